This design comes from an exercise in tuning for small area, a short achievable clock period and few clock cycles per item on the open sky130 flow, not from production work.
At most, simulation tests tie the RTL to the original design; equivalence was not proved.
Runs are listed by start time; runs that overlapped did not see each other's results, and the first one shown may already differ from the original design.
Not every run is shown, and edits may drop behaviour that the tests do not exercise.
Function not checked in runs 2, 3, 7 and 13: the RTL went through the layout flow alone.
Power and IR drop assume default switching activity.

`design/flow/design.v`:
```
`timescale 1ns / 1ps
module fixed_div#(
    parameter Q = 16,
    parameter N = 32
)(
    input 	        clk_i,
    input           nrst_i,
    input 	        valid_i,
    input 	[N-1:0] opA_i,
    input 	[N-1:0] opB_i,
    output 	        ready_o,
    output 	[N-1:0] result_o
);
reg [2*N+Q-3:0] aux_quotient_r;
reg [N-1:0]     quotient_r;			
reg [N-2+Q:0]   aux_dividend_r;	
reg [2*N+Q-3:0]	aux_divisor_r;	
reg [N-1:0]     cnt_r;
reg             done_r;	
reg             sign_r;	
reg             compute_r;
assign result_o     = {sign_r, quotient_r[N-2:0]};			
assign ready_o      = done_r;
always @(posedge clk_i or negedge nrst_i) begin
    if(~nrst_i) begin
        compute_r       <= 1'b0;
        done_r          <= 1'b0;		
        sign_r          <= 1'b0;		
        aux_quotient_r  <= 0;
        quotient_r      <= 0;		
        aux_dividend_r  <= 0;
        aux_divisor_r   <= 0;
        cnt_r           <= 0; 		
    end
    else begin
        if(valid_i) begin
            if(~compute_r) begin
                compute_r       <= 1'b1;
                done_r          <= 1'b0;
                cnt_r           <= N+Q-1;                 
                aux_quotient_r  <= 0;                      
                aux_dividend_r  <= 0;							
                aux_divisor_r   <= 0;								
                aux_dividend_r[N+Q-2:Q]         <= opA_i[N-2:0];				
                aux_divisor_r[2*N+Q-3:N+Q-1]    <= opB_i[N-2:0];		
                sign_r <= opA_i[N-1] ^ opB_i[N-1];
            end
            else if(~done_r) begin
                aux_divisor_r   <= aux_divisor_r >> 1;	
                cnt_r           <= cnt_r - 1;								
                if(aux_dividend_r >= aux_divisor_r) begin
                    aux_quotient_r[cnt_r]   <= 1'b1;										
                    aux_dividend_r          <= aux_dividend_r - aux_divisor_r;	
                end
                if(cnt_r == 0) begin
                    done_r      <= 1'b1;										
                    quotient_r  <= aux_quotient_r;		
                end           
            end
        end
        else begin
            compute_r   <= 1'b0;
            done_r      <= 1'b0;
        end
    end
end
endmodule
`timescale 1ns / 1ps
module fixed_sub #(
    parameter Q = 16,
    parameter N = 32
)(
    input           clk_i,
    input           nrst_i,
    input           valid_i,
    input   [N-1:0] opA_i,
    input   [N-1:0] opB_i,
    output          ready_o,
    output  [N-1:0] result_o
);
reg [N-1:0] result_r;
reg         ready_r;
assign ready_o  = ready_r;
assign result_o = result_r[N-1]?{1'b1,~result_r[N-2:0]}:result_r;
always @(posedge clk_i or negedge nrst_i) begin
    if(~nrst_i) begin
        result_r    <= 0;
        ready_r     <= 1'b0;
    end
    else begin
        if(valid_i)begin
            result_r    <= opA_i - opB_i;
            ready_r     <= 1'b1;
        end
        else begin
            ready_r         <= 1'b0;
        end
    end
end
endmodule
`timescale 1ns / 1ps
module fixed_sqrt #(
    parameter   Q       = 16,    
    parameter   N       = 32,  
    localparam  ITER    = (N+Q) >> 1
)(
    input           clk_i,
    input           nrst_i,
    input           valid_i,  
    input   [N-1:0] opA_i,    
    output          ready_o,   
    output  [N-1:0] result_o   
);
reg [N-1:0] radCpy_r;   
reg [N-1:0] radCpy_next_r;   
reg [N-1:0] auxRoot_r;
reg [N-1:0] auxRoot_next_r; 
reg [N+1:0] acc_r;
reg [N+1:0] acc_next_r;  
reg [N+1:0] checkSign_r;  
reg [clog2(ITER)-1:0] iterator_r;     
reg compute_r;
reg done_r;	
assign ready_o  = done_r;
assign result_o = auxRoot_next_r;
always @(*) begin
    checkSign_r = acc_r - {auxRoot_r, 2'b01};
    if (checkSign_r[N+1] == 0) begin 
        {acc_next_r, radCpy_next_r} = {checkSign_r[N-1:0], radCpy_r, 2'b0};
        auxRoot_next_r              = {auxRoot_r[N-2:0], 1'b1};
    end else begin
        {acc_next_r, radCpy_next_r} = {acc_r[N-1:0], radCpy_r, 2'b0};
        auxRoot_next_r              = auxRoot_r << 1;
    end
end
always @(posedge clk_i or negedge nrst_i) begin
    if(~nrst_i) begin
        compute_r           <= 1'b0;
        done_r              <= 1'b0;
        iterator_r          <= 0;
        auxRoot_r           <= 0;
        acc_r               <= 0;
        radCpy_r            <= 0;
    end
    else begin
        if(valid_i) begin
            if(~compute_r) begin
                compute_r           <= 1'b1;
                done_r              <= 1'b0;
                iterator_r          <= 0;
                auxRoot_r           <= 0;
                acc_r               <= 0;
                radCpy_r            <= 0;
                {acc_r, radCpy_r}   <= {{N{1'b0}}, opA_i, 2'b0};
            end
            else if(~done_r) begin
                if (iterator_r >= ITER-1) begin 
                    done_r  <= 1'b1; 
                end 
                else begin 
                    iterator_r  <= iterator_r + 1;
                    radCpy_r    <= radCpy_next_r;
                    acc_r       <= acc_next_r;
                    auxRoot_r   <= auxRoot_next_r;
                end
            end
        end
        else begin
            compute_r   <= 1'b0;
            done_r      <= 1'b0;    
        end
    end
end
function integer clog2;
input integer value;
begin  
    value = value-1;
    for (clog2=0; value>0; clog2=clog2+1)
        value = value>>1;
end  
endfunction
endmodule
`timescale 1ns / 1ps
module new_fixed_mul #(
    parameter Q = 16,
    parameter N = 32
)(
    input   clk_i, 
    input   nrst_i,
    input   signed	[(N-1):0]  opA_i, 
    input   signed	[(N-1):0]  opB_i, 
    input   valid_i, 
    output  signed	[(N-1):0]   result_o, 
    output  ready_o
);
reg	[clog2(N)-1:0]	mult_it_r;
reg	[N-1:0]	        opA_r;
reg	[N-1:0]	        opB_r;
reg	[N+N-1:0]	    result_r;
reg			        ready_r;
reg                 busy_r;
wire	last_step_w;
assign	last_step_w = (mult_it_r == 0);
wire	[N-1:0]	soft_mult_w;
assign	soft_mult_w = (opB_r[0] ? opA_r : 0);
wire [N+N-1:0] pre_result_w;
assign pre_result_w = result_r[N+N-1:0] + {1'b1, {(N-2){1'b0}}, 1'b1, {(N){1'b0}}};
assign result_o =  {(opA_i[N-1] ^ opB_i[N-1]), pre_result_w[N-2+Q : Q]};
assign ready_o =   ready_r;
always @(posedge clk_i or negedge nrst_i) begin
    if (~nrst_i) begin
        ready_r <= 1'b0;
        busy_r <= 1'b0;
    end 
    else begin
        if(valid_i) begin
            ready_r <= last_step_w;
            busy_r <= 1'b1;
        end
        else begin
            ready_r <= 1'b0;
            busy_r <= 1'b0;
        end
    end
end
always @(posedge clk_i or negedge nrst_i) begin
    if (~nrst_i) begin
        mult_it_r <= N-1;
        result_r <= 0;
        opA_r <= 0;
        opB_r <= 0;
    end 
    else begin
        if(busy_r) begin
            if (~ready_r) begin
                opB_r <= (opB_r >> 1);
                result_r[N-2:0] <= result_r[N-1:1];
                if(~last_step_w) begin
                    result_r[N+N-1:N-1] <=   {1'b0,result_r[N+N-1:N]} +
                                            { 1'b0, !soft_mult_w[N-1], soft_mult_w[N-2:0] };
                    mult_it_r <= mult_it_r - 1;
                end
                else begin
                    result_r[N+N-1:N-1] <=   { 1'b0, result_r[N+N-1:N]} +
                                                { 1'b0, soft_mult_w[N-1], ~soft_mult_w[N-2:0] };
                end
            end
        end
        else begin
            mult_it_r <= N-1;
            result_r <= 0;
            opA_r <= {1'b0, opA_i[N-2:0]};
            opB_r <= {1'b0, opB_i[N-2:0]};
        end
    end
end
function integer clog2;
input integer value;
begin  
    value = value-1;
    for (clog2=0; value>0; clog2=clog2+1)
        value = value>>1;
end  
endfunction
endmodule
`timescale 1ns / 1ps
module arcTan #(
    localparam	IW=16,      
    localparam	NSTAGES=18,
    localparam	WW=21,       
    localparam	PW=26	     
)(
	input                       clk_i,
    input                       nrst_i,
    input                       valid_i,
	input   signed	[(IW-1):0]	cos_i,
    input   signed	[(IW-1):0]	sin_i,
	output          [(IW-1):0]	phase_o,
	output                      atang_valid_o
);
wire	signed  [(WW-1):0]	    cos_w;
wire	signed  [(WW-1):0]	    sin_w;
reg	    signed  [(WW-1):0]	    x_r	    [0:NSTAGES];
reg	    signed	[(WW-1):0]	    y_r	    [0:NSTAGES];
reg		        [(PW-1):0]	    ph_r    [0:NSTAGES];
reg		        [(NSTAGES):0]   atang_valid_r;
wire	[25:0]	cordic_angles_w [0:(NSTAGES-1)];
assign	cos_w = { {(2){cos_i[(IW-1)]}}, cos_i, {(WW-IW-2){1'b0}} };
assign	sin_w = { {(2){sin_i[(IW-1)]}}, sin_i, {(WW-IW-2){1'b0}} };
assign phase_o          = ph_r[NSTAGES][(PW-2):9];
assign atang_valid_o    = atang_valid_r[NSTAGES];
always @(posedge clk_i or negedge nrst_i) begin
    if (~nrst_i) begin
        atang_valid_r <= 0;
    end
    else begin
        atang_valid_r <= { atang_valid_r[(NSTAGES-1):0], valid_i };
    end
end
always @(posedge clk_i or negedge nrst_i) begin
    if (~nrst_i) begin
        x_r[0] <= 0;
        y_r[0] <= 0;
        ph_r[0] <= 0;
    end 
    else if (valid_i) begin
        case({cos_i[IW-1], sin_i[IW-1]})
            2'b01: begin  
                x_r[0]  <=  cos_w - sin_w;
                y_r[0]  <=  cos_w + sin_w;
                ph_r[0] <= 26'b01010111111101101110111110;
            end
            2'b10: begin  
                x_r[0]  <= -cos_w + sin_w;
                y_r[0]  <= -cos_w - sin_w;
                ph_r[0] <= 26'b00100101101100101111100011;
            end
            2'b11: begin  
                x_r[0]  <= -cos_w - sin_w;
                y_r[0]  <=  cos_w - sin_w;
                ph_r[0] <= 26'b00111110110101001111010001;
            end
            default: begin  
                x_r[0]  <=  cos_w + sin_w;
                y_r[0]  <=  sin_w - cos_w;
                ph_r[0] <= 26'b00001100100100001111110110;
            end                
        endcase
    end
end
assign	cordic_angles_w[ 0] =  26'b00000111011010110001100111;  
assign	cordic_angles_w[ 1] =  26'b00000011111010110110111010;  
assign	cordic_angles_w[ 2] =  26'b00000001111111010101101110;  
assign	cordic_angles_w[ 3] =  26'b00000000111111111010101011;  
assign	cordic_angles_w[ 4] =  26'b00000000011111111111010101;  
assign	cordic_angles_w[ 5] =  26'b00000000001111111111111010;  
assign	cordic_angles_w[ 6] =  26'b00000000000111111111111111;  
assign	cordic_angles_w[ 7] =  26'b00000000000011111111111111;  
assign	cordic_angles_w[ 8] =  26'b00000000000010000000000000;  
assign	cordic_angles_w[ 9] =  26'b00000000000001000000000000;  
assign	cordic_angles_w[10] =  26'b00000000000000011111111111;  
assign	cordic_angles_w[11] =  26'b00000000000000001111111111;  
assign	cordic_angles_w[12] =  26'b00000000000000000111111111;  
assign	cordic_angles_w[13] =  26'b00000000000000000011111111;  
assign	cordic_angles_w[14] =  26'b00000000000000000010000000;  
assign	cordic_angles_w[15] =  26'b00000000000000000000111111;  
assign	cordic_angles_w[16] =  26'b00000000000000000000011111;  
assign	cordic_angles_w[17] =  26'b00000000000000000000010000;  
genvar	i;
generate 
    for(i=0; i<NSTAGES; i=i+1) begin : CORDIC_ROT
        always @(posedge clk_i or negedge nrst_i) begin
            if (~nrst_i) begin
                x_r[i+1]    <= 0;
                y_r[i+1]    <= 0;
                ph_r[i+1]   <= 0;
            end 
            else if (valid_i) begin
                if ((cordic_angles_w[i] == 0)||(i >= WW)) begin  
                    x_r[i+1]    <= x_r[i];
                    y_r[i+1]    <= y_r[i];
                    ph_r[i+1]   <= ph_r[i];
                end 
                else if (y_r[i][WW-1]) begin 
                    x_r[i+1]    <= x_r[i]   - (y_r[i]>>>(i+1));
                    y_r[i+1]    <= y_r[i]   + (x_r[i]>>>(i+1));
                    ph_r[i+1]   <= ph_r[i]  - cordic_angles_w[i];
                end 
                else begin
                    x_r[i+1]    <= x_r[i]   + (y_r[i]>>>(i+1));
                    y_r[i+1]    <= y_r[i]   - (x_r[i]>>>(i+1));
                    ph_r[i+1]   <= ph_r[i]  + cordic_angles_w[i];
                end
            end
        end
    end 
endgenerate
endmodule
`timescale 1ns / 1ps
module thetaCos #(
    parameter   [4:0]   THETAMAX_P      = 9, 
    parameter   [9:0]   FRAME_COLUMNS_P = 360, 
    parameter   [2:0]   FRAME_NUMBER_P  = 5, 
    localparam  [11:0]  TOTAL_POINTS_P  = (FRAME_COLUMNS_P*FRAME_NUMBER_P) 
)(
    input           clk_i,
    input           nrst_i,
    input           theta_iteration_valid_i,
    input   [11:0]  theta_iteration_i,
    output          thetaCos_valid_o,
    output  [33:0]  thetaCos_o
);
reg         thetaM_valid_r;
wire        thetaM_ready_w;
wire [36:0] thetaM_w;
reg         mirrorStepPoints_valid_r;
wire        mirrorStepPoints_ready_w;
wire [37:0] mirrorStepPoints_w;
wire        mirrorStep_ready_w;
wire [33:0] mirrorStep_w;
wire        thetaItStep_ready_w;
wire [47:0] thetaItStep_w;
wire        thetaStep_valid_w;
wire [33:0] thetaStep_w;
wire        thetaCos_ovr_w;
always @(posedge clk_i or negedge nrst_i) begin
    if(~nrst_i) begin
        thetaM_valid_r              <= 1'b0;
        mirrorStepPoints_valid_r    <= 1'b0;
    end
    else begin
        thetaM_valid_r              <= 1'b1;
        mirrorStepPoints_valid_r    <= 1'b1;
    end
end
new_fixed_mul #(32,37) mul_uut ( 
    .clk_i(clk_i),
    .nrst_i(nrst_i),
    .valid_i(thetaM_valid_r),
    .opA_i({THETAMAX_P, {32{1'b0}}}), 
    .opB_i({{5{1'b0}}, 32'b00000100011101111101000110101000}), 
    .ready_o(thetaM_ready_w),
    .result_o(thetaM_w)
);
fixed_div #(26,38) div_uut ( 
    .clk_i(clk_i),
    .nrst_i(nrst_i),
    .valid_i(mirrorStepPoints_valid_r), 
    .opA_i({12'd2, {26{1'b0}}}), 
    .opB_i({TOTAL_POINTS_P - 1'b1, {26{1'b0}}}), 
    .ready_o(mirrorStepPoints_ready_w),
    .result_o(mirrorStepPoints_w)
);
new_fixed_mul #(32,34) mul_uut2 ( 
    .clk_i(clk_i),
    .nrst_i(nrst_i),
    .valid_i(thetaM_ready_w & mirrorStepPoints_ready_w),
    .opA_i({mirrorStepPoints_w[27:0], {6{1'b0}}}), 
    .opB_i(thetaM_w[33:0]), 
    .ready_o(mirrorStep_ready_w),
    .result_o(mirrorStep_w)
);
new_fixed_mul #(32,48) mul_uut3 ( 
    .clk_i(clk_i),
    .nrst_i(nrst_i),
    .valid_i(mirrorStep_ready_w & theta_iteration_valid_i),
    .opA_i({{4{1'b0}}, theta_iteration_i, {32{1'b0}}}), 
    .opB_i({{14{1'b0}}, mirrorStep_w}), 
    .ready_o(thetaItStep_ready_w),
    .result_o(thetaItStep_w)
);
fixed_sub #(32,34) sub_uut ( 
    .clk_i(clk_i),
    .nrst_i(nrst_i),
    .valid_i(thetaM_ready_w & thetaItStep_ready_w),
    .opA_i(thetaM_w[33:0]), 
    .opB_i(thetaItStep_w[33:0]), 
    .ready_o(thetaStep_valid_w),
    .result_o(thetaStep_w)
);
fixed_div #(32,34) div_uut1 ( 
    .clk_i(clk_i),
    .nrst_i(nrst_i),
    .valid_i(thetaStep_valid_w&thetaM_ready_w), 
    .opA_i(thetaStep_w), 
    .opB_i(thetaM_w[33:0]), 
    .ready_o(thetaCos_valid_o),
    .result_o(thetaCos_o)
);
endmodule
`timescale 1ns / 1ps
module thetaSin(
    input           clk_i,
    input           nrst_i,
    input           thetaCos_valid_i,
    input   [33:0]  thetaCos_i,
    output          thetaSin_valid_o,
    output  [33:0]  thetaSin_o
);
wire        squared_thetaCos_ready_w;
wire [33:0] squared_thetaCos_w;
wire        pre_thetaSin_ready_w;
wire [33:0] pre_thetaSin_w;
new_fixed_mul #(32,34) mul_uut ( 
    .clk_i(clk_i),
    .nrst_i(nrst_i),
    .valid_i(thetaCos_valid_i),
    .opA_i(thetaCos_i), 
    .opB_i(thetaCos_i), 
    .ready_o(squared_thetaCos_ready_w),
    .result_o(squared_thetaCos_w)
);
fixed_sub #(32,34) sub_uut ( 
    .clk_i(clk_i),
    .nrst_i(nrst_i),
    .valid_i(squared_thetaCos_ready_w),
    .opA_i({2'b01, {32{1'b0}}}), 
    .opB_i(squared_thetaCos_w), 
    .ready_o(pre_thetaSin_ready_w),
    .result_o(pre_thetaSin_w)
);
fixed_sqrt #(32,34) fixed_sqrt_uut ( 
    .clk_i(clk_i),
    .nrst_i(nrst_i),
    .valid_i(pre_thetaSin_ready_w),    
    .opA_i(pre_thetaSin_w), 
    .ready_o(thetaSin_valid_o),   
    .result_o(thetaSin_o)
);
endmodule
`timescale 1ns / 1ps
module cordicManager #(
  parameter   [4:0]   THETAMAX_P      = 9, 
  parameter   [9:0]   FRAME_COLUMNS_P = 360, 
  parameter   [2:0]   FRAME_NUMBER_P  = 5, 
  localparam  [11:0]  TOTAL_POINTS_P  = (FRAME_COLUMNS_P*FRAME_NUMBER_P)
)(
  input           clk_i,
  input           nrst_i,
  input   [23:0]  freq_i,
  input           theta_iteration_valid_i,
  input   [11:0]  theta_iteration_i,
  output          dt_Ticks_valid_o,
  output          next_dt_Ticks_o,
  output  [15:0]  dt_Ticks_o
);
reg         new_dtTick_r, next_dtTick_r;
reg [1:0]   dtTick_states_r;
wire        thetaCos_valid_w;
wire [33:0] thetaCos_w;
wire        thetaSin_valid_w;
wire [33:0] thetaSin_w;
wire        cordic_dout_tvalid_w;
wire [15:0] cordic_dout_tdata_w;
wire        pre_dtTicks_valid_w;
wire [31:0] pre_dtTicks_w;
wire        dtTicks_valid_w;
wire [38:0] dtTicks_w;
assign  dt_Ticks_valid_o  = new_dtTick_r;
assign  next_dt_Ticks_o   = next_dtTick_r;
assign  dt_Ticks_o        = dtTicks_w[35:20];
wire [15:0] cordic_cos_w;
wire [15:0] cordic_sin_w;
assign cordic_cos_w = thetaCos_w[33] ? {1'b1,~thetaCos_w[32:18] + 1'b1}:thetaCos_w[33:18];
assign cordic_sin_w = (theta_iteration_i == TOTAL_POINTS_P-1) ? {16{1'b0}} : thetaSin_w[33:18]; 
always @(posedge clk_i or negedge nrst_i) begin
  if(~nrst_i) begin
    dtTick_states_r <= 2'b00;
    new_dtTick_r    <= 1'b0;
    next_dtTick_r   <= 1'b0;
  end
  else begin 
    dtTick_states_r <= {dtTick_states_r[0], dtTicks_valid_w};
    new_dtTick_r    <= (dtTick_states_r[0] & ~dtTick_states_r[1]);
    next_dtTick_r   <= (~dtTick_states_r[0] & dtTick_states_r[1]);
  end
end
fixed_div #(20,39) div_uut( 
  .clk_i(clk_i),
  .nrst_i(nrst_i),
  .valid_i(pre_dtTicks_valid_w), 
  .opA_i({pre_dtTicks_w, {7{1'b0}}}), 
  .opB_i({{16{1'b0}}, 23'b11001001000011111101101}),  
  .ready_o(dtTicks_valid_w),
  .result_o(dtTicks_w)
);
new_fixed_mul #(13,32) mul_uut( 
  .clk_i(clk_i),
  .nrst_i(nrst_i),
  .valid_i(cordic_dout_tvalid_w),
  .opA_i({{16{1'b0}}, cordic_dout_tdata_w}),
  .opB_i({freq_i[18:0], {13{1'b0}}}), 
  .ready_o(pre_dtTicks_valid_w),
  .result_o(pre_dtTicks_w)
);
arcTan arcTan_uut(
  .clk_i(clk_i),
  .nrst_i(nrst_i),
  .valid_i(thetaCos_valid_w & thetaSin_valid_w),
  .cos_i(cordic_cos_w),
  .sin_i(cordic_sin_w),
  .phase_o(cordic_dout_tdata_w),
  .atang_valid_o(cordic_dout_tvalid_w)
);
thetaCos  #(
  .THETAMAX_P(THETAMAX_P),
  .FRAME_COLUMNS_P(FRAME_COLUMNS_P),
  .FRAME_NUMBER_P(FRAME_NUMBER_P)
) thetaCos_uut(
  .clk_i(clk_i),
  .nrst_i(nrst_i),
  .theta_iteration_valid_i(theta_iteration_valid_i),
  .theta_iteration_i(theta_iteration_i),
  .thetaCos_valid_o(thetaCos_valid_w),
  .thetaCos_o(thetaCos_w)
);
thetaSin  thetaSin_uut(
  .clk_i(clk_i),
  .nrst_i(nrst_i),
  .thetaCos_valid_i(thetaCos_valid_w),
  .thetaCos_i(thetaCos_w),
  .thetaSin_valid_o(thetaSin_valid_w),
  .thetaSin_o(thetaSin_w)
);
endmodule
```
`design/flow/run.sh`:
```
#!/bin/bash
# synth_recipe.tcl (not shown) runs the flow's synth.tcl, then flattens the netlist and writes it again
# the make line also repeats each setting of config.mk as NAME=value (left out here)
make -C /OpenROAD-flow-scripts/flow DESIGN_CONFIG=/design/flow/config.mk WORK_HOME=/design/flow/orfs CLKGATE_MAP_FILE= SYNTH_SCRIPT=/design/flow/synth_recipe.tcl finish
```
`design/flow/config.mk`:
```
export PLATFORM = sky130hd
export DESIGN_NAME = cordicManager
export DESIGN_NICKNAME = cordicManager
export VERILOG_FILES = /design/flow/design.v
export SDC_FILE = /design/flow/constraint.sdc
export NUM_CORES = 4
export LEC_CHECK = 0
export CAP_MARGIN = 20
export CORE_MARGIN = 2
export CORE_UTILIZATION = 40
export SLEW_MARGIN = 20
```
`design/flow/constraint.sdc`:
```
create_clock -name core_clock -period 8.0 [get_ports {clk_i}]
set_input_delay 1.6000 -clock core_clock [delete_from_list [all_inputs] [get_ports {clk_i}]]
set_output_delay 1.6000 -clock core_clock [all_outputs]
set_load 0.01 [all_outputs]
```
==> impl_results.md, run 1 <==
* Status: timing/DRC/antenna clean
* Final setup violation count at 0
* Pwr per Cell Area at 146 nW/um^2
* Htree depth at 5
* Overall global routing resource usage at between 15 and 20%
* CTS buffer count at 321
* Share of layout cells above drive strength 1 at 5.44%
* Vias in the first global route at 142000
* Worst-path cell chain: clkdlybuf4s50_1 -> nor4bb_1 -> nand3_1 -> nand2_1 -> inv_1 -> ha_1 -> inv_1 -> fa_1 -> o21bai_1 -> a21oi_1 -> o21bai_1 -> o311ai_0 -> nand2_1 -> o41a_1 -> a221oi_1 -> o211ai_1 -> o21a_1 -> o221ai_1 -> and3_1 -> nand2b_1
* Min-Delay Path Class: flop to flop
* Die H at 680 um
* Routed wl met2 at slightly above 200 mm
* Period utilisation layout at 75.4%
* Max-slew violation count at 0
* RSZ-0062 raised after global routing: no
* Post-DR vias/cell at around 5.4
* # resized after CTS at 0
* Max Cap Viol at 0
* Crit path required time at 8.90 ns
* Wire per inst at 16.2 um
* Post-Syn Nets at about 23000
* R2r endpoint: arcTan_uut.x_r[0][16]
* Crit path DAT at ~7 ns
* Worst-margin pin slew at 1.03 ns
* Largest stage delay, worst path at 0.56 ns
* HP Start: arcTan_uut.atang_valid_r[13]
* Final Hold Viols at 0
* Clk latency of the worst-skew pair at a little under 1 ns
* Crit path from: theta_iteration_i[9]
* Iter 0 DRT Violations at about 8700
* CP max stage cell: nand3_1
* Max Freq at 166 MHz
* Largest net degree at the start of global routing at roughly 250
* WL met1 at 210 mm
* DP Area at ~190000 sq um
* Worst Path Max Fanout at 3
* Die area at 462000 sq um
* CTS Hold Bufs at 0
* Fin Setup TNS at 0 ns
* Max Used Layer: met4
* Cell Area, Synth at ~180000 sq um
* Tot Pwr at 29.2 mW
* Initial core utilization at between 40% and 50%
* CP Launch Type: input port
* Cell chosen for the clock root: clkbuf_16
* IO Count at 57
* Post-route cell area at 200000 sq um
* Antenna viol nets, final at 0
* Worst Reg-to-Reg Cells at 19
* NumNets Final at around 23000
* Synth Flop Type: dfrtp_1
* Placer Congestion at approximately 0.86
* Synthesis-stage register bit count at 2590
* Hold path endpoint: arcTan_uut.atang_valid_r[14]
* Clk buf depth at 4
* Crit. End Element: flop
* Minimum clock period after layout at just over 6 ns
* EDFF count, synth at 0
* Avg Cell Area, Syn at 8.61 sq um
* Sequential fraction of the synthesis area at a little over a third
* Remaining Overflow, GRT at 0
* Initial antenna violation count at 7
* LEAKAGE at 94.4 nW
* VDD IR max at 0.181 mV
* Slew margin rel. at 29.3%
* Core area at around 460000 sq um
* Hpwl dp at roughly 310 mm
* Cells on Worst Hold Path at 0
* Crit Path Class: input port to flop
* Row count at 248
* Clock sinks at 2590
* Drt first pass iters at 7
* Area growth syn-to-layout at 9.49%
* Worst-path clk slew at approximately 0.06 ns
* DRC at 0
* Drt total wl at around 440 mm
* First-pass GRT wire length at 734 mm
* Clock tree from TritonCTS: done
* Async SR Flop Fraction at 100%
* Post-synthesis cell type count at 99
* Reg-to-reg slack, setup at between 2 and 3 ns
* Critical R2R Launch: thetaCos_uut.div_uut1.sign_r
* Yosys warning count at 15
* Met3 WL at 13.3 mm
* Chip width at 680 um
* Worst clock skew at around 0.073 ns
* Number of I/O port buffers at 50
* Setup Buffers After CTS at 0
* Post-Syn Instances at between 20000 and 25000
* Via count at 147000
## cell usage after synthesis (all sizes together), types with 46 or more instances
library cell,number,share of area [%]
o31ai,357,1.5
nor4,144,0.50
and3,155,0.53
or2,83,0.28
a31oi,218,0.75
a21oi,1491,4.1
o21bai,174,0.72
fa,60,0.66
or4,50,0.21
o21a,154,0.63
nor3,464,1.3
a21o,527,2.2
o41ai,53,0.26
a22o,77,0.37
a31o,51,0.24
or3,138,0.48
o21ai,2024,5.5
ha,1615,11
a21boi,60,0.25
inv,907,1.9
clkbuf,761,1.6
xor2,797,3.8
xnor2,1146,5.5
buf,128,0.31
mux2,197,1.2
o22ai,249,0.85
nor3b,46,0.19
nand4,96,0.33
and2,230,0.79
nand3,438,1.2
nor2b,180,0.62
dfrtp,2574,35
nand2b,227,0.78
nor2,1441,3.0
a211oi,161,0.66
o211ai,54,0.22
nand2,2824,5.8
mux2i,255,1.4
## metal layers
layer | GRT usage (%) | up-vias
met1 | 25.5 | 69800
met4 | 4.09 | 0
met3 | 1.72 | 540
met5 | 0 | -
li1 | - | 74500
met2 | 31.8 | 1857
## cells in the final DEF (no fill, tap or decap), types with 216 or more instances in the layout
| cell | synthesis | final |
|---|---|---|
| nand2_1 | 2822 | 2817 |
| xor2_1 | 797 | 797 |
| inv_1 | 906 | 904 |
| o21ai_0 | 2023 | 2023 |
| a21o_1 | 527 | 527 |
| xnor2_1 | 1146 | 1146 |
| dfrtp_1 | 2574 | 2559 |
| nand2b_1 | 227 | 227 |
| clkbuf_16 | 0 | 324 |
| mux2i_1 | 255 | 255 |
| o31ai_1 | 357 | 356 |
| nand3_1 | 438 | 436 |
| and2_1 | 229 | 227 |
| o22ai_1 | 249 | 249 |
| a21oi_1 | 1491 | 1489 |
| a31oi_1 | 218 | 216 |
| ha_1 | 1615 | 1615 |
| nor3_1 | 461 | 460 |
| nor2_1 | 1441 | 1438 |
## worst max path at each step
stage,end,slack (ns),cells after the start
after floorplan,arcTan_uut.y_r[0][20],2.78,19
after global placement,arcTan_uut.y_r[0][18],0.98,18
after detailed placement,arcTan_uut.y_r[0][20],1.05,20
after CTS,arcTan_uut.y_r[0][19],2.09,20
after global routing,arcTan_uut.x_r[0][18],1.68,18
final,arcTan_uut.y_r[0][19],1.97,20
## flip-flops by register name (all words and copies together), names as in the netlist, 36 cells and up
| signal | count |
|---|---|
| div_uut.aux_divisor_r | 81 |
| arcTan_uut.y_r | 353 |
| arcTan_uut.x_r | 335 |
| thetaCos_uut.div_uut.cnt_r | 38 |
| thetaCos_uut.div_uut.aux_dividend_r | 63 |
| div_uut.aux_dividend_r | 58 |
| thetaCos_uut.mul_uut2.result_r | 36 |
| thetaCos_uut.div_uut1.aux_dividend_r | 65 |
| thetaSin_uut.fixed_sqrt_uut.acc_r | 36 |
| thetaSin_uut.mul_uut.result_r | 36 |
| thetaCos_uut.div_uut.aux_divisor_r | 100 |
| div_uut.cnt_r | 39 |
| arcTan_uut.ph_r | 447 |
| thetaCos_uut.div_uut1.aux_divisor_r | 98 |
| thetaCos_uut.mul_uut3.result_r | 64 |
| mul_uut.result_r | 51 |
| thetaCos_uut.mul_uut.result_r | 42 |
## stage by stage
step	setup WS, ns	instances	hold WS [ns]	util [%]
detailed placement	1.05	26500	0.335	41.4
global placement	0.985	26500	0.333	41.4
finish	1.97	27100	0.342	43.9
global route	1.68	27100	0.351	43.9
floorplan	2.78	21200	0.331	-
CTS	2.09	27100	0.347	43.9
## worst max-delay path: cells and delay by family
kind	cells	cell delay, ns
adders and majority gates	2	0.49
and+or+nand+nor	6	1.90
buffers and inverters	3	0.69
AOI/OAI and AO/OA	9	2.25
## cell type report
class | instances | area (sq um)
multi-input combinational | 16800 | 111000
clock inverter | 142 | 1920
timing repair buffer | 200 | 1940
fill | 45000 | 256000
clock buffer | 438 | 9140
sequential | 2590 | 64900
tap | 6000 | 7510
antenna | 3 | 7.51
inverter | 913 | 3440
## power by group
| group | internal (mW) | leakage, nW | total, mW | switching (mW) |
|---|---|---|---|---|
| Sequential | 13.2 | 35.8 | 13.2 | 0.0454 |
| Combinational | 0.187 | 53.2 | 0.704 | 0.517 |
| Clock | 9.10 | 5.37 | 15.3 | 6.18 |
## kinds of logic (layout without fill, tap and decap cells)
family          after synthesis  after routing  share of synthesized area [%]
compound gates             6114           6114                           20.6
xor+xnor                   1943           1943                           9.32
fa+ha+maj                  1675           1675                           11.7
buf+inv                    1802           1693                           3.75
flops                      2590           2590                           35.5
mux                         452            452                           2.61
other cells                   1              4                        0.00205
simple gates               6628           6628                           16.5
Testbench counts, summed over its fixed seeds: cycles 169,040, items 512.
==> run 2, diff against run 1 <==
==> design/flow/design.v (replaced) <==
module phase_rom(
    input  [10:0] theta_i,
    output [14:0] phase_o
);
function [25:0] seg_tab;
    input [7:0] s;
    begin
        case (s)
        8'd0: seg_tab = {15'd0, 11'd1168};
        8'd1: seg_tab = {15'd1093, 11'd462};
        8'd2: seg_tab = {15'd1547, 11'd352};
        8'd3: seg_tab = {15'd1896, 11'd299};
        8'd4: seg_tab = {15'd2191, 11'd262};
        8'd5: seg_tab = {15'd2452, 11'd236};
        8'd6: seg_tab = {15'd2688, 11'd216};
        8'd7: seg_tab = {15'd2905, 11'd204};
        8'd8: seg_tab = {15'd3108, 11'd192};
        8'd9: seg_tab = {15'd3299, 11'd181};
        8'd10: seg_tab = {15'd3481, 11'd173};
        8'd11: seg_tab = {15'd3653, 11'd166};
        8'd12: seg_tab = {15'd3818, 11'd160};
        8'd13: seg_tab = {15'd3978, 11'd152};
        8'd14: seg_tab = {15'd4131, 11'd149};
        8'd15: seg_tab = {15'd4279, 11'd144};
        8'd16: seg_tab = {15'd4423, 11'd140};
        8'd17: seg_tab = {15'd4563, 11'd136};
        8'd18: seg_tab = {15'd4699, 11'd132};
        8'd19: seg_tab = {15'd4831, 11'd131};
        8'd20: seg_tab = {15'd4961, 11'd126};
        8'd21: seg_tab = {15'd5088, 11'd124};
        8'd22: seg_tab = {15'd5211, 11'd122};
        8'd23: seg_tab = {15'd5333, 11'd118};
        8'd24: seg_tab = {15'd5452, 11'd116};
        8'd25: seg_tab = {15'd5569, 11'd115};
        8'd26: seg_tab = {15'd5684, 11'd114};
        8'd27: seg_tab = {15'd5797, 11'd111};
        8'd28: seg_tab = {15'd5908, 11'd109};
        8'd29: seg_tab = {15'd6018, 11'd108};
        8'd30: seg_tab = {15'd6125, 11'd107};
        8'd31: seg_tab = {15'd6232, 11'd106};
        8'd32: seg_tab = {15'd6337, 11'd104};
        8'd33: seg_tab = {15'd6440, 11'd102};
        8'd34: seg_tab = {15'd6543, 11'd100};
        8'd35: seg_tab = {15'd6644, 11'd99};
        8'd36: seg_tab = {15'd6744, 11'd98};
        8'd37: seg_tab = {15'd6843, 11'd96};
        8'd38: seg_tab = {15'd6941, 11'd95};
        8'd39: seg_tab = {15'd7037, 11'd96};
        8'd40: seg_tab = {15'd7133, 11'd94};
        8'd41: seg_tab = {15'd7228, 11'd92};
        8'd42: seg_tab = {15'd7322, 11'd93};
        8'd43: seg_tab = {15'd7414, 11'd92};
        8'd44: seg_tab = {15'd7507, 11'd91};
        8'd45: seg_tab = {15'd7598, 11'd91};
        8'd46: seg_tab = {15'd7689, 11'd90};
        8'd47: seg_tab = {15'd7779, 11'd88};
        8'd48: seg_tab = {15'd7868, 11'd88};
        8'd49: seg_tab = {15'd7957, 11'd88};
        8'd50: seg_tab = {15'd8044, 11'd88};
        8'd51: seg_tab = {15'd8132, 11'd86};
        8'd52: seg_tab = {15'd8219, 11'd85};
        8'd53: seg_tab = {15'd8305, 11'd85};
        8'd54: seg_tab = {15'd8390, 11'd85};
        8'd55: seg_tab = {15'd8475, 11'd84};
        8'd56: seg_tab = {15'd8560, 11'd83};
        8'd57: seg_tab = {15'd8644, 11'd84};
        8'd58: seg_tab = {15'd8727, 11'd83};
        8'd59: seg_tab = {15'd8810, 11'd83};
        8'd60: seg_tab = {15'd8893, 11'd82};
        8'd61: seg_tab = {15'd8975, 11'd82};
        8'd62: seg_tab = {15'd9057, 11'd82};
        8'd63: seg_tab = {15'd9138, 11'd80};
        8'd64: seg_tab = {15'd9219, 11'd80};
        8'd65: seg_tab = {15'd9300, 11'd79};
        8'd66: seg_tab = {15'd9380, 11'd79};
        8'd67: seg_tab = {15'd9459, 11'd80};
        8'd68: seg_tab = {15'd9539, 11'd79};
        8'd69: seg_tab = {15'd9618, 11'd78};
        8'd70: seg_tab = {15'd9697, 11'd78};
        8'd71: seg_tab = {15'd9775, 11'd79};
        8'd72: seg_tab = {15'd9854, 11'd77};
        8'd73: seg_tab = {15'd9932, 11'd77};
        8'd74: seg_tab = {15'd10009, 11'd78};
        8'd75: seg_tab = {15'd10087, 11'd78};
        8'd76: seg_tab = {15'd10164, 11'd76};
        8'd77: seg_tab = {15'd10241, 11'd76};
        8'd78: seg_tab = {15'd10317, 11'd77};
        8'd79: seg_tab = {15'd10394, 11'd76};
        8'd80: seg_tab = {15'd10470, 11'd76};
        8'd81: seg_tab = {15'd10546, 11'd76};
        8'd82: seg_tab = {15'd10622, 11'd75};
        8'd83: seg_tab = {15'd10698, 11'd74};
        8'd84: seg_tab = {15'd10773, 11'd75};
        8'd85: seg_tab = {15'd10848, 11'd75};
        8'd86: seg_tab = {15'd10923, 11'd74};
        8'd87: seg_tab = {15'd10998, 11'd74};
        8'd88: seg_tab = {15'd11073, 11'd74};
        8'd89: seg_tab = {15'd11147, 11'd75};
        8'd90: seg_tab = {15'd11222, 11'd74};
        8'd91: seg_tab = {15'd11296, 11'd74};
        8'd92: seg_tab = {15'd11370, 11'd74};
        8'd93: seg_tab = {15'd11444, 11'd74};
        8'd94: seg_tab = {15'd11518, 11'd74};
        8'd95: seg_tab = {15'd11592, 11'd74};
        8'd96: seg_tab = {15'd11666, 11'd72};
        8'd97: seg_tab = {15'd11739, 11'd72};
        8'd98: seg_tab = {15'd11813, 11'd72};
        8'd99: seg_tab = {15'd11886, 11'd74};
        8'd100: seg_tab = {15'd11960, 11'd72};
        8'd101: seg_tab = {15'd12033, 11'd74};
        8'd102: seg_tab = {15'd12106, 11'd72};
        8'd103: seg_tab = {15'd12179, 11'd72};
        8'd104: seg_tab = {15'd12252, 11'd74};
        8'd105: seg_tab = {15'd12326, 11'd72};
        8'd106: seg_tab = {15'd12398, 11'd72};
        8'd107: seg_tab = {15'd12471, 11'd72};
        8'd108: seg_tab = {15'd12544, 11'd74};
        8'd109: seg_tab = {15'd12617, 11'd72};
        8'd110: seg_tab = {15'd12690, 11'd72};
        8'd111: seg_tab = {15'd12763, 11'd72};
        8'd112: seg_tab = {15'd12836, 11'd71};
        8'd113: seg_tab = {15'd12908, 11'd72};
        8'd114: seg_tab = {15'd12981, 11'd72};
        8'd115: seg_tab = {15'd13054, 11'd72};
        8'd116: seg_tab = {15'd13126, 11'd72};
        8'd117: seg_tab = {15'd13200, 11'd72};
        8'd118: seg_tab = {15'd13273, 11'd72};
        8'd119: seg_tab = {15'd13346, 11'd72};
        8'd120: seg_tab = {15'd13418, 11'd74};
        8'd121: seg_tab = {15'd13492, 11'd72};
        8'd122: seg_tab = {15'd13565, 11'd72};
        8'd123: seg_tab = {15'd13638, 11'd72};
        8'd124: seg_tab = {15'd13711, 11'd72};
        8'd125: seg_tab = {15'd13784, 11'd72};
        8'd126: seg_tab = {15'd13858, 11'd72};
        8'd127: seg_tab = {15'd13931, 11'd74};
        8'd128: seg_tab = {15'd14005, 11'd74};
        8'd129: seg_tab = {15'd14078, 11'd74};
        8'd130: seg_tab = {15'd14152, 11'd74};
        8'd131: seg_tab = {15'd14226, 11'd74};
        8'd132: seg_tab = {15'd14300, 11'd74};
        8'd133: seg_tab = {15'd14374, 11'd74};
        8'd134: seg_tab = {15'd14448, 11'd74};
        8'd135: seg_tab = {15'd14522, 11'd74};
        8'd136: seg_tab = {15'd14597, 11'd75};
        8'd137: seg_tab = {15'd14671, 11'd75};
        8'd138: seg_tab = {15'd14746, 11'd75};
        8'd139: seg_tab = {15'd14821, 11'd75};
        8'd140: seg_tab = {15'd14896, 11'd75};
        8'd141: seg_tab = {15'd14971, 11'd75};
        8'd142: seg_tab = {15'd15047, 11'd75};
        8'd143: seg_tab = {15'd15122, 11'd76};
        8'd144: seg_tab = {15'd15198, 11'd76};
        8'd145: seg_tab = {15'd15274, 11'd76};
        8'd146: seg_tab = {15'd15350, 11'd76};
        8'd147: seg_tab = {15'd15427, 11'd76};
        8'd148: seg_tab = {15'd15503, 11'd77};
        8'd149: seg_tab = {15'd15580, 11'd77};
        8'd150: seg_tab = {15'd15658, 11'd76};
        8'd151: seg_tab = {15'd15735, 11'd77};
        8'd152: seg_tab = {15'd15813, 11'd78};
        8'd153: seg_tab = {15'd15891, 11'd77};
        8'd154: seg_tab = {15'd15969, 11'd78};
        8'd155: seg_tab = {15'd16047, 11'd78};
        8'd156: seg_tab = {15'd16126, 11'd79};
        8'd157: seg_tab = {15'd16206, 11'd78};
        8'd158: seg_tab = {15'd16285, 11'd80};
        8'd159: seg_tab = {15'd16365, 11'd80};
        8'd160: seg_tab = {15'd16445, 11'd80};
        8'd161: seg_tab = {15'd16526, 11'd80};
        8'd162: seg_tab = {15'd16607, 11'd80};
        8'd163: seg_tab = {15'd16688, 11'd82};
        8'd164: seg_tab = {15'd16770, 11'd82};
        8'd165: seg_tab = {15'd16852, 11'd83};
        8'd166: seg_tab = {15'd16935, 11'd83};
        8'd167: seg_tab = {15'd17018, 11'd83};
        8'd168: seg_tab = {15'd17102, 11'd83};
        8'd169: seg_tab = {15'd17185, 11'd84};
        8'd170: seg_tab = {15'd17270, 11'd85};
        8'd171: seg_tab = {15'd17355, 11'd85};
        8'd172: seg_tab = {15'd17441, 11'd86};
        8'd173: seg_tab = {15'd17527, 11'd86};
        8'd174: seg_tab = {15'd17614, 11'd86};
        8'd175: seg_tab = {15'd17701, 11'd88};
        8'd176: seg_tab = {15'd17789, 11'd88};
        8'd177: seg_tab = {15'd17878, 11'd88};
        8'd178: seg_tab = {15'd17967, 11'd90};
        8'd179: seg_tab = {15'd18057, 11'd90};
        8'd180: seg_tab = {15'd18148, 11'd91};
        8'd181: seg_tab = {15'd18240, 11'd91};
        8'd182: seg_tab = {15'd18332, 11'd92};
        8'd183: seg_tab = {15'd18425, 11'd93};
        8'd184: seg_tab = {15'd18519, 11'd95};
        8'd185: seg_tab = {15'd18614, 11'd95};
        8'd186: seg_tab = {15'd18709, 11'd98};
        8'd187: seg_tab = {15'd18807, 11'd96};
        8'd188: seg_tab = {15'd18905, 11'd98};
        8'd189: seg_tab = {15'd19003, 11'd100};
        8'd190: seg_tab = {15'd19104, 11'd101};
        8'd191: seg_tab = {15'd19205, 11'd102};
        8'd192: seg_tab = {15'd19307, 11'd104};
        8'd193: seg_tab = {15'd19411, 11'd104};
        8'd194: seg_tab = {15'd19516, 11'd107};
        8'd195: seg_tab = {15'd19623, 11'd108};
        8'd196: seg_tab = {15'd19731, 11'd108};
        8'd197: seg_tab = {15'd19840, 11'd112};
        8'd198: seg_tab = {15'd19952, 11'd112};
        8'd199: seg_tab = {15'd20065, 11'd115};
        8'd200: seg_tab = {15'd20180, 11'd116};
        8'd201: seg_tab = {15'd20297, 11'd120};
        8'd202: seg_tab = {15'd20417, 11'd122};
        8'd203: seg_tab = {15'd20539, 11'd123};
        8'd204: seg_tab = {15'd20663, 11'd126};
        8'd205: seg_tab = {15'd20789, 11'd130};
        8'd206: seg_tab = {15'd20920, 11'd132};
        8'd207: seg_tab = {15'd21052, 11'd136};
        8'd208: seg_tab = {15'd21189, 11'd140};
        8'd209: seg_tab = {15'd21329, 11'd144};
        8'd210: seg_tab = {15'd21474, 11'd147};
        8'd211: seg_tab = {15'd21622, 11'd154};
        8'd212: seg_tab = {15'd21776, 11'd160};
        8'd213: seg_tab = {15'd21936, 11'd165};
        8'd214: seg_tab = {15'd22102, 11'd173};
        8'd215: seg_tab = {15'd22276, 11'd181};
        8'd216: seg_tab = {15'd22458, 11'd191};
        8'd217: seg_tab = {15'd22650, 11'd203};
        8'd218: seg_tab = {15'd22854, 11'd219};
        8'd219: seg_tab = {15'd23074, 11'd237};
        8'd220: seg_tab = {15'd23312, 11'd261};
        8'd221: seg_tab = {15'd23574, 11'd298};
        8'd222: seg_tab = {15'd23873, 11'd351};
        8'd223: seg_tab = {15'd24222, 11'd461};
        8'd224: seg_tab = {15'd24455, 11'd1171};
        default: seg_tab = 26'd0;
        endcase
    end
endfunction
function [8:0] res_tab;
    input [10:0] t;
    begin
        case (t)
        11'd1: res_tab = 9'd240;
        11'd2: res_tab = 9'd253;
        11'd3: res_tab = 9'd230;
        11'd4: res_tab = 9'd188;
        11'd5: res_tab = 9'd134;
        11'd6: res_tab = 9'd70;
        11'd9: res_tab = 9'd9;
        11'd10: res_tab = 9'd14;
        11'd11: res_tab = 9'd16;
        11'd12: res_tab = 9'd15;
        11'd13: res_tab = 9'd13;
        11'd14: res_tab = 9'd8;
        11'd17: res_tab = 9'd4;
        11'd18: res_tab = 9'd6;
        11'd19: res_tab = 9'd7;
        11'd20: res_tab = 9'd7;
        11'd21: res_tab = 9'd6;
        11'd22: res_tab = 9'd4;
        11'd23: res_tab = 9'd1;
        11'd25: res_tab = 9'd2;
        11'd26: res_tab = 9'd4;
        11'd27: res_tab = 9'd4;
        11'd28: res_tab = 9'd4;
        11'd29: res_tab = 9'd3;
        11'd30: res_tab = 9'd1;
        11'd33: res_tab = 9'd2;
        11'd34: res_tab = 9'd3;
        11'd35: res_tab = 9'd3;
        11'd36: res_tab = 9'd3;
        11'd37: res_tab = 9'd3;
        11'd38: res_tab = 9'd2;
        11'd39: res_tab = 9'd1;
        11'd41: res_tab = 9'd1;
        11'd42: res_tab = 9'd1;
        11'd43: res_tab = 9'd3;
        11'd44: res_tab = 9'd2;
        11'd45: res_tab = 9'd3;
        11'd46: res_tab = 9'd2;
        11'd47: res_tab = 9'd1;
        11'd49: res_tab = 9'd1;
        11'd50: res_tab = 9'd2;
        11'd51: res_tab = 9'd2;
        11'd52: res_tab = 9'd2;
        11'd53: res_tab = 9'd2;
        11'd54: res_tab = 9'd2;
        11'd55: res_tab = 9'd2;
        11'd57: res_tab = 9'd1;
        11'd58: res_tab = 9'd1;
        11'd59: res_tab = 9'd2;
        11'd60: res_tab = 9'd1;
        11'd61: res_tab = 9'd2;
        11'd62: res_tab = 9'd1;
        11'd65: res_tab = 9'd1;
        11'd66: res_tab = 9'd1;
        11'd67: res_tab = 9'd1;
        11'd68: res_tab = 9'd1;
        11'd69: res_tab = 9'd1;
        11'd73: res_tab = 9'd1;
        11'd74: res_tab = 9'd1;
        11'd75: res_tab = 9'd2;
        11'd76: res_tab = 9'd2;
        11'd77: res_tab = 9'd2;
        11'd78: res_tab = 9'd2;
        11'd79: res_tab = 9'd1;
        11'd83: res_tab = 9'd1;
        11'd84: res_tab = 9'd1;
        11'd85: res_tab = 9'd1;
        11'd86: res_tab = 9'd1;
        11'd89: res_tab = 9'd1;
        11'd90: res_tab = 9'd1;
        11'd91: res_tab = 9'd1;
        11'd92: res_tab = 9'd1;
        11'd93: res_tab = 9'd1;
        11'd94: res_tab = 9'd1;
        11'd97: res_tab = 9'd1;
        11'd98: res_tab = 9'd1;
        11'd99: res_tab = 9'd1;
        11'd100: res_tab = 9'd1;
        11'd101: res_tab = 9'd1;
        11'd102: res_tab = 9'd1;
        11'd106: res_tab = 9'd1;
        11'd107: res_tab = 9'd1;
        11'd108: res_tab = 9'd1;
        11'd109: res_tab = 9'd1;
        11'd110: res_tab = 9'd1;
        11'd111: res_tab = 9'd1;
        11'd113: res_tab = 9'd1;
        11'd114: res_tab = 9'd1;
        11'd115: res_tab = 9'd1;
        11'd116: res_tab = 9'd1;
        11'd117: res_tab = 9'd1;
        11'd118: res_tab = 9'd1;
        11'd121: res_tab = 9'd1;
        11'd122: res_tab = 9'd1;
        11'd123: res_tab = 9'd1;
        11'd124: res_tab = 9'd1;
        11'd125: res_tab = 9'd1;
        11'd126: res_tab = 9'd1;
        11'd127: res_tab = 9'd1;
        11'd129: res_tab = 9'd1;
        11'd130: res_tab = 9'd1;
        11'd131: res_tab = 9'd1;
        11'd132: res_tab = 9'd1;
        11'd133: res_tab = 9'd1;
        11'd140: res_tab = 9'd1;
        11'd145: res_tab = 9'd1;
        11'd146: res_tab = 9'd1;
        11'd147: res_tab = 9'd1;
        11'd148: res_tab = 9'd1;
        11'd149: res_tab = 9'd1;
        11'd150: res_tab = 9'd1;
        11'd151: res_tab = 9'd1;
        11'd153: res_tab = 9'd1;
        11'd154: res_tab = 9'd1;
        11'd155: res_tab = 9'd1;
        11'd156: res_tab = 9'd1;
        11'd157: res_tab = 9'd1;
        11'd161: res_tab = 9'd1;
        11'd162: res_tab = 9'd1;
        11'd163: res_tab = 9'd1;
        11'd164: res_tab = 9'd1;
        11'd165: res_tab = 9'd1;
        11'd166: res_tab = 9'd1;
        11'd167: res_tab = 9'd1;
        11'd177: res_tab = 9'd1;
        11'd178: res_tab = 9'd1;
        11'd179: res_tab = 9'd1;
        11'd181: res_tab = 9'd1;
        11'd182: res_tab = 9'd1;
        11'd183: res_tab = 9'd1;
        11'd185: res_tab = 9'd1;
        11'd186: res_tab = 9'd1;
        11'd187: res_tab = 9'd1;
        11'd188: res_tab = 9'd1;
        11'd189: res_tab = 9'd1;
        11'd190: res_tab = 9'd1;
        11'd191: res_tab = 9'd1;
        11'd193: res_tab = 9'd1;
        11'd195: res_tab = 9'd1;
        11'd196: res_tab = 9'd1;
        11'd197: res_tab = 9'd1;
        11'd198: res_tab = 9'd1;
        11'd199: res_tab = 9'd1;
        11'd202: res_tab = 9'd1;
        11'd205: res_tab = 9'd1;
        11'd206: res_tab = 9'd1;
        11'd207: res_tab = 9'd1;
        11'd217: res_tab = 9'd1;
        11'd218: res_tab = 9'd1;
        11'd219: res_tab = 9'd1;
        11'd220: res_tab = 9'd1;
        11'd221: res_tab = 9'd1;
        11'd222: res_tab = 9'd1;
        11'd225: res_tab = 9'd1;
        11'd226: res_tab = 9'd1;
        11'd227: res_tab = 9'd1;
        11'd228: res_tab = 9'd1;
        11'd229: res_tab = 9'd1;
        11'd230: res_tab = 9'd1;
        11'd231: res_tab = 9'd1;
        11'd241: res_tab = 9'd1;
        11'd242: res_tab = 9'd1;
        11'd243: res_tab = 9'd1;
        11'd244: res_tab = 9'd1;
        11'd245: res_tab = 9'd1;
        11'd247: res_tab = 9'd1;
        11'd265: res_tab = 9'd1;
        11'd266: res_tab = 9'd1;
        11'd267: res_tab = 9'd1;
        11'd268: res_tab = 9'd1;
        11'd269: res_tab = 9'd1;
        11'd270: res_tab = 9'd1;
        11'd271: res_tab = 9'd1;
        11'd273: res_tab = 9'd1;
        11'd275: res_tab = 9'd1;
        11'd276: res_tab = 9'd1;
        11'd277: res_tab = 9'd1;
        11'd278: res_tab = 9'd1;
        11'd279: res_tab = 9'd1;
        11'd281: res_tab = 9'd1;
        11'd282: res_tab = 9'd1;
        11'd284: res_tab = 9'd1;
        11'd285: res_tab = 9'd1;
        11'd286: res_tab = 9'd1;
        11'd287: res_tab = 9'd1;
        11'd290: res_tab = 9'd1;
        11'd291: res_tab = 9'd1;
        11'd293: res_tab = 9'd1;
        11'd294: res_tab = 9'd1;
        11'd295: res_tab = 9'd1;
        11'd299: res_tab = 9'd1;
        11'd300: res_tab = 9'd1;
        11'd301: res_tab = 9'd1;
        11'd302: res_tab = 9'd1;
        11'd303: res_tab = 9'd1;
        11'd306: res_tab = 9'd1;
        11'd307: res_tab = 9'd1;
        11'd308: res_tab = 9'd1;
        11'd309: res_tab = 9'd1;
        11'd310: res_tab = 9'd1;
        11'd311: res_tab = 9'd1;
        11'd321: res_tab = 9'd1;
        11'd322: res_tab = 9'd1;
        11'd323: res_tab = 9'd1;
        11'd325: res_tab = 9'd1;
        11'd326: res_tab = 9'd1;
        11'd327: res_tab = 9'd1;
        11'd331: res_tab = 9'd1;
        11'd332: res_tab = 9'd1;
        11'd333: res_tab = 9'd1;
        11'd334: res_tab = 9'd1;
        11'd335: res_tab = 9'd1;
        11'd345: res_tab = 9'd1;
        11'd346: res_tab = 9'd1;
        11'd347: res_tab = 9'd1;
        11'd348: res_tab = 9'd1;
        11'd349: res_tab = 9'd1;
        11'd350: res_tab = 9'd1;
        11'd351: res_tab = 9'd1;
        11'd354: res_tab = 9'd1;
        11'd357: res_tab = 9'd1;
        11'd359: res_tab = 9'd1;
        11'd361: res_tab = 9'd1;
        11'd362: res_tab = 9'd1;
        11'd364: res_tab = 9'd1;
        11'd365: res_tab = 9'd1;
        11'd367: res_tab = 9'd1;
        11'd370: res_tab = 9'd1;
        11'd371: res_tab = 9'd1;
        11'd374: res_tab = 9'd1;
        11'd375: res_tab = 9'd1;
        11'd379: res_tab = 9'd1;
        11'd380: res_tab = 9'd1;
        11'd381: res_tab = 9'd1;
        11'd383: res_tab = 9'd1;
        11'd388: res_tab = 9'd1;
        11'd389: res_tab = 9'd1;
        11'd390: res_tab = 9'd1;
        11'd402: res_tab = 9'd1;
        11'd409: res_tab = 9'd1;
        11'd411: res_tab = 9'd1;
        11'd413: res_tab = 9'd1;
        11'd414: res_tab = 9'd1;
        11'd415: res_tab = 9'd1;
        11'd419: res_tab = 9'd1;
        11'd420: res_tab = 9'd1;
        11'd421: res_tab = 9'd1;
        11'd422: res_tab = 9'd1;
        11'd423: res_tab = 9'd1;
        11'd425: res_tab = 9'd1;
        11'd427: res_tab = 9'd1;
        11'd428: res_tab = 9'd1;
        11'd430: res_tab = 9'd1;
        11'd431: res_tab = 9'd1;
        11'd433: res_tab = 9'd1;
        11'd434: res_tab = 9'd1;
        11'd435: res_tab = 9'd1;
        11'd436: res_tab = 9'd1;
        11'd438: res_tab = 9'd1;
        11'd439: res_tab = 9'd1;
        11'd441: res_tab = 9'd1;
        11'd443: res_tab = 9'd1;
        11'd444: res_tab = 9'd1;
        11'd445: res_tab = 9'd1;
        11'd446: res_tab = 9'd1;
        11'd447: res_tab = 9'd1;
        11'd449: res_tab = 9'd1;
        11'd450: res_tab = 9'd1;
        11'd452: res_tab = 9'd1;
        11'd453: res_tab = 9'd1;
        11'd454: res_tab = 9'd1;
        11'd455: res_tab = 9'd1;
        11'd466: res_tab = 9'd1;
        11'd467: res_tab = 9'd1;
        11'd468: res_tab = 9'd1;
        11'd469: res_tab = 9'd1;
        11'd471: res_tab = 9'd1;
        11'd473: res_tab = 9'd1;
        11'd474: res_tab = 9'd1;
        11'd476: res_tab = 9'd1;
        11'd477: res_tab = 9'd1;
        11'd479: res_tab = 9'd1;
        11'd482: res_tab = 9'd1;
        11'd483: res_tab = 9'd1;
        11'd486: res_tab = 9'd1;
        11'd487: res_tab = 9'd1;
        11'd490: res_tab = 9'd1;
        11'd491: res_tab = 9'd1;
        11'd495: res_tab = 9'd1;
        11'd506: res_tab = 9'd1;
        11'd508: res_tab = 9'd1;
        11'd509: res_tab = 9'd1;
        11'd510: res_tab = 9'd1;
        11'd511: res_tab = 9'd1;
        11'd514: res_tab = 9'd1;
        11'd518: res_tab = 9'd1;
        11'd519: res_tab = 9'd1;
        11'd523: res_tab = 9'd1;
        11'd524: res_tab = 9'd1;
        11'd525: res_tab = 9'd1;
        11'd526: res_tab = 9'd1;
        11'd527: res_tab = 9'd1;
        11'd529: res_tab = 9'd1;
        11'd530: res_tab = 9'd1;
        11'd532: res_tab = 9'd1;
        11'd533: res_tab = 9'd1;
        11'd534: res_tab = 9'd1;
        11'd535: res_tab = 9'd1;
        11'd537: res_tab = 9'd1;
        11'd538: res_tab = 9'd1;
        11'd545: res_tab = 9'd1;
        11'd546: res_tab = 9'd1;
        11'd547: res_tab = 9'd1;
        11'd548: res_tab = 9'd1;
        11'd551: res_tab = 9'd1;
        11'd553: res_tab = 9'd1;
        11'd554: res_tab = 9'd1;
        11'd555: res_tab = 9'd1;
        11'd556: res_tab = 9'd1;
        11'd557: res_tab = 9'd1;
        11'd558: res_tab = 9'd1;
        11'd559: res_tab = 9'd1;
        11'd561: res_tab = 9'd1;
        11'd562: res_tab = 9'd1;
        11'd563: res_tab = 9'd1;
        11'd565: res_tab = 9'd1;
        11'd566: res_tab = 9'd1;
        11'd567: res_tab = 9'd1;
        11'd569: res_tab = 9'd1;
        11'd570: res_tab = 9'd1;
        11'd571: res_tab = 9'd1;
        11'd572: res_tab = 9'd1;
        11'd574: res_tab = 9'd1;
        11'd577: res_tab = 9'd1;
        11'd579: res_tab = 9'd1;
        11'd580: res_tab = 9'd1;
        11'd581: res_tab = 9'd1;
        11'd582: res_tab = 9'd1;
        11'd583: res_tab = 9'd1;
        11'd585: res_tab = 9'd1;
        11'd587: res_tab = 9'd1;
        11'd588: res_tab = 9'd1;
        11'd590: res_tab = 9'd1;
        11'd591: res_tab = 9'd1;
        11'd593: res_tab = 9'd1;
        11'd594: res_tab = 9'd1;
        11'd595: res_tab = 9'd1;
        11'd597: res_tab = 9'd1;
        11'd598: res_tab = 9'd1;
        11'd609: res_tab = 9'd1;
        11'd611: res_tab = 9'd1;
        11'd612: res_tab = 9'd1;
        11'd613: res_tab = 9'd1;
        11'd614: res_tab = 9'd1;
        11'd615: res_tab = 9'd1;
        11'd617: res_tab = 9'd1;
        11'd621: res_tab = 9'd1;
        11'd623: res_tab = 9'd1;
        11'd625: res_tab = 9'd1;
        11'd626: res_tab = 9'd1;
        11'd627: res_tab = 9'd1;
        11'd628: res_tab = 9'd1;
        11'd630: res_tab = 9'd1;
        11'd631: res_tab = 9'd1;
        11'd635: res_tab = 9'd1;
        11'd637: res_tab = 9'd1;
        11'd641: res_tab = 9'd1;
        11'd643: res_tab = 9'd1;
        11'd644: res_tab = 9'd1;
        11'd645: res_tab = 9'd1;
        11'd647: res_tab = 9'd1;
        11'd649: res_tab = 9'd1;
        11'd651: res_tab = 9'd1;
        11'd655: res_tab = 9'd1;
        11'd658: res_tab = 9'd1;
        11'd660: res_tab = 9'd1;
        11'd661: res_tab = 9'd1;
        11'd663: res_tab = 9'd1;
        11'd667: res_tab = 9'd1;
        11'd669: res_tab = 9'd1;
        11'd670: res_tab = 9'd1;
        11'd671: res_tab = 9'd1;
        11'd674: res_tab = 9'd1;
        11'd677: res_tab = 9'd1;
        11'd679: res_tab = 9'd1;
        11'd682: res_tab = 9'd1;
        11'd684: res_tab = 9'd1;
        11'd685: res_tab = 9'd1;
        11'd687: res_tab = 9'd1;
        11'd690: res_tab = 9'd1;
        11'd691: res_tab = 9'd1;
        11'd692: res_tab = 9'd1;
        11'd693: res_tab = 9'd1;
        11'd694: res_tab = 9'd1;
        11'd695: res_tab = 9'd1;
        11'd698: res_tab = 9'd1;
        11'd699: res_tab = 9'd1;
        11'd700: res_tab = 9'd1;
        11'd701: res_tab = 9'd1;
        11'd702: res_tab = 9'd1;
        11'd703: res_tab = 9'd1;
        11'd706: res_tab = 9'd1;
        11'd707: res_tab = 9'd1;
        11'd710: res_tab = 9'd1;
        11'd711: res_tab = 9'd1;
        11'd714: res_tab = 9'd1;
        11'd716: res_tab = 9'd1;
        11'd717: res_tab = 9'd1;
        11'd719: res_tab = 9'd1;
        11'd730: res_tab = 9'd1;
        11'd731: res_tab = 9'd1;
        11'd733: res_tab = 9'd1;
        11'd734: res_tab = 9'd1;
        11'd735: res_tab = 9'd1;
        11'd738: res_tab = 9'd1;
        11'd739: res_tab = 9'd1;
        11'd742: res_tab = 9'd1;
        11'd743: res_tab = 9'd1;
        11'd746: res_tab = 9'd1;
        11'd747: res_tab = 9'd1;
        11'd749: res_tab = 9'd1;
        11'd750: res_tab = 9'd1;
        11'd751: res_tab = 9'd1;
        11'd753: res_tab = 9'd1;
        11'd754: res_tab = 9'd1;
        11'd755: res_tab = 9'd1;
        11'd758: res_tab = 9'd1;
        11'd759: res_tab = 9'd1;
        11'd763: res_tab = 9'd1;
        11'd767: res_tab = 9'd1;
        11'd773: res_tab = 9'd1;
        11'd774: res_tab = 9'd1;
        11'd775: res_tab = 9'd1;
        11'd779: res_tab = 9'd1;
        11'd780: res_tab = 9'd1;
        11'd781: res_tab = 9'd1;
        11'd782: res_tab = 9'd1;
        11'd783: res_tab = 9'd1;
        11'd789: res_tab = 9'd1;
        11'd790: res_tab = 9'd1;
        11'd791: res_tab = 9'd1;
        11'd794: res_tab = 9'd1;
        11'd795: res_tab = 9'd1;
        11'd799: res_tab = 9'd1;
        11'd806: res_tab = 9'd1;
        11'd807: res_tab = 9'd1;
        11'd819: res_tab = 9'd1;
        11'd820: res_tab = 9'd1;
        11'd821: res_tab = 9'd1;
        11'd822: res_tab = 9'd1;
        11'd823: res_tab = 9'd1;
        11'd826: res_tab = 9'd1;
        11'd827: res_tab = 9'd1;
        11'd828: res_tab = 9'd1;
        11'd829: res_tab = 9'd1;
        11'd830: res_tab = 9'd1;
        11'd831: res_tab = 9'd1;
        11'd850: res_tab = 9'd1;
        11'd851: res_tab = 9'd1;
        11'd852: res_tab = 9'd1;
        11'd853: res_tab = 9'd1;
        11'd854: res_tab = 9'd1;
        11'd855: res_tab = 9'd1;
        11'd859: res_tab = 9'd1;
        11'd860: res_tab = 9'd1;
        11'd861: res_tab = 9'd1;
        11'd862: res_tab = 9'd1;
        11'd863: res_tab = 9'd1;
        11'd878: res_tab = 9'd1;
        11'd879: res_tab = 9'd1;
        11'd885: res_tab = 9'd1;
        11'd886: res_tab = 9'd1;
        11'd887: res_tab = 9'd1;
        11'd892: res_tab = 9'd1;
        11'd893: res_tab = 9'd1;
        11'd894: res_tab = 9'd1;
        11'd897: res_tab = 9'd1;
        11'd898: res_tab = 9'd1;
        11'd899: res_tab = 9'd1;
        11'd901: res_tab = 9'd1;
        11'd902: res_tab = 9'd1;
        11'd903: res_tab = 9'd1;
        11'd909: res_tab = 9'd1;
        11'd910: res_tab = 9'd1;
        11'd911: res_tab = 9'd1;
        11'd916: res_tab = 9'd1;
        11'd918: res_tab = 9'd1;
        11'd919: res_tab = 9'd1;
        11'd924: res_tab = 9'd1;
        11'd925: res_tab = 9'd1;
        11'd926: res_tab = 9'd1;
        11'd929: res_tab = 9'd1;
        11'd930: res_tab = 9'd1;
        11'd931: res_tab = 9'd1;
        11'd932: res_tab = 9'd1;
        11'd933: res_tab = 9'd1;
        11'd934: res_tab = 9'd1;
        11'd935: res_tab = 9'd1;
        11'd943: res_tab = 9'd1;
        11'd961: res_tab = 9'd1;
        11'd962: res_tab = 9'd1;
        11'd963: res_tab = 9'd1;
        11'd966: res_tab = 9'd1;
        11'd967: res_tab = 9'd1;
        11'd981: res_tab = 9'd1;
        11'd982: res_tab = 9'd1;
        11'd983: res_tab = 9'd1;
        11'd990: res_tab = 9'd1;
        11'd991: res_tab = 9'd1;
        11'd994: res_tab = 9'd1;
        11'd995: res_tab = 9'd1;
        11'd996: res_tab = 9'd1;
        11'd997: res_tab = 9'd1;
        11'd998: res_tab = 9'd1;
        11'd999: res_tab = 9'd1;
        11'd1001: res_tab = 9'd1;
        11'd1002: res_tab = 9'd1;
        11'd1003: res_tab = 9'd1;
        11'd1004: res_tab = 9'd1;
        11'd1005: res_tab = 9'd1;
        11'd1006: res_tab = 9'd1;
        11'd1007: res_tab = 9'd1;
        11'd1013: res_tab = 9'd1;
        11'd1014: res_tab = 9'd1;
        11'd1015: res_tab = 9'd1;
        11'd1018: res_tab = 9'd1;
        11'd1019: res_tab = 9'd1;
        11'd1022: res_tab = 9'd1;
        11'd1023: res_tab = 9'd1;
        11'd1033: res_tab = 9'd1;
        11'd1034: res_tab = 9'd1;
        11'd1035: res_tab = 9'd1;
        11'd1038: res_tab = 9'd1;
        11'd1039: res_tab = 9'd1;
        11'd1043: res_tab = 9'd1;
        11'd1047: res_tab = 9'd1;
        11'd1051: res_tab = 9'd1;
        11'd1055: res_tab = 9'd1;
        11'd1067: res_tab = 9'd1;
        11'd1071: res_tab = 9'd1;
        11'd1074: res_tab = 9'd1;
        11'd1075: res_tab = 9'd1;
        11'd1078: res_tab = 9'd1;
        11'd1079: res_tab = 9'd1;
        11'd1082: res_tab = 9'd1;
        11'd1083: res_tab = 9'd1;
        11'd1084: res_tab = 9'd1;
        11'd1085: res_tab = 9'd1;
        11'd1086: res_tab = 9'd1;
        11'd1087: res_tab = 9'd1;
        11'd1097: res_tab = 9'd1;
        11'd1098: res_tab = 9'd1;
        11'd1101: res_tab = 9'd1;
        11'd1103: res_tab = 9'd1;
        11'd1106: res_tab = 9'd1;
        11'd1109: res_tab = 9'd1;
        11'd1111: res_tab = 9'd1;
        11'd1114: res_tab = 9'd1;
        11'd1116: res_tab = 9'd1;
        11'd1117: res_tab = 9'd1;
        11'd1119: res_tab = 9'd1;
        11'd1121: res_tab = 9'd1;
        11'd1122: res_tab = 9'd1;
        11'd1125: res_tab = 9'd1;
        11'd1126: res_tab = 9'd1;
        11'd1127: res_tab = 9'd1;
        11'd1130: res_tab = 9'd1;
        11'd1131: res_tab = 9'd1;
        11'd1132: res_tab = 9'd1;
        11'd1133: res_tab = 9'd1;
        11'd1134: res_tab = 9'd1;
        11'd1135: res_tab = 9'd1;
        11'd1140: res_tab = 9'd1;
        11'd1141: res_tab = 9'd1;
        11'd1143: res_tab = 9'd1;
        11'd1145: res_tab = 9'd1;
        11'd1147: res_tab = 9'd1;
        11'd1149: res_tab = 9'd1;
        11'd1153: res_tab = 9'd1;
        11'd1157: res_tab = 9'd1;
        11'd1159: res_tab = 9'd1;
        11'd1163: res_tab = 9'd1;
        11'd1165: res_tab = 9'd1;
        11'd1167: res_tab = 9'd1;
        11'd1169: res_tab = 9'd1;
        11'd1171: res_tab = 9'd1;
        11'd1172: res_tab = 9'd1;
        11'd1173: res_tab = 9'd1;
        11'd1174: res_tab = 9'd1;
        11'd1175: res_tab = 9'd1;
        11'd1177: res_tab = 9'd1;
        11'd1181: res_tab = 9'd1;
        11'd1183: res_tab = 9'd1;
        11'd1185: res_tab = 9'd1;
        11'd1186: res_tab = 9'd1;
        11'd1187: res_tab = 9'd1;
        11'd1188: res_tab = 9'd1;
        11'd1190: res_tab = 9'd1;
        11'd1191: res_tab = 9'd1;
        11'd1193: res_tab = 9'd1;
        11'd1195: res_tab = 9'd1;
        11'd1196: res_tab = 9'd1;
        11'd1198: res_tab = 9'd1;
        11'd1199: res_tab = 9'd1;
        11'd1205: res_tab = 9'd1;
        11'd1206: res_tab = 9'd1;
        11'd1207: res_tab = 9'd1;
        11'd1209: res_tab = 9'd1;
        11'd1211: res_tab = 9'd1;
        11'd1212: res_tab = 9'd1;
        11'd1213: res_tab = 9'd1;
        11'd1214: res_tab = 9'd1;
        11'd1215: res_tab = 9'd1;
        11'd1227: res_tab = 9'd1;
        11'd1228: res_tab = 9'd1;
        11'd1229: res_tab = 9'd1;
        11'd1230: res_tab = 9'd1;
        11'd1231: res_tab = 9'd1;
        11'd1233: res_tab = 9'd1;
        11'd1237: res_tab = 9'd1;
        11'd1238: res_tab = 9'd1;
        11'd1239: res_tab = 9'd1;
        11'd1241: res_tab = 9'd2;
        11'd1242: res_tab = 9'd1;
        11'd1243: res_tab = 9'd1;
        11'd1244: res_tab = 9'd1;
        11'd1245: res_tab = 9'd2;
        11'd1246: res_tab = 9'd2;
        11'd1247: res_tab = 9'd1;
        11'd1249: res_tab = 9'd1;
        11'd1250: res_tab = 9'd1;
        11'd1251: res_tab = 9'd1;
        11'd1252: res_tab = 9'd1;
        11'd1253: res_tab = 9'd1;
        11'd1255: res_tab = 9'd1;
        11'd1257: res_tab = 9'd1;
        11'd1260: res_tab = 9'd1;
        11'd1261: res_tab = 9'd1;
        11'd1262: res_tab = 9'd1;
        11'd1263: res_tab = 9'd1;
        11'd1283: res_tab = 9'd1;
        11'd1284: res_tab = 9'd1;
        11'd1286: res_tab = 9'd1;
        11'd1287: res_tab = 9'd1;
        11'd1294: res_tab = 9'd1;
        11'd1295: res_tab = 9'd1;
        11'd1302: res_tab = 9'd1;
        11'd1303: res_tab = 9'd1;
        11'd1307: res_tab = 9'd1;
        11'd1311: res_tab = 9'd1;
        11'd1314: res_tab = 9'd1;
        11'd1315: res_tab = 9'd1;
        11'd1318: res_tab = 9'd1;
        11'd1319: res_tab = 9'd1;
        11'd1321: res_tab = 9'd1;
        11'd1322: res_tab = 9'd1;
        11'd1325: res_tab = 9'd1;
        11'd1327: res_tab = 9'd1;
        11'd1330: res_tab = 9'd1;
        11'd1333: res_tab = 9'd1;
        11'd1335: res_tab = 9'd1;
        11'd1338: res_tab = 9'd1;
        11'd1340: res_tab = 9'd1;
        11'd1341: res_tab = 9'd1;
        11'd1343: res_tab = 9'd1;
        11'd1349: res_tab = 9'd1;
        11'd1351: res_tab = 9'd1;
        11'd1353: res_tab = 9'd1;
        11'd1354: res_tab = 9'd1;
        11'd1355: res_tab = 9'd1;
        11'd1356: res_tab = 9'd1;
        11'd1357: res_tab = 9'd1;
        11'd1358: res_tab = 9'd1;
        11'd1359: res_tab = 9'd1;
        11'd1361: res_tab = 9'd1;
        11'd1363: res_tab = 9'd1;
        11'd1364: res_tab = 9'd1;
        11'd1366: res_tab = 9'd1;
        11'd1367: res_tab = 9'd1;
        11'd1369: res_tab = 9'd1;
        11'd1371: res_tab = 9'd1;
        11'd1372: res_tab = 9'd1;
        11'd1373: res_tab = 9'd1;
        11'd1374: res_tab = 9'd1;
        11'd1375: res_tab = 9'd1;
        11'd1381: res_tab = 9'd1;
        11'd1382: res_tab = 9'd1;
        11'd1385: res_tab = 9'd1;
        11'd1386: res_tab = 9'd1;
        11'd1389: res_tab = 9'd1;
        11'd1390: res_tab = 9'd1;
        11'd1391: res_tab = 9'd1;
        11'd1393: res_tab = 9'd1;
        11'd1395: res_tab = 9'd1;
        11'd1397: res_tab = 9'd1;
        11'd1398: res_tab = 9'd1;
        11'd1399: res_tab = 9'd1;
        11'd1414: res_tab = 9'd1;
        11'd1415: res_tab = 9'd1;
        11'd1421: res_tab = 9'd1;
        11'd1422: res_tab = 9'd1;
        11'd1423: res_tab = 9'd1;
        11'd1427: res_tab = 9'd1;
        11'd1431: res_tab = 9'd1;
        11'd1434: res_tab = 9'd1;
        11'd1435: res_tab = 9'd1;
        11'd1437: res_tab = 9'd1;
        11'd1438: res_tab = 9'd1;
        11'd1439: res_tab = 9'd1;
        11'd1442: res_tab = 9'd1;
        11'd1444: res_tab = 9'd1;
        11'd1445: res_tab = 9'd1;
        11'd1447: res_tab = 9'd1;
        11'd1452: res_tab = 9'd1;
        11'd1453: res_tab = 9'd1;
        11'd1454: res_tab = 9'd1;
        11'd1455: res_tab = 9'd1;
        11'd1457: res_tab = 9'd1;
        11'd1461: res_tab = 9'd1;
        11'd1463: res_tab = 9'd1;
        11'd1465: res_tab = 9'd1;
        11'd1466: res_tab = 9'd1;
        11'd1467: res_tab = 9'd1;
        11'd1468: res_tab = 9'd1;
        11'd1470: res_tab = 9'd1;
        11'd1471: res_tab = 9'd1;
        11'd1481: res_tab = 9'd1;
        11'd1482: res_tab = 9'd1;
        11'd1484: res_tab = 9'd1;
        11'd1485: res_tab = 9'd1;
        11'd1486: res_tab = 9'd1;
        11'd1487: res_tab = 9'd1;
        11'd1489: res_tab = 9'd1;
        11'd1490: res_tab = 9'd1;
        11'd1491: res_tab = 9'd1;
        11'd1494: res_tab = 9'd1;
        11'd1502: res_tab = 9'd1;
        11'd1503: res_tab = 9'd1;
        11'd1510: res_tab = 9'd1;
        11'd1511: res_tab = 9'd1;
        11'd1513: res_tab = 9'd1;
        11'd1517: res_tab = 9'd1;
        11'd1519: res_tab = 9'd1;
        11'd1533: res_tab = 9'd1;
        11'd1535: res_tab = 9'd1;
        11'd1550: res_tab = 9'd1;
        11'd1551: res_tab = 9'd1;
        11'd1554: res_tab = 9'd1;
        11'd1559: res_tab = 9'd1;
        11'd1571: res_tab = 9'd1;
        11'd1573: res_tab = 9'd1;
        11'd1574: res_tab = 9'd1;
        11'd1575: res_tab = 9'd1;
        11'd1577: res_tab = 9'd1;
        11'd1588: res_tab = 9'd1;
        11'd1591: res_tab = 9'd1;
        11'd1594: res_tab = 9'd1;
        11'd1597: res_tab = 9'd1;
        11'd1599: res_tab = 9'd1;
        11'd1601: res_tab = 9'd1;
        11'd1603: res_tab = 9'd1;
        11'd1605: res_tab = 9'd1;
        11'd1606: res_tab = 9'd1;
        11'd1607: res_tab = 9'd1;
        11'd1629: res_tab = 9'd1;
        11'd1631: res_tab = 9'd1;
        11'd1633: res_tab = 9'd1;
        11'd1637: res_tab = 9'd1;
        11'd1638: res_tab = 9'd1;
        11'd1640: res_tab = 9'd1;
        11'd1642: res_tab = 9'd1;
        11'd1643: res_tab = 9'd1;
        11'd1646: res_tab = 9'd1;
        11'd1647: res_tab = 9'd1;
        11'd1655: res_tab = 9'd1;
        11'd1657: res_tab = 9'd1;
        11'd1663: res_tab = 9'd1;
        11'd1685: res_tab = 9'd1;
        11'd1687: res_tab = 9'd1;
        11'd1691: res_tab = 9'd1;
        11'd1695: res_tab = 9'd1;
        11'd1705: res_tab = 9'd1;
        11'd1707: res_tab = 9'd1;
        11'd1708: res_tab = 9'd1;
        11'd1710: res_tab = 9'd1;
        11'd1711: res_tab = 9'd1;
        11'd1713: res_tab = 9'd1;
        11'd1715: res_tab = 9'd1;
        11'd1718: res_tab = 9'd1;
        11'd1719: res_tab = 9'd1;
        11'd1726: res_tab = 9'd1;
        11'd1727: res_tab = 9'd1;
        11'd1728: res_tab = 9'd1;
        11'd1729: res_tab = 9'd1;
        11'd1732: res_tab = 9'd1;
        11'd1734: res_tab = 9'd1;
        11'd1735: res_tab = 9'd1;
        11'd1736: res_tab = 9'd1;
        11'd1737: res_tab = 9'd1;
        11'd1738: res_tab = 9'd1;
        11'd1741: res_tab = 9'd1;
        11'd1742: res_tab = 9'd1;
        11'd1743: res_tab = 9'd2;
        11'd1744: res_tab = 9'd1;
        11'd1745: res_tab = 9'd1;
        11'd1746: res_tab = 9'd1;
        11'd1749: res_tab = 9'd1;
        11'd1750: res_tab = 9'd1;
        11'd1751: res_tab = 9'd2;
        11'd1752: res_tab = 9'd1;
        11'd1753: res_tab = 9'd1;
        11'd1758: res_tab = 9'd1;
        11'd1759: res_tab = 9'd2;
        11'd1760: res_tab = 9'd2;
        11'd1761: res_tab = 9'd1;
        11'd1766: res_tab = 9'd2;
        11'd1767: res_tab = 9'd3;
        11'd1768: res_tab = 9'd4;
        11'd1769: res_tab = 9'd2;
        11'd1770: res_tab = 9'd1;
        11'd1774: res_tab = 9'd2;
        11'd1775: res_tab = 9'd4;
        11'd1776: res_tab = 9'd6;
        11'd1777: res_tab = 9'd3;
        11'd1778: res_tab = 9'd1;
        11'd1781: res_tab = 9'd1;
        11'd1782: res_tab = 9'd3;
        11'd1783: res_tab = 9'd7;
        11'd1784: res_tab = 9'd15;
        11'd1785: res_tab = 9'd8;
        11'd1786: res_tab = 9'd3;
        11'd1787: res_tab = 9'd1;
        11'd1789: res_tab = 9'd2;
        11'd1790: res_tab = 9'd8;
        11'd1791: res_tab = 9'd16;
        11'd1792: res_tab = 9'd256;
        11'd1793: res_tab = 9'd186;
        11'd1794: res_tab = 9'd123;
        11'd1795: res_tab = 9'd67;
        11'd1796: res_tab = 9'd24;
        11'd1798: res_tab = 9'd12;
        11'd1799: res_tab = 9'd257;
        default: res_tab = 9'd0;
        endcase
    end
endfunction
wire [25:0] seg_w = seg_tab(theta_i[10:3]);
wire [8:0] res_w = res_tab(theta_i);
wire [13:0] lin_w = seg_w[10:0] * theta_i[2:0];
assign phase_o = seg_w[25:11] + lin_w[13:3] + res_w;
endmodule
`timescale 1ns / 1ps
module cordicManager (
  input           clk_i,
  input           nrst_i,
  input   [23:0]  freq_i,
  input           theta_iteration_valid_i,
  input   [11:0]  theta_iteration_i,
  output          dt_Ticks_valid_o,
  output          next_dt_Ticks_o,
  output  [15:0]  dt_Ticks_o
);
localparam S  = 3;                   
localparam NC = (18 + S - 1) / S;    
localparam FB = S * NC;              
localparam [24:0] C1 = 25'd6588397;
localparam [24:0] C2 = 25'd13176794;
reg         busy_r, fin_r, vo_r;
reg [2:0]   cnt_r;                   
wire start_w = theta_iteration_valid_i & ~busy_r & ~fin_r;
always @(posedge clk_i or negedge nrst_i) begin
  if (~nrst_i) begin
    busy_r <= 1'b0;
    fin_r  <= 1'b0;
    vo_r   <= 1'b0;
    cnt_r  <= 3'd0;
  end else begin
    vo_r <= 1'b0;
    if (start_w) begin
      busy_r <= 1'b1;
      cnt_r  <= 3'd0;
    end else if (busy_r) begin
      cnt_r <= cnt_r + 3'd1;
      if (cnt_r == NC) begin
        busy_r <= 1'b0;
        fin_r  <= 1'b1;
        vo_r   <= 1'b1;
      end
    end else if (fin_r & ~theta_iteration_valid_i) begin
      fin_r <= 1'b0;
    end
  end
end
assign dt_Ticks_valid_o = vo_r;
assign next_dt_Ticks_o  = fin_r & ~theta_iteration_valid_i;
wire [14:0] rom_w;
phase_rom rom_uut (.theta_i(theta_iteration_i[10:0]), .phase_o(rom_w));
reg  [14:0] ph_r;
reg  [S-1:0] fb_r;                   
wire [FB-1:0] fpad_w = {{(FB-18){1'b0}}, freq_i[17:0]};
wire [2:0]  fidx_w = start_w ? 3'd0 : cnt_r + 3'd1;
function [S-1:0] fsel;
  input [2:0]    idx;
  input [FB-1:0] f;
  integer k;
  begin
    fsel = f[FB-1 -: S];
    for (k = 1; k < NC; k = k + 1)
      if (idx == k) fsel = f[FB-1-S*k -: S];
  end
endfunction
wire [S-1:0] fsel_w = fsel(fidx_w, fpad_w);
always @(posedge clk_i) begin
  ph_r <= rom_w;
  fb_r <= fsel_w;
end
function [51:0] srt_step;
  input [24:0] ws;
  input [24:0] wc;
  input        b;
  input [14:0] ph;
  reg [24:0] a, c, d, s1, c1, kc, s2, c2;
  reg [4:0]  est;
  reg        qp2, qp1, qm1;
  begin
    a   = {ws[23:0], 1'b0};
    c   = {wc[23:0], 1'b0};
    d   = b ? {3'b000, ph, 7'b0} : 25'd0;
    est = a[24:20] + c[24:20] + {3'b000, d[21:20]};
    qp2 = ~est[4] & est[3];                          
    qp1 = ~est[4] & ~est[3] & (est[2] | est[1]);     
    qm1 = est[4] & ~(est[3] & est[2]);               
    kc  = qp2 ? ~C2 : qp1 ? ~C1 : qm1 ? C1 : 25'd0;  
    s1  = a ^ c ^ d;
    c1  = {(a[23:0] & c[23:0]) | (a[23:0] & d[23:0]) | (c[23:0] & d[23:0]), 1'b0};
    s2  = s1 ^ c1 ^ kc;
    c2  = {(s1[23:0] & c1[23:0]) | (s1[23:0] & kc[23:0]) | (c1[23:0] & kc[23:0]), qp2 | qp1};
    srt_step = {qp2 | qp1, qp2 | ~(qp1 | qm1), s2, c2};
  end
endfunction
reg  [24:0] ws_r, wc_r;
reg  [17:0] dhi_r, dlo_r;            
wire [24:0] ws_w [0:S];
wire [24:0] wc_w [0:S];
wire [S-1:0] dhi_w, dlo_w;
assign ws_w[0] = ws_r;
assign wc_w[0] = wc_r;
genvar g;
generate
  for (g = 0; g < S; g = g + 1) begin : STEP
    wire [51:0] r_w = srt_step(ws_w[g], wc_w[g], fb_r[S-1-g], ph_r);
    assign dhi_w[S-1-g] = r_w[51];
    assign dlo_w[S-1-g] = r_w[50];
    assign ws_w[g+1]    = r_w[49:25];
    assign wc_w[g+1]    = r_w[24:0];
  end
endgenerate
always @(posedge clk_i) begin
  ws_r  <= start_w ? 25'd0 : ws_w[S];
  wc_r  <= start_w ? 25'd0 : wc_w[S];
  dhi_r <= {dhi_r[17-S:0], dhi_w};
  dlo_r <= {dlo_r[17-S:0], dlo_w};
end
wire [24:0] w_w;
pfx_add #(25) add_w (.a_i(ws_r), .b_i(wc_r), .c_i(1'b0), .s_o(w_w));
wire        neg_w = w_w[24];
wire [22:0] r_w;
pfx_add #(23) add_r (.a_i(w_w[22:0]), .b_i(neg_w ? C1[22:0] : 23'd0), .c_i(1'b0), .s_o(r_w));
wire [17:0] qt_w;
pfx_add #(18) add_q (.a_i(dlo_r), .b_i({dhi_r[16:0], 1'b0}), .c_i(~neg_w), .s_o(qt_w));
reg  [16:0] qt_r;
reg  [2:0]  ge_r;
always @(posedge clk_i) begin
  qt_r <= qt_w[16:0];
  ge_r <= {r_w >= 23'd3598724, r_w >= 23'd203017, r_w >= 23'd3395707};
end
wire sel1_w = (qt_r > 17'd41721)  | ((qt_r == 17'd41721)  & ge_r[0]);
wire sel2_w = (qt_r > 17'd83443)  | ((qt_r == 17'd83443)  & ge_r[1]);
wire sel3_w = (qt_r > 17'd125164) | ((qt_r == 17'd125164) & ge_r[2]);
wire [16:0] qj_w = sel3_w ? 17'd125164 : sel2_w ? 17'd83443 : sel1_w ? 17'd41721 : 17'd0;
wire        bw_w = sel3_w ? ~ge_r[2] : sel2_w ? ~ge_r[1] : sel1_w & ~ge_r[0];
wire [16:0] dt_w;
pfx_add #(17) add_dt (.a_i(qt_r), .b_i(~qj_w), .c_i(~bw_w), .s_o(dt_w));
assign dt_Ticks_o = dt_w[15:0];
endmodule
module pfx_add #(parameter W = 8) (
  input  [W-1:0] a_i,
  input  [W-1:0] b_i,
  input          c_i,
  output [W-1:0] s_o
);
function [W-1:0] carries;            
  input [W-1:0] a, b;
  input         c;
  reg   [W-1:0] gg, pp;
  integer d, i;
  begin
    gg = a & b;
    pp = a ^ b;
    gg[0] = gg[0] | (pp[0] & c);
    for (d = 1; d < W; d = d * 2)
      for (i = W - 1; i >= d; i = i - 1) begin
        gg[i] = gg[i] | (pp[i] & gg[i-d]);
        pp[i] = pp[i] & pp[i-d];
      end
    carries = {gg[W-2:0], c};
  end
endfunction
assign s_o = a_i ^ b_i ^ carries(a_i, b_i, c_i);
endmodule
--- a/design/flow/config.mk
+++ b/design/flow/config.mk
@@ -9,3 +9,4 @@
 export CORE_MARGIN = 2
 export CORE_UTILIZATION = 40
 export SLEW_MARGIN = 20
+export SYNTH_MEMORY_MAX_BITS = 65536
==> run 2 against run 1 <==
  * Clock skew shrank 0.062 ns
  * Fmax shrank 23%
  * Global-route usage grew 13 points
  * Cell count shrank 88%
  * Core utilization grew 5.1 points
  * Wire length shrank 82%
  * Worst setup slack lost 1.8 ns
  * Synthesized area shrank 89%
  * Critical path depth grew 13
  * Cell area shrank 88%
  * Via count shrank 86%
  * Register-to-register slack lost 2.4 ns
==> impl_results.md, run 2 <==
* Status: timing/DRC/antenna clean (unchanged)
* Core area at 47500 sq um (was 456000 sq um)
* Clk buf depth at 2 (was 4)
* Synth area leader: fa_1 (was dfrtp_1)
* Area growth syn-to-layout at 21.3% (was 9.49%)
* Max FFs per register at 25 (was 447)
* Mux cell area share after synthesis at 3.15% (was 2.61%)
* Fin Hold WS at 0.354 ns (was 0.342 ns)
* Htree depth at 4 (was 5)
* Share of layout cells above drive strength 1 at 18.1% (was 5.44%)
* Cell chosen for the clock root: clkbuf_16 (unchanged)
* CP max stage cell: fa_2 (was nand3_1)
* Simple-gate area share of the yosys netlist at 20.0% (was 16.5%)
* FF+latch area at 2560 sq um (was 64900 sq um)
* Worst-path clk slew at 0.06 ns (about the same)
* Die area at 49800 sq um (was 462000 sq um)
* Clk latency of the worst-skew pair at 0.44 ns (was 0.98 ns)
* Crit Path Class: flop to flop (was input port to flop)
* NumNets Final at 3082 (was 22600)
* N_diodes at 0 (was 3)
* Clock tree from TritonCTS: done (unchanged)
* Placed cell count at 3325 (was 26500)
* Antenna viol nets, final at 0 (unchanged)
* Slew margin rel. at 30.2% (was 29.3%)
* Die H at 223 um (was 680 um)
* Wire per inst at 23.2 um (was 16.2 um)
* Max Cap Viol at 0 (unchanged)
* Crit. End Element: flop (unchanged)
* Commonest cells after routing, fill and taps aside: buf_4, nor2_1, nand2_1 (was nand2_1, dfrtp_1, o21ai_0)
* Fin cells at 3370 (was 27100)
* Avg Cell Area, Syn at 7.64 sq um (was 8.61 sq um)
* Top post-synthesis cells by count: nor2_1, nand2_1, a21oi_1 (was nand2_1, dfrtp_1, o21ai_0)
* Post-synthesis cell type count at 105 (was 99)
* Fin Setup TNS at 0 ns (unchanged)
* Iter 0 DRT Violations at 2052 (was 8677)
* Post-DR vias/cell at 6.08 (was 5.41)
* EDFF count, synth at 0 (unchanged)
* Synth Flop Type: dfxtp_1 (was dfrtp_1)
* Area share of xor/xnor cells in the synthesized design at 4.25% (was 9.32%)
* Yosys warning count at 6 (was 15)
* Worst Path Max Fanout at 7 (was 3)
* Period utilisation layout at 97.5% (was 75.4%)
* Crit path required time at 8.33 ns (was 8.90 ns)
* Max Freq at 128 MHz (was 166 MHz)
* Chip width at 223 um (was 680 um)
* Cell with the most instances after synthesis: nor2_1 (was nand2_1)
* Drt first pass iters at 6 (was 7)
* Final Hold Viols at 0 (unchanged)
* CTS buffer count at 17 (was 321)
* RSZ-0062 raised after global routing: yes (was no)
* Adder-cell area share of the yosys netlist at 24.6% (was 11.7%)
* Largest net degree at the start of global routing at 86 (was 249)
* CTS Hold Bufs at 0 (unchanged)
* Max-slew violation count at 0 (unchanged)
* Clock sinks at 126 (was 2590)
* Top flop regs: ws_r (25), wc_r (24) (was arcTan_uut.ph_r (447), arcTan_uut.y_r (353), arcTan_uut.x_r (335))
* Crit path DAT at 8.13 ns (was 6.93 ns)
* Largest stage delay, worst path at 0.46 ns (was 0.56 ns)
* Drt total wl at 78.2 mm (was 439 mm)
* Worst clock skew at 0.0104 ns (was 0.0727 ns)
* Initial core utilization at 40.4% (was 40.1%)
* Post-Syn Nets at 2855 (was 22900)
* Multi-input logic area at 15700 sq um (was 111000 sq um)
* Placer Congestion at 1.01 (was 0.863)
* Post-synthesis compound-gate area fraction at 27.8% (was 20.6%)
* Most flop-heavy register: ws_r (was arcTan_uut.ph_r)
* Sequential fraction of the synthesis area at 13.3% (was 35.5%)
* Combinational family with the most area after synthesis: compound AO/OA/AOI/OAI gates (unchanged)
* Via count at 20500 (was 147000)
* Initial antenna violation count at 0 (was 7)
* Synthesis-stage register bit count at 126 (was 2590)
* Cell Area, Synth at 19200 sq um (was 183000 sq um)
* Number of I/O port buffers at 49 (was 50)
* Final setup violation count at 0 (unchanged)
* Minimum clock period after layout at 7.80 ns (was 6.03 ns)
* Filler cell count at 4656 (was 45000)
* Remaining Overflow, GRT at 0 (unchanged)
* Top-area cell type share of the netlist area at 13.3% (was 35.3%)
* Min-Delay Path Class: flop to flop (unchanged)
* Post-Syn Instances at 2515 (was 21200)
* Async SR Flop Fraction at 4.76% (was 100%)
* Commonest non-fill, non-tap cell in the layout: buf_4 (was nand2_1)
* IO Count at 57 (unchanged)
* Hpwl dp at 61.7 mm (was 312 mm)
* First-pass GRT wire length at 119 mm (was 734 mm)
* Worst-margin pin slew at 1.04 ns (was 1.03 ns)
* Synth area leaders: fa_1, dfxtp_1, ha_1 (was dfrtp_1, ha_1, nand2_1)
* Overall global routing resource usage at 31.1% (was 18.6%)
* Vias in the first global route at 20200 (was 142000)
* DRC at 0 (unchanged)
* Row count at 80 (was 248)
* CP Launch Type: flop (was input port)
[run 2: changes by cell type after synthesis, moves of 766 or more]
cell,previous run,this run
nand2_1,2822,216
dfrtp_1,2574,6
xnor2_1,1146,56
a21oi_1,1491,198
xor2_1,797,31
ha_1,1615,173
o21ai_0,2023,197
nor2_1,1441,230
[run 2: logic make-up (layout without fill, tap and decap cells)]
family,Yosys count,after routing
buffers and inverters,343,583
XOR/XNOR,90,90
multiplexers,43,43
adder cells (fa/ha/maj),301,301
flip-flops,126,126
AO/OA/AOI/OAI,805,805
AND/OR/NAND/NOR,807,807
[run 2: path summary, 6_finish.rpt]
check                       endpoint  depth (start not counted)  slack [ns]  startpoint
setup / recovery            ws_r[23]                         33        0.20     fb_r[2]
hold / removal             dlo_r[11]                          0        0.35    dlo_r[8]
setup reg to reg            ws_r[23]                         33        0.20     fb_r[2]
hold reg to reg            dlo_r[11]                          0        0.35    dlo_r[8]
max in group asynchronous   cnt_r[1]                          1        6.38      nrst_i
min in group asynchronous      fin_r                          1        1.40      nrst_i
[run 2: layer usage]
layer	GRT usage (%)	share of wire (%)
met1	38.3	39
met2	52.7	47
met4	17.9	6.8
met3	3.62	7.0
met5	0	0
[run 2: worst max-delay path: cells and delay by family (launching register included)]
kind / cells / cell delay (ns)
buffers and inverters: 7 / 0.86
xor gates and xnor gates: 3 / 0.63
adders and majority gates: 10 / 3.35
AOI/OAI and AO/OA: 5 / 0.91
DFF: 1 / 0.39
and+or+nand+nor: 8 / 1.56
[run 2: timing repair]
action,4_1_cts,5_1_grt
endpoints found under the setup margin,52,39
pin swaps,3,27
endpoints found under the hold margin,0,0
setup buffers,3,10
resized for setup,22,45
[run 2: final cells by class]
cell class | count | share of cell area, %
Clock inverter | 15 | 0.650
Tap cell | 615 | 3.30
Multi-Input combinational cell | 2046 | 67.2
Clock buffer | 17 | 1.83
Inverter | 180 | 2.93
Timing Repair Buffer | 371 | 13.1
Sequential cell | 126 | 11.0
[run 2: through the flow]
| stage | setup slack (ns) | area [sq um] | utilization [%] |
|---|---|---|---|
| after floorplan | -0.0123 | 19300 | - |
| after global placement | -0.481 | 22300 | 47.0 |
| after detailed placement | -0.606 | 22300 | 47.0 |
| after CTS | 0.00956 | 23000 | 48.4 |
| after global routing | -0.105 | 23300 | 49.0 |
| final | 0.198 | 23300 | 49.0 |
Power of run 2 is left out: the tool's default activity adds up to more than one toggle a clock period on the data nets, which glitch-free logic cannot reach.
==> run 3, diff against run 2 <==
--- a/design/flow/design.v
+++ b/design/flow/design.v
@@ -1,6 +1,8 @@
-module phase_rom(
+module phase_lut(
     input  [10:0] theta_i,
-    output [14:0] phase_o
+    output [14:0] base_o,
+    output [10:0] slope_o,
+    output [8:0]  res_o
 );
 function [25:0] seg_tab;
     input [7:0] s;
@@ -1085,10 +1087,8 @@
         endcase
     end
 endfunction
-wire [25:0] seg_w = seg_tab(theta_i[10:3]);
-wire [8:0] res_w = res_tab(theta_i);
-wire [13:0] lin_w = seg_w[10:0] * theta_i[2:0];
-assign phase_o = seg_w[25:11] + lin_w[13:3] + res_w;
+assign {base_o, slope_o} = seg_tab(theta_i[10:3]);
+assign res_o = res_tab(theta_i);
 endmodule
 `timescale 1ns / 1ps
 module cordicManager (
@@ -1101,28 +1101,24 @@
   output          next_dt_Ticks_o,
   output  [15:0]  dt_Ticks_o
 );
-localparam S  = 3;                   
-localparam NC = (18 + S - 1) / S;    
-localparam FB = S * NC;              
-localparam [24:0] C1 = 25'd6588397;
-localparam [24:0] C2 = 25'd13176794;
+localparam [26:0] C1 = 27'd6588397;
 reg         busy_r, fin_r, vo_r;
-reg [2:0]   cnt_r;                   
+reg [3:0]   cnt_r;
 wire start_w = theta_iteration_valid_i & ~busy_r & ~fin_r;
 always @(posedge clk_i or negedge nrst_i) begin
   if (~nrst_i) begin
     busy_r <= 1'b0;
     fin_r  <= 1'b0;
     vo_r   <= 1'b0;
-    cnt_r  <= 3'd0;
+    cnt_r  <= 4'd0;
   end else begin
     vo_r <= 1'b0;
     if (start_w) begin
       busy_r <= 1'b1;
-      cnt_r  <= 3'd0;
+      cnt_r  <= 4'd0;
     end else if (busy_r) begin
-      cnt_r <= cnt_r + 3'd1;
-      if (cnt_r == NC) begin
+      cnt_r <= cnt_r + 4'd1;
+      if (cnt_r == 4'd11) begin
         busy_r <= 1'b0;
         fin_r  <= 1'b1;
         vo_r   <= 1'b1;
@@ -1134,95 +1130,170 @@
 end
 assign dt_Ticks_valid_o = vo_r;
 assign next_dt_Ticks_o  = fin_r & ~theta_iteration_valid_i;
-wire [14:0] rom_w;
-phase_rom rom_uut (.theta_i(theta_iteration_i[10:0]), .phase_o(rom_w));
+wire [14:0] base_w;
+wire [10:0] slope_w;
+wire [8:0]  res_w;
+phase_lut lut_uut (.theta_i(theta_iteration_i[10:0]), .base_o(base_w), .slope_o(slope_w), .res_o(res_w));
+reg  [14:0] base_r;
+reg  [10:0] slope_r;
+reg  [8:0]  res_r;
+reg  [2:0]  tlo_r;
+always @(posedge clk_i) begin
+  base_r  <= base_w;
+  slope_r <= slope_w;
+  res_r   <= res_w;
+  tlo_r   <= theta_iteration_i[2:0];
+end
+function [35:0] csa;                 
+  input [17:0] x, y, z;
+  begin
+    csa = {x ^ y ^ z, (x[16:0] & y[16:0]) | (x[16:0] & z[16:0]) | (y[16:0] & z[16:0]), 1'b0};
+  end
+endfunction
+wire [17:0] pp0_w = tlo_r[0] ? {7'd0, slope_r}       : 18'd0;
+wire [17:0] pp1_w = tlo_r[1] ? {6'd0, slope_r, 1'b0} : 18'd0;
+wire [17:0] pp2_w = tlo_r[2] ? {5'd0, slope_r, 2'b0} : 18'd0;
+wire [35:0] cs1_w = csa({base_r, 3'd0}, {6'd0, res_r, 3'd0}, pp0_w);
+wire [35:0] cs2_w = csa(cs1_w[35:18], cs1_w[17:0], pp1_w);
+wire [35:0] cs3_w = csa(cs2_w[35:18], cs2_w[17:0], pp2_w);
+wire [17:0] phx_w;
+pfx_add #(18) add_ph (.a_i(cs3_w[35:18]), .b_i(cs3_w[17:0]), .c_i(1'b0), .s_o(phx_w));
+wire [14:0] phn_w = phx_w[17:3];
 reg  [14:0] ph_r;
-reg  [S-1:0] fb_r;                   
-wire [FB-1:0] fpad_w = {{(FB-18){1'b0}}, freq_i[17:0]};
-wire [2:0]  fidx_w = start_w ? 3'd0 : cnt_r + 3'd1;
-function [S-1:0] fsel;
-  input [2:0]    idx;
-  input [FB-1:0] f;
-  integer k;
+always @(posedge clk_i) ph_r <= phn_w;
+wire [20:0] fp_w = {2'b00, freq_i[17:0], 1'b0};
+function [2:0] fbits;                
+  input [3:0]  cnt;
+  input [20:0] fp;
   begin
-    fsel = f[FB-1 -: S];
-    for (k = 1; k < NC; k = k + 1)
-      if (idx == k) fsel = f[FB-1-S*k -: S];
+    case (cnt)
+      4'd1:    fbits = fp[18:16];
+      4'd2:    fbits = fp[16:14];
+      4'd3:    fbits = fp[14:12];
+      4'd4:    fbits = fp[12:10];
+      4'd5:    fbits = fp[10:8];
+      4'd6:    fbits = fp[8:6];
+      4'd7:    fbits = fp[6:4];
+      4'd8:    fbits = fp[4:2];
+      4'd9:    fbits = fp[2:0];
+      default: fbits = fp[20:18];
+    endcase
   end
 endfunction
-wire [S-1:0] fsel_w = fsel(fidx_w, fpad_w);
+wire [2:0]  bd_w   = fbits(cnt_r, fp_w);
+wire        bneg_w = bd_w[2] & ~(bd_w[1] & bd_w[0]);
+wire        bone_w = bd_w[1] ^ bd_w[0];
+wire        btwo_w = (bd_w == 3'b011) | (bd_w == 3'b100);
+wire [14:0] phm_w  = (cnt_r == 4'd0) ? phn_w : ph_r;
+wire [26:0] mag_w  = (bone_w | (cnt_r == 4'd0)) ? {5'd0, phm_w, 7'd0} :
+                     btwo_w                      ? {4'd0, phm_w, 8'd0} : 27'd0;
+reg  [26:0] db_r;
+reg         dneg_r;
 always @(posedge clk_i) begin
-  ph_r <= rom_w;
-  fb_r <= fsel_w;
+  if (cnt_r == 4'd0) begin
+    db_r   <= freq_i[17] ? mag_w : 27'd0;
+    dneg_r <= 1'b0;
+  end else begin
+    db_r   <= bneg_w ? ~mag_w : mag_w;
+    dneg_r <= bneg_w;
+  end
 end
-function [51:0] srt_step;
-  input [24:0] ws;
-  input [24:0] wc;
-  input        b;
-  input [14:0] ph;
-  reg [24:0] a, c, d, s1, c1, kc, s2, c2;
-  reg [4:0]  est;
-  reg        qp2, qp1, qm1;
+function [26:0] qc_vec;              
+  input [3:0] q;
   begin
-    a   = {ws[23:0], 1'b0};
-    c   = {wc[23:0], 1'b0};
-    d   = b ? {3'b000, ph, 7'b0} : 25'd0;
-    est = a[24:20] + c[24:20] + {3'b000, d[21:20]};
-    qp2 = ~est[4] & est[3];                          
-    qp1 = ~est[4] & ~est[3] & (est[2] | est[1]);     
-    qm1 = est[4] & ~(est[3] & est[2]);               
-    kc  = qp2 ? ~C2 : qp1 ? ~C1 : qm1 ? C1 : 25'd0;  
-    s1  = a ^ c ^ d;
-    c1  = {(a[23:0] & c[23:0]) | (a[23:0] & d[23:0]) | (c[23:0] & d[23:0]), 1'b0};
-    s2  = s1 ^ c1 ^ kc;
-    c2  = {(s1[23:0] & c1[23:0]) | (s1[23:0] & kc[23:0]) | (c1[23:0] & kc[23:0]), qp2 | qp1};
-    srt_step = {qp2 | qp1, qp2 | ~(qp1 | qm1), s2, c2};
+    case (q)
+      4'd4:    qc_vec = ~(C1 * 4);
+      4'd3:    qc_vec = ~(C1 * 3);
+      4'd2:    qc_vec = ~(C1 * 2);
+      4'd1:    qc_vec = ~C1;
+      4'd15:   qc_vec = C1;
+      4'd14:   qc_vec = C1 * 2;
+      4'd13:   qc_vec = C1 * 3;
+      4'd12:   qc_vec = C1 * 4;
+      default: qc_vec = 27'd0;
+    endcase
   end
 endfunction
-reg  [24:0] ws_r, wc_r;
-reg  [17:0] dhi_r, dlo_r;            
-wire [24:0] ws_w [0:S];
-wire [24:0] wc_w [0:S];
-wire [S-1:0] dhi_w, dlo_w;
-assign ws_w[0] = ws_r;
-assign wc_w[0] = wc_r;
-genvar g;
-generate
-  for (g = 0; g < S; g = g + 1) begin : STEP
-    wire [51:0] r_w = srt_step(ws_w[g], wc_w[g], fb_r[S-1-g], ph_r);
-    assign dhi_w[S-1-g] = r_w[51];
-    assign dlo_w[S-1-g] = r_w[50];
-    assign ws_w[g+1]    = r_w[49:25];
-    assign wc_w[g+1]    = r_w[24:0];
+function sum_neg;
+  input [5:0] x, y, k;
+  reg   [5:0] hs, hc, g, p;
+  reg         c5;
+  begin
+    hs = x ^ y ^ k;
+    hc = {(x[4:0] & y[4:0]) | (x[4:0] & k[4:0]) | (y[4:0] & k[4:0]), 1'b0};
+    g  = hs & hc;
+    p  = hs | hc;
+    c5 = g[4] | (p[4] & g[3]) | (p[4] & p[3] & g[2]) | (p[4] & p[3] & p[2] & g[1]) |
+         (p[4] & p[3] & p[2] & p[1] & g[0]);
+    sum_neg = hs[5] ^ hc[5] ^ c5;
+  end
+endfunction
+function [3:0] qsel;
+  input [5:0] x, y;
+  reg [7:0] t;                       
+  begin
+    t[0] = ~sum_neg(x, y, 6'd12);
+    t[1] = ~sum_neg(x, y, 6'd9);
+    t[2] = ~sum_neg(x, y, 6'd6);
+    t[3] = ~sum_neg(x, y, 6'd3);
+    t[4] = ~sum_neg(x, y, 6'd63);
+    t[5] = ~sum_neg(x, y, 6'd60);
+    t[6] = ~sum_neg(x, y, 6'd57);
+    t[7] = ~sum_neg(x, y, 6'd54);
+    qsel = t[7] ? 4'd4 : t[6] ? 4'd3 : t[5] ? 4'd2 : t[4] ? 4'd1 : t[3] ? 4'd0 :
+           t[2] ? 4'd15 : t[1] ? 4'd14 : t[0] ? 4'd13 : 4'd12;
   end
-endgenerate
+endfunction
+reg  [24:0] ws_r, wc_r;
+reg  [17:0] qa_r;                    
+reg  [3:0]  qd_r;                    
+wire [26:0] a_w   = {ws_r, 2'b00};
+wire [26:0] c_w   = {wc_r, 1'b0, dneg_r};
+wire [26:0] s1_w  = a_w ^ c_w ^ db_r;
+wire [26:0] c1_w  = {(a_w[25:0] & c_w[25:0]) | (a_w[25:0] & db_r[25:0]) | (c_w[25:0] & db_r[25:0]), 1'b0};
+wire [3:0]  q_w   = qsel(s1_w[26:21], c1_w[26:21]);
+wire [26:0] kc_w  = qc_vec(q_w);
+wire [26:0] s2_w  = s1_w ^ c1_w ^ kc_w;
+wire [26:0] c2_w  = {(s1_w[25:0] & c1_w[25:0]) | (s1_w[25:0] & kc_w[25:0]) | (c1_w[25:0] & kc_w[25:0]),
+                     ~q_w[3] & (q_w != 4'd0)};
+wire [17:0] qsum_w;
+pfx_add #(18) add_qs (.a_i({qa_r[15:0], 2'b00}), .b_i({{14{qd_r[3]}}, qd_r}), .c_i(1'b0), .s_o(qsum_w));
 always @(posedge clk_i) begin
-  ws_r  <= start_w ? 25'd0 : ws_w[S];
-  wc_r  <= start_w ? 25'd0 : wc_w[S];
-  dhi_r <= {dhi_r[17-S:0], dhi_w};
-  dlo_r <= {dlo_r[17-S:0], dlo_w};
+  if (cnt_r == 4'd0) begin
+    ws_r <= 25'd0;
+    wc_r <= 25'd0;
+    qa_r <= 18'd0;
+    qd_r <= 4'd0;
+  end else begin
+    ws_r <= s2_w[24:0];
+    wc_r <= c2_w[24:0];
+    qa_r <= qsum_w;
+    qd_r <= q_w;
+  end
 end
 wire [24:0] w_w;
 pfx_add #(25) add_w (.a_i(ws_r), .b_i(wc_r), .c_i(1'b0), .s_o(w_w));
-wire        neg_w = w_w[24];
-wire [22:0] r_w;
-pfx_add #(23) add_r (.a_i(w_w[22:0]), .b_i(neg_w ? C1[22:0] : 23'd0), .c_i(1'b0), .s_o(r_w));
-wire [17:0] qt_w;
-pfx_add #(18) add_q (.a_i(dlo_r), .b_i({dhi_r[16:0], 1'b0}), .c_i(~neg_w), .s_o(qt_w));
-reg  [16:0] qt_r;
-reg  [2:0]  ge_r;
+wire signed [24:0] ws_s = w_w;
+wire f0_w = ~w_w[24];
+wire a1_w = ws_s >= 25'sd3395707;
+wire a2_w = ws_s >= 25'sd203017;
+wire a3_w = ws_s >= 25'sd3598724;
+wire b1_w = ws_s >= -25'sd3192690;
+wire b2_w = ws_s >= -25'sd6385380;
+wire b3_w = ws_s >= -25'sd2989673;
+wire s1_sel = (qsum_w >= 18'd41723)  | ((qsum_w == 18'd41722)  & b1_w) | ((qsum_w == 18'd41721)  & a1_w);
+wire s2_sel = (qsum_w >= 18'd83445)  | ((qsum_w == 18'd83444)  & b2_w) | ((qsum_w == 18'd83443)  & a2_w);
+wire s3_sel = (qsum_w >= 18'd125166) | ((qsum_w == 18'd125165) & b3_w) | ((qsum_w == 18'd125164) & a3_w);
+wire [15:0] kj_w = s3_sel ? (a3_w ? 16'd5908  : b3_w ? 16'd5907  : 16'd5906)  :
+                   s2_sel ? (a2_w ? 16'd47629 : b2_w ? 16'd47628 : 16'd47627) :
+                   s1_sel ? (a1_w ? 16'd23815 : b1_w ? 16'd23814 : 16'd23813) :
+                            (f0_w ? 16'd0     : 16'd65535);
+reg  [15:0] qr_r, kj_r;
 always @(posedge clk_i) begin
-  qt_r <= qt_w[16:0];
-  ge_r <= {r_w >= 23'd3598724, r_w >= 23'd203017, r_w >= 23'd3395707};
+  qr_r <= qsum_w[15:0];
+  kj_r <= kj_w;
 end
-wire sel1_w = (qt_r > 17'd41721)  | ((qt_r == 17'd41721)  & ge_r[0]);
-wire sel2_w = (qt_r > 17'd83443)  | ((qt_r == 17'd83443)  & ge_r[1]);
-wire sel3_w = (qt_r > 17'd125164) | ((qt_r == 17'd125164) & ge_r[2]);
-wire [16:0] qj_w = sel3_w ? 17'd125164 : sel2_w ? 17'd83443 : sel1_w ? 17'd41721 : 17'd0;
-wire        bw_w = sel3_w ? ~ge_r[2] : sel2_w ? ~ge_r[1] : sel1_w & ~ge_r[0];
-wire [16:0] dt_w;
-pfx_add #(17) add_dt (.a_i(qt_r), .b_i(~qj_w), .c_i(~bw_w), .s_o(dt_w));
-assign dt_Ticks_o = dt_w[15:0];
+pfx_add #(16) add_dt (.a_i(qr_r), .b_i(kj_r), .c_i(1'b0), .s_o(dt_Ticks_o));
 endmodule
 module pfx_add #(parameter W = 8) (
   input  [W-1:0] a_i,
==> run 3 against run 2 <==
  * Flip-flop and latch count grew 47
  * Global-route usage shrank 1.1 points
  * Sequential share of layout area up 5.9 points
  * Still clean
  * Synthesized cell count increased by 5.8%
  * Hold slack improved by 0.095 ns
  * Highest routed layer is now met5
  * Non-clock buffer count down 291
  * Synthesized area is 0.84% higher
  * Core utilization shrank 5.5 points
  * Die area is 0.83% higher
==> impl_results.md, run 3 <==
* Status: timing/DRC/antenna clean (unchanged)
* Top flop regs: ws_r (25), wc_r (24), db_r (18) (was ws_r (25), wc_r (24))
* Fin cells at 3209 (was 3370)
* Iter 0 DRT Violations at 2443 (was 2052)
* CTS buffer count at 17 (unchanged)
* R2r endpoint: ws_r[19] (was ws_r[23])
* Crit path required time at 6.40 ns (was 8.33 ns)
* Post-Syn Instances at 2661 (was 2515)
* Clock sinks at 173 (was 126)
* Final setup violation count at 0 (unchanged)
* Post-synthesis cell type count at 112 (was 105)
* Clk buf depth at 2 (unchanged)
* Clk latency of the worst-skew pair at 0.45 ns (was 0.44 ns)
* Placed cell count at 3177 (was 3325)
* Hold path endpoint: ph_r[14] (was dlo_r[11])
* Core area at 47700 sq um (was 47500 sq um)
* Max Freq at 178 MHz (was 128 MHz)
* Row count at 80 (unchanged)
* Worst clock skew at 0.0103 ns (was 0.0104 ns)
* Worst-path clk slew at 0.07 ns (was 0.06 ns)
* Synth area leaders: dfxtp_1, ha_1, fa_1 (was fa_1, dfxtp_1, ha_1)
* Top post-synthesis cells by count: nand2_1, nor2_1, a21oi_1 (was nor2_1, nand2_1, a21oi_1)
* Worst-margin pin slew at 1.10 ns (was 1.04 ns)
* Cell chosen for the clock root: clkbuf_16 (unchanged)
* Die H at 224 um (was 223 um)
* Crit path DAT at 4.01 ns (was 8.13 ns)
* RSZ-0062 raised after global routing: no (was yes)
* Filler cell count at 5012 (was 4656)
* Async SR Flop Fraction at 4.05% (was 4.76%)
* EDFF count, synth at 0 (unchanged)
* Top-area cell type share of the netlist area at 17.2% (was 13.3%)
* Htree depth at 4 (unchanged)
* Minimum clock period after layout at 5.61 ns (was 7.80 ns)
* Synth Flop Type: dfxtp_1 (unchanged)
* Max-slew violation count at 0 (unchanged)
* Initial core utilization at 40.6% (was 40.4%)
* Antenna viol nets, final at 0 (unchanged)
* Slew margin rel. at 26.7% (was 30.2%)
* Vias in the first global route at 19800 (was 20200)
* Chip width at 224 um (was 223 um)
* CP Launch Type: flop (unchanged)
* First-pass GRT wire length at 118 mm (was 119 mm)
* Avg Cell Area, Syn at 7.28 sq um (was 7.64 sq um)
* Cells on Worst Hold Path at 1 (was 0)
* Synthesis-stage register bit count at 173 (was 126)
* Remaining Overflow, GRT at 0 (unchanged)
* NumNets Final at 2827 (was 3082)
* Yosys warning count at 5 (was 6)
* Final setup margin at 2.39 ns (was 0.198 ns)
* Via count at 20500 (about the same)
* Crit. End Element: output pin (was flop)
* Drt first pass iters at 6 (unchanged)
* IO Count at 57 (unchanged)
* N_diodes at 0 (unchanged)
* Share of layout cells above drive strength 1 at 5.24% (was 18.1%)
* Min-Delay Path Class: flop to flop (unchanged)
* Sequential fraction of the synthesis area at 18.1% (was 13.3%)
* Worst Reg-to-Reg Cells at 17 (was 33)
* Post-DR vias/cell at 6.40 (was 6.08)
* Clock tree from TritonCTS: done (unchanged)
* Synth area leader: dfxtp_1 (was fa_1)
* # resized after CTS at 0 (was 22)
* Setup Buffers After CTS at 0 (was 3)
* Placement Setup Slack at 2.41 ns (was -0.606 ns)
* Post-Syn Nets at 2907 (was 2855)
* CTS Hold Bufs at 0 (unchanged)
* HP Start: base_r[14] (was dlo_r[8])
* Reg-to-reg slack, setup at 2.73 ns (was 0.20 ns)
* Hpwl dp at 56.0 mm (was 61.7 mm)
* Cell Area, Synth at 19400 sq um (was 19200 sq um)
* Overall global routing resource usage at 30.0% (was 31.1%)
* Crit Path Class: flop to output pin (was flop to flop)
* Period utilisation layout at 70.1% (was 97.5%)
* Commonest cells after routing, fill and taps aside: nand2_1, nor2_1, a21oi_1 (was buf_4, nor2_1, nand2_1)
* Max FFs per register at 25 (unchanged)
* Critical R2R Launch: db_r[22] (was fb_r[2])
* Area growth syn-to-layout at 7.14% (was 21.3%)
* Largest net degree at the start of global routing at 147 (was 86)
* Wire per inst at 23.7 um (was 23.2 um)
* Most flop-heavy register: ws_r (unchanged)
* Placer Congestion at 0.985 (was 1.01)
* DRC at 0 (unchanged)
* Drt total wl at 76.0 mm (was 78.2 mm)
* Initial antenna violation count at 2 (was 0)
* Final Hold Viols at 0 (unchanged)
* Die area at 50200 sq um (was 49800 sq um)
* Commonest non-fill, non-tap cell in the layout: nand2_1 (was buf_4)
* Fin Setup TNS at 0 ns (unchanged)
* Fin Hold WS at 0.449 ns (was 0.354 ns)
* Worst Path Max Fanout at 2 (was 7)
* Number of I/O port buffers at 49 (unchanged)
* Max Cap Viol at 0 (unchanged)
* Cell with the most instances after synthesis: nand2_1 (was nor2_1)
run 3: layout make-up:
cell class | count | area (sq um) | area share (%)
flip-flops and latches | 173 | 3500 | 16.9
multi-input cells | 2130 | 14500 | 69.8
clock buffers | 19 | 443 | 2.13
repair buffers | 80 | 711 | 3.42
inverters | 179 | 672 | 3.24
well taps | 615 | 769 | 3.71
clock inverters | 13 | 171 | 0.826
run 3: how the worst max path moves through the flow:
| stage | slack [ns] | cells after the start | to | start |
|---|---|---|---|---|
| 6_report | 2.39 | 15 | dt_Ticks_o[14] | qr_r[0] |
| 5_1_grt | 1.84 | 15 | dt_Ticks_o[14] | qr_r[0] |
| 4_1_cts | 2.36 | 15 | dt_Ticks_o[14] | qr_r[0] |
| 3_5_place_dp | 2.41 | 12 | res_r[0] | theta_iteration_i[0] |
| 3_3_place_gp | 2.40 | 12 | res_r[0] | theta_iteration_i[0] |
| 2_1_floorplan | 3.46 | 14 | res_r[0] | theta_iteration_i[1] |
run 3: worst max-delay path: stages (launching register included):
cell and delay (ns):
dfxtp_1 0.32, ha_1 0.16, inv_1 0.05, fa_1 0.40, nor2b_1 0.12, o21ai_0 0.11
a21boi_0 0.26, o21ai_0 0.14, a21boi_0 0.23, o21ai_0 0.13, a21boi_0 0.25, o21ai_0 0.14
a21oi_1 0.22, nor2_1 0.10, o311ai_0 0.32, clkdlybuf4s50_1 0.60
run 3: cells by family (layout without fill, tap and decap cells):
kind of cell / count (synthesis) / after routing / share of synthesized area [%]
mux: 30 / 30 / 1.91
buf+inv: 358 / 291 / 7.17
simple gates: 927 / 927 / 23.0
flops: 173 / 173 / 18.1
fa+ha+maj: 215 / 215 / 16.5
xor+xnor: 67 / 67 / 3.16
compound gates: 891 / 891 / 30.2
run 3: stage by stage:
step           util, %  cell area, sq um
2_1_floorplan        -             19400
3_3_place_gp      42.2             20100
3_5_place_dp      42.2             20100
4_1_cts           43.5             20800
5_1_grt           43.5             20800
6_report          43.5             20800
run 3: layer usage:
metal  vias up  part of all wire [%]  global-route usage [%]  wire length, um
li1       9452                     -                       -                -
met1      9763                    41                    38.3            31000
met2      1040                    45                    48.3            34300
met3       263                   8.0                    4.87             6080
met4         4                   6.1                    17.0             4620
met5         -                 0.036                       0               27
Power of run 3 is not shown: the default activity estimate is doubtful for this run.
==> run 4, diff against run 3 <==
--- a/design/flow/design.v
+++ b/design/flow/design.v
@@ -1118,7 +1118,7 @@
       cnt_r  <= 4'd0;
     end else if (busy_r) begin
       cnt_r <= cnt_r + 4'd1;
-      if (cnt_r == 4'd11) begin
+      if (cnt_r == 4'd10) begin
         busy_r <= 1'b0;
         fin_r  <= 1'b1;
         vo_r   <= 1'b1;
@@ -1167,16 +1167,15 @@
   input [20:0] fp;
   begin
     case (cnt)
-      4'd1:    fbits = fp[18:16];
-      4'd2:    fbits = fp[16:14];
-      4'd3:    fbits = fp[14:12];
-      4'd4:    fbits = fp[12:10];
-      4'd5:    fbits = fp[10:8];
-      4'd6:    fbits = fp[8:6];
-      4'd7:    fbits = fp[6:4];
-      4'd8:    fbits = fp[4:2];
-      4'd9:    fbits = fp[2:0];
-      default: fbits = fp[20:18];
+      4'd1:    fbits = fp[16:14];
+      4'd2:    fbits = fp[14:12];
+      4'd3:    fbits = fp[12:10];
+      4'd4:    fbits = fp[10:8];
+      4'd5:    fbits = fp[8:6];
+      4'd6:    fbits = fp[6:4];
+      4'd7:    fbits = fp[4:2];
+      4'd8:    fbits = fp[2:0];
+      default: fbits = fp[18:16];
     endcase
   end
 endfunction
@@ -1185,18 +1184,13 @@
 wire        bone_w = bd_w[1] ^ bd_w[0];
 wire        btwo_w = (bd_w == 3'b011) | (bd_w == 3'b100);
 wire [14:0] phm_w  = (cnt_r == 4'd0) ? phn_w : ph_r;
-wire [26:0] mag_w  = (bone_w | (cnt_r == 4'd0)) ? {5'd0, phm_w, 7'd0} :
-                     btwo_w                      ? {4'd0, phm_w, 8'd0} : 27'd0;
+wire [26:0] mag_w  = bone_w ? {5'd0, phm_w, 7'd0} :
+                     btwo_w ? {4'd0, phm_w, 8'd0} : 27'd0;
 reg  [26:0] db_r;
 reg         dneg_r;
 always @(posedge clk_i) begin
-  if (cnt_r == 4'd0) begin
-    db_r   <= freq_i[17] ? mag_w : 27'd0;
-    dneg_r <= 1'b0;
-  end else begin
-    db_r   <= bneg_w ? ~mag_w : mag_w;
-    dneg_r <= bneg_w;
-  end
+  db_r   <= bneg_w ? ~mag_w : mag_w;
+  dneg_r <= bneg_w;
 end
 function [26:0] qc_vec;              
   input [3:0] q;
@@ -1260,7 +1254,7 @@
 pfx_add #(18) add_qs (.a_i({qa_r[15:0], 2'b00}), .b_i({{14{qd_r[3]}}, qd_r}), .c_i(1'b0), .s_o(qsum_w));
 always @(posedge clk_i) begin
   if (cnt_r == 4'd0) begin
-    ws_r <= 25'd0;
+    ws_r <= freq_i[17] ? {3'd0, phn_w, 7'd0} : 25'd0;
     wc_r <= 25'd0;
     qa_r <= 18'd0;
     qd_r <= 4'd0;
@@ -1288,12 +1282,11 @@
                    s2_sel ? (a2_w ? 16'd47629 : b2_w ? 16'd47628 : 16'd47627) :
                    s1_sel ? (a1_w ? 16'd23815 : b1_w ? 16'd23814 : 16'd23813) :
                             (f0_w ? 16'd0     : 16'd65535);
-reg  [15:0] qr_r, kj_r;
-always @(posedge clk_i) begin
-  qr_r <= qsum_w[15:0];
-  kj_r <= kj_w;
-end
-pfx_add #(16) add_dt (.a_i(qr_r), .b_i(kj_r), .c_i(1'b0), .s_o(dt_Ticks_o));
+wire [15:0] dt_w;
+pfx_add #(16) add_dt (.a_i(qsum_w[15:0]), .b_i(kj_w), .c_i(1'b0), .s_o(dt_w));
+reg  [15:0] dt_r;
+always @(posedge clk_i) dt_r <= dt_w;
+assign dt_Ticks_o = dt_r;
 endmodule
 module pfx_add #(parameter W = 8) (
   input  [W-1:0] a_i,
--- a/design/flow/config.mk
+++ b/design/flow/config.mk
@@ -5,6 +5,7 @@
 export SDC_FILE = /design/flow/constraint.sdc
 export NUM_CORES = 4
 export LEC_CHECK = 0
+export ABC_AREA = 1
 export CAP_MARGIN = 20
 export CORE_MARGIN = 2
 export CORE_UTILIZATION = 40
==> run 4 against run 3 <==
  * Still clean
  * Synthesized cell count is 19% higher
  * First-iteration DRC count is 11% higher
  * Clock skew is 0.0068 ns higher
  * Global-route usage is 3.7 points higher
  * Cell count is 19% higher
  * Flip-flop and latch count is 11 lower
  * Via count is 7.7% higher
  * Register-to-register slack worse by 0.46 ns
  * Core utilization is 1.1 points higher
  * Wire length is 12% higher
  * Critical endpoint is now dt_r[14]
==> impl_results.md, run 4 <==
* # resized after CTS at 0 (unchanged)
* Crit Path Class: flop to flop (was flop to output pin)
* Slew margin rel. at 25.7% (was 26.7%)
* Clock sinks at 162 (was 173)
* First-pass GRT wire length at 129 mm (was 118 mm)
* Most used cell, CP: nand2_1 (was o21ai_0)
* Status: timing/DRC/antenna clean (unchanged)
* Clk latency of the worst-skew pair at 0.45 ns (about the same)
* RSZ-0062 raised after global routing: no (unchanged)
* Commonest cells after routing, fill and taps aside: nand2_1, inv_1, nor2_1 (was nand2_1, nor2_1, a21oi_1)
* Cell Area, Synth at 19400 sq um (about the same)
* Cell with the most instances after synthesis: nand2_1 (unchanged)
* Drt first pass iters at 9 (was 6)
* Fin cells at 3819 (was 3209)
* Core area at 47700 sq um (unchanged)
* Synthesis-stage register bit count at 162 (was 173)
* Min-Delay Path Class: flop to flop (unchanged)
* Vias in the first global route at 21700 (was 19800)
* Share of layout cells above drive strength 1 at 5.78% (was 5.24%)
* Adder-cell area share of the yosys netlist at 16.2% (was 16.5%)
* Reg-to-reg slack, setup at 2.27 ns (was 2.73 ns)
* Crit path required time at 8.38 ns (was 6.40 ns)
* Mux cell area share after synthesis at 0.155% (was 1.91%)
* CTS buffer count at 17 (unchanged)
* Remaining Overflow, GRT at 0 (unchanged)
* Antenna viol nets, final at 0 (unchanged)
* Critical R2R Launch: qd_r[3] (was db_r[22])
* Overall global routing resource usage at 33.8% (was 30.0%)
* Crit path DAT at 6.11 ns (was 4.01 ns)
* CTS Hold Bufs at 0 (unchanged)
* R2r endpoint: dt_r[14] (was ws_r[19])
* Fin Setup TNS at 0 ns (unchanged)
* Die area at 50200 sq um (about the same)
* Post-DR vias/cell at 5.79 (was 6.40)
* Yosys warning count at 5 (unchanged)
* Cells on Worst Hold Path at 1 (unchanged)
* Worst Reg-to-Reg Cells at 34 (was 17)
* Hpwl dp at 65.9 mm (was 56.0 mm)
* EDFF count, synth at 0 (unchanged)
* CP max stage cell: dfxtp_1 (was clkdlybuf4s50_1)
* Clock tree from TritonCTS: done (unchanged)
* Area share of xor/xnor cells in the synthesized design at 2.89% (was 3.16%)
* Post-synthesis cell type count at 72 (was 112)
* Post-Syn Nets at 3411 (was 2907)
* Synth Flop Type: dfxtp_1 (unchanged)
* Max Freq at 175 MHz (was 178 MHz)
* Number of I/O port buffers at 49 (unchanged)
* Top post-synthesis cells by count: nand2_1, inv_1, nor2_1 (was nand2_1, nor2_1, a21oi_1)
* Worst-margin pin slew at 1.10 ns (about the same)
* Async SR Flop Fraction at 4.32% (was 4.05%)
* Setup Buffers After CTS at 0 (unchanged)
* NumNets Final at 3438 (was 2827)
* Chip width at 224 um (about the same)
* Hold path endpoint: cnt_r[0] (was ph_r[14])
* Row count at 80 (unchanged)
* CP Launch Type: flop (unchanged)
* Sequential fraction of the synthesis area at 16.9% (was 18.1%)
* Drt total wl at 85.1 mm (was 76.0 mm)
* Placed cell count at 3786 (was 3177)
* IO Count at 57 (unchanged)
* HP Start: cnt_r[0] (was base_r[14])
* Synth area leader: dfxtp_1 (unchanged)
* Placer Congestion at 1.05 (was 0.985)
* Clk buf depth at 2 (unchanged)
* Avg Cell Area, Syn at 6.13 sq um (was 7.28 sq um)
* Period utilisation layout at 71.6% (was 70.1%)
* Die H at 224 um (about the same)
* Worst Path Max Fanout at 16 (was 2)
* Final Hold Viols at 0 (unchanged)
* Final setup violation count at 0 (unchanged)
* Post-synthesis compound-gate area fraction at 18.9% (was 30.2%)
* Worst clock skew at 0.0172 ns (was 0.0103 ns)
* Area growth syn-to-layout at 9.81% (was 7.14%)
* Fin util at 44.6% (was 43.5%)
* Post-Syn Instances at 3163 (was 2661)
* Combinational family with the most area after synthesis: simple AND/OR/NAND/NOR gates (was compound AO/OA/AOI/OAI gates)
* Cell chosen for the clock root: clkbuf_16 (unchanged)
* Commonest non-fill, non-tap cell in the layout: nand2_1 (unchanged)
* Simple-gate area share of the yosys netlist at 32.0% (was 23.0%)
* Top-area cell type share of the netlist area at 16.0% (was 17.2%)
* Max FFs per register at 25 (unchanged)
* DRC at 0 (unchanged)
* Filler cell count at 5159 (was 5012)
* Largest stage delay, worst path at 0.78 ns (was 0.60 ns)
* Htree depth at 4 (unchanged)
* Initial antenna violation count at 1 (was 2)
* Initial core utilization at 40.6% (about the same)
* Minimum clock period after layout at 5.73 ns (was 5.61 ns)
* Iter 0 DRT Violations at 2711 (was 2443)
* Most flop-heavy register: ws_r (unchanged)
* Top flop regs: ws_r (25), wc_r (24), db_r (18) (unchanged)
* Wire per inst at 22.3 um (was 23.7 um)
* Via count at 22100 (was 20500)
* Worst-path clk slew at 0.08 ns (was 0.07 ns)
* Max-slew violation count at 0 (unchanged)
* Synth area leaders: dfxtp_1, nand2_1, inv_1 (was dfxtp_1, ha_1, fa_1)
* Crit. End Element: flop (was output pin)
* Max Cap Viol at 0 (unchanged)
* Largest net degree at the start of global routing at 65 (was 147)
==> run 4: cell types whose count changed in the layout (fill, tap and decap cells not counted), sizes merged, moves of 33 or more <==
cell and change:
a211oi -48, a21oi -61, and2 -74, inv +381, nand2 +535, nand3 +97
nor2 +119, nor2b -39, xnor2 -33
==> run 4: cells by family after synthesis <==
group	after synthesis
AND/OR/NAND/NOR	1465
buffers and inverters	659
AO/OA/AOI/OAI	608
adder cells (fa/ha/maj)	209
flip-flops	162
XOR/XNOR	57
multiplexers	3
==> run 4: area by class of cell <==
type                       count  area [sq um]  area share [%]
antenna                        1          2.50          0.0118
clock buffer                  17           425            2.00
clock inverter                15           190           0.894
inverter                     566          2120            9.98
multi-input combinational   2342         13600            64.0
sequential                   162          3280            15.4
tap                          615           769            3.62
timing repair buffer         101           868            4.08
==> run 4: layer usage <==
layer | global-route usage (%) | up-vias | wire [um]
met2 | 56.1 | 1127 | 38600
met1 | 40.9 | 10300 | 33900
met4 | 19.7 | 0 | 5590
li1 | - | 10300 | -
met5 | 0 | - | 0
met3 | 6.22 | 339 | 7100
==> run 4: worst max-delay path by stage <==
stage / cells after the start / endpoint / start
after floorplan: 34 / dt_r[14] / qd_r[3]
after global placement: 34 / dt_r[14] / qd_r[3]
after detailed placement: 34 / dt_r[14] / qd_r[3]
after CTS: 34 / dt_r[14] / qd_r[3]
after global routing: 31 / dt_r[14] / qd_r[3]
final: 34 / dt_r[14] / qd_r[3]
==> run 4: stage by stage <==
| stage | area (sq um) | hold slack (ns) | setup slack (ns) |
|---|---|---|---|
| 3_3_place_gp | 20700 | 0.527 | 2.34 |
| 4_1_cts | 21300 | 0.546 | 2.29 |
| 3_5_place_dp | 20700 | 0.536 | 2.32 |
| 2_1_floorplan | 19400 | 0.482 | 3.24 |
| 5_1_grt | 21300 | 0.585 | 1.67 |
| 6_report | 21300 | 0.545 | 2.27 |
==> run 4: critical path: cells and delay by family, from the launching register on <==
kind	cells	cell delay (ns)
AND/OR/NAND/NOR	21	2.20
AO/OA/AOI/OAI	7	1.19
adder cells (fa/ha/maj)	3	1.09
buffers and inverters	2	0.23
XOR/XNOR	1	0.13
flip-flops	1	0.78
Testbench counts for the RTL of run 4, summed over its fixed seeds: cycles 7,160, items 512.
Power of run 4 is not shown: the default activity estimate is doubtful for this run.
==> run 5, diff against run 4 <==
--- a/design/flow/config.mk
+++ b/design/flow/config.mk
@@ -9,5 +9,6 @@
 export CAP_MARGIN = 20
 export CORE_MARGIN = 2
 export CORE_UTILIZATION = 40
+export SETUP_SLACK_MARGIN = 3
 export SLEW_MARGIN = 20
 export SYNTH_MEMORY_MAX_BITS = 65536
==> run 5 against run 4 <==
  * Via count increased by 1.3%
  * Cell area increased by 4.9%
  * Hold slack about the same
  * Cell count increased by 0.65%
  * Global-route usage increased by 0.067 points
  * Synthesized area unchanged
  * Count of clock-buffer cells in the layout unchanged
  * Critical path depth decreased by 20
  * Non-clock buffer count increased by 25
  * First-iteration DRC count decreased by 0.59%
==> impl_results.md, run 5 <==
* Status: timing/DRC/antenna clean (unchanged)
* Cell chosen for the clock root: clkbuf_16 (unchanged)
* Top flop regs: ws_r (25), wc_r (24), db_r (18) (unchanged)
* Post-Syn Nets at 3411 (unchanged)
* Crit path DAT at 5.26 ns (was 6.11 ns)
* First-pass GRT wire length at 130 mm (was 129 mm)
* Largest stage delay, worst path at 0.88 ns (was 0.78 ns)
* Fin Setup TNS at 0 ns (unchanged)
* Synth area leader: dfxtp_1 (unchanged)
* Clk latency of the worst-skew pair at 0.45 ns (about the same)
* Synth Flop Type: dfxtp_1 (unchanged)
* Die H at 224 um (unchanged)
* EDFF count, synth at 0 (unchanged)
* Most used cell, CP: o21ai_0 (was nand2_1)
* CTS Hold Bufs at 0 (unchanged)
* Via count at 22400 (was 22100)
* Max Used Layer: met5 (was met4)
* Die area at 50200 sq um (unchanged)
* CP Launch Type: input port (was flop)
* Max Cap Viol at 0 (unchanged)
* Number of I/O port buffers at 49 (unchanged)
* NumNets Final at 3463 (was 3438)
* Htree depth at 4 (unchanged)
* DRC at 0 (unchanged)
* Post-synthesis cell type count at 72 (unchanged)
* Wire per inst at 22.5 um (was 22.3 um)
* Drt first pass iters at 6 (was 9)
* Worst-path clk slew at 0.07 ns (was 0.08 ns)
* Share of layout cells above drive strength 1 at 10.7% (was 5.78%)
* Largest net degree at the start of global routing at 65 (unchanged)
* WL met1 at 34.3 mm (was 33.9 mm)
* Commonest cells after routing, fill and taps aside: nand2_1, inv_1, nor2_1 (unchanged)
* Top-area cell type share of the netlist area at 16.0% (unchanged)
* Most flop-heavy register: ws_r (unchanged)
* Crit path max-delay family: compound AO/OA/AOI/OAI gates (was simple AND/OR/NAND/NOR gates)
* Yosys warning count at 5 (unchanged)
* Routed wl met2 at 39.1 mm (was 38.6 mm)
* Fin cells at 3844 (was 3819)
* Clock tree from TritonCTS: done (unchanged)
* Crit Path Class: input port to flop (was flop to flop)
* Minimum clock period after layout at 4.93 ns (was 5.73 ns)
* Worst clock skew at 0.0189 ns (was 0.0172 ns)
* Drt total wl at 86.4 mm (was 85.1 mm)
* Max FFs per register at 25 (unchanged)
* Row count at 80 (unchanged)
* Crit. End Element: flop (unchanged)
* Min-Delay Path Class: flop to flop (unchanged)
* Cell Area, Synth at 19400 sq um (unchanged)
* Cell with the most instances after synthesis: nand2_1 (unchanged)
* Chip width at 224 um (unchanged)
* Worst Path Max Fanout at 10 (was 16)
* Period utilisation layout at 61.6% (was 71.6%)
* RSZ-0062 raised after global routing: yes (was no)
* Post-DR vias/cell at 5.82 (was 5.79)
* Worst-margin pin slew at 1.06 ns (was 1.10 ns)
* Clk buf depth at 2 (unchanged)
* Hpwl dp at 65.9 mm (unchanged)
* Vias in the first global route at 21700 (about the same)
* Worst-path cell chain: clkdlybuf4s50_1 -> ha_1 -> inv_1 -> ha_1 -> nand2_1 -> o21ai_0 -> a221oi_1 -> o22ai_1 -> nand2_1 -> o21ai_0 -> o21ai_0 -> nand4_1 -> o21ai_1 -> inv_1
* Area growth syn-to-layout at 15.2% (was 9.81%)
* Remaining Overflow, GRT at 0 (unchanged)
* Commonest non-fill, non-tap cell in the layout: nand2_1 (unchanged)
* Placer Congestion at 1.05 (unchanged)
* CTS buffer count at 17 (unchanged)
* Initial antenna violation count at 1 (unchanged)
* Max-slew violation count at 0 (unchanged)
* Synth area leaders: dfxtp_1, nand2_1, inv_1 (unchanged)
* Synthesis-stage register bit count at 162 (unchanged)
* Top post-synthesis cells by count: nand2_1, inv_1, nor2_1 (unchanged)
* Avg Cell Area, Syn at 6.13 sq um (unchanged)
* Met3 WL at 7.13 mm (was 7.10 mm)
* Max Freq at 203 MHz (was 175 MHz)
* Iter 0 DRT Violations at 2695 (was 2711)
* Final setup violation count at 0 (unchanged)
* Placed cell count at 3786 (unchanged)
* Core area at 47700 sq um (unchanged)
* Clock sinks at 162 (unchanged)
* Final Hold Viols at 0 (unchanged)
* IO Count at 57 (unchanged)
* Sequential fraction of the synthesis area at 16.9% (unchanged)
* Crit path required time at 8.34 ns (was 8.38 ns)
* Overall global routing resource usage at 33.8% (about the same)
* CP max stage cell: clkdlybuf4s50_1 (was dfxtp_1)
* Antenna viol nets, final at 0 (unchanged)
* Async SR Flop Fraction at 4.32% (unchanged)
* Slew margin rel. at 28.8% (was 25.7%)
* Buf+Inv Stages, Crit Path at 3 (was 2)
* Post-Syn Instances at 3163 (unchanged)
* Fin Hold WS at 0.545 ns (about the same)
* Initial core utilization at 40.6% (unchanged)
[run 5: cell counts after synthesis]
No cell type changed its count.
[run 5: worst paths after layout]
kind,start,endpoint,slack (ns),cells after the start
setup / recovery,theta_iteration_i[0],res_r[0],3.07,14
hold / removal,cnt_r[0],cnt_r[0],0.55,1
setup reg to reg,qd_r[3],dt_r[13],3.22,29
hold reg to reg,cnt_r[0],cnt_r[0],0.55,1
max in group asynchronous,nrst_i,cnt_r[1],6.36,1
min in group asynchronous,nrst_i,fin_r,1.41,1
[run 5: what timing repair did]
action,in CTS,in global routing
resized for setup,19,174
pin swaps,1,27
setup endpoints to repair,16,27
buffers inserted,4,21
[run 5: stage by stage]
| step | setup slack (ns) | cell area (sq um) | util (%) |
|---|---|---|---|
| after floorplan | 3.24 | 19400 | - |
| after global placement | 2.34 | 20700 | 43.3 |
| after detailed placement | 2.32 | 20700 | 43.3 |
| after CTS | 3.00 | 21400 | 44.8 |
| after global routing | 2.87 | 22300 | 46.8 |
| final | 3.07 | 22300 | 46.8 |
[run 5: kinds of logic after synthesis]
group | share of synthesized area, %
compound gates | 18.9
xor+xnor | 2.89
fa+ha+maj | 16.2
buf+inv | 12.9
flops | 16.9
mux | 0.155
simple gates | 32.0
[run 5: per-layer routing]
metal  vias up  GRT usage, %
li1      10400             -
met1     10400          40.9
met2      1184          56.2
met3       373          6.24
met4         2          19.8
met5         -             0
[run 5: cell type report]
cell class                 count  area, sq um
timing repair buffer         126         1070
multi-input combinational   2342        14500
fill                        5003        25400
tap                          615          769
clock inverter                15          190
sequential                   162         3290
antenna                        1         2.50
inverter                     566         2120
clock buffer                  17          425
[run 5: worst reg2reg max path, delay by kind of cell (launching register included)]
family / cells / cell delay [ns]
adder cells (fa/ha/maj): 2 / 0.67
flip-flops: 1 / 0.39
AO/OA/AOI/OAI: 8 / 1.32
XOR/XNOR: 2 / 0.33
AND/OR/NAND/NOR: 15 / 1.78
buffers and inverters: 2 / 0.24
Power of run 5 is not shown: default switching activity piles up to over one toggle a cycle in this logic, so the estimate is an artifact.
==> run 6, diff against run 5 <==
--- a/design/flow/config.mk
+++ b/design/flow/config.mk
@@ -9,6 +9,6 @@
 export CAP_MARGIN = 20
 export CORE_MARGIN = 2
 export CORE_UTILIZATION = 40
-export SETUP_SLACK_MARGIN = 3
+export SETUP_SLACK_MARGIN = 4
 export SLEW_MARGIN = 20
 export SYNTH_MEMORY_MAX_BITS = 65536
==> run 6 against run 5 <==
  * Still clean on timing, DRC and antenna
  * Worst setup slack better by 0.24 ns
  * Cell area grew 12%
  * Global-route usage increased by 0.48 points
  * Via count up 3.8%
  * Hold slack gained 0.0038 ns
  * Cell count up 3.9%
  * Core utilization increased by 5.6 points
  * Fmax grew 5.2%
  * First-iteration DRC count rose by 2.6%
  * Register-to-register slack improved by 0.097 ns
  * Critical endpoint is now dt_r[8]
==> impl_results.md, run 6 <==
* Worst-path clk slew at 0.08 ns (was 0.07 ns)
* DRC at 0 (unchanged)
* Top flop regs: ws_r (25), wc_r (24), db_r (18) (unchanged)
* Post-Syn Instances at 3163 (unchanged)
* Row count at 80 (unchanged)
* Worst clock skew at 0.0205 ns (was 0.0189 ns)
* Fin Setup TNS at 0 ns (unchanged)
* Drt total wl at 89.1 mm (was 86.4 mm)
* Clk latency of the worst-skew pair at 0.45 ns (about the same)
* Wire per inst at 22.3 um (was 22.5 um)
* Crit. End Element: flop (unchanged)
* Synth Flop Type: dfxtp_1 (unchanged)
* IO Count at 57 (unchanged)
* Top-area cell type share of the netlist area at 16.0% (unchanged)
* Initial core utilization at 40.6% (unchanged)
* Remaining Overflow, GRT at 0 (unchanged)
* Post-synthesis cell type count at 72 (unchanged)
* Number of I/O port buffers at 49 (unchanged)
* Avg Cell Area, Syn at 6.13 sq um (unchanged)
* Core area at 47700 sq um (unchanged)
* Slew margin rel. at 33.2% (was 28.8%)
* Cell chosen for the clock root: clkbuf_16 (unchanged)
* CTS buffer count at 17 (unchanged)
* Largest stage delay, worst path at 0.39 ns (was 0.88 ns)
* Worst Path Max Fanout at 7 (was 10)
* Area growth syn-to-layout at 29.1% (was 15.2%)
* Max Cap Viol at 0 (unchanged)
* Max Freq at 214 MHz (was 203 MHz)
* EDFF count, synth at 0 (unchanged)
* Async SR Flop Fraction at 4.32% (unchanged)
* Period utilisation layout at 58.5% (was 61.6%)
* Top post-synthesis cells by count: nand2_1, inv_1, nor2_1 (unchanged)
* Minimum clock period after layout at 4.68 ns (was 4.93 ns)
* Largest net degree at the start of global routing at 67 (was 65)
* Filler cell count at 4680 (was 5003)
* Htree depth at 4 (unchanged)
* Vias in the first global route at 22600 (was 21700)
* Most used cell, CP: buf_6 (was o21ai_0)
* Final setup violation count at 0 (unchanged)
* Chip width at 224 um (unchanged)
* Iter 0 DRT Violations at 2764 (was 2695)
* Max-slew violation count at 0 (unchanged)
* Worst-margin pin slew at 1.00 ns (was 1.06 ns)
* CP Launch Type: flop (was input port)
* Crit path required time at 8.34 ns (about the same)
* Crit Path Class: flop to flop (was input port to flop)
* Most flop-heavy register: ws_r (unchanged)
* Commonest non-fill, non-tap cell in the layout: nand2_1 (unchanged)
* Yosys warning count at 5 (unchanged)
* Hpwl dp at 63.0 mm (was 65.9 mm)
* Commonest cells after routing, fill and taps aside: nand2_1, inv_1, nor2_1 (unchanged)
* Multi-input logic area at 15700 sq um (was 14500 sq um)
* Die area at 50200 sq um (unchanged)
* Clock tree from TritonCTS: done (unchanged)
* RSZ-0062 raised after global routing: yes (unchanged)
* NumNets Final at 3612 (was 3463)
* Post-DR vias/cell at 5.82 (about the same)
* Cell with the most instances after synthesis: nand2_1 (unchanged)
* Max FFs per register at 25 (unchanged)
* Initial antenna violation count at 1 (unchanged)
* Sequential fraction of the synthesis area at 16.9% (unchanged)
* Final Hold Viols at 0 (unchanged)
* Post-Syn Nets at 3411 (unchanged)
* Clock sinks at 162 (unchanged)
* Drt first pass iters at 7 (was 6)
* Min-Delay Path Class: flop to flop (unchanged)
* Status: timing/DRC/antenna clean (unchanged)
* Synth area leader: dfxtp_1 (unchanged)
* FF+latch area at 3310 sq um (was 3290 sq um)
* Synth area leaders: dfxtp_1, nand2_1, inv_1 (unchanged)
* Cell Area, Synth at 19400 sq um (unchanged)
* First-pass GRT wire length at 132 mm (was 130 mm)
* Die H at 224 um (unchanged)
* Overall global routing resource usage at 34.3% (was 33.8%)
* Placer Congestion at 1.08 (was 1.05)
* Clk buf depth at 2 (unchanged)
* Synthesis-stage register bit count at 162 (unchanged)
* Crit path DAT at 5.03 ns (was 5.26 ns)
* CP max stage cell: dfxtp_4 (was clkdlybuf4s50_1)
* Share of layout cells above drive strength 1 at 22.4% (was 10.7%)
* Via count at 23200 (was 22400)
* Antenna viol nets, final at 0 (unchanged)
-- run 6: repair_timing --
action,in CTS,in global routing
setup endpoints to repair,80,83
setup buffers,116,60
pin swaps,117,120
gates resized for setup,334,232
hold buffers,0,0
cloned,1,1
-- run 6: metal layers --
| metal | up-vias | global-route usage, % | wire (um) |
|---|---|---|---|
| met5 | - | 0 | 0 |
| met4 | 0 | 21.3 | 6900 |
| met3 | 419 | 5.75 | 7760 |
| met2 | 1334 | 57.5 | 41000 |
| met1 | 10800 | 41.0 | 33400 |
| li1 | 10700 | - | - |
-- run 6: worst max-delay path, delay by kind of cell, from the launching register on --
kind / cells / cell delay [ns]
and+or+nand+nor: 14 / 1.52
buffers and inverters: 11 / 1.30
adders and majority gates: 3 / 0.71
DFF: 1 / 0.39
xor gates and xnor gates: 2 / 0.33
AOI/OAI and AO/OA: 3 / 0.32
-- run 6: cell type report --
cell class | count | area share [%]
Multi-Input combinational cell | 2342 | 62.8
Timing Repair Buffer | 275 | 9.63
Inverter | 566 | 8.82
Clock buffer | 18 | 1.76
Clock inverter | 14 | 0.635
Antenna cell | 1 | 0.0100
Sequential cell | 162 | 13.2
Tap cell | 615 | 3.08
-- run 6: cell families (layout without fill, tap and decap cells) --
kind of cell	after synthesis	in the layout	synth area share, %
mux	3	3	0.155
buf+inv	659	873	12.9
fa+ha+maj	209	209	16.2
other cells	0	1	0
simple gates	1465	1465	32.0
flops	162	162	16.9
xor+xnor	57	57	2.89
compound gates	608	608	18.9
-- run 6: path summary, 6_finish.rpt --
path | from | endpoint | slack (ns) | cells after the start
max | qd_r[3] | dt_r[8] | 3.32 | 33
min | cnt_r[0] | cnt_r[0] | 0.55 | 1
max reg2reg | qd_r[3] | dt_r[8] | 3.32 | 33
min reg2reg | cnt_r[0] | cnt_r[0] | 0.55 | 1
max in group asynchronous | nrst_i | cnt_r[2] | 6.35 | 1
min in group asynchronous | nrst_i | cnt_r[1] | 1.40 | 1
-- run 6: metrics by stage --
| stage | setup WS, ns | instances | instance area [sq um] | hold slack [ns] | utilization [%] |
|---|---|---|---|---|---|
| 3_3_place_gp | 2.81 | 3782 | 20900 | 0.515 | 43.7 |
| 6_report | 3.32 | 3993 | 25000 | 0.549 | 52.4 |
| 4_1_cts | 3.51 | 3931 | 23700 | 0.555 | 49.7 |
| 5_1_grt | 3.11 | 3992 | 25000 | 0.592 | 52.4 |
| 2_1_floorplan | 3.82 | 3163 | 19600 | 0.484 | - |
| 3_5_place_dp | 2.81 | 3782 | 20900 | 0.536 | 43.7 |
Power of run 6 is left out for the same reason.
==> run 7: too many edits to list; what changed since run 6 <==
design/flow/design.v: 1315 -> 5208 lines; modules unchanged: 2
  phase_lut: edited, 1092 -> 4985 lines, shown in part
==> module phase_lut as of run 7, first 113 of 4985 lines <==
module phase_lut(theta_i, base_o, slope_o, res_o);
  input [10:0] theta_i;
  wire [10:0] theta_i;
  output [14:0] base_o;
  wire [14:0] base_o;
  output [10:0] slope_o;
  wire [10:0] slope_o;
  output [8:0] res_o;
  wire [8:0] res_o;
  wire _0000_;
  wire _0001_;
  wire _0002_;
  wire _0003_;
  wire _0004_;
  wire _0005_;
  wire _0006_;
  wire _0007_;
  wire _0008_;
  wire _0009_;
  wire _0010_;
  wire _0011_;
  wire _0012_;
  wire _0013_;
  wire _0014_;
  wire _0015_;
  wire _0016_;
  wire _0017_;
  wire _0018_;
  wire _0019_;
  wire _0020_;
  wire _0021_;
  wire _0022_;
  wire _0023_;
  wire _0024_;
  wire _0025_;
  wire _0026_;
  wire _0027_;
  wire _0028_;
  wire _0029_;
  wire _0030_;
  wire _0031_;
  wire _0032_;
  wire _0033_;
  wire _0034_;
  wire _0035_;
  wire _0036_;
  wire _0037_;
  wire _0038_;
  wire _0039_;
  wire _0040_;
  wire _0041_;
  wire _0042_;
  wire _0043_;
  wire _0044_;
  wire _0045_;
  wire _0046_;
  wire _0047_;
  wire _0048_;
  wire _0049_;
  wire _0050_;
  wire _0051_;
  wire _0052_;
  wire _0053_;
  wire _0054_;
  wire _0055_;
  wire _0056_;
  wire _0057_;
  wire _0058_;
  wire _0059_;
  wire _0060_;
  wire _0061_;
  wire _0062_;
  wire _0063_;
  wire _0064_;
  wire _0065_;
  wire _0066_;
  wire _0067_;
  wire _0068_;
  wire _0069_;
  wire _0070_;
  wire _0071_;
  wire _0072_;
  wire _0073_;
  wire _0074_;
  wire _0075_;
  wire _0076_;
  wire _0077_;
  wire _0078_;
  wire _0079_;
  wire _0080_;
  wire _0081_;
  wire _0082_;
  wire _0083_;
  wire _0084_;
  wire _0085_;
  wire _0086_;
  wire _0087_;
  wire _0088_;
  wire _0089_;
  wire _0090_;
  wire _0091_;
  wire _0092_;
  wire _0093_;
  wire _0094_;
  wire _0095_;
  wire _0096_;
  wire _0097_;
  wire _0098_;
  wire _0099_;
  wire _0100_;
  wire _0101_;
  wire _0102_;
  wire _0103_;
--- a/design/flow/config.mk
+++ b/design/flow/config.mk
@@ -9,6 +9,6 @@
 export CAP_MARGIN = 20
 export CORE_MARGIN = 2
 export CORE_UTILIZATION = 40
-export SETUP_SLACK_MARGIN = 4
+export SETUP_SLACK_MARGIN = 3
 export SLEW_MARGIN = 20
 export SYNTH_MEMORY_MAX_BITS = 65536
==> run 7 against run 6 <==
  * Still clean
  * Count of clock-buffer cells in the layout stayed put
  * Worst setup slack got worse by 0.34 ns
  * Global-route usage fell by 0.63 points
  * Synthesized area down 5.1%
  * Core utilization is 6.1 points lower
  * Non-clock buffer count fell by 172
  * First-iteration DRC count decreased by 9.2%
  * Cell count shrank 7.6%
  * Critical endpoint is now base_r[7]
==> impl_results.md, run 7 <==
* Crit. End Element: flop (unchanged)
* Clock sinks at 162 (unchanged)
* Drt first pass iters at 8 (was 7)
* Worst-margin pin slew at 1.12 ns (was 1.00 ns)
* Area growth syn-to-layout at 14.3% (was 29.1%)
* Largest stage delay, worst path at 0.58 ns (was 0.39 ns)
* Max-slew violation count at 0 (unchanged)
* Post-Syn Instances at 3024 (was 3163)
* NumNets Final at 3316 (was 3612)
* Async SR Flop Fraction at 4.32% (unchanged)
* Commonest cells after routing, fill and taps aside: nand2_1, inv_1, nor2_1 (unchanged)
* Fin Setup TNS at 0 ns (unchanged)
* Most used cell, CP: inv_1 (was buf_6)
* Number of I/O port buffers at 49 (unchanged)
* Core area at 45400 sq um (was 47700 sq um)
* Antenna viol nets, final at 0 (unchanged)
* Critical R2R Launch: qd_r[3] (unchanged)
* Crit path required time at 8.29 ns (was 8.34 ns)
* CP max stage cell: a221oi_1 (was dfxtp_4)
* Max FFs per register at 25 (unchanged)
* Min-Delay Path Class: flop to flop (unchanged)
* CTS Hold Bufs at 0 (unchanged)
* Clock tree from TritonCTS: done (unchanged)
* Top post-synthesis cells by count: nand2_1, inv_1, nor2_1 (unchanged)
* Worst-path clk slew at 0.07 ns (was 0.08 ns)
* Synthesis-stage register bit count at 162 (unchanged)
* Post-Syn Nets at 3263 (was 3411)
* Cell Area, Synth at 18400 sq um (was 19400 sq um)
* Clk buf depth at 2 (unchanged)
* CP Launch Type: input port (was flop)
* Post-synthesis cell type count at 66 (was 72)
* Max Cap Viol at 0 (unchanged)
* Hold path endpoint: cnt_r[1] (was cnt_r[0])
* Initial core utilization at 40.5% (was 40.6%)
* Slew margin rel. at 25.3% (was 33.2%)
* Largest net degree at the start of global routing at 81 (was 67)
* Via count at 21000 (was 23200)
* Placer Congestion at 1.09 (was 1.08)
* CTS buffer count at 17 (unchanged)
* Crit path DAT at 5.31 ns (was 5.03 ns)
* Top flop regs: ws_r (25), wc_r (24), db_r (18) (unchanged)
* Worst Path Max Fanout at 12 (was 7)
* Synth Flop Type: dfxtp_1 (unchanged)
* Hpwl dp at 63.4 mm (was 63.0 mm)
* Chip width at 218 um (was 224 um)
* Die area at 47700 sq um (was 50200 sq um)
* Final Hold Viols at 0 (unchanged)
* Clk latency of the worst-skew pair at 0.46 ns (was 0.45 ns)
* Yosys warning count at 4 (was 5)
* Top-area cell type share of the netlist area at 16.9% (was 16.0%)
* Cells on Worst Hold Path at 2 (was 1)
* HP Start: cnt_r[1] (was cnt_r[0])
* Minimum clock period after layout at 5.02 ns (was 4.68 ns)
* Worst clock skew at 0.0107 ns (was 0.0205 ns)
* DRC at 0 (unchanged)
* Sequential fraction of the synthesis area at 17.8% (was 16.9%)
* N_diodes at 0 (was 1)
* Row count at 78 (was 80)
* R2r endpoint: dt_r[12] (was dt_r[8])
* Filler cell count at 4733 (was 4680)
* Reg-to-reg slack, setup at 3.18 ns (was 3.32 ns)
* Overall global routing resource usage at 33.7% (was 34.3%)
* Initial antenna violation count at 1 (unchanged)
* Drt total wl at 81.3 mm (was 89.1 mm)
* Worst Reg-to-Reg Cells at 36 (was 33)
* Post-DR vias/cell at 5.70 (was 5.82)
* Iter 0 DRT Violations at 2511 (was 2764)
* Final setup violation count at 0 (unchanged)
* Htree depth at 4 (unchanged)
* EDFF count, synth at 0 (unchanged)
* First-pass GRT wire length at 121 mm (was 132 mm)
* Worst-path cell chain: clkdlybuf4s50_1 -> inv_1 -> ha_2 -> inv_1 -> nor2_1 -> inv_1 -> nor2_1 -> inv_1 -> nor2_1 -> inv_1 -> nand2_1 -> a2111oi_0 -> a221oi_1
* Synth area leaders: dfxtp_1, nand2_1, inv_1 (unchanged)
* Cell with the most instances after synthesis: nand2_1 (unchanged)
* Max Freq at 199 MHz (was 214 MHz)
* Crit Path Class: input port to flop (was flop to flop)
* Wire per inst at 22.0 um (was 22.3 um)
* IO Count at 57 (unchanged)
* Commonest non-fill, non-tap cell in the layout: nand2_1 (unchanged)
* Synth area leader: dfxtp_1 (unchanged)
* Fin util at 46.3% (was 52.4%)
* Status: timing/DRC/antenna clean (unchanged)
* Remaining Overflow, GRT at 0 (unchanged)
* Die H at 218 um (was 224 um)
* Most flop-heavy register: ws_r (unchanged)
* Vias in the first global route at 20400 (was 22600)
* Cell chosen for the clock root: clkbuf_16 (unchanged)
* RSZ-0062 raised after global routing: yes (unchanged)
* Share of layout cells above drive strength 1 at 8.96% (was 22.4%)
* Period utilisation layout at 62.8% (was 58.5%)
* Avg Cell Area, Syn at 6.08 sq um (was 6.13 sq um)
-- run 7: cell types whose count changed after synthesis, moves of 12 or more --
cell,delta
nor2_2,-17
nand2_2,-21
nand2_1,-18
nand3_1,+12
o21ai_0,-34
clkbuf_1,-19
nor2_1,+30
a21oi_1,-19
-- run 7: layout make-up --
type,instances,area (sq um),share of cell area [%]
Clock inverter,14,148,0.702
Timing Repair Buffer,103,898,4.27
Inverter,568,2140,10.2
Sequential cell,162,3290,15.7
Tap cell,600,751,3.57
Multi-Input combinational cell,2225,13400,63.6
Clock buffer,18,429,2.04
-- run 7: critical path: cells and delay by family --
| kind | cells | cell delay, ns |
|---|---|---|
| AO/OA/AOI/OAI | 2 | 0.72 |
| buffers and inverters | 6 | 1.44 |
| AND/OR/NAND/NOR | 4 | 1.06 |
| adder cells (fa/ha/maj) | 1 | 0.47 |
-- run 7: kinds of logic after synthesis --
| logic type | after synthesis | share of synthesized area [%] |
|---|---|---|
| compound gates | 520 | 17.2 |
| xor+xnor | 50 | 2.61 |
| fa+ha+maj | 200 | 16.5 |
| buf+inv | 637 | 13.1 |
| flops | 162 | 17.8 |
| mux | 2 | 0.109 |
| simple gates | 1453 | 32.7 |
-- run 7: what timing repair did --
item	CTS	global route
gates resized for setup	34	161
gates cloned	0	0
pin swaps	0	18
setup buffers	1	14
endpoints found under the setup margin	7	18
endpoints found under the hold margin	0	0
-- run 7: worst max path at each step --
stage                         startpoint        end  slack, ns  depth (start not counted)
finish              theta_iteration_i[4]  base_r[7]       2.98                         13
global route                    ws_r[19]   dt_r[12]       2.84                         38
CTS                              qd_r[2]   dt_r[12]       2.90                         38
detailed placement  theta_iteration_i[4]  base_r[7]       2.37                         13
global placement    theta_iteration_i[4]  base_r[7]       2.28                         13
floorplan                        qd_r[3]   dt_r[12]       3.30                         36
-- run 7: through the flow --
| stage | instances | instance area, sq um | hold WS [ns] | setup slack (ns) |
|---|---|---|---|---|
| 2_1_floorplan | 3024 | 18400 | 0.472 | 3.30 |
| 3_3_place_gp | 3643 | 19700 | 0.512 | 2.28 |
| 3_5_place_dp | 3643 | 19700 | 0.531 | 2.37 |
| 4_1_cts | 3676 | 20300 | 0.548 | 2.90 |
| 5_1_grt | 3690 | 21000 | 0.581 | 2.84 |
| 6_report | 3690 | 21000 | 0.544 | 2.98 |
-- run 7: routing by layer --
metal,routed length (um),global-route usage [%],vias up
li1,-,-,9879
met1,32000,40.2,9802
met2,37500,56.1,1050
met3,6180,5.93,299
met4,5640,20.9,0
met5,0,0,-
Power of run 7 is left out for the same reason.
==> run 8, diff against run 7 <==
--- a/design/flow/design.v
+++ b/design/flow/design.v
@@ -5052,8 +5052,6 @@
 wire [17:0] phx_w;
 pfx_add #(18) add_ph (.a_i(cs3_w[35:18]), .b_i(cs3_w[17:0]), .c_i(1'b0), .s_o(phx_w));
 wire [14:0] phn_w = phx_w[17:3];
-reg  [14:0] ph_r;
-always @(posedge clk_i) ph_r <= phn_w;
 wire [20:0] fp_w = {2'b00, freq_i[17:0], 1'b0};
 function [2:0] fbits;                
   input [3:0]  cnt;
@@ -5076,9 +5074,8 @@
 wire        bneg_w = bd_w[2] & ~(bd_w[1] & bd_w[0]);
 wire        bone_w = bd_w[1] ^ bd_w[0];
 wire        btwo_w = (bd_w == 3'b011) | (bd_w == 3'b100);
-wire [14:0] phm_w  = (cnt_r == 4'd0) ? phn_w : ph_r;
-wire [26:0] mag_w  = bone_w ? {5'd0, phm_w, 7'd0} :
-                     btwo_w ? {4'd0, phm_w, 8'd0} : 27'd0;
+wire [26:0] mag_w  = bone_w ? {5'd0, phn_w, 7'd0} :
+                     btwo_w ? {4'd0, phn_w, 8'd0} : 27'd0;
 reg  [26:0] db_r;
 reg         dneg_r;
 always @(posedge clk_i) begin
--- a/design/flow/config.mk
+++ b/design/flow/config.mk
@@ -5,7 +5,6 @@
 export SDC_FILE = /design/flow/constraint.sdc
 export NUM_CORES = 4
 export LEC_CHECK = 0
-export ABC_AREA = 1
 export CAP_MARGIN = 20
 export CORE_MARGIN = 2
 export CORE_UTILIZATION = 40
==> run 8 against run 7 <==
  * Via count fell by 2.6%
  * Non-clock buffer count rose by 75
  * First-iteration DRC count fell by 0.64%
==> impl_results.md, run 8 <==
* Crit Path Class: flop to flop (was input port to flop)
* Antenna viol nets, final at 0 (unchanged)
* Largest stage delay, worst path at 0.57 ns (was 0.58 ns)
* RSZ-0062 raised after global routing: yes (unchanged)
* Max Cap Viol at 0 (unchanged)
* Critical R2R Launch: qd_r[3] (unchanged)
* Crit. End Element: flop (unchanged)
* Async SR Flop Fraction at 4.76% (was 4.32%)
* Worst Path Max Fanout at 6 (was 12)
* FF+latch area at 2990 sq um (was 3290 sq um)
* Filler cell count at 4512 (was 4733)
* Cells on Worst Hold Path at 1 (was 2)
* Final setup violation count at 0 (unchanged)
* Slew margin rel. at 28.0% (was 25.3%)
* Period utilisation layout at 77.2% (was 62.8%)
* Hold path endpoint: fin_r (was cnt_r[1])
* Top-area cell type share of the netlist area at 15.4% (was 16.9%)
* Crit path required time at 8.29 ns (about the same)
* Minimum clock period after layout at 6.18 ns (was 5.02 ns)
* Reg-to-reg slack, setup at 1.82 ns (was 3.18 ns)
* Wire per inst at 23.8 um (was 22.0 um)
* Fin Setup TNS at 0 ns (unchanged)
* Min-Delay Path Class: flop to flop (unchanged)
* Cell with the most instances after synthesis: nand2_1 (unchanged)
* EDFF count, synth at 0 (unchanged)
* Status: timing/DRC/antenna clean (unchanged)
* Iter 0 DRT Violations at 2495 (was 2511)
* Die area at 47100 sq um (was 47700 sq um)
* Clock sinks at 147 (was 162)
* Via count at 20500 (was 21000)
* Post-synthesis cell type count at 115 (was 66)
* Top flop regs: ws_r (25), wc_r (24), db_r (18) (unchanged)
* Post-Syn Instances at 2505 (was 3024)
* Post-DR vias/cell at 6.49 (was 5.70)
* Crit path DAT at 6.47 ns (was 5.31 ns)
* Number of I/O port buffers at 49 (unchanged)
* CTS buffer count at 17 (unchanged)
* Max FFs per register at 25 (unchanged)
* Worst-path clk slew at 0.06 ns (was 0.07 ns)
* Initial core utilization at 40.3% (was 40.5%)
* Worst clock skew at 0.0101 ns (was 0.0107 ns)
* Commonest cells after routing, fill and taps aside: nand2_1, nor2_1, o21ai_0 (was nand2_1, inv_1, nor2_1)
* Max-slew violation count at 0 (unchanged)
* WL met1 at 28.5 mm (was 32.0 mm)
* Die H at 217 um (was 218 um)
* Cell Area, Synth at 18200 sq um (was 18400 sq um)
* Drt total wl at 75.2 mm (was 81.3 mm)
* Clk latency of the worst-skew pair at 0.44 ns (was 0.46 ns)
* Core area at 45100 sq um (was 45400 sq um)
* Sequential fraction of the synthesis area at 16.4% (was 17.8%)
* Clk buf depth at 2 (unchanged)
* Post-Syn Nets at 2744 (was 3263)
* CP max stage cell: or4b_4 (was a221oi_1)
* Final Hold Viols at 0 (unchanged)
* Top post-synthesis cells by count: nand2_1, nor2_1, o21ai_0 (was nand2_1, inv_1, nor2_1)
* Crit path max-delay family: compound AO/OA/AOI/OAI gates (was buffers and inverters)
* Max Used Layer: met5 (was met4)
* Hpwl dp at 53.4 mm (was 63.4 mm)
* Area growth syn-to-layout at 17.6% (was 14.3%)
* HP Start: fin_r (was cnt_r[1])
* Commonest non-fill, non-tap cell in the layout: nand2_1 (unchanged)
* Synthesis-stage register bit count at 147 (was 162)
* CP Launch Type: flop (was input port)
* First-pass GRT wire length at 115 mm (was 121 mm)
* Drt first pass iters at 6 (was 8)
* Worst-margin pin slew at 1.08 ns (was 1.12 ns)
* Largest net degree at the start of global routing at 63 (was 81)
* Row count at 78 (unchanged)
* Crit path from: qd_r[3] (was theta_iteration_i[4])
* Yosys warning count at 4 (unchanged)
* Most flop-heavy register: ws_r (unchanged)
* Htree depth at 4 (unchanged)
* Share of layout cells above drive strength 1 at 15.3% (was 8.96%)
* DRC at 0 (unchanged)
* Vias in the first global route at 19900 (was 20400)
* Synth Flop Type: dfxtp_1 (unchanged)
* Avg Cell Area, Syn at 7.25 sq um (was 6.08 sq um)
* Met3 WL at 7.52 mm (was 6.18 mm)
* Synth area leaders: dfxtp_1, ha_1, fa_1 (was dfxtp_1, nand2_1, inv_1)
* Most used cell, CP: a21oi_2 (was inv_1)
* Remaining Overflow, GRT at 0 (unchanged)
* Synth area leader: dfxtp_1 (unchanged)
* Overall global routing resource usage at 31.1% (was 33.7%)
* Worst Reg-to-Reg Cells at 27 (was 36)
* Max Freq at 162 MHz (was 199 MHz)
* IO Count at 57 (unchanged)
* Buf+Inv Stages, Crit Path at 2 (was 6)
* Clock tree from TritonCTS: done (unchanged)
* Cell chosen for the clock root: clkbuf_16 (unchanged)
* Routed wl met2 at 34.0 mm (was 37.5 mm)
* NumNets Final at 2778 (was 3316)
* Initial antenna violation count at 3 (was 1)
* Chip width at 217 um (was 218 um)
* Placer Congestion at 1.06 (was 1.09)
* R2r endpoint: dt_r[14] (was dt_r[12])
* Multi-input logic area at 14700 sq um (was 13400 sq um)
-- run 8: worst register-to-register path: stages, from the launching register on --
cell and delay [ns]:
dfxtp_4 0.39, buf_6 0.14, ha_4 0.30, o21a_1 0.20, o22ai_4 0.11, or3_1 0.44
a2111oi_4 0.42, nand3_2 0.16, or4_4 0.45, nor4_4 0.25, buf_4 0.17, nor4_4 0.04
or4b_4 0.57, a21oi_2 0.14, o31ai_2 0.10, ha_2 0.22, fa_2 0.39, a21o_1 0.17
a21oi_2 0.18, o21bai_1 0.12, a21oi_2 0.20, o21bai_1 0.12, a21oi_2 0.18, o21bai_1 0.10
a21oi_2 0.18, o21ai_2 0.10, nand4_1 0.10, o311ai_2 0.11
-- run 8: worst max-delay path by stage --
stage / slack (ns) / depth (start not counted) / to
after floorplan: 2.35 / 24 / dt_r[15]
after detailed placement: 1.50 / 25 / dt_r[14]
final: 1.82 / 27 / dt_r[14]
after global routing: 1.62 / 31 / dt_r[14]
after global placement: 1.56 / 25 / dt_r[15]
after CTS: 2.06 / 25 / dt_r[14]
-- run 8: timing repair --
item / in CTS / in global routing
buffers inserted: 66 / 22
setup endpoints to repair: 52 / 48
cloned: 0 / 0
gates resized for setup: 102 / 104
pin swaps: 68 / 57
hold buffers: 0 / 0
-- run 8: kinds of logic after synthesis --
kind of cell	Yosys count	synth area share, %
buffers and inverters	365	7.70
adder cells (fa/ha/maj)	215	17.5
XOR/XNOR	82	3.96
flip-flops	147	16.4
AO/OA/AOI/OAI	863	32.0
AND/OR/NAND/NOR	823	21.9
multiplexers	10	0.620
-- run 8: final cells by class --
class                   count  area share [%]
clock inverters            14           0.557
well taps                 600            3.52
flip-flops and latches    147            14.0
diodes                      2          0.0234
multi-input cells        1993            69.1
repair buffers            178            7.13
inverters                 202            3.63
clock buffers              18            2.06
-- run 8: metal layers --
layer / track usage (%) / vias to the layer above
met2: 50.6 / 1312
li1: - / 9145
met1: 38.2 / 9668
met5: 0 / -
met4: 18.4 / 2
met3: 6.21 / 355
-- run 8: metrics by stage --
step / worst slack, ns / util, % / hold slack [ns] / area, sq um / instances
2_1_floorplan: 2.35 / - / 0.489 / 18300 / 2505
3_3_place_gp: 1.56 / 42.6 / 0.503 / 19200 / 3032
3_5_place_dp: 1.50 / 42.6 / 0.515 / 19200 / 3032
4_1_cts: 2.06 / 46.0 / 0.529 / 20700 / 3130
5_1_grt: 1.62 / 47.3 / 0.563 / 21300 / 3152
6_report: 1.82 / 47.3 / 0.525 / 21300 / 3154
Testbench counts for the RTL of run 8, summed over its fixed seeds: cycles 7,160, items 512.
Power of run 8 is left out for the same reason.
==> run 9, diff against run 8 <==
--- a/design/flow/config.mk
+++ b/design/flow/config.mk
@@ -5,6 +5,7 @@
 export SDC_FILE = /design/flow/constraint.sdc
 export NUM_CORES = 4
 export LEC_CHECK = 0
+export ABC_AREA = 1
 export CAP_MARGIN = 20
 export CORE_MARGIN = 2
 export CORE_UTILIZATION = 40
==> run 9 against run 8 <==
  * Still clean on timing, DRC and antenna
  * Register-to-register slack improved by 1.4 ns
  * Die area shrank 0.93%
  * Count of clock-buffer cells in the layout fell by 1
  * Wire length is 5.7% higher
  * Synthesized area shrank 0.95%
==> impl_results.md, run 9 <==
* Max-slew violation count at 0 (unchanged)
* Worst Path Max Fanout at 9 (was 6)
* Placer Congestion at 1.07 (was 1.06)
* CTS buffer count at 17 (unchanged)
* Slew margin rel. at 24.5% (was 28.0%)
* Async SR Flop Fraction at 4.76% (unchanged)
* Avg Cell Area, Syn at 6.08 sq um (was 7.25 sq um)
* Overall global routing resource usage at 33.5% (was 31.1%)
* Cell with the most instances after synthesis: nand2_1 (unchanged)
* Sequential fraction of the synthesis area at 16.6% (was 16.4%)
* Minimum clock period after layout at 5.00 ns (was 6.18 ns)
* Crit Path Class: input port to flop (was flop to flop)
* Min-Delay Path Class: flop to flop (unchanged)
* R2r endpoint: dt_r[14] (unchanged)
* Synth Flop Type: dfxtp_1 (unchanged)
* Synthesis-stage register bit count at 147 (unchanged)
* Crit. End Element: flop (unchanged)
* Final Hold Viols at 0 (unchanged)
* Filler cell count at 4743 (was 4512)
* Critical R2R Launch: qd_r[2] (was qd_r[3])
* Synth area leader: nand2_1 (was dfxtp_1)
* Post-route cell area at 20400 sq um (was 21300 sq um)
* Multi-input logic area at 13100 sq um (was 14700 sq um)
* Period utilisation layout at 62.5% (was 77.2%)
* Post-Syn Instances at 2959 (was 2505)
* Buf+Inv Stages, Crit Path at 3 (was 2)
* Top-area cell type share of the netlist area at 15.6% (was 15.4%)
* Worst clock skew at 0.0155 ns (was 0.0101 ns)
* EDFF count, synth at 0 (unchanged)
* Die area at 46700 sq um (was 47100 sq um)
* Top post-synthesis cells by count: nand2_1, inv_1, nor2_1 (was nand2_1, nor2_1, o21ai_0)
* Wire per inst at 22.0 um (was 23.8 um)
* CTS Hold Bufs at 0 (unchanged)
* Largest net degree at the start of global routing at 62 (was 63)
* Cell chosen for the clock root: clkbuf_16 (unchanged)
* Row count at 77 (was 78)
* Clock sinks at 147 (unchanged)
* Clk latency of the worst-skew pair at 0.47 ns (was 0.44 ns)
* Post-synthesis cell type count at 65 (was 115)
* FF+latch area at 2990 sq um (unchanged)
* Largest stage delay, worst path at 0.61 ns (was 0.57 ns)
* Worst Reg-to-Reg Cells at 33 (was 27)
* Worst-path cell chain: clkdlybuf4s50_1 -> inv_1 -> ha_1 -> nand2_1 -> nand2_1 -> inv_1 -> nor3_1 -> a21oi_1 -> o2111ai_1 -> nand2_1 -> a21oi_1
* Worst-margin pin slew at 1.13 ns (was 1.08 ns)
* Number of I/O port buffers at 49 (unchanged)
* Max Freq at 200 MHz (was 162 MHz)
* Yosys warning count at 4 (unchanged)
* DP Area at 19200 sq um (about the same)
* Most flop-heavy register: ws_r (unchanged)
* Cell Area, Synth at 18000 sq um (was 18200 sq um)
* Worst-path clk slew at 0.07 ns (was 0.06 ns)
* Die H at 216 um (was 217 um)
* Max FFs per register at 25 (unchanged)
* Initial antenna violation count at 1 (was 3)
* Remaining Overflow, GRT at 0 (unchanged)
* NumNets Final at 3249 (was 2778)
* CP max stage cell: ha_1 (was or4b_4)
* Chip width at 216 um (was 217 um)
* Crit path max-delay family: simple AND/OR/NAND/NOR gates (was compound AO/OA/AOI/OAI gates)
* Antenna viol nets, final at 0 (unchanged)
* Iter 0 DRT Violations at 2392 (was 2495)
* Final setup violation count at 0 (unchanged)
* Crit path from: theta_iteration_i[4] (was qd_r[3])
* Critical Path Sink: base_r[4] (was dt_r[14])
* Commonest cells after routing, fill and taps aside: nand2_1, inv_1, nor2_1 (was nand2_1, nor2_1, o21ai_0)
* IO Count at 57 (unchanged)
* Drt total wl at 79.5 mm (was 75.2 mm)
* Fin util at 46.1% (was 47.3%)
* Status: timing/DRC/antenna clean (unchanged)
* Initial core utilization at 40.6% (was 40.3%)
* RSZ-0062 raised after global routing: yes (unchanged)
* Clock tree from TritonCTS: done (unchanged)
* Crit path required time at 8.30 ns (was 8.29 ns)
* Vias in the first global route at 20300 (was 19900)
* HP Start: cnt_r[1] (was fin_r)
* Synth area leaders: nand2_1, dfxtp_1, inv_1 (was dfxtp_1, ha_1, fa_1)
* Worst path depth at 11 (was 27)
* Commonest non-fill, non-tap cell in the layout: nand2_1 (unchanged)
* Crit path DAT at 5.30 ns (was 6.47 ns)
* Htree depth at 4 (unchanged)
* Core area at 44300 sq um (was 45100 sq um)
* Fin Setup TNS at 0 ns (unchanged)
* Max Cap Viol at 0 (unchanged)
* Most used cell, CP: nand2_1 (was a21oi_2)
* Clk buf depth at 2 (unchanged)
* Post-DR vias/cell at 5.73 (was 6.49)
* Post-Syn Nets at 3198 (was 2744)
* Via count at 20700 (was 20500)
* Top flop regs: ws_r (25), wc_r (24), db_r (18) (unchanged)
* Drt first pass iters at 8 (was 6)
* CP Launch Type: input port (was flop)
* First-pass GRT wire length at 119 mm (was 115 mm)
* Reg-to-reg slack, setup at 3.26 ns (was 1.82 ns)
* Share of layout cells above drive strength 1 at 9.16% (was 15.3%)
* Hpwl dp at 61.4 mm (was 53.4 mm)
* Area growth syn-to-layout at 13.5% (was 17.6%)
* DRC at 0 (unchanged)
-- run 9: cell count changes after synthesis, sizes merged, moves of 26 or more --
cell    previous run  this run
and2              38         2
clkbuf           133        51
nand2            233       771
a211oi            42        16
a21oi            197       151
nor2             225       378
o21ai            207       150
xnor2             55        13
inv              199       542
nand3             60       186
nor2b             47         0
a21o              29         1
nor3              78        40
-- run 9: through the flow --
step                      std cells  hold WS (ns)  worst slack, ns
after detailed placement       3564         0.544             2.48
after floorplan                2959         0.492             3.40
after CTS                      3597         0.561             2.99
final                          3617         0.557             3.00
after global routing           3615         0.573             2.87
after global placement         3564         0.520             2.41
-- run 9: how the worst min path moves through the flow --
stage | end | slack, ns | cells past startpoint
CTS | cnt_r[1] | 0.56 | 2
finish | cnt_r[1] | 0.56 | 2
global placement | cnt_r[1] | 0.52 | 2
detailed placement | cnt_r[1] | 0.54 | 2
global route | cnt_r[1] | 0.57 | 2
floorplan | cnt_r[1] | 0.49 | 2
-- run 9: routing by layer --
| layer | share of wire [%] | vias up | track usage, % |
|---|---|---|---|
| met1 | 38 | 9596 | 39.6 |
| li1 | - | 9657 | - |
| met4 | 7.3 | 2 | 21.9 |
| met5 | 0.024 | - | 0 |
| met3 | 8.8 | 346 | 6.65 |
| met2 | 46 | 1117 | 55.4 |
-- run 9: logic make-up (layout without fill, tap and decap cells) --
logic type	after synthesis	after routing	synth area share, %
and+or+nand+nor	1435	1435	33.4
buffers and inverters	622	686	13.1
AOI/OAI and AO/OA	503	503	17.1
adders and majority gates	200	200	16.8
DFF	147	147	16.6
xor gates and xnor gates	52	52	3.05
other	0	2	0
-- run 9: final cells by class --
cell class	count	area share (%)
multi-input combinational	2190	64.2
clock buffer	17	2.08
inverter	552	10.2
sequential	147	14.6
antenna	2	0.0245
clock inverter	15	0.858
tap	592	3.63
timing repair buffer	102	4.40
-- run 9: tightest hold or removal path, stage by stage, from the launching register on --
cell and delay [ns]:
dfrtp_1 0.40, nand2_1 0.07, nand2_1 0.05
-- run 9: what timing repair did --
| item | 4_1_cts | 5_1_grt |
|---|---|---|
| pin swaps | 1 | 26 |
| resized for setup | 15 | 131 |
| endpoints found under the setup margin | 7 | 19 |
| buffers inserted | 1 | 18 |
Power of run 9 is left out for the same reason.
==> run 10, diff against run 9 <==
--- a/design/flow/config.mk
+++ b/design/flow/config.mk
@@ -12,3 +12,4 @@
 export SETUP_SLACK_MARGIN = 3
 export SLEW_MARGIN = 20
 export SYNTH_MEMORY_MAX_BITS = 65536
+export TNS_END_PERCENT = 10
==> run 10 against run 9 <==
  * Worst setup slack worse by 0.027 ns
  * Sequential share of layout area barely moved
  * Critical path depth grew 2
  * Cell count unchanged
  * First-iteration DRC count is 0.13% higher
  * Global-route usage is the same
  * Register-to-register slack about the same
  * Critical endpoint is now res_r[0]
==> impl_results.md, run 10 <==
* Largest stage delay, worst path at 0.71 ns (was 0.61 ns)
* Wire per inst at 21.9 um (was 22.0 um)
* Worst-path cell chain: clkdlybuf4s50_1 -> buf_4 -> ha_1 -> clkinvlp_4 -> a21oi_1 -> inv_1 -> o2111ai_1 -> o41ai_1 -> a21oi_1 -> a21oi_1 -> o21ai_0 -> inv_1 -> nand2_1 (was clkdlybuf4s50_1 -> inv_1 -> ha_1 -> nand2_1 -> nand2_1 -> inv_1 -> nor3_1 -> a21oi_1 -> o2111ai_1 -> nand2_1 -> a21oi_1)
* Top flop regs: ws_r (25), wc_r (24), db_r (18) (unchanged)
* Minimum clock period after layout at 5.03 ns (was 5.00 ns)
* Avg Cell Area, Syn at 6.08 sq um (unchanged)
* Initial core utilization at 40.6% (unchanged)
* Top post-synthesis cells by count: nand2_1, inv_1, nor2_1 (unchanged)
* Cells on Worst Hold Path at 2 (unchanged)
* First-pass GRT wire length at 119 mm (unchanged)
* Post-Syn Instances at 2959 (unchanged)
* Row count at 77 (unchanged)
* Drt first pass iters at 6 (was 8)
* Clk latency of the worst-skew pair at 0.47 ns (about the same)
* IO Count at 57 (unchanged)
* Die area at 46700 sq um (unchanged)
* Placer Congestion at 1.07 (unchanged)
* Placed cell count at 3564 (unchanged)
* CTS buffer count at 17 (unchanged)
* Cell Area, Synth at 18000 sq um (unchanged)
* Area growth syn-to-layout at 13.3% (was 13.5%)
* Status: timing/DRC/antenna clean (unchanged)
* Commonest cells after routing, fill and taps aside: nand2_1, inv_1, nor2_1 (unchanged)
* RSZ-0062 raised after global routing: yes (unchanged)
* Max-slew violation count at 0 (unchanged)
* Post-DR vias/cell at 5.71 (was 5.73)
* Post-Syn Nets at 3198 (unchanged)
* Via count at 20600 (was 20700)
* Final setup violation count at 0 (unchanged)
* CTS Hold Bufs at 0 (unchanged)
* Post-route cell area at 20400 sq um (about the same)
* Crit. End Element: flop (unchanged)
* Sequential fraction of the synthesis area at 16.6% (unchanged)
* Crit Path Class: input port to flop (unchanged)
* Core area at 44300 sq um (unchanged)
* Worst Reg-to-Reg Cells at 35 (was 33)
* DRC at 0 (unchanged)
* Hpwl dp at 61.4 mm (unchanged)
* Yosys warning count at 4 (unchanged)
* Max Freq at 199 MHz (was 200 MHz)
* Worst-path clk slew at 0.07 ns (about the same)
* Cell chosen for the clock root: clkbuf_16 (unchanged)
* Die H at 216 um (unchanged)
* Fin cells at 3617 (unchanged)
* Drt total wl at 79.3 mm (was 79.5 mm)
* Number of I/O port buffers at 49 (unchanged)
* Worst Path Max Fanout at 21 (was 9)
* Worst clock skew at 0.0147 ns (was 0.0155 ns)
* EDFF count, synth at 0 (unchanged)
* Async SR Flop Fraction at 4.76% (unchanged)
* Synth area leader: nand2_1 (unchanged)
* Max Cap Viol at 0 (unchanged)
* Crit path required time at 8.40 ns (was 8.30 ns)
* Share of layout cells above drive strength 1 at 9.06% (was 9.16%)
* Filler cell count at 4745 (was 4743)
* Synthesis-stage register bit count at 147 (unchanged)
* CP max stage cell: ha_1 (unchanged)
* Max FFs per register at 25 (unchanged)
* Crit path DAT at 5.43 ns (was 5.30 ns)
* DP Area at 19200 sq um (unchanged)
* Final Hold Viols at 0 (unchanged)
* Iter 0 DRT Violations at 2395 (was 2392)
* Largest net degree at the start of global routing at 62 (unchanged)
* Worst-margin pin slew at 1.14 ns (was 1.13 ns)
* Most used cell, CP: a21oi_1 (was nand2_1)
* Fin Setup TNS at 0 ns (unchanged)
* Period utilisation layout at 62.9% (was 62.5%)
* Most flop-heavy register: ws_r (unchanged)
* Chip width at 216 um (unchanged)
* Post-synthesis cell type count at 65 (unchanged)
* Synth area leaders: nand2_1, dfxtp_1, inv_1 (unchanged)
* NumNets Final at 3249 (unchanged)
* Clk buf depth at 2 (unchanged)
* Overall global routing resource usage at 33.5% (unchanged)
* Cell with the most instances after synthesis: nand2_1 (unchanged)
* Clock tree from TritonCTS: done (unchanged)
* Synth Flop Type: dfxtp_1 (unchanged)
* Vias in the first global route at 20300 (unchanged)
* Commonest non-fill, non-tap cell in the layout: nand2_1 (unchanged)
* Clock sinks at 147 (unchanged)
* Initial antenna violation count at 1 (unchanged)
* Remaining Overflow, GRT at 0 (unchanged)
* CP Launch Type: input port (unchanged)
* Fin Hold WS at 0.557 ns (about the same)
* Slew margin rel. at 23.9% (was 24.5%)
* Top-area cell type share of the netlist area at 15.6% (unchanged)
* Min-Delay Path Class: flop to flop (unchanged)
* Antenna viol nets, final at 0 (unchanged)
* Htree depth at 4 (unchanged)
==> run 10: cell counts after synthesis <==
No cell type changed its count.
==> run 10: worst paths after layout <==
path	endpoint	slack (ns)	startpoint
setup / recovery	res_r[0]	2.97	theta_iteration_i[4]
hold / removal	cnt_r[1]	0.56	cnt_r[1]
setup reg to reg	dt_r[14]	3.27	qd_r[2]
hold reg to reg	cnt_r[1]	0.56	cnt_r[1]
max in group asynchronous	fin_r	6.36	nrst_i
min in group asynchronous	vo_r	1.40	nrst_i
==> run 10: routing by layer <==
layer	wire, um	GRT usage, %	share of wire (%)
met1	30600	39.6	39
met2	36100	55.4	45
met3	6480	6.65	8.2
met4	6150	21.9	7.8
met5	0	0	0
==> run 10: through the flow <==
step	utilization [%]	worst slack [ns]
2_1_floorplan	-	3.40
3_3_place_gp	43.3	2.41
3_5_place_dp	43.3	2.48
4_1_cts	44.8	2.99
5_1_grt	46.0	2.87
6_report	46.0	2.97
==> run 10: repair_timing <==
action                     CTS  global route
setup endpoints to repair    7            19
buffers inserted             1            18
pin swaps                    1            26
hold endpoints to repair     0             0
resized for setup           15           125
==> run 10: cell type report <==
class,instances,area [sq um],area share (%)
Timing Repair Buffer,102,898,4.41
Inverter,552,2080,10.2
Antenna cell,2,5.00,0.0246
Multi-Input combinational cell,2190,13100,64.1
Tap cell,592,741,3.63
Clock buffer,17,425,2.09
Sequential cell,147,2990,14.7
Clock inverter,15,175,0.859
==> run 10: logic make-up (layout without fill, tap and decap cells) <==
logic type      after synthesis  in the layout  synth area share (%)
simple gates               1435           1435                  33.4
buf+inv                     622            686                  13.1
compound gates              503            503                  17.1
fa+ha+maj                   200            200                  16.8
flops                       147            147                  16.6
xor+xnor                     52             52                  3.05
other cells                   0              2                     0
==> run 10: critical path, delay by kind of cell <==
kind / cells / cell delay, ns
buf+inv: 5 / 1.55
compound gates: 6 / 1.45
simple gates: 1 / 0.09
fa+ha+maj: 1 / 0.71
Power of run 10 is left out for the same reason.
==> run 11, diff against run 10 <==
--- a/design/flow/config.mk
+++ b/design/flow/config.mk
@@ -9,7 +9,7 @@
 export CAP_MARGIN = 20
 export CORE_MARGIN = 2
 export CORE_UTILIZATION = 40
-export SETUP_SLACK_MARGIN = 3
+export SETUP_SLACK_MARGIN = 3.5
 export SLEW_MARGIN = 20
 export SYNTH_MEMORY_MAX_BITS = 65536
 export TNS_END_PERCENT = 10
==> run 11 against run 10 <==
  * Still clean on timing, DRC and antenna
  * Clock skew grew 0.0020 ns
  * Worst setup slack improved by 0.24 ns
  * Global-route usage rose by 0.66 points
  * Synthesized cell count is the same
  * Hold slack worse by 0.0068 ns
  * Synthesized area did not move
  * Non-clock buffer count up 47
  * Sequential share of layout area is 0.91 points lower
  * Die area unchanged
  * Fmax up 4.9%
==> impl_results.md, run 11 <==
* Max FFs per register at 25 (unchanged)
* Top-area cell type share of the netlist area at 15.6% (unchanged)
* Yosys warning count at 4 (unchanged)
* Row count at 77 (unchanged)
* Worst-margin pin slew at 0.948 ns (was 1.14 ns)
* Worst Path Max Fanout at 14 (was 21)
* Crit path required time at 8.39 ns (was 8.40 ns)
* Share of layout cells above drive strength 1 at 14.9% (was 9.06%)
* Synth area leaders: nand2_1, dfxtp_1, inv_1 (unchanged)
* Min-Delay Path Class: flop to flop (unchanged)
* Crit Path Class: input port to flop (unchanged)
* Initial antenna violation count at 1 (unchanged)
* Clk buf depth at 2 (unchanged)
* Most used cell, CP: nand2_1 (was a21oi_1)
* Final setup violation count at 0 (unchanged)
* Remaining Overflow, GRT at 0 (unchanged)
* Drt first pass iters at 6 (unchanged)
* Synthesis-stage register bit count at 147 (unchanged)
* CTS buffer count at 17 (unchanged)
* Die H at 216 um (unchanged)
* Initial core utilization at 40.6% (unchanged)
* Fin Setup TNS at 0 ns (unchanged)
* Worst-path cell chain: clkdlybuf4s50_1 -> inv_1 -> ha_1 -> nor2_1 -> nand2_1 -> nand2_1 -> nand2_1 -> nand2_1 -> inv_1 -> o2111ai_1 -> nand2_1 -> nand2_1 -> o221ai_1 -> o21ai_0 -> inv_1 -> nand2_1 (was clkdlybuf4s50_1 -> buf_4 -> ha_1 -> clkinvlp_4 -> a21oi_1 -> inv_1 -> o2111ai_1 -> o41ai_1 -> a21oi_1 -> a21oi_1 -> o21ai_0 -> inv_1 -> nand2_1)
* Sequential fraction of the synthesis area at 16.6% (unchanged)
* Status: timing/DRC/antenna clean (unchanged)
* Commonest cells after routing, fill and taps aside: nand2_1, inv_1, nor2_1 (unchanged)
* CTS Hold Bufs at 0 (unchanged)
* CP max stage cell: clkdlybuf4s50_1 (was ha_1)
* Cell Area, Synth at 18000 sq um (unchanged)
* Async SR Flop Fraction at 4.76% (unchanged)
* Final Hold Viols at 0 (unchanged)
* Minimum clock period after layout at 4.79 ns (was 5.03 ns)
* Synth area leader: nand2_1 (unchanged)
* Max Freq at 209 MHz (was 199 MHz)
* Vias in the first global route at 20400 (was 20300)
* DRC at 0 (unchanged)
* Post-synthesis cell type count at 65 (unchanged)
* Area growth syn-to-layout at 21.3% (was 13.3%)
* Crit path DAT at 5.18 ns (was 5.43 ns)
* NumNets Final at 3296 (was 3249)
* Most flop-heavy register: ws_r (unchanged)
* Largest stage delay, worst path at 0.95 ns (was 0.71 ns)
* Synth Flop Type: dfxtp_1 (unchanged)
* Crit. End Element: flop (unchanged)
* Fin util at 49.2% (was 46.0%)
* Cell chosen for the clock root: clkbuf_16 (unchanged)
* Hpwl dp at 62.5 mm (was 61.4 mm)
* Top post-synthesis cells by count: nand2_1, inv_1, nor2_1 (unchanged)
* Number of I/O port buffers at 49 (unchanged)
* First-pass GRT wire length at 121 mm (was 119 mm)
* Via count at 21000 (was 20600)
* Cell with the most instances after synthesis: nand2_1 (unchanged)
* Chip width at 216 um (unchanged)
* IO Count at 57 (unchanged)
* RSZ-0062 raised after global routing: yes (unchanged)
* Crit path max-delay family: buffers and inverters (unchanged)
* Placer Congestion at 1.07 (about the same)
* Clock sinks at 147 (unchanged)
* Core area at 44300 sq um (unchanged)
* Largest net degree at the start of global routing at 62 (unchanged)
* Die area at 46700 sq um (unchanged)
* Clk latency of the worst-skew pair at 0.48 ns (was 0.47 ns)
* Post-Syn Nets at 3198 (unchanged)
* Antenna viol nets, final at 0 (unchanged)
* Worst clock skew at 0.0167 ns (was 0.0147 ns)
* Post-DR vias/cell at 5.74 (was 5.71)
* Fin Hold WS at 0.550 ns (was 0.557 ns)
* Wire per inst at 22.6 um (was 21.9 um)
* Clock tree from TritonCTS: done (unchanged)
* Slew margin rel. at 36.6% (was 23.9%)
* Period utilisation layout at 59.9% (was 62.9%)
* Commonest non-fill, non-tap cell in the layout: nand2_1 (unchanged)
* Iter 0 DRT Violations at 2508 (was 2395)
* Worst-path clk slew at 0.07 ns (about the same)
* Placed cell count at 3568 (was 3564)
* CP Launch Type: input port (unchanged)
* EDFF count, synth at 0 (unchanged)
* Post-Syn Instances at 2959 (unchanged)
* Htree depth at 4 (unchanged)
* Avg Cell Area, Syn at 6.08 sq um (unchanged)
* Buf+Inv Stages, Crit Path at 4 (was 5)
* Overall global routing resource usage at 34.2% (was 33.5%)
* Max-slew violation count at 0 (unchanged)
* Top flop regs: ws_r (25), wc_r (24), db_r (18) (unchanged)
* Max Cap Viol at 0 (unchanged)
* Drt total wl at 82.6 mm (was 79.3 mm)
* Fin cells at 3663 (was 3617)
[run 11: what timing repair did]
action / in CTS / in global routing
endpoints found under the setup margin: 34 / 66
pin swaps: 29 / 85
setup buffers: 40 / 22
endpoints found under the hold margin: 0 / 0
gates resized for setup: 137 / 240
[run 11: layout make-up]
type	count	area (sq um)
Tap cell	592	741
Clock buffer	17	425
Fill cell	4527	22500
Multi-Input combinational cell	2190	14100
Timing Repair Buffer	149	1290
Antenna cell	1	2.50
Inverter	552	2080
Sequential cell	147	3000
Clock inverter	15	199
[run 11: per-layer routing]
layer / wire (um) / global-route usage [%] / vias up
li1: - / - / 9747
met2: 37600 / 56.7 / 1168
met4: 6670 / 23.1 / 0
met5: 0 / 0 / -
met1: 32000 / 40.6 / 9726
met3: 6410 / 5.57 / 371
[run 11: cell families (layout without fill, tap and decap cells)]
| family | count (synthesis) | count (layout) | synth area share [%] |
|---|---|---|---|
| simple gates | 1435 | 1435 | 33.4 |
| buf+inv | 622 | 733 | 13.1 |
| other cells | 0 | 1 | 0 |
| fa+ha+maj | 200 | 200 | 16.8 |
| flops | 147 | 147 | 16.6 |
| compound gates | 503 | 503 | 17.1 |
| xor+xnor | 52 | 52 | 3.05 |
[run 11: through the flow]
stage	setup slack, ns	area (sq um)
after floorplan	3.50	18000
after global routing	3.12	21800
after global placement	2.19	19200
after detailed placement	2.22	19200
after CTS	3.37	20700
final	3.21	21800
[run 11: worst paths after layout]
| kind | start | endpoint | slack, ns | depth (start not counted) |
|---|---|---|---|---|
| max | theta_iteration_i[0] | res_r[0] | 3.21 | 16 |
| max in group asynchronous | nrst_i | cnt_r[3] | 6.39 | 1 |
| min | cnt_r[0] | cnt_r[0] | 0.55 | 1 |
| max reg2reg | qd_r[3] | dt_r[8] | 3.36 | 32 |
| min reg2reg | cnt_r[0] | cnt_r[0] | 0.55 | 1 |
| min in group asynchronous | nrst_i | cnt_r[0] | 1.38 | 1 |
[run 11: worst register-to-register path: cells and delay by family, from the launching register on]
| family | cells | cell delay (ns) |
|---|---|---|
| buf+inv | 9 | 1.19 |
| fa+ha+maj | 3 | 0.89 |
| flops | 1 | 0.41 |
| compound gates | 1 | 0.11 |
| simple gates | 18 | 1.78 |
| xor+xnor | 1 | 0.13 |
Power of run 11 is left out for the same reason.
==> run 12, diff against run 11 <==
--- a/design/flow/design.v
+++ b/design/flow/design.v
@@ -1,3 +1,4 @@
+`timescale 1ns / 1ps
 module phase_lut(theta_i, base_o, slope_o, res_o);
   input [10:0] theta_i;
   wire [10:0] theta_i;
@@ -5011,7 +5012,7 @@
       cnt_r  <= 4'd0;
     end else if (busy_r) begin
       cnt_r <= cnt_r + 4'd1;
-      if (cnt_r == 4'd10) begin
+      if (cnt_r == 4'd7) begin
         busy_r <= 1'b0;
         fin_r  <= 1'b1;
         vo_r   <= 1'b1;
@@ -5052,102 +5053,140 @@
 wire [17:0] phx_w;
 pfx_add #(18) add_ph (.a_i(cs3_w[35:18]), .b_i(cs3_w[17:0]), .c_i(1'b0), .s_o(phx_w));
 wire [14:0] phn_w = phx_w[17:3];
-wire [20:0] fp_w = {2'b00, freq_i[17:0], 1'b0};
-function [2:0] fbits;                
+wire [19:0] fp_w = {1'b0, freq_i[17:0], 1'b0};
+function [3:0] fbits;                
   input [3:0]  cnt;
-  input [20:0] fp;
+  input [19:0] fp;
   begin
     case (cnt)
-      4'd1:    fbits = fp[16:14];
-      4'd2:    fbits = fp[14:12];
-      4'd3:    fbits = fp[12:10];
-      4'd4:    fbits = fp[10:8];
-      4'd5:    fbits = fp[8:6];
-      4'd6:    fbits = fp[6:4];
-      4'd7:    fbits = fp[4:2];
-      4'd8:    fbits = fp[2:0];
-      default: fbits = fp[18:16];
+      4'd1:    fbits = fp[15:12];
+      4'd2:    fbits = fp[12:9];
+      4'd3:    fbits = fp[9:6];
+      4'd4:    fbits = fp[6:3];
+      4'd5:    fbits = fp[3:0];
+      default: fbits = fp[18:15];
     endcase
   end
 endfunction
-wire [2:0]  bd_w   = fbits(cnt_r, fp_w);
-wire        bneg_w = bd_w[2] & ~(bd_w[1] & bd_w[0]);
-wire        bone_w = bd_w[1] ^ bd_w[0];
-wire        btwo_w = (bd_w == 3'b011) | (bd_w == 3'b100);
-wire [26:0] mag_w  = bone_w ? {5'd0, phn_w, 7'd0} :
-                     btwo_w ? {4'd0, phn_w, 8'd0} : 27'd0;
-reg  [26:0] db_r;
+wire [3:0]  bd_w   = fbits(cnt_r, fp_w);
+wire        bneg_w = bd_w[3] & ~(bd_w[2] & bd_w[1] & bd_w[0]);
+wire [2:0]  bsum_w = {1'b0, bd_w[2], 1'b0} + {2'b00, bd_w[1]} + {2'b00, bd_w[0]};   
+wire [2:0]  bmag_w = bd_w[3] ? 3'd4 - bsum_w : bsum_w;
+wire [16:0] ph3_w;
+pfx_add #(17) add_ph3 (.a_i({2'b00, phn_w}), .b_i({1'b0, phn_w, 1'b0}), .c_i(1'b0), .s_o(ph3_w));
+wire [27:0] mag_w  = (bmag_w == 3'd1) ? {6'd0, phn_w, 7'd0} :
+                     (bmag_w == 3'd2) ? {5'd0, phn_w, 8'd0} :
+                     (bmag_w == 3'd3) ? {4'd0, ph3_w, 7'd0} :
+                     (bmag_w == 3'd4) ? {4'd0, phn_w, 9'd0} : 28'd0;
+reg  [27:0] db_r;
 reg         dneg_r;
 always @(posedge clk_i) begin
   db_r   <= bneg_w ? ~mag_w : mag_w;
   dneg_r <= bneg_w;
 end
-function [26:0] qc_vec;              
-  input [3:0] q;
+function [27:0] qc_vec;              
+  input [4:0] q;
   begin
     case (q)
-      4'd4:    qc_vec = ~(C1 * 4);
-      4'd3:    qc_vec = ~(C1 * 3);
-      4'd2:    qc_vec = ~(C1 * 2);
-      4'd1:    qc_vec = ~C1;
-      4'd15:   qc_vec = C1;
-      4'd14:   qc_vec = C1 * 2;
-      4'd13:   qc_vec = C1 * 3;
-      4'd12:   qc_vec = C1 * 4;
-      default: qc_vec = 27'd0;
+      5'd1:    qc_vec = ~(C1 * 1);
+      5'd2:    qc_vec = ~(C1 * 2);
+      5'd3:    qc_vec = ~(C1 * 3);
+      5'd4:    qc_vec = ~(C1 * 4);
+      5'd5:    qc_vec = ~(C1 * 5);
+      5'd6:    qc_vec = ~(C1 * 6);
+      5'd7:    qc_vec = ~(C1 * 7);
+      5'd8:    qc_vec = ~(C1 * 8);
+      5'd9:    qc_vec = ~(C1 * 9);
+      5'd31:   qc_vec = C1 * 1;
+      5'd30:   qc_vec = C1 * 2;
+      5'd29:   qc_vec = C1 * 3;
+      5'd28:   qc_vec = C1 * 4;
+      5'd27:   qc_vec = C1 * 5;
+      5'd26:   qc_vec = C1 * 6;
+      5'd25:   qc_vec = C1 * 7;
+      5'd24:   qc_vec = C1 * 8;
+      5'd23:   qc_vec = C1 * 9;
+      default: qc_vec = 28'd0;
     endcase
   end
 endfunction
 function sum_neg;
-  input [5:0] x, y, k;
-  reg   [5:0] hs, hc, g, p;
-  reg         c5;
+  input [6:0] x, y, k;
+  reg   [6:0] hs, hc, g, p;
+  reg         c6;
   begin
     hs = x ^ y ^ k;
-    hc = {(x[4:0] & y[4:0]) | (x[4:0] & k[4:0]) | (y[4:0] & k[4:0]), 1'b0};
+    hc = {(x[5:0] & y[5:0]) | (x[5:0] & k[5:0]) | (y[5:0] & k[5:0]), 1'b0};
     g  = hs & hc;
     p  = hs | hc;
-    c5 = g[4] | (p[4] & g[3]) | (p[4] & p[3] & g[2]) | (p[4] & p[3] & p[2] & g[1]) |
-         (p[4] & p[3] & p[2] & p[1] & g[0]);
-    sum_neg = hs[5] ^ hc[5] ^ c5;
+    c6 = g[5] | (p[5] & g[4]) | (p[5] & p[4] & g[3]) | (p[5] & p[4] & p[3] & g[2]) |
+         (p[5] & p[4] & p[3] & p[2] & g[1]) | (p[5] & p[4] & p[3] & p[2] & p[1] & g[0]);
+    sum_neg = hs[6] ^ hc[6] ^ c6;
   end
 endfunction
-function [3:0] qsel;
-  input [5:0] x, y;
-  reg [7:0] t;                       
+function [4:0] qsel;
+  input [6:0] x, y;
+  reg [17:0] t;                      
   begin
-    t[0] = ~sum_neg(x, y, 6'd12);
-    t[1] = ~sum_neg(x, y, 6'd9);
-    t[2] = ~sum_neg(x, y, 6'd6);
-    t[3] = ~sum_neg(x, y, 6'd3);
-    t[4] = ~sum_neg(x, y, 6'd63);
-    t[5] = ~sum_neg(x, y, 6'd60);
-    t[6] = ~sum_neg(x, y, 6'd57);
-    t[7] = ~sum_neg(x, y, 6'd54);
-    qsel = t[7] ? 4'd4 : t[6] ? 4'd3 : t[5] ? 4'd2 : t[4] ? 4'd1 : t[3] ? 4'd0 :
-           t[2] ? 4'd15 : t[1] ? 4'd14 : t[0] ? 4'd13 : 4'd12;
+    t[0] = ~sum_neg(x, y, 7'd28);
+    t[1] = ~sum_neg(x, y, 7'd25);
+    t[2] = ~sum_neg(x, y, 7'd21);
+    t[3] = ~sum_neg(x, y, 7'd18);
+    t[4] = ~sum_neg(x, y, 7'd15);
+    t[5] = ~sum_neg(x, y, 7'd12);
+    t[6] = ~sum_neg(x, y, 7'd9);
+    t[7] = ~sum_neg(x, y, 7'd6);
+    t[8] = ~sum_neg(x, y, 7'd3);
+    t[9] = ~sum_neg(x, y, 7'd127);
+    t[10] = ~sum_neg(x, y, 7'd124);
+    t[11] = ~sum_neg(x, y, 7'd121);
+    t[12] = ~sum_neg(x, y, 7'd118);
+    t[13] = ~sum_neg(x, y, 7'd115);
+    t[14] = ~sum_neg(x, y, 7'd112);
+    t[15] = ~sum_neg(x, y, 7'd109);
+    t[16] = ~sum_neg(x, y, 7'd106);
+    t[17] = ~sum_neg(x, y, 7'd102);
+    qsel = t[17] ? 5'd9 :
+           t[16] ? 5'd8 :
+           t[15] ? 5'd7 :
+           t[14] ? 5'd6 :
+           t[13] ? 5'd5 :
+           t[12] ? 5'd4 :
+           t[11] ? 5'd3 :
+           t[10] ? 5'd2 :
+           t[9] ? 5'd1 :
+           t[8] ? 5'd0 :
+           t[7] ? 5'd31 :
+           t[6] ? 5'd30 :
+           t[5] ? 5'd29 :
+           t[4] ? 5'd28 :
+           t[3] ? 5'd27 :
+           t[2] ? 5'd26 :
+           t[1] ? 5'd25 :
+           t[0] ? 5'd24 :
+           5'd23;
   end
 endfunction
 reg  [24:0] ws_r, wc_r;
 reg  [17:0] qa_r;                    
-reg  [3:0]  qd_r;                    
-wire [26:0] a_w   = {ws_r, 2'b00};
-wire [26:0] c_w   = {wc_r, 1'b0, dneg_r};
-wire [26:0] s1_w  = a_w ^ c_w ^ db_r;
-wire [26:0] c1_w  = {(a_w[25:0] & c_w[25:0]) | (a_w[25:0] & db_r[25:0]) | (c_w[25:0] & db_r[25:0]), 1'b0};
-wire [3:0]  q_w   = qsel(s1_w[26:21], c1_w[26:21]);
-wire [26:0] kc_w  = qc_vec(q_w);
-wire [26:0] s2_w  = s1_w ^ c1_w ^ kc_w;
-wire [26:0] c2_w  = {(s1_w[25:0] & c1_w[25:0]) | (s1_w[25:0] & kc_w[25:0]) | (c1_w[25:0] & kc_w[25:0]),
-                     ~q_w[3] & (q_w != 4'd0)};
+reg  [4:0]  qd_r;                    
+wire [27:0] a_w   = {ws_r, 3'b000};
+wire [27:0] c_w   = {wc_r, 2'b00, dneg_r};
+wire [27:0] s1_w  = a_w ^ c_w ^ db_r;
+wire [27:0] c1_w  = {(a_w[26:0] & c_w[26:0]) | (a_w[26:0] & db_r[26:0]) | (c_w[26:0] & db_r[26:0]), 1'b0};
+wire [4:0]  q_w   = qsel(s1_w[27:21], c1_w[27:21]);
+wire [27:0] kc_w  = qc_vec(q_w);
+wire [27:0] s2_w  = s1_w ^ c1_w ^ kc_w;
+wire [27:0] c2_w  = {(s1_w[26:0] & c1_w[26:0]) | (s1_w[26:0] & kc_w[26:0]) | (c1_w[26:0] & kc_w[26:0]),
+                     ~q_w[4] & (q_w != 5'd0)};
 wire [17:0] qsum_w;
-pfx_add #(18) add_qs (.a_i({qa_r[15:0], 2'b00}), .b_i({{14{qd_r[3]}}, qd_r}), .c_i(1'b0), .s_o(qsum_w));
+pfx_add #(18) add_qs (.a_i({qa_r[14:0], 3'b000}), .b_i({{13{qd_r[4]}}, qd_r}), .c_i(1'b0), .s_o(qsum_w));
 always @(posedge clk_i) begin
   if (cnt_r == 4'd0) begin
     ws_r <= freq_i[17] ? {3'd0, phn_w, 7'd0} : 25'd0;
     wc_r <= 25'd0;
     qa_r <= 18'd0;
-    qd_r <= 4'd0;
+    qd_r <= 5'd0;
   end else begin
     ws_r <= s2_w[24:0];
     wc_r <= c2_w[24:0];
--- a/design/flow/config.mk
+++ b/design/flow/config.mk
@@ -9,7 +9,6 @@
 export CAP_MARGIN = 20
 export CORE_MARGIN = 2
 export CORE_UTILIZATION = 40
-export SETUP_SLACK_MARGIN = 3.5
+export SETUP_SLACK_MARGIN = 3
 export SLEW_MARGIN = 20
 export SYNTH_MEMORY_MAX_BITS = 65536
-export TNS_END_PERCENT = 10
==> run 12 against run 11 <==
  * Still clean on timing, DRC and antenna
  * Synthesized area increased by 3.5%
  * Register-to-register slack worse by 0.78 ns
  * Cell count rose by 1.9%
==> impl_results.md, run 12 <==
* Share of layout cells above drive strength 1 at 17.9% (was 14.9%)
* Crit Path Class: flop to flop (was input port to flop)
* Worst-margin pin slew at 1.03 ns (was 0.948 ns)
* Overall global routing resource usage at 35.0% (was 34.2%)
* Antenna viol nets, final at 0 (unchanged)
* CP Launch Type: flop (was input port)
* Combinational family with the most area after synthesis: simple AND/OR/NAND/NOR gates (unchanged)
* Post-Syn Nets at 3201 (was 3198)
* Top flop regs: ws_r (25), wc_r (24), db_r (19) (was ws_r (25), wc_r (24), db_r (18))
* Fin Hold WS at 0.553 ns (was 0.550 ns)
* Multi-input logic area at 14800 sq um (was 14100 sq um)
* Post-DR vias/cell at 5.87 (was 5.74)
* Synth area leaders: dfxtp_1, nand2_1, inv_1 (was nand2_1, dfxtp_1, inv_1)
* Wire per inst at 23.3 um (was 22.6 um)
* Most used cell, CP: nand2_2 (was nand2_1)
* Crit. End Element: flop (unchanged)
* Cell with the most instances after synthesis: nand2_1 (unchanged)
* FF+latch area at 3010 sq um (was 3000 sq um)
* RSZ-0062 raised after global routing: yes (unchanged)
* Largest net degree at the start of global routing at 58 (was 62)
* Fin util at 49.9% (was 49.2%)
* Post-synthesis compound-gate area fraction at 20.6% (was 17.1%)
* Row count at 79 (was 77)
* Crit path required time at 8.34 ns (was 8.39 ns)
* Sequential fraction of the synthesis area at 16.1% (was 16.6%)
* First-pass GRT wire length at 126 mm (was 121 mm)
* Worst clock skew at 0.0141 ns (was 0.0167 ns)
* Most flop-heavy register: ws_r (unchanged)
* Synth area leader: dfxtp_1 (was nand2_1)
* Worst-path clk slew at 0.07 ns (about the same)
* Max Cap Viol at 0 (unchanged)
* Max Freq at 185 MHz (was 209 MHz)
* Simple-gate area share of the yosys netlist at 27.7% (was 33.4%)
* Crit path DAT at 5.75 ns (was 5.18 ns)
* EDFF count, synth at 0 (unchanged)
* HP Start: fin_r (was cnt_r[0])
* DRC at 0 (unchanged)
* CP max stage cell: fa_1 (was clkdlybuf4s50_1)
* NumNets Final at 3369 (was 3296)
* Yosys warning count at 5 (was 4)
* Area share of xor/xnor cells in the synthesized design at 5.24% (was 3.05%)
* Commonest non-fill, non-tap cell in the layout: nand2_1 (unchanged)
* Drt total wl at 86.9 mm (was 82.6 mm)
* IO Count at 57 (unchanged)
* Period utilisation layout at 67.7% (was 59.9%)
* Drt first pass iters at 6 (unchanged)
* Top post-synthesis cells by count: nand2_1, inv_1, nor2_1 (unchanged)
* Htree depth at 4 (unchanged)
* Placer Congestion at 1.08 (was 1.07)
* Synth Flop Type: dfxtp_1 (unchanged)
* Worst Path Max Fanout at 6 (was 14)
* Avg Cell Area, Syn at 6.32 sq um (was 6.08 sq um)
* Remaining Overflow, GRT at 0 (unchanged)
* CTS buffer count at 17 (unchanged)
* Adder-cell area share of the yosys netlist at 17.4% (was 16.8%)
* Slew margin rel. at 31.0% (was 36.6%)
* Fin Setup TNS at 0 ns (unchanged)
* Vias in the first global route at 21200 (was 20400)
* Clock tree from TritonCTS: done (unchanged)
* Min-Delay Path Class: flop to flop (unchanged)
* Max-slew violation count at 0 (unchanged)
* Post-Syn Instances at 2944 (was 2959)
* Post-synthesis cell type count at 76 (was 65)
* Initial antenna violation count at 1 (unchanged)
* Mux cell area share after synthesis at 0% (unchanged)
* Commonest cells after routing, fill and taps aside: nand2_1, inv_1, nor2_1 (unchanged)
* Cell Area, Synth at 18600 sq um (was 18000 sq um)
* Async SR Flop Fraction at 4.73% (was 4.76%)
* Clk latency of the worst-skew pair at 0.47 ns (was 0.48 ns)
* Critical R2R Launch: tlo_r[0] (was qd_r[3])
* Number of I/O port buffers at 49 (unchanged)
* Top-area cell type share of the netlist area at 15.2% (was 15.6%)
* Area growth syn-to-layout at 24.1% (was 21.3%)
* Iter 0 DRT Violations at 2351 (was 2508)
* Via count at 21900 (was 21000)
* Filler cell count at 4619 (was 4527)
* Die area at 48300 sq um (was 46700 sq um)
* Minimum clock period after layout at 5.42 ns (was 4.79 ns)
* Hpwl dp at 65.9 mm (was 62.5 mm)
* Largest stage delay, worst path at 0.54 ns (was 0.95 ns)
* Initial core utilization at 40.2% (was 40.6%)
* Final setup violation count at 0 (unchanged)
* Max FFs per register at 25 (unchanged)
* Die H at 220 um (was 216 um)
* Final Hold Viols at 0 (unchanged)
* Crit path from: tlo_r[0] (was theta_iteration_i[0])
* Status: timing/DRC/antenna clean (unchanged)
* Cell chosen for the clock root: clkbuf_16 (unchanged)
* Core area at 46300 sq um (was 44300 sq um)
* Chip width at 220 um (was 216 um)
* Clk buf depth at 2 (unchanged)
* Synthesis-stage register bit count at 148 (was 147)
* Clock sinks at 148 (was 147)
[run 12: cell count changes in the layout (fill, tap and decap cells not counted), sizes merged, moves of 14 or more]
cell   change
a21oi     +36
xor2      +39
nand2    -180
buf       +69
xnor2     +14
nand3     -35
ha        +19
o21ai     +68
[run 12: final timing paths]
path	endpoint	slack, ns	depth (start not counted)
worst min-delay path	fin_r	0.55	2
worst min register to register	fin_r	0.55	2
worst max-delay path	db_r[18]	2.58	33
worst max register to register	db_r[18]	2.58	33
max in group asynchronous	busy_r	6.34	1
min in group asynchronous	cnt_r[1]	1.41	1
[run 12: layout make-up]
cell class,count,share of cell area [%]
Tap cell,607,3.29
Clock buffer,19,1.92
Clock inverter,12,0.520
Multi-Input combinational cell,2169,64.0
Timing Repair Buffer,219,8.10
Antenna cell,1,0.0108
Inverter,557,9.13
Sequential cell,148,13.0
[run 12: worst max-delay path, delay by kind of cell, from the launching register on]
kind            cells  cell delay, ns
compound gates      7            0.78
flops               1            0.37
simple gates       10            0.88
buf+inv             8            0.60
xor+xnor            3            0.46
fa+ha+maj           5            2.19
[run 12: through the flow]
step | std cells | setup slack [ns] | instance area, sq um
floorplan | 2944 | 2.89 | 18700
global placement | 3581 | 2.10 | 20000
detailed placement | 3581 | 2.11 | 20000
CTS | 3695 | 2.70 | 22100
global route | 3731 | 2.29 | 23100
finish | 3732 | 2.58 | 23100
[run 12: metal layers]
layer	vias up	share of wire, %	track usage [%]
met5	-	0	0
met4	0	8.0	24.7
met3	384	7.5	5.04
met2	1248	46	58.4
met1	10300	38	41.2
li1	9935	-	-
[run 12: cell families after synthesis]
| family | after synthesis |
|---|---|
| AND/OR/NAND/NOR | 1215 |
| AO/OA/AOI/OAI | 631 |
| buffers and inverters | 627 |
| XOR/XNOR | 105 |
| flip-flops | 148 |
| adder cells (fa/ha/maj) | 218 |
[run 12: what timing repair did]
action                     in CTS  in global routing
buffers inserted               83                 36
hold buffers                    0                  0
pin swaps                     100                 89
setup endpoints to repair      55                 57
gates resized for setup       191                171
Testbench counts for the RTL of run 12, summed over its fixed seeds: cycles 5,624, items 512.
Power of run 12 is left out for the same reason.
==> run 13, diff against run 12 <==
--- a/design/flow/design.v
+++ b/design/flow/design.v
@@ -5012,7 +5012,7 @@
       cnt_r  <= 4'd0;
     end else if (busy_r) begin
       cnt_r <= cnt_r + 4'd1;
-      if (cnt_r == 4'd7) begin
+      if (cnt_r == 4'd8) begin
         busy_r <= 1'b0;
         fin_r  <= 1'b1;
         vo_r   <= 1'b1;
@@ -5059,11 +5059,11 @@
   input [19:0] fp;
   begin
     case (cnt)
-      4'd1:    fbits = fp[15:12];
-      4'd2:    fbits = fp[12:9];
-      4'd3:    fbits = fp[9:6];
-      4'd4:    fbits = fp[6:3];
-      4'd5:    fbits = fp[3:0];
+      4'd2:    fbits = fp[15:12];
+      4'd3:    fbits = fp[12:9];
+      4'd4:    fbits = fp[9:6];
+      4'd5:    fbits = fp[6:3];
+      4'd6:    fbits = fp[3:0];
       default: fbits = fp[18:15];
     endcase
   end
@@ -5072,12 +5072,18 @@
 wire        bneg_w = bd_w[3] & ~(bd_w[2] & bd_w[1] & bd_w[0]);
 wire [2:0]  bsum_w = {1'b0, bd_w[2], 1'b0} + {2'b00, bd_w[1]} + {2'b00, bd_w[0]};   
 wire [2:0]  bmag_w = bd_w[3] ? 3'd4 - bsum_w : bsum_w;
-wire [16:0] ph3_w;
-pfx_add #(17) add_ph3 (.a_i({2'b00, phn_w}), .b_i({1'b0, phn_w, 1'b0}), .c_i(1'b0), .s_o(ph3_w));
-wire [27:0] mag_w  = (bmag_w == 3'd1) ? {6'd0, phn_w, 7'd0} :
-                     (bmag_w == 3'd2) ? {5'd0, phn_w, 8'd0} :
-                     (bmag_w == 3'd3) ? {4'd0, ph3_w, 7'd0} :
-                     (bmag_w == 3'd4) ? {4'd0, phn_w, 9'd0} : 28'd0;
+wire [16:0] ph3n_w;
+pfx_add #(17) add_ph3 (.a_i({2'b00, phn_w}), .b_i({1'b0, phn_w, 1'b0}), .c_i(1'b0), .s_o(ph3n_w));
+reg  [14:0] ph_r;
+reg  [16:0] ph3_r;
+always @(posedge clk_i) begin
+  ph_r  <= phn_w;
+  ph3_r <= ph3n_w;
+end
+wire [27:0] mag_w  = (bmag_w == 3'd1) ? {6'd0, ph_r, 7'd0} :
+                     (bmag_w == 3'd2) ? {5'd0, ph_r, 8'd0} :
+                     (bmag_w == 3'd3) ? {4'd0, ph3_r, 7'd0} :
+                     (bmag_w == 3'd4) ? {4'd0, ph_r, 9'd0} : 28'd0;
 reg  [27:0] db_r;
 reg         dneg_r;
 always @(posedge clk_i) begin
@@ -5182,8 +5188,8 @@
 wire [17:0] qsum_w;
 pfx_add #(18) add_qs (.a_i({qa_r[14:0], 3'b000}), .b_i({{13{qd_r[4]}}, qd_r}), .c_i(1'b0), .s_o(qsum_w));
 always @(posedge clk_i) begin
-  if (cnt_r == 4'd0) begin
-    ws_r <= freq_i[17] ? {3'd0, phn_w, 7'd0} : 25'd0;
+  if (cnt_r[3:1] == 3'd0) begin
+    ws_r <= freq_i[17] ? {3'd0, ph_r, 7'd0} : 25'd0;
     wc_r <= 25'd0;
     qa_r <= 18'd0;
     qd_r <= 5'd0;
==> run 13 against run 12 <==
  * First-iteration DRC count fell by 20%
  * Worst setup slack improved by 0.12 ns
  * Cell count fell by 0.54%
  * Critical path type unchanged
  * Fmax rose by 2.3%
  * Via count fell by 2.0%
  * Cell area fell by 0.69%
  * Global-route usage fell by 1.8 points
  * Hold slack got worse by 0.032 ns
  * Critical endpoint is now dt_r[15]
==> impl_results.md, run 13 <==
* Most flop-heavy register: ws_r (unchanged)
* Number of I/O port buffers at 49 (unchanged)
* Synthesis-stage register bit count at 179 (was 148)
* Minimum clock period after layout at 5.29 ns (was 5.42 ns)
* Final setup margin at 2.71 ns (was 2.58 ns)
* Clock sinks at 179 (was 148)
* Crit path DAT at 5.64 ns (was 5.75 ns)
* HP Start: ph_r[1] (was fin_r)
* Row count at 80 (was 79)
* Chip width at 223 um (was 220 um)
* Worst Reg-to-Reg Cells at 35 (was 33)
* EDFF count, synth at 0 (unchanged)
* CP max stage cell: dfxtp_4 (was fa_1)
* Wire per inst at 22.7 um (was 23.3 um)
* Worst clock skew at 0.0173 ns (was 0.0141 ns)
* Top flop regs: ws_r (25), wc_r (24), db_r (19) (unchanged)
* Filler cell count at 4856 (was 4619)
* Worst-margin pin slew at 1.05 ns (was 1.03 ns)
* Largest stage delay, worst path at 0.39 ns (was 0.54 ns)
* Initial antenna violation count at 1 (unchanged)
* Max Cap Viol at 0 (unchanged)
* Post-Syn Nets at 3224 (was 3201)
* Multi-input logic area at 14400 sq um (was 14800 sq um)
* Synth area leader: dfxtp_1 (unchanged)
* Drt total wl at 84.4 mm (was 86.9 mm)
* Placer Congestion at 1.06 (was 1.08)
* Synth area leaders: dfxtp_1, nand2_1, inv_1 (unchanged)
* Yosys warning count at 5 (unchanged)
* Crit Path Class: flop to flop (unchanged)
* Antenna viol nets, final at 0 (unchanged)
* Cell Area, Synth at 19200 sq um (was 18600 sq um)
* WL met1 at 32.1 mm (was 33.2 mm)
* Synth Flop Type: dfxtp_1 (unchanged)
* Min-Delay Path Class: flop to flop (unchanged)
* Max Used Layer: met4 (unchanged)
* Post-synthesis cell type count at 75 (was 76)
* Period utilisation layout at 66.2% (was 67.7%)
* Cell chosen for the clock root: clkbuf_16 (unchanged)
* Final Hold Viols at 0 (unchanged)
* DRC at 0 (unchanged)
* CTS Hold Bufs at 0 (unchanged)
* Via count at 21500 (was 21900)
* Vias in the first global route at 21000 (was 21200)
* Die H at 223 um (was 220 um)
* Hpwl dp at 65.8 mm (was 65.9 mm)
* Max-slew violation count at 0 (unchanged)
* Htree depth at 4 (unchanged)
* Async SR Flop Fraction at 3.91% (was 4.73%)
* R2r endpoint: dt_r[15] (was db_r[18])
* CP Launch Type: flop (unchanged)
* Worst Path Max Fanout at 6 (unchanged)
* NumNets Final at 3342 (was 3369)
* Fin util at 48.3% (was 49.9%)
* Commonest non-fill, non-tap cell in the layout: nand2_1 (unchanged)
* Placement Setup Slack at 2.18 ns (was 2.11 ns)
* Max FFs per register at 25 (unchanged)
* RSZ-0062 raised after global routing: yes (unchanged)
* Reg-to-reg slack, setup at 2.71 ns (was 2.58 ns)
* Crit path required time at 8.35 ns (was 8.34 ns)
* Post-DR vias/cell at 5.78 (was 5.87)
* Status: timing/DRC/antenna clean (unchanged)
* Final setup violation count at 0 (unchanged)
* Avg Cell Area, Syn at 6.47 sq um (was 6.32 sq um)
* Critical R2R Launch: qd_r[4] (was tlo_r[0])
* Met3 WL at 5.87 mm (was 6.48 mm)
* FF+latch area at 3630 sq um (was 3010 sq um)
* Clk latency of the worst-skew pair at 0.45 ns (was 0.47 ns)
* Area growth syn-to-layout at 19.6% (was 24.1%)
* Sequential fraction of the synthesis area at 18.9% (was 16.1%)
* Remaining Overflow, GRT at 0 (unchanged)
* Max Freq at 189 MHz (was 185 MHz)
* Hold path endpoint: ws_r[8] (was fin_r)
* Overall global routing resource usage at 33.1% (was 35.0%)
* Drt first pass iters at 6 (unchanged)
* Worst-path clk slew at 0.07 ns (about the same)
* Routed wl met2 at 39.7 mm (was 40.3 mm)
* Cells on Worst Hold Path at 2 (unchanged)
* CTS buffer count at 17 (unchanged)
* IO Count at 57 (unchanged)
* Iter 0 DRT Violations at 1871 (was 2351)
* Largest net degree at the start of global routing at 73 (was 58)
* Core area at 47500 sq um (was 46300 sq um)
* Die area at 49700 sq um (was 48300 sq um)
* Post-Syn Instances at 2965 (was 2944)
* Top post-synthesis cells by count: nand2_1, inv_1, nor2_1 (unchanged)
* Clk buf depth at 2 (unchanged)
* Slew margin rel. at 29.4% (was 31.0%)
* Share of layout cells above drive strength 1 at 15.4% (was 17.9%)
* First-pass GRT wire length at 125 mm (was 126 mm)
* Cell with the most instances after synthesis: nand2_1 (unchanged)
* Initial core utilization at 40.4% (was 40.2%)
* Clock tree from TritonCTS: done (unchanged)
* Top-area cell type share of the netlist area at 17.9% (was 15.2%)
* Fin Setup TNS at 0 ns (unchanged)
* Commonest cells after routing, fill and taps aside: nand2_1, inv_1, nor2_1 (unchanged)
* Crit. End Element: flop (unchanged)
## run 13: cell count changes after synthesis, moves of 5 or more
cell,delta
a21oi_1,+7
a22oi_1,+7
nor3_1,+6
buf_1,-8
xor2_1,+11
inv_2,+14
nor2_1,-10
dfxtp_1,+31
o2111ai_1,+5
o21ai_0,-5
nand2_1,-15
clkbuf_1,+8
a31oi_1,-8
a311oi_1,-5
## run 13: final cells by class
class / count / share of cell area (%)
Clock buffer: 18 / 1.87
Inverter: 568 / 9.33
Timing Repair Buffer: 171 / 6.27
Tap cell: 615 / 3.35
Clock inverter: 14 / 0.649
Sequential cell: 179 / 15.8
Antenna cell: 1 / 0.0109
Multi-Input combinational cell: 2146 / 62.7
## run 13: how the worst max path moves through the flow
stage	from	end	slack, ns	cells after the start
floorplan	tlo_r[0]	ph3_r[15]	3.02	28
global placement	qd_r[4]	dt_r[14]	2.24	32
detailed placement	qd_r[4]	dt_r[14]	2.18	32
CTS	qa_r[0]	dt_r[14]	2.87	34
global route	qd_r[4]	dt_r[15]	2.37	38
finish	qd_r[4]	dt_r[15]	2.71	35
## run 13: cell families after synthesis
family / share of synthesized area, %
AO/OA/AOI/OAI: 19.8
XOR/XNOR: 5.18
adder cells (fa/ha/maj): 17.1
buffers and inverters: 12.6
flip-flops: 18.9
AND/OR/NAND/NOR: 26.4
## run 13: stage by stage
step	std cells	hold slack, ns	cell area, sq um
after floorplan	2965	0.455	19200
after global placement	3597	0.499	20500
after detailed placement	3597	0.498	20500
after CTS	3673	0.514	21900
after global routing	3711	0.550	22900
final	3712	0.521	22900
## run 13: worst max-delay path, delay by kind of cell (launching register included)
| kind | cells | cell delay (ns) |
|---|---|---|
| compound gates | 11 | 1.47 |
| xor+xnor | 2 | 0.40 |
| fa+ha+maj | 2 | 0.60 |
| buf+inv | 5 | 0.54 |
| flops | 1 | 0.39 |
| simple gates | 15 | 1.77 |
## run 13: layer usage
metal / GRT usage, % / vias to the layer above
li1: - / 9876
met2: 56.1 / 1038
met1: 38.4 / 10200
met3: 5.31 / 342
met4: 22.9 / 0
met5: 0 / -
## run 13: timing repair
item	in CTS	in global routing
pin swaps	61	86
setup buffers	44	38
setup endpoints to repair	26	74
gates resized for setup	106	175
Power of run 13 is left out for the same reason.
==> run 14, diff against run 13 <==
--- a/design/flow/design.v
+++ b/design/flow/design.v
@@ -5012,7 +5012,7 @@
       cnt_r  <= 4'd0;
     end else if (busy_r) begin
       cnt_r <= cnt_r + 4'd1;
-      if (cnt_r == 4'd8) begin
+      if (cnt_r == 4'd7) begin
         busy_r <= 1'b0;
         fin_r  <= 1'b1;
         vo_r   <= 1'b1;
@@ -5059,11 +5059,11 @@
   input [19:0] fp;
   begin
     case (cnt)
-      4'd2:    fbits = fp[15:12];
-      4'd3:    fbits = fp[12:9];
-      4'd4:    fbits = fp[9:6];
-      4'd5:    fbits = fp[6:3];
-      4'd6:    fbits = fp[3:0];
+      4'd1:    fbits = fp[15:12];
+      4'd2:    fbits = fp[12:9];
+      4'd3:    fbits = fp[9:6];
+      4'd4:    fbits = fp[6:3];
+      4'd5:    fbits = fp[3:0];
       default: fbits = fp[18:15];
     endcase
   end
@@ -5072,18 +5072,20 @@
 wire        bneg_w = bd_w[3] & ~(bd_w[2] & bd_w[1] & bd_w[0]);
 wire [2:0]  bsum_w = {1'b0, bd_w[2], 1'b0} + {2'b00, bd_w[1]} + {2'b00, bd_w[0]};   
 wire [2:0]  bmag_w = bd_w[3] ? 3'd4 - bsum_w : bsum_w;
-wire [16:0] ph3n_w;
-pfx_add #(17) add_ph3 (.a_i({2'b00, phn_w}), .b_i({1'b0, phn_w, 1'b0}), .c_i(1'b0), .s_o(ph3n_w));
 reg  [14:0] ph_r;
-reg  [16:0] ph3_r;
-always @(posedge clk_i) begin
-  ph_r  <= phn_w;
-  ph3_r <= ph3n_w;
-end
-wire [27:0] mag_w  = (bmag_w == 3'd1) ? {6'd0, ph_r, 7'd0} :
-                     (bmag_w == 3'd2) ? {5'd0, ph_r, 8'd0} :
-                     (bmag_w == 3'd3) ? {4'd0, ph3_r, 7'd0} :
-                     (bmag_w == 3'd4) ? {4'd0, ph_r, 9'd0} : 28'd0;
+always @(posedge clk_i) ph_r <= phn_w;
+wire [16:0] ph3_w;
+pfx_add #(17) add_ph3 (.a_i({2'b00, ph_r}), .b_i({1'b0, ph_r, 1'b0}), .c_i(1'b0), .s_o(ph3_w));
+wire        first_w = (cnt_r == 4'd0);
+wire        bm3_w   = (bmag_w == 3'd3);
+wire [27:0] mag0_w  = (bmag_w == 3'd1)            ? {6'd0, phn_w, 7'd0} :
+                      (bmag_w == 3'd2 || (bm3_w & ~bneg_w)) ? {5'd0, phn_w, 8'd0} :
+                      (bmag_w == 3'd4 || (bm3_w &  bneg_w)) ? {4'd0, phn_w, 9'd0} : 28'd0;
+wire [27:0] magn_w  = (bmag_w == 3'd1) ? {6'd0, ph_r, 7'd0} :
+                      (bmag_w == 3'd2) ? {5'd0, ph_r, 8'd0} :
+                      (bmag_w == 3'd3) ? {4'd0, ph3_w, 7'd0} :
+                      (bmag_w == 3'd4) ? {4'd0, ph_r, 9'd0} : 28'd0;
+wire [27:0] mag_w   = first_w ? mag0_w : magn_w;
 reg  [27:0] db_r;
 reg         dneg_r;
 always @(posedge clk_i) begin
@@ -5188,9 +5190,9 @@
 wire [17:0] qsum_w;
 pfx_add #(18) add_qs (.a_i({qa_r[14:0], 3'b000}), .b_i({{13{qd_r[4]}}, qd_r}), .c_i(1'b0), .s_o(qsum_w));
 always @(posedge clk_i) begin
-  if (cnt_r[3:1] == 3'd0) begin
-    ws_r <= freq_i[17] ? {3'd0, ph_r, 7'd0} : 25'd0;
-    wc_r <= 25'd0;
+  if (cnt_r == 4'd0) begin
+    ws_r <= freq_i[17] ? {3'd0, phn_w, 7'd0} : 25'd0;
+    wc_r <= bm3_w ? {6'd0, phn_w, 4'd0} : 25'd0;    
     qa_r <= 18'd0;
     qd_r <= 5'd0;
   end else begin
==> run 14 against run 13 <==
  * First-iteration DRC count increased by 19%
  * Synthesized cell count increased by 3.6%
  * Hold slack got worse by 0.0033 ns
  * Fmax increased by 2.9%
  * Global-route usage increased by 1.1 points
  * Clock skew decreased by 0.0050 ns
  * Cell count increased by 3.6%
  * Flip-flop and latch count decreased by 16
  * Critical path depth decreased by 1
  * Core utilization increased by 1.9 points
  * Still clean on timing, DRC and antenna
  * Critical path type unchanged
  * Synthesized area increased by 1.2%
==> impl_results.md, run 14 <==
* Status: timing/DRC/antenna clean (unchanged)
* Final setup violation count at 0 (unchanged)
* Drt total wl at 88.6 mm (was 84.4 mm)
* Clk latency of the worst-skew pair at 0.47 ns (was 0.45 ns)
* Crit. End Element: flop (unchanged)
* NumNets Final at 3476 (was 3342)
* Drt first pass iters at 6 (unchanged)
* Post-route cell area at 24000 sq um (was 22900 sq um)
* EDFF count, synth at 0 (unchanged)
* Commonest non-fill, non-tap cell in the layout: nand2_1 (unchanged)
* Post-Syn Nets at 3332 (was 3224)
* Slew margin rel. at 30.6% (was 29.4%)
* Synth Flop Type: dfxtp_1 (unchanged)
* Hpwl dp at 67.2 mm (was 65.8 mm)
* Max FFs per register at 25 (unchanged)
* Sequential fraction of the synthesis area at 17.0% (was 18.9%)
* Yosys warning count at 5 (unchanged)
* Worst-margin pin slew at 1.03 ns (was 1.05 ns)
* CTS buffer count at 17 (unchanged)
* Core area at 47800 sq um (was 47500 sq um)
* Max Cap Viol at 0 (unchanged)
* Cell Area, Synth at 19400 sq um (was 19200 sq um)
* Placement Setup Slack at 1.94 ns (was 2.18 ns)
* Synth area leaders: dfxtp_1, nand2_1, ha_1 (was dfxtp_1, nand2_1, inv_1)
* Post-Syn Instances at 3073 (was 2965)
* Number of I/O port buffers at 49 (unchanged)
* Crit path required time at 8.40 ns (was 8.35 ns)
* Commonest cells after routing, fill and taps aside: nand2_1, inv_1, nor2_1 (unchanged)
* Initial core utilization at 40.6% (was 40.4%)
* Period utilisation layout at 64.3% (was 66.2%)
* Area growth syn-to-layout at 23.6% (was 19.6%)
* Minimum clock period after layout at 5.14 ns (was 5.29 ns)
* Worst Path Max Fanout at 6 (unchanged)
* Max Freq at 194 MHz (was 189 MHz)
* Filler cell count at 4791 (was 4856)
* Final Hold Viols at 0 (unchanged)
* RSZ-0062 raised after global routing: yes (unchanged)
* Largest net degree at the start of global routing at 63 (was 73)
* Antenna viol nets, final at 0 (unchanged)
* Synthesis-stage register bit count at 163 (was 179)
* IO Count at 57 (unchanged)
* Iter 0 DRT Violations at 2235 (was 1871)
* Final setup margin at 2.86 ns (was 2.71 ns)
* Share of layout cells above drive strength 1 at 18.5% (was 15.4%)
* Placer Congestion at 1.08 (was 1.06)
* Htree depth at 4 (unchanged)
* Via count at 22700 (was 21500)
* Fin Setup TNS at 0 ns (unchanged)
* Max-slew violation count at 0 (unchanged)
* Most flop-heavy register: ws_r (unchanged)
* Min-Delay Path Class: flop to flop (unchanged)
* First-pass GRT wire length at 130 mm (was 125 mm)
* Fin util at 50.2% (was 48.3%)
* Post-synthesis cell type count at 71 (was 75)
* Synth area leader: dfxtp_1 (unchanged)
* Top-area cell type share of the netlist area at 16.1% (was 17.9%)
* Clock tree from TritonCTS: done (unchanged)
* Vias in the first global route at 21700 (was 21000)
* Largest stage delay, worst path at 0.41 ns (was 0.39 ns)
* Initial antenna violation count at 4 (was 1)
* CP max stage cell: ha_2 (was dfxtp_4)
* Wire per inst at 23.0 um (was 22.7 um)
* Die H at 224 um (was 223 um)
* Post-DR vias/cell at 5.90 (was 5.78)
* DRC at 0 (unchanged)
* Cell chosen for the clock root: clkbuf_16 (unchanged)
* Die area at 50300 sq um (was 49700 sq um)
* Worst clock skew at 0.0123 ns (was 0.0173 ns)
* Crit path DAT at 5.54 ns (was 5.64 ns)
* Chip width at 224 um (was 223 um)
* Async SR Flop Fraction at 4.29% (was 3.91%)
* Worst-path clk slew at 0.07 ns (about the same)
* Clock sinks at 163 (was 179)
* DP Area at 20800 sq um (was 20500 sq um)
* Top post-synthesis cells by count: nand2_1, inv_1, nor2_1 (unchanged)
* Avg Cell Area, Syn at 6.32 sq um (was 6.47 sq um)
* Cell with the most instances after synthesis: nand2_1 (unchanged)
* CP Launch Type: flop (unchanged)
* Crit Path Class: flop to flop (unchanged)
* Row count at 80 (unchanged)
* Clk buf depth at 2 (unchanged)
* Overall global routing resource usage at 34.2% (was 33.1%)
* Top flop regs: ws_r (25), wc_r (24), db_r (19) (unchanged)
* Remaining Overflow, GRT at 0 (unchanged)
[run 14: cell types whose count changed in the layout (fill, tap and decap cells not counted), moves of 23 or more]
cell	change
o21ai_0	+52
nor2_1	-23
dfxtp_1	-38
inv_1	-31
buf_4	+27
nand2_1	+31
[run 14: stage by stage]
step | std cells | hold slack [ns]
3_5_place_dp | 3712 | 0.501
5_1_grt | 3845 | 0.578
4_1_cts | 3784 | 0.514
2_1_floorplan | 3073 | 0.474
3_3_place_gp | 3712 | 0.497
6_report | 3846 | 0.517
[run 14: path summary, 6_finish.rpt]
kind                            slack, ns  endpoint  startpoint  depth (start not counted)
worst min register to register       0.52  cnt_r[2]    cnt_r[2]                          1
worst max-delay path                 2.86  dt_r[14]     qd_r[4]                         34
min in group asynchronous            1.39      vo_r      nrst_i                          1
max in group asynchronous            6.38  cnt_r[1]      nrst_i                          1
worst min-delay path                 0.52  cnt_r[2]    cnt_r[2]                          1
worst max register to register       2.86  dt_r[14]     qd_r[4]                         34
[run 14: cell families after synthesis]
logic type                 count (synthesis)  synth area share (%)
xor gates and xnor gates                  98                  4.67
adders and majority gates                220                  16.9
and+or+nand+nor                         1251                  27.1
buffers and inverters                    621                  12.1
DFF                                      163                  17.0
AOI/OAI and AO/OA                        720                  22.2
[run 14: critical path, delay by kind of cell, from the launching register on]
family	cells	cell delay [ns]
AO/OA/AOI/OAI	11	1.62
AND/OR/NAND/NOR	12	1.02
adder cells (fa/ha/maj)	3	0.96
buffers and inverters	6	0.66
XOR/XNOR	2	0.41
flip-flops	1	0.39
[run 14: area by class of cell]
type                            count  area [sq um]  area share, %
Antenna cell                        1          2.50         0.0104
Clock buffer                       19           443           1.85
Clock inverter                     13           126          0.527
Inverter                          540          2060           8.60
Multi-Input combinational cell   2289         15500           64.6
Sequential cell                   163          3350           14.0
Tap cell                          615           769           3.21
Timing Repair Buffer              204          1730           7.21
Timing Repair inverter              2          12.5         0.0521
[run 14: what timing repair did]
item,in CTS,in global routing
gates resized for setup,160,285
endpoints found under the setup margin,36,74
hold buffers,0,0
pin swaps,48,114
cloned,0,2
buffers inserted,40,59
[run 14: metal layers]
layer  share of wire (%)  global-route usage, %  up-vias
li1                    -                      -    10400
met1                  39                   40.8    10700
met2                  46                   57.2     1179
met3                 8.1                   6.75      355
met4                 6.7                   20.0        6
met5               0.088                      0        -
Testbench counts for the RTL of run 14, summed over its fixed seeds: cycles 5,624, items 512.
Power of run 14 is left out for the same reason.
==> run 15, diff against run 14 <==
--- a/design/flow/design.v
+++ b/design/flow/design.v
@@ -5072,20 +5072,12 @@
 wire        bneg_w = bd_w[3] & ~(bd_w[2] & bd_w[1] & bd_w[0]);
 wire [2:0]  bsum_w = {1'b0, bd_w[2], 1'b0} + {2'b00, bd_w[1]} + {2'b00, bd_w[0]};   
 wire [2:0]  bmag_w = bd_w[3] ? 3'd4 - bsum_w : bsum_w;
-reg  [14:0] ph_r;
-always @(posedge clk_i) ph_r <= phn_w;
 wire [16:0] ph3_w;
-pfx_add #(17) add_ph3 (.a_i({2'b00, ph_r}), .b_i({1'b0, ph_r, 1'b0}), .c_i(1'b0), .s_o(ph3_w));
-wire        first_w = (cnt_r == 4'd0);
-wire        bm3_w   = (bmag_w == 3'd3);
-wire [27:0] mag0_w  = (bmag_w == 3'd1)            ? {6'd0, phn_w, 7'd0} :
-                      (bmag_w == 3'd2 || (bm3_w & ~bneg_w)) ? {5'd0, phn_w, 8'd0} :
-                      (bmag_w == 3'd4 || (bm3_w &  bneg_w)) ? {4'd0, phn_w, 9'd0} : 28'd0;
-wire [27:0] magn_w  = (bmag_w == 3'd1) ? {6'd0, ph_r, 7'd0} :
-                      (bmag_w == 3'd2) ? {5'd0, ph_r, 8'd0} :
-                      (bmag_w == 3'd3) ? {4'd0, ph3_w, 7'd0} :
-                      (bmag_w == 3'd4) ? {4'd0, ph_r, 9'd0} : 28'd0;
-wire [27:0] mag_w   = first_w ? mag0_w : magn_w;
+pfx_add #(17) add_ph3 (.a_i({2'b00, phn_w}), .b_i({1'b0, phn_w, 1'b0}), .c_i(1'b0), .s_o(ph3_w));
+wire [27:0] mag_w  = (bmag_w == 3'd1) ? {6'd0, phn_w, 7'd0} :
+                     (bmag_w == 3'd2) ? {5'd0, phn_w, 8'd0} :
+                     (bmag_w == 3'd3) ? {4'd0, ph3_w, 7'd0} :
+                     (bmag_w == 3'd4) ? {4'd0, phn_w, 9'd0} : 28'd0;
 reg  [27:0] db_r;
 reg         dneg_r;
 always @(posedge clk_i) begin
@@ -5192,7 +5184,7 @@
 always @(posedge clk_i) begin
   if (cnt_r == 4'd0) begin
     ws_r <= freq_i[17] ? {3'd0, phn_w, 7'd0} : 25'd0;
-    wc_r <= bm3_w ? {6'd0, phn_w, 4'd0} : 25'd0;    
+    wc_r <= 25'd0;
     qa_r <= 18'd0;
     qd_r <= 5'd0;
   end else begin
--- a/design/flow/config.mk
+++ b/design/flow/config.mk
@@ -9,6 +9,6 @@
 export CAP_MARGIN = 20
 export CORE_MARGIN = 2
 export CORE_UTILIZATION = 40
-export SETUP_SLACK_MARGIN = 3
+export SETUP_SLACK_MARGIN = 2.5
 export SLEW_MARGIN = 20
 export SYNTH_MEMORY_MAX_BITS = 65536
==> run 15 against run 14 <==
  * Count of clock-buffer cells in the layout fell by 1
  * Clock skew grew 0.0042 ns
  * Core utilization shrank 2.3 points
  * Wire length shrank 4.2%
  * Critical path depth decreased by 18
  * Die area fell by 4.1%
==> impl_results.md, run 15 <==
* Row count at 79 (was 80)
* Drt total wl at 84.9 mm (was 88.6 mm)
* Period utilisation layout at 68.9% (was 64.3%)
* Post-synthesis compound-gate area fraction at 20.6% (was 22.2%)
* Minimum clock period after layout at 5.51 ns (was 5.14 ns)
* Crit path DAT at 5.80 ns (was 5.54 ns)
* Overall global routing resource usage at 34.0% (was 34.2%)
* Antenna viol nets, final at 0 (unchanged)
* Crit path required time at 8.29 ns (was 8.40 ns)
* Post-synthesis cell type count at 76 (was 71)
* RSZ-0062 raised after global routing: yes (unchanged)
* Area growth syn-to-layout at 18.9% (was 23.6%)
* Post-Syn Instances at 2944 (was 3073)
* Remaining Overflow, GRT at 0 (unchanged)
* Yosys warning count at 5 (unchanged)
* Die H at 220 um (was 224 um)
* Max Freq at 181 MHz (was 194 MHz)
* Sequential fraction of the synthesis area at 16.1% (was 17.0%)
* Worst Path Max Fanout at 16 (was 6)
* Cell chosen for the clock root: clkbuf_16 (unchanged)
* Commonest cells after routing, fill and taps aside: nand2_1, inv_1, nor2_1 (unchanged)
* Fin util at 47.8% (was 50.2%)
* Met3 WL at 6.50 mm (was 7.19 mm)
* Core area at 46300 sq um (was 47800 sq um)
* Post-DR vias/cell at 5.81 (was 5.90)
* Placer Congestion at 1.06 (was 1.08)
* Min-Delay Path Class: flop to flop (unchanged)
* Commonest non-fill, non-tap cell in the layout: nand2_1 (unchanged)
* Synthesis-stage register bit count at 148 (was 163)
* Htree depth at 4 (unchanged)
* CP max stage cell: ha_2 (unchanged)
* Max FFs per register at 25 (unchanged)
* CTS Hold Bufs at 0 (unchanged)
* Worst-path cell chain: clkdlybuf4s50_1 -> buf_4 -> clkinv_1 -> ha_2 -> nand2_1 -> nand2_1 -> nand2_1 -> inv_1 -> nor2_1 -> ha_1 -> nor2_1 -> o21ai_0 -> nand3_1 -> nand3_1 -> a221oi_1 -> nand2_1
* Worst-path clk slew at 0.07 ns (about the same)
* Most flop-heavy register: ws_r (unchanged)
* Synth Flop Type: dfxtp_1 (unchanged)
* Synth area leader: dfxtp_1 (unchanged)
* Final Hold Viols at 0 (unchanged)
* Initial antenna violation count at 2 (was 4)
* Iter 0 DRT Violations at 2222 (was 2235)
* Clk latency of the worst-skew pair at 0.45 ns (was 0.47 ns)
* Synth area leaders: dfxtp_1, nand2_1, inv_1 (was dfxtp_1, nand2_1, ha_1)
* Clock sinks at 148 (was 163)
* Largest stage delay, worst path at 0.71 ns (was 0.41 ns)
* Top post-synthesis cells by count: nand2_1, inv_1, nor2_1 (unchanged)
* Final setup violation count at 0 (unchanged)
* Worst-margin pin slew at 1.05 ns (was 1.03 ns)
* Crit Path Class: input port to flop (was flop to flop)
* Clock tree from TritonCTS: done (unchanged)
* DRC at 0 (unchanged)
* CP Launch Type: input port (was flop)
* Largest net degree at the start of global routing at 58 (was 63)
* Async SR Flop Fraction at 4.73% (was 4.29%)
* Buf+Inv Stages, Crit Path at 4 (was 6)
* NumNets Final at 3314 (was 3476)
* Chip width at 220 um (was 224 um)
* Max-slew violation count at 0 (unchanged)
* IO Count at 57 (unchanged)
* Combinational family with the most area after synthesis: simple AND/OR/NAND/NOR gates (unchanged)
* Max Cap Viol at 0 (unchanged)
* Wire per inst at 23.1 um (was 23.0 um)
* Final setup margin at 2.49 ns (was 2.86 ns)
* Status: timing/DRC/antenna clean (unchanged)
* N_diodes at 0 (was 1)
* Adder-cell area share of the yosys netlist at 17.4% (was 16.9%)
* Share of layout cells above drive strength 1 at 13.5% (was 18.5%)
* Routed wl met2 at 39.9 mm (was 41.2 mm)
* Top flop regs: ws_r (25), wc_r (24), db_r (19) (unchanged)
* Cell with the most instances after synthesis: nand2_1 (unchanged)
* Max Used Layer: met5 (unchanged)
* Fin Hold WS at 0.519 ns (was 0.517 ns)
* Most used cell, CP: nand2_1
* Slew margin rel. at 29.6% (was 30.6%)
* Area share of xor/xnor cells in the synthesized design at 5.24% (was 4.67%)
* Initial core utilization at 40.2% (was 40.6%)
* Crit path max-delay family: buffers and inverters (was compound AO/OA/AOI/OAI gates)
* Placement Setup Slack at 2.05 ns (was 1.94 ns)
* Worst clock skew at 0.0165 ns (was 0.0123 ns)
* First-pass GRT wire length at 123 mm (was 130 mm)
* Simple-gate area share of the yosys netlist at 27.7% (was 27.1%)
* Cell Area, Synth at 18600 sq um (was 19400 sq um)
* Crit. End Element: flop (unchanged)
* Drt first pass iters at 6 (unchanged)
* Avg Cell Area, Syn at 6.32 sq um (about the same)
* WL met1 at 32.6 mm (was 34.3 mm)
* EDFF count, synth at 0 (unchanged)
* Fin Setup TNS at 0 ns (unchanged)
* Number of I/O port buffers at 49 (unchanged)
* CTS buffer count at 17 (unchanged)
* Top-area cell type share of the netlist area at 15.2% (was 16.1%)
* Post-Syn Nets at 3201 (was 3332)
* Hpwl dp at 65.5 mm (was 67.2 mm)
* Mux cell area share after synthesis at 0% (unchanged)
* Die area at 48300 sq um (was 50300 sq um)
* Clk buf depth at 2 (unchanged)
* Vias in the first global route at 20500 (was 21700)
* Via count at 21300 (was 22700)
run 15: cell types whose count changed in the layout (fill, tap and decap cells not counted), moves of 13 or more:
cell	change
buf_4	-33
ha_1	+14
o211ai_1	-13
nand2_2	-27
ha_4	-13
dfxtp_2	-20
nand3_2	-13
inv_1	+36
nor2_1	+38
o21ai_0	-53
inv_2	-13
a21oi_2	-13
run 15: final timing paths:
check | startpoint | end | slack (ns) | cells past startpoint
min | fin_r | fin_r | 0.52 | 2
min in group asynchronous | nrst_i | cnt_r[3] | 1.42 | 1
min reg2reg | fin_r | fin_r | 0.52 | 2
max reg2reg | tlo_r[0] | db_r[19] | 2.61 | 29
max | theta_iteration_i[5] | base_r[6] | 2.49 | 16
max in group asynchronous | nrst_i | fin_r | 6.34 | 1
run 15: worst min-delay path, stage by stage (launching register included):
cell and delay (ns):
dfrtp_1 0.34, o21ai_0 0.07, o21ai_0 0.07
run 15: stage by stage:
step / std cells / instance area, sq um
6_report: 3677 / 22100
5_1_grt: 3677 / 22100
4_1_cts: 3628 / 20800
3_5_place_dp: 3584 / 20000
3_3_place_gp: 3584 / 20000
2_1_floorplan: 2944 / 18600
run 15: kinds of logic after synthesis:
group | Yosys count
compound gates | 631
xor+xnor | 105
fa+ha+maj | 218
buf+inv | 627
flops | 148
simple gates | 1215
run 15: timing repair:
action | CTS | global route
pin swaps | 7 | 96
resized for setup | 28 | 200
endpoints found under the hold margin | 0 | 0
buffers inserted | 12 | 49
setup endpoints to repair | 9 | 44
run 15: area by class of cell:
type,count,area (sq um)
well taps,607,759
fillers,4749,24100
multi-input cells,2169,14300
flip-flops and latches,148,3010
clock inverters,14,169
repair buffers,164,1380
clock buffers,18,429
inverters,557,2100
run 15: per-layer routing:
layer,track usage [%],up-vias
met5,0,-
met4,20.9,6
met3,5.36,351
met2,57.9,1097
met1,40.1,10100
li1,-,9830
Testbench counts for the RTL of run 15, summed over its fixed seeds: cycles 5,624, items 512.
Power of run 15 is left out for the same reason.
==> run 16, diff against run 15 <==
--- a/design/flow/design.v
+++ b/design/flow/design.v
@@ -5072,12 +5072,20 @@
 wire        bneg_w = bd_w[3] & ~(bd_w[2] & bd_w[1] & bd_w[0]);
 wire [2:0]  bsum_w = {1'b0, bd_w[2], 1'b0} + {2'b00, bd_w[1]} + {2'b00, bd_w[0]};   
 wire [2:0]  bmag_w = bd_w[3] ? 3'd4 - bsum_w : bsum_w;
+reg  [14:0] ph_r;
+always @(posedge clk_i) ph_r <= phn_w;
 wire [16:0] ph3_w;
-pfx_add #(17) add_ph3 (.a_i({2'b00, phn_w}), .b_i({1'b0, phn_w, 1'b0}), .c_i(1'b0), .s_o(ph3_w));
-wire [27:0] mag_w  = (bmag_w == 3'd1) ? {6'd0, phn_w, 7'd0} :
-                     (bmag_w == 3'd2) ? {5'd0, phn_w, 8'd0} :
-                     (bmag_w == 3'd3) ? {4'd0, ph3_w, 7'd0} :
-                     (bmag_w == 3'd4) ? {4'd0, phn_w, 9'd0} : 28'd0;
+pfx_add #(17) add_ph3 (.a_i({2'b00, ph_r}), .b_i({1'b0, ph_r, 1'b0}), .c_i(1'b0), .s_o(ph3_w));
+wire        first_w = (cnt_r == 4'd0);
+wire        bm3_w   = (bmag_w == 3'd3);
+wire [27:0] mag0_w  = (bmag_w == 3'd1)            ? {6'd0, phn_w, 7'd0} :
+                      (bmag_w == 3'd2 || (bm3_w & ~bneg_w)) ? {5'd0, phn_w, 8'd0} :
+                      (bmag_w == 3'd4 || (bm3_w &  bneg_w)) ? {4'd0, phn_w, 9'd0} : 28'd0;
+wire [27:0] magn_w  = (bmag_w == 3'd1) ? {6'd0, ph_r, 7'd0} :
+                      (bmag_w == 3'd2) ? {5'd0, ph_r, 8'd0} :
+                      (bmag_w == 3'd3) ? {4'd0, ph3_w, 7'd0} :
+                      (bmag_w == 3'd4) ? {4'd0, ph_r, 9'd0} : 28'd0;
+wire [27:0] mag_w   = first_w ? mag0_w : magn_w;
 reg  [27:0] db_r;
 reg         dneg_r;
 always @(posedge clk_i) begin
@@ -5184,7 +5192,7 @@
 always @(posedge clk_i) begin
   if (cnt_r == 4'd0) begin
     ws_r <= freq_i[17] ? {3'd0, phn_w, 7'd0} : 25'd0;
-    wc_r <= 25'd0;
+    wc_r <= bm3_w ? {6'd0, phn_w, 4'd0} : 25'd0;    
     qa_r <= 18'd0;
     qd_r <= 5'd0;
   end else begin
==> run 16 against run 15 <==
  * Still clean on timing, DRC and antenna
  * Sequential share of layout area up 1.2 points
  * Die area up 4.2%
  * Cell area grew 0.96%
  * Wire length rose by 1.3%
  * Flip-flop and latch count grew 15
  * Global-route usage decreased by 0.36 points
  * Clock skew decreased by 0.0022 ns
  * Non-clock buffer count decreased by 30
  * Cell count increased by 2.6%
  * Fmax up 1.9%
==> impl_results.md, run 16 <==
* RSZ-0062 raised after global routing: yes (unchanged)
* Synth area leaders: dfxtp_1, nand2_1, ha_1 (was dfxtp_1, nand2_1, inv_1)
* Htree depth at 4 (unchanged)
* Initial core utilization at 40.6% (was 40.2%)
* CTS buffer count at 17 (unchanged)
* Period utilisation layout at 67.6% (was 68.9%)
* Post-DR vias/cell at 5.86 (was 5.81)
* Clock sinks at 163 (was 148)
* Slew margin rel. at 29.9% (was 29.6%)
* Top-area cell type share of the netlist area at 16.1% (was 15.2%)
* Worst-path clk slew at 0.06 ns (was 0.07 ns)
* Core area at 47800 sq um (was 46300 sq um)
* Filler cell count at 5019 (was 4749)
* Wire per inst at 22.8 um (was 23.1 um)
* Initial antenna violation count at 4 (was 2)
* Max Freq at 185 MHz (was 181 MHz)
* Overall global routing resource usage at 33.7% (was 34.0%)
* Post-Syn Instances at 3073 (was 2944)
* Worst-margin pin slew at 1.04 ns (was 1.05 ns)
* Die area at 50300 sq um (was 48300 sq um)
* Clk latency of the worst-skew pair at 0.47 ns (was 0.45 ns)
* Drt first pass iters at 6 (unchanged)
* Avg Cell Area, Syn at 6.32 sq um (about the same)
* Crit path required time at 8.32 ns (was 8.29 ns)
* Clock tree from TritonCTS: done (unchanged)
* DRC at 0 (unchanged)
* First-pass GRT wire length at 128 mm (was 123 mm)
* Cell Area, Synth at 19400 sq um (was 18600 sq um)
* Iter 0 DRT Violations at 2410 (was 2222)
* Synthesis-stage register bit count at 163 (was 148)
* Cell chosen for the clock root: clkbuf_16 (unchanged)
* Die H at 224 um (was 220 um)
* Most flop-heavy register: ws_r (unchanged)
* Chip width at 224 um (was 220 um)
* IO Count at 57 (unchanged)
* Worst Path Max Fanout at 33 (was 16)
* Post-synthesis cell type count at 71 (was 76)
* Number of I/O port buffers at 49 (unchanged)
* Crit path DAT at 5.72 ns (was 5.80 ns)
* Crit. End Element: flop (unchanged)
* Cells on Worst Hold Path at 1 (was 2)
* Worst Reg-to-Reg Cells at 35 (was 29)
* Via count at 22100 (was 21300)
* Area growth syn-to-layout at 15.0% (was 18.9%)
* Post-Syn Nets at 3332 (was 3201)
* Async SR Flop Fraction at 4.29% (was 4.73%)
* EDFF count, synth at 0 (unchanged)
* Crit Path Class: input port to flop (unchanged)
* Cell with the most instances after synthesis: nand2_1 (unchanged)
* Synth area leader: dfxtp_1 (unchanged)
* Fin Setup TNS at 0 ns (unchanged)
* Synth Flop Type: dfxtp_1 (unchanged)
* Top flop regs: ws_r (25), wc_r (24), db_r (19) (unchanged)
* Sequential fraction of the synthesis area at 17.0% (was 16.1%)
* Largest net degree at the start of global routing at 63 (was 58)
* Final setup violation count at 0 (unchanged)
* Max-slew violation count at 0 (unchanged)
* Hpwl dp at 67.2 mm (was 65.5 mm)
* Status: timing/DRC/antenna clean (unchanged)
* CTS Hold Bufs at 0 (unchanged)
* Worst clock skew at 0.0144 ns (was 0.0165 ns)
* Max Cap Viol at 0 (unchanged)
* Row count at 80 (was 79)
* Minimum clock period after layout at 5.41 ns (was 5.51 ns)
* Final Hold Viols at 0 (unchanged)
* Antenna viol nets, final at 0 (unchanged)
* Drt total wl at 86.0 mm (was 84.9 mm)
* Clk buf depth at 2 (unchanged)
* NumNets Final at 3404 (was 3314)
* Min-Delay Path Class: flop to flop (unchanged)
* Vias in the first global route at 21400 (was 20500)
* Commonest non-fill, non-tap cell in the layout: nand2_1 (unchanged)
* CP Launch Type: input port (unchanged)
* Max FFs per register at 25 (unchanged)
* Top post-synthesis cells by count: nand2_1, inv_1, nor2_1 (unchanged)
* Share of layout cells above drive strength 1 at 10.4% (was 13.5%)
* Yosys warning count at 5 (unchanged)
* Commonest cells after routing, fill and taps aside: nand2_1, inv_1, nor2_1 (unchanged)
* Remaining Overflow, GRT at 0 (unchanged)
* Placer Congestion at 1.08 (was 1.06)
-- run 16: changes by cell type in the layout (fill, tap and decap cells not counted), moves of 13 or more --
cell | before | now
nand3_1 | 140 | 157
inv_1 | 511 | 495
o21ai_0 | 170 | 231
nor2_1 | 335 | 313
buf_4 | 111 | 84
nand2_2 | 40 | 25
nand2_1 | 544 | 605
dfxtp_1 | 136 | 151
o211ai_1 | 22 | 35
a21oi_1 | 164 | 178
ha_4 | 19 | 5
-- run 16: final timing paths --
kind	from	endpoint	slack (ns)
worst max-delay path	theta_iteration_i[3]	slope_r[1]	2.59
worst min-delay path	cnt_r[2]	cnt_r[2]	0.52
worst max register to register	ws_r[16]	dt_r[15]	2.73
worst min register to register	cnt_r[2]	cnt_r[2]	0.52
max in group asynchronous	nrst_i	cnt_r[1]	6.38
min in group asynchronous	nrst_i	vo_r	1.39
-- run 16: cell families after synthesis --
family / count (synthesis) / synth area share (%)
adders and majority gates: 220 / 16.9
xor gates and xnor gates: 98 / 4.67
AOI/OAI and AO/OA: 720 / 22.2
DFF: 163 / 17.0
buffers and inverters: 621 / 12.1
and+or+nand+nor: 1251 / 27.1
-- run 16: layer usage --
layer  routed length, um  global-route usage, %
met1               33900                   40.5
met2               39600                   55.8
met3                6630                   6.70
met4                5760                   19.8
met5                  61                      0
-- run 16: layout make-up --
type	instances	area [sq um]	area share, %
clock inverters	13	126	0.566
multi-input cells	2289	14500	65.0
clock buffers	19	443	1.98
flip-flops and latches	163	3310	14.8
inverters	540	2030	9.09
well taps	615	769	3.44
repair buffers	134	1140	5.11
diodes	1	2.50	0.0112
-- run 16: metrics by stage --
step	util (%)	std cells	area, sq um	setup WS, ns	hold slack [ns]
2_1_floorplan	-	3073	19400	3.02	0.474
3_3_place_gp	43.5	3712	20800	2.09	0.497
4_1_cts	44.9	3747	21500	2.50	0.514
6_report	46.7	3774	22300	2.59	0.517
5_1_grt	46.7	3773	22300	2.36	0.568
3_5_place_dp	43.5	3712	20800	1.94	0.501
-- run 16: repair_timing --
action / 4_1_cts / 5_1_grt
resized for setup: 18 / 154
setup buffers: 3 / 26
endpoints found under the setup margin: 4 / 35
pin swaps: 4 / 42
-- run 16: critical path: stages --
cell             delay [ns]
clkdlybuf4s50_1        0.65
buf_4                  0.48
ha_1                   0.57
clkinv_1               0.19
buf_4                  0.23
nor2_1                 0.11
inv_1                  0.32
nand2_1                0.34
nor2_1                 0.06
nor3_1                 0.53
o21ai_0                0.21
a21oi_1                0.40
Testbench counts for the RTL of run 16, summed over its fixed seeds: cycles 5,624, items 512.
Power of run 16 is left out for the same reason.
==> run 17, diff against run 16 <==
--- a/design/flow/config.mk
+++ b/design/flow/config.mk
@@ -8,7 +8,7 @@
 export ABC_AREA = 1
 export CAP_MARGIN = 20
 export CORE_MARGIN = 2
-export CORE_UTILIZATION = 40
+export CORE_UTILIZATION = 50
 export SETUP_SLACK_MARGIN = 2.5
 export SLEW_MARGIN = 20
 export SYNTH_MEMORY_MAX_BITS = 65536
==> run 17 against run 16 <==
  * Critical path depth increased by 21
  * Cell count is 3.0% lower
  * Cell area down 1.6%
==> impl_results.md, run 17 <==
* Combinational family with the most area after synthesis: simple AND/OR/NAND/NOR gates (unchanged)
* Initial antenna violation count at 1 (was 4)
* CP max stage cell: dfxtp_1 (was clkdlybuf4s50_1)
* Top flop regs: ws_r (25), wc_r (24), db_r (19) (unchanged)
* Busiest grt layer: met2 (unchanged)
* Final Hold Viols at 0 (unchanged)
* Most used cell, CP: nand2_1
* Crit. End Element: flop (unchanged)
* Filler cell count at 3548 (was 5019)
* Share of layout cells above drive strength 1 at 9.33% (was 10.4%)
* Remaining Overflow, GRT at 0 (unchanged)
* Wire per inst at 24.4 um (was 22.8 um)
* Synthesis-stage register bit count at 163 (unchanged)
* Post-DR vias/cell at 6.42 (was 5.86)
* Worst clock skew at 0.0123 ns (was 0.0144 ns)
* Die H at 201 um (was 224 um)
* Hpwl dp at 65.6 mm (was 67.2 mm)
* Core area at 38500 sq um (was 47800 sq um)
* CTS buffer count at 17 (unchanged)
* Fin util at 57.1% (was 46.7%)
* Area growth syn-to-layout at 13.2% (was 15.0%)
* NumNets Final at 3387 (was 3404)
* Largest stage delay, worst path at 0.40 ns (was 0.65 ns)
* Most flop-heavy register: ws_r (unchanged)
* Clock tree from TritonCTS: done (unchanged)
* Drt first pass iters at 15 (was 6)
* Clk buf depth at 2 (unchanged)
* Cell chosen for the clock root: clkbuf_16 (unchanged)
* Antenna viol nets, final at 0 (unchanged)
* Crit Path Class: flop to flop (was input port to flop)
* Clk latency of the worst-skew pair at 0.46 ns (was 0.47 ns)
* Via count at 23500 (was 22100)
* Crit path DAT at 5.94 ns (was 5.72 ns)
* Worst Path Max Fanout at 5 (was 33)
* Min-Delay Path Class: flop to flop (unchanged)
* Initial core utilization at 50.5% (was 40.6%)
* Yosys warning count at 5 (unchanged)
* Simple-gate area share of the yosys netlist at 27.1% (unchanged)
* Top post-synthesis cells by count: nand2_1, inv_1, nor2_1 (unchanged)
* Cell with the most instances after synthesis: nand2_1 (unchanged)
* Max-slew violation count at 0 (unchanged)
* Final setup violation count at 0 (unchanged)
* Met2 usage at 68.2% (was 55.8%)
* Worst Reg-to-Reg Cells at 33 (was 35)
* Cells on Worst Hold Path at 1 (unchanged)
* Placer Congestion at 1.15 (was 1.08)
* Post-Syn Nets at 3332 (unchanged)
* Post-synthesis cell type count at 71 (unchanged)
* First-pass GRT wire length at 129 mm (was 128 mm)
* Reg-to-reg slack, setup at 2.44 ns (was 2.73 ns)
* Iter 0 DRT Violations at 3363 (was 2410)
* Synth area leaders: dfxtp_1, nand2_1, ha_1 (unchanged)
* Commonest non-fill, non-tap cell in the layout: nand2_1 (unchanged)
* GR Util met1 at 47.8% (was 40.5%)
* EDFF count, synth at 0 (unchanged)
* Period utilisation layout at 69.4% (was 67.6%)
* Commonest cells after routing, fill and taps aside: nand2_1, inv_1, nor2_1 (unchanged)
* Post-synthesis compound-gate area fraction at 22.2% (unchanged)
* Sequential fraction of the synthesis area at 17.0% (unchanged)
* Max FFs per register at 25 (unchanged)
* CP Launch Type: flop (was input port)
* Worst-margin pin slew at 0.935 ns (was 1.04 ns)
* Htree depth at 4 (unchanged)
* Row count at 72 (was 80)
* Worst-path clk slew at 0.08 ns (was 0.06 ns)
* Slew margin rel. at 37.5% (was 29.9%)
* DRC at 0 (unchanged)
* Avg Cell Area, Syn at 6.32 sq um (unchanged)
* Post-Syn Instances at 3073 (unchanged)
* Top-area cell type share of the netlist area at 16.1% (unchanged)
* Async SR Flop Fraction at 4.29% (unchanged)
* Mux cell area share after synthesis at 0% (unchanged)
* Number of I/O port buffers at 49 (unchanged)
* Chip width at 201 um (was 224 um)
* Clock sinks at 163 (unchanged)
* Synth Flop Type: dfxtp_1 (unchanged)
* Synth area leader: dfxtp_1 (unchanged)
* Fin Setup TNS at 0 ns (unchanged)
* IO Count at 57 (unchanged)
* Max Cap Viol at 0 (unchanged)
* Largest net degree at the start of global routing at 63 (unchanged)
* FF+latch area at 3310 sq um (about the same)
* Overall global routing resource usage at 41.8% (was 33.7%)
* Drt total wl at 89.4 mm (was 86.0 mm)
* Max Freq at 180 MHz (was 185 MHz)
* GR Util met3 at 9.74% (was 6.70%)
* Crit path required time at 8.38 ns (was 8.32 ns)
* Minimum clock period after layout at 5.56 ns (was 5.41 ns)
* Area share of xor/xnor cells in the synthesized design at 4.67% (unchanged)
* Vias in the first global route at 22400 (was 21400)
* Adder-cell area share of the yosys netlist at 16.9% (unchanged)
* Die area at 40400 sq um (was 50300 sq um)
* Status: timing/DRC/antenna clean (unchanged)
* Multi-input logic area at 14400 sq um (was 14500 sq um)
* RSZ-0062 raised after global routing: yes (unchanged)
* Cell Area, Synth at 19400 sq um (unchanged)
* CTS Hold Bufs at 0 (unchanged)
[run 17: cell families after synthesis]
family | after synthesis
AO/OA/AOI/OAI | 720
XOR/XNOR | 98
adder cells (fa/ha/maj) | 220
buffers and inverters | 621
flip-flops | 163
AND/OR/NAND/NOR | 1251
[run 17: final timing paths]
| check | startpoint | to |
|---|---|---|
| hold reg to reg | cnt_r[2] | cnt_r[2] |
| min in group asynchronous | nrst_i | vo_r |
| hold / removal | cnt_r[2] | cnt_r[2] |
| setup / recovery | ws_r[12] | dt_r[14] |
| setup reg to reg | ws_r[12] | dt_r[14] |
| max in group asynchronous | nrst_i | cnt_r[2] |
[run 17: worst max-delay path: cells and delay by family, from the launching register on]
family,cells,cell delay (ns)
buffers and inverters,1,0.10
adders and majority gates,3,0.91
and+or+nand+nor,15,1.66
AOI/OAI and AO/OA,12,1.91
DFF,1,0.40
xor gates and xnor gates,2,0.52
[run 17: layout make-up]
type,instances,area share (%)
multi-input combinational,2289,65.4
clock inverter,13,0.746
tap,518,2.95
antenna,2,0.0228
inverter,540,9.24
clock buffer,18,2.00
sequential,163,15.1
timing repair buffer,117,4.56
[run 17: timing repair]
action,4_1_cts,5_1_grt
setup buffers,4,16
pin swaps,5,34
endpoints found under the setup margin,6,41
resized for setup,24,120
[run 17: per-stage QoR]
| stage | hold WS (ns) | instances | setup slack (ns) | area [sq um] |
|---|---|---|---|---|
| after floorplan | 0.474 | 3073 | 3.02 | 19400 |
| after global placement | 0.497 | 3607 | 2.16 | 20600 |
| after detailed placement | 0.509 | 3607 | 2.06 | 20600 |
| after CTS | 0.521 | 3642 | 2.50 | 21300 |
| after global routing | 0.556 | 3658 | 2.14 | 22000 |
| final | 0.518 | 3660 | 2.44 | 22000 |
[run 17: per-layer routing]
layer,up-vias,wire length [um]
met2,1823,40100
met5,-,15
met1,10800,31500
met4,2,8180
li1,10200,-
met3,581,9590
Power of run 17 is left out for the same reason.
==> run 18, diff against run 17 <==
--- a/design/flow/config.mk
+++ b/design/flow/config.mk
@@ -8,7 +8,7 @@
 export ABC_AREA = 1
 export CAP_MARGIN = 20
 export CORE_MARGIN = 2
-export CORE_UTILIZATION = 50
-export SETUP_SLACK_MARGIN = 2.5
+export CORE_UTILIZATION = 40
+export SETUP_SLACK_MARGIN = 1.5
 export SLEW_MARGIN = 20
 export SYNTH_MEMORY_MAX_BITS = 65536
==> run 18 against run 17 <==
  * Wire length is 5.2% lower
  * Worst setup slack worse by 0.30 ns
  * Flip-flop and latch count stayed put
  * Synthesized area stayed put
  * Sequential share of layout area is 0.37 points higher
  * Register-to-register slack worse by 0.30 ns
  * Core utilization is 12 points lower
  * Count of clock-buffer cells in the layout is 1 higher
  * First-iteration DRC count is 26% lower
==> impl_results.md, run 18 <==
* Status: timing/DRC/antenna clean (unchanged)
* Worst-margin pin slew at 1.05 ns (was 0.935 ns)
* Die area at 50300 sq um (was 40400 sq um)
* Row count at 80 (was 72)
* Top-area cell type share of the netlist area at 16.1% (unchanged)
* Antenna viol nets, final at 0 (unchanged)
* Top flop regs: ws_r (25), wc_r (24), db_r (19) (unchanged)
* Placer Congestion at 1.08 (was 1.15)
* Crit Path Class: flop to flop (unchanged)
* Iter 0 DRT Violations at 2497 (was 3363)
* CTS buffer count at 17 (unchanged)
* Vias in the first global route at 21300 (was 22400)
* Clock sinks at 163 (unchanged)
* Post-Syn Nets at 3332 (unchanged)
* Clk latency of the worst-skew pair at 0.47 ns (was 0.46 ns)
* Post-synthesis cell type count at 71 (unchanged)
* Crit path required time at 8.35 ns (was 8.38 ns)
* Clock tree from TritonCTS: done (unchanged)
* Cell Area, Synth at 19400 sq um (unchanged)
* Worst-path clk slew at 0.06 ns (was 0.08 ns)
* CP Launch Type: flop (unchanged)
* DRC at 0 (unchanged)
* Most flop-heavy register: ws_r (unchanged)
* Min-Delay Path Class: flop to flop (unchanged)
* Area share of xor/xnor cells in the synthesized design at 4.67% (unchanged)
* Post-synthesis compound-gate area fraction at 22.2% (unchanged)
* Most used cell, CP: nand2_1 (unchanged)
* Synth area leader: dfxtp_1 (unchanged)
* Chip width at 224 um (was 201 um)
* Share of layout cells above drive strength 1 at 5.66% (was 9.33%)
* Largest stage delay, worst path at 0.48 ns (was 0.40 ns)
* Initial antenna violation count at 4 (was 1)
* Top post-synthesis cells by count: nand2_1, inv_1, nor2_1 (unchanged)
* Overall global routing resource usage at 33.6% (was 41.8%)
* Fin Setup TNS at 0 ns (unchanged)
* Post-DR vias/cell at 5.87 (was 6.42)
* Drt first pass iters at 9 (was 15)
* Cell with the most instances after synthesis: nand2_1 (unchanged)
* Largest net degree at the start of global routing at 63 (unchanged)
* Clk buf depth at 2 (unchanged)
* Cell chosen for the clock root: clkbuf_16 (unchanged)
* CP max stage cell: fa_1 (was dfxtp_1)
* First-pass GRT wire length at 127 mm (was 129 mm)
* Commonest non-fill, non-tap cell in the layout: nand2_1 (unchanged)
* Hpwl dp at 67.2 mm (was 65.6 mm)
* Worst Path Max Fanout at 6 (was 5)
* Via count at 22000 (was 23500)
* Synthesis-stage register bit count at 163 (unchanged)
* Post-Syn Instances at 3073 (unchanged)
* Remaining Overflow, GRT at 0 (unchanged)
* Avg Cell Area, Syn at 6.32 sq um (unchanged)
* Die H at 224 um (was 201 um)
* Final setup violation count at 0 (unchanged)
* Slew margin rel. at 29.0% (was 37.5%)
* CTS Hold Bufs at 0 (unchanged)
* Period utilisation layout at 73.2% (was 69.4%)
* Wire per inst at 22.6 um (was 24.4 um)
* Yosys warning count at 5 (unchanged)
* Minimum clock period after layout at 5.85 ns (was 5.56 ns)
* Worst Reg-to-Reg Cells at 30 (was 33)
* Area growth syn-to-layout at 10.1% (was 13.2%)
* Max FFs per register at 25 (unchanged)
* Filler cell count at 5101 (was 3548)
* Combinational family with the most area after synthesis: simple AND/OR/NAND/NOR gates (unchanged)
* Synth area leaders: dfxtp_1, nand2_1, ha_1 (unchanged)
* Crit. End Element: flop (unchanged)
* Number of I/O port buffers at 49 (unchanged)
* Drt total wl at 84.8 mm (was 89.4 mm)
* Fin util at 44.7% (was 57.1%)
* Sequential fraction of the synthesis area at 17.0% (unchanged)
* Commonest cells after routing, fill and taps aside: nand2_1, inv_1, nor2_1 (unchanged)
* Max Cap Viol at 0 (unchanged)
* Cells on Worst Hold Path at 1 (unchanged)
* NumNets Final at 3375 (was 3387)
* Max-slew violation count at 0 (unchanged)
* Simple-gate area share of the yosys netlist at 27.1% (unchanged)
* Worst clock skew at 0.0120 ns (was 0.0123 ns)
* Htree depth at 4 (unchanged)
* Initial core utilization at 40.6% (was 50.5%)
* Final Hold Viols at 0 (unchanged)
* Crit path DAT at 6.20 ns (was 5.94 ns)
* RSZ-0062 raised after global routing: no (was yes)
* Max Freq at 171 MHz (was 180 MHz)
* Synth Flop Type: dfxtp_1 (unchanged)
* Core area at 47800 sq um (was 38500 sq um)
* EDFF count, synth at 0 (unchanged)
* IO Count at 57 (unchanged)
* Async SR Flop Fraction at 4.29% (unchanged)
* Mux cell area share after synthesis at 0% (unchanged)
* Adder-cell area share of the yosys netlist at 16.9% (unchanged)
## run 18: cell counts after synthesis
Identical to the previous run, type by type.
## run 18: final cells by class
| cell class | instances | area, sq um | area share, % |
|---|---|---|---|
| multi-input combinational | 2289 | 13800 | 64.5 |
| clock buffer | 19 | 443 | 2.07 |
| clock inverter | 13 | 126 | 0.591 |
| inverter | 540 | 2030 | 9.49 |
| antenna | 2 | 5.00 | 0.0234 |
| sequential | 163 | 3300 | 15.4 |
| timing repair buffer | 105 | 923 | 4.32 |
| tap | 615 | 769 | 3.60 |
## run 18: routing by layer
metal	wire, um	track usage (%)
met3	7040	6.70
met4	5740	19.8
met5	60	0
met2	38700	55.6
met1	33300	40.4
## run 18: worst max-delay path, delay by kind of cell, from the launching register on
family / cells / cell delay [ns]
simple gates: 9 / 0.99
flops: 1 / 0.31
buf+inv: 2 / 0.19
xor+xnor: 2 / 0.65
fa+ha+maj: 3 / 1.07
compound gates: 14 / 2.54
## run 18: cell families after synthesis
| family | Yosys count |
|---|---|
| AO/OA/AOI/OAI | 720 |
| XOR/XNOR | 98 |
| adder cells (fa/ha/maj) | 220 |
| buffers and inverters | 621 |
| flip-flops | 163 |
| AND/OR/NAND/NOR | 1251 |
## run 18: timing repair
action                                  CTS  global route
setup buffers                             0             0
resized for setup                         0             3
endpoints found under the setup margin    0             2
## run 18: through the flow
step / setup slack [ns] / hold WS (ns) / cells / cell area [sq um]
2_1_floorplan: 3.02 / 0.474 / 3073 / 19400
3_3_place_gp: 2.09 / 0.497 / 3712 / 20800
3_5_place_dp: 1.94 / 0.501 / 3712 / 20800
4_1_cts: 1.90 / 0.514 / 3744 / 21400
5_1_grt: 1.50 / 0.566 / 3744 / 21400
6_report: 2.15 / 0.517 / 3746 / 21400
## run 18: final timing paths
check	end	slack [ns]	start
worst max-delay path	dt_r[15]	2.15	qd_r[3]
worst min-delay path	cnt_r[2]	0.52	cnt_r[2]
worst max register to register	dt_r[15]	2.15	qd_r[3]
worst min register to register	cnt_r[2]	0.52	cnt_r[2]
max in group asynchronous	cnt_r[1]	6.38	nrst_i
min in group asynchronous	vo_r	1.39	nrst_i
Power of run 18 is left out for the same reason.
==> run 19, diff against run 18 <==
--- a/design/flow/config.mk
+++ b/design/flow/config.mk
@@ -9,6 +9,6 @@
 export CAP_MARGIN = 20
 export CORE_MARGIN = 2
 export CORE_UTILIZATION = 40
-export SETUP_SLACK_MARGIN = 1.5
+export SETUP_SLACK_MARGIN = 2
 export SLEW_MARGIN = 20
 export SYNTH_MEMORY_MAX_BITS = 65536
==> run 19 against run 18 <==
  * Register-to-register slack better by 0.38 ns
  * Worst setup slack better by 0.38 ns
  * Via count is 0.12% lower
  * Synthesized cell count stayed put
  * Flip-flop and latch count stayed put
  * Synthesized area stayed put
==> impl_results.md, run 19 <==
* Max Used Layer: met5 (unchanged)
* Min-Delay Path Class: flop to flop (unchanged)
* Period utilisation layout at 68.4% (was 73.2%)
* Minimum clock period after layout at 5.47 ns (was 5.85 ns)
* Area growth syn-to-layout at 11.1% (was 10.1%)
* Sequential fraction of the synthesis area at 17.0% (unchanged)
* Post-synthesis cell type count at 71 (unchanged)
* Crit Path Class: flop to flop (unchanged)
* Die H at 224 um (unchanged)
* Worst-path clk slew at 0.07 ns (was 0.06 ns)
* Yosys warning count at 5 (unchanged)
* Post-DR vias/cell at 5.86 (was 5.87)
* Top flop regs: ws_r (25), wc_r (24), db_r (19) (unchanged)
* Worst-margin pin slew at 1.06 ns (was 1.05 ns)
* Chip width at 224 um (unchanged)
* Synth Flop Type: dfxtp_1 (unchanged)
* Clk buf depth at 2 (unchanged)
* Reg-to-reg slack, setup at 2.53 ns (was 2.15 ns)
* Largest net degree at the start of global routing at 63 (unchanged)
* Drt first pass iters at 6 (was 9)
* Async SR Flop Fraction at 4.29% (unchanged)
* CTS buffer count at 17 (unchanged)
* Met3 WL at 7.10 mm (was 7.04 mm)
* CP Launch Type: flop (unchanged)
* Routed wl met2 at 39.1 mm (was 38.7 mm)
* WL met1 at 33.2 mm (was 33.3 mm)
* Crit path required time at 8.35 ns (about the same)
* Filler cell count at 5080 (was 5101)
* Max Freq at 183 MHz (was 171 MHz)
* Worst clock skew at 0.0122 ns (was 0.0120 ns)
* Most used cell, CP: nand2_1 (unchanged)
* Initial antenna violation count at 4 (unchanged)
* Drt total wl at 85.2 mm (was 84.8 mm)
* Iter 0 DRT Violations at 2430 (was 2497)
* Hpwl dp at 67.2 mm (unchanged)
* IO Count at 57 (unchanged)
* Number of I/O port buffers at 49 (unchanged)
* Share of layout cells above drive strength 1 at 6.45% (was 5.66%)
* Top-area cell type share of the netlist area at 16.1% (unchanged)
* Synth area leader: dfxtp_1 (unchanged)
* Status: timing/DRC/antenna clean (unchanged)
* Max Cap Viol at 0 (unchanged)
* Overall global routing resource usage at 33.6% (unchanged)
* Placer Congestion at 1.08 (unchanged)
* Post-Syn Instances at 3073 (unchanged)
* Via count at 21900 (was 22000)
* Mux cell area share after synthesis at 0% (unchanged)
* Crit path DAT at 5.82 ns (was 6.20 ns)
* Remaining Overflow, GRT at 0 (unchanged)
* Cell chosen for the clock root: clkbuf_16 (unchanged)
* Cell with the most instances after synthesis: nand2_1 (unchanged)
* Die area at 50300 sq um (unchanged)
* Adder-cell area share of the yosys netlist at 16.9% (unchanged)
* First-pass GRT wire length at 127 mm (unchanged)
* Fin Setup TNS at 0 ns (unchanged)
* Commonest non-fill, non-tap cell in the layout: nand2_1 (unchanged)
* EDFF count, synth at 0 (unchanged)
* Commonest cells after routing, fill and taps aside: nand2_1, inv_1, nor2_1 (unchanged)
* Synthesis-stage register bit count at 163 (unchanged)
* Combinational family with the most area after synthesis: simple AND/OR/NAND/NOR gates (unchanged)
* Area share of xor/xnor cells in the synthesized design at 4.67% (unchanged)
* Cell Area, Synth at 19400 sq um (unchanged)
* Crit. End Element: flop (unchanged)
* Synth area leaders: dfxtp_1, nand2_1, ha_1 (unchanged)
* Initial core utilization at 40.6% (unchanged)
* DRC at 0 (unchanged)
* Top post-synthesis cells by count: nand2_1, inv_1, nor2_1 (unchanged)
* Max FFs per register at 25 (unchanged)
* RSZ-0062 raised after global routing: no (unchanged)
* Final setup violation count at 0 (unchanged)
* Clk latency of the worst-skew pair at 0.47 ns (about the same)
* Vias in the first global route at 21300 (about the same)
* Core area at 47800 sq um (unchanged)
* NumNets Final at 3379 (was 3375)
* Clock sinks at 163 (unchanged)
* Row count at 80 (unchanged)
* Max-slew violation count at 0 (unchanged)
* Largest stage delay, worst path at 0.40 ns (was 0.48 ns)
* Slew margin rel. at 28.7% (was 29.0%)
* Wire per inst at 22.7 um (was 22.6 um)
* Simple-gate area share of the yosys netlist at 27.1% (unchanged)
* Worst Path Max Fanout at 4 (was 6)
* Avg Cell Area, Syn at 6.32 sq um (unchanged)
* Post-synthesis compound-gate area fraction at 22.2% (unchanged)
* Post-Syn Nets at 3332 (unchanged)
* CP max stage cell: dfxtp_1 (was fa_1)
* Htree depth at 4 (unchanged)
* N_diodes at 0 (was 2)
* Antenna viol nets, final at 0 (unchanged)
* Final Hold Viols at 0 (unchanged)
* Most flop-heavy register: ws_r (unchanged)
* Clock tree from TritonCTS: done (unchanged)
[run 19: changes by cell type in the layout (fill, tap and decap cells not counted), moves of 3 or more]
cell,delta
o21ai_0,-4
buf_4,+4
o21ai_1,+3
a21oi_1,-4
nand3_2,+3
nand3_1,-3
xor2_1,-3
[run 19: cell families after synthesis]
family / count (synthesis)
AOI/OAI and AO/OA: 720
xor gates and xnor gates: 98
and+or+nand+nor: 1251
adders and majority gates: 220
buffers and inverters: 621
DFF: 163
[run 19: path summary, 6_finish.rpt]
path / start / endpoint / cells past startpoint
min in group asynchronous: nrst_i / vo_r / 1
max in group asynchronous: nrst_i / cnt_r[1] / 1
worst min-delay path: cnt_r[2] / cnt_r[2] / 1
worst max register to register: wc_r[0] / dt_r[15] / 37
worst max-delay path: wc_r[0] / dt_r[15] / 37
worst min register to register: cnt_r[2] / cnt_r[2] / 1
[run 19: critical path: cells and delay by family, from the launching register on]
family	cells	cell delay, ns
XOR/XNOR	2	0.49
AO/OA/AOI/OAI	14	1.90
buffers and inverters	3	0.29
AND/OR/NAND/NOR	15	1.48
flip-flops	1	0.40
adder cells (fa/ha/maj)	3	0.76
[run 19: per-layer routing]
| metal | vias up | track usage [%] |
|---|---|---|
| met2 | 1131 | 55.5 |
| met5 | - | 0 |
| met4 | 8 | 19.8 |
| li1 | 10200 | - |
| met3 | 318 | 6.70 |
| met1 | 10200 | 40.5 |
[run 19: repair_timing]
item	4_1_cts	5_1_grt
setup buffers	0	4
endpoints found under the setup margin	1	3
hold buffers	0	0
gates resized for setup	1	37
pin swaps	0	5
[run 19: through the flow]
stage               std cells  utilization [%]  setup WS, ns  hold slack (ns)  cell area [sq um]
global placement         3712             43.5          2.09            0.497              20800
CTS                      3744             44.7          2.12            0.514              21400
global route             3748             45.1          1.95            0.566              21600
floorplan                3073                -          3.02            0.474              19400
finish                   3748             45.1          2.53            0.517              21600
detailed placement       3712             43.5          1.94            0.501              20800
[run 19: area by class of cell]
| cell class | count | area [sq um] | area share (%) |
|---|---|---|---|
| Clock inverter | 13 | 126 | 0.586 |
| Sequential cell | 163 | 3300 | 15.3 |
| Inverter | 540 | 2030 | 9.41 |
| Tap cell | 615 | 769 | 3.57 |
| Clock buffer | 19 | 443 | 2.05 |
| Multi-Input combinational cell | 2289 | 13900 | 64.7 |
| Timing Repair Buffer | 109 | 953 | 4.42 |
Power of run 19 is left out for the same reason.
==> run 20, diff against run 19 <==
--- a/design/flow/config.mk
+++ b/design/flow/config.mk
@@ -6,9 +6,9 @@
 export NUM_CORES = 4
 export LEC_CHECK = 0
 export ABC_AREA = 1
-export CAP_MARGIN = 20
+export CAP_MARGIN = 0
 export CORE_MARGIN = 2
 export CORE_UTILIZATION = 40
 export SETUP_SLACK_MARGIN = 2
-export SLEW_MARGIN = 20
+export SLEW_MARGIN = 0
 export SYNTH_MEMORY_MAX_BITS = 65536
==> run 20 against run 19 <==
  * Sequential share of layout area is the same
  * Flip-flop and latch count is the same
  * Clock skew is the same
  * Cell area is the same
  * Synthesized area is the same
  * Non-clock buffer count is the same
  * Register-to-register slack is essentially flat
  * First-iteration DRC count is the same
==> impl_results.md, run 20 <==
* Most used cell, CP: nand2_1 (unchanged)
* Period utilisation layout at 68.4% (unchanged)
* Post-synthesis cell type count at 71 (unchanged)
* Htree depth at 4 (unchanged)
* Final Hold Viols at 0 (unchanged)
* Initial antenna violation count at 4 (unchanged)
* Placed cell count at 3712 (unchanged)
* Most flop-heavy register: ws_r (unchanged)
* N_diodes at 0 (unchanged)
* Commonest cells after routing, fill and taps aside: nand2_1, inv_1, nor2_1 (unchanged)
* Cell with the most instances after synthesis: nand2_1 (unchanged)
* Clk buf depth at 2 (unchanged)
* Vias in the first global route at 21300 (unchanged)
* Largest net degree at the start of global routing at 63 (unchanged)
* Synth Flop Type: dfxtp_1 (unchanged)
* Top flop regs: ws_r (25), wc_r (24), db_r (19) (unchanged)
* Max-slew violation count at 0 (unchanged)
* Top-area cell type share of the netlist area at 16.1% (unchanged)
* EDFF count, synth at 0 (unchanged)
* Synth area leader: dfxtp_1 (unchanged)
* IO Count at 57 (unchanged)
* Worst-margin pin slew at 1.06 ns (unchanged)
* DRC at 0 (unchanged)
* Drt first pass iters at 6 (unchanged)
* Area growth syn-to-layout at 11.1% (unchanged)
* Synthesis-stage register bit count at 163 (unchanged)
* Remaining Overflow, GRT at 0 (unchanged)
* Cell Area, Synth at 19400 sq um (unchanged)
* DP Area at 20800 sq um (unchanged)
* Final setup violation count at 0 (unchanged)
* Placer Congestion at 1.08 (unchanged)
* Worst-path clk slew at 0.07 ns (about the same)
* Max FFs per register at 25 (unchanged)
* Post-Syn Nets at 3332 (unchanged)
* Post-Syn Instances at 3073 (unchanged)
* Fin cells at 3748 (unchanged)
* Die H at 224 um (unchanged)
* First-pass GRT wire length at 127 mm (unchanged)
* Worst Path Max Fanout at 4 (unchanged)
* Wire per inst at 22.7 um (unchanged)
* Overall global routing resource usage at 33.6% (unchanged)
* Post-route cell area at 21600 sq um (unchanged)
* Hpwl dp at 67.2 mm (unchanged)
* Async SR Flop Fraction at 4.29% (unchanged)
* Crit path required time at 8.35 ns (about the same)
* Largest stage delay, worst path at 0.40 ns (about the same)
* Max Freq at 183 MHz (unchanged)
* Status: timing/DRC/antenna clean (unchanged)
* Post-DR vias/cell at 5.86 (unchanged)
* Min-Delay Path Class: flop to flop (unchanged)
* Commonest non-fill, non-tap cell in the layout: nand2_1 (unchanged)
* RSZ-0062 raised after global routing: no (unchanged)
* Clock sinks at 163 (unchanged)
* Number of I/O port buffers at 49 (unchanged)
* Filler cell count at 5080 (unchanged)
* CTS buffer count at 17 (unchanged)
* Placement Setup Slack at 1.94 ns (unchanged)
* Share of layout cells above drive strength 1 at 6.45% (unchanged)
* Top post-synthesis cells by count: nand2_1, inv_1, nor2_1 (unchanged)
* Sequential fraction of the synthesis area at 17.0% (unchanged)
* CTS Hold Bufs at 0 (unchanged)
* Row count at 80 (unchanged)
* Cell chosen for the clock root: clkbuf_16 (unchanged)
* Yosys warning count at 5 (unchanged)
* Via count at 21900 (unchanged)
* Clk latency of the worst-skew pair at 0.47 ns (about the same)
* Fin Setup TNS at 0 ns (unchanged)
* Initial core utilization at 40.6% (unchanged)
* Multi-input logic area at 13900 sq um (unchanged)
* Clock tree from TritonCTS: done (unchanged)
* Drt total wl at 85.2 mm (unchanged)
* CP Launch Type: flop (unchanged)
* Core area at 47800 sq um (unchanged)
* Max Cap Viol at 0 (unchanged)
* Crit. End Element: flop (unchanged)
* Synth area leaders: dfxtp_1, nand2_1, ha_1 (unchanged)
* Chip width at 224 um (unchanged)
* CP max stage cell: dfxtp_1 (unchanged)
* Avg Cell Area, Syn at 6.32 sq um (unchanged)
* Iter 0 DRT Violations at 2430 (unchanged)
* Slew margin rel. at 28.7% (unchanged)
* NumNets Final at 3379 (unchanged)
* Die area at 50300 sq um (unchanged)
* Minimum clock period after layout at 5.47 ns (unchanged)
* Crit path DAT at 5.82 ns (about the same)
* Crit Path Class: flop to flop (unchanged)
* Antenna viol nets, final at 0 (unchanged)
* Worst clock skew at 0.0122 ns (unchanged)
* FF+latch area at 3300 sq um (unchanged)
* Final setup margin at 2.53 ns (unchanged)
-- run 20: cell counts after synthesis --
No cell type changed its count.
-- run 20: critical path, delay by kind of cell, from the launching register on --
kind	cells	cell delay, ns
buffers and inverters	3	0.29
AOI/OAI and AO/OA	14	1.90
xor gates and xnor gates	2	0.49
adders and majority gates	3	0.76
DFF	1	0.40
and+or+nand+nor	15	1.48
-- run 20: cell type report --
class	instances	share of cell area (%)
multi-input cells	2289	64.7
flip-flops and latches	163	15.3
inverters	540	9.41
repair buffers	109	4.42
well taps	615	3.57
clock buffers	19	2.05
clock inverters	13	0.586
-- run 20: worst paths after layout --
kind                       slack [ns]  cells after the start      from       end
min reg2reg                      0.52                      1  cnt_r[2]  cnt_r[2]
min                              0.52                      1  cnt_r[2]  cnt_r[2]
max reg2reg                      2.53                     37   wc_r[0]  dt_r[15]
min in group asynchronous        1.39                      1    nrst_i      vo_r
max                              2.53                     37   wc_r[0]  dt_r[15]
max in group asynchronous        6.38                      1    nrst_i  cnt_r[1]
-- run 20: timing repair --
item	in CTS	in global routing
pin swaps	0	5
gates resized for setup	1	37
endpoints found under the setup margin	1	3
setup buffers	0	4
-- run 20: metrics by stage --
| stage | hold WS [ns] | utilization (%) |
|---|---|---|
| finish | 0.517 | 45.1 |
| floorplan | 0.474 | - |
| CTS | 0.514 | 44.7 |
| detailed placement | 0.501 | 43.5 |
| global placement | 0.497 | 43.5 |
| global route | 0.566 | 45.1 |
-- run 20: layer usage --
layer  global-route usage, %  routed length (um)
met5                       0                  93
met4                    19.8                5700
met3                    6.70                7100
met2                    55.5               39100
met1                    40.5               33200
-- run 20: logic make-up after synthesis --
group | count (synthesis) | synth area share (%)
compound gates | 720 | 22.2
simple gates | 1251 | 27.1
flops | 163 | 17.0
fa+ha+maj | 220 | 16.9
xor+xnor | 98 | 4.67
buf+inv | 621 | 12.1
Power of run 20 is left out for the same reason.
==> run 21, diff against run 20 <==
--- a/design/flow/config.mk
+++ b/design/flow/config.mk
@@ -6,9 +6,9 @@
 export NUM_CORES = 4
 export LEC_CHECK = 0
 export ABC_AREA = 1
-export CAP_MARGIN = 0
+export CAP_MARGIN = 20
 export CORE_MARGIN = 2
-export CORE_UTILIZATION = 40
+export CORE_UTILIZATION = 35
 export SETUP_SLACK_MARGIN = 2
-export SLEW_MARGIN = 0
+export SLEW_MARGIN = 20
 export SYNTH_MEMORY_MAX_BITS = 65536
==> run 21 against run 20 <==
  * Still clean on timing, DRC and antenna
  * Worst setup slack got worse by 0.067 ns
  * Register-to-register slack got worse by 0.07 ns
  * Synthesized area did not move
  * Synthesized cell count did not move
  * Non-clock buffer count fell by 15
  * Clock skew rose by 0.011 ns
  * Count of clock-buffer cells in the layout rose by 1
  * Die area rose by 14%
  * Via count fell by 2.3%
  * Fmax fell by 1.2%
  * Sequential share of layout area barely moved
  * Critical endpoint is now dt_r[14]
  * Highest routed layer unchanged
==> impl_results.md, run 21 <==
* HP Start: cnt_r[2] (unchanged)
* Synthesis-stage register bit count at 163 (unchanged)
* Most used cell, CP: nand2_1 (unchanged)
* Yosys warning count at 5 (unchanged)
* RSZ-0062 raised after global routing: no (unchanged)
* Vias in the first global route at 20800 (was 21300)
* Most flop-heavy register: ws_r (unchanged)
* Worst-margin pin slew at 1.23 ns (was 1.06 ns)
* Remaining Overflow, GRT at 0 (unchanged)
* Top flop regs: ws_r (25), wc_r (24), db_r (19) (unchanged)
* Drt first pass iters at 7 (was 6)
* Initial antenna violation count at 4 (unchanged)
* Crit Path Class: flop to flop (unchanged)
* Cell chosen for the clock root: clkbuf_16 (unchanged)
* Post-DR vias/cell at 5.54 (was 5.86)
* DP Area at 20900 sq um (was 20800 sq um)
* Worst Path Max Fanout at 4 (unchanged)
* Filler cell count at 6097 (was 5080)
* Sequential fraction of the synthesis area at 17.0% (unchanged)
* Reg-to-reg slack, setup at 2.46 ns (was 2.53 ns)
* Worst Reg-to-Reg Cells at 35 (was 37)
* Crit path max-delay family: simple AND/OR/NAND/NOR gates (was compound AO/OA/AOI/OAI gates)
* Cell Area, Synth at 19400 sq um (unchanged)
* Largest net degree at the start of global routing at 61 (was 63)
* Cell with the most instances after synthesis: nand2_1 (unchanged)
* CTS buffer count at 17 (unchanged)
* Hold path endpoint: cnt_r[2] (unchanged)
* Die area at 57400 sq um (was 50300 sq um)
* Minimum clock period after layout at 5.54 ns (was 5.47 ns)
* Fin Setup TNS at 0 ns (unchanged)
* IO Count at 57 (unchanged)
* Crit path DAT at 5.92 ns (was 5.82 ns)
* Final setup violation count at 0 (unchanged)
* Clock sinks at 163 (unchanged)
* Avg Cell Area, Syn at 6.32 sq um (unchanged)
* Hpwl dp at 62.7 mm (was 67.2 mm)
* Drt total wl at 79.4 mm (was 85.2 mm)
* Area growth syn-to-layout at 10.8% (was 11.1%)
* First-pass GRT wire length at 121 mm (was 127 mm)
* Synth area leaders: dfxtp_1, nand2_1, ha_1 (unchanged)
* Htree depth at 4 (unchanged)
* R2r endpoint: dt_r[14] (was dt_r[15])
* Slew margin rel. at 17.1% (was 28.7%)
* Initial core utilization at 35.3% (was 40.6%)
* Top-area cell type share of the netlist area at 16.1% (unchanged)
* Max FFs per register at 25 (unchanged)
* Worst clock skew at 0.0233 ns (was 0.0122 ns)
* Multi-input logic area at 13900 sq um (about the same)
* CP Launch Type: flop (unchanged)
* Antenna viol nets, final at 0 (unchanged)
* Post-Syn Nets at 3332 (unchanged)
* Chip width at 240 um (was 224 um)
* Wire per inst at 20.5 um (was 22.7 um)
* Core area at 55000 sq um (was 47800 sq um)
* Clk latency of the worst-skew pair at 0.46 ns (was 0.47 ns)
* Max-slew violation count at 0 (unchanged)
* Number of I/O port buffers at 49 (unchanged)
* Max Freq at 181 MHz (was 183 MHz)
* DRC at 0 (unchanged)
* Status: timing/DRC/antenna clean (unchanged)
* Crit path required time at 8.38 ns (was 8.35 ns)
* Commonest non-fill, non-tap cell in the layout: nand2_1 (unchanged)
* Worst-path clk slew at 0.07 ns (about the same)
* Min-Delay Path Class: flop to flop (unchanged)
* Overall global routing resource usage at 27.7% (was 33.6%)
* Row count at 86 (was 80)
* Synth Flop Type: dfxtp_1 (unchanged)
* Post-synthesis cell type count at 71 (unchanged)
* Clock tree from TritonCTS: done (unchanged)
* Final Hold Viols at 0 (unchanged)
* Placer Congestion at 1.09 (was 1.08)
* Via count at 21400 (was 21900)
* Critical R2R Launch: qd_r[3] (was wc_r[0])
* Largest stage delay, worst path at 0.47 ns (was 0.40 ns)
* Post-route cell area at 21500 sq um (was 21600 sq um)
* Cells on Worst Hold Path at 1 (unchanged)
* EDFF count, synth at 0 (unchanged)
* Iter 0 DRT Violations at 2606 (was 2430)
* CP max stage cell: fa_1 (was dfxtp_1)
* NumNets Final at 3364 (was 3379)
* Max Cap Viol at 0 (unchanged)
* Clk buf depth at 2 (unchanged)
* Async SR Flop Fraction at 4.29% (unchanged)
* Buf+Inv Stages, Crit Path at 1 (was 3)
* Die H at 240 um (was 224 um)
* Crit. End Element: flop (unchanged)
* Post-Syn Instances at 3073 (unchanged)
* Period utilisation layout at 69.2% (was 68.4%)
* Synth area leader: dfxtp_1 (unchanged)
* FF+latch area at 3300 sq um (unchanged)
* Top post-synthesis cells by count: nand2_1, inv_1, nor2_1 (unchanged)
* Share of layout cells above drive strength 1 at 5.55% (was 6.45%)
* Commonest cells after routing, fill and taps aside: nand2_1, inv_1, nor2_1 (unchanged)
-- run 21: timing repair --
action | CTS | global route
setup buffers | 0 | 2
hold buffers | 0 | 0
pin swaps | 0 | 2
endpoints found under the hold margin | 0 | 0
endpoints found under the setup margin | 2 | 4
gates resized for setup | 1 | 17
-- run 21: layout make-up --
cell class	count	share of cell area (%)
Sequential cell	163	15.3
Clock inverter	12	0.523
Inverter	540	9.43
Timing Repair Buffer	94	3.85
Antenna cell	2	0.0233
Multi-Input combinational cell	2289	64.4
Clock buffer	20	2.08
Tap cell	748	4.35
-- run 21: worst register-to-register path: cells and delay by family (launching register included) --
| kind | cells | cell delay (ns) |
|---|---|---|
| DFF | 1 | 0.30 |
| and+or+nand+nor | 18 | 1.87 |
| adders and majority gates | 4 | 1.38 |
| AOI/OAI and AO/OA | 11 | 1.72 |
| xor gates and xnor gates | 1 | 0.15 |
| buffers and inverters | 1 | 0.07 |
-- run 21: cell families (layout without fill, tap and decap cells) --
logic type | Yosys count | in the layout | synth area share, %
adders and majority gates | 220 | 220 | 16.9
xor gates and xnor gates | 98 | 98 | 4.67
buffers and inverters | 621 | 666 | 12.1
AOI/OAI and AO/OA | 720 | 720 | 22.2
other | 0 | 2 | 0
and+or+nand+nor | 1251 | 1251 | 27.1
DFF | 163 | 163 | 17.0
-- run 21: worst max-delay path by stage --
stage,depth (start not counted),slack [ns],endpoint,startpoint
global route,40,1.99,dt_r[14],ws_r[0]
detailed placement,29,1.90,dt_r[15],qd_r[4]
floorplan,34,3.02,dt_r[15],qd_r[4]
finish,35,2.46,dt_r[14],qd_r[3]
global placement,29,1.80,dt_r[15],qd_r[4]
CTS,30,2.08,dt_r[15],qd_r[3]
-- run 21: stage by stage --
| step | hold slack, ns | utilization, % | instances | worst slack (ns) |
|---|---|---|---|---|
| final | 0.516 | 39.1 | 3868 | 2.46 |
| after global routing | 0.559 | 39.1 | 3866 | 1.99 |
| after CTS | 0.525 | 38.9 | 3864 | 2.08 |
| after detailed placement | 0.511 | 37.9 | 3832 | 1.90 |
| after global placement | 0.503 | 37.9 | 3832 | 1.80 |
| after floorplan | 0.474 | - | 3073 | 3.02 |
-- run 21: layer usage --
layer	up-vias	share of wire, %	GRT usage [%]
met2	1101	45	45.5
met5	-	0.034	0
met4	4	7.1	17.2
met3	308	7.9	4.84
met1	9822	40	33.6
li1	10200	-	-
Power of run 21 is left out for the same reason.

==> afterwards: timing with drivers on the ports <==
The results above use ideal ports. As a check the final layouts listed here were re-extracted and re-timed, cells and wires unchanged. Step 1 (the two cells are an assumption about what drives the block):
set clk [get_ports {clk_i}]
set_driving_cell -lib_cell sky130_fd_sc_hd__clkbuf_16 $clk
set_driving_cell -lib_cell sky130_fd_sc_hd__buf_2 [delete_from_list [all_inputs] $clk]
Step 2 times the ports against the registers' clock, not the clock port: input delays grow and output delays shrink by t, the midpoint of the rising clock arrivals with the driver on. a / b / c = ideal ports / drivers / drivers and shift; a / b = the first two.
run	shift t [ns]	setup WS [ns]	clock arrival spread, ns	worst slew at a driven data input, ns	cell pins on the clock port's net
run 1	1.054	1.967 / 2.058 / 1.004	0.073 / 0.073	0.10	1
run 2	0.479	0.198 / 0.198 / -0.231	0.011 / 0.011	0.04	1
run 3	0.503	2.391 / 2.336 / 2.147	0.012 / 0.012	0.04	1
run 4	0.494	2.273 / 2.273 / 2.273	0.018 / 0.018	0.11	1
run 5	0.500	3.075 / 3.070 / 2.570	0.019 / 0.020	0.10	1
run 6	0.496	3.317 / 3.317 / 3.317	0.020 / 0.021	0.11	1
run 7	0.502	2.977 / 3.006 / 2.503	0.011 / 0.011	0.04	1
run 8	0.487	1.822 / 1.822 / 1.822	0.010 / 0.010	0.04	1
run 9	0.513	2.998 / 3.023 / 2.510	0.016 / 0.016	0.04	1
run 10	0.512	2.971 / 2.993 / 2.482	0.015 / 0.015	0.04	1
run 11	0.520	3.208 / 3.233 / 2.713	0.016 / 0.017	0.03	1
run 12	0.523	2.584 / 2.584 / 2.397	0.014 / 0.014	0.04	1
run 13	0.497	2.706 / 2.706 / 2.601	0.018 / 0.018	0.04	1
run 14	0.529	2.857 / 2.857 / 2.466	0.013 / 0.012	0.06	1
run 15	0.496	2.487 / 2.515 / 2.018	0.016 / 0.017	0.04	1
run 16	0.520	2.591 / 2.617 / 2.098	0.015 / 0.015	0.06	1
run 17	0.512	2.445 / 2.445 / 2.197	0.013 / 0.013	0.04	1
run 18	0.518	2.148 / 2.148 / 2.077	0.012 / 0.012	0.06	1
run 19	0.520	2.531 / 2.531 / 2.107	0.012 / 0.013	0.06	1
run 20	0.520	2.531 / 2.531 / 2.107	0.012 / 0.013	0.06	1
run 21	0.504	2.464 / 2.464 / 2.111	0.024 / 0.023	0.04	1
Met with ideal ports but missed after step 2: setup timing in run 2. For run 1, which loses most, drivers alone change the setup slack by +0.091 ns; drivers and shift together by -0.963 ns.
